Context: an optimization exercise on an open-source flow, tuned for small area. The choices shown serve that exercise and are no tape-out recipe.
In this exercise RTL edits were held to simulation tests only and were not proved equivalent to the original.
Order is by start time. A run may have started before the one above it ended, and the first run may already hold edits.
Not every run is shown, and edits may drop behaviour that the tests do not exercise.
Power and IR drop assume default switching activity.

File: design.v
module SPC700_MCode(
    input CLK,
    input RST_N,
    input EN,
    input [7:0] IR,
    input [3:0] STATE,
    output [39:0] M
);
reg [30:0] MI_d;
reg [30:0] MI;
reg [9:0] ALUFlags;
reg [9:0] R;
always @* begin
    case ({IR, STATE})
    12'h000: MI_d = 31'b00_00_000000_00001_00_00000_000000_000;  
    12'h001: MI_d = 31'b10_00_000000_00000_00_00000_000000_000;  
    12'h010: MI_d = 31'b00_00_000000_00001_00_00000_000000_000;  
    12'h011: MI_d = 31'b00_00_000000_00000_00_00000_000000_000;  
    12'h012: MI_d = 31'b00_00_000000_00000_00_00000_000000_000;  
    12'h013: MI_d = 31'b00_10_000000_01101_00_00000_000000_101;  
    12'h014: MI_d = 31'b00_10_000000_01101_00_00000_000000_100;  
    12'h015: MI_d = 31'b00_00_000000_00000_00_00000_000000_000;  
    12'h016: MI_d = 31'b00_11_000000_00000_00_00000_000000_000;  
    12'h017: MI_d = 31'b10_11_000000_01100_00_00000_000000_000;  
    12'h020: MI_d = 31'b00_00_000000_00001_00_00000_000000_000;  
    12'h021: MI_d = 31'b00_00_100100_00001_00_00000_000000_000;  
    12'h022: MI_d = 31'b00_01_000000_01011_00_10010_010110_000;  
    12'h023: MI_d = 31'b10_01_000000_00000_00_01100_000000_001;  
    12'h030: MI_d = 31'b00_00_000000_00001_00_00000_000000_000;  
    12'h031: MI_d = 31'b00_00_100100_00001_00_00000_000000_000;  
    12'h032: MI_d = 31'b00_00_000000_00000_00_00000_000000_000;  
    12'h033: MI_d = 31'b00_01_000000_00000_00_00000_000000_000;  
    12'h034: MI_d = 31'b10_00_000000_00001_00_00000_000000_000;  
    12'h035: MI_d = 31'b00_00_000000_01001_00_00000_000000_000;  
    12'h036: MI_d = 31'b10_00_000000_00000_00_00000_000000_000;  
    12'h040: MI_d = 31'b00_00_000000_00001_00_00000_000000_000;  
    12'h041: MI_d = 31'b00_00_100100_00001_00_00000_000000_000;  
    12'h042: MI_d = 31'b10_01_000000_00011_01_00000_000100_000;  
    12'h050: MI_d = 31'b00_00_000000_00001_00_00000_000000_000;  
    12'h051: MI_d = 31'b00_00_100000_00001_00_00000_000000_000;  
    12'h052: MI_d = 31'b00_00_001000_00001_00_00000_000000_000;  
    12'h053: MI_d = 31'b10_01_000000_00011_01_00000_000100_000;  
    12'h060: MI_d = 31'b00_00_000000_00001_00_00000_000000_000;  
    12'h061: MI_d = 31'b00_00_100101_00000_00_00000_000000_000;  
    12'h062: MI_d = 31'b10_01_000000_00011_01_00000_000100_000;  
    12'h070: MI_d = 31'b00_00_000000_00001_00_00000_000000_000;  
    12'h071: MI_d = 31'b00_00_100100_00001_00_00000_000000_000;  
    12'h072: MI_d = 31'b00_00_010000_00000_00_00000_000000_000;  
    12'h073: MI_d = 31'b00_01_110000_00000_00_00000_000000_000;  
    12'h074: MI_d = 31'b00_01_011010_00000_00_00000_000000_000;  
    12'h075: MI_d = 31'b10_01_000000_00011_01_00000_000100_000;  
    12'h080: MI_d = 31'b00_00_000000_00001_00_00000_000000_000;  
    12'h081: MI_d = 31'b10_00_000000_00010_01_00000_000100_000;  
    12'h090: MI_d = 31'b00_00_000000_00001_00_00000_000000_000;  
    12'h091: MI_d = 31'b00_00_100100_00001_00_00000_000000_000;  
    12'h092: MI_d = 31'b00_01_000000_00110_00_00000_000000_000;  
    12'h093: MI_d = 31'b00_00_100100_00001_00_00000_000000_000;  
    12'h094: MI_d = 31'b00_01_000000_00111_00_01100_000100_000;  
    12'h095: MI_d = 31'b10_01_000000_00000_00_01100_000000_001;  
    12'h0A0: MI_d = 31'b00_00_000000_00001_00_00000_000000_000;  
    12'h0A1: MI_d = 31'b00_00_100000_00001_00_00000_000000_000;  
    12'h0A2: MI_d = 31'b00_00_001000_00001_00_00000_000000_000;  
    12'h0A3: MI_d = 31'b10_01_000000_01010_00_10111_011001_000;  
    12'h0B0: MI_d = 31'b00_00_000000_00001_00_00000_000000_000;  
    12'h0B1: MI_d = 31'b00_00_100100_00001_00_00000_000000_000;  
    12'h0B2: MI_d = 31'b00_01_000000_00111_00_00000_001010_000;  
    12'h0B3: MI_d = 31'b10_01_000000_00000_00_01100_000000_001;  
    12'h0C0: MI_d = 31'b00_00_000000_00001_00_00000_000000_000;  
    12'h0C1: MI_d = 31'b00_00_100000_00001_00_00000_000000_000;  
    12'h0C2: MI_d = 31'b00_00_001000_00001_00_00000_000000_000;  
    12'h0C3: MI_d = 31'b00_01_000000_00111_00_00000_001010_000;  
    12'h0C4: MI_d = 31'b10_01_000000_00000_00_01100_000000_001;  
    12'h0D0: MI_d = 31'b00_00_000000_00001_00_00000_000000_000;  
    12'h0D1: MI_d = 31'b00_00_000000_00000_00_00000_000000_000;  
    12'h0D2: MI_d = 31'b00_10_000000_00000_00_00000_000000_011;  
    12'h0D3: MI_d = 31'b10_10_000000_01101_00_00000_000000_000;  
    12'h0E0: MI_d = 31'b00_00_000000_00001_00_00000_000000_000;  
    12'h0E1: MI_d = 31'b00_00_100000_00001_00_00000_000000_000;  
    12'h0E2: MI_d = 31'b00_00_001000_00001_00_00000_000000_000;  
    12'h0E3: MI_d = 31'b00_01_000000_00011_00_00000_000101_000;  
    12'h0E4: MI_d = 31'b00_01_000000_01011_00_00000_001111_000;  
    12'h0E5: MI_d = 31'b10_01_000000_00000_00_01100_000000_001;  
    12'h0F0: MI_d = 31'b00_00_000000_00001_00_00000_000000_000;  
    12'h0F1: MI_d = 31'b00_00_000000_01111_00_00000_000000_000;  
    12'h0F2: MI_d = 31'b00_10_000000_01101_00_00000_000000_101;  
    12'h0F3: MI_d = 31'b00_10_000000_01101_00_00000_000000_100;  
    12'h0F4: MI_d = 31'b00_00_000000_00000_00_00000_000000_011;  
    12'h0F5: MI_d = 31'b00_00_000000_01000_00_00000_000000_000;  
    12'h0F6: MI_d = 31'b00_11_000000_00000_00_00000_000000_000;  
    12'h0F7: MI_d = 31'b10_11_000000_01100_00_00000_000000_000;  
    12'h100: MI_d = 31'b00_00_000000_00001_00_00000_000000_000;  
    12'h101: MI_d = 31'b10_00_000000_00001_00_00000_000000_000;  
    12'h102: MI_d = 31'b00_00_000000_01001_00_00000_000000_000;  
    12'h103: MI_d = 31'b10_00_000000_00000_00_00000_000000_000;  
    12'h110: MI_d = 31'b00_00_000000_00001_00_00000_000000_000;  
    12'h111: MI_d = 31'b00_00_000000_00000_00_00000_000000_000;  
    12'h112: MI_d = 31'b00_00_000000_00000_00_00000_000000_000;  
    12'h113: MI_d = 31'b00_10_000000_01101_00_00000_000000_101;  
    12'h114: MI_d = 31'b00_10_000000_01101_00_00000_000000_100;  
    12'h115: MI_d = 31'b00_00_000000_00000_00_00000_000000_000;  
    12'h116: MI_d = 31'b00_11_000000_00000_00_00000_000000_000;  
    12'h117: MI_d = 31'b10_11_000000_01100_00_00000_000000_000;  
    12'h120: MI_d = 31'b00_00_000000_00001_00_00000_000000_000;  
    12'h121: MI_d = 31'b00_00_100100_00001_00_00000_000000_000;  
    12'h122: MI_d = 31'b00_01_000000_01011_00_10010_010101_000;  
    12'h123: MI_d = 31'b10_01_000000_00000_00_01100_000000_001;  
    12'h130: MI_d = 31'b00_00_000000_00001_00_00000_000000_000;  
    12'h131: MI_d = 31'b00_00_100100_00001_00_00000_000000_000;  
    12'h132: MI_d = 31'b00_00_000000_00000_00_00000_000000_000;  
    12'h133: MI_d = 31'b00_01_000000_00000_00_00000_000000_000;  
    12'h134: MI_d = 31'b10_00_000000_00001_00_00000_000000_000;  
    12'h135: MI_d = 31'b00_00_000000_01001_00_00000_000000_000;  
    12'h136: MI_d = 31'b10_00_000000_00000_00_00000_000000_000;  
    12'h140: MI_d = 31'b00_00_000000_00001_00_00000_000000_000;  
    12'h141: MI_d = 31'b00_00_100100_00001_00_00000_000000_000;  
    12'h142: MI_d = 31'b00_00_010000_00000_00_00000_000000_000;  
    12'h143: MI_d = 31'b10_01_000000_00011_01_00000_000100_000;  
    12'h150: MI_d = 31'b00_00_000000_00001_00_00000_000000_000;  
    12'h151: MI_d = 31'b00_00_100000_00001_00_00000_000000_000;  
    12'h152: MI_d = 31'b00_00_011000_00001_00_00000_000000_000;  
    12'h153: MI_d = 31'b00_00_001100_00000_00_00000_000000_000;  
    12'h154: MI_d = 31'b10_01_000000_00011_01_00000_000100_000;  
    12'h160: MI_d = 31'b00_00_000000_00001_00_00000_000000_000;  
    12'h161: MI_d = 31'b00_00_100000_00001_00_00000_000000_000;  
    12'h162: MI_d = 31'b00_00_011001_00001_00_00000_000000_000;  
    12'h163: MI_d = 31'b00_00_001100_00000_00_00000_000000_000;  
    12'h164: MI_d = 31'b10_01_000000_00011_01_00000_000100_000;  
    12'h170: MI_d = 31'b00_00_000000_00001_00_00000_000000_000;  
    12'h171: MI_d = 31'b00_00_100100_00001_00_00000_000000_000;  
    12'h172: MI_d = 31'b00_01_110000_00000_00_00000_000000_000;  
    12'h173: MI_d = 31'b00_01_011011_00000_00_00000_000000_000;  
    12'h174: MI_d = 31'b00_00_001100_00000_00_00000_000000_000;  
    12'h175: MI_d = 31'b10_01_000000_00011_01_00000_000100_000;  
    12'h180: MI_d = 31'b00_00_000000_00001_00_00000_000000_000;  
    12'h181: MI_d = 31'b00_00_000000_00101_00_00000_000000_000;  
    12'h182: MI_d = 31'b00_00_100100_00001_00_00000_000000_000;  
    12'h183: MI_d = 31'b00_01_000000_00111_00_10000_000100_000;  
    12'h184: MI_d = 31'b10_01_000000_00000_00_01100_000000_001;  
    12'h190: MI_d = 31'b00_00_000000_00001_00_00000_000000_000;  
    12'h191: MI_d = 31'b00_00_100110_00000_00_00000_000000_000;  
    12'h192: MI_d = 31'b00_01_100101_00110_00_00000_000000_000;  
    12'h193: MI_d = 31'b00_01_000000_00111_00_10000_000100_000;  
    12'h194: MI_d = 31'b10_01_000000_00000_00_01100_000000_001;  
    12'h1A0: MI_d = 31'b00_00_000000_00001_00_00000_000000_000;  
    12'h1A1: MI_d = 31'b00_00_100100_00001_00_00000_000000_000;  
    12'h1A2: MI_d = 31'b00_01_000000_00111_00_10000_000010_000;  
    12'h1A3: MI_d = 31'b00_01_110000_00000_00_01100_000000_001;  
    12'h1A4: MI_d = 31'b00_01_000000_00111_00_10000_000001_000;  
    12'h1A5: MI_d = 31'b10_01_000000_00000_00_01100_000000_001;  
    12'h1B0: MI_d = 31'b00_00_000000_00001_00_00000_000000_000;  
    12'h1B1: MI_d = 31'b00_00_100100_00001_00_00000_000000_000;  
    12'h1B2: MI_d = 31'b00_00_010000_00000_00_00000_000000_000;  
    12'h1B3: MI_d = 31'b00_01_000000_00111_00_00000_001010_000;  
    12'h1B4: MI_d = 31'b10_01_000000_00000_00_01100_000000_001;  
    12'h1C0: MI_d = 31'b00_00_000000_00001_00_00000_000000_000;  
    12'h1C1: MI_d = 31'b10_00_000000_00011_01_00001_001010_000;  
    12'h1D0: MI_d = 31'b00_00_000000_00001_00_00000_000000_000;  
    12'h1D1: MI_d = 31'b10_00_000000_00011_10_00101_000010_000;  
    12'h1E0: MI_d = 31'b00_00_000000_00001_00_00000_000000_000;  
    12'h1E1: MI_d = 31'b00_00_100000_00001_00_00000_000000_000;  
    12'h1E2: MI_d = 31'b00_00_001000_00001_00_00000_000000_000;  
    12'h1E3: MI_d = 31'b10_01_000000_00011_00_00100_010011_000;  
    12'h1F0: MI_d = 31'b00_00_000000_00001_00_00000_000000_000;  
    12'h1F1: MI_d = 31'b00_00_100000_00001_00_00000_000000_000;  
    12'h1F2: MI_d = 31'b00_00_011000_00001_00_00000_000000_000;  
    12'h1F3: MI_d = 31'b00_00_001100_00000_00_00000_000000_000;  
    12'h1F4: MI_d = 31'b00_01_111100_00000_00_00000_000000_000;  
    12'h1F5: MI_d = 31'b10_01_000000_01100_00_00000_000000_000;  
    12'h200: MI_d = 31'b00_00_000000_00001_00_00000_000000_000;  
    12'h201: MI_d = 31'b10_00_000000_01000_00_00000_000000_000;  
    12'h210: MI_d = 31'b00_00_000000_00001_00_00000_000000_000;  
    12'h211: MI_d = 31'b00_00_000000_00000_00_00000_000000_000;  
    12'h212: MI_d = 31'b00_00_000000_00000_00_00000_000000_000;  
    12'h213: MI_d = 31'b00_10_000000_01101_00_00000_000000_101;  
    12'h214: MI_d = 31'b00_10_000000_01101_00_00000_000000_100;  
    12'h215: MI_d = 31'b00_00_000000_00000_00_00000_000000_000;  
    12'h216: MI_d = 31'b00_11_000000_00000_00_00000_000000_000;  
    12'h217: MI_d = 31'b10_11_000000_01100_00_00000_000000_000;  
    12'h220: MI_d = 31'b00_00_000000_00001_00_00000_000000_000;  
    12'h221: MI_d = 31'b00_00_100100_00001_00_00000_000000_000;  
    12'h222: MI_d = 31'b00_01_000000_01011_00_10010_010110_000;  
    12'h223: MI_d = 31'b10_01_000000_00000_00_01100_000000_001;  
    12'h230: MI_d = 31'b00_00_000000_00001_00_00000_000000_000;  
    12'h231: MI_d = 31'b00_00_100100_00001_00_00000_000000_000;  
    12'h232: MI_d = 31'b00_00_000000_00000_00_00000_000000_000;  
    12'h233: MI_d = 31'b00_01_000000_00000_00_00000_000000_000;  
    12'h234: MI_d = 31'b10_00_000000_00001_00_00000_000000_000;  
    12'h235: MI_d = 31'b00_00_000000_01001_00_00000_000000_000;  
    12'h236: MI_d = 31'b10_00_000000_00000_00_00000_000000_000;  
    12'h240: MI_d = 31'b00_00_000000_00001_00_00000_000000_000;  
    12'h241: MI_d = 31'b00_00_100100_00001_00_00000_000000_000;  
    12'h242: MI_d = 31'b10_01_000000_00011_01_00000_000101_000;  
    12'h250: MI_d = 31'b00_00_000000_00001_00_00000_000000_000;  
    12'h251: MI_d = 31'b00_00_100000_00001_00_00000_000000_000;  
    12'h252: MI_d = 31'b00_00_001000_00001_00_00000_000000_000;  
    12'h253: MI_d = 31'b10_01_000000_00011_01_00000_000101_000;  
    12'h260: MI_d = 31'b00_00_000000_00001_00_00000_000000_000;  
    12'h261: MI_d = 31'b00_00_100101_00000_00_00000_000000_000;  
    12'h262: MI_d = 31'b10_01_000000_00011_01_00000_000101_000;  
    12'h270: MI_d = 31'b00_00_000000_00001_00_00000_000000_000;  
    12'h271: MI_d = 31'b00_00_100100_00001_00_00000_000000_000;  
    12'h272: MI_d = 31'b00_00_010000_00000_00_00000_000000_000;  
    12'h273: MI_d = 31'b00_01_110000_00000_00_00000_000000_000;  
    12'h274: MI_d = 31'b00_01_011010_00000_00_00000_000000_000;  
    12'h275: MI_d = 31'b10_01_000000_00011_01_00000_000101_000;  
    12'h280: MI_d = 31'b00_00_000000_00001_00_00000_000000_000;  
    12'h281: MI_d = 31'b10_00_000000_00010_01_00000_000101_000;  
    12'h290: MI_d = 31'b00_00_000000_00001_00_00000_000000_000;  
    12'h291: MI_d = 31'b00_00_100100_00001_00_00000_000000_000;  
    12'h292: MI_d = 31'b00_01_000000_00110_00_00000_000000_000;  
    12'h293: MI_d = 31'b00_00_100100_00001_00_00000_000000_000;  
    12'h294: MI_d = 31'b00_01_000000_00111_00_10000_000101_000;  
    12'h295: MI_d = 31'b10_01_000000_00000_00_01100_000000_001;  
    12'h2A0: MI_d = 31'b00_00_000000_00001_00_00000_000000_000;  
    12'h2A1: MI_d = 31'b00_00_100000_00001_00_00000_000000_000;  
    12'h2A2: MI_d = 31'b00_00_001000_00001_00_00000_000000_000;  
    12'h2A3: MI_d = 31'b10_01_000000_01010_00_10111_011001_000;  
    12'h2B0: MI_d = 31'b00_00_000000_00001_00_00000_000000_000;  
    12'h2B1: MI_d = 31'b00_00_100100_00001_00_00000_000000_000;  
    12'h2B2: MI_d = 31'b00_01_000000_00111_00_00000_001100_000;  
    12'h2B3: MI_d = 31'b10_01_000000_00000_00_01100_000000_001;  
    12'h2C0: MI_d = 31'b00_00_000000_00001_00_00000_000000_000;  
    12'h2C1: MI_d = 31'b00_00_100000_00001_00_00000_000000_000;  
    12'h2C2: MI_d = 31'b00_00_001000_00001_00_00000_000000_000;  
    12'h2C3: MI_d = 31'b00_01_000000_00111_00_10000_001100_000;  
    12'h2C4: MI_d = 31'b10_01_000000_00000_00_01100_000000_001;  
    12'h2D0: MI_d = 31'b00_00_000000_00001_00_00000_000000_000;  
    12'h2D1: MI_d = 31'b00_00_000000_00000_00_00000_000000_000;  
    12'h2D2: MI_d = 31'b00_10_000000_00000_00_00000_000000_001;  
    12'h2D3: MI_d = 31'b10_10_000000_01101_00_00000_000000_000;  
    12'h2E0: MI_d = 31'b00_00_000000_00001_00_00000_000000_000;  
    12'h2E1: MI_d = 31'b00_00_100100_00001_00_00000_000000_000;  
    12'h2E2: MI_d = 31'b00_00_000000_00000_00_00000_000000_000;  
    12'h2E3: MI_d = 31'b00_01_000000_00000_00_00000_010011_000;  
    12'h2E4: MI_d = 31'b10_00_000000_00001_00_00000_000000_000;  
    12'h2E5: MI_d = 31'b00_00_000000_01001_00_00000_000000_000;  
    12'h2E6: MI_d = 31'b10_00_000000_00000_00_00000_000000_000;  
    12'h2F0: MI_d = 31'b00_00_000000_00001_00_00000_000000_000;  
    12'h2F1: MI_d = 31'b00_00_000000_00001_00_00000_000000_000;  
    12'h2F2: MI_d = 31'b00_00_000000_01001_00_00000_000000_000;  
    12'h2F3: MI_d = 31'b10_00_000000_00000_00_00000_000000_000;  
    12'h300: MI_d = 31'b00_00_000000_00001_00_00000_000000_000;  
    12'h301: MI_d = 31'b10_00_000000_00001_00_00000_000000_000;  
    12'h302: MI_d = 31'b00_00_000000_01001_00_00000_000000_000;  
    12'h303: MI_d = 31'b10_00_000000_00000_00_00000_000000_000;  
    12'h310: MI_d = 31'b00_00_000000_00001_00_00000_000000_000;  
    12'h311: MI_d = 31'b00_00_000000_00000_00_00000_000000_000;  
    12'h312: MI_d = 31'b00_00_000000_00000_00_00000_000000_000;  
    12'h313: MI_d = 31'b00_10_000000_01101_00_00000_000000_101;  
    12'h314: MI_d = 31'b00_10_000000_01101_00_00000_000000_100;  
    12'h315: MI_d = 31'b00_00_000000_00000_00_00000_000000_000;  
    12'h316: MI_d = 31'b00_11_000000_00000_00_00000_000000_000;  
    12'h317: MI_d = 31'b10_11_000000_01100_00_00000_000000_000;  
    12'h320: MI_d = 31'b00_00_000000_00001_00_00000_000000_000;  
    12'h321: MI_d = 31'b00_00_100100_00001_00_00000_000000_000;  
    12'h322: MI_d = 31'b00_01_000000_01011_00_10010_010101_000;  
    12'h323: MI_d = 31'b10_01_000000_00000_00_01100_000000_001;  
    12'h330: MI_d = 31'b00_00_000000_00001_00_00000_000000_000;  
    12'h331: MI_d = 31'b00_00_100100_00001_00_00000_000000_000;  
    12'h332: MI_d = 31'b00_00_000000_00000_00_00000_000000_000;  
    12'h333: MI_d = 31'b00_01_000000_00000_00_00000_000000_000;  
    12'h334: MI_d = 31'b10_00_000000_00001_00_00000_000000_000;  
    12'h335: MI_d = 31'b00_00_000000_01001_00_00000_000000_000;  
    12'h336: MI_d = 31'b10_00_000000_00000_00_00000_000000_000;  
    12'h340: MI_d = 31'b00_00_000000_00001_00_00000_000000_000;  
    12'h341: MI_d = 31'b00_00_100100_00001_00_00000_000000_000;  
    12'h342: MI_d = 31'b00_00_010000_00000_00_00000_000000_000;  
    12'h343: MI_d = 31'b10_01_000000_00011_01_00000_000101_000;  
    12'h350: MI_d = 31'b00_00_000000_00001_00_00000_000000_000;  
    12'h351: MI_d = 31'b00_00_100000_00001_00_00000_000000_000;  
    12'h352: MI_d = 31'b00_00_011000_00001_00_00000_000000_000;  
    12'h353: MI_d = 31'b00_00_001100_00000_00_00000_000000_000;  
    12'h354: MI_d = 31'b10_01_000000_00011_01_00000_000101_000;  
    12'h360: MI_d = 31'b00_00_000000_00001_00_00000_000000_000;  
    12'h361: MI_d = 31'b00_00_100000_00001_00_00000_000000_000;  
    12'h362: MI_d = 31'b00_00_011001_00001_00_00000_000000_000;  
    12'h363: MI_d = 31'b00_00_001100_00000_00_00000_000000_000;  
    12'h364: MI_d = 31'b10_01_000000_00011_01_00000_000101_000;  
    12'h370: MI_d = 31'b00_00_000000_00001_00_00000_000000_000;  
    12'h371: MI_d = 31'b00_00_100100_00001_00_00000_000000_000;  
    12'h372: MI_d = 31'b00_01_110000_00000_00_00000_000000_000;  
    12'h373: MI_d = 31'b00_01_011011_00000_00_00000_000000_000;  
    12'h374: MI_d = 31'b00_00_001100_00000_00_00000_000000_000;  
    12'h375: MI_d = 31'b10_01_000000_00011_01_00000_000101_000;  
    12'h380: MI_d = 31'b00_00_000000_00001_00_00000_000000_000;  
    12'h381: MI_d = 31'b00_00_000000_00101_00_00000_000000_000;  
    12'h382: MI_d = 31'b00_00_100100_00001_00_00000_000000_000;  
    12'h383: MI_d = 31'b00_01_000000_00111_00_10000_000101_000;  
    12'h384: MI_d = 31'b10_01_000000_00000_00_01100_000000_001;  
    12'h390: MI_d = 31'b00_00_000000_00001_00_00000_000000_000;  
    12'h391: MI_d = 31'b00_00_100110_00000_00_00000_000000_000;  
    12'h392: MI_d = 31'b00_01_100101_00110_00_00000_000000_000;  
    12'h393: MI_d = 31'b00_01_000000_00111_00_10000_000101_000;  
    12'h394: MI_d = 31'b10_01_000000_00000_00_01100_000000_001;  
    12'h3A0: MI_d = 31'b00_00_000000_00001_00_00000_000000_000;  
    12'h3A1: MI_d = 31'b00_00_100100_00001_00_00000_000000_000;  
    12'h3A2: MI_d = 31'b00_01_000000_00111_00_10000_000011_000;  
    12'h3A3: MI_d = 31'b00_01_110000_00000_00_01100_000000_001;  
    12'h3A4: MI_d = 31'b00_01_000000_00111_00_10000_001001_000;  
    12'h3A5: MI_d = 31'b10_01_000000_00000_00_01100_000000_001;  
    12'h3B0: MI_d = 31'b00_00_000000_00001_00_00000_000000_000;  
    12'h3B1: MI_d = 31'b00_00_100100_00001_00_00000_000000_000;  
    12'h3B2: MI_d = 31'b00_00_010000_00000_00_00000_000000_000;  
    12'h3B3: MI_d = 31'b00_01_000000_00111_00_00000_001100_000;  
    12'h3B4: MI_d = 31'b10_01_000000_00000_00_01100_000000_001;  
    12'h3C0: MI_d = 31'b00_00_000000_00001_00_00000_000000_000;  
    12'h3C1: MI_d = 31'b10_00_000000_00011_01_00001_001100_000;  
    12'h3D0: MI_d = 31'b00_00_000000_00001_00_00000_000000_000;  
    12'h3D1: MI_d = 31'b10_00_000000_00011_10_00101_000011_000;  
    12'h3E0: MI_d = 31'b00_00_000000_00001_00_00000_000000_000;  
    12'h3E1: MI_d = 31'b00_00_100100_00001_00_00000_000000_000;  
    12'h3E2: MI_d = 31'b10_01_000000_00011_00_00100_010011_000;  
    12'h3F0: MI_d = 31'b00_00_000000_00001_00_00000_000000_000;  
    12'h3F1: MI_d = 31'b00_00_100000_00001_00_00000_000000_000;  
    12'h3F2: MI_d = 31'b00_00_001000_00001_00_00000_000000_000;  
    12'h3F3: MI_d = 31'b00_10_000000_01101_00_00000_000000_101;  
    12'h3F4: MI_d = 31'b00_10_000000_01101_00_00000_000000_100;  
    12'h3F5: MI_d = 31'b00_00_000000_00000_00_00000_000000_000;  
    12'h3F6: MI_d = 31'b00_00_000000_00000_00_00000_000000_000;  
    12'h3F7: MI_d = 31'b10_00_000000_01110_00_00000_000000_000;  
    12'h400: MI_d = 31'b00_00_000000_00001_00_00000_000000_000;  
    12'h401: MI_d = 31'b10_00_000000_01000_00_00000_000000_000;  
    12'h410: MI_d = 31'b00_00_000000_00001_00_00000_000000_000;  
    12'h411: MI_d = 31'b00_00_000000_00000_00_00000_000000_000;  
    12'h412: MI_d = 31'b00_00_000000_00000_00_00000_000000_000;  
    12'h413: MI_d = 31'b00_10_000000_01101_00_00000_000000_101;  
    12'h414: MI_d = 31'b00_10_000000_01101_00_00000_000000_100;  
    12'h415: MI_d = 31'b00_00_000000_00000_00_00000_000000_000;  
    12'h416: MI_d = 31'b00_11_000000_00000_00_00000_000000_000;  
    12'h417: MI_d = 31'b10_11_000000_01100_00_00000_000000_000;  
    12'h420: MI_d = 31'b00_00_000000_00001_00_00000_000000_000;  
    12'h421: MI_d = 31'b00_00_100100_00001_00_00000_000000_000;  
    12'h422: MI_d = 31'b00_01_000000_01011_00_10010_010110_000;  
    12'h423: MI_d = 31'b10_01_000000_00000_00_01100_000000_001;  
    12'h430: MI_d = 31'b00_00_000000_00001_00_00000_000000_000;  
    12'h431: MI_d = 31'b00_00_100100_00001_00_00000_000000_000;  
    12'h432: MI_d = 31'b00_00_000000_00000_00_00000_000000_000;  
    12'h433: MI_d = 31'b00_01_000000_00000_00_00000_000000_000;  
    12'h434: MI_d = 31'b10_00_000000_00001_00_00000_000000_000;  
    12'h435: MI_d = 31'b00_00_000000_01001_00_00000_000000_000;  
    12'h436: MI_d = 31'b10_00_000000_00000_00_00000_000000_000;  
    12'h440: MI_d = 31'b00_00_000000_00001_00_00000_000000_000;  
    12'h441: MI_d = 31'b00_00_100100_00001_00_00000_000000_000;  
    12'h442: MI_d = 31'b10_01_000000_00011_01_00000_000110_000;  
    12'h450: MI_d = 31'b00_00_000000_00001_00_00000_000000_000;  
    12'h451: MI_d = 31'b00_00_100000_00001_00_00000_000000_000;  
    12'h452: MI_d = 31'b00_00_001000_00001_00_00000_000000_000;  
    12'h453: MI_d = 31'b10_01_000000_00011_01_00000_000110_000;  
    12'h460: MI_d = 31'b00_00_000000_00001_00_00000_000000_000;  
    12'h461: MI_d = 31'b00_00_100101_00000_00_00000_000000_000;  
    12'h462: MI_d = 31'b10_01_000000_00011_01_00000_000110_000;  
    12'h470: MI_d = 31'b00_00_000000_00001_00_00000_000000_000;  
    12'h471: MI_d = 31'b00_00_100100_00001_00_00000_000000_000;  
    12'h472: MI_d = 31'b00_00_010000_00000_00_00000_000000_000;  
    12'h473: MI_d = 31'b00_01_110000_00000_00_00000_000000_000;  
    12'h474: MI_d = 31'b00_01_011010_00000_00_00000_000000_000;  
    12'h475: MI_d = 31'b10_01_000000_00011_01_00000_000110_000;  
    12'h480: MI_d = 31'b00_00_000000_00001_00_00000_000000_000;  
    12'h481: MI_d = 31'b10_00_000000_00010_01_00000_000110_000;  
    12'h490: MI_d = 31'b00_00_000000_00001_00_00000_000000_000;  
    12'h491: MI_d = 31'b00_00_100100_00001_00_00000_000000_000;  
    12'h492: MI_d = 31'b00_01_000000_00110_00_00000_000000_000;  
    12'h493: MI_d = 31'b00_00_100100_00001_00_00000_000000_000;  
    12'h494: MI_d = 31'b00_01_000000_00111_00_10000_000110_000;  
    12'h495: MI_d = 31'b10_01_000000_00000_00_01100_000000_001;  
    12'h4A0: MI_d = 31'b00_00_000000_00001_00_00000_000000_000;  
    12'h4A1: MI_d = 31'b00_00_100000_00001_00_00000_000000_000;  
    12'h4A2: MI_d = 31'b00_00_001000_00001_00_00000_000000_000;  
    12'h4A3: MI_d = 31'b10_01_000000_01010_00_10111_010111_000;  
    12'h4B0: MI_d = 31'b00_00_000000_00001_00_00000_000000_000;  
    12'h4B1: MI_d = 31'b00_00_100100_00001_00_00000_000000_000;  
    12'h4B2: MI_d = 31'b00_01_000000_00111_00_00000_001011_000;  
    12'h4B3: MI_d = 31'b10_01_000000_00000_00_01100_000000_001;  
    12'h4C0: MI_d = 31'b00_00_000000_00001_00_00000_000000_000;  
    12'h4C1: MI_d = 31'b00_00_100000_00001_00_00000_000000_000;  
    12'h4C2: MI_d = 31'b00_00_001000_00001_00_00000_000000_000;  
    12'h4C3: MI_d = 31'b00_01_000000_00111_00_10000_001011_000;  
    12'h4C4: MI_d = 31'b10_01_000000_00000_00_01100_000000_001;  
    12'h4D0: MI_d = 31'b00_00_000000_00001_00_00000_000000_000;  
    12'h4D1: MI_d = 31'b00_00_000000_00000_00_00000_000000_000;  
    12'h4D2: MI_d = 31'b00_10_000000_00000_00_00100_000000_001;  
    12'h4D3: MI_d = 31'b10_10_000000_01101_00_00000_000000_000;  
    12'h4E0: MI_d = 31'b00_00_000000_00001_00_00000_000000_000;  
    12'h4E1: MI_d = 31'b00_00_100000_00001_00_00000_000000_000;  
    12'h4E2: MI_d = 31'b00_00_001000_00001_00_00000_000000_000;  
    12'h4E3: MI_d = 31'b00_01_000000_00011_00_00000_000101_000;  
    12'h4E4: MI_d = 31'b00_01_000000_01011_00_00000_001110_000;  
    12'h4E5: MI_d = 31'b10_01_000000_00000_00_01100_000000_001;  
    12'h4F0: MI_d = 31'b00_00_000000_00001_00_00000_000000_000;  
    12'h4F1: MI_d = 31'b00_00_100000_00001_00_00000_000000_000;  
    12'h4F2: MI_d = 31'b00_00_000000_00000_00_00000_000000_000;  
    12'h4F3: MI_d = 31'b00_10_000000_01101_00_00000_000000_101;  
    12'h4F4: MI_d = 31'b00_10_000000_01101_00_00000_000000_100;  
    12'h4F5: MI_d = 31'b10_00_000000_10010_00_00000_000000_000;  
    12'h500: MI_d = 31'b00_00_000000_00001_00_00000_000000_000;  
    12'h501: MI_d = 31'b10_00_000000_00001_00_00000_000000_000;  
    12'h502: MI_d = 31'b00_00_000000_01001_00_00000_000000_000;  
    12'h503: MI_d = 31'b10_00_000000_00000_00_00000_000000_000;  
    12'h510: MI_d = 31'b00_00_000000_00001_00_00000_000000_000;  
    12'h511: MI_d = 31'b00_00_000000_00000_00_00000_000000_000;  
    12'h512: MI_d = 31'b00_00_000000_00000_00_00000_000000_000;  
    12'h513: MI_d = 31'b00_10_000000_01101_00_00000_000000_101;  
    12'h514: MI_d = 31'b00_10_000000_01101_00_00000_000000_100;  
    12'h515: MI_d = 31'b00_00_000000_00000_00_00000_000000_000;  
    12'h516: MI_d = 31'b00_11_000000_00000_00_00000_000000_000;  
    12'h517: MI_d = 31'b10_11_000000_01100_00_00000_000000_000;  
    12'h520: MI_d = 31'b00_00_000000_00001_00_00000_000000_000;  
    12'h521: MI_d = 31'b00_00_100100_00001_00_00000_000000_000;  
    12'h522: MI_d = 31'b00_01_000000_01011_00_10010_010101_000;  
    12'h523: MI_d = 31'b10_01_000000_00000_00_01100_000000_001;  
    12'h530: MI_d = 31'b00_00_000000_00001_00_00000_000000_000;  
    12'h531: MI_d = 31'b00_00_100100_00001_00_00000_000000_000;  
    12'h532: MI_d = 31'b00_00_000000_00000_00_00000_000000_000;  
    12'h533: MI_d = 31'b00_01_000000_00000_00_00000_000000_000;  
    12'h534: MI_d = 31'b10_00_000000_00001_00_00000_000000_000;  
    12'h535: MI_d = 31'b00_00_000000_01001_00_00000_000000_000;  
    12'h536: MI_d = 31'b10_00_000000_00000_00_00000_000000_000;  
    12'h540: MI_d = 31'b00_00_000000_00001_00_00000_000000_000;  
    12'h541: MI_d = 31'b00_00_100100_00001_00_00000_000000_000;  
    12'h542: MI_d = 31'b00_00_010000_00000_00_00000_000000_000;  
    12'h543: MI_d = 31'b10_01_000000_00011_01_00000_000110_000;  
    12'h550: MI_d = 31'b00_00_000000_00001_00_00000_000000_000;  
    12'h551: MI_d = 31'b00_00_100000_00001_00_00000_000000_000;  
    12'h552: MI_d = 31'b00_00_011000_00001_00_00000_000000_000;  
    12'h553: MI_d = 31'b00_00_001100_00000_00_00000_000000_000;  
    12'h554: MI_d = 31'b10_01_000000_00011_01_00000_000110_000;  
    12'h560: MI_d = 31'b00_00_000000_00001_00_00000_000000_000;  
    12'h561: MI_d = 31'b00_00_100000_00001_00_00000_000000_000;  
    12'h562: MI_d = 31'b00_00_011001_00001_00_00000_000000_000;  
    12'h563: MI_d = 31'b00_00_001100_00000_00_00000_000000_000;  
    12'h564: MI_d = 31'b10_01_000000_00011_01_00000_000110_000;  
    12'h570: MI_d = 31'b00_00_000000_00001_00_00000_000000_000;  
    12'h571: MI_d = 31'b00_00_100100_00001_00_00000_000000_000;  
    12'h572: MI_d = 31'b00_01_110000_00000_00_00000_000000_000;  
    12'h573: MI_d = 31'b00_01_011011_00000_00_00000_000000_000;  
    12'h574: MI_d = 31'b00_00_001100_00000_00_00000_000000_000;  
    12'h575: MI_d = 31'b10_01_000000_00011_01_00000_000110_000;  
    12'h580: MI_d = 31'b00_00_000000_00001_00_00000_000000_000;  
    12'h581: MI_d = 31'b00_00_000000_00101_00_00000_000000_000;  
    12'h582: MI_d = 31'b00_00_100100_00001_00_00000_000000_000;  
    12'h583: MI_d = 31'b00_01_000000_00111_00_10000_000110_000;  
    12'h584: MI_d = 31'b10_01_000000_00000_00_01100_000000_001;  
    12'h590: MI_d = 31'b00_00_000000_00001_00_00000_000000_000;  
    12'h591: MI_d = 31'b00_00_100110_00000_00_00000_000000_000;  
    12'h592: MI_d = 31'b00_01_100101_00110_00_00000_000000_000;  
    12'h593: MI_d = 31'b00_01_000000_00111_00_10000_000110_000;  
    12'h594: MI_d = 31'b10_01_000000_00000_00_01100_000000_001;  
    12'h5A0: MI_d = 31'b00_00_000000_00001_00_00000_000000_000;  
    12'h5A1: MI_d = 31'b00_00_100100_00001_00_00000_000000_000;  
    12'h5A2: MI_d = 31'b00_01_000000_00011_00_00000_010011_000;  
    12'h5A3: MI_d = 31'b00_01_110000_00000_00_00000_000000_000;  
    12'h5A4: MI_d = 31'b10_01_000000_00011_00_01000_010000_000;  
    12'h5B0: MI_d = 31'b00_00_000000_00001_00_00000_000000_000;  
    12'h5B1: MI_d = 31'b00_00_100100_00001_00_00000_000000_000;  
    12'h5B2: MI_d = 31'b00_00_010000_00000_00_00000_000000_000;  
    12'h5B3: MI_d = 31'b00_01_000000_00111_00_00000_001011_000;  
    12'h5B4: MI_d = 31'b10_01_000000_00000_00_01100_000000_001;  
    12'h5C0: MI_d = 31'b00_00_000000_00001_00_00000_000000_000;  
    12'h5C1: MI_d = 31'b10_00_000000_00011_01_00001_001011_000;  
    12'h5D0: MI_d = 31'b00_00_000000_00001_00_00000_000000_000;  
    12'h5D1: MI_d = 31'b10_00_000000_00011_10_00001_000000_000;  
    12'h5E0: MI_d = 31'b00_00_000000_00001_00_00000_000000_000;  
    12'h5E1: MI_d = 31'b00_00_100000_00001_00_00000_000000_000;  
    12'h5E2: MI_d = 31'b00_00_001000_00001_00_00000_000000_000;  
    12'h5E3: MI_d = 31'b10_01_000000_00011_00_01000_010011_000;  
    12'h5F0: MI_d = 31'b00_00_000000_00001_00_00000_000000_000;  
    12'h5F1: MI_d = 31'b00_00_000000_00001_00_00000_000000_000;  
    12'h5F2: MI_d = 31'b10_00_000000_01100_00_00000_000000_000;  
    12'h600: MI_d = 31'b00_00_000000_00001_00_00000_000000_000;  
    12'h601: MI_d = 31'b10_00_000000_01000_00_00000_000000_000;  
    12'h610: MI_d = 31'b00_00_000000_00001_00_00000_000000_000;  
    12'h611: MI_d = 31'b00_00_000000_00000_00_00000_000000_000;  
    12'h612: MI_d = 31'b00_00_000000_00000_00_00000_000000_000;  
    12'h613: MI_d = 31'b00_10_000000_01101_00_00000_000000_101;  
    12'h614: MI_d = 31'b00_10_000000_01101_00_00000_000000_100;  
    12'h615: MI_d = 31'b00_00_000000_00000_00_00000_000000_000;  
    12'h616: MI_d = 31'b00_11_000000_00000_00_00000_000000_000;  
    12'h617: MI_d = 31'b10_11_000000_01100_00_00000_000000_000;  
    12'h620: MI_d = 31'b00_00_000000_00001_00_00000_000000_000;  
    12'h621: MI_d = 31'b00_00_100100_00001_00_00000_000000_000;  
    12'h622: MI_d = 31'b00_01_000000_01011_00_10010_010110_000;  
    12'h623: MI_d = 31'b10_01_000000_00000_00_01100_000000_001;  
    12'h630: MI_d = 31'b00_00_000000_00001_00_00000_000000_000;  
    12'h631: MI_d = 31'b00_00_100100_00001_00_00000_000000_000;  
    12'h632: MI_d = 31'b00_00_000000_00000_00_00000_000000_000;  
    12'h633: MI_d = 31'b00_01_000000_00000_00_00000_000000_000;  
    12'h634: MI_d = 31'b10_00_000000_00001_00_00000_000000_000;  
    12'h635: MI_d = 31'b00_00_000000_01001_00_00000_000000_000;  
    12'h636: MI_d = 31'b10_00_000000_00000_00_00000_000000_000;  
    12'h640: MI_d = 31'b00_00_000000_00001_00_00000_000000_000;  
    12'h641: MI_d = 31'b00_00_100100_00001_00_00000_000000_000;  
    12'h642: MI_d = 31'b10_01_000000_00011_00_00000_010011_000;  
    12'h650: MI_d = 31'b00_00_000000_00001_00_00000_000000_000;  
    12'h651: MI_d = 31'b00_00_100000_00001_00_00000_000000_000;  
    12'h652: MI_d = 31'b00_00_001000_00001_00_00000_000000_000;  
    12'h653: MI_d = 31'b10_01_000000_00011_00_00000_010011_000;  
    12'h660: MI_d = 31'b00_00_000000_00001_00_00000_000000_000;  
    12'h661: MI_d = 31'b00_00_100101_00000_00_00000_000000_000;  
    12'h662: MI_d = 31'b10_01_000000_00011_00_00000_010011_000;  
    12'h670: MI_d = 31'b00_00_000000_00001_00_00000_000000_000;  
    12'h671: MI_d = 31'b00_00_100100_00001_00_00000_000000_000;  
    12'h672: MI_d = 31'b00_00_010000_00000_00_00000_000000_000;  
    12'h673: MI_d = 31'b00_01_110000_00000_00_00000_000000_000;  
    12'h674: MI_d = 31'b00_01_011010_00000_00_00000_000000_000;  
    12'h675: MI_d = 31'b10_01_000000_00011_00_00000_010011_000;  
    12'h680: MI_d = 31'b00_00_000000_00001_00_00000_000000_000;  
    12'h681: MI_d = 31'b10_00_000000_00010_00_00000_010011_000;  
    12'h690: MI_d = 31'b00_00_000000_00001_00_00000_000000_000;  
    12'h691: MI_d = 31'b00_00_100100_00001_00_00000_000000_000;  
    12'h692: MI_d = 31'b00_01_000000_00110_00_00000_000000_000;  
    12'h693: MI_d = 31'b00_00_100100_00001_00_00000_000000_000;  
    12'h694: MI_d = 31'b00_01_000000_00111_00_10000_010011_000;  
    12'h695: MI_d = 31'b10_01_000000_00000_00_00000_000000_000; 
    12'h6A0: MI_d = 31'b00_00_000000_00001_00_00000_000000_000;  
    12'h6A1: MI_d = 31'b00_00_100000_00001_00_00000_000000_000;  
    12'h6A2: MI_d = 31'b00_00_001000_00001_00_00000_000000_000;  
    12'h6A3: MI_d = 31'b10_01_000000_01010_00_10111_011000_000;  
    12'h6B0: MI_d = 31'b00_00_000000_00001_00_00000_000000_000;  
    12'h6B1: MI_d = 31'b00_00_100100_00001_00_00000_000000_000;  
    12'h6B2: MI_d = 31'b00_01_000000_00111_00_00000_001101_000;  
    12'h6B3: MI_d = 31'b10_01_000000_00000_00_01100_000000_001;  
    12'h6C0: MI_d = 31'b00_00_000000_00001_00_00000_000000_000;  
    12'h6C1: MI_d = 31'b00_00_100000_00001_00_00000_000000_000;  
    12'h6C2: MI_d = 31'b00_00_001000_00001_00_00000_000000_000;  
    12'h6C3: MI_d = 31'b00_01_000000_00111_00_10000_001101_000;  
    12'h6C4: MI_d = 31'b10_01_000000_00000_00_01100_000000_001;  
    12'h6D0: MI_d = 31'b00_00_000000_00001_00_00000_000000_000;  
    12'h6D1: MI_d = 31'b00_00_000000_00000_00_00000_000000_000;  
    12'h6D2: MI_d = 31'b00_10_000000_00000_00_01000_000000_001;  
    12'h6D3: MI_d = 31'b10_10_000000_01101_00_00000_000000_000;  
    12'h6E0: MI_d = 31'b00_00_000000_00001_00_00000_000000_000;  
    12'h6E1: MI_d = 31'b00_00_100100_00001_00_00000_000000_000;  
    12'h6E2: MI_d = 31'b00_01_000000_00111_00_10000_000010_000;  
    12'h6E3: MI_d = 31'b00_01_000000_00000_00_01101_000000_001;  
    12'h6E4: MI_d = 31'b10_00_000000_00001_00_00000_000000_000;  
    12'h6E5: MI_d = 31'b00_00_000000_01001_00_00000_000000_000;  
    12'h6E6: MI_d = 31'b10_00_000000_00000_00_00000_000000_000;  
    12'h6F0: MI_d = 31'b00_00_000000_00001_00_00000_000000_000;  
    12'h6F1: MI_d = 31'b00_00_000000_10000_00_00000_000000_000;  
    12'h6F2: MI_d = 31'b00_10_000000_10000_00_00000_000000_000;  
    12'h6F3: MI_d = 31'b00_10_000000_01100_00_00000_000000_000;  
    12'h6F4: MI_d = 31'b10_00_000000_00000_00_00000_000000_000;  
    12'h700: MI_d = 31'b00_00_000000_00001_00_00000_000000_000;  
    12'h701: MI_d = 31'b10_00_000000_00001_00_00000_000000_000;  
    12'h702: MI_d = 31'b00_00_000000_01001_00_00000_000000_000;  
    12'h703: MI_d = 31'b10_00_000000_00000_00_00000_000000_000;  
    12'h710: MI_d = 31'b00_00_000000_00001_00_00000_000000_000;  
    12'h711: MI_d = 31'b00_00_000000_00000_00_00000_000000_000;  
    12'h712: MI_d = 31'b00_00_000000_00000_00_00000_000000_000;  
    12'h713: MI_d = 31'b00_10_000000_01101_00_00000_000000_101;  
    12'h714: MI_d = 31'b00_10_000000_01101_00_00000_000000_100;  
    12'h715: MI_d = 31'b00_00_000000_00000_00_00000_000000_000;  
    12'h716: MI_d = 31'b00_11_000000_00000_00_00000_000000_000;  
    12'h717: MI_d = 31'b10_11_000000_01100_00_00000_000000_000;  
    12'h720: MI_d = 31'b00_00_000000_00001_00_00000_000000_000;  
    12'h721: MI_d = 31'b00_00_100100_00001_00_00000_000000_000;  
    12'h722: MI_d = 31'b00_01_000000_01011_00_10010_010101_000;  
    12'h723: MI_d = 31'b10_01_000000_00000_00_01100_000000_001;  
    12'h730: MI_d = 31'b00_00_000000_00001_00_00000_000000_000;  
    12'h731: MI_d = 31'b00_00_100100_00001_00_00000_000000_000;  
    12'h732: MI_d = 31'b00_00_000000_00000_00_00000_000000_000;  
    12'h733: MI_d = 31'b00_01_000000_00000_00_00000_000000_000;  
    12'h734: MI_d = 31'b10_00_000000_00001_00_00000_000000_000;  
    12'h735: MI_d = 31'b00_00_000000_01001_00_00000_000000_000;  
    12'h736: MI_d = 31'b10_00_000000_00000_00_00000_000000_000;  
    12'h740: MI_d = 31'b00_00_000000_00001_00_00000_000000_000;  
    12'h741: MI_d = 31'b00_00_100100_00001_00_00000_000000_000;  
    12'h742: MI_d = 31'b00_00_010000_00000_00_00000_000000_000;  
    12'h743: MI_d = 31'b10_01_000000_00011_00_00000_010011_000;  
    12'h750: MI_d = 31'b00_00_000000_00001_00_00000_000000_000;  
    12'h751: MI_d = 31'b00_00_100000_00001_00_00000_000000_000;  
    12'h752: MI_d = 31'b00_00_011000_00001_00_00000_000000_000;  
    12'h753: MI_d = 31'b00_00_001100_00000_00_00000_000000_000;  
    12'h754: MI_d = 31'b10_01_000000_00011_00_00000_010011_000;  
    12'h760: MI_d = 31'b00_00_000000_00001_00_00000_000000_000;  
    12'h761: MI_d = 31'b00_00_100000_00001_00_00000_000000_000;  
    12'h762: MI_d = 31'b00_00_011001_00001_00_00000_000000_000;  
    12'h763: MI_d = 31'b00_00_001100_00000_00_00000_000000_000;  
    12'h764: MI_d = 31'b10_01_000000_00011_00_00000_010011_000;  
    12'h770: MI_d = 31'b00_00_000000_00001_00_00000_000000_000;  
    12'h771: MI_d = 31'b00_00_100100_00001_00_00000_000000_000;  
    12'h772: MI_d = 31'b00_01_110000_00000_00_00000_000000_000;  
    12'h773: MI_d = 31'b00_01_011011_00000_00_00000_000000_000;  
    12'h774: MI_d = 31'b00_00_001100_00000_00_00000_000000_000;  
    12'h775: MI_d = 31'b10_01_000000_00011_00_00000_010011_000;  
    12'h780: MI_d = 31'b00_00_000000_00001_00_00000_000000_000;  
    12'h781: MI_d = 31'b00_00_000000_00101_00_00000_000000_000;  
    12'h782: MI_d = 31'b00_00_100100_00001_00_00000_000000_000;  
    12'h783: MI_d = 31'b00_01_000000_00111_00_10000_010011_000;  
    12'h784: MI_d = 31'b10_01_000000_00000_00_00000_000000_000; 
    12'h790: MI_d = 31'b00_00_000000_00001_00_00000_000000_000;  
    12'h791: MI_d = 31'b00_00_100110_00000_00_00000_000000_000;  
    12'h792: MI_d = 31'b00_01_100101_00110_00_00000_000000_000;  
    12'h793: MI_d = 31'b00_01_000000_00111_00_10000_010011_000;  
    12'h794: MI_d = 31'b10_01_000000_00000_00_00000_000000_000; 
    12'h7A0: MI_d = 31'b00_00_000000_00001_00_00000_000000_000;  
    12'h7A1: MI_d = 31'b00_00_100100_00001_00_00000_000000_000;  
    12'h7A2: MI_d = 31'b00_01_000000_00011_01_00000_010001_000;  
    12'h7A3: MI_d = 31'b00_01_110000_00000_00_00000_000000_000;  
    12'h7A4: MI_d = 31'b10_01_000000_00011_11_01000_010010_000;  
    12'h7B0: MI_d = 31'b00_00_000000_00001_00_00000_000000_000;  
    12'h7B1: MI_d = 31'b00_00_100100_00001_00_00000_000000_000;  
    12'h7B2: MI_d = 31'b00_00_010000_00000_00_00000_000000_000;  
    12'h7B3: MI_d = 31'b00_01_000000_00111_00_00000_001101_000;  
    12'h7B4: MI_d = 31'b10_01_000000_00000_00_01100_000000_001;  
    12'h7C0: MI_d = 31'b00_00_000000_00001_00_00000_000000_000;  
    12'h7C1: MI_d = 31'b10_00_000000_00011_01_00001_001101_000;  
    12'h7D0: MI_d = 31'b00_00_000000_00001_00_00000_000000_000;  
    12'h7D1: MI_d = 31'b10_00_000000_00011_01_00101_000000_000;  
    12'h7E0: MI_d = 31'b00_00_000000_00001_00_00000_000000_000;  
    12'h7E1: MI_d = 31'b00_00_100100_00001_00_00000_000000_000;  
    12'h7E2: MI_d = 31'b10_01_000000_00011_00_01000_010011_000;  
    12'h7F0: MI_d = 31'b00_00_000000_00001_00_00000_000000_000;  
    12'h7F1: MI_d = 31'b00_00_000000_10000_00_00000_000000_000;  
    12'h7F2: MI_d = 31'b00_10_000000_10001_00_00000_000000_000;  
    12'h7F3: MI_d = 31'b00_00_000000_10000_00_00000_000000_000;  
    12'h7F4: MI_d = 31'b00_10_000000_10000_00_00000_000000_000;  
    12'h7F5: MI_d = 31'b10_10_000000_01100_00_00000_000000_000;  
    12'h800: MI_d = 31'b00_00_000000_00001_00_00000_000000_000;  
    12'h801: MI_d = 31'b10_00_000000_01000_00_00000_000000_000;  
    12'h810: MI_d = 31'b00_00_000000_00001_00_00000_000000_000;  
    12'h811: MI_d = 31'b00_00_000000_00000_00_00000_000000_000;  
    12'h812: MI_d = 31'b00_00_000000_00000_00_00000_000000_000;  
    12'h813: MI_d = 31'b00_10_000000_01101_00_00000_000000_101;  
    12'h814: MI_d = 31'b00_10_000000_01101_00_00000_000000_100;  
    12'h815: MI_d = 31'b00_00_000000_00000_00_00000_000000_000;  
    12'h816: MI_d = 31'b00_11_000000_00000_00_00000_000000_000;  
    12'h817: MI_d = 31'b10_11_000000_01100_00_00000_000000_000;  
    12'h820: MI_d = 31'b00_00_000000_00001_00_00000_000000_000;  
    12'h821: MI_d = 31'b00_00_100100_00001_00_00000_000000_000;  
    12'h822: MI_d = 31'b00_01_000000_01011_00_10010_010110_000;  
    12'h823: MI_d = 31'b10_01_000000_00000_00_01100_000000_001;  
    12'h830: MI_d = 31'b00_00_000000_00001_00_00000_000000_000;  
    12'h831: MI_d = 31'b00_00_100100_00001_00_00000_000000_000;  
    12'h832: MI_d = 31'b00_00_000000_00000_00_00000_000000_000;  
    12'h833: MI_d = 31'b00_01_000000_00000_00_00000_000000_000;  
    12'h834: MI_d = 31'b10_00_000000_00001_00_00000_000000_000;  
    12'h835: MI_d = 31'b00_00_000000_01001_00_00000_000000_000;  
    12'h836: MI_d = 31'b10_00_000000_00000_00_00000_000000_000;  
    12'h840: MI_d = 31'b00_00_000000_00001_00_00000_000000_000;  
    12'h841: MI_d = 31'b00_00_100100_00001_00_00000_000000_000;  
    12'h842: MI_d = 31'b10_01_000000_00011_01_00000_000111_000;  
    12'h850: MI_d = 31'b00_00_000000_00001_00_00000_000000_000;  
    12'h851: MI_d = 31'b00_00_100000_00001_00_00000_000000_000;  
    12'h852: MI_d = 31'b00_00_001000_00001_00_00000_000000_000;  
    12'h853: MI_d = 31'b10_01_000000_00011_01_00000_000111_000;  
    12'h860: MI_d = 31'b00_00_000000_00001_00_00000_000000_000;  
    12'h861: MI_d = 31'b00_00_100101_00000_00_00000_000000_000;  
    12'h862: MI_d = 31'b10_01_000000_00011_01_00000_000111_000;  
    12'h870: MI_d = 31'b00_00_000000_00001_00_00000_000000_000;  
    12'h871: MI_d = 31'b00_00_100100_00001_00_00000_000000_000;  
    12'h872: MI_d = 31'b00_00_010000_00000_00_00000_000000_000;  
    12'h873: MI_d = 31'b00_01_110000_00000_00_00000_000000_000;  
    12'h874: MI_d = 31'b00_01_011010_00000_00_00000_000000_000;  
    12'h875: MI_d = 31'b10_01_000000_00011_01_00000_000111_000;  
    12'h880: MI_d = 31'b00_00_000000_00001_00_00000_000000_000;  
    12'h881: MI_d = 31'b10_00_000000_00010_01_00000_000111_000;  
    12'h890: MI_d = 31'b00_00_000000_00001_00_00000_000000_000;  
    12'h891: MI_d = 31'b00_00_100100_00001_00_00000_000000_000;  
    12'h892: MI_d = 31'b00_01_000000_00110_00_00000_000000_000;  
    12'h893: MI_d = 31'b00_00_100100_00001_00_00000_000000_000;  
    12'h894: MI_d = 31'b00_01_000000_00111_00_10000_000111_000;  
    12'h895: MI_d = 31'b10_01_000000_00000_00_01100_000000_001;  
    12'h8A0: MI_d = 31'b00_00_000000_00001_00_00000_000000_000;  
    12'h8A1: MI_d = 31'b00_00_100000_00001_00_00000_000000_000;  
    12'h8A2: MI_d = 31'b00_00_001000_00001_00_00000_000000_000;  
    12'h8A3: MI_d = 31'b10_01_000000_01010_00_10111_011011_000;  
    12'h8B0: MI_d = 31'b00_00_000000_00001_00_00000_000000_000;  
    12'h8B1: MI_d = 31'b00_00_100100_00001_00_00000_000000_000;  
    12'h8B2: MI_d = 31'b00_01_000000_00111_00_10000_000010_000;  
    12'h8B3: MI_d = 31'b10_01_000000_00000_00_01100_000000_001;  
    12'h8C0: MI_d = 31'b00_00_000000_00001_00_00000_000000_000;  
    12'h8C1: MI_d = 31'b00_00_100000_00001_00_00000_000000_000;  
    12'h8C2: MI_d = 31'b00_00_001000_00001_00_00000_000000_000;  
    12'h8C3: MI_d = 31'b00_01_000000_00111_00_10000_000010_000;  
    12'h8C4: MI_d = 31'b10_01_000000_00000_00_01100_000000_001;  
    12'h8D0: MI_d = 31'b00_00_000000_00001_00_00000_000000_000;  
    12'h8D1: MI_d = 31'b10_00_000000_00010_11_00000_000000_000;  
    12'h8E0: MI_d = 31'b00_00_000000_00001_00_00000_000000_000;  
    12'h8E1: MI_d = 31'b00_00_000000_10000_00_00000_000000_000;  
    12'h8E2: MI_d = 31'b00_10_000000_10001_00_00000_000000_000;  
    12'h8E3: MI_d = 31'b10_00_000000_00000_00_00000_000000_000;  
    12'h8F0: MI_d = 31'b00_00_000000_00001_00_00000_000000_000;  
    12'h8F1: MI_d = 31'b00_00_000000_00101_00_00000_000000_000;  
    12'h8F2: MI_d = 31'b00_00_100100_00001_00_00000_000000_000;  
    12'h8F3: MI_d = 31'b00_01_000000_00000_00_00000_000000_000;  
    12'h8F4: MI_d = 31'b10_01_000000_00000_00_01100_000000_001;  
    12'h900: MI_d = 31'b00_00_000000_00001_00_00000_000000_000;  
    12'h901: MI_d = 31'b10_00_000000_00001_00_00000_000000_000;  
    12'h902: MI_d = 31'b00_00_000000_01001_00_00000_000000_000;  
    12'h903: MI_d = 31'b10_00_000000_00000_00_00000_000000_000;  
    12'h910: MI_d = 31'b00_00_000000_00001_00_00000_000000_000;  
    12'h911: MI_d = 31'b00_00_000000_00000_00_00000_000000_000;  
    12'h912: MI_d = 31'b00_00_000000_00000_00_00000_000000_000;  
    12'h913: MI_d = 31'b00_10_000000_01101_00_00000_000000_101;  
    12'h914: MI_d = 31'b00_10_000000_01101_00_00000_000000_100;  
    12'h915: MI_d = 31'b00_00_000000_00000_00_00000_000000_000;  
    12'h916: MI_d = 31'b00_11_000000_00000_00_00000_000000_000;  
    12'h917: MI_d = 31'b10_11_000000_01100_00_00000_000000_000;  
    12'h920: MI_d = 31'b00_00_000000_00001_00_00000_000000_000;  
    12'h921: MI_d = 31'b00_00_100100_00001_00_00000_000000_000;  
    12'h922: MI_d = 31'b00_01_000000_01011_00_10010_010101_000;  
    12'h923: MI_d = 31'b10_01_000000_00000_00_01100_000000_001;  
    12'h930: MI_d = 31'b00_00_000000_00001_00_00000_000000_000;  
    12'h931: MI_d = 31'b00_00_100100_00001_00_00000_000000_000;  
    12'h932: MI_d = 31'b00_00_000000_00000_00_00000_000000_000;  
    12'h933: MI_d = 31'b00_01_000000_00000_00_00000_000000_000;  
    12'h934: MI_d = 31'b10_00_000000_00001_00_00000_000000_000;  
    12'h935: MI_d = 31'b00_00_000000_01001_00_00000_000000_000;  
    12'h936: MI_d = 31'b10_00_000000_00000_00_00000_000000_000;  
    12'h940: MI_d = 31'b00_00_000000_00001_00_00000_000000_000;  
    12'h941: MI_d = 31'b00_00_100100_00001_00_00000_000000_000;  
    12'h942: MI_d = 31'b00_00_010000_00000_00_00000_000000_000;  
    12'h943: MI_d = 31'b10_01_000000_00011_01_00000_000111_000;  
    12'h950: MI_d = 31'b00_00_000000_00001_00_00000_000000_000;  
    12'h951: MI_d = 31'b00_00_100000_00001_00_00000_000000_000;  
    12'h952: MI_d = 31'b00_00_011000_00001_00_00000_000000_000;  
    12'h953: MI_d = 31'b00_00_001100_00000_00_00000_000000_000;  
    12'h954: MI_d = 31'b10_01_000000_00011_01_00000_000111_000;  
    12'h960: MI_d = 31'b00_00_000000_00001_00_00000_000000_000;  
    12'h961: MI_d = 31'b00_00_100000_00001_00_00000_000000_000;  
    12'h962: MI_d = 31'b00_00_011001_00001_00_00000_000000_000;  
    12'h963: MI_d = 31'b00_00_001100_00000_00_00000_000000_000;  
    12'h964: MI_d = 31'b10_01_000000_00011_01_00000_000111_000;  
    12'h970: MI_d = 31'b00_00_000000_00001_00_00000_000000_000;  
    12'h971: MI_d = 31'b00_00_100100_00001_00_00000_000000_000;  
    12'h972: MI_d = 31'b00_01_110000_00000_00_00000_000000_000;  
    12'h973: MI_d = 31'b00_01_011011_00000_00_00000_000000_000;  
    12'h974: MI_d = 31'b00_00_001100_00000_00_00000_000000_000;  
    12'h975: MI_d = 31'b10_01_000000_00011_01_00000_000111_000;  
    12'h980: MI_d = 31'b00_00_000000_00001_00_00000_000000_000;  
    12'h981: MI_d = 31'b00_00_000000_00101_00_00000_000000_000;  
    12'h982: MI_d = 31'b00_00_100100_00001_00_00000_000000_000;  
    12'h983: MI_d = 31'b00_01_000000_00111_00_10000_000111_000;  
    12'h984: MI_d = 31'b10_01_000000_00000_00_01100_000000_001;  
    12'h990: MI_d = 31'b00_00_000000_00001_00_00000_000000_000;  
    12'h991: MI_d = 31'b00_00_100110_00000_00_00000_000000_000;  
    12'h992: MI_d = 31'b00_01_100101_00110_00_00000_000000_000;  
    12'h993: MI_d = 31'b00_01_000000_00111_00_10000_000111_000;  
    12'h994: MI_d = 31'b10_01_000000_00000_00_01100_000000_001;  
    12'h9A0: MI_d = 31'b00_00_000000_00001_00_00000_000000_000;  
    12'h9A1: MI_d = 31'b00_00_100100_00001_00_00000_000000_000;  
    12'h9A2: MI_d = 31'b00_01_000000_00011_01_00000_010011_000;  
    12'h9A3: MI_d = 31'b00_01_110000_00000_00_00000_000000_000;  
    12'h9A4: MI_d = 31'b10_01_000000_00011_11_01000_010100_000;  
    12'h9B0: MI_d = 31'b00_00_000000_00001_00_00000_000000_000;  
    12'h9B1: MI_d = 31'b00_00_100100_00001_00_00000_000000_000;  
    12'h9B2: MI_d = 31'b00_00_010000_00000_00_00000_000000_000;  
    12'h9B3: MI_d = 31'b00_01_000000_00111_00_10000_000010_000;  
    12'h9B4: MI_d = 31'b10_01_000000_00000_00_01100_000000_001;  
    12'h9C0: MI_d = 31'b00_00_000000_00001_00_00000_000000_000;  
    12'h9C1: MI_d = 31'b10_00_000000_00011_01_00001_000010_000;  
    12'h9D0: MI_d = 31'b00_00_000000_00001_00_00000_000000_000;  
    12'h9D1: MI_d = 31'b10_00_000000_00011_10_11101_000000_000;  
    12'h9E0: MI_d = 31'b00_00_000000_00001_00_00000_000000_000;  
    12'h9E1: MI_d = 31'b00_00_000000_00000_00_00000_100001_000;  
    12'h9E2: MI_d = 31'b00_00_000000_00000_00_00000_100001_000;  
    12'h9E3: MI_d = 31'b00_00_000000_00000_00_00000_100001_000;  
    12'h9E4: MI_d = 31'b00_00_000000_00000_00_00000_100001_000;  
    12'h9E5: MI_d = 31'b00_00_000000_00000_00_00000_100001_000;  
    12'h9E6: MI_d = 31'b00_00_000000_00000_00_00000_100001_000;  
    12'h9E7: MI_d = 31'b00_00_000000_00000_00_00000_100001_000;  
    12'h9E8: MI_d = 31'b00_00_000000_00000_00_00000_100001_000;  
    12'h9E9: MI_d = 31'b00_00_000000_00000_00_00000_100001_000;  
    12'h9EA: MI_d = 31'b00_00_000000_00011_01_11001_100001_000;  
    12'h9EB: MI_d = 31'b10_00_000000_00000_00_00000_000000_000;  
    12'h9F0: MI_d = 31'b00_00_000000_00001_00_00000_000000_000;  
    12'h9F1: MI_d = 31'b00_00_000000_00011_01_00001_011101_000;  
    12'h9F2: MI_d = 31'b00_00_000000_00000_00_00000_000000_000; 
    12'h9F3: MI_d = 31'b00_00_000000_00000_00_00000_000000_000; 
    12'h9F4: MI_d = 31'b10_00_000000_00000_00_00000_000000_000; 
    12'hA00: MI_d = 31'b00_00_000000_00001_00_00000_000000_000;  
    12'hA01: MI_d = 31'b10_00_000000_01000_00_00000_000000_000;  
    12'hA10: MI_d = 31'b00_00_000000_00001_00_00000_000000_000;  
    12'hA11: MI_d = 31'b00_00_000000_00000_00_00000_000000_000;  
    12'hA12: MI_d = 31'b00_00_000000_00000_00_00000_000000_000;  
    12'hA13: MI_d = 31'b00_10_000000_01101_00_00000_000000_101;  
    12'hA14: MI_d = 31'b00_10_000000_01101_00_00000_000000_100;  
    12'hA15: MI_d = 31'b00_00_000000_00000_00_00000_000000_000;  
    12'hA16: MI_d = 31'b00_11_000000_00000_00_00000_000000_000;  
    12'hA17: MI_d = 31'b10_11_000000_01100_00_00000_000000_000;  
    12'hA20: MI_d = 31'b00_00_000000_00001_00_00000_000000_000;  
    12'hA21: MI_d = 31'b00_00_100100_00001_00_00000_000000_000;  
    12'hA22: MI_d = 31'b00_01_000000_01011_00_10010_010110_000;  
    12'hA23: MI_d = 31'b10_01_000000_00000_00_01100_000000_001;  
    12'hA30: MI_d = 31'b00_00_000000_00001_00_00000_000000_000;  
    12'hA31: MI_d = 31'b00_00_100100_00001_00_00000_000000_000;  
    12'hA32: MI_d = 31'b00_00_000000_00000_00_00000_000000_000;  
    12'hA33: MI_d = 31'b00_01_000000_00000_00_00000_000000_000;  
    12'hA34: MI_d = 31'b10_00_000000_00001_00_00000_000000_000;  
    12'hA35: MI_d = 31'b00_00_000000_01001_00_00000_000000_000;  
    12'hA36: MI_d = 31'b10_00_000000_00000_00_00000_000000_000;  
    12'hA40: MI_d = 31'b00_00_000000_00001_00_00000_000000_000;  
    12'hA41: MI_d = 31'b00_00_100100_00001_00_00000_000000_000;  
    12'hA42: MI_d = 31'b10_01_000000_00011_01_00000_001000_000;  
    12'hA50: MI_d = 31'b00_00_000000_00001_00_00000_000000_000;  
    12'hA51: MI_d = 31'b00_00_100000_00001_00_00000_000000_000;  
    12'hA52: MI_d = 31'b00_00_001000_00001_00_00000_000000_000;  
    12'hA53: MI_d = 31'b10_01_000000_00011_01_00000_001000_000;  
    12'hA60: MI_d = 31'b00_00_000000_00001_00_00000_000000_000;  
    12'hA61: MI_d = 31'b00_00_100101_00000_00_00000_000000_000;  
    12'hA62: MI_d = 31'b10_01_000000_00011_01_00000_001000_000;  
    12'hA70: MI_d = 31'b00_00_000000_00001_00_00000_000000_000;  
    12'hA71: MI_d = 31'b00_00_100100_00001_00_00000_000000_000;  
    12'hA72: MI_d = 31'b00_00_010000_00000_00_00000_000000_000;  
    12'hA73: MI_d = 31'b00_01_110000_00000_00_00000_000000_000;  
    12'hA74: MI_d = 31'b00_01_011010_00000_00_00000_000000_000;  
    12'hA75: MI_d = 31'b10_01_000000_00011_01_00000_001000_000;  
    12'hA80: MI_d = 31'b00_00_000000_00001_00_00000_000000_000;  
    12'hA81: MI_d = 31'b10_00_000000_00010_01_00000_001000_000;  
    12'hA90: MI_d = 31'b00_00_000000_00001_00_00000_000000_000;  
    12'hA91: MI_d = 31'b00_00_100100_00001_00_00000_000000_000;  
    12'hA92: MI_d = 31'b00_01_000000_00110_00_00000_000000_000;  
    12'hA93: MI_d = 31'b00_00_100100_00001_00_00000_000000_000;  
    12'hA94: MI_d = 31'b00_01_000000_00111_00_10000_001000_000;  
    12'hA95: MI_d = 31'b10_01_000000_00000_00_01100_000000_001;  
    12'hAA0: MI_d = 31'b00_00_000000_00001_00_00000_000000_000;  
    12'hAA1: MI_d = 31'b00_00_100000_00001_00_00000_000000_000;  
    12'hAA2: MI_d = 31'b00_00_001000_00001_00_00000_000000_000;  
    12'hAA3: MI_d = 31'b10_01_000000_01010_00_00011_000000_000;  
    12'hAB0: MI_d = 31'b00_00_000000_00001_00_00000_000000_000;  
    12'hAB1: MI_d = 31'b00_00_100100_00001_00_00000_000000_000;  
    12'hAB2: MI_d = 31'b00_01_000000_00111_00_10000_000011_000;  
    12'hAB3: MI_d = 31'b10_01_000000_00000_00_01100_000000_001;  
    12'hAC0: MI_d = 31'b00_00_000000_00001_00_00000_000000_000;  
    12'hAC1: MI_d = 31'b00_00_100000_00001_00_00000_000000_000;  
    12'hAC2: MI_d = 31'b00_00_001000_00001_00_00000_000000_000;  
    12'hAC3: MI_d = 31'b00_01_000000_00111_00_10000_000011_000;  
    12'hAC4: MI_d = 31'b10_01_000000_00000_00_01100_000000_001;  
    12'hAD0: MI_d = 31'b00_00_000000_00001_00_00000_000000_000;  
    12'hAD1: MI_d = 31'b10_00_000000_00010_00_01000_010011_000;  
    12'hAE0: MI_d = 31'b00_00_000000_00001_00_00000_000000_000;  
    12'hAE1: MI_d = 31'b00_00_000000_10000_00_00000_000000_000;  
    12'hAE2: MI_d = 31'b00_10_000000_00000_01_00000_000000_000;  
    12'hAE3: MI_d = 31'b10_00_000000_00000_00_00000_000000_000;  
    12'hAF0: MI_d = 31'b00_00_000000_00001_00_00000_000000_000;  
    12'hAF1: MI_d = 31'b00_00_100101_00000_00_00000_000000_000;  
    12'hAF2: MI_d = 31'b00_00_000000_00000_10_00101_000011_000;  
    12'hAF3: MI_d = 31'b10_01_000000_00000_00_00000_000000_001;  
    12'hB00: MI_d = 31'b00_00_000000_00001_00_00000_000000_000;  
    12'hB01: MI_d = 31'b10_00_000000_00001_00_00000_000000_000;  
    12'hB02: MI_d = 31'b00_00_000000_01001_00_00000_000000_000;  
    12'hB03: MI_d = 31'b10_00_000000_00000_00_00000_000000_000;  
    12'hB10: MI_d = 31'b00_00_000000_00001_00_00000_000000_000;  
    12'hB11: MI_d = 31'b00_00_000000_00000_00_00000_000000_000;  
    12'hB12: MI_d = 31'b00_00_000000_00000_00_00000_000000_000;  
    12'hB13: MI_d = 31'b00_10_000000_01101_00_00000_000000_101;  
    12'hB14: MI_d = 31'b00_10_000000_01101_00_00000_000000_100;  
    12'hB15: MI_d = 31'b00_00_000000_00000_00_00000_000000_000;  
    12'hB16: MI_d = 31'b00_11_000000_00000_00_00000_000000_000;  
    12'hB17: MI_d = 31'b10_11_000000_01100_00_00000_000000_000;  
    12'hB20: MI_d = 31'b00_00_000000_00001_00_00000_000000_000;  
    12'hB21: MI_d = 31'b00_00_100100_00001_00_00000_000000_000;  
    12'hB22: MI_d = 31'b00_01_000000_01011_00_10010_010101_000;  
    12'hB23: MI_d = 31'b10_01_000000_00000_00_01100_000000_001;  
    12'hB30: MI_d = 31'b00_00_000000_00001_00_00000_000000_000;  
    12'hB31: MI_d = 31'b00_00_100100_00001_00_00000_000000_000;  
    12'hB32: MI_d = 31'b00_00_000000_00000_00_00000_000000_000;  
    12'hB33: MI_d = 31'b00_01_000000_00000_00_00000_000000_000;  
    12'hB34: MI_d = 31'b10_00_000000_00001_00_00000_000000_000;  
    12'hB35: MI_d = 31'b00_00_000000_01001_00_00000_000000_000;  
    12'hB36: MI_d = 31'b10_00_000000_00000_00_00000_000000_000;  
    12'hB40: MI_d = 31'b00_00_000000_00001_00_00000_000000_000;  
    12'hB41: MI_d = 31'b00_00_100100_00001_00_00000_000000_000;  
    12'hB42: MI_d = 31'b00_00_010000_00000_00_00000_000000_000;  
    12'hB43: MI_d = 31'b10_01_000000_00011_01_00000_001000_000;  
    12'hB50: MI_d = 31'b00_00_000000_00001_00_00000_000000_000;  
    12'hB51: MI_d = 31'b00_00_100000_00001_00_00000_000000_000;  
    12'hB52: MI_d = 31'b00_00_011000_00001_00_00000_000000_000;  
    12'hB53: MI_d = 31'b00_00_001100_00000_00_00000_000000_000;  
    12'hB54: MI_d = 31'b10_01_000000_00011_01_00000_001000_000;  
    12'hB60: MI_d = 31'b00_00_000000_00001_00_00000_000000_000;  
    12'hB61: MI_d = 31'b00_00_100000_00001_00_00000_000000_000;  
    12'hB62: MI_d = 31'b00_00_011001_00001_00_00000_000000_000;  
    12'hB63: MI_d = 31'b00_00_001100_00000_00_00000_000000_000;  
    12'hB64: MI_d = 31'b10_01_000000_00011_01_00000_001000_000;  
    12'hB70: MI_d = 31'b00_00_000000_00001_00_00000_000000_000;  
    12'hB71: MI_d = 31'b00_00_100100_00001_00_00000_000000_000;  
    12'hB72: MI_d = 31'b00_01_110000_00000_00_00000_000000_000;  
    12'hB73: MI_d = 31'b00_01_011011_00000_00_00000_000000_000;  
    12'hB74: MI_d = 31'b00_00_001100_00000_00_00000_000000_000;  
    12'hB75: MI_d = 31'b10_01_000000_00011_01_00000_001000_000;  
    12'hB80: MI_d = 31'b00_00_000000_00001_00_00000_000000_000;  
    12'hB81: MI_d = 31'b00_00_000000_00101_00_00000_000000_000;  
    12'hB82: MI_d = 31'b00_00_100100_00001_00_00000_000000_000;  
    12'hB83: MI_d = 31'b00_01_000000_00111_00_10000_001000_000;  
    12'hB84: MI_d = 31'b10_01_000000_00000_00_01100_000000_001;  
    12'hB90: MI_d = 31'b00_00_000000_00001_00_00000_000000_000;  
    12'hB91: MI_d = 31'b00_00_100110_00000_00_00000_000000_000;  
    12'hB92: MI_d = 31'b00_01_100101_00110_00_00000_000000_000;  
    12'hB93: MI_d = 31'b00_01_000000_00111_00_10000_001000_000;  
    12'hB94: MI_d = 31'b10_01_000000_00000_00_01100_000000_001;  
    12'hBA0: MI_d = 31'b00_00_000000_00001_00_00000_000000_000;  
    12'hBA1: MI_d = 31'b00_00_100100_00001_00_00000_000000_000;  
    12'hBA2: MI_d = 31'b00_01_000000_00011_01_00000_000000_000;  
    12'hBA3: MI_d = 31'b00_00_110000_00000_00_00000_000000_000;  
    12'hBA4: MI_d = 31'b10_01_000000_00011_11_00000_000000_000;  
    12'hBB0: MI_d = 31'b00_00_000000_00001_00_00000_000000_000;  
    12'hBB1: MI_d = 31'b00_00_100100_00001_00_00000_000000_000;  
    12'hBB2: MI_d = 31'b00_00_010000_00000_00_00000_000000_000;  
    12'hBB3: MI_d = 31'b00_01_000000_00111_00_10000_000011_000;  
    12'hBB4: MI_d = 31'b10_01_000000_00000_00_01100_000000_001;  
    12'hBC0: MI_d = 31'b00_00_000000_00001_00_00000_000000_000;  
    12'hBC1: MI_d = 31'b10_00_000000_00011_01_00001_000011_000;  
    12'hBD0: MI_d = 31'b00_00_000000_00001_00_00000_000000_000;  
    12'hBD1: MI_d = 31'b10_00_000000_00100_00_00000_000000_000;  
    12'hBE0: MI_d = 31'b00_00_000000_00001_00_00000_000000_000;  
    12'hBE1: MI_d = 31'b00_00_000000_00111_01_00000_011111_000;  
    12'hBE2: MI_d = 31'b10_00_000000_00000_00_00000_000000_000;  
    12'hBF0: MI_d = 31'b00_00_000000_00001_00_00000_000000_000;  
    12'hBF1: MI_d = 31'b00_00_100101_00000_00_00000_000000_000;  
    12'hBF2: MI_d = 31'b00_00_000000_00000_10_00101_000011_000;  
    12'hBF3: MI_d = 31'b10_01_000000_00011_01_00000_000000_000;  
    12'hC00: MI_d = 31'b00_00_000000_00001_00_00000_000000_000;  
    12'hC01: MI_d = 31'b10_00_000000_01000_00_00000_000000_000;  
    12'hC10: MI_d = 31'b00_00_000000_00001_00_00000_000000_000;  
    12'hC11: MI_d = 31'b00_00_000000_00000_00_00000_000000_000;  
    12'hC12: MI_d = 31'b00_00_000000_00000_00_00000_000000_000;  
    12'hC13: MI_d = 31'b00_10_000000_01101_00_00000_000000_101;  
    12'hC14: MI_d = 31'b00_10_000000_01101_00_00000_000000_100;  
    12'hC15: MI_d = 31'b00_00_000000_00000_00_00000_000000_000;  
    12'hC16: MI_d = 31'b00_11_000000_00000_00_00000_000000_000;  
    12'hC17: MI_d = 31'b10_11_000000_01100_00_00000_000000_000;  
    12'hC20: MI_d = 31'b00_00_000000_00001_00_00000_000000_000;  
    12'hC21: MI_d = 31'b00_00_100100_00001_00_00000_000000_000;  
    12'hC22: MI_d = 31'b00_01_000000_01011_00_10010_010110_000;  
    12'hC23: MI_d = 31'b10_01_000000_00000_00_01100_000000_001;  
    12'hC30: MI_d = 31'b00_00_000000_00001_00_00000_000000_000;  
    12'hC31: MI_d = 31'b00_00_100100_00001_00_00000_000000_000;  
    12'hC32: MI_d = 31'b00_00_000000_00000_00_00000_000000_000;  
    12'hC33: MI_d = 31'b00_01_000000_00000_00_00000_000000_000;  
    12'hC34: MI_d = 31'b10_00_000000_00001_00_00000_000000_000;  
    12'hC35: MI_d = 31'b00_00_000000_01001_00_00000_000000_000;  
    12'hC36: MI_d = 31'b10_00_000000_00000_00_00000_000000_000;  
    12'hC40: MI_d = 31'b00_00_000000_00001_00_00000_000000_000;  
    12'hC41: MI_d = 31'b00_00_100100_00001_00_00000_000000_000;  
    12'hC42: MI_d = 31'b00_01_000000_00000_00_00000_000000_000;  
    12'hC43: MI_d = 31'b10_01_000000_00000_00_00000_000000_001;  
    12'hC50: MI_d = 31'b00_00_000000_00001_00_00000_000000_000;  
    12'hC51: MI_d = 31'b00_00_100000_00001_00_00000_000000_000;  
    12'hC52: MI_d = 31'b00_00_001000_00001_00_00000_000000_000;  
    12'hC53: MI_d = 31'b00_01_000000_00000_00_00000_000000_000;  
    12'hC54: MI_d = 31'b10_01_000000_00000_00_00000_000000_001;  
    12'hC60: MI_d = 31'b00_00_000000_00001_00_00000_000000_000;  
    12'hC61: MI_d = 31'b00_00_100101_00000_00_00000_000000_000;  
    12'hC62: MI_d = 31'b00_01_000000_00000_00_00000_000000_000;  
    12'hC63: MI_d = 31'b10_01_000000_00000_00_00000_000000_001;  
    12'hC70: MI_d = 31'b00_00_000000_00001_00_00000_000000_000;  
    12'hC71: MI_d = 31'b00_00_100100_00001_00_00000_000000_000;  
    12'hC72: MI_d = 31'b00_00_010000_00000_00_00000_000000_000;  
    12'hC73: MI_d = 31'b00_01_110000_00000_00_00000_000000_000;  
    12'hC74: MI_d = 31'b00_01_011010_00000_00_00000_000000_000;  
    12'hC75: MI_d = 31'b00_01_000000_00000_00_00000_000000_000;  
    12'hC76: MI_d = 31'b10_01_000000_00000_00_00000_000000_001;  
    12'hC80: MI_d = 31'b00_00_000000_00001_00_00000_000000_000;  
    12'hC81: MI_d = 31'b10_00_000000_00010_00_00100_010011_000;  
    12'hC90: MI_d = 31'b00_00_000000_00001_00_00000_000000_000;  
    12'hC91: MI_d = 31'b00_00_100000_00001_00_00000_000000_000;  
    12'hC92: MI_d = 31'b00_00_001000_00001_00_00000_000000_000;  
    12'hC93: MI_d = 31'b00_01_000000_00000_00_00000_000000_000;  
    12'hC94: MI_d = 31'b10_01_000000_00000_00_00100_000000_001;  
    12'hCA0: MI_d = 31'b00_00_000000_00001_00_00000_000000_000;  
    12'hCA1: MI_d = 31'b00_00_100000_00001_00_00000_000000_000;  
    12'hCA2: MI_d = 31'b00_00_001000_00001_00_00000_000000_000;  
    12'hCA3: MI_d = 31'b00_01_000000_01011_00_10010_010101_000;  
    12'hCA4: MI_d = 31'b00_00_000000_01011_00_11111_010110_000;  
    12'hCA5: MI_d = 31'b10_01_000000_00000_00_01100_000000_001;  
    12'hCB0: MI_d = 31'b00_00_000000_00001_00_00000_000000_000;  
    12'hCB1: MI_d = 31'b00_00_100100_00001_00_00000_000000_000;  
    12'hCB2: MI_d = 31'b00_01_000000_00000_00_00000_000000_000;  
    12'hCB3: MI_d = 31'b10_01_000000_00000_00_01000_000000_001;  
    12'hCC0: MI_d = 31'b00_00_000000_00001_00_00000_000000_000;  
    12'hCC1: MI_d = 31'b00_00_100000_00001_00_00000_000000_000;  
    12'hCC2: MI_d = 31'b00_00_001000_00001_00_00000_000000_000;  
    12'hCC3: MI_d = 31'b00_01_000000_00000_00_00000_000000_000;  
    12'hCC4: MI_d = 31'b10_01_000000_00000_00_01000_000000_001;  
    12'hCD0: MI_d = 31'b00_00_000000_00001_00_00000_000000_000;  
    12'hCD1: MI_d = 31'b10_00_000000_00010_10_00000_000000_000;  
    12'hCE0: MI_d = 31'b00_00_000000_00001_00_00000_000000_000;  
    12'hCE1: MI_d = 31'b00_00_000000_10000_00_00000_000000_000;  
    12'hCE2: MI_d = 31'b00_10_000000_00000_10_00000_000000_000;  
    12'hCE3: MI_d = 31'b10_00_000000_00000_00_00000_000000_000;  
    12'hCF0: MI_d = 31'b00_00_000000_00001_00_00000_000000_000;  
    12'hCF1: MI_d = 31'b00_00_000000_00000_00_00000_100000_000;  
    12'hCF2: MI_d = 31'b00_00_000000_00000_00_00000_100000_000;  
    12'hCF3: MI_d = 31'b00_00_000000_00000_00_00000_100000_000;  
    12'hCF4: MI_d = 31'b00_00_000000_00000_00_00000_100000_000;  
    12'hCF5: MI_d = 31'b00_00_000000_00000_00_00000_100000_000;  
    12'hCF6: MI_d = 31'b00_00_000000_00000_00_00000_100000_000;  
    12'hCF7: MI_d = 31'b00_00_000000_00000_00_00000_100000_000;  
    12'hCF8: MI_d = 31'b10_00_000000_00011_01_11001_100000_000;  
    12'hD00: MI_d = 31'b00_00_000000_00001_00_00000_000000_000;  
    12'hD01: MI_d = 31'b10_00_000000_00001_00_00000_000000_000;  
    12'hD02: MI_d = 31'b00_00_000000_01001_00_00000_000000_000;  
    12'hD03: MI_d = 31'b10_00_000000_00000_00_00000_000000_000;  
    12'hD10: MI_d = 31'b00_00_000000_00001_00_00000_000000_000;  
    12'hD11: MI_d = 31'b00_00_000000_00000_00_00000_000000_000;  
    12'hD12: MI_d = 31'b00_00_000000_00000_00_00000_000000_000;  
    12'hD13: MI_d = 31'b00_10_000000_01101_00_00000_000000_101;  
    12'hD14: MI_d = 31'b00_10_000000_01101_00_00000_000000_100;  
    12'hD15: MI_d = 31'b00_00_000000_00000_00_00000_000000_000;  
    12'hD16: MI_d = 31'b00_11_000000_00000_00_00000_000000_000;  
    12'hD17: MI_d = 31'b10_11_000000_01100_00_00000_000000_000;  
    12'hD20: MI_d = 31'b00_00_000000_00001_00_00000_000000_000;  
    12'hD21: MI_d = 31'b00_00_100100_00001_00_00000_000000_000;  
    12'hD22: MI_d = 31'b00_01_000000_01011_00_10010_010101_000;  
    12'hD23: MI_d = 31'b10_01_000000_00000_00_01100_000000_001;  
    12'hD30: MI_d = 31'b00_00_000000_00001_00_00000_000000_000;  
    12'hD31: MI_d = 31'b00_00_100100_00001_00_00000_000000_000;  
    12'hD32: MI_d = 31'b00_00_000000_00000_00_00000_000000_000;  
    12'hD33: MI_d = 31'b00_01_000000_00000_00_00000_000000_000;  
    12'hD34: MI_d = 31'b10_00_000000_00001_00_00000_000000_000;  
    12'hD35: MI_d = 31'b00_00_000000_01001_00_00000_000000_000;  
    12'hD36: MI_d = 31'b10_00_000000_00000_00_00000_000000_000;  
    12'hD40: MI_d = 31'b00_00_000000_00001_00_00000_000000_000;  
    12'hD41: MI_d = 31'b00_00_100100_00001_00_00000_000000_000;  
    12'hD42: MI_d = 31'b00_00_010000_00000_00_00000_000000_000;  
    12'hD43: MI_d = 31'b00_01_000000_00000_00_00000_000000_000;  
    12'hD44: MI_d = 31'b10_01_000000_00000_00_00000_000000_001;  
    12'hD50: MI_d = 31'b00_00_000000_00001_00_00000_000000_000;  
    12'hD51: MI_d = 31'b00_00_100000_00001_00_00000_000000_000;  
    12'hD52: MI_d = 31'b00_00_011000_00001_00_00000_000000_000;  
    12'hD53: MI_d = 31'b00_00_001100_00000_00_00000_000000_000;  
    12'hD54: MI_d = 31'b00_01_000000_00000_00_00000_000000_000;  
    12'hD55: MI_d = 31'b10_01_000000_00000_00_00000_000000_001;  
    12'hD60: MI_d = 31'b00_00_000000_00001_00_00000_000000_000;  
    12'hD61: MI_d = 31'b00_00_100000_00001_00_00000_000000_000;  
    12'hD62: MI_d = 31'b00_00_011001_00001_00_00000_000000_000;  
    12'hD63: MI_d = 31'b00_00_001100_00000_00_00000_000000_000;  
    12'hD64: MI_d = 31'b00_01_000000_00000_00_00000_000000_000;  
    12'hD65: MI_d = 31'b10_01_000000_00000_00_00000_000000_001;  
    12'hD70: MI_d = 31'b00_00_000000_00001_00_00000_000000_000;  
    12'hD71: MI_d = 31'b00_00_100100_00001_00_00000_000000_000;  
    12'hD72: MI_d = 31'b00_01_110000_00000_00_00000_000000_000;  
    12'hD73: MI_d = 31'b00_01_011011_00000_00_00000_000000_000;  
    12'hD74: MI_d = 31'b00_00_001100_00000_00_00000_000000_000;  
    12'hD75: MI_d = 31'b00_01_000000_00000_00_00000_000000_000;  
    12'hD76: MI_d = 31'b10_01_000000_00000_00_00000_000000_001;  
    12'hD80: MI_d = 31'b00_00_000000_00001_00_00000_000000_000;  
    12'hD81: MI_d = 31'b00_00_100100_00001_00_00000_000000_000;  
    12'hD82: MI_d = 31'b00_01_000000_00000_00_00000_000000_000;  
    12'hD83: MI_d = 31'b10_01_000000_00000_00_00100_000000_001;  
    12'hD90: MI_d = 31'b00_00_000000_00001_00_00000_000000_000;  
    12'hD91: MI_d = 31'b00_00_100100_00001_00_00000_000000_000;  
    12'hD92: MI_d = 31'b00_00_010001_00000_00_00000_000000_000;  
    12'hD93: MI_d = 31'b00_01_000000_00000_00_00000_000000_000;  
    12'hD94: MI_d = 31'b10_01_000000_00000_00_00100_000000_001;  
    12'hDA0: MI_d = 31'b00_00_000000_00001_00_00000_000000_000;  
    12'hDA1: MI_d = 31'b00_00_100100_00001_00_00000_000000_000;  
    12'hDA2: MI_d = 31'b00_01_000000_00000_00_00000_000000_000;  
    12'hDA3: MI_d = 31'b00_01_110000_00000_00_00000_000000_001;  
    12'hDA4: MI_d = 31'b10_01_000000_00000_00_01000_000000_001;  
    12'hDB0: MI_d = 31'b00_00_000000_00001_00_00000_000000_000;  
    12'hDB1: MI_d = 31'b00_00_100100_00001_00_00000_000000_000;  
    12'hDB2: MI_d = 31'b00_00_010000_00000_00_00000_000000_000;  
    12'hDB3: MI_d = 31'b00_01_000000_00000_00_00000_000000_000;  
    12'hDB4: MI_d = 31'b10_01_000000_00000_00_01000_000000_001;  
    12'hDC0: MI_d = 31'b00_00_000000_00001_00_00000_000000_000;  
    12'hDC1: MI_d = 31'b10_00_000000_00011_11_01001_000010_000;  
    12'hDD0: MI_d = 31'b00_00_000000_00001_00_00000_000000_000;  
    12'hDD1: MI_d = 31'b10_00_000000_00011_01_01001_000000_000;  
    12'hDE0: MI_d = 31'b00_00_000000_00001_00_00000_000000_000;  
    12'hDE1: MI_d = 31'b00_00_100100_00001_00_00000_000000_000;  
    12'hDE2: MI_d = 31'b00_00_010000_00000_00_00000_000000_000;  
    12'hDE3: MI_d = 31'b00_00_000000_00000_00_00000_000000_000;  
    12'hDE4: MI_d = 31'b00_01_000000_00000_00_00000_010011_000;  
    12'hDE5: MI_d = 31'b10_00_000000_00001_00_00000_000000_000;  
    12'hDE6: MI_d = 31'b00_00_000000_01001_00_00000_000000_000;  
    12'hDE7: MI_d = 31'b10_00_000000_00000_00_00000_000000_000;  
    12'hDF0: MI_d = 31'b00_00_000000_00001_00_00000_000000_000;  
    12'hDF1: MI_d = 31'b00_00_000000_00111_01_00000_011110_000;  
    12'hDF2: MI_d = 31'b10_00_000000_00000_00_00000_000000_000;  
    12'hE00: MI_d = 31'b00_00_000000_00001_00_00000_000000_000;  
    12'hE01: MI_d = 31'b10_00_000000_01000_00_00000_000000_000;  
    12'hE10: MI_d = 31'b00_00_000000_00001_00_00000_000000_000;  
    12'hE11: MI_d = 31'b00_00_000000_00000_00_00000_000000_000;  
    12'hE12: MI_d = 31'b00_00_000000_00000_00_00000_000000_000;  
    12'hE13: MI_d = 31'b00_10_000000_01101_00_00000_000000_101;  
    12'hE14: MI_d = 31'b00_10_000000_01101_00_00000_000000_100;  
    12'hE15: MI_d = 31'b00_00_000000_00000_00_00000_000000_000;  
    12'hE16: MI_d = 31'b00_11_000000_00000_00_00000_000000_000;  
    12'hE17: MI_d = 31'b10_11_000000_01100_00_00000_000000_000;  
    12'hE20: MI_d = 31'b00_00_000000_00001_00_00000_000000_000;  
    12'hE21: MI_d = 31'b00_00_100100_00001_00_00000_000000_000;  
    12'hE22: MI_d = 31'b00_01_000000_01011_00_10010_010110_000;  
    12'hE23: MI_d = 31'b10_01_000000_00000_00_01100_000000_001;  
    12'hE30: MI_d = 31'b00_00_000000_00001_00_00000_000000_000;  
    12'hE31: MI_d = 31'b00_00_100100_00001_00_00000_000000_000;  
    12'hE32: MI_d = 31'b00_00_000000_00000_00_00000_000000_000;  
    12'hE33: MI_d = 31'b00_01_000000_00000_00_00000_000000_000;  
    12'hE34: MI_d = 31'b10_00_000000_00001_00_00000_000000_000;  
    12'hE35: MI_d = 31'b00_00_000000_01001_00_00000_000000_000;  
    12'hE36: MI_d = 31'b10_00_000000_00000_00_00000_000000_000;  
    12'hE40: MI_d = 31'b00_00_000000_00001_00_00000_000000_000;  
    12'hE41: MI_d = 31'b00_00_100100_00001_00_00000_000000_000;  
    12'hE42: MI_d = 31'b10_01_000000_00011_01_00000_000000_000;  
    12'hE50: MI_d = 31'b00_00_000000_00001_00_00000_000000_000;  
    12'hE51: MI_d = 31'b00_00_100000_00001_00_00000_000000_000;  
    12'hE52: MI_d = 31'b00_00_001000_00001_00_00000_000000_000;  
    12'hE53: MI_d = 31'b10_01_000000_00011_01_00000_000000_000;  
    12'hE60: MI_d = 31'b00_00_000000_00001_00_00000_000000_000;  
    12'hE61: MI_d = 31'b00_00_100101_00000_00_00000_000000_000;  
    12'hE62: MI_d = 31'b10_01_000000_00011_01_00000_000000_000;  
    12'hE70: MI_d = 31'b00_00_000000_00001_00_00000_000000_000;  
    12'hE71: MI_d = 31'b00_00_100100_00001_00_00000_000000_000;  
    12'hE72: MI_d = 31'b00_00_010000_00000_00_00000_000000_000;  
    12'hE73: MI_d = 31'b00_01_110000_00000_00_00000_000000_000;  
    12'hE74: MI_d = 31'b00_01_011010_00000_00_00000_000000_000;  
    12'hE75: MI_d = 31'b10_01_000000_00011_01_00000_000000_000;  
    12'hE80: MI_d = 31'b00_00_000000_00001_00_00000_000000_000;  
    12'hE81: MI_d = 31'b10_00_000000_00010_01_00000_000000_000;  
    12'hE90: MI_d = 31'b00_00_000000_00001_00_00000_000000_000;  
    12'hE91: MI_d = 31'b00_00_100000_00001_00_00000_000000_000;  
    12'hE92: MI_d = 31'b00_00_001000_00001_00_00000_000000_000;  
    12'hE93: MI_d = 31'b10_01_000000_00011_10_00000_000000_000;  
    12'hEA0: MI_d = 31'b00_00_000000_00001_00_00000_000000_000;  
    12'hEA1: MI_d = 31'b00_00_100000_00001_00_00000_000000_000;  
    12'hEA2: MI_d = 31'b00_00_001000_00001_00_00000_000000_000;  
    12'hEA3: MI_d = 31'b00_01_000000_01011_00_10010_011011_000;  
    12'hEA4: MI_d = 31'b10_01_000000_00000_00_01100_000000_001;  
    12'hEB0: MI_d = 31'b00_00_000000_00001_00_00000_000000_000;  
    12'hEB1: MI_d = 31'b00_00_100100_00001_00_00000_000000_000;  
    12'hEB2: MI_d = 31'b10_01_000000_00011_11_00000_000000_000;  
    12'hEC0: MI_d = 31'b00_00_000000_00001_00_00000_000000_000;  
    12'hEC1: MI_d = 31'b00_00_100000_00001_00_00000_000000_000;  
    12'hEC2: MI_d = 31'b00_00_001000_00001_00_00000_000000_000;  
    12'hEC3: MI_d = 31'b10_01_000000_00011_11_00000_000000_000;  
    12'hED0: MI_d = 31'b00_00_000000_00001_00_00000_000000_000;  
    12'hED1: MI_d = 31'b00_00_000000_01010_00_10100_011100_000;  
    12'hED2: MI_d = 31'b10_00_000000_00000_00_00000_000000_000;  
    12'hEE0: MI_d = 31'b00_00_000000_00001_00_00000_000000_000;  
    12'hEE1: MI_d = 31'b00_00_000000_10000_00_00000_000000_000;  
    12'hEE2: MI_d = 31'b00_10_000000_00000_11_00000_000000_000;  
    12'hEE3: MI_d = 31'b10_00_000000_00000_00_00000_000000_000; 
    12'hEF0: MI_d = 31'b00_00_000000_00001_00_00000_000000_000;  
    12'hEF1: MI_d = 31'b00_00_000000_00000_00_00000_000000_000;  
    12'hEF2: MI_d = 31'b10_00_000000_00000_00_00000_000000_000;  
    12'hF00: MI_d = 31'b00_00_000000_00001_00_00000_000000_000;  
    12'hF01: MI_d = 31'b10_00_000000_00001_00_00000_000000_000;  
    12'hF02: MI_d = 31'b00_00_000000_01001_00_00000_000000_000;  
    12'hF03: MI_d = 31'b10_00_000000_00000_00_00000_000000_000;  
    12'hF10: MI_d = 31'b00_00_000000_00001_00_00000_000000_000;  
    12'hF11: MI_d = 31'b00_00_000000_00000_00_00000_000000_000;  
    12'hF12: MI_d = 31'b00_00_000000_00000_00_00000_000000_000;  
    12'hF13: MI_d = 31'b00_10_000000_01101_00_00000_000000_101;  
    12'hF14: MI_d = 31'b00_10_000000_01101_00_00000_000000_100;  
    12'hF15: MI_d = 31'b00_00_000000_00000_00_00000_000000_000;  
    12'hF16: MI_d = 31'b00_11_000000_00000_00_00000_000000_000;  
    12'hF17: MI_d = 31'b10_11_000000_01100_00_00000_000000_000;  
    12'hF20: MI_d = 31'b00_00_000000_00001_00_00000_000000_000;  
    12'hF21: MI_d = 31'b00_00_100100_00001_00_00000_000000_000;  
    12'hF22: MI_d = 31'b00_01_000000_01011_00_10010_010101_000;  
    12'hF23: MI_d = 31'b10_01_000000_00000_00_01100_000000_001;  
    12'hF30: MI_d = 31'b00_00_000000_00001_00_00000_000000_000;  
    12'hF31: MI_d = 31'b00_00_100100_00001_00_00000_000000_000;  
    12'hF32: MI_d = 31'b00_00_000000_00000_00_00000_000000_000;  
    12'hF33: MI_d = 31'b00_01_000000_00000_00_00000_000000_000;  
    12'hF34: MI_d = 31'b10_00_000000_00001_00_00000_000000_000;  
    12'hF35: MI_d = 31'b00_00_000000_01001_00_00000_000000_000;  
    12'hF36: MI_d = 31'b10_00_000000_00000_00_00000_000000_000;  
    12'hF40: MI_d = 31'b00_00_000000_00001_00_00000_000000_000;  
    12'hF41: MI_d = 31'b00_00_100100_00001_00_00000_000000_000;  
    12'hF42: MI_d = 31'b00_00_010000_00000_00_00000_000000_000;  
    12'hF43: MI_d = 31'b10_01_000000_00011_01_00000_000000_000;  
    12'hF50: MI_d = 31'b00_00_000000_00001_00_00000_000000_000;  
    12'hF51: MI_d = 31'b00_00_100000_00001_00_00000_000000_000;  
    12'hF52: MI_d = 31'b00_00_011000_00001_00_00000_000000_000;  
    12'hF53: MI_d = 31'b00_00_001100_00000_00_00000_000000_000;  
    12'hF54: MI_d = 31'b10_01_000000_00011_01_00000_000000_000;  
    12'hF60: MI_d = 31'b00_00_000000_00001_00_00000_000000_000;  
    12'hF61: MI_d = 31'b00_00_100000_00001_00_00000_000000_000;  
    12'hF62: MI_d = 31'b00_00_011001_00001_00_00000_000000_000;  
    12'hF63: MI_d = 31'b00_00_001100_00000_00_00000_000000_000;  
    12'hF64: MI_d = 31'b10_01_000000_00011_01_00000_000000_000;  
    12'hF70: MI_d = 31'b00_00_000000_00001_00_00000_000000_000;  
    12'hF71: MI_d = 31'b00_00_100100_00001_00_00000_000000_000;  
    12'hF72: MI_d = 31'b00_01_110000_00000_00_00000_000000_000;  
    12'hF73: MI_d = 31'b00_01_011011_00000_00_00000_000000_000;  
    12'hF74: MI_d = 31'b00_00_001100_00000_00_00000_000000_000;  
    12'hF75: MI_d = 31'b10_01_000000_00011_01_00000_000000_000;  
    12'hF80: MI_d = 31'b00_00_000000_00001_00_00000_000000_000;  
    12'hF81: MI_d = 31'b00_00_100100_00001_00_00000_000000_000;  
    12'hF82: MI_d = 31'b10_01_000000_00011_10_00000_000000_000;  
    12'hF90: MI_d = 31'b00_00_000000_00001_00_00000_000000_000;  
    12'hF91: MI_d = 31'b00_00_100100_00001_00_00000_000000_000;  
    12'hF92: MI_d = 31'b00_00_010001_00000_00_00000_000000_000;  
    12'hF93: MI_d = 31'b10_01_000000_00011_10_00000_000000_000;  
    12'hFA0: MI_d = 31'b00_00_000000_00001_00_00000_000000_000;  
    12'hFA1: MI_d = 31'b00_00_100100_00001_00_00000_000000_000;  
    12'hFA2: MI_d = 31'b00_01_000000_00110_00_00000_000000_000;  
    12'hFA3: MI_d = 31'b00_00_100100_00001_00_00000_000000_000;  
    12'hFA4: MI_d = 31'b10_01_000000_00000_00_01100_000000_001;  
    12'hFB0: MI_d = 31'b00_00_000000_00001_00_00000_000000_000;  
    12'hFB1: MI_d = 31'b00_00_100100_00001_00_00000_000000_000;  
    12'hFB2: MI_d = 31'b00_00_010000_00000_00_00000_000000_000;  
    12'hFB3: MI_d = 31'b10_01_000000_00011_11_00000_000000_000;  
    12'hFC0: MI_d = 31'b00_00_000000_00001_00_00000_000000_000;  
    12'hFC1: MI_d = 31'b10_00_000000_00011_11_01001_000011_000;  
    12'hFD0: MI_d = 31'b00_00_000000_00001_00_00000_000000_000;  
    12'hFD1: MI_d = 31'b10_00_000000_00011_11_00001_000000_000;  
    12'hFE0: MI_d = 31'b00_00_000000_00001_00_00000_000000_000;  
    12'hFE1: MI_d = 31'b00_00_000000_00000_00_00000_000000_000;  
    12'hFE2: MI_d = 31'b00_00_000000_00000_11_01001_000010_000;  
    12'hFE3: MI_d = 31'b10_00_000000_00001_00_00000_000000_000;  
    12'hFE4: MI_d = 31'b00_00_000000_01001_00_00000_000000_000;  
    12'hFE5: MI_d = 31'b10_00_000000_00000_00_00000_000000_000;  
    12'hFF0: MI_d = 31'b00_00_000000_00001_00_00000_000000_000;  
    12'hFF1: MI_d = 31'b00_00_000000_00000_00_00000_000000_000;  
    12'hFF2: MI_d = 31'b10_00_000000_00000_00_00000_000000_000;  
    default: MI_d = 31'b0;
    endcase
end
always @* begin
    case (MI[8:3])
    6'd0: ALUFlags = 10'b110_0011_0_0_0;  
    6'd1: ALUFlags = 10'b100_1011_0_1_0;  
    6'd2: ALUFlags = 10'b101_1011_0_0_0;  
    6'd3: ALUFlags = 10'b101_1001_0_0_0;  
    6'd4: ALUFlags = 10'b110_0000_0_0_0;  
    6'd5: ALUFlags = 10'b110_0001_0_0_0;  
    6'd6: ALUFlags = 10'b110_0010_0_0_0;  
    6'd7: ALUFlags = 10'b110_1000_1_0_1;  
    6'd8: ALUFlags = 10'b110_1010_1_0_1;  
    6'd9: ALUFlags = 10'b100_1001_0_1_0;  
    6'd10: ALUFlags = 10'b000_0011_0_0_1;  
    6'd11: ALUFlags = 10'b010_0011_0_0_1;  
    6'd12: ALUFlags = 10'b001_0011_0_0_1;  
    6'd13: ALUFlags = 10'b011_0011_0_0_1;  
    6'd14: ALUFlags = 10'b110_0100_0_0_0;  
    6'd15: ALUFlags = 10'b110_0101_0_0_0;  
    6'd16: ALUFlags = 10'b110_1011_0_1_1;  
    6'd17: ALUFlags = 10'b110_1001_0_0_1;  
    6'd18: ALUFlags = 10'b110_1001_1_1_1;  
    6'd19: ALUFlags = 10'b110_1011_0_0_1;  
    6'd20: ALUFlags = 10'b110_1011_1_1_1;  
    6'd21: ALUFlags = 10'b111_0001_0_0_0;  
    6'd22: ALUFlags = 10'b110_0000_0_0_0;  
    6'd23: ALUFlags = 10'b110_0001_0_0_0;  
    6'd24: ALUFlags = 10'b111_0001_0_0_0;  
    6'd25: ALUFlags = 10'b110_0000_0_0_0;  
    6'd26: ALUFlags = 10'b111_0000_0_0_0;  
    6'd27: ALUFlags = 10'b110_0010_0_0_0;  
    6'd28: ALUFlags = 10'b101_0010_0_0_0;  
    6'd29: ALUFlags = 10'b110_0110_0_0_0;  
    6'd30: ALUFlags = 10'b110_1100_0_0_1;  
    6'd31: ALUFlags = 10'b110_1101_0_0_1;  
    6'd32: ALUFlags = 10'b110_1110_0_0_0;  
    6'd33: ALUFlags = 10'b110_1111_1_0_0;  
    default: ALUFlags = 10'b0;
    endcase
end
always @* begin
    case (MI[20:16])
    5'd0: R = 10'b000_00_000_00;  
    5'd1: R = 10'b001_00_000_00;  
    5'd2: R = 10'b001_00_001_00;  
    5'd3: R = 10'b000_00_001_00;  
    5'd4: R = 10'b000_11_000_00;  
    5'd5: R = 10'b001_00_000_01;  
    5'd6: R = 10'b000_00_000_01;  
    5'd7: R = 10'b000_00_001_10;  
    5'd8: R = 10'b000_00_100_00;  
    5'd9: R = 10'b011_00_000_00;  
    5'd10: R = 10'b000_00_101_00;  
    5'd11: R = 10'b000_00_000_10;  
    5'd12: R = 10'b010_00_000_00;  
    5'd13: R = 10'b000_10_000_00;  
    5'd14: R = 10'b100_00_000_00;  
    5'd15: R = 10'b000_00_010_00;  
    5'd16: R = 10'b000_01_000_00;  
    5'd17: R = 10'b000_00_011_00;  
    5'd18: R = 10'b101_00_000_00;  
    default: R = 10'b0;
    endcase
end
always @(posedge CLK) begin
    if (~RST_N)
        MI <= {2'b0, 2'b0, 6'b0, 5'b1, 2'b0, 5'b0, 6'b0, 3'b0};
    else
        if (EN)
            MI <= MI_d;
end
assign M = {ALUFlags,
            MI[30:29],    
            MI[28:27],    
            MI[26:21],    
            R[9:7],       
            R[6:5],       
            MI[15:14],    
            R[4:2],       
            R[1:0],       
            MI[13:9],     
            MI[2:0]};     
endmodule
module SPC700_AddrGen(
    input wire CLK,
    input wire RST_N,
    input wire EN,
    input wire [5:0] ADDR_CTRL,
    input wire [2:0] LOAD_PC,
    input wire GotInterrupt,
    input wire [7:0] D_IN,
    input wire [7:0] X,
    input wire [7:0] Y,
    input wire [7:0] S,
    input wire [7:0] T,
    input wire P,
    output wire [15:0] PC,
    output wire [15:0] AX,
    output wire ALCarry,
    input wire [7:0] DBG_REG,
    input wire [7:0] DBG_DAT_IN,
    input wire DBG_DAT_WR
);
reg [7:0] AL; reg [7:0] AH;
reg SavedCarry;
reg [8:0] NewAL; wire [8:0] NewAH;
wire [7:0] NewAHWithCarry;
wire [15:0] NextAX;
reg [7:0] DR;
reg [15:0] PCr;
reg [15:0] NextPC; wire [15:0] NewPCWithOffset;
wire [1:0] ALCtrl;
wire [1:0] AHCtrl;
wire [1:0] MuxCtrl;
assign ALCtrl = ADDR_CTRL[5:4];
assign AHCtrl = ADDR_CTRL[3:2];
assign MuxCtrl = ADDR_CTRL[1:0];
assign NewPCWithOffset = PCr + {{8{DR[7]}}, DR}; 
always @* begin
    case(LOAD_PC)
    3'b000 : begin
      NextPC = PCr;
    end
    3'b001 : begin
      if(GotInterrupt == 1'b0) begin
        NextPC = (PCr) + 1;
      end
      else begin
        NextPC = PCr;
      end
    end
    3'b010 : begin
      NextPC = {D_IN,DR};
    end
    3'b011 : begin
      NextPC = NewPCWithOffset;
    end
    3'b100 : begin
      NextPC = {AH,AL};
    end
    3'b101 : begin
      NextPC = {8'hFF,AL};
    end
    default : begin
      NextPC = PCr;
    end
    endcase
end
always @(posedge CLK) begin
    if(RST_N == 1'b0) begin
      PCr <= {16{1'b0}};
      DR <= {8{1'b0}};
    end else begin
      if(EN == 1'b0) begin
        if(DBG_DAT_WR == 1'b1) begin
          case(DBG_REG)
          8'h03 : begin
            PCr[7:0] <= DBG_DAT_IN;
          end
          8'h04 : begin
            PCr[15:8] <= DBG_DAT_IN;
          end
          default : begin
          end
          endcase
        end
      end else begin
        DR <= D_IN;
        PCr <= NextPC;
      end
    end
end
always @* begin
    case(MuxCtrl)
    2'b00 : begin
      NewAL = ({1'b0,AL}) + ({1'b0,X});
    end
    2'b01 : begin
      NewAL = ({1'b0,AL}) + ({1'b0,Y});
    end
    2'b10 : begin
      NewAL = {1'b0,DR};
    end
    2'b11 : begin
      NewAL = ({1'b0,DR}) + ({1'b0,Y});
    end
    default : ;
    endcase
end
assign NewAHWithCarry = (AH) + ({7'b0000000,SavedCarry});
assign NextAX = ({AH,AL}) + 1;
always @(posedge CLK) begin
    if(RST_N == 1'b0) begin
      AL <= {8{1'b0}};
      AH <= {8{1'b0}};
      SavedCarry <= 1'b0;
    end else begin
      if(EN == 1'b1) begin
        case(ALCtrl)
        2'b00 : begin
          SavedCarry <= 1'b0;
        end
        2'b01 : begin
          AL <= NewAL[7:0];
          SavedCarry <= NewAL[8];
        end
        2'b10 : begin
          case(MuxCtrl)
          2'b00 : begin
            AL <= D_IN;
          end
          2'b01 : begin
            AL <= X;
          end
          2'b10 : begin
            AL <= Y;
          end
          default : begin
          end
          endcase
          SavedCarry <= 1'b0;
        end
        2'b11 : begin
          AL <= NextAX[7:0];
          SavedCarry <= 1'b0;
        end
        default : begin
        end
        endcase
        case(AHCtrl)
        2'b00 : begin
        end
        2'b01 : begin
          AH <= {7'b0000000,P};
        end
        2'b10 : begin
          AH <= D_IN;
        end
        2'b11 : begin
          if(ALCtrl != 2'b11) begin
            AH <= NewAHWithCarry;
          end
          else begin
            AH <= NextAX[15:8];
          end
        end
        default : begin
        end
        endcase
      end
    end
end
assign ALCarry = NewAL[8];
assign AX = {AH,AL};
assign PC = PCr;
endmodule
module SPC700_AddSub(
    input wire [7:0] A,
    input wire [7:0] B,
    input wire CI,
    input wire ADD,
    output wire [7:0] S,
    output wire CO,
    output wire VO,
    output wire HO
);
wire [7:0] tempB;
reg [7:0] res;
reg C7;
assign tempB = ADD == 1'b1 ? B : B ^ 8'hFF;
always @* begin : P1
    reg [4:0] temp0, temp1;
    temp0 = ({1'b0,A[3:0]}) + ({1'b0,tempB[3:0]}) + ({4'b0000,CI});
    temp1 = ({1'b0,A[7:4]}) + ({1'b0,tempB[7:4]}) + ({4'b0000,temp0[4]});
    res = {temp1[3:0],temp0[3:0]};
    C7 = temp1[4];
end
assign S = res;
assign VO = ( ~(A[7] ^ tempB[7])) & (A[7] ^ res[7]);
assign HO = ( ~(A[3] ^ tempB[3])) & (A[3] ^ res[3]);
assign CO = C7;
endmodule
module SPC700_BCDAdj(
    input wire [7:0] A,
    input wire ADD,
    input wire CI,
    input wire HI,
    output wire [7:0] R,
    output wire CO
);
reg [7:0] res;
reg tempC;
always @* begin : P1
    reg [7:0] temp0, temp1;
    temp0 = A;
    tempC = CI;
    temp1 = temp0;
    if(CI == ( ~ADD) || temp0 > 8'h99) begin
        if(ADD == 1'b0) begin
            temp1 = temp0 + 8'h60;
        end else begin
            temp1 = temp0 - 8'h60;
        end
        tempC =  ~ADD;
    end
    res = temp1;
    if(HI == ( ~ADD) || temp1[3:0] > 4'h9) begin
        if(ADD == 1'b0) begin
            res = temp1 + 8'h06;
        end else begin
            res = temp1 - 8'h06;
        end
    end
end
assign R = res;
assign CO = tempC;
endmodule
module SPC700_ALU(
    input wire CLK,
    input wire RST_N,
    input wire EN,
    input wire [9:0] CTRL,   
    input wire [7:0] L,
    input wire [7:0] R,
    input wire w16,
    input wire CI,
    input wire VI,
    input wire SI,
    input wire ZI,
    input wire HI,
    input wire DivZI,
    input wire DivVI,
    input wire DivHI,
    output wire CO,
    output reg VO,
    output reg SO,
    output wire ZO,
    output wire HO,
    output wire [7:0] RES
);
reg [7:0] tIntR;
reg CR; reg COut; reg HOut; wire tZ; reg SaveC;
wire CIIn; wire ADDIn;
wire [7:0] AddR; wire [7:0] BCDR;
wire AddCO; wire AddVO; wire AddHO;
wire BCDCO;
reg [7:0] tResult;
always @* begin
    CR = CI;
    case(CTRL[9:7])
    3'b000 : begin
      CR = R[7];
      tIntR = {R[6:0],1'b0};
    end
    3'b001 : begin
      CR = R[7];
      tIntR = {R[6:0],CI};
    end
    3'b010 : begin
      CR = R[0];
      tIntR = {1'b0,R[7:1]};
    end
    3'b011 : begin
      CR = R[0];
      tIntR = {CI,R[7:1]};
    end
    3'b100 : begin
      tIntR = 8'h00;
    end
    3'b101 : begin
      tIntR = 8'h01;
    end
    3'b110 : begin
      tIntR = R;
    end
    3'b111 : begin
      tIntR =  ~R;
    end
    default : begin
    end
    endcase
  end
  always @(posedge CLK) begin
    if(RST_N == 1'b0) begin
      SaveC <= 1'b0;
    end else begin
      if(EN == 1'b1) begin
        if(CTRL[6] == 1'b1) begin
          SaveC <= AddCO;
        end
      end
    end
  end
  assign CIIn = CTRL[1] == 1'b1 ? SaveC : CTRL[3] == 1'b0 ? CI : CTRL[4];
  assign ADDIn =  ~CTRL[4];
  SPC700_AddSub AddSub(
    .A(L),
    .B(tIntR),
    .CI(CIIn),
    .ADD(ADDIn),
    .S(AddR),
    .CO(AddCO),
    .VO(AddVO),
    .HO(AddHO));
  SPC700_BCDAdj BCD(
    .A(L),
    .ADD(CTRL[3]),
    .CI(CI),
    .HI(HI),
    .R(BCDR),
    .CO(BCDCO));
  always @* begin
    HOut = 1'b0;
    COut = CR;
    case(CTRL[6:3])
    4'b0000 : begin
      tResult = L | tIntR;
    end
    4'b0001 : begin
      tResult = L & tIntR;
    end
    4'b0010 : begin
      tResult = L ^ tIntR;
    end
    4'b0011 : begin
      tResult = tIntR;
    end
    4'b0100 : begin
      tResult = tIntR & ( ~L);
    end
    4'b0101 : begin
      tResult = tIntR | L;
    end
    4'b0110 : begin
      tResult = {tIntR[3:0],tIntR[7:4]};
    end
    4'b1000,4'b1010,4'b1001,4'b1011 : begin
      tResult = AddR;
      COut = AddCO;
      HOut = AddHO;
    end
    4'b1100,4'b1101 : begin
      tResult = BCDR;
      COut = BCDCO;
    end
    4'b1110 : begin
      tResult = tIntR;
    end
    4'b1111 : begin
      tResult = tIntR;
      HOut = DivHI;
    end
    default : begin
      tResult = 8'h00;
    end
    endcase
  end
  always @* begin
    VO = VI;
    SO = tResult[7];
    case(CTRL[6:3])
    4'b1000 : begin
      VO = AddVO;
    end
    4'b1010 : begin
      VO = AddVO;
    end
    4'b1111 : begin
      VO = DivVI;
    end
    default : begin
    end
    endcase
  end
  assign tZ = CTRL[6:4] == 3'b111 ? DivZI : tResult == 8'h00 ? 1'b1 : 1'b0;
  assign ZO = w16 == 1'b1 ? ZI & tZ : tZ;
  assign CO = CTRL[0] == 1'b1 ? COut : CI;
  assign HO = CTRL[2] == 1'b1 ? HOut : HI;
  assign RES = tResult;
endmodule
module MulDiv(
    input wire CLK,
    input wire RST_N,
    input wire EN,
    input wire [9:0] CTRL,   
    input wire [7:0] A,
    input wire [7:0] X,
    input wire [7:0] Y,
    output wire [15:0] RES,
    output wire ZO,
    output wire VO,
    output wire HO
);
reg [15:0] tResult;
reg tV; reg tZ;
reg [15:0] mulRes; reg [15:0] mulTemp;
reg [15:0] mulA;
reg [7:0] mulY;
reg [15:0] divt;
reg [8:0] quotient;
reg [15:0] remainder;
always @(posedge CLK) begin
    if(RST_N == 1'b0) begin
      mulA <= {16{1'b0}};
      mulY <= {8{1'b0}};
      mulRes <= {16{1'b0}};
      divt <= {16{1'b0}};
      remainder <= {16{1'b0}};
      quotient <= {9{1'b0}};
    end else begin
      if(EN == 1'b1) begin
        if(CTRL[6:3] == 4'b1110) begin
          mulRes <= mulTemp;
          mulA <= {mulA[14:0],1'b0};
          mulY <= {1'b0,mulY[7:1]};
        end
        else if(CTRL[6:3] == 4'b1111) begin
          if(remainder >= divt) begin
            remainder <= remainder - divt;
            quotient <= {quotient[7:0],1'b1};
          end
          else begin
            quotient <= {quotient[7:0],1'b0};
          end
          divt <= {1'b0,divt[15:1]};
        end
        else begin
          mulA <= {8'b00000000,A};
          mulY <= Y;
          mulRes <= {16{1'b0}};
          divt <= {X,8'b00000000};
          remainder <= {Y,A};
          quotient <= {9{1'b0}};
        end
      end
    end
end
always @* begin
    mulTemp = {16{1'b0}};
    if(CTRL[6:3] == 4'b1110) begin
      if(mulY[0] == 1'b1) begin
        mulTemp = mulRes + mulA;
      end
      else begin
        mulTemp = mulRes;
      end
      tResult = mulTemp;
      if(mulTemp[15:8] == 0) begin
        tZ = 1'b1;
      end
      else begin
        tZ = 1'b0;
      end
      tV = 1'b0;
    end
    else if(CTRL[6:3] == 4'b1111) begin
      tResult = {remainder[7:0],quotient[7:0]};
      if(quotient[7:0] == 0) begin
        tZ = 1'b1;
      end
      else begin
        tZ = 1'b0;
      end
      tV = quotient[8];
    end
    else begin
      tResult = {16{1'b0}};
      tZ = 1'b0;
      tV = 1'b0;
    end
end
assign RES = tResult;
assign ZO = tZ;
assign VO = tV;
assign HO = Y[3:0] >= X[3:0] ? 1'b1 : 1'b0;
endmodule
module SPC700(
    input wire CLK,
    input wire RST_N,
    input wire RDY,
    input wire [7:0] D_IN,
    output wire [7:0] D_OUT,
    output reg [15:0] A_OUT,
    output reg WE_N,
    input wire [7:0] DBG_REG,
    input wire [7:0] DBG_DAT_IN,
    input wire DBG_DAT_WR
);
reg [7:0] A; reg [7:0] X; reg [7:0] Y; reg [7:0] SP; reg [7:0] PSW; reg [7:0] T;
wire [15:0] PC;
reg [7:0] IR;
reg [3:0] NextState;
wire [7:0] NextIR;
reg [3:0] STATE;
wire LAST_CYCLE;
reg GotInterrupt;
reg JumpTaken;
reg IsResetInterrupt; reg IsIRQInterrupt;
wire EN;
reg STPExec;
wire IrqActive;
wire AYLoad;
wire [7:0] CToBit; wire [7:0] BitToC;
wire [39:0] MC;
wire [9:0] MC_ALU_CTRL = MC[39:30];
wire [1:0] MC_STATE_CTRL = MC[29:28];
wire [1:0] MC_ADDR_BUS = MC[27:26];
wire [5:0] MC_ADDR_CTRL = MC[25:20];
wire [2:0] MC_LOAD_PC = MC[19:17];
wire [1:0] MC_LOAD_SP = MC[16:15];
wire [1:0] MC_LOAD_AXY = MC[14:13];
wire [2:0] MC_LOAD_P = MC[12:10];
wire [1:0] MC_LOAD_T = MC[9:8];
wire [4:0] MC_BUS_CTRL = MC[7:3];
wire [2:0] MC_OUT_BUS = MC[2:0];
wire [7:0] SB; wire [7:0] DB;
wire [15:0] AX;
wire ALCarry;
wire [7:0] AluR;
wire [15:0] MulDivR;
wire CO; wire VO; wire SO; wire ZO; wire HO; wire DivZO; wire DivVO; wire DivHO;
wire w16;
reg [7:0] BitMask;
reg [2:0] nBit;
parameter ONE = 8'h01;
assign EN = RDY &  ~STPExec;
assign NextIR = (STATE != 4'b0000) ? IR : GotInterrupt == 1'b1 ? 8'h0F : D_IN;
always @(posedge CLK) begin
    if(RST_N == 1'b0) begin
      JumpTaken <= 1'b0;
      BitMask <= {8{1'b0}};
      nBit <= 0;
    end else begin
      if(EN == 1'b1) begin
        JumpTaken <= 1'b0;
        if(STATE == 4'b0000 && D_IN[3:0] == 4'h0) begin
          case(D_IN[7:4])
          4'h1 : begin
            JumpTaken <=  ~PSW[7];
          end
          4'h3 : begin
            JumpTaken <= PSW[7];
          end
          4'h5 : begin
            JumpTaken <=  ~PSW[6];
          end
          4'h7 : begin
            JumpTaken <= PSW[6];
          end
          4'h9 : begin
            JumpTaken <=  ~PSW[0];
          end
          4'hB : begin
            JumpTaken <= PSW[0];
          end
          4'hD : begin
            JumpTaken <=  ~PSW[1];
          end
          4'hF : begin
            JumpTaken <= PSW[1];
          end
          default : begin
          end
          endcase
        end
        else if(STATE == 4'b0011 && IR[3:0] == 4'h3) begin
          case(IR[7:4])
          4'h0 : begin
            JumpTaken <= D_IN[0];
          end
          4'h1 : begin
            JumpTaken <=  ~D_IN[0];
          end
          4'h2 : begin
            JumpTaken <= D_IN[1];
          end
          4'h3 : begin
            JumpTaken <=  ~D_IN[1];
          end
          4'h4 : begin
            JumpTaken <= D_IN[2];
          end
          4'h5 : begin
            JumpTaken <=  ~D_IN[2];
          end
          4'h6 : begin
            JumpTaken <= D_IN[3];
          end
          4'h7 : begin
            JumpTaken <=  ~D_IN[3];
          end
          4'h8 : begin
            JumpTaken <= D_IN[4];
          end
          4'h9 : begin
            JumpTaken <=  ~D_IN[4];
          end
          4'hA : begin
            JumpTaken <= D_IN[5];
          end
          4'hB : begin
            JumpTaken <=  ~D_IN[5];
          end
          4'hC : begin
            JumpTaken <= D_IN[6];
          end
          4'hD : begin
            JumpTaken <=  ~D_IN[6];
          end
          4'hE : begin
            JumpTaken <= D_IN[7];
          end
          4'hF : begin
            JumpTaken <=  ~D_IN[7];
          end
          default : begin
          end
          endcase
        end
        else if(STATE == 4'b0010 && IR == 8'hFE) begin
          JumpTaken <=  ~ZO;
        end
        else if(STATE == 4'b0011 && IR == 8'h6E) begin
          JumpTaken <=  ~ZO;
        end
        else if(STATE == 4'b0011 && IR == 8'h2E) begin
          JumpTaken <=  ~ZO;
        end
        else if(STATE == 4'b0100 && IR == 8'hDE) begin
          JumpTaken <=  ~ZO;
        end
        if(STATE == 4'b0001 && IR[3:0] == 4'h2) begin
          BitMask <= ONE << (IR[7:5]);
        end
        else if(STATE == 4'b0010 && IR[4:0] == {1'b0,4'hA}) begin
          BitMask <= ONE << (D_IN[7:5]);
          nBit <= D_IN[7:5];
        end
      end
    end
end
always @* begin
    case(MC_STATE_CTRL)
    2'b00 :
      NextState = STATE + 1;
    2'b01 : begin
      if(ALCarry == 1'b1)
        NextState = STATE + 1;
      else
        NextState = STATE + 2;
    end
    2'b10 : begin
      if(JumpTaken == 1'b1)
        NextState = STATE + 1;
      else
        NextState = 4'b0000;
    end
    default :
      NextState = 4'b0000;
    endcase
end
always @(posedge CLK) begin
    if(RST_N == 1'b0) begin
      STATE <= {4{1'b0}};
      IR <= {8{1'b0}};
    end else begin
      if(EN == 1'b1) begin
        IR <= NextIR;
        STATE <= NextState;
      end
    end
end
assign LAST_CYCLE = NextState == 4'b0000 ? 1'b1 : 1'b0;
SPC700_MCode MCode(
    .CLK(CLK),
    .RST_N(RST_N),
    .EN(EN),
    .IR(NextIR),
    .STATE(NextState),
    .M(MC));
SPC700_AddrGen AddrGen(
    .CLK(CLK),
    .RST_N(RST_N),
    .EN(EN),
    .ADDR_CTRL(MC_ADDR_CTRL),
    .LOAD_PC(MC_LOAD_PC),
    .GotInterrupt(GotInterrupt),
    .D_IN(D_IN),
    .X(X),
    .Y(Y),
    .S(SP),
    .T(T),
    .P(PSW[5]),
    .PC(PC),
    .AX(AX),
    .ALCarry(ALCarry),
    .DBG_REG(DBG_REG),
    .DBG_DAT_IN(DBG_DAT_IN),
    .DBG_DAT_WR(DBG_DAT_WR));
assign BitToC = (D_IN) >> nBit;
assign CToBit = (PSW & 8'h01) << nBit;
assign SB = MC_BUS_CTRL[4:2] == 3'b000 ? A : MC_BUS_CTRL[4:2] == 3'b001 ? X : MC_BUS_CTRL[4:2] == 3'b010 ? Y : MC_BUS_CTRL[4:2] == 3'b011 ? T : MC_BUS_CTRL[4:2] == 3'b100 ? D_IN : MC_BUS_CTRL[4:2] == 3'b101 ? {7'b0000000,PSW[0]} : MC_BUS_CTRL[4:2] == 3'b110 ? MulDivR[7:0] : MC_BUS_CTRL[4:2] == 3'b111 ? SP : 8'h00;
assign DB = MC_BUS_CTRL[1:0] == 2'b00 && MC_BUS_CTRL[4] == 1'b0 ? D_IN : MC_BUS_CTRL[1:0] == 2'b00 && MC_BUS_CTRL[4] == 1'b1 ? T : MC_BUS_CTRL[1:0] == 2'b01 ? SB : MC_BUS_CTRL[1:0] == 2'b10 ? BitMask : MC_BUS_CTRL[1:0] == 2'b11 && MC_BUS_CTRL[4:2] != 3'b111 ? BitToC : MC_BUS_CTRL[1:0] == 2'b11 && MC_BUS_CTRL[4:2] == 3'b111 ? CToBit : 8'h00;
assign w16 = (IR == 8'hBA && STATE == 4'b0100) || (IR == 8'h3A && STATE == 4'b0100) || (IR == 8'h1A && STATE == 4'b0100) || (IR == 8'h7A && STATE == 4'b0100) || (IR == 8'h5A && STATE == 4'b0100) || (IR == 8'hDA && STATE == 4'b0100) || (IR == 8'h9A && STATE == 4'b0100) ? 1'b1 : 1'b0;
SPC700_ALU ALU(
    .CLK(CLK),
    .RST_N(RST_N),
    .EN(EN),
    .L(SB),
    .R(DB),
    .CTRL(MC_ALU_CTRL),
    .w16(w16),
    .CI(PSW[0]),
    .VI(PSW[6]),
    .SI(PSW[7]),
    .ZI(PSW[1]),
    .HI(PSW[3]),
    .DivZI(DivZO),
    .DivVI(DivVO),
    .DivHI(DivHO),
    .CO(CO),
    .VO(VO),
    .SO(SO),
    .ZO(ZO),
    .HO(HO),
    .RES(AluR));
MulDiv MulDiv(
    .CLK(CLK),
    .EN(EN),
    .RST_N(RST_N),
    .CTRL(MC_ALU_CTRL),
    .A(A),
    .X(X),
    .Y(Y),
    .RES(MulDivR),
    .ZO(DivZO),
    .VO(DivVO),
    .HO(DivHO));
assign AYLoad = IR == 8'hCF || IR == 8'h9E ? 1'b1 : 1'b0;
always @(posedge CLK) begin
    if(RST_N == 1'b0) begin
      A <= 8'b0;
      X <= 8'b0;
      Y <= 8'b0;
    end else begin
      if(EN == 1'b0) begin
        if(DBG_DAT_WR == 1'b1) begin
          case(DBG_REG)
          8'h00 : begin
            A <= DBG_DAT_IN;
          end
          8'h01 : begin
            X <= DBG_DAT_IN;
          end
          8'h02 : begin
            Y <= DBG_DAT_IN;
          end
          default : begin
          end
          endcase
        end
      end else begin
        if(MC_LOAD_AXY == 2'b10) begin
          X <= AluR;
        end
        if(MC_LOAD_AXY == 2'b01) begin
          if(AYLoad == 1'b0) begin
            A <= AluR;
          end
          else begin
            A <= AluR;
          end
        end
        if(MC_LOAD_AXY == 2'b11) begin
          Y <= AluR;
        end
        else if(MC_LOAD_AXY == 2'b01 && AYLoad == 1'b1) begin
          Y <= MulDivR[15:8];
        end
      end
    end
end
always @(posedge CLK) begin
    if(RST_N == 1'b0) begin
      PSW <= 8'b0;
      SP <= 8'b0;
      T <= 8'b0;
    end else begin
      if(EN == 1'b0) begin
        if(DBG_DAT_WR == 1'b1) begin
          case(DBG_REG)
          8'h05 : begin
            PSW <= DBG_DAT_IN;
          end
          8'h06 : begin
            SP <= DBG_DAT_IN;
          end
          default : begin
          end
          endcase
        end
      end
      else begin
        case(MC_LOAD_SP)
        2'b00 : begin
        end
        2'b01 : begin
          SP <= (SP) + 1;
        end
        2'b10 : begin
          SP <= (SP) - 1;
        end
        2'b11 : begin
          SP <= X;
        end
        default : begin
        end
        endcase
        case(MC_LOAD_T)
        2'b01 : begin
          T <= D_IN;
        end
        2'b10 : begin
          T <= AluR;
        end
        default : begin
        end
        endcase
        case(MC_LOAD_P)
        3'b000 : begin
        end
        3'b001 : begin
          PSW[1:0] <= {ZO,CO};
          PSW[3] <= HO;
          PSW[7:6] <= {SO,VO};
        end
        3'b011 : begin
          PSW <= {D_IN[7:5],1'b0,D_IN[3:0]};
        end
        3'b100 : begin
          case(IR[7:5])
          3'b001 : begin
            PSW[5] <= 1'b0;
          end
          3'b010 : begin
            PSW[5] <= 1'b1;
          end
          3'b011 : begin
            PSW[0] <= 1'b0;
          end
          3'b100 : begin
            PSW[0] <= 1'b1;
          end
          3'b101 : begin
            PSW[2] <= 1'b1;
          end
          3'b110 : begin
            PSW[2] <= 1'b0;
          end
          3'b111 : begin
            PSW[6] <= 1'b0;
            PSW[3] <= 1'b0;
          end
          default : begin
          end
          endcase
        end
        3'b101 : begin
          PSW[0] <= AluR[0];
        end
        default : ;
        endcase
      end
    end
end
assign D_OUT = MC_OUT_BUS == 3'b001 ? SB : MC_OUT_BUS == 3'b010 ? AluR : MC_OUT_BUS == 3'b011 ? {PSW[7:5], ~GotInterrupt,PSW[3:0]} : MC_OUT_BUS == 3'b100 ? PC[7:0] : MC_OUT_BUS == 3'b101 ? PC[15:8] : 8'hFF;
always @* begin
    WE_N = 1'b1;
    if (MC_OUT_BUS != 3'b000 && ~IsResetInterrupt && EN)
      WE_N = 1'b0;
end
always @* begin
    case(MC_ADDR_BUS)
    2'b00 : 
      A_OUT = PC;
    2'b01 : begin
      if(IR == 8'h0A || IR == 8'h4A || IR == 8'h8A || IR == 8'hAA || IR == 8'hCA || IR == 8'hEA) 
        A_OUT = AX & 16'h1FFF;
      else 
        A_OUT = AX;
    end
    2'b10 : 
      A_OUT = {8'h01,SP};
    2'b11 : begin
      if(IR[3:0] == 4'h1)
        A_OUT = {8'hFF,3'b110, ~IR[7:4],STATE[0]};         
      else begin
        if(GotInterrupt == 1'b1) 
          A_OUT = {8'hFF,2'b11, ~IsIRQInterrupt,4'b1111,STATE[0]};  
        else 
          A_OUT = {8'hFF,3'b110, ~IR[7:4],STATE[0]};
      end
    end
    default : ;
    endcase
end
wire IRQ_N = 1'b1;
assign IrqActive =  ~IRQ_N &  ~PSW[2];
always @(posedge CLK) begin
    if(RST_N == 1'b0) begin
      GotInterrupt <= 1'b1;
      IsResetInterrupt <= 1'b1;
      IsIRQInterrupt <= 1'b0;
      STPExec <= 1'b0;
    end else begin
      if(EN == 1'b0) begin
        if(DBG_DAT_WR == 1'b1 && (DBG_REG == 8'h03 || DBG_REG == 8'h04)) begin
          GotInterrupt <= 1'b0;
          IsResetInterrupt <= 1'b0;
        end
      end
      else begin
        if(LAST_CYCLE == 1'b1) begin
          GotInterrupt <= IrqActive;
          IsResetInterrupt <= 1'b0;
          if(IrqActive == 1'b1 && IsIRQInterrupt == 1'b0) begin
            IsIRQInterrupt <= 1'b1;
          end
          else begin
            IsIRQInterrupt <= 1'b0;
          end
        end
        if(STATE == 4'b0000) begin
          if(D_IN == 8'hEF || D_IN == 8'hFF) begin
            STPExec <= 1'b1;
          end
        end
      end
    end
end
endmodule
File: constraint.sdc
create_clock -name core_clock -period 12.0 [get_ports {CLK}]
set_input_delay 2.4000 -clock core_clock [delete_from_list [all_inputs] [get_ports {CLK}]]
set_output_delay 2.4000 -clock core_clock [all_outputs]
set_load 0.01 [all_outputs]
File: run.sh
#!/bin/bash
# synth_recipe.tcl (not shown) runs the flow's synth.tcl, then flattens the netlist and writes it again
# the make line also repeats each setting of config.mk as NAME=value (left out here)
make -C /OpenROAD-flow-scripts/flow DESIGN_CONFIG=/design/flow/config.mk WORK_HOME=/design/flow/orfs CLKGATE_MAP_FILE= SYNTH_SCRIPT=/design/flow/synth_recipe.tcl finish
File: config.mk
export PLATFORM = sky130hd
export DESIGN_NAME = SPC700
export DESIGN_NICKNAME = SPC700
export VERILOG_FILES = /design/flow/design.v
export SDC_FILE = /design/flow/constraint.sdc
export NUM_CORES = 4
export LEC_CHECK = 0
export CAP_MARGIN = 20
export CORE_MARGIN = 2
export CORE_UTILIZATION = 40
export SLEW_MARGIN = 20
export SYNTH_MEMORY_MAX_BITS = 262144
==> impl_metrics.env, run 1 <==
export IMPL_finish_instance_area_mm2=0.02742
export IMPL_design_core_area_mm2=0.06183
export IMPL_postCtsSetupBuffers=0
export IMPL_critical_path_startpoint_type="input port"
export IMPL_ys_flop_type="dfxtp_1"
export IMPL_synth_most_common_cell="nor2_1"
export IMPL_grt_ovfl_total=0
export IMPL_final_fill_count=6543
export IMPL_die_height_um=254.5
export IMPL_hpwl_um=92180
export IMPL_avgRoutedWirePerCell_um=28.24
export IMPL_io_pins=53
export IMPL_most_common_library_cells_after_synthesis="nor2_1, nand2_1, a21oi_1"
export IMPL_critical_path_required_ps=9600
export IMPL_route_detailed_drc=0
export IMPL_worst_pin_slew_ps=1327
export IMPL_synth_warnings=7
export IMPL_cts_num_sinks=226
export IMPL_met1_length_um=50970
export IMPL_postSynthAreaPerCell_um2=6.709
export IMPL_critical_path_slowest_cell="clkdlybuf4s50_1"
export IMPL_power_ir_vdd_worst_mv=0.09969
export IMPL_period_minus_slack_ps=11030
export IMPL_met2_wirelength_um=50550
export IMPL_syn_to_final_growth_pct=9.204
export IMPL_dr_wl_met3_um=17050
export IMPL_number_of_global_route_vias_before_repair=28170
export IMPL_distinct_cell_type_count_of_the_synthesized_netlist=98
export IMPL_arrival_ps=8630
export IMPL_grt_usage=0.3795
export IMPL_synthArstFlopShare=0
export IMPL_worst_r2r_cell_count=26
export IMPL_relSlewSlack=0.09241
export IMPL_clock_tree_from_tritoncts="built"
export IMPL_layout_worst_path_cycle_share=0.9193
export IMPL_top_layer_used="met5"
export IMPL_crit_type="in -> out"
export IMPL_outcome="no timing/DRC/antenna violations"
export IMPL_cts_repair_resize_count=0
export IMPL_synth_top_cell_area_share=0.1802
export IMPL_route_vias_total=31240
export IMPL_drt_antenna_violating_nets=0
export IMPL_global_route_wire_length_before_repair_um=187400
export IMPL_clkLatencyLatePin_ps=580
export IMPL_critical_path_most_common_cell="fa_1"
export IMPL_worst_min_delay_path_class="reg -> reg"
export IMPL_synth_seq_area_share=0.1802
export IMPL_synth_seq_cells=226
export IMPL_setup_tns_final_ps=0
export IMPL_synth_enable_flop_cells=0
export IMPL_totalWireLength_um=127100
export IMPL_cts_hold_buf=0
export IMPL_crit_path_end_kind="primary output"
export IMPL_max_h_tree_level=1
export IMPL_setup_skew_ps=16.10
export IMPL_grt_start_max_net_pins=83
export IMPL_timing_hold_violations_final=0
export IMPL_cts_path_max_buffers=3
export IMPL_row_count=91
export IMPL_number_of_antenna_violations_at_the_first_check_in_global_routing=5
export IMPL_area_taken_by_multi_input_logic_gates_mm2=0.01915
export IMPL_layout_drive_gt1_share=0.06827
export IMPL_finalSetupViolations=0
export IMPL_fmax_ghz=0.09065
export IMPL_nets=3811
export IMPL_drv_slew=0
export IMPL_postSynthCellCount=3742
export IMPL_post_drt_via_cell_ratio=6.942
export IMPL_hold_path_depth=2
export IMPL_initial_utilization=0.4061
export IMPL_timing_critical_path_cells="clkdlybuf4s50_1, nand2b_1, a21oi_1, o211ai_1, mux2_1, a21o_1, o221ai_1, xor2_1, fa_1, fa_1, inv_1, a21o_1, a21oi_1, fa_1, inv_1, fa_1, a221oi_1, o221ai_1, a211oi_1, a21oi_1, a21o_1, clkdlybuf4s50_1"
export IMPL_leakage_nw=10.07
export IMPL_drv_max_cap_violation_count=0
export IMPL_power_density_normalized_to_cell_area_mw_per_mm2=125.2
export IMPL_number_of_nets_produced_by_synthesis=3913
export IMPL_place_port_buffers=52
export IMPL_cts_buffers_inserted=29
export IMPL_die_area_mm2=0.06479
export IMPL_rsz_0062_raised_after_global_routing="no"
export IMPL_crit_path_max_fanout=5
export IMPL_clockRootBuffer="clkbuf_16"
export IMPL_finalPower_w=0.003433
export IMPL_synthesis_area_mm2=0.02511
export IMPL_cell_taking_the_most_area_after_synthesis="dfxtp_1"
export IMPL_floorplan_die_width_um=254.5
export IMPL_gp_congestion=1.142
export IMPL_post_dp_cell_area_mm2=0.02642
export IMPL_drtPass1Iterations=9
export IMPL_regArea_mm2=0.004524
export IMPL_clkSlewWorstSetupHoldPaths_ps=50
export IMPL_crit_path_max_incr_delay_ps=610
export IMPL_synth_area_top_cells="dfxtp_1, nor2_1, a21oi_1, ha_1, nand2_1"
export IMPL_drt_initial_drc_count=4814
## sequential cells by signal, indices dropped and copies added (netlist names), 9 cells and up
register          count
MulDiv.remainder     16
MulDiv.mulRes        16
AddrGen.PCr          16
MulDiv.mulA          16
MulDiv.quotient       9
MCode.MI             30
MulDiv.divt          16
## routing by layer
metal,vias to the layer above,track usage
li1,13650,-
met1,14620,0.5076
met2,2352,0.5444
met3,613,0.1192
met4,6,0.1925
met5,-,0.009774
## cells by family (layout without fill, tap and decap cells)
group | after synthesis | in the layout | share of synthesized area
fa+ha+maj | 143 | 143 | 0.07485
mux | 107 | 107 | 0.04784
buf+inv | 403 | 323 | 0.06150
simple gates | 1401 | 1401 | 0.2485
compound gates | 1379 | 1379 | 0.3581
other cells | 0 | 2 | 0
flops | 226 | 226 | 0.1802
xor+xnor | 83 | 83 | 0.02895
## per-stage QoR
step / hold slack, ps / util / setup WS, ps / instances
floorplan: 446.1 / - / 2567 / 3742
CTS: 470.5 / 0.4431 / 1162 / 4498
finish: 472.9 / 0.4435 / 968.2 / 4501
global placement: 459.2 / 0.4274 / 1182 / 4445
global route: 487.7 / 0.4434 / 780.0 / 4500
detailed placement: 463.6 / 0.4274 / 1179 / 4445
## where the power goes
group	leakage, nW	total, W	internal (W)	switching [W]
Clock	0.466	0.000920	0.000546	0.000375
Combinational	7.77	0.00167	0.000527	0.00115
Sequential	1.84	0.000839	0.000781	0.0000579
## cells in the final DEF, fill, tap and decap left out, types with 86 or more instances in the layout
cell and count:
a21oi_1 381, nor3_1 112, nor2_1 510, nand3_1 109, ha_1 131, dfxtp_1 226
a31oi_1 86, buf_4 102, nand2_1 420, inv_1 110, o21ai_0 284, a211oi_1 89
## final timing paths
check	from	endpoint	slack, ps
setup reg to reg	MCode.MI[4]$_SDFFE_PN0P_	PSW[1]$_SDFFE_PN0P_	3500
hold / removal	MulDiv.mulRes[15]$_SDFFE_PN0P_	MulDiv.mulRes[15]$_SDFFE_PN0P_	470
setup / recovery	D_IN[1]	D_OUT[5]	970
hold reg to reg	MulDiv.mulRes[15]$_SDFFE_PN0P_	MulDiv.mulRes[15]$_SDFFE_PN0P_	470
## worst max-delay path: cells and delay by family
kind                     cells  cell delay [ps]
adder cells (fa/ha/maj)      4             1680
multiplexers                 1              350
AO/OA/AOI/OAI               11             2570
buffers and inverters        4             1290
XOR/XNOR                     1              180
AND/OR/NAND/NOR              1              130
## layout make-up
type | count | area share
antenna | 2 | 0.0001825
sequential | 226 | 0.1650
inverter | 116 | 0.01606
clock buffer | 44 | 0.03071
tap | 837 | 0.03820
multi-input combinational | 3113 | 0.6983
clock inverter | 9 | 0.004792
timing repair buffer | 154 | 0.04673
==> run 2, diff against run 1 <==
==> design.v (replaced) <==
module SPC700_MCode(IR, STATE, M);
  input [7:0] IR;
  wire [7:0] IR;
  input [3:0] STATE;
  wire [3:0] STATE;
  output [39:0] M;
  wire [39:0] M;
  wire _0000_;
  wire _0001_;
  wire _0002_;
  wire _0003_;
  wire _0004_;
  wire _0005_;
  wire _0006_;
  wire _0007_;
  wire _0008_;
  wire _0009_;
  wire _0010_;
  wire _0011_;
  wire _0012_;
  wire _0013_;
  wire _0014_;
  wire _0015_;
  wire _0016_;
  wire _0017_;
  wire _0018_;
  wire _0019_;
  wire _0020_;
  wire _0021_;
  wire _0022_;
  wire _0023_;
  wire _0024_;
  wire _0025_;
  wire _0026_;
  wire _0027_;
  wire _0028_;
  wire _0029_;
  wire _0030_;
  wire _0031_;
  wire _0032_;
  wire _0033_;
  wire _0034_;
  wire _0035_;
  wire _0036_;
  wire _0037_;
  wire _0038_;
  wire _0039_;
  wire _0040_;
  wire _0041_;
  wire _0042_;
  wire _0043_;
  wire _0044_;
  wire _0045_;
  wire _0046_;
  wire _0047_;
  wire _0048_;
  wire _0049_;
  wire _0050_;
  wire _0051_;
  wire _0052_;
  wire _0053_;
  wire _0054_;
  wire _0055_;
  wire _0056_;
  wire _0057_;
  wire _0058_;
  wire _0059_;
  wire _0060_;
  wire _0061_;
  wire _0062_;
  wire _0063_;
  wire _0064_;
  wire _0065_;
  wire _0066_;
  wire _0067_;
  wire _0068_;
  wire _0069_;
  wire _0070_;
  wire _0071_;
  wire _0072_;
  wire _0073_;
  wire _0074_;
  wire _0075_;
  wire _0076_;
  wire _0077_;
  wire _0078_;
  wire _0079_;
  wire _0080_;
  wire _0081_;
  wire _0082_;
  wire _0083_;
  wire _0084_;
  wire _0085_;
  wire _0086_;
  wire _0087_;
  wire _0088_;
  wire _0089_;
  wire _0090_;
  wire _0091_;
  wire _0092_;
  wire _0093_;
  wire _0094_;
  wire _0095_;
  wire _0096_;
  wire _0097_;
  wire _0098_;
  wire _0099_;
  wire _0100_;
  wire _0101_;
  wire _0102_;
  wire _0103_;
  wire _0104_;
  wire _0105_;
  wire _0106_;
  wire _0107_;
  wire _0108_;
  wire _0109_;
  wire _0110_;
  wire _0111_;
  wire _0112_;
  wire _0113_;
  wire _0114_;
  wire _0115_;
  wire _0116_;
  wire _0117_;
  wire _0118_;
  wire _0119_;
  wire _0120_;
  wire _0121_;
  wire _0122_;
  wire _0123_;
  wire _0124_;
  wire _0125_;
  wire _0126_;
  wire _0127_;
  wire _0128_;
  wire _0129_;
  wire _0130_;
  wire _0131_;
  wire _0132_;
  wire _0133_;
  wire _0134_;
  wire _0135_;
  wire _0136_;
  wire _0137_;
  wire _0138_;
  wire _0139_;
  wire _0140_;
  wire _0141_;
  wire _0142_;
  wire _0143_;
  wire _0144_;
  wire _0145_;
  wire _0146_;
  wire _0147_;
  wire _0148_;
  wire _0149_;
  wire _0150_;
  wire _0151_;
  wire _0152_;
  wire _0153_;
  wire _0154_;
  wire _0155_;
  wire _0156_;
  wire _0157_;
  wire _0158_;
  wire _0159_;
  wire _0160_;
  wire _0161_;
  wire _0162_;
  wire _0163_;
  wire _0164_;
  wire _0165_;
  wire _0166_;
  wire _0167_;
  wire _0168_;
  wire _0169_;
  wire _0170_;
  wire _0171_;
  wire _0172_;
  wire _0173_;
  wire _0174_;
  wire _0175_;
  wire _0176_;
  wire _0177_;
  wire _0178_;
  wire _0179_;
  wire _0180_;
  wire _0181_;
  wire _0182_;
  wire _0183_;
  wire _0184_;
  wire _0185_;
  wire _0186_;
  wire _0187_;
  wire _0188_;
  wire _0189_;
  wire _0190_;
  wire _0191_;
  wire _0192_;
  wire _0193_;
  wire _0194_;
  wire _0195_;
  wire _0196_;
  wire _0197_;
  wire _0198_;
  wire _0199_;
  wire _0200_;
  wire _0201_;
  wire _0202_;
  wire _0203_;
  wire _0204_;
  wire _0205_;
  wire _0206_;
  wire _0207_;
  wire _0208_;
  wire _0209_;
  wire _0210_;
  wire _0211_;
  wire _0212_;
  wire _0213_;
  wire _0214_;
  wire _0215_;
  wire _0216_;
  wire _0217_;
  wire _0218_;
  wire _0219_;
  wire _0220_;
  wire _0221_;
  wire _0222_;
  wire _0223_;
  wire _0224_;
  wire _0225_;
  wire _0226_;
  wire _0227_;
  wire _0228_;
  wire _0229_;
  wire _0230_;
  wire _0231_;
  wire _0232_;
  wire _0233_;
  wire _0234_;
  wire _0235_;
  wire _0236_;
  wire _0237_;
  wire _0238_;
  wire _0239_;
  wire _0240_;
  wire _0241_;
  wire _0242_;
  wire _0243_;
  wire _0244_;
  wire _0245_;
  wire _0246_;
  wire _0247_;
  wire _0248_;
  wire _0249_;
  wire _0250_;
  wire _0251_;
  wire _0252_;
  wire _0253_;
  wire _0254_;
  wire _0255_;
  wire _0256_;
  wire _0257_;
  wire _0258_;
  wire _0259_;
  wire _0260_;
  wire _0261_;
  wire _0262_;
  wire _0263_;
  wire _0264_;
  wire _0265_;
  wire _0266_;
  wire _0267_;
  wire _0268_;
  wire _0269_;
  wire _0270_;
  wire _0271_;
  wire _0272_;
  wire _0273_;
  wire _0274_;
  wire _0275_;
  wire _0276_;
  wire _0277_;
  wire _0278_;
  wire _0279_;
  wire _0280_;
  wire _0281_;
  wire _0282_;
  wire _0283_;
  wire _0284_;
  wire _0285_;
  wire _0286_;
  wire _0287_;
  wire _0288_;
  wire _0289_;
  wire _0290_;
  wire _0291_;
  wire _0292_;
  wire _0293_;
  wire _0294_;
  wire _0295_;
  wire _0296_;
  wire _0297_;
  wire _0298_;
  wire _0299_;
  wire _0300_;
  wire _0301_;
  wire _0302_;
  wire _0303_;
  wire _0304_;
  wire _0305_;
  wire _0306_;
  wire _0307_;
  wire _0308_;
  wire _0309_;
  wire _0310_;
  wire _0311_;
  wire _0312_;
  wire _0313_;
  wire _0314_;
  wire _0315_;
  wire _0316_;
  wire _0317_;
  wire _0318_;
  wire _0319_;
  wire _0320_;
  wire _0321_;
  wire _0322_;
  wire _0323_;
  wire _0324_;
  wire _0325_;
  wire _0326_;
  wire _0327_;
  wire _0328_;
  wire _0329_;
  wire _0330_;
  wire _0331_;
  wire _0332_;
  wire _0333_;
  wire _0334_;
  wire _0335_;
  wire _0336_;
  wire _0337_;
  wire _0338_;
  wire _0339_;
  wire _0340_;
  wire _0341_;
  wire _0342_;
  wire _0343_;
  wire _0344_;
  wire _0345_;
  wire _0346_;
  wire _0347_;
  wire _0348_;
  wire _0349_;
  wire _0350_;
  wire _0351_;
  wire _0352_;
  wire _0353_;
  wire _0354_;
  wire _0355_;
  wire _0356_;
  wire _0357_;
  wire _0358_;
  wire _0359_;
  wire _0360_;
  wire _0361_;
  wire _0362_;
  wire _0363_;
  wire _0364_;
  wire _0365_;
  wire _0366_;
  wire _0367_;
  wire _0368_;
  wire _0369_;
  wire _0370_;
  wire _0371_;
  wire _0372_;
  wire _0373_;
  wire _0374_;
  wire _0375_;
  wire _0376_;
  wire _0377_;
  wire _0378_;
  wire _0379_;
  wire _0380_;
  wire _0381_;
  wire _0382_;
  wire _0383_;
  wire _0384_;
  wire _0385_;
  wire _0386_;
  wire _0387_;
  wire _0388_;
  wire _0389_;
  wire _0390_;
  wire _0391_;
  wire _0392_;
  wire _0393_;
  wire _0394_;
  wire _0395_;
  wire _0396_;
  wire _0397_;
  wire _0398_;
  wire _0399_;
  wire _0400_;
  wire _0401_;
  wire _0402_;
  wire _0403_;
  wire _0404_;
  wire _0405_;
  wire _0406_;
  wire _0407_;
  wire _0408_;
  wire _0409_;
  wire _0410_;
  wire _0411_;
  wire _0412_;
  wire _0413_;
  wire _0414_;
  wire _0415_;
  wire _0416_;
  wire _0417_;
  wire _0418_;
  wire _0419_;
  wire _0420_;
  wire _0421_;
  wire _0422_;
  wire _0423_;
  wire _0424_;
  wire _0425_;
  wire _0426_;
  wire _0427_;
  wire _0428_;
  wire _0429_;
  wire _0430_;
  wire _0431_;
  wire _0432_;
  wire _0433_;
  wire _0434_;
  wire _0435_;
  wire _0436_;
  wire _0437_;
  wire _0438_;
  wire _0439_;
  wire _0440_;
  wire _0441_;
  wire _0442_;
  wire _0443_;
  wire _0444_;
  wire _0445_;
  wire _0446_;
  wire _0447_;
  wire _0448_;
  wire _0449_;
  wire _0450_;
  wire _0451_;
  wire _0452_;
  wire _0453_;
  wire _0454_;
  wire _0455_;
  wire _0456_;
  wire _0457_;
  wire _0458_;
  wire _0459_;
  wire _0460_;
  wire _0461_;
  wire _0462_;
  wire _0463_;
  wire _0464_;
  wire _0465_;
  wire _0466_;
  wire _0467_;
  wire _0468_;
  wire _0469_;
  wire _0470_;
  wire _0471_;
  wire _0472_;
  wire _0473_;
  wire _0474_;
  wire _0475_;
  wire _0476_;
  wire _0477_;
  wire _0478_;
  wire _0479_;
  wire _0480_;
  wire _0481_;
  wire _0482_;
  wire _0483_;
  wire _0484_;
  wire _0485_;
  wire _0486_;
  wire _0487_;
  wire _0488_;
  wire _0489_;
  wire _0490_;
  wire _0491_;
  wire _0492_;
  wire _0493_;
  wire _0494_;
  wire _0495_;
  wire _0496_;
  wire _0497_;
  wire _0498_;
  wire _0499_;
  wire _0500_;
  wire _0501_;
  wire _0502_;
  wire _0503_;
  wire _0504_;
  wire _0505_;
  wire _0506_;
  wire _0507_;
  wire _0508_;
  wire _0509_;
  wire _0510_;
  wire _0511_;
  wire _0512_;
  wire _0513_;
  wire _0514_;
  wire _0515_;
  wire _0516_;
  wire _0517_;
  wire _0518_;
  wire _0519_;
  wire _0520_;
  wire _0521_;
  wire _0522_;
  wire _0523_;
  wire _0524_;
  wire _0525_;
  wire _0526_;
  wire _0527_;
  wire _0528_;
  wire _0529_;
  wire _0530_;
  wire _0531_;
  wire _0532_;
  wire _0533_;
  wire _0534_;
  wire _0535_;
  wire _0536_;
  wire _0537_;
  wire _0538_;
  wire _0539_;
  wire _0540_;
  wire _0541_;
  wire _0542_;
  wire _0543_;
  wire _0544_;
  wire _0545_;
  wire _0546_;
  wire _0547_;
  wire _0548_;
  wire _0549_;
  wire _0550_;
  wire _0551_;
  wire _0552_;
  wire _0553_;
  wire _0554_;
  wire _0555_;
  wire _0556_;
  wire _0557_;
  wire _0558_;
  wire _0559_;
  wire _0560_;
  wire _0561_;
  wire _0562_;
  wire _0563_;
  wire _0564_;
  wire _0565_;
  wire _0566_;
  wire _0567_;
  wire _0568_;
  wire _0569_;
  wire _0570_;
  wire _0571_;
  wire _0572_;
  wire _0573_;
  wire _0574_;
  wire _0575_;
  wire _0576_;
  wire _0577_;
  wire _0578_;
  wire _0579_;
  wire _0580_;
  wire _0581_;
  wire _0582_;
  wire _0583_;
  wire _0584_;
  wire _0585_;
  wire _0586_;
  wire _0587_;
  wire _0588_;
  wire _0589_;
  wire _0590_;
  wire _0591_;
  wire _0592_;
  wire _0593_;
  wire _0594_;
  wire _0595_;
  wire _0596_;
  wire _0597_;
  wire _0598_;
  wire _0599_;
  wire _0600_;
  wire _0601_;
  wire _0602_;
  wire _0603_;
  wire _0604_;
  wire _0605_;
  wire _0606_;
  wire _0607_;
  wire _0608_;
  wire _0609_;
  wire _0610_;
  wire _0611_;
  wire _0612_;
  wire _0613_;
  wire _0614_;
  wire _0615_;
  wire _0616_;
  wire _0617_;
  wire _0618_;
  wire _0619_;
  wire _0620_;
  wire _0621_;
  wire _0622_;
  wire _0623_;
  wire _0624_;
  wire _0625_;
  wire _0626_;
  wire _0627_;
  wire _0628_;
  wire _0629_;
  wire _0630_;
  wire _0631_;
  wire _0632_;
  wire _0633_;
  wire _0634_;
  wire _0635_;
  wire _0636_;
  wire _0637_;
  wire _0638_;
  wire _0639_;
  wire _0640_;
  wire _0641_;
  wire _0642_;
  wire _0643_;
  wire _0644_;
  wire _0645_;
  wire _0646_;
  wire _0647_;
  wire _0648_;
  wire _0649_;
  wire _0650_;
  wire _0651_;
  wire _0652_;
  wire _0653_;
  wire _0654_;
  wire _0655_;
  wire _0656_;
  wire _0657_;
  wire _0658_;
  wire _0659_;
  wire _0660_;
  wire _0661_;
  wire _0662_;
  wire _0663_;
  wire _0664_;
  wire _0665_;
  wire _0666_;
  wire _0667_;
  wire _0668_;
  wire _0669_;
  wire _0670_;
  wire _0671_;
  wire _0672_;
  wire _0673_;
  wire _0674_;
  wire _0675_;
  wire _0676_;
  wire _0677_;
  wire _0678_;
  wire _0679_;
  wire _0680_;
  wire _0681_;
  wire _0682_;
  wire _0683_;
  wire _0684_;
  wire _0685_;
  wire _0686_;
  wire _0687_;
  wire _0688_;
  wire _0689_;
  wire _0690_;
  wire _0691_;
  wire _0692_;
  wire _0693_;
  wire _0694_;
  wire _0695_;
  wire _0696_;
  wire _0697_;
  wire _0698_;
  wire _0699_;
  wire _0700_;
  wire _0701_;
  wire _0702_;
  wire _0703_;
  wire _0704_;
  wire _0705_;
  wire _0706_;
  wire _0707_;
  wire _0708_;
  wire _0709_;
  wire _0710_;
  wire _0711_;
  wire _0712_;
  wire _0713_;
  wire _0714_;
  wire _0715_;
  wire _0716_;
  wire _0717_;
  wire _0718_;
  wire _0719_;
  wire _0720_;
  wire _0721_;
  wire _0722_;
  wire _0723_;
  wire _0724_;
  wire _0725_;
  wire _0726_;
  wire _0727_;
  wire _0728_;
  wire _0729_;
  wire _0730_;
  wire _0731_;
  wire _0732_;
  wire _0733_;
  wire _0734_;
  wire _0735_;
  wire _0736_;
  wire _0737_;
  wire _0738_;
  wire _0739_;
  wire _0740_;
  wire _0741_;
  wire _0742_;
  wire _0743_;
  wire _0744_;
  wire _0745_;
  wire _0746_;
  wire _0747_;
  wire _0748_;
  wire _0749_;
  wire _0750_;
  wire _0751_;
  wire _0752_;
  wire _0753_;
  wire _0754_;
  wire _0755_;
  wire _0756_;
  wire _0757_;
  wire _0758_;
  wire _0759_;
  wire _0760_;
  wire _0761_;
  wire _0762_;
  wire _0763_;
  wire _0764_;
  wire _0765_;
  wire _0766_;
  wire _0767_;
  wire _0768_;
  wire _0769_;
  wire _0770_;
  wire _0771_;
  wire _0772_;
  wire _0773_;
  wire _0774_;
  wire _0775_;
  wire _0776_;
  wire _0777_;
  wire _0778_;
  wire _0779_;
  wire _0780_;
  wire _0781_;
  wire _0782_;
  wire _0783_;
  wire _0784_;
  wire _0785_;
  wire _0786_;
  wire _0787_;
  wire _0788_;
  wire _0789_;
  wire _0790_;
  wire _0791_;
  wire _0792_;
  wire _0793_;
  wire _0794_;
  wire _0795_;
  wire _0796_;
  wire _0797_;
  wire _0798_;
  wire _0799_;
  wire _0800_;
  wire _0801_;
  wire _0802_;
  wire _0803_;
  wire _0804_;
  wire _0805_;
  wire _0806_;
  wire _0807_;
  wire _0808_;
  wire _0809_;
  wire _0810_;
  wire _0811_;
  wire _0812_;
  wire _0813_;
  wire _0814_;
  wire _0815_;
  wire _0816_;
  wire _0817_;
  wire _0818_;
  wire _0819_;
  wire _0820_;
  wire _0821_;
  wire _0822_;
  wire _0823_;
  wire _0824_;
  wire _0825_;
  wire _0826_;
  wire _0827_;
  wire _0828_;
  wire _0829_;
  wire _0830_;
  wire _0831_;
  wire _0832_;
  wire _0833_;
  wire _0834_;
  wire _0835_;
  wire _0836_;
  wire _0837_;
  wire _0838_;
  wire _0839_;
  wire _0840_;
  wire _0841_;
  wire _0842_;
  wire _0843_;
  wire _0844_;
  wire _0845_;
  wire _0846_;
  wire _0847_;
  wire _0848_;
  wire _0849_;
  wire _0850_;
  wire _0851_;
  wire _0852_;
  wire _0853_;
  wire _0854_;
  wire _0855_;
  wire _0856_;
  wire _0857_;
  wire _0858_;
  wire _0859_;
  wire _0860_;
  wire _0861_;
  wire _0862_;
  wire _0863_;
  wire _0864_;
  wire _0865_;
  wire _0866_;
  wire _0867_;
  wire _0868_;
  wire _0869_;
  wire _0870_;
  wire _0871_;
  wire _0872_;
  wire _0873_;
  wire _0874_;
  wire _0875_;
  wire _0876_;
  wire _0877_;
  wire _0878_;
  wire _0879_;
  wire _0880_;
  wire _0881_;
  wire _0882_;
  wire _0883_;
  wire _0884_;
  wire _0885_;
  wire _0886_;
  wire _0887_;
  wire _0888_;
  wire _0889_;
  wire _0890_;
  wire _0891_;
  wire _0892_;
  wire _0893_;
  wire _0894_;
  wire _0895_;
  wire _0896_;
  wire _0897_;
  wire _0898_;
  wire _0899_;
  wire _0900_;
  wire _0901_;
  wire _0902_;
  wire _0903_;
  wire _0904_;
  wire _0905_;
  wire _0906_;
  wire _0907_;
  wire _0908_;
  wire _0909_;
  wire _0910_;
  wire _0911_;
  wire _0912_;
  wire _0913_;
  wire _0914_;
  wire _0915_;
  wire _0916_;
  wire _0917_;
  wire _0918_;
  wire _0919_;
  wire _0920_;
  wire _0921_;
  wire _0922_;
  wire _0923_;
  wire _0924_;
  wire _0925_;
  wire _0926_;
  wire _0927_;
  wire _0928_;
  wire _0929_;
  wire _0930_;
  wire _0931_;
  wire _0932_;
  wire _0933_;
  wire _0934_;
  wire _0935_;
  wire _0936_;
  wire _0937_;
  wire _0938_;
  wire _0939_;
  wire _0940_;
  wire _0941_;
  wire _0942_;
  wire _0943_;
  wire _0944_;
  wire _0945_;
  wire _0946_;
  wire _0947_;
  wire _0948_;
  wire _0949_;
  wire _0950_;
  wire _0951_;
  wire _0952_;
  wire _0953_;
  wire _0954_;
  wire _0955_;
  wire _0956_;
  wire _0957_;
  wire _0958_;
  wire _0959_;
  wire _0960_;
  wire _0961_;
  wire _0962_;
  wire _0963_;
  wire _0964_;
  wire _0965_;
  wire _0966_;
  wire _0967_;
  wire _0968_;
  wire _0969_;
  wire _0970_;
  wire _0971_;
  wire _0972_;
  wire _0973_;
  wire _0974_;
  wire _0975_;
  wire _0976_;
  wire _0977_;
  wire _0978_;
  wire _0979_;
  wire _0980_;
  wire _0981_;
  wire _0982_;
  wire _0983_;
  wire _0984_;
  wire _0985_;
  wire _0986_;
  wire _0987_;
  wire _0988_;
  wire _0989_;
  wire _0990_;
  wire _0991_;
  wire _0992_;
  wire _0993_;
  wire _0994_;
  wire _0995_;
  wire _0996_;
  wire _0997_;
  wire _0998_;
  wire _0999_;
  wire _1000_;
  wire _1001_;
  wire _1002_;
  wire _1003_;
  wire _1004_;
  wire _1005_;
  wire _1006_;
  wire _1007_;
  wire _1008_;
  wire _1009_;
  wire _1010_;
  wire _1011_;
  wire _1012_;
  wire _1013_;
  wire _1014_;
  wire _1015_;
  wire _1016_;
  wire _1017_;
  wire _1018_;
  wire _1019_;
  wire _1020_;
  wire _1021_;
  wire _1022_;
  wire _1023_;
  wire _1024_;
  wire _1025_;
  wire _1026_;
  wire _1027_;
  wire _1028_;
  wire _1029_;
  wire _1030_;
  wire _1031_;
  wire _1032_;
  wire _1033_;
  wire _1034_;
  wire _1035_;
  wire _1036_;
  wire _1037_;
  wire _1038_;
  wire _1039_;
  wire _1040_;
  wire _1041_;
  wire _1042_;
  wire _1043_;
  wire _1044_;
  wire _1045_;
  wire _1046_;
  wire _1047_;
  wire _1048_;
  wire _1049_;
  wire _1050_;
  wire _1051_;
  wire _1052_;
  wire _1053_;
  wire _1054_;
  wire _1055_;
  wire _1056_;
  wire _1057_;
  wire _1058_;
  wire _1059_;
  wire _1060_;
  wire _1061_;
  wire _1062_;
  wire _1063_;
  wire _1064_;
  wire _1065_;
  assign _0634_ = _0633_ | STATE[0];
  assign _0635_ = ~(_0483_ & _0212_);
  assign _0636_ = _0177_ | ~(_0266_);
  assign _0637_ = _0568_ & ~(_0636_);
  assign _0639_ = _0635_ & ~(_0637_);
  assign _0640_ = IR[7] & ~(_0639_);
  assign _0641_ = ~_0437_;
  assign _0642_ = ~(_0184_ & IR[0]);
  assign _0643_ = ~(IR[6] | IR[2]);
  assign _0644_ = _0642_ & ~(_0643_);
  assign _0645_ = _0644_ | _0641_;
  assign _0646_ = IR[0] & ~(_0645_);
  assign _0647_ = _0646_ | _0640_;
  assign _0648_ = _0286_ & ~(_0177_);
  assign _0650_ = _0350_ & ~(_0648_);
  assign _0651_ = STATE[1] & ~(_0650_);
  assign _0652_ = _0651_ | _0355_;
  assign _0653_ = _0652_ | _0647_;
  assign _0654_ = _0161_ & ~(_0060_);
  assign _0655_ = _0242_ & ~(_0654_);
  assign _0656_ = _0451_ & ~(_0655_);
  assign _0657_ = _0377_ & ~(_0656_);
  assign _0658_ = _0307_ & ~(_0657_);
  assign _0659_ = _0257_ & ~(_0267_);
  assign _0661_ = _0659_ & ~(_0480_);
  assign _0662_ = _0437_ | _0060_;
  assign _0663_ = _0662_ & ~(_0636_);
  assign _0664_ = _0663_ | _0661_;
  assign _0665_ = _0308_ & _0597_;
  assign _0666_ = _0410_ & ~(_0665_);
  assign _0667_ = ~_0588_;
  assign _0668_ = _0904_ | ~(_0194_);
  assign _0669_ = _0667_ & ~(_0668_);
  assign _0670_ = _0669_ | _0666_;
  assign _0672_ = _0670_ | _0664_;
  assign _0673_ = _0584_ | _0462_;
  assign _0674_ = STATE[2] & ~(_0574_);
  assign _0675_ = ~(_0472_ | _0660_);
  assign _0676_ = _0675_ | _0674_;
  assign _0677_ = _0676_ | _0673_;
  assign _0678_ = _0234_ & ~(_0366_);
  assign _0679_ = _0404_ & ~(_0617_);
  assign _0680_ = _0460_ & _0184_;
  assign _0681_ = _0680_ & ~(_0679_);
  assign _0683_ = _0681_ | _0678_;
  assign _0684_ = _0683_ | _0677_;
  assign _0685_ = _0684_ | _0672_;
  assign _0686_ = _0685_ | _0658_;
  assign _0687_ = _0686_ | _0653_;
  assign M[10] = _0634_ & ~(_0687_);
  assign _0688_ = IR[5] & IR[7];
  assign _0689_ = _0246_ & ~(_0574_);
  assign _0690_ = _0339_ | _0689_;
  assign _0691_ = _0690_ | ~(_0313_);
  assign _0693_ = ~(_0691_ & _0688_);
  assign _0694_ = IR[4] & ~(_0342_);
  assign _0695_ = ~_0674_;
  assign _0696_ = ~(_0029_ & IR[1]);
  assign _0697_ = _0696_ | _0628_;
  assign _0698_ = _0695_ & ~(_0697_);
  assign _0699_ = _0167_ & ~(_0324_);
  assign _0700_ = _0189_ & ~(_0699_);
  assign _0701_ = _0700_ | _0698_;
  assign _0702_ = _0701_ | _0694_;
  assign _0704_ = _0276_ & ~(_0627_);
  assign _0705_ = _0218_ & ~(_0350_);
  assign _0706_ = _0705_ | _0704_;
  assign _0707_ = _0341_ | _0320_;
  assign _0708_ = _0688_ | IR[6];
  assign _0709_ = _0173_ & ~(_0708_);
  assign _0710_ = _0709_ | _0707_;
  assign _0711_ = _0710_ | _0706_;
  assign _0712_ = _0711_ | _0702_;
  assign M[34] = _0693_ & ~(_0712_);
  assign _0714_ = ~(_0160_ & IR[2]);
  assign _0715_ = ~(_0714_ | _0451_);
  assign _0716_ = _0715_ & ~(_0248_);
  assign _0717_ = _0060_ & ~(_0556_);
  assign _0718_ = ~(_0569_ | _0217_);
  assign _0719_ = _0724_ | IR[4];
  assign _0720_ = _0247_ & ~(_0178_);
  assign _0721_ = _0720_ & ~(_0719_);
  assign _0722_ = _0721_ | _0718_;
  assign _0723_ = _0722_ | _0717_;
  assign _0725_ = _0723_ | _0716_;
  assign _0726_ = _0339_ & ~(_0853_);
  assign _0727_ = ~(_0568_ & _0184_);
  assign _0728_ = ~_0451_;
  assign _0729_ = _0191_ & ~(_0333_);
  assign _0730_ = _0729_ | _0728_;
  assign _0731_ = _0730_ & ~(_0727_);
  assign _0732_ = _0731_ | _0726_;
  assign _0733_ = _0732_ | _0725_;
  assign _0734_ = ~(_0225_ | _0178_);
  assign _0736_ = _0131_ | _0617_;
  assign _0737_ = _0728_ & ~(_0736_);
  assign _0738_ = ~(_0737_ | _0734_);
  assign _0739_ = _0563_ & ~(_0738_);
  assign _0740_ = _0060_ | IR[4];
  assign _0741_ = _0740_ & _0330_;
  assign _0742_ = _0342_ | ~(_0286_);
  assign _0743_ = _0727_ | _0304_;
  assign _0744_ = _0372_ & ~(_0743_);
  assign _0745_ = _0744_ | ~(_0742_);
  assign _0747_ = _0745_ & ~(_0741_);
  assign _0748_ = _0280_ | ~(_0438_);
  assign _0749_ = _0359_ & ~(_0748_);
  assign _0750_ = _0436_ & ~(_0719_);
  assign _0751_ = ~(_0750_ | _0749_);
  assign _0752_ = _0267_ & ~(_0751_);
  assign _0753_ = _0752_ | _0747_;
  assign _0754_ = _0753_ | _0739_;
  assign M[9] = _0754_ | _0733_;
  assign _0755_ = _0202_ | IR[4];
  assign _0757_ = _0755_ & ~(_0000_);
  assign _0758_ = ~(_0191_ & IR[5]);
  assign _0759_ = _0235_ & ~(_0758_);
  assign _0760_ = _0759_ | _0757_;
  assign _0761_ = _0588_ & ~(_0350_);
  assign _0762_ = _0476_ & ~(_0873_);
  assign _0763_ = _0762_ | _0761_;
  assign _0764_ = _0763_ | _0760_;
  assign _0765_ = _0184_ & ~(_0563_);
  assign _0766_ = _0325_ | _0765_;
  assign _0768_ = ~(_0060_ & _0574_);
  assign _0769_ = _0189_ | ~(_0200_);
  assign _0770_ = _0768_ & ~(_0769_);
  assign _0771_ = _0766_ & ~(_0770_);
  assign _0772_ = _0547_ & _0460_;
  assign _0773_ = _0210_ | ~(_0589_);
  assign _0774_ = _0773_ | _0772_;
  assign _0775_ = _0559_ & ~(_0212_);
  assign _0776_ = _0775_ | _0606_;
  assign _0777_ = _0776_ | _0774_;
  assign _0779_ = _0777_ | _0771_;
  assign M[33] = _0779_ | _0764_;
  assign _0780_ = _0212_ | _0060_;
  assign _0781_ = _0780_ | _0243_;
  assign _0782_ = _0588_ & ~(_0781_);
  assign _0783_ = _0162_ | _0553_;
  assign _0784_ = ~(_0783_ & _0528_);
  assign _0785_ = _0784_ | ~(_0659_);
  assign _0786_ = _0758_ & ~(_0584_);
  assign _0787_ = _0786_ | _0641_;
  assign _0789_ = ~(_0787_ & _0785_);
  assign _0790_ = _0789_ | _0782_;
  assign _0791_ = _0660_ & ~(_0674_);
  assign _0792_ = _0459_ | _0617_;
  assign _0793_ = _0792_ | _0767_;
  assign _0794_ = STATE[2] & ~(_0182_);
  assign _0795_ = _0794_ | ~(_0793_);
  assign _0796_ = _0795_ & ~(_0791_);
  assign _0797_ = STATE[0] & ~(STATE[1]);
  assign _0798_ = STATE[2] | ~(IR[4]);
  assign _0800_ = _0798_ & ~(_0404_);
  assign _0801_ = _0800_ | _0166_;
  assign _0802_ = _0453_ | _0315_;
  assign _0803_ = _0801_ & ~(_0802_);
  assign _0804_ = _0797_ & ~(_0803_);
  assign _0805_ = _0804_ | _0603_;
  assign _0806_ = _0805_ | _0796_;
  assign M[25] = _0806_ | _0790_;
  assign _0807_ = _0499_ | _0152_;
  assign _0808_ = _0545_ | ~(_0281_);
  assign _0810_ = _0807_ & ~(_0808_);
  assign _0811_ = _0842_ & ~(_0597_);
  assign _0812_ = _0414_ & ~(_0811_);
  assign _0813_ = _0720_ & ~(_0812_);
  assign _0814_ = _0813_ | _0749_;
  assign _0815_ = _0810_ & ~(_0814_);
  assign _0816_ = IR[1] | ~(STATE[2]);
  assign _0817_ = _0181_ & ~(_0816_);
  assign _0818_ = _0817_ | _0750_;
  assign _0819_ = ~(_0818_ | _0737_);
  assign _0821_ = _0271_ & ~(_0227_);
  assign _0822_ = _0821_ | STATE[2];
  assign _0823_ = _0142_ & ~(_0547_);
  assign _0824_ = _0823_ | ~(_0822_);
  assign _0825_ = _0436_ & ~(_0451_);
  assign _0826_ = _0792_ & ~(_0825_);
  assign _0827_ = _0194_ & ~(_0826_);
  assign _0828_ = _0824_ & ~(_0827_);
  assign _0829_ = ~(_0828_ & _0819_);
  assign _0830_ = _0815_ & ~(_0829_);
  assign _0832_ = _0563_ & ~(_0830_);
  assign _0833_ = _0842_ | _0266_;
  assign _0834_ = _0833_ | _0242_;
  assign _0835_ = _0825_ & ~(_0834_);
  assign _0836_ = _0245_ | _0208_;
  assign _0837_ = _0836_ | _0835_;
  assign _0838_ = _0837_ | _0832_;
  assign _0839_ = _0451_ | ~(_0185_);
  assign _0840_ = _0614_ | _0842_;
  assign _0841_ = _0839_ & ~(_0840_);
  assign _0843_ = IR[2] ? IR[5] : _0165_;
  assign _0844_ = _0843_ | ~(_0152_);
  assign _0845_ = ~(_0844_ & _0568_);
  assign _0846_ = _0845_ | _0841_;
  assign _0847_ = _0394_ & ~(_0819_);
  assign _0848_ = _0397_ & ~(_0276_);
  assign _0849_ = _0734_ | IR[7];
  assign _0850_ = _0849_ | _0848_;
  assign _0851_ = _0850_ | _0847_;
  assign _0852_ = _0846_ & ~(_0851_);
  assign _0854_ = _0838_ & ~(_0852_);
  assign _0855_ = _0215_ | _0257_;
  assign _0856_ = ~(_0855_ | _0346_);
  assign _0857_ = _0856_ & ~(_0873_);
  assign _0858_ = _0857_ | _0745_;
  assign _0859_ = _0204_ & ~(_0828_);
  assign _0860_ = _0859_ | _0858_;
  assign _0861_ = _0260_ & ~(_0715_);
  assign _0862_ = _0568_ & ~(_0861_);
  assign _0863_ = ~(_0224_ | _0596_);
  assign _0865_ = _0863_ | _0356_;
  assign _0866_ = ~(_0566_ | _0596_);
  assign _0867_ = STATE[1] & ~(_0866_);
  assign _0868_ = _0865_ & ~(_0867_);
  assign _0869_ = _0868_ | _0862_;
  assign _0870_ = _0869_ | _0860_;
  assign M[36] = _0870_ | _0854_;
  assign M[39] = ~_0220_;
  assign _0871_ = ~(_0268_ & _0162_);
  assign _0872_ = _0201_ & ~(_0871_);
  assign _0874_ = _0109_ & ~(_0872_);
  assign _0875_ = _0598_ & ~(_0874_);
  assign _0876_ = IR[0] ? IR[4] : IR[2];
  assign _0877_ = _0797_ & ~(_0876_);
  assign _0878_ = _0877_ & ~(_0602_);
  assign M[8] = _0878_ | _0875_;
  assign _0879_ = ~(_0325_ | _0069_);
  assign _0880_ = _0514_ | IR[1];
  assign _0881_ = IR[4] & ~(_0880_);
  assign _0882_ = _0881_ | _0879_;
  assign _0884_ = _0882_ | _0435_;
  assign _0885_ = ~(_0397_ | _0317_);
  assign _0886_ = _0885_ & ~(_0705_);
  assign _0887_ = _0884_ & ~(_0886_);
  assign _0888_ = _0740_ | ~(_0211_);
  assign _0889_ = _0171_ & ~(_0196_);
  assign _0890_ = ~(_0160_ & _0660_);
  assign _0891_ = _0438_ & ~(_0890_);
  assign _0892_ = _0891_ | _0889_;
  assign _0893_ = _0892_ | ~(_0888_);
  assign _0895_ = _0893_ & ~(_0552_);
  assign _0896_ = _0215_ | IR[5];
  assign _0897_ = _0896_ & ~(_0268_);
  assign _0898_ = _0318_ & ~(_0897_);
  assign _0899_ = _0389_ & STATE[3];
  assign _0900_ = _0899_ | _0704_;
  assign _0901_ = _0900_ | _0539_;
  assign _0902_ = _0901_ | _0898_;
  assign _0903_ = _0902_ | _0895_;
  assign M[7] = _0903_ | _0887_;
  assign _0905_ = _0290_ & ~(IR[2]);
  assign _0906_ = _0905_ & ~(_0344_);
  assign _0907_ = _0505_ & ~(_0906_);
  assign _0908_ = _0907_ | _0170_;
  assign _0909_ = _0208_ & ~(_0574_);
  assign _0910_ = _0909_ & ~(_0308_);
  assign _0911_ = _0160_ & ~(_0182_);
  assign _0912_ = _0911_ | _0910_;
  assign _0913_ = ~(_0736_ | _0778_);
  assign _0914_ = _0913_ | _0912_;
  assign _0916_ = _0521_ | _0351_;
  assign _0917_ = _0060_ & ~(_0152_);
  assign _0918_ = _0917_ | _0856_;
  assign _0919_ = _0918_ | _0916_;
  assign _0920_ = _0919_ | _0914_;
  assign _0921_ = _0908_ & ~(_0920_);
  assign _0922_ = _0410_ & _0242_;
  assign _0923_ = _0645_ & ~(_0922_);
  assign _0924_ = _0788_ & ~(_0923_);
  assign _0925_ = ~(IR[0] | STATE[0]);
  assign _0927_ = _0069_ | ~(_0788_);
  assign _0928_ = _0958_ & _0904_;
  assign _0929_ = _0991_ & ~(_0215_);
  assign _0930_ = _0929_ | _0928_;
  assign _0931_ = _0927_ & ~(_0930_);
  assign _0932_ = _0925_ & ~(_0931_);
  assign _0933_ = _0239_ | _0864_;
  assign _0934_ = _0178_ | _0208_;
  assign _0935_ = _0933_ & ~(_0934_);
  assign _0936_ = _0935_ | _0820_;
  assign _0938_ = _0441_ | _0649_;
  assign _0939_ = _1002_ | ~(_0451_);
  assign _0940_ = _0939_ | _0654_;
  assign _0941_ = _0938_ & ~(_0940_);
  assign _0942_ = _0209_ | _0177_;
  assign _0943_ = _0942_ & _0524_;
  assign _0944_ = _0410_ & ~(_0943_);
  assign _0945_ = _0944_ | _0941_;
  assign _0946_ = _0945_ | _0936_;
  assign _0947_ = _0946_ | _0932_;
  assign _0949_ = _0947_ | _0924_;
  assign M[26] = _0921_ & ~(_0949_);
  assign _0950_ = IR[4] ? _0873_ : _0266_;
  assign _0951_ = ~(IR[7] | IR[0]);
  assign _0952_ = _0951_ | ~(_0883_);
  assign _0953_ = ~(_0952_ & _0950_);
  assign _0954_ = _0958_ & ~(_0784_);
  assign _0955_ = _0954_ | _0478_;
  assign _0956_ = _0953_ & ~(_0955_);
  assign _0957_ = _0234_ & ~(_0956_);
  assign _0959_ = _0177_ & ~(_0271_);
  assign _0960_ = _0959_ | _0659_;
  assign _0961_ = _0215_ | IR[1];
  assign _0962_ = _0961_ | _0304_;
  assign _0963_ = _0162_ | _0627_;
  assign _0964_ = _0181_ | ~(_0351_);
  assign _0965_ = _0963_ & ~(_0964_);
  assign _0966_ = _0962_ & ~(_0965_);
  assign _0967_ = _0960_ & ~(_0966_);
  assign _0968_ = ~_0746_;
  assign _0970_ = _0968_ & ~(_0871_);
  assign _0971_ = IR[0] | IR[1];
  assign _0972_ = _0704_ & ~(_0971_);
  assign _0973_ = _0194_ ? _0184_ : _0507_;
  assign _0974_ = _0973_ & ~(_0377_);
  assign _0975_ = _0974_ | _0972_;
  assign _0976_ = _0975_ | _0970_;
  assign _0977_ = _0976_ | _0967_;
  assign _0978_ = _0977_ | _0957_;
  assign _0979_ = _0415_ & ~(_0255_);
  assign _0981_ = _0565_ | _0193_;
  assign _0982_ = _0185_ & ~(_0414_);
  assign _0983_ = _0981_ & ~(_0982_);
  assign _0984_ = _0598_ & ~(_0983_);
  assign _0985_ = _0984_ | _0979_;
  assign _0986_ = _0985_ | _0978_;
  assign _0987_ = _0305_ & ~(_0271_);
  assign _0988_ = _0987_ | _0257_;
  assign _0989_ = _0351_ & ~(_0303_);
  assign _0990_ = _0988_ & ~(_0989_);
  assign _0992_ = _0990_ | _0599_;
  assign _0993_ = ~(_0303_ & IR[7]);
  assign _0994_ = ~(_0079_ & _0873_);
  assign _0995_ = _0994_ | _0451_;
  assign _0996_ = _0993_ & ~(_0995_);
  assign _0997_ = _0992_ & ~(_0996_);
  assign _0998_ = _0216_ & ~(_0997_);
  assign _0999_ = _0163_ & ~(_0459_);
  assign _1000_ = _0215_ & ~(_0654_);
  assign _1001_ = _0166_ & ~(_1000_);
  assign _1003_ = ~(_0720_ & _0909_);
  assign _1004_ = ~(_1003_ & _0356_);
  assign _1005_ = _1004_ | _1001_;
  assign _1006_ = _1005_ | _0999_;
  assign _1007_ = _0328_ & ~(_1006_);
  assign _1008_ = _0403_ & ~(_1007_);
  assign _1009_ = _1008_ | _0998_;
  assign M[17] = _1009_ | _0986_;
  assign _1010_ = _0276_ & ~(_0551_);
  assign _1011_ = _0298_ & ~(_1010_);
  assign _1013_ = _0414_ | IR[7];
  assign _1014_ = _1011_ & ~(_1013_);
  assign _1015_ = _1014_ | _0486_;
  assign _1016_ = _0400_ & ~(_0589_);
  assign _1017_ = _0185_ & ~(_0942_);
  assign _1018_ = _1017_ | _1016_;
  assign _1019_ = _0674_ & ~(_0358_);
  assign _1020_ = _1019_ | _1018_;
  assign _1021_ = _0200_ | _0873_;
  assign _1022_ = _0196_ & ~(_1021_);
  assign _1024_ = _1022_ | _0331_;
  assign _1025_ = _1024_ | _0120_;
  assign _1026_ = _1025_ | _1020_;
  assign _1027_ = _1026_ | _1015_;
  assign _1028_ = _0178_ | _0329_;
  assign _1029_ = _0667_ | _1028_;
  assign _1030_ = _0982_ | _0316_;
  assign _1031_ = _1029_ & ~(_1030_);
  assign _1032_ = _0208_ & ~(_1031_);
  assign _1033_ = _0414_ | ~(_0350_);
  assign _1035_ = _0781_ & ~(_1033_);
  assign _1036_ = IR[1] & ~(_0627_);
  assign _1037_ = _1036_ | ~(_0182_);
  assign _1038_ = _1037_ & _0098_;
  assign _1039_ = _1038_ | _1035_;
  assign _1040_ = _0329_ & ~(_0600_);
  assign _1041_ = _0528_ & ~(_0636_);
  assign _1042_ = _1041_ | _0899_;
  assign _1043_ = _1042_ | _1040_;
  assign _1044_ = _1043_ | _1039_;
  assign _1046_ = _1044_ | _1032_;
  assign M[6] = _1046_ | _1027_;
  assign _1047_ = STATE[2] & ~(_0131_);
  assign _1048_ = _0574_ | STATE[0];
  assign _1049_ = _1048_ & ~(_1047_);
  assign _1050_ = _0465_ & ~(_1049_);
  assign _1051_ = _0560_ | _0317_;
  assign _1052_ = _1051_ | _1050_;
  assign _1053_ = _0414_ & ~(_0649_);
  assign _1054_ = _1053_ | _0388_;
  assign _1056_ = _0948_ & ~(_0816_);
  assign _1057_ = ~(_0242_ | _0200_);
  assign _1058_ = _1057_ | IR[7];
  assign _1059_ = _1058_ | _1056_;
  assign _1060_ = _1054_ & ~(_1059_);
  assign _1061_ = _1052_ & ~(_1060_);
  assign _1062_ = _0466_ & _0197_;
  assign _1063_ = _0659_ & ~(_1062_);
  assign _1064_ = _0872_ | _0980_;
  assign _1065_ = _1064_ | _1063_;
  assign _0001_ = _0243_ & ~(_0414_);
  assign _0002_ = _0680_ & ~(_0755_);
  assign _0003_ = _0002_ | _0397_;
  assign _0004_ = _0003_ | _0001_;
  assign _0005_ = _0004_ | _0646_;
  assign _0006_ = ~(_0588_ & _0247_);
  assign _0007_ = _0842_ ? _0079_ : _0006_;
  assign _0008_ = _0191_ & ~(_0007_);
  assign _0009_ = _0008_ | _1015_;
  assign _0010_ = _0009_ | _0005_;
  assign _0012_ = _0010_ | _1065_;
  assign M[5] = _0012_ | _1061_;
  assign _0013_ = ~_0410_;
  assign _0014_ = _0756_ & ~(_0013_);
  assign _0015_ = _0014_ & ~(_0161_);
  assign _0016_ = _0601_ & _0558_;
  assign _0017_ = _0049_ & ~(_0719_);
  assign _0018_ = _0017_ | _0016_;
  assign M[21] = _0018_ | _0015_;
  assign _0019_ = _0277_ & ~(_0209_);
  assign M[4] = _0019_ | _0706_;
  assign _0021_ = _0283_ & ~(_0620_);
  assign M[31] = _0021_ | _0734_;
  assign _0022_ = _0069_ & ~(_0258_);
  assign _0023_ = _0256_ & ~(_0022_);
  assign _0024_ = _0567_ & ~(_0023_);
  assign _0025_ = _0324_ & _0958_;
  assign _0026_ = _0879_ | _0244_;
  assign _0027_ = _0026_ | _0025_;
  assign _0028_ = _1042_ | _0705_;
  assign _0030_ = _0028_ | _0027_;
  assign M[3] = _0030_ | _0024_;
  assign _0031_ = _0329_ & ~(_0597_);
  assign _0032_ = _0564_ & ~(_0039_);
  assign _0033_ = _0161_ & ~(_0032_);
  assign _0034_ = _0345_ & ~(_0033_);
  assign _0035_ = _0031_ & ~(_0034_);
  assign _0036_ = ~(_0604_ & STATE[2]);
  assign _0037_ = ~(_0304_ & IR[5]);
  assign _0038_ = _0037_ & ~(_0736_);
  assign _0040_ = _0038_ | ~(_0036_);
  assign _0041_ = _0040_ & ~(_0079_);
  assign _0042_ = _0597_ | _0089_;
  assign _0043_ = _0042_ & _0605_;
  assign _0044_ = _0049_ & ~(_0043_);
  assign _0045_ = _0484_ & ~(_0569_);
  assign _0046_ = _0045_ | _0014_;
  assign _0047_ = _0046_ | _0044_;
  assign _0048_ = _0047_ | _0041_;
  assign M[23] = _0048_ | _0035_;
  assign _0050_ = _0785_ | IR[5];
  assign _0051_ = ~(_0212_ & _0029_);
  assign _0052_ = ~(_0051_ | _0254_);
  assign _0053_ = _0052_ & ~(_0654_);
  assign _0054_ = _0053_ | _0022_;
  assign _0055_ = _0050_ & ~(_0054_);
  assign _0056_ = STATE[1] & ~(_0055_);
  assign _0057_ = _0069_ | ~(_0409_);
  assign _0058_ = _0626_ & ~(_0057_);
  assign _0059_ = _0017_ | _0795_;
  assign _0061_ = _0059_ | _0058_;
  assign M[24] = _0061_ | _0056_;
  assign _0062_ = _0530_ & _0607_;
  assign M[2] = _0062_ | _1045_;
  assign _0063_ = STATE[1] & ~(_0266_);
  assign _0064_ = _0982_ | _0063_;
  assign _0065_ = _0064_ | _1037_;
  assign _0066_ = STATE[0] & STATE[2];
  assign _0067_ = ~(_0972_ | _0066_);
  assign _0068_ = _0067_ | _0235_;
  assign _0070_ = _0065_ & ~(_0068_);
  assign _0071_ = _0607_ & ~(_0736_);
  assign _0072_ = _0530_ | _0066_;
  assign _0073_ = ~(_0299_ & IR[2]);
  assign _0074_ = _0072_ & ~(_0073_);
  assign _0075_ = _0074_ | _0071_;
  assign _0076_ = _0075_ | _0070_;
  assign M[18] = _0076_ | _0985_;
  assign _0077_ = _0235_ & ~(_0853_);
  assign _0078_ = _0548_ & ~(_0077_);
  assign _0080_ = _0371_ & ~(_0078_);
  assign _0081_ = _0660_ | IR[1];
  assign _0082_ = _0081_ & ~(_0922_);
  assign _0083_ = STATE[1] & ~(_0082_);
  assign _0084_ = IR[0] ? IR[3] : IR[1];
  assign _0085_ = _0166_ | ~(_0084_);
  assign _0086_ = _0085_ & ~(_0460_);
  assign _0087_ = _0083_ & ~(_0086_);
  assign M[20] = _0087_ | _0080_;
  assign _0088_ = ~(_0720_ & _0514_);
  assign _0090_ = _0088_ & ~(_0173_);
  assign _0091_ = _0090_ | _0431_;
  assign M[32] = ~(_0091_ & _0292_);
  assign _0092_ = _0613_ & ~(_0042_);
  assign _0093_ = IR[7] | STATE[0];
  assign _0094_ = ~(_0560_ & _0479_);
  assign _0095_ = ~(_0094_ | _0093_);
  assign M[1] = _0095_ | _0092_;
  assign _0096_ = _0215_ & ~(_0410_);
  assign _0097_ = _0494_ | _0200_;
  assign _0099_ = _0097_ | _0096_;
  assign _0100_ = ~(_0365_ & _0329_);
  assign _0101_ = _0607_ & ~(_0100_);
  assign _0102_ = _0099_ & ~(_0101_);
  assign _0103_ = _0350_ | _0344_;
  assign _0104_ = ~(_0178_ | _0883_);
  assign _0105_ = _0103_ & ~(_0104_);
  assign _0106_ = _0307_ & ~(_0105_);
  assign _0107_ = IR[3] & ~(_0372_);
  assign _0108_ = _0194_ & ~(_0107_);
  assign _0110_ = _0108_ | _0106_;
  assign _0111_ = _0102_ & ~(_0110_);
  assign _0112_ = _0968_ & ~(_0111_);
  assign _0113_ = IR[7] & ~(_0971_);
  assign _0114_ = _0436_ & ~(_0767_);
  assign _0115_ = _0114_ | ~(_0792_);
  assign _0116_ = _0115_ | _0113_;
  assign _0117_ = _0834_ & ~(_0116_);
  assign _0118_ = STATE[2] & ~(_0117_);
  assign _0119_ = _0118_ | _0112_;
  assign _0121_ = _0093_ | ~(_0332_);
  assign _0122_ = ~(_0121_ & _0853_);
  assign _0123_ = ~(_0565_ | _0189_);
  assign _0124_ = ~(_0123_ & _0239_);
  assign _0125_ = _0122_ & ~(_0124_);
  assign _0126_ = _0042_ | _0223_;
  assign _0127_ = _0660_ & ~(_0816_);
  assign _0128_ = _0126_ & ~(_0127_);
  assign _0129_ = IR[2] & ~(_0128_);
  assign _0130_ = _0588_ | _0243_;
  assign _0132_ = _0414_ | ~(_0202_);
  assign _0133_ = _0130_ & ~(_0132_);
  assign _0134_ = _0133_ | _0129_;
  assign _0135_ = _0276_ & ~(_0094_);
  assign _0136_ = _0484_ | ~(_0100_);
  assign _0137_ = _0415_ & ~(_0136_);
  assign _0138_ = _0137_ | _0135_;
  assign _0139_ = _0138_ | _0134_;
  assign _0140_ = _0139_ | _0125_;
  assign _0141_ = _0140_ | _0937_;
  assign M[0] = _0141_ | _0119_;
  assign _0143_ = _0281_ & ~(_1047_);
  assign _0144_ = _0222_ & ~(_0143_);
  assign _0145_ = _0551_ | _0528_;
  assign _0146_ = _0145_ & ~(_0565_);
  assign _0147_ = _0089_ & ~(_0146_);
  assign _0148_ = _0239_ & ~(_0147_);
  assign _0149_ = _0148_ | _0144_;
  assign _0150_ = ~(_0149_ | _1045_);
  assign _0151_ = _0208_ & ~(_0150_);
  assign _0153_ = IR[7] & ~(_0241_);
  assign _0154_ = _0276_ ? _0873_ : _0280_;
  assign _0155_ = ~(_0154_ | _0638_);
  assign _0156_ = _0155_ | _0153_;
  assign M[27] = _0156_ | _0151_;
  assign _0157_ = _0249_ & ~(_0607_);
  assign M[19] = _0066_ & ~(_0157_);
  assign _0553_ = IR[0] & ~(IR[7]);
  assign _0563_ = ~IR[6];
  assign _0574_ = ~(IR[2] & IR[3]);
  assign _0585_ = _0574_ | _0563_;
  assign _0596_ = _0585_ | IR[5];
  assign _0607_ = _0553_ & ~(_0596_);
  assign _0617_ = ~STATE[1];
  assign _0627_ = IR[2] | IR[3];
  assign _0638_ = _0627_ | IR[1];
  assign _0649_ = IR[5] & ~(_0574_);
  assign _0660_ = STATE[0] | ~(IR[4]);
  assign _0671_ = _0660_ | IR[6];
  assign _0682_ = _0649_ & ~(_0671_);
  assign _0692_ = _0638_ & ~(_0682_);
  assign _0703_ = _0617_ & ~(_0692_);
  assign _0713_ = _0703_ | _0607_;
  assign _0724_ = STATE[0] | ~(STATE[2]);
  assign _0735_ = _0713_ & ~(_0724_);
  assign _0746_ = ~(STATE[1] & STATE[0]);
  assign _0756_ = IR[0] & ~(_0746_);
  assign _0767_ = ~(IR[0] & IR[1]);
  assign _0778_ = _0767_ | STATE[0];
  assign _0788_ = ~(IR[1] | STATE[2]);
  assign _0799_ = _0788_ | _0617_;
  assign _0809_ = _0778_ & ~(_0799_);
  assign _0820_ = ~(_0809_ | _0627_);
  assign _0831_ = _0820_ & _0756_;
  assign _0842_ = IR[4] & IR[3];
  assign _0853_ = ~(IR[5] & STATE[0]);
  assign _0864_ = _0842_ & ~(_0853_);
  assign _0873_ = ~STATE[2];
  assign _0883_ = IR[6] | IR[7];
  assign _0894_ = _0873_ & ~(_0883_);
  assign _0904_ = IR[2] & STATE[1];
  assign _0915_ = ~(_0904_ & _0894_);
  assign _0926_ = _0864_ & ~(_0915_);
  assign _0937_ = _0926_ | _0831_;
  assign _0948_ = IR[2] & ~(IR[4]);
  assign _0958_ = IR[3] & ~(IR[5]);
  assign _0969_ = _0958_ & _0553_;
  assign _0980_ = _0969_ & _0948_;
  assign _0991_ = STATE[1] & ~(IR[6]);
  assign _1002_ = IR[1] & ~(STATE[2]);
  assign _1012_ = ~(_1002_ & _0991_);
  assign _1023_ = _0980_ & ~(_1012_);
  assign _1034_ = _1023_ | _0937_;
  assign _1045_ = _1034_ | _0735_;
  assign _1055_ = _0980_ & ~(STATE[2]);
  assign _0000_ = _0574_ | IR[1];
  assign _0011_ = _0000_ & ~(_1055_);
  assign _0020_ = _0756_ & ~(_0011_);
  assign _0029_ = ~(IR[5] & IR[2]);
  assign _0039_ = ~_0029_;
  assign _0049_ = ~IR[3];
  assign _0060_ = IR[6] & IR[7];
  assign _0069_ = _0060_ | _0049_;
  assign _0079_ = IR[7] | ~(IR[2]);
  assign _0089_ = IR[1] | ~(IR[0]);
  assign _0098_ = _0079_ & ~(_0089_);
  assign _0109_ = _0069_ | ~(_0098_);
  assign _0120_ = _0039_ & ~(_0109_);
  assign _0131_ = ~(IR[4] & IR[3]);
  assign _0142_ = ~(IR[2] & STATE[0]);
  assign _0152_ = _0142_ | _0131_;
  assign _0158_ = _0120_ & ~(_0152_);
  assign _0159_ = _0158_ | _0020_;
  assign M[16] = _0159_ | _1045_;
  assign _0160_ = IR[7] & ~(IR[6]);
  assign _0161_ = ~IR[1];
  assign _0162_ = IR[4] & ~(IR[0]);
  assign _0163_ = _0161_ ? IR[0] : _0162_;
  assign _0164_ = ~(_0163_ & _0039_);
  assign _0165_ = IR[1] & ~(STATE[0]);
  assign _0166_ = ~(IR[0] | IR[2]);
  assign _0167_ = ~(_0166_ & _0165_);
  assign _0168_ = _0958_ & ~(_0167_);
  assign _0169_ = ~(IR[2] | IR[1]);
  assign _0170_ = IR[4] | STATE[0];
  assign _0171_ = _0169_ & ~(_0170_);
  assign _0172_ = IR[2] ? _0049_ : _0788_;
  assign _0173_ = _0172_ | _0171_;
  assign _0174_ = _0173_ | _0168_;
  assign _0175_ = _0164_ & ~(_0174_);
  assign _0176_ = _0160_ & ~(_0175_);
  assign _0177_ = ~(IR[2] & IR[1]);
  assign _0178_ = IR[0] | ~(IR[1]);
  assign _0179_ = _0178_ | STATE[0];
  assign _0180_ = ~(_0179_ & _0177_);
  assign _0181_ = IR[4] & IR[2];
  assign _0182_ = ~(_0181_ & _0958_);
  assign _0183_ = _0182_ | _0160_;
  assign _0184_ = IR[3] & ~(IR[7]);
  assign _0185_ = IR[6] & IR[4];
  assign _0186_ = _0185_ & _0184_;
  assign _0187_ = _0183_ & ~(_0186_);
  assign _0188_ = _0180_ & ~(_0187_);
  assign _0189_ = IR[5] & ~(IR[7]);
  assign _0190_ = ~_0189_;
  assign _0191_ = IR[1] & ~(IR[6]);
  assign _0192_ = _0574_ | ~(_0191_);
  assign _0193_ = _0192_ | _0190_;
  assign _0194_ = ~(IR[4] | IR[0]);
  assign _0195_ = ~_0194_;
  assign _0196_ = IR[7] & ~(IR[5]);
  assign _0197_ = ~(_0196_ & _0169_);
  assign _0198_ = _0197_ | _0195_;
  assign _0199_ = ~(_0198_ & _0193_);
  assign _0200_ = IR[2] | ~(IR[1]);
  assign _0201_ = ~_0200_;
  assign _0202_ = ~(IR[6] & IR[5]);
  assign _0203_ = _0202_ | IR[7];
  assign _0204_ = _0574_ & ~(_0203_);
  assign _0205_ = _0204_ & ~(_0201_);
  assign _0206_ = _0205_ | _0199_;
  assign _0207_ = _0206_ | _0188_;
  assign _0208_ = ~IR[7];
  assign _0209_ = IR[0] | STATE[2];
  assign _0210_ = ~(_0209_ | _0574_);
  assign _0211_ = _0210_ & ~(IR[1]);
  assign _0212_ = IR[4] & IR[0];
  assign _0213_ = ~(_0212_ & _1002_);
  assign _0214_ = _0213_ & ~(_0211_);
  assign _0215_ = IR[4] | ~(IR[3]);
  assign _0216_ = ~_0215_;
  assign _0217_ = _0200_ | STATE[0];
  assign _0218_ = _0216_ & ~(_0217_);
  assign _0219_ = _0214_ & ~(_0218_);
  assign _0220_ = _0208_ & ~(_0219_);
  assign _0221_ = _0220_ | _0207_;
  assign M[30] = _0221_ | _0176_;
  assign _0222_ = ~_0585_;
  assign _0223_ = ~_0184_;
  assign _0224_ = _0660_ | _0873_;
  assign _0225_ = _0224_ | _0223_;
  assign _0226_ = _0189_ & ~(_0767_);
  assign _0227_ = IR[4] | ~(STATE[1]);
  assign _0228_ = STATE[2] | ~(STATE[0]);
  assign _0229_ = _0227_ ? _0228_ : STATE[0];
  assign _0230_ = _0226_ & ~(_0229_);
  assign _0231_ = _0225_ & ~(_0230_);
  assign _0232_ = _0222_ & ~(_0231_);
  assign _0233_ = _0194_ & ~(_0142_);
  assign _0234_ = IR[1] & ~(STATE[1]);
  assign _0235_ = IR[7] & IR[3];
  assign _0236_ = ~(_0235_ & _0234_);
  assign _0237_ = _0233_ & ~(_0236_);
  assign _0238_ = _0237_ | _0158_;
  assign M[15] = _0238_ | _0232_;
  assign _0239_ = STATE[1] & ~(_0574_);
  assign _0240_ = _0131_ & ~(_0179_);
  assign _0241_ = ~(_0240_ & _0239_);
  assign _0242_ = IR[0] | ~(STATE[0]);
  assign _0243_ = IR[4] & ~(IR[1]);
  assign _0244_ = _0243_ & ~(_0574_);
  assign _0245_ = _0244_ & ~(_0242_);
  assign _0246_ = _0162_ & ~(IR[1]);
  assign _0247_ = ~IR[5];
  assign _0248_ = ~(STATE[1] & IR[3]);
  assign _0249_ = _0248_ | _0247_;
  assign _0250_ = _0246_ & ~(_0249_);
  assign _0251_ = _0250_ | _0245_;
  assign _0252_ = _0241_ & ~(_0251_);
  assign _0253_ = ~IR[0];
  assign _0254_ = STATE[0] | ~(IR[3]);
  assign _0255_ = _0254_ | _0029_;
  assign _0256_ = _0255_ | _0253_;
  assign _0257_ = ~IR[2];
  assign _0258_ = _0660_ | _0257_;
  assign _0259_ = _0248_ | _0202_;
  assign _0260_ = _0259_ | _0258_;
  assign _0261_ = _0256_ & ~(_0260_);
  assign _0262_ = _0252_ & ~(_0261_);
  assign _0263_ = _0060_ & ~(_0262_);
  assign _0264_ = _0178_ & ~(_0617_);
  assign _0265_ = _0264_ | _0244_;
  assign _0266_ = IR[5] & IR[3];
  assign _0267_ = ~(IR[6] & IR[7]);
  assign _0268_ = _0266_ & ~(_0267_);
  assign _0269_ = ~_0268_;
  assign _0270_ = _0265_ & ~(_0269_);
  assign _0271_ = IR[0] & ~(IR[1]);
  assign _0272_ = ~(_0202_ & _0271_);
  assign _0273_ = _0842_ & ~(_0079_);
  assign _0274_ = _0273_ & ~(_0272_);
  assign _0275_ = _0274_ | _0270_;
  assign _0276_ = ~STATE[0];
  assign _0277_ = ~(_0215_ | _0200_);
  assign _0278_ = _0276_ & ~(_0277_);
  assign _0279_ = _0275_ & ~(_0278_);
  assign _0280_ = ~(IR[0] & STATE[1]);
  assign _0281_ = _0255_ | _0280_;
  assign _0282_ = IR[1] & STATE[2];
  assign _0283_ = _0282_ & _0166_;
  assign _0284_ = _0281_ & ~(_0283_);
  assign _0285_ = _0160_ & ~(_0284_);
  assign _0286_ = _0196_ & ~(_0276_);
  assign _0287_ = _0185_ | _0253_;
  assign _0288_ = _0287_ | _0000_;
  assign _0289_ = _0286_ & ~(_0288_);
  assign _0290_ = ~(IR[5] & STATE[2]);
  assign _0291_ = _0290_ | IR[0];
  assign _0292_ = _0291_ | ~(_0186_);
  assign _0293_ = IR[1] & ~(_0292_);
  assign _0294_ = _0293_ | _0289_;
  assign _0295_ = _0294_ | _0285_;
  assign _0296_ = _0295_ | _0279_;
  assign M[14] = _0296_ | _0263_;
  assign _0297_ = IR[5] & ~(_0214_);
  assign _0298_ = ~_0165_;
  assign _0299_ = IR[5] & ~(_0215_);
  assign _0300_ = _0299_ & ~(_0298_);
  assign _0301_ = _0300_ | IR[7];
  assign _0302_ = _0301_ | _0297_;
  assign _0303_ = IR[6] | ~(IR[0]);
  assign _0304_ = STATE[0] | STATE[2];
  assign _0305_ = _0304_ | _0303_;
  assign _0306_ = ~_0210_;
  assign _0307_ = IR[4] & ~(IR[2]);
  assign _0308_ = STATE[2] | ~(IR[0]);
  assign _0309_ = _0307_ & ~(_0308_);
  assign _0310_ = _0305_ & ~(_0309_);
  assign _0311_ = _0161_ ? _0306_ : _0310_;
  assign _0312_ = _0563_ & ~(_0311_);
  assign _0313_ = _0305_ & ~(_0312_);
  assign _0314_ = IR[0] & ~(_0029_);
  assign _0315_ = IR[6] & ~(_0215_);
  assign _0316_ = _0315_ & _0314_;
  assign _0317_ = _0316_ | _0208_;
  assign _0318_ = _0166_ & _1002_;
  assign _0319_ = ~(_0318_ & _0315_);
  assign _0320_ = _0247_ & ~(_0319_);
  assign _0321_ = _0320_ | _0317_;
  assign _0322_ = _0313_ & ~(_0321_);
  assign _0323_ = _0302_ & ~(_0322_);
  assign _0324_ = _0181_ & ~(_0303_);
  assign _0325_ = _0200_ | ~(_0194_);
  assign _0326_ = _0325_ | _0202_;
  assign _0327_ = _0326_ & ~(_0324_);
  assign _0328_ = _0327_ | _0223_;
  assign _0329_ = ~IR[4];
  assign _0330_ = _0267_ | _0329_;
  assign _0331_ = _0210_ & ~(_0330_);
  assign _0332_ = _0894_ | _0049_;
  assign _0333_ = _0660_ | IR[2];
  assign _0334_ = _0332_ & ~(_0333_);
  assign _0335_ = ~(_0334_ | _0331_);
  assign _0336_ = ~(_0335_ & _0328_);
  assign M[37] = _0336_ | _0323_;
  assign _0337_ = ~(IR[4] & IR[7]);
  assign _0338_ = _0337_ | _0314_;
  assign _0339_ = ~(_0338_ | _0192_);
  assign _0340_ = _0079_ | ~(_0165_);
  assign _0341_ = _0958_ & ~(_0340_);
  assign _0342_ = _0767_ | _0585_;
  assign _0343_ = _0341_ | ~(_0342_);
  assign M[35] = _0343_ | _0339_;
  assign _0344_ = IR[0] | ~(IR[3]);
  assign _0345_ = _0344_ | ~(_0029_);
  assign _0346_ = _0267_ | _0161_;
  assign _0347_ = _0234_ & ~(_0257_);
  assign _0348_ = _0346_ & ~(_0347_);
  assign _0349_ = _0348_ | _0345_;
  assign _0350_ = _0267_ | IR[5];
  assign _0351_ = ~(STATE[1] | STATE[2]);
  assign _0352_ = _0351_ | _0257_;
  assign _0353_ = _0350_ & ~(_0352_);
  assign _0354_ = _0049_ & ~(_0353_);
  assign _0355_ = _0354_ | ~(_0349_);
  assign _0356_ = STATE[3] | STATE[1];
  assign _0357_ = ~(_0356_ | _0778_);
  assign _0358_ = IR[1] & ~(_0212_);
  assign _0359_ = _0358_ | _0254_;
  assign _0360_ = ~(_1002_ & STATE[0]);
  assign _0361_ = _0360_ | ~(_0337_);
  assign _0362_ = ~(_0361_ & _0359_);
  assign _0363_ = _0362_ | _0357_;
  assign _0364_ = _0233_ & ~(_0069_);
  assign _0365_ = IR[1] & ~(IR[5]);
  assign _0366_ = _0215_ | STATE[3];
  assign _0367_ = _0365_ & ~(_0366_);
  assign _0368_ = _0367_ | _0364_;
  assign _0369_ = _0166_ | STATE[1];
  assign _0370_ = _0299_ & ~(_0369_);
  assign _0371_ = ~_0177_;
  assign _0372_ = _0371_ & ~(_0203_);
  assign _0373_ = _0372_ | _0370_;
  assign _0374_ = _0373_ | _0368_;
  assign _0375_ = ~(_0374_ | _0363_);
  assign _0376_ = _0375_ & ~(_0355_);
  assign _0377_ = ~_0351_;
  assign _0378_ = _0660_ & ~(IR[6]);
  assign _0379_ = _0377_ & ~(_0378_);
  assign _0380_ = _0201_ & ~(_0379_);
  assign _0381_ = _0202_ & ~(_0161_);
  assign _0382_ = _0381_ | _0329_;
  assign _0383_ = _0169_ | ~(_0184_);
  assign _0384_ = _0382_ & ~(_0383_);
  assign _0385_ = _0384_ | _0380_;
  assign _0386_ = _0182_ | STATE[3];
  assign _0387_ = _0386_ | _0178_;
  assign _0388_ = ~_0212_;
  assign _0389_ = IR[6] | STATE[1];
  assign _0390_ = _0266_ ? _0389_ : _0617_;
  assign _0391_ = _0390_ | _0388_;
  assign _0392_ = ~(_0391_ & _0387_);
  assign _0393_ = _0392_ | _0385_;
  assign _0394_ = ~_0202_;
  assign _0395_ = ~(_1002_ & _0617_);
  assign _0396_ = _0394_ & ~(_0395_);
  assign _0397_ = _0244_ & ~(_0303_);
  assign _0398_ = _0397_ | _0396_;
  assign _0399_ = _0196_ | _0189_;
  assign _0400_ = IR[1] | ~(IR[6]);
  assign _0401_ = _0400_ | _0842_;
  assign _0402_ = _0399_ & ~(_0401_);
  assign _0403_ = ~_0304_;
  assign _0404_ = ~(IR[0] & IR[2]);
  assign _0405_ = _0404_ | STATE[3];
  assign _0406_ = _0403_ & ~(_0405_);
  assign _0407_ = _0406_ | _0402_;
  assign _0408_ = _0407_ | _0398_;
  assign _0409_ = ~(_0178_ | _0746_);
  assign _0410_ = IR[4] & ~(IR[3]);
  assign _0411_ = _0410_ & ~(_0304_);
  assign _0412_ = _0411_ | _0409_;
  assign _0413_ = _0169_ & ~(_0194_);
  assign _0414_ = ~(STATE[2] & IR[3]);
  assign _0415_ = _0060_ & ~(_0414_);
  assign _0416_ = _0415_ | _0413_;
  assign _0417_ = _0416_ | _0412_;
  assign _0418_ = _0969_ | _0682_;
  assign _0419_ = _0418_ | _0417_;
  assign _0420_ = _0419_ | _0408_;
  assign _0421_ = _0420_ | _0393_;
  assign M[13] = _0376_ & ~(_0421_);
  assign _0422_ = _0255_ & ~(_0318_);
  assign _0423_ = _0422_ | _0344_;
  assign _0424_ = ~(_0215_ & STATE[1]);
  assign _0425_ = ~_0365_;
  assign _0426_ = _0405_ | _0425_;
  assign _0427_ = _0424_ & ~(_0426_);
  assign _0428_ = _0370_ | _0267_;
  assign _0429_ = _0428_ | _0427_;
  assign _0430_ = _0423_ & ~(_0429_);
  assign _0431_ = ~_0160_;
  assign _0432_ = _0300_ | _0431_;
  assign _0433_ = _0387_ & ~(_0432_);
  assign _0434_ = _0563_ & ~(_0167_);
  assign _0435_ = _0434_ | IR[7];
  assign _0436_ = IR[3] & ~(IR[2]);
  assign _0437_ = STATE[0] & ~(IR[4]);
  assign _0438_ = _0436_ & ~(_0437_);
  assign _0439_ = ~(_0438_ | _0210_);
  assign _0440_ = _0329_ & ~(_0439_);
  assign _0441_ = ~_0308_;
  assign _0442_ = ~(_0746_ & _0329_);
  assign _0443_ = _0442_ & ~(_0169_);
  assign _0444_ = _0441_ & ~(_0443_);
  assign _0445_ = ~(_0444_ | _0440_);
  assign _0446_ = _0445_ & ~(_0435_);
  assign _0447_ = _0446_ | _0433_;
  assign _0448_ = _0447_ | _0430_;
  assign _0449_ = _0213_ & ~(_0233_);
  assign _0450_ = _0189_ & ~(_0449_);
  assign _0451_ = IR[1] | ~(STATE[0]);
  assign _0452_ = ~(_0451_ | _0212_);
  assign _0453_ = ~(STATE[2] | IR[3]);
  assign _0454_ = ~_0453_;
  assign _0455_ = _0194_ | _0166_;
  assign _0456_ = ~(_0455_ | _0454_);
  assign _0457_ = _0456_ & ~(_0452_);
  assign _0458_ = _0457_ | _0450_;
  assign _0459_ = IR[3] | ~(IR[2]);
  assign _0460_ = IR[1] & STATE[0];
  assign _0461_ = _0459_ & ~(_0460_);
  assign _0462_ = ~(_0356_ | _0304_);
  assign _0463_ = _0461_ & ~(_0462_);
  assign _0464_ = _0351_ & ~(_0463_);
  assign _0465_ = ~_0303_;
  assign _0466_ = IR[4] | ~(STATE[2]);
  assign _0467_ = _0247_ & ~(_0466_);
  assign _0468_ = _0467_ | _0465_;
  assign _0469_ = _0468_ & ~(_0340_);
  assign _0470_ = _0469_ | _0464_;
  assign _0471_ = _0470_ | _0458_;
  assign _0472_ = IR[2] | ~(IR[0]);
  assign _0473_ = _0268_ & ~(_0359_);
  assign _0474_ = _0473_ | _0453_;
  assign _0475_ = _0474_ & ~(_0472_);
  assign _0476_ = ~(_0202_ & _0131_);
  assign _0477_ = _0211_ & ~(_0476_);
  assign _0478_ = ~_0627_;
  assign _0479_ = IR[0] & ~(STATE[1]);
  assign _0480_ = ~_0479_;
  assign _0481_ = _0276_ ? _0282_ : _0480_;
  assign _0482_ = _0478_ & ~(_0481_);
  assign _0483_ = _0266_ & ~(_0389_);
  assign _0484_ = IR[4] & ~(_0177_);
  assign _0485_ = _0484_ & _0483_;
  assign _0486_ = STATE[0] & ~(_0627_);
  assign _0487_ = _0486_ & ~(_0767_);
  assign _0488_ = _0487_ | _0485_;
  assign _0489_ = _0488_ | _0482_;
  assign _0490_ = _0489_ | _0477_;
  assign _0491_ = _0490_ | _0475_;
  assign _0492_ = _0491_ | _0471_;
  assign _0493_ = ~_0350_;
  assign _0494_ = IR[0] ^ IR[3];
  assign _0495_ = _0282_ | _0329_;
  assign _0496_ = _0451_ & ~(_0495_);
  assign _0497_ = ~(_0496_ & _0494_);
  assign _0498_ = _0309_ | _0240_;
  assign _0499_ = _0212_ | STATE[3];
  assign _0500_ = _0403_ & ~(_0499_);
  assign _0501_ = _0500_ | _0456_;
  assign _0502_ = _0501_ | _0498_;
  assign _0503_ = _0497_ & ~(_0502_);
  assign _0504_ = _0493_ & ~(_0503_);
  assign _0505_ = _0308_ | _0257_;
  assign _0506_ = _0563_ & ~(_0505_);
  assign _0507_ = IR[2] & ~(IR[3]);
  assign _0508_ = _0507_ | STATE[0];
  assign _0509_ = _0404_ & ~(_0508_);
  assign _0510_ = _0509_ | _0506_;
  assign _0511_ = ~(_0365_ & _0627_);
  assign _0512_ = _0511_ | _0307_;
  assign _0513_ = _0510_ & ~(_0512_);
  assign _0514_ = IR[2] | STATE[2];
  assign _0515_ = ~(_0256_ & _0514_);
  assign _0516_ = IR[4] & ~(_0069_);
  assign _0517_ = _0272_ & ~(_0516_);
  assign _0518_ = _0515_ & ~(_0517_);
  assign _0519_ = _0518_ | _0513_;
  assign _0520_ = _0215_ | _0079_;
  assign _0521_ = _0479_ & ~(_0520_);
  assign _0522_ = ~(_0521_ | _0171_);
  assign _0523_ = _0563_ & ~(_0522_);
  assign _0524_ = ~(_0479_ & _0165_);
  assign _0525_ = _0507_ & ~(_0524_);
  assign _0526_ = _0131_ | IR[2];
  assign _0527_ = _0351_ & ~(_0526_);
  assign _0528_ = IR[6] & STATE[0];
  assign _0529_ = ~(_0528_ & _0904_);
  assign _0530_ = ~(_0529_ | _0767_);
  assign _0531_ = _0530_ | _0527_;
  assign _0532_ = _0531_ | _0525_;
  assign _0533_ = _0532_ | _0523_;
  assign _0534_ = _0533_ | _0519_;
  assign _0535_ = _0534_ | _0504_;
  assign _0536_ = _0535_ | _0492_;
  assign M[29] = _0448_ & ~(_0536_);
  assign _0537_ = _0223_ & ~(_0316_);
  assign _0538_ = _0435_ & ~(_0537_);
  assign _0539_ = _0299_ & ~(_0340_);
  assign _0540_ = _0244_ & ~(_0883_);
  assign _0541_ = _0540_ | _0331_;
  assign _0542_ = _0541_ | _0539_;
  assign _0543_ = ~(_0542_ | _0538_);
  assign M[38] = _0543_ & ~(_0312_);
  assign _0544_ = _0451_ | _0404_;
  assign _0545_ = _0299_ & ~(_0544_);
  assign _0546_ = _0545_ & ~(_0267_);
  assign _0547_ = ~(IR[0] | IR[3]);
  assign _0548_ = ~(_0547_ & _0437_);
  assign _0549_ = _0461_ & ~(_0548_);
  assign _0550_ = _0549_ | _0546_;
  assign _0551_ = ~(IR[6] | IR[5]);
  assign _0552_ = _0551_ & ~(IR[7]);
  assign _0554_ = _0550_ & ~(_0552_);
  assign _0555_ = ~(_0215_ | _0746_);
  assign _0556_ = ~(_0555_ & _0166_);
  assign _0557_ = _0267_ & ~(_0556_);
  assign _0558_ = _0479_ & ~(_0276_);
  assign _0559_ = _0563_ & ~(_0574_);
  assign _0560_ = _0559_ & ~(_0466_);
  assign _0561_ = _0560_ & _0558_;
  assign _0562_ = _0561_ | _0557_;
  assign M[12] = _0562_ | _0554_;
  assign _0564_ = _0267_ | _0049_;
  assign _0565_ = IR[4] | ~(IR[0]);
  assign _0566_ = _0565_ | _0564_;
  assign _0567_ = _0649_ & ~(_0553_);
  assign _0568_ = STATE[1] & ~(IR[0]);
  assign _0569_ = ~(_0568_ & _0049_);
  assign _0570_ = _0567_ | ~(_0569_);
  assign _0571_ = _0566_ & ~(_0570_);
  assign _0572_ = _0460_ & ~(_0571_);
  assign _0573_ = ~_0547_;
  assign _0575_ = IR[1] ? _0181_ : _0573_;
  assign _0576_ = _0575_ & _0564_;
  assign _0577_ = STATE[1] & ~(_0268_);
  assign _0578_ = _0547_ & ~(_0282_);
  assign _0579_ = _0329_ & ~(_0578_);
  assign _0580_ = _0579_ | _0577_;
  assign _0581_ = _0580_ | _0576_;
  assign _0582_ = STATE[0] & ~(_0581_);
  assign _0583_ = _0582_ | _0572_;
  assign _0584_ = _0453_ & _0460_;
  assign _0586_ = ~(_0584_ | _0307_);
  assign _0587_ = _0558_ & ~(_0586_);
  assign _0588_ = STATE[0] & ~(IR[2]);
  assign _0589_ = _0565_ | ~(_0588_);
  assign _0590_ = _0267_ & ~(_0589_);
  assign _0591_ = _0271_ & ~(_0746_);
  assign _0592_ = _0290_ & ~(_0591_);
  assign _0593_ = _0410_ & ~(_0592_);
  assign _0594_ = _0593_ | _0590_;
  assign _0595_ = _0594_ | _0587_;
  assign _0597_ = STATE[0] | ~(STATE[1]);
  assign _0598_ = ~_0597_;
  assign _0599_ = ~_0196_;
  assign _0600_ = _0599_ | _0192_;
  assign _0601_ = _0243_ & ~(_0069_);
  assign _0602_ = _0600_ & ~(_0601_);
  assign _0603_ = _0598_ & ~(_0602_);
  assign _0604_ = IR[4] & ~(IR[5]);
  assign _0605_ = _0767_ | _0724_;
  assign _0606_ = _0184_ & ~(_0142_);
  assign _0608_ = _0606_ & ~(_0617_);
  assign _0609_ = _0605_ & ~(_0608_);
  assign _0610_ = _0604_ & ~(_0609_);
  assign _0611_ = _0610_ | _0603_;
  assign _0612_ = _0611_ | _0595_;
  assign M[22] = _0612_ | _0583_;
  assign _0613_ = _0551_ & ~(_0574_);
  assign _0614_ = _0437_ & _0191_;
  assign _0615_ = ~(_0614_ & _0351_);
  assign _0616_ = _0613_ & ~(_0615_);
  assign _0618_ = _0260_ & ~(_0616_);
  assign _0619_ = _0553_ & ~(_0618_);
  assign _0620_ = ~(_0551_ & IR[7]);
  assign _0621_ = ~(_0620_ | _0241_);
  assign M[11] = _0621_ | _0619_;
  assign _0622_ = _1002_ & ~(_0324_);
  assign _0623_ = ~(_0767_ & _0574_);
  assign _0624_ = _0308_ & ~(_0623_);
  assign _0625_ = _0624_ | _0622_;
  assign _0626_ = IR[4] | IR[7];
  assign _0628_ = _0626_ | _0344_;
  assign _0629_ = _0202_ & ~(_0628_);
  assign _0630_ = _0405_ | IR[4];
  assign _0631_ = ~(_0630_ & _0386_);
  assign _0632_ = _0631_ | _0629_;
  assign _0633_ = _0625_ & ~(_0632_);
  assign M[28] = 1'h0;
endmodule
module SPC700_AddrGen(
    input wire CLK,
    input wire RST_N,
    input wire EN,
    input wire [5:0] ADDR_CTRL,
    input wire [2:0] LOAD_PC,
    input wire GotInterrupt,
    input wire [7:0] D_IN,
    input wire [7:0] X,
    input wire [7:0] Y,
    input wire P,
    output wire [15:0] PC,
    output wire [15:0] AX,
    input wire [7:0] DBG_REG,
    input wire [7:0] DBG_DAT_IN,
    input wire DBG_DAT_WR
);
reg [7:0] AL; reg [7:0] AH;
reg SavedCarry;
reg [7:0] DR;
reg [15:0] PCr;
reg [15:0] NextPC;
wire [1:0] ALCtrl = ADDR_CTRL[5:4];
wire [1:0] AHCtrl = ADDR_CTRL[3:2];
wire [1:0] MuxCtrl = ADDR_CTRL[1:0];
wire [15:0] pcAddend = LOAD_PC[1] ? {{8{DR[7]}}, DR} : {15'b0, ~GotInterrupt};
wire [15:0] pcSum = PCr + pcAddend;
always @* begin
    case(LOAD_PC)
    3'b001, 3'b011 : NextPC = pcSum;
    3'b010 : NextPC = {D_IN,DR};
    3'b100 : NextPC = {AH,AL};
    3'b101 : NextPC = {8'hFF,AL};
    default : NextPC = PCr;
    endcase
end
always @(posedge CLK) begin
    if(RST_N == 1'b0) begin
      PCr <= {16{1'b0}};
    end else begin
      if(EN == 1'b0) begin
        if(DBG_DAT_WR == 1'b1) begin
          case(DBG_REG)
          8'h03 : PCr[7:0] <= DBG_DAT_IN;
          8'h04 : PCr[15:8] <= DBG_DAT_IN;
          default : ;
          endcase
        end
      end else begin
        PCr <= NextPC;
      end
    end
end
always @(posedge CLK) begin
    if(EN == 1'b1)
      DR <= D_IN;
end
wire [7:0] alA = (ALCtrl[1] | ~MuxCtrl[1]) ? AL : DR;
wire [7:0] alB = ALCtrl[1] ? 8'h00 : MuxCtrl == 2'b00 ? X : MuxCtrl == 2'b10 ? 8'h00 : Y;
wire [8:0] NewAL = {1'b0, alA} + {1'b0, alB} + {8'h00, ALCtrl[1]};
wire [7:0] NewAH = AH + {7'b0, (ALCtrl == 2'b11) ? NewAL[8] : SavedCarry};
always @(posedge CLK) begin
    if(EN == 1'b1) begin
        case(ALCtrl)
        2'b01 : begin
          AL <= NewAL[7:0];
          SavedCarry <= NewAL[8];
        end
        2'b10 : begin
          case(MuxCtrl)
          2'b00 : AL <= D_IN;
          2'b01 : AL <= X;
          2'b10 : AL <= Y;
          default : ;
          endcase
          SavedCarry <= 1'b0;
        end
        2'b11 : begin
          AL <= NewAL[7:0];
          SavedCarry <= 1'b0;
        end
        default : SavedCarry <= 1'b0;
        endcase
        case(AHCtrl)
        2'b01 : AH <= {7'b0000000,P};
        2'b10 : AH <= D_IN;
        2'b11 : AH <= NewAH;
        default : ;
        endcase
    end
end
assign AX = {AH,AL};
assign PC = PCr;
endmodule
module SPC700_AddSub(
    input wire [7:0] A,
    input wire [7:0] B,
    input wire CI,
    input wire ADD,
    output wire [7:0] S,
    output wire CO,
    output wire VO,
    output wire HO
);
wire [7:0] tempB;
reg [7:0] res;
reg C7;
assign tempB = ADD == 1'b1 ? B : B ^ 8'hFF;
always @* begin : P1
    reg [4:0] temp0, temp1;
    temp0 = ({1'b0,A[3:0]}) + ({1'b0,tempB[3:0]}) + ({4'b0000,CI});
    temp1 = ({1'b0,A[7:4]}) + ({1'b0,tempB[7:4]}) + ({4'b0000,temp0[4]});
    res = {temp1[3:0],temp0[3:0]};
    C7 = temp1[4];
end
assign S = res;
assign VO = ( ~(A[7] ^ tempB[7])) & (A[7] ^ res[7]);
assign HO = ( ~(A[3] ^ tempB[3])) & (A[3] ^ res[3]);
assign CO = C7;
endmodule
module SPC700_BCDAdj(
    input wire [7:0] A,
    input wire ADD,
    input wire CI,
    input wire HI,
    output wire [7:0] R,
    output wire CO
);
wire hiAdj = (CI == ~ADD) || (A > 8'h99);
wire loAdj = (HI == ~ADD) || (A[3:0] > 4'h9);
wire [7:0] delta = {1'b0, hiAdj, hiAdj, 2'b00, loAdj, loAdj, 1'b0};
assign R = ADD ? A - delta : A + delta;
assign CO = hiAdj ? ~ADD : CI;
endmodule
module SPC700_ALU(
    input wire CLK,
    input wire EN,
    input wire [9:0] CTRL,   
    input wire [7:0] L,
    input wire [7:0] R,
    input wire w16,
    input wire CI,
    input wire VI,
    input wire ZI,
    input wire HI,
    input wire DivZI,
    input wire DivVI,
    input wire DivHI,
    output wire CO,
    output reg VO,
    output reg SO,
    output wire ZO,
    output wire HO,
    output wire [7:0] RES
);
reg [7:0] tIntR;
reg CR; reg COut; reg HOut; wire tZ; reg SaveC;
wire CIIn; wire ADDIn;
wire [7:0] AddR; wire [7:0] BCDR;
wire AddCO; wire AddVO; wire AddHO;
wire BCDCO;
reg [7:0] tResult;
always @* begin
    CR = CI;
    case(CTRL[9:7])
    3'b000 : begin
      CR = R[7];
      tIntR = {R[6:0],1'b0};
    end
    3'b001 : begin
      CR = R[7];
      tIntR = {R[6:0],CI};
    end
    3'b010 : begin
      CR = R[0];
      tIntR = {1'b0,R[7:1]};
    end
    3'b011 : begin
      CR = R[0];
      tIntR = {CI,R[7:1]};
    end
    3'b100 : begin
      tIntR = 8'h00;
    end
    3'b101 : begin
      tIntR = 8'h01;
    end
    3'b110 : begin
      tIntR = R;
    end
    3'b111 : begin
      tIntR =  ~R;
    end
    default : begin
    end
    endcase
  end
  always @(posedge CLK) begin
    if(EN == 1'b1 && CTRL[6] == 1'b1) begin
      SaveC <= AddCO;
    end
  end
  assign CIIn = CTRL[1] == 1'b1 ? SaveC : CTRL[3] == 1'b0 ? CI : CTRL[4];
  assign ADDIn =  ~CTRL[4];
  SPC700_AddSub AddSub(
    .A(L),
    .B(tIntR),
    .CI(CIIn),
    .ADD(ADDIn),
    .S(AddR),
    .CO(AddCO),
    .VO(AddVO),
    .HO(AddHO));
  SPC700_BCDAdj BCD(
    .A(L),
    .ADD(CTRL[3]),
    .CI(CI),
    .HI(HI),
    .R(BCDR),
    .CO(BCDCO));
  always @* begin
    HOut = 1'b0;
    COut = CR;
    case(CTRL[6:3])
    4'b0000 : begin
      tResult = L | tIntR;
    end
    4'b0001 : begin
      tResult = L & tIntR;
    end
    4'b0010 : begin
      tResult = L ^ tIntR;
    end
    4'b0011 : begin
      tResult = tIntR;
    end
    4'b0100 : begin
      tResult = tIntR & ( ~L);
    end
    4'b0101 : begin
      tResult = tIntR | L;
    end
    4'b0110 : begin
      tResult = {tIntR[3:0],tIntR[7:4]};
    end
    4'b1000,4'b1010,4'b1001,4'b1011 : begin
      tResult = AddR;
      COut = AddCO;
      HOut = AddHO;
    end
    4'b1100,4'b1101 : begin
      tResult = BCDR;
      COut = BCDCO;
    end
    4'b1110 : begin
      tResult = tIntR;
    end
    4'b1111 : begin
      tResult = tIntR;
      HOut = DivHI;
    end
    default : begin
      tResult = 8'h00;
    end
    endcase
  end
  always @* begin
    VO = VI;
    SO = tResult[7];
    case(CTRL[6:3])
    4'b1000 : begin
      VO = AddVO;
    end
    4'b1010 : begin
      VO = AddVO;
    end
    4'b1111 : begin
      VO = DivVI;
    end
    default : begin
    end
    endcase
  end
  assign tZ = CTRL[6:4] == 3'b111 ? DivZI : tResult == 8'h00 ? 1'b1 : 1'b0;
  assign ZO = w16 == 1'b1 ? ZI & tZ : tZ;
  assign CO = CTRL[0] == 1'b1 ? COut : CI;
  assign HO = CTRL[2] == 1'b1 ? HOut : HI;
  assign RES = tResult;
endmodule
module MulDiv(
    input wire CLK,
    input wire EN,
    input wire [9:0] CTRL,   
    input wire FIRST,        
    input wire LAST,         
    input wire [7:0] A,
    input wire [7:0] X,
    input wire [7:0] Y,
    output reg [15:0] RES,
    output reg STEP,
    output reg ZO,
    output wire VO,
    output wire HO
);
wire isMul = CTRL[6:3] == 4'b1110;
wire isDiv = CTRL[6:3] == 4'b1111;
reg [7:0] M;
reg Q8, H;
wire ovf = {1'b0, Y} >= {X, 1'b0};
wire useA = isDiv & LAST;
wire useShift = isDiv & ~FIRST & ~LAST;
wire [7:0] opA = (isMul & FIRST) ? 8'h00 : useA ? A : useShift ? {Y[6:0], A[7]} : Y;
wire [7:0] opB = isMul ? (A[0] ? M : 8'h00) : (useA ? X : ~X);
wire [8:0] sum = {1'b0, opA} + {1'b0, opB} + {8'h00, isDiv & ~LAST};
wire dGe = sum[8] | (useShift & Y[7]);
wire [7:0] dNewY = dGe ? sum[7:0] : opA;
always @(posedge CLK) begin
    if (EN) begin
        if (!isMul)
            M <= Y;
        if (isDiv && FIRST) begin
            Q8 <= ovf | dGe;
            H <= Y[3:0] >= X[3:0];
        end
    end
end
always @* begin
    STEP = 1'b0;
    ZO = 1'b0;
    RES = 16'h0000;
    if (isMul) begin
        RES = {sum[8:1], sum[0], A[7:1]};
        STEP = 1'b1;
        ZO = sum[8:1] == 8'h00;
    end else if (isDiv) begin
        if (LAST) begin
            RES = ovf ? {sum[7:0], 8'hFF} : {Y, A};
            ZO = ~ovf & (A == 8'h00);
        end else begin
            STEP = ~ovf;
            RES = FIRST ? {dNewY, A} : {dNewY, A[6:0], dGe};
        end
    end
end
assign VO = Q8;
assign HO = H;
endmodule
module SPC700(
    input wire CLK,
    input wire RST_N,
    input wire RDY,
    input wire [7:0] D_IN,
    output wire [7:0] D_OUT,
    output reg [15:0] A_OUT,
    output reg WE_N,
    input wire [7:0] DBG_REG,
    input wire [7:0] DBG_DAT_IN,
    input wire DBG_DAT_WR
);
reg [7:0] A; reg [7:0] X; reg [7:0] Y; reg [7:0] SP; reg [7:0] PSW; reg [7:0] T;
wire [15:0] PC;
reg [7:0] IR;
wire [3:0] NextState;
wire [7:0] NextIR;
reg [3:0] STATE;
reg GotInterrupt;
reg JumpTaken;
wire EN;
reg STPExec;
wire [7:0] CToBit; wire [7:0] BitToC;
wire [7:0] BitMask;
wire [39:0] MC;
wire [9:0] MC_ALU_CTRL = MC[39:30];
wire [1:0] MC_STATE_CTRL = MC[29:28];
wire [1:0] MC_ADDR_BUS = MC[27:26];
wire [5:0] MC_ADDR_CTRL = MC[25:20];
wire [2:0] MC_LOAD_PC = MC[19:17];
wire [1:0] MC_LOAD_SP = MC[16:15];
wire [1:0] MC_LOAD_AXY = MC[14:13];
wire [2:0] MC_LOAD_P = MC[12:10];
wire [1:0] MC_LOAD_T = MC[9:8];
wire [4:0] MC_BUS_CTRL = MC[7:3];
wire [2:0] MC_OUT_BUS = MC[2:0];
wire [7:0] SB; wire [7:0] DB;
wire [15:0] AX;
wire [7:0] AluR;
wire [15:0] MulDivR;
wire CO; wire VO; wire SO; wire ZO; wire HO; wire DivZO; wire DivVO; wire DivHO;
wire w16;
reg [2:0] nBit;
assign EN = RDY &  ~STPExec;
assign NextIR = (STATE != 4'b0000) ? IR : GotInterrupt == 1'b1 ? 8'h0F : D_IN;
always @(posedge CLK) begin
    if(EN == 1'b1) begin
      JumpTaken <= 1'b0;
      if(STATE == 4'b0000 && D_IN[3:0] == 4'h0 && D_IN[4] == 1'b1) begin
        case(D_IN[7:6])
        2'b00 : JumpTaken <= PSW[7] ^ ~D_IN[5];
        2'b01 : JumpTaken <= PSW[6] ^ ~D_IN[5];
        2'b10 : JumpTaken <= PSW[0] ^ ~D_IN[5];
        default : JumpTaken <= PSW[1] ^ ~D_IN[5];
        endcase
      end
      else if(STATE == 4'b0011 && IR[3:0] == 4'h3) begin
        JumpTaken <= D_IN[IR[7:5]] ^ IR[4];
      end
      else if((STATE == 4'b0010 && IR == 8'hFE) ||
              (STATE == 4'b0011 && (IR == 8'h6E || IR == 8'h2E)) ||
              (STATE == 4'b0100 && IR == 8'hDE)) begin
        JumpTaken <=  ~ZO;
      end
      if(STATE == 4'b0001 && IR[3:0] == 4'h2) begin
        nBit <= IR[7:5];
      end
      else if(STATE == 4'b0010 && IR[4:0] == {1'b0,4'hA}) begin
        nBit <= D_IN[7:5];
      end
    end
end
assign BitMask = 8'h01 << nBit;
assign NextState = (MC_STATE_CTRL[1] & ~JumpTaken) ? 4'b0000 : STATE + 4'b0001;
always @(posedge CLK) begin
    if(RST_N == 1'b0) begin
      STATE <= {4{1'b0}};
      IR <= {8{1'b0}};
    end else begin
      if(EN == 1'b1) begin
        IR <= NextIR;
        STATE <= NextState;
      end
    end
end
SPC700_MCode MCode(
    .IR(IR),
    .STATE(STATE),
    .M(MC));
SPC700_AddrGen AddrGen(
    .CLK(CLK),
    .RST_N(RST_N),
    .EN(EN),
    .ADDR_CTRL(MC_ADDR_CTRL),
    .LOAD_PC(MC_LOAD_PC),
    .GotInterrupt(GotInterrupt),
    .D_IN(D_IN),
    .X(X),
    .Y(Y),
    .P(PSW[5]),
    .PC(PC),
    .AX(AX),
    .DBG_REG(DBG_REG),
    .DBG_DAT_IN(DBG_DAT_IN),
    .DBG_DAT_WR(DBG_DAT_WR));
assign BitToC = (D_IN) >> nBit;
assign CToBit = {7'b0000000, PSW[0]} << nBit;
assign SB = MC_BUS_CTRL[4:2] == 3'b000 ? A : MC_BUS_CTRL[4:2] == 3'b001 ? X : MC_BUS_CTRL[4:2] == 3'b010 ? Y : MC_BUS_CTRL[4:2] == 3'b011 ? T : MC_BUS_CTRL[4:2] == 3'b100 ? D_IN : MC_BUS_CTRL[4:2] == 3'b101 ? {7'b0000000,PSW[0]} : MC_BUS_CTRL[4:2] == 3'b110 ? MulDivR[7:0] : SP;
assign DB = MC_BUS_CTRL[1:0] == 2'b00 ? (MC_BUS_CTRL[4] ? T : D_IN) : MC_BUS_CTRL[1:0] == 2'b01 ? SB : MC_BUS_CTRL[1:0] == 2'b10 ? BitMask : MC_BUS_CTRL[4:2] != 3'b111 ? BitToC : CToBit;
assign w16 = IR[4:0] == 5'b11010 && IR[7:5] != 3'b111 && STATE == 4'b0100;
SPC700_ALU ALU(
    .CLK(CLK),
    .EN(EN),
    .L(SB),
    .R(DB),
    .CTRL(MC_ALU_CTRL),
    .w16(w16),
    .CI(PSW[0]),
    .VI(PSW[6]),
    .ZI(PSW[1]),
    .HI(PSW[3]),
    .DivZI(DivZO),
    .DivVI(DivVO),
    .DivHI(DivHO),
    .CO(CO),
    .VO(VO),
    .SO(SO),
    .ZO(ZO),
    .HO(HO),
    .RES(AluR));
wire MulDivStep;
MulDiv MulDiv(
    .CLK(CLK),
    .EN(EN),
    .CTRL(MC_ALU_CTRL),
    .FIRST(STATE == 4'b0001),
    .LAST(MC_LOAD_AXY == 2'b01),
    .A(A),
    .X(X),
    .Y(Y),
    .RES(MulDivR),
    .STEP(MulDivStep),
    .ZO(DivZO),
    .VO(DivVO),
    .HO(DivHO));
wire AYLoad = IR == 8'hCF || IR == 8'h9E;
always @(posedge CLK) begin
    if(RST_N == 1'b0) begin
      A <= 8'b0;
      X <= 8'b0;
      Y <= 8'b0;
    end else begin
      if(EN == 1'b0) begin
        if(DBG_DAT_WR == 1'b1) begin
          case(DBG_REG)
          8'h00 : A <= DBG_DAT_IN;
          8'h01 : X <= DBG_DAT_IN;
          8'h02 : Y <= DBG_DAT_IN;
          default : ;
          endcase
        end
      end else begin
        if(MulDivStep == 1'b1) begin
          A <= MulDivR[7:0];
          Y <= MulDivR[15:8];
        end
        if(MC_LOAD_AXY == 2'b10) X <= AluR;
        if(MC_LOAD_AXY == 2'b01) A <= AluR;
        if(MC_LOAD_AXY == 2'b11) Y <= AluR;
        else if(MC_LOAD_AXY == 2'b01 && AYLoad == 1'b1) Y <= MulDivR[15:8];
      end
    end
end
wire [7:0] SPNext = SP + {{7{MC_LOAD_SP[1]}}, 1'b1};
always @(posedge CLK) begin
    if(RST_N == 1'b0) begin
      PSW <= 8'b0;
      SP <= 8'b0;
      T <= 8'b0;
    end else begin
      if(EN == 1'b0) begin
        if(DBG_DAT_WR == 1'b1) begin
          case(DBG_REG)
          8'h05 : PSW <= DBG_DAT_IN;
          8'h06 : SP <= DBG_DAT_IN;
          default : ;
          endcase
        end
      end
      else begin
        case(MC_LOAD_SP)
        2'b01, 2'b10 : SP <= SPNext;
        2'b11 : SP <= X;
        default : ;
        endcase
        case(MC_LOAD_T)
        2'b01 : T <= D_IN;
        2'b10 : T <= AluR;
        default : ;
        endcase
        case(MC_LOAD_P)
        3'b001 : begin
          PSW[1:0] <= {ZO,CO};
          PSW[3] <= HO;
          PSW[7:6] <= {SO,VO};
        end
        3'b011 : begin
          PSW <= {D_IN[7:5],1'b0,D_IN[3:0]};
        end
        3'b100 : begin
          case(IR[7:5])
          3'b001 : PSW[5] <= 1'b0;   
          3'b010 : PSW[5] <= 1'b1;   
          3'b011 : PSW[0] <= 1'b0;   
          3'b100 : PSW[0] <= 1'b1;   
          3'b101 : PSW[2] <= 1'b1;   
          3'b110 : PSW[2] <= 1'b0;   
          3'b111 : begin             
            PSW[6] <= 1'b0;
            PSW[3] <= 1'b0;
          end
          default : ;
          endcase
        end
        3'b101 : PSW[0] <= AluR[0];
        default : ;
        endcase
      end
    end
end
assign D_OUT = MC_OUT_BUS == 3'b001 ? SB : MC_OUT_BUS == 3'b010 ? AluR : MC_OUT_BUS == 3'b011 ? {PSW[7:5], ~GotInterrupt,PSW[3:0]} : MC_OUT_BUS == 3'b100 ? PC[7:0] : MC_OUT_BUS == 3'b101 ? PC[15:8] : 8'hFF;
always @* begin
    WE_N = 1'b1;
    if (MC_OUT_BUS != 3'b000 && ~GotInterrupt && EN)
      WE_N = 1'b0;
end
always @* begin
    case(MC_ADDR_BUS)
    2'b00 :
      A_OUT = PC;
    2'b01 : begin
      if(IR == 8'h0A || IR == 8'h4A || IR == 8'h8A || IR == 8'hAA || IR == 8'hCA || IR == 8'hEA)
        A_OUT = AX & 16'h1FFF;
      else
        A_OUT = AX;
    end
    2'b10 :
      A_OUT = {8'h01,SP};
    default : begin
      if(IR[3:0] == 4'h1 || GotInterrupt == 1'b0)
        A_OUT = {8'hFF,3'b110, ~IR[7:4],STATE[0]};         
      else
        A_OUT = {8'hFF,3'b111,4'b1111,STATE[0]};           
    end
    endcase
end
always @(posedge CLK) begin
    if(RST_N == 1'b0) begin
      GotInterrupt <= 1'b1;
      STPExec <= 1'b0;
    end else begin
      if(EN == 1'b0) begin
        if(DBG_DAT_WR == 1'b1 && (DBG_REG == 8'h03 || DBG_REG == 8'h04)) begin
          GotInterrupt <= 1'b0;
        end
      end
      else begin
        if(NextState == 4'b0000) begin
          GotInterrupt <= 1'b0;
        end
        if(STATE == 4'b0000) begin
          if(D_IN == 8'hEF || D_IN == 8'hFF) begin
            STPExec <= 1'b1;
          end
        end
      end
    end
end
endmodule
--- a/config.mk
+++ b/config.mk
@@ -7,2 +7,3 @@
 export LEC_CHECK = 0
+export ABC_AREA = 1
 export CAP_MARGIN = 20
==> impl_metrics.env, run 2 <==
export IMPL_outcome="no timing/DRC/antenna violations"
export IMPL_fin_cells=3501
export IMPL_post_drt_via_cell_ratio=6.857
export IMPL_totalWireLength_um=109000
export IMPL_crit_path_end_kind="primary output"
export IMPL_setup_skew_ps=21.01
export IMPL_power_density_normalized_to_cell_area_mw_per_mm2=146.8
export IMPL_worst_pin_slew_ps=1142
export IMPL_met2_wirelength_um=41230
export IMPL_grt_start_max_net_pins=63
export IMPL_cts_path_max_buffers=2
export IMPL_dominant_combinational_cell_family_by_area_after_synthesis="compound AO/OA/AOI/OAI gates"
export IMPL_cts_hold_buf=0
export IMPL_critical_path_required_ps=9600
export IMPL_cts_num_sinks=117
export IMPL_largest_register_ff_count=16
export IMPL_hold_path_depth=0
export IMPL_synth_mux_area_fraction=0.0006064
export IMPL_io_pins=53
export IMPL_timing_hold_violations_final=0
export IMPL_worst_r2r_endpoint="JumpTaken$_DFFE_PP_"
export IMPL_nets=3079
export IMPL_finalSetupViolations=0
export IMPL_largest_register="AddrGen.PCr"
export IMPL_endpoint="D_OUT[5]"
export IMPL_synth_top_cell_area_share=0.1312
export IMPL_synthesis_area_mm2=0.01651
export IMPL_synth_area_top_cells="nand2_1, o21ai_0, dfxtp_1, inv_1, edfxtp_1"
export IMPL_grt_usage=0.4866
export IMPL_initial_utilization=0.4052
export IMPL_ys_flop_type="dfxtp_1"
export IMPL_startpoint="STATE[2]$_SDFFE_PN0P_"
export IMPL_clock_tree_from_tritoncts="built"
export IMPL_placed_cells_incl_taps=3452
export IMPL_synth_simple_gate_area_share=0.2989
export IMPL_max_h_tree_level=4
export IMPL_yosys_area_share_adder=0.08005
export IMPL_route_detailed_drc=0
export IMPL_setup_tns_final_ps=0
export IMPL_layout_worst_path_cycle_share=0.9655
export IMPL_synth_seq_area_share=0.1662
export IMPL_r2r_start="STATE[2]$_SDFFE_PN0P_"
export IMPL_post_dp_cell_area_mm2=0.01868
export IMPL_drv_slew=0
export IMPL_clkLatencyLatePin_ps=480
export IMPL_top_layer_used="met5"
export IMPL_floorplan_die_width_um=207.1
export IMPL_leakage_nw=8.660
export IMPL_synth_enable_flop_cells=40
export IMPL_synth_xor_xnor_area_share=0.02282
export IMPL_number_of_nets_produced_by_synthesis=2905
export IMPL_clkSlewWorstSetupHoldPaths_ps=70
export IMPL_crit_type="reg -> out"
export IMPL_period_minus_slack_ps=11590
export IMPL_met1_length_um=38760
export IMPL_dr_wl_met3_um=19100
export IMPL_cell_taking_the_most_area_after_synthesis="nand2_1"
export IMPL_layout_drive_gt1_share=0.1319
export IMPL_route_vias_total=24010
export IMPL_design_core_area_mm2=0.04074
export IMPL_grt_ovfl_total=0
export IMPL_synth_warnings=5
export IMPL_place_port_buffers=52
export IMPL_avgRoutedWirePerCell_um=31.13
export IMPL_postSynthAreaPerCell_um2=5.942
export IMPL_hpwl_um=85280
export IMPL_syn_to_final_growth_pct=19.13
export IMPL_finish_instance_area_mm2=0.01966
export IMPL_drv_max_cap_violation_count=0
export IMPL_critical_path_startpoint_type="flip-flop"
export IMPL_critical_path_most_common_cell="nand2_1"
export IMPL_synthArstFlopShare=0
export IMPL_cts_buffers_inserted=17
export IMPL_gp_congestion=1.212
export IMPL_number_of_antenna_violations_at_the_first_check_in_global_routing=10
export IMPL_most_common_library_cells_after_synthesis="nand2_1, inv_1, o21ai_0"
export IMPL_global_route_wire_length_before_repair_um=153400
export IMPL_final_cell_mix="nand2_1, inv_1, o21ai_0"
export IMPL_synth_compound_gate_area_share=0.3110
export IMPL_drtPass1Iterations=12
export IMPL_number_of_global_route_vias_before_repair=22150
export IMPL_worst_min_delay_path_class="reg -> reg"
export IMPL_worst_r2r_cell_count=59
export IMPL_drt_antenna_violating_nets=0
export IMPL_final_common_cell="nand2_1"
export IMPL_distinct_cell_type_count_of_the_synthesized_netlist=67
export IMPL_crit_path_max_fanout=16
export IMPL_power_ir_vdd_worst_mv=0.1535
export IMPL_drt_initial_drc_count=4754
export IMPL_relSlewSlack=0.2303
export IMPL_die_area_mm2=0.04290
export IMPL_postSynthCellCount=2778
export IMPL_arrival_ps=9190
export IMPL_die_height_um=207.1
export IMPL_clockRootBuffer="clkbuf_16"
export IMPL_fmax_ghz=0.08631
export IMPL_synth_seq_cells=117
export IMPL_crit_path_max_incr_delay_ps=470
export IMPL_synth_most_common_cell="nand2_1"
export IMPL_row_count=74
export IMPL_rrSetupSlack_ps=2940
export IMPL_critical_path_slowest_cell="fa_1"
## run 2: cell count changes after synthesis, moves of 65 or more
cell,previous run,this run
clkbuf_1,239,60
nor2_1,511,276
a22oi_1,74,9
dfxtp_1,226,77
mux2i_1,75,1
a211oi_1,89,15
inv_1,111,343
nand2_1,420,577
a21oi_1,383,207
## run 2: logic make-up after synthesis
group / Yosys count
fa+ha+maj: 99
flops: 117
simple gates: 1157
compound gates: 872
mux: 1
xor+xnor: 43
buf+inv: 489
## run 2: per-layer routing
metal  vias to the layer above  GRT usage
met1                     10890     0.5972
met2                      2471     0.6647
met3                       675     0.2359
met5                         -   0.005562
met4                        12     0.3276
li1                       9957          -
## run 2: cell type report
cell class / count / area (µm²)
diodes: 4 / 10.01
clock buffers: 18 / 439.2
clock inverters: 14 / 171.4
fillers: 4291 / 21080
inverters: 375 / 1433
multi-input cells: 2172 / 11960
flip-flops and latches: 117 / 2759
well taps: 532 / 665.6
repair buffers: 269 / 2230
## run 2: how the worst min path moves through the flow
stage	startpoint	end	slack (ps)
CTS	Y[0]$_SDFFE_PN0P_	MulDiv.M[0]$_DFFE_PP_	460
detailed placement	Y[0]$_SDFFE_PN0P_	MulDiv.M[0]$_DFFE_PP_	450
finish	Y[0]$_SDFFE_PN0P_	MulDiv.M[0]$_DFFE_PP_	460
global route	Y[0]$_SDFFE_PN0P_	MulDiv.M[0]$_DFFE_PP_	470
floorplan	Y[0]$_SDFFE_PN0P_	MulDiv.M[0]$_DFFE_PP_	420
global placement	Y[0]$_SDFFE_PN0P_	MulDiv.M[0]$_DFFE_PP_	440
## run 2: power breakdown
part	internal, W	leakage [nW]	switching, W
clock network	0.000334	0.293	0.000241
logic	0.000575	7.35	0.00125
registers	0.000445	1.02	0.0000421
total	0.00135	8.66	0.00153
## run 2: worst max-delay path, delay by kind of cell, from the launching register on
kind | cells | cell delay (ps)
AOI/OAI and AO/OA | 12 | 2030
xor gates and xnor gates | 1 | 210
adders and majority gates | 5 | 1760
buffers and inverters | 11 | 1470
DFF | 1 | 410
and+or+nand+nor | 26 | 2780
## run 2: timing repair
action,4_1_cts,5_1_grt
gates resized for setup,10,77
setup buffers,0,13
endpoints found under the setup margin,3,6
pin swaps,0,5
## run 2: metrics by stage
step / setup WS [ps] / hold slack (ps) / power (W) / util
final: 413.6 / 463.2 / 0.002886 / 0.4827
after global routing: -73.71 / 465.1 / 0.002981 / 0.4824
after CTS: 98.41 / 457.7 / 0.002718 / 0.4740
after detailed placement: 152.3 / 447.3 / 0.002153 / 0.4585
after global placement: -71.82 / 438.7 / 0.002150 / 0.4585
after floorplan: 1224 / 424.9 / 0.001452 / -
==> run 3, diff against run 2 <==
==> design.v (replaced) <==
module SPC700_MCode(IR, STATE, M);
  input [7:0] IR;
  wire [7:0] IR;
  input [3:0] STATE;
  wire [3:0] STATE;
  output [39:0] M;
  wire [39:0] M;
  wire _0000_;
  wire _0001_;
  wire _0002_;
  wire _0003_;
  wire _0004_;
  wire _0005_;
  wire _0006_;
  wire _0007_;
  wire _0008_;
  wire _0009_;
  wire _0010_;
  wire _0011_;
  wire _0012_;
  wire _0013_;
  wire _0014_;
  wire _0015_;
  wire _0016_;
  wire _0017_;
  wire _0018_;
  wire _0019_;
  wire _0020_;
  wire _0021_;
  wire _0022_;
  wire _0023_;
  wire _0024_;
  wire _0025_;
  wire _0026_;
  wire _0027_;
  wire _0028_;
  wire _0029_;
  wire _0030_;
  wire _0031_;
  wire _0032_;
  wire _0033_;
  wire _0034_;
  wire _0035_;
  wire _0036_;
  wire _0037_;
  wire _0038_;
  wire _0039_;
  wire _0040_;
  wire _0041_;
  wire _0042_;
  wire _0043_;
  wire _0044_;
  wire _0045_;
  wire _0046_;
  wire _0047_;
  wire _0048_;
  wire _0049_;
  wire _0050_;
  wire _0051_;
  wire _0052_;
  wire _0053_;
  wire _0054_;
  wire _0055_;
  wire _0056_;
  wire _0057_;
  wire _0058_;
  wire _0059_;
  wire _0060_;
  wire _0061_;
  wire _0062_;
  wire _0063_;
  wire _0064_;
  wire _0065_;
  wire _0066_;
  wire _0067_;
  wire _0068_;
  wire _0069_;
  wire _0070_;
  wire _0071_;
  wire _0072_;
  wire _0073_;
  wire _0074_;
  wire _0075_;
  wire _0076_;
  wire _0077_;
  wire _0078_;
  wire _0079_;
  wire _0080_;
  wire _0081_;
  wire _0082_;
  wire _0083_;
  wire _0084_;
  wire _0085_;
  wire _0086_;
  wire _0087_;
  wire _0088_;
  wire _0089_;
  wire _0090_;
  wire _0091_;
  wire _0092_;
  wire _0093_;
  wire _0094_;
  wire _0095_;
  wire _0096_;
  wire _0097_;
  wire _0098_;
  wire _0099_;
  wire _0100_;
  wire _0101_;
  wire _0102_;
  wire _0103_;
  wire _0104_;
  wire _0105_;
  wire _0106_;
  wire _0107_;
  wire _0108_;
  wire _0109_;
  wire _0110_;
  wire _0111_;
  wire _0112_;
  wire _0113_;
  wire _0114_;
  wire _0115_;
  wire _0116_;
  wire _0117_;
  wire _0118_;
  wire _0119_;
  wire _0120_;
  wire _0121_;
  wire _0122_;
  wire _0123_;
  wire _0124_;
  wire _0125_;
  wire _0126_;
  wire _0127_;
  wire _0128_;
  wire _0129_;
  wire _0130_;
  wire _0131_;
  wire _0132_;
  wire _0133_;
  wire _0134_;
  wire _0135_;
  wire _0136_;
  wire _0137_;
  wire _0138_;
  wire _0139_;
  wire _0140_;
  wire _0141_;
  wire _0142_;
  wire _0143_;
  wire _0144_;
  wire _0145_;
  wire _0146_;
  wire _0147_;
  wire _0148_;
  wire _0149_;
  wire _0150_;
  wire _0151_;
  wire _0152_;
  wire _0153_;
  wire _0154_;
  wire _0155_;
  wire _0156_;
  wire _0157_;
  wire _0158_;
  wire _0159_;
  wire _0160_;
  wire _0161_;
  wire _0162_;
  wire _0163_;
  wire _0164_;
  wire _0165_;
  wire _0166_;
  wire _0167_;
  wire _0168_;
  wire _0169_;
  wire _0170_;
  wire _0171_;
  wire _0172_;
  wire _0173_;
  wire _0174_;
  wire _0175_;
  wire _0176_;
  wire _0177_;
  wire _0178_;
  wire _0179_;
  wire _0180_;
  wire _0181_;
  wire _0182_;
  wire _0183_;
  wire _0184_;
  wire _0185_;
  wire _0186_;
  wire _0187_;
  wire _0188_;
  wire _0189_;
  wire _0190_;
  wire _0191_;
  wire _0192_;
  wire _0193_;
  wire _0194_;
  wire _0195_;
  wire _0196_;
  wire _0197_;
  wire _0198_;
  wire _0199_;
  wire _0200_;
  wire _0201_;
  wire _0202_;
  wire _0203_;
  wire _0204_;
  wire _0205_;
  wire _0206_;
  wire _0207_;
  wire _0208_;
  wire _0209_;
  wire _0210_;
  wire _0211_;
  wire _0212_;
  wire _0213_;
  wire _0214_;
  wire _0215_;
  wire _0216_;
  wire _0217_;
  wire _0218_;
  wire _0219_;
  wire _0220_;
  wire _0221_;
  wire _0222_;
  wire _0223_;
  wire _0224_;
  wire _0225_;
  wire _0226_;
  wire _0227_;
  wire _0228_;
  wire _0229_;
  wire _0230_;
  wire _0231_;
  wire _0232_;
  wire _0233_;
  wire _0234_;
  wire _0235_;
  wire _0236_;
  wire _0237_;
  wire _0238_;
  wire _0239_;
  wire _0240_;
  wire _0241_;
  wire _0242_;
  wire _0243_;
  wire _0244_;
  wire _0245_;
  wire _0246_;
  wire _0247_;
  wire _0248_;
  wire _0249_;
  wire _0250_;
  wire _0251_;
  wire _0252_;
  wire _0253_;
  wire _0254_;
  wire _0255_;
  wire _0256_;
  wire _0257_;
  wire _0258_;
  wire _0259_;
  wire _0260_;
  wire _0261_;
  wire _0262_;
  wire _0263_;
  wire _0264_;
  wire _0265_;
  wire _0266_;
  wire _0267_;
  wire _0268_;
  wire _0269_;
  wire _0270_;
  wire _0271_;
  wire _0272_;
  wire _0273_;
  wire _0274_;
  wire _0275_;
  wire _0276_;
  wire _0277_;
  wire _0278_;
  wire _0279_;
  wire _0280_;
  wire _0281_;
  wire _0282_;
  wire _0283_;
  wire _0284_;
  wire _0285_;
  wire _0286_;
  wire _0287_;
  wire _0288_;
  wire _0289_;
  wire _0290_;
  wire _0291_;
  wire _0292_;
  wire _0293_;
  wire _0294_;
  wire _0295_;
  wire _0296_;
  wire _0297_;
  wire _0298_;
  wire _0299_;
  wire _0300_;
  wire _0301_;
  wire _0302_;
  wire _0303_;
  wire _0304_;
  wire _0305_;
  wire _0306_;
  wire _0307_;
  wire _0308_;
  wire _0309_;
  wire _0310_;
  wire _0311_;
  wire _0312_;
  wire _0313_;
  wire _0314_;
  wire _0315_;
  wire _0316_;
  wire _0317_;
  wire _0318_;
  wire _0319_;
  wire _0320_;
  wire _0321_;
  wire _0322_;
  wire _0323_;
  wire _0324_;
  wire _0325_;
  wire _0326_;
  wire _0327_;
  wire _0328_;
  wire _0329_;
  wire _0330_;
  wire _0331_;
  wire _0332_;
  wire _0333_;
  wire _0334_;
  wire _0335_;
  wire _0336_;
  wire _0337_;
  wire _0338_;
  wire _0339_;
  wire _0340_;
  wire _0341_;
  wire _0342_;
  wire _0343_;
  wire _0344_;
  wire _0345_;
  wire _0346_;
  wire _0347_;
  wire _0348_;
  wire _0349_;
  wire _0350_;
  wire _0351_;
  wire _0352_;
  wire _0353_;
  wire _0354_;
  wire _0355_;
  wire _0356_;
  wire _0357_;
  wire _0358_;
  wire _0359_;
  wire _0360_;
  wire _0361_;
  wire _0362_;
  wire _0363_;
  wire _0364_;
  wire _0365_;
  wire _0366_;
  wire _0367_;
  wire _0368_;
  wire _0369_;
  wire _0370_;
  wire _0371_;
  wire _0372_;
  wire _0373_;
  wire _0374_;
  wire _0375_;
  wire _0376_;
  wire _0377_;
  wire _0378_;
  wire _0379_;
  wire _0380_;
  wire _0381_;
  wire _0382_;
  wire _0383_;
  wire _0384_;
  wire _0385_;
  wire _0386_;
  wire _0387_;
  wire _0388_;
  wire _0389_;
  wire _0390_;
  wire _0391_;
  wire _0392_;
  wire _0393_;
  wire _0394_;
  wire _0395_;
  wire _0396_;
  wire _0397_;
  wire _0398_;
  wire _0399_;
  wire _0400_;
  wire _0401_;
  wire _0402_;
  wire _0403_;
  wire _0404_;
  wire _0405_;
  wire _0406_;
  wire _0407_;
  wire _0408_;
  wire _0409_;
  wire _0410_;
  wire _0411_;
  wire _0412_;
  wire _0413_;
  wire _0414_;
  wire _0415_;
  wire _0416_;
  wire _0417_;
  wire _0418_;
  wire _0419_;
  wire _0420_;
  wire _0421_;
  wire _0422_;
  wire _0423_;
  wire _0424_;
  wire _0425_;
  wire _0426_;
  wire _0427_;
  wire _0428_;
  wire _0429_;
  wire _0430_;
  wire _0431_;
  wire _0432_;
  wire _0433_;
  wire _0434_;
  wire _0435_;
  wire _0436_;
  wire _0437_;
  wire _0438_;
  wire _0439_;
  wire _0440_;
  wire _0441_;
  wire _0442_;
  wire _0443_;
  wire _0444_;
  wire _0445_;
  wire _0446_;
  wire _0447_;
  wire _0448_;
  wire _0449_;
  wire _0450_;
  wire _0451_;
  wire _0452_;
  wire _0453_;
  wire _0454_;
  wire _0455_;
  wire _0456_;
  wire _0457_;
  wire _0458_;
  wire _0459_;
  wire _0460_;
  wire _0461_;
  wire _0462_;
  wire _0463_;
  wire _0464_;
  wire _0465_;
  wire _0466_;
  wire _0467_;
  wire _0468_;
  wire _0469_;
  wire _0470_;
  wire _0471_;
  wire _0472_;
  wire _0473_;
  wire _0474_;
  wire _0475_;
  wire _0476_;
  wire _0477_;
  wire _0478_;
  wire _0479_;
  wire _0480_;
  wire _0481_;
  wire _0482_;
  wire _0483_;
  wire _0484_;
  wire _0485_;
  wire _0486_;
  wire _0487_;
  wire _0488_;
  wire _0489_;
  wire _0490_;
  wire _0491_;
  wire _0492_;
  wire _0493_;
  wire _0494_;
  wire _0495_;
  wire _0496_;
  wire _0497_;
  wire _0498_;
  wire _0499_;
  wire _0500_;
  wire _0501_;
  wire _0502_;
  wire _0503_;
  wire _0504_;
  wire _0505_;
  wire _0506_;
  wire _0507_;
  wire _0508_;
  wire _0509_;
  wire _0510_;
  wire _0511_;
  wire _0512_;
  wire _0513_;
  wire _0514_;
  wire _0515_;
  wire _0516_;
  wire _0517_;
  wire _0518_;
  wire _0519_;
  wire _0520_;
  wire _0521_;
  wire _0522_;
  wire _0523_;
  wire _0524_;
  wire _0525_;
  wire _0526_;
  wire _0527_;
  wire _0528_;
  wire _0529_;
  wire _0530_;
  wire _0531_;
  wire _0532_;
  wire _0533_;
  wire _0534_;
  wire _0535_;
  wire _0536_;
  wire _0537_;
  wire _0538_;
  wire _0539_;
  wire _0540_;
  wire _0541_;
  wire _0542_;
  wire _0543_;
  wire _0544_;
  wire _0545_;
  wire _0546_;
  wire _0547_;
  wire _0548_;
  wire _0549_;
  wire _0550_;
  wire _0551_;
  wire _0552_;
  wire _0553_;
  wire _0554_;
  wire _0555_;
  wire _0556_;
  wire _0557_;
  wire _0558_;
  wire _0559_;
  wire _0560_;
  wire _0561_;
  wire _0562_;
  wire _0563_;
  wire _0564_;
  wire _0565_;
  wire _0566_;
  wire _0567_;
  wire _0568_;
  wire _0569_;
  wire _0570_;
  wire _0571_;
  wire _0572_;
  wire _0573_;
  wire _0574_;
  wire _0575_;
  wire _0576_;
  wire _0577_;
  wire _0578_;
  wire _0579_;
  wire _0580_;
  wire _0581_;
  wire _0582_;
  wire _0583_;
  wire _0584_;
  wire _0585_;
  wire _0586_;
  wire _0587_;
  wire _0588_;
  wire _0589_;
  wire _0590_;
  wire _0591_;
  wire _0592_;
  wire _0593_;
  wire _0594_;
  wire _0595_;
  wire _0596_;
  wire _0597_;
  wire _0598_;
  wire _0599_;
  wire _0600_;
  wire _0601_;
  wire _0602_;
  wire _0603_;
  wire _0604_;
  wire _0605_;
  wire _0606_;
  wire _0607_;
  wire _0608_;
  wire _0609_;
  wire _0610_;
  wire _0611_;
  wire _0612_;
  wire _0613_;
  wire _0614_;
  wire _0615_;
  wire _0616_;
  wire _0617_;
  wire _0618_;
  wire _0619_;
  wire _0620_;
  wire _0621_;
  wire _0622_;
  wire _0623_;
  wire _0624_;
  wire _0625_;
  wire _0626_;
  wire _0627_;
  wire _0628_;
  wire _0629_;
  wire _0630_;
  wire _0631_;
  wire _0632_;
  wire _0633_;
  wire _0634_;
  wire _0635_;
  wire _0636_;
  wire _0637_;
  wire _0638_;
  wire _0639_;
  wire _0640_;
  wire _0641_;
  wire _0642_;
  wire _0643_;
  wire _0644_;
  wire _0645_;
  wire _0646_;
  wire _0647_;
  wire _0648_;
  wire _0649_;
  wire _0650_;
  wire _0651_;
  wire _0652_;
  wire _0653_;
  wire _0654_;
  wire _0655_;
  wire _0656_;
  wire _0657_;
  wire _0658_;
  wire _0659_;
  wire _0660_;
  wire _0661_;
  wire _0662_;
  wire _0663_;
  wire _0664_;
  wire _0665_;
  wire _0666_;
  wire _0667_;
  wire _0668_;
  wire _0669_;
  wire _0670_;
  wire _0671_;
  wire _0672_;
  wire _0673_;
  wire _0674_;
  wire _0675_;
  wire _0676_;
  wire _0677_;
  wire _0678_;
  wire _0679_;
  wire _0680_;
  wire _0681_;
  wire _0682_;
  wire _0683_;
  wire _0684_;
  wire _0685_;
  wire _0686_;
  wire _0687_;
  wire _0688_;
  wire _0689_;
  wire _0690_;
  wire _0691_;
  wire _0692_;
  wire _0693_;
  wire _0694_;
  wire _0695_;
  wire _0696_;
  wire _0697_;
  wire _0698_;
  wire _0699_;
  wire _0700_;
  wire _0701_;
  wire _0702_;
  wire _0703_;
  wire _0704_;
  wire _0705_;
  wire _0706_;
  wire _0707_;
  wire _0708_;
  wire _0709_;
  wire _0710_;
  wire _0711_;
  wire _0712_;
  wire _0713_;
  wire _0714_;
  wire _0715_;
  wire _0716_;
  wire _0717_;
  wire _0718_;
  wire _0719_;
  wire _0720_;
  wire _0721_;
  wire _0722_;
  wire _0723_;
  wire _0724_;
  wire _0725_;
  wire _0726_;
  wire _0727_;
  wire _0728_;
  wire _0729_;
  wire _0730_;
  wire _0731_;
  wire _0732_;
  wire _0733_;
  wire _0734_;
  wire _0735_;
  wire _0736_;
  wire _0737_;
  wire _0738_;
  wire _0739_;
  wire _0740_;
  wire _0741_;
  wire _0742_;
  wire _0743_;
  wire _0744_;
  wire _0745_;
  wire _0746_;
  wire _0747_;
  wire _0748_;
  wire _0749_;
  wire _0750_;
  wire _0751_;
  wire _0752_;
  wire _0753_;
  wire _0754_;
  wire _0755_;
  wire _0756_;
  wire _0757_;
  wire _0758_;
  wire _0759_;
  wire _0760_;
  wire _0761_;
  wire _0762_;
  wire _0763_;
  wire _0764_;
  wire _0765_;
  wire _0766_;
  wire _0767_;
  wire _0768_;
  wire _0769_;
  wire _0770_;
  wire _0771_;
  wire _0772_;
  wire _0773_;
  wire _0774_;
  wire _0775_;
  wire _0776_;
  wire _0777_;
  wire _0778_;
  wire _0779_;
  wire _0780_;
  wire _0781_;
  wire _0782_;
  wire _0783_;
  wire _0784_;
  wire _0785_;
  wire _0786_;
  wire _0787_;
  wire _0788_;
  wire _0789_;
  wire _0790_;
  wire _0791_;
  wire _0792_;
  wire _0793_;
  wire _0794_;
  wire _0795_;
  wire _0796_;
  wire _0797_;
  wire _0798_;
  wire _0799_;
  wire _0800_;
  wire _0801_;
  wire _0802_;
  wire _0803_;
  wire _0804_;
  wire _0805_;
  wire _0806_;
  wire _0807_;
  wire _0808_;
  wire _0809_;
  wire _0810_;
  wire _0811_;
  wire _0812_;
  wire _0813_;
  wire _0814_;
  wire _0815_;
  wire _0816_;
  wire _0817_;
  wire _0818_;
  wire _0819_;
  wire _0820_;
  wire _0821_;
  wire _0822_;
  wire _0823_;
  wire _0824_;
  wire _0825_;
  wire _0826_;
  wire _0827_;
  wire _0828_;
  wire _0829_;
  wire _0830_;
  wire _0831_;
  wire _0832_;
  wire _0833_;
  wire _0834_;
  wire _0835_;
  wire _0836_;
  wire _0837_;
  wire _0838_;
  wire _0839_;
  wire _0840_;
  wire _0841_;
  wire _0842_;
  wire _0843_;
  wire _0844_;
  wire _0845_;
  wire _0846_;
  wire _0847_;
  wire _0848_;
  wire _0849_;
  wire _0850_;
  wire _0851_;
  wire _0852_;
  wire _0853_;
  wire _0854_;
  wire _0855_;
  wire _0856_;
  wire _0857_;
  wire _0858_;
  wire _0859_;
  wire _0860_;
  wire _0861_;
  wire _0862_;
  wire _0863_;
  wire _0864_;
  wire _0865_;
  wire _0866_;
  wire _0867_;
  wire _0868_;
  wire _0869_;
  wire _0870_;
  wire _0871_;
  wire _0872_;
  wire _0873_;
  wire _0874_;
  wire _0875_;
  wire _0876_;
  wire _0877_;
  wire _0878_;
  wire _0879_;
  wire _0880_;
  wire _0881_;
  wire _0882_;
  wire _0883_;
  wire _0884_;
  wire _0885_;
  wire _0886_;
  wire _0887_;
  wire _0888_;
  wire _0889_;
  wire _0890_;
  wire _0891_;
  wire _0892_;
  wire _0893_;
  wire _0894_;
  wire _0895_;
  wire _0896_;
  wire _0897_;
  wire _0898_;
  wire _0899_;
  wire _0900_;
  wire _0901_;
  wire _0902_;
  wire _0903_;
  wire _0904_;
  wire _0905_;
  wire _0906_;
  wire _0907_;
  wire _0908_;
  wire _0909_;
  wire _0910_;
  wire _0911_;
  wire _0912_;
  wire _0913_;
  wire _0914_;
  wire _0915_;
  wire _0916_;
  wire _0917_;
  wire _0918_;
  wire _0919_;
  wire _0920_;
  wire _0921_;
  wire _0922_;
  wire _0923_;
  wire _0924_;
  wire _0925_;
  wire _0926_;
  wire _0927_;
  wire _0928_;
  wire _0929_;
  wire _0930_;
  wire _0931_;
  wire _0932_;
  wire _0933_;
  wire _0934_;
  wire _0935_;
  wire _0936_;
  wire _0937_;
  wire _0938_;
  wire _0939_;
  wire _0940_;
  wire _0941_;
  wire _0942_;
  wire _0943_;
  wire _0944_;
  wire _0945_;
  wire _0946_;
  wire _0947_;
  wire _0948_;
  wire _0949_;
  wire _0950_;
  wire _0951_;
  wire _0952_;
  wire _0953_;
  wire _0954_;
  wire _0955_;
  wire _0956_;
  wire _0957_;
  wire _0958_;
  wire _0959_;
  wire _0960_;
  wire _0961_;
  wire _0962_;
  wire _0963_;
  wire _0964_;
  wire _0965_;
  wire _0966_;
  wire _0967_;
  wire _0968_;
  wire _0969_;
  wire _0970_;
  wire _0971_;
  wire _0972_;
  wire _0973_;
  wire _0974_;
  wire _0975_;
  wire _0976_;
  wire _0977_;
  wire _0978_;
  wire _0979_;
  wire _0980_;
  wire _0981_;
  wire _0982_;
  wire _0983_;
  wire _0984_;
  wire _0985_;
  wire _0986_;
  wire _0987_;
  wire _0988_;
  wire _0989_;
  wire _0990_;
  wire _0991_;
  wire _0992_;
  wire _0993_;
  wire _0994_;
  wire _0995_;
  wire _0996_;
  assign _0477_ = _0084_ & ~(_0476_);
  assign _0478_ = ~_0557_;
  assign _0479_ = _0191_ & ~(_0373_);
  assign _0480_ = _0479_ & ~(_0084_);
  assign _0481_ = STATE[1] & ~(_0480_);
  assign _0482_ = _0481_ | _0478_;
  assign _0483_ = _0482_ | _0477_;
  assign _0484_ = ~_0226_;
  assign _0485_ = STATE[1] & ~(_0158_);
  assign _0486_ = _0208_ & ~(_0485_);
  assign _0487_ = _0113_ & ~(_0486_);
  assign _0488_ = _0063_ | _0874_;
  assign _0489_ = _0488_ | _0487_;
  assign _0490_ = _0384_ | _0695_;
  assign _0491_ = _0175_ | _0293_;
  assign _0493_ = _0490_ & ~(_0491_);
  assign _0494_ = _0334_ & ~(_0493_);
  assign _0495_ = _0489_ & ~(_0494_);
  assign _0496_ = _0484_ & ~(_0495_);
  assign _0497_ = _0483_ & ~(_0496_);
  assign _0498_ = _0492_ & ~(_0497_);
  assign _0499_ = _0175_ & ~(_0390_);
  assign _0500_ = ~_0769_;
  assign _0501_ = IR[4] & ~(_0454_);
  assign _0502_ = _0295_ | IR[7];
  assign _0504_ = _0502_ & ~(_0501_);
  assign _0505_ = _0317_ & ~(_0504_);
  assign _0506_ = _0505_ | _0500_;
  assign _0507_ = _0506_ & ~(_0307_);
  assign _0508_ = _0507_ | _0499_;
  assign _0509_ = _0198_ | _0557_;
  assign _0510_ = _0509_ | _0441_;
  assign _0511_ = _0821_ & ~(_0094_);
  assign _0512_ = _0511_ & ~(_0192_);
  assign _0513_ = _0510_ & ~(_0512_);
  assign _0515_ = IR[6] & ~(_0513_);
  assign _0516_ = _0362_ & ~(_0456_);
  assign _0517_ = _0516_ | STATE[0];
  assign _0518_ = _0317_ | ~(_0267_);
  assign _0519_ = _0208_ & ~(_0153_);
  assign _0520_ = _0519_ & ~(IR[0]);
  assign _0521_ = _0520_ | ~(_0518_);
  assign _0522_ = ~(_0176_ | _0098_);
  assign _0523_ = ~(_0522_ & _0521_);
  assign _0524_ = ~(_0523_ & _0517_);
  assign _0526_ = _0524_ | _0515_;
  assign _0527_ = _0267_ | _0165_;
  assign _0528_ = ~_0832_;
  assign _0529_ = _0536_ | ~(_0021_);
  assign _0530_ = _0529_ | _0528_;
  assign _0531_ = _0527_ & ~(_0530_);
  assign _0532_ = _0226_ | ~(_0195_);
  assign _0533_ = _0138_ & ~(_0188_);
  assign _0534_ = _0533_ | ~(_0532_);
  assign _0535_ = _0384_ | STATE[2];
  assign _0537_ = _0534_ & ~(_0535_);
  assign _0538_ = _0537_ | _0531_;
  assign _0539_ = ~_0152_;
  assign _0540_ = _0084_ | IR[1];
  assign _0541_ = _0540_ | _0539_;
  assign _0542_ = _0536_ | STATE[1];
  assign _0543_ = _0248_ & ~(_0542_);
  assign _0544_ = _0541_ & ~(_0543_);
  assign _0545_ = _0484_ & ~(_0544_);
  assign _0546_ = _0110_ & ~(_0207_);
  assign _0548_ = _0546_ | _0545_;
  assign _0549_ = _0548_ | _0538_;
  assign _0550_ = _0549_ | _0526_;
  assign _0551_ = _0550_ | _0508_;
  assign _0552_ = _0551_ | _0498_;
  assign M[17] = _0552_ | _0473_;
  assign _0553_ = ~_0398_;
  assign _0554_ = STATE[1] & ~(_0358_);
  assign _0555_ = _0101_ | ~(_0554_);
  assign _0556_ = IR[0] & ~(_0394_);
  assign _0558_ = _0556_ & _0169_;
  assign _0559_ = _0555_ & ~(_0558_);
  assign _0560_ = _0553_ & ~(_0559_);
  assign _0561_ = _0252_ & ~(_0883_);
  assign _0562_ = _0160_ & ~(_0561_);
  assign _0563_ = _0419_ & ~(_0562_);
  assign _0564_ = _0563_ & ~(_0094_);
  assign M[11] = _0564_ | _0560_;
  assign _0565_ = _0567_ & ~(_0189_);
  assign _0566_ = _0334_ & ~(_0565_);
  assign _0568_ = _0517_ & ~(_0566_);
  assign _0569_ = ~(_0318_ | _0539_);
  assign _0570_ = ~(_0168_ & _0000_);
  assign _0571_ = _0570_ & ~(_0789_);
  assign _0572_ = _0571_ | _0500_;
  assign _0573_ = _0572_ | _0569_;
  assign _0574_ = IR[0] & ~(_0532_);
  assign _0575_ = _0600_ & ~(_0084_);
  assign _0576_ = _0575_ & ~(STATE[3]);
  assign _0577_ = _0576_ | _0574_;
  assign _0579_ = ~IR[1];
  assign _0580_ = _0903_ & ~(_0579_);
  assign _0581_ = _0010_ & ~(_0580_);
  assign _0582_ = STATE[2] & ~(_0557_);
  assign _0583_ = _0582_ | _0199_;
  assign _0584_ = _0583_ | _0581_;
  assign _0585_ = _0584_ | _0577_;
  assign _0586_ = _0585_ | _0573_;
  assign _0587_ = _0568_ & ~(_0586_);
  assign _0588_ = _0275_ & ~(_0241_);
  assign _0590_ = _0165_ & ~(_0588_);
  assign _0591_ = ~(_0600_ & _0130_);
  assign _0592_ = _0591_ & ~(_0294_);
  assign _0593_ = _0727_ & ~(_0592_);
  assign _0594_ = _0104_ & ~(_0396_);
  assign _0595_ = _0594_ | ~(_0219_);
  assign _0596_ = _0595_ & ~(_0145_);
  assign _0597_ = _0596_ | _0593_;
  assign _0598_ = _0597_ | _0590_;
  assign _0599_ = _0587_ & ~(_0598_);
  assign _0601_ = ~(_0258_ & _0251_);
  assign _0602_ = _0601_ & ~(_0338_);
  assign _0603_ = _0259_ & ~(_0602_);
  assign _0604_ = ~_0522_;
  assign _0605_ = ~(_0604_ & _0271_);
  assign _0606_ = _0350_ & ~(_0864_);
  assign _0607_ = _0605_ & ~(_0606_);
  assign _0608_ = ~(_0607_ | _0603_);
  assign _0609_ = _0112_ | ~(_0021_);
  assign _0610_ = STATE[0] & ~(IR[4]);
  assign _0612_ = _0610_ | _0104_;
  assign _0613_ = _0612_ | _0554_;
  assign _0614_ = _0326_ | _0355_;
  assign _0615_ = _0613_ ? _0609_ : _0614_;
  assign _0616_ = ~(_0615_ & _0608_);
  assign _0617_ = _0208_ & ~(_0557_);
  assign _0618_ = STATE[3] | ~(_0832_);
  assign _0619_ = _0238_ & ~(_0118_);
  assign _0620_ = _0618_ & ~(_0619_);
  assign _0621_ = _0617_ & ~(_0620_);
  assign _0623_ = _0293_ & ~(_0205_);
  assign _0624_ = _0204_ & ~(_0623_);
  assign _0625_ = _0173_ & ~(_0624_);
  assign _0626_ = _0625_ | _0621_;
  assign _0627_ = _0626_ | _0616_;
  assign M[10] = _0599_ & ~(_0627_);
  assign _0628_ = IR[6] | ~(IR[5]);
  assign _0629_ = _0628_ & ~(_0302_);
  assign _0630_ = _0629_ | _0579_;
  assign _0631_ = IR[6] & ~(_0168_);
  assign _0633_ = _0130_ & ~(_0104_);
  assign _0634_ = _0633_ | _0631_;
  assign _0635_ = _0630_ & ~(_0634_);
  assign _0636_ = _0610_ & ~(_0635_);
  assign _0637_ = _0084_ & ~(_0293_);
  assign _0638_ = _0637_ | _0302_;
  assign _0639_ = _0514_ & ~(_0638_);
  assign _0640_ = _0213_ & ~(_0639_);
  assign _0641_ = _0640_ | _0636_;
  assign _0642_ = _0197_ & ~(_0235_);
  assign _0644_ = _0642_ & ~(_0528_);
  assign _0645_ = _0695_ & ~(_0116_);
  assign _0646_ = _0623_ & ~(_0645_);
  assign _0647_ = ~_0150_;
  assign _0648_ = _0582_ & ~(_0647_);
  assign _0649_ = _0648_ | _0646_;
  assign _0650_ = _0649_ | _0644_;
  assign _0651_ = _0650_ | _0193_;
  assign M[25] = _0651_ | _0641_;
  assign _0652_ = _0436_ | _0695_;
  assign _0654_ = _0652_ | _0272_;
  assign _0655_ = _0157_ & ~(_0479_);
  assign _0656_ = _0655_ | ~(_0198_);
  assign _0657_ = _0205_ & ~(_0600_);
  assign _0658_ = _0657_ | IR[2];
  assign _0659_ = _0658_ | _0165_;
  assign _0660_ = _0656_ & ~(_0659_);
  assign _0661_ = _0166_ & ~(_0211_);
  assign _0662_ = _0119_ | IR[1];
  assign _0663_ = _0478_ & ~(_0662_);
  assign _0665_ = _0663_ | _0063_;
  assign _0666_ = _0665_ | _0661_;
  assign _0667_ = ~(_0173_ & _0132_);
  assign _0668_ = ~(_0667_ | _0198_);
  assign _0669_ = _0668_ | IR[7];
  assign _0670_ = _0277_ & ~(_0669_);
  assign _0671_ = _0670_ | _0419_;
  assign _0672_ = _0671_ | ~(_0666_);
  assign _0673_ = _0672_ & ~(_0660_);
  assign _0674_ = _0654_ & ~(_0673_);
  assign _0676_ = _0454_ | _0935_;
  assign _0677_ = _0111_ & ~(_0676_);
  assign _0678_ = _0864_ & ~(_0355_);
  assign _0679_ = _0678_ | _0258_;
  assign _0680_ = _0679_ & ~(_0662_);
  assign _0681_ = _0191_ & ~(_0769_);
  assign _0682_ = _0314_ & ~(_0681_);
  assign _0683_ = _0173_ & ~(_0682_);
  assign _0684_ = _0683_ | _0680_;
  assign _0685_ = _0684_ | _0677_;
  assign M[9] = _0685_ | _0674_;
  assign _0687_ = IR[0] ? IR[4] : IR[2];
  assign _0688_ = _0687_ | _0176_;
  assign _0689_ = _0190_ & ~(_0688_);
  assign _0690_ = _0145_ & ~(_0277_);
  assign _0691_ = _0479_ & ~(_0188_);
  assign _0692_ = _0691_ & ~(_0892_);
  assign _0693_ = _0692_ | _0690_;
  assign M[8] = _0693_ | _0689_;
  assign _0694_ = STATE[0] & ~(_0253_);
  assign _0696_ = _0600_ & ~(_0238_);
  assign _0697_ = _0696_ | _0694_;
  assign _0698_ = ~(M[35] & _0944_);
  assign _0699_ = _0697_ & ~(_0698_);
  assign _0700_ = _0063_ | _0208_;
  assign _0701_ = ~(_0700_ | _0115_);
  assign _0702_ = _0132_ & _0419_;
  assign _0703_ = _0389_ & _0702_;
  assign _0704_ = _0703_ & ~(_0528_);
  assign _0705_ = _0522_ & _0359_;
  assign _0707_ = _0705_ | _0704_;
  assign _0708_ = _0707_ | _0701_;
  assign M[15] = _0708_ | _0699_;
  assign _0709_ = _0664_ | IR[6];
  assign _0710_ = _0519_ | _0342_;
  assign _0711_ = _0709_ & ~(_0710_);
  assign _0712_ = _0184_ & ~(_0711_);
  assign _0713_ = _0185_ & ~(_0419_);
  assign _0714_ = _0276_ & ~(_0713_);
  assign _0715_ = _0579_ ? IR[0] : _0166_;
  assign _0717_ = _0063_ | ~(_0306_);
  assign _0718_ = _0715_ & ~(_0717_);
  assign _0719_ = _0718_ | _0714_;
  assign _0720_ = _0384_ | ~(_0152_);
  assign _0721_ = _0727_ & ~(_0720_);
  assign _0722_ = _0944_ & ~(_0423_);
  assign _0723_ = _0722_ | _0721_;
  assign _0724_ = _0723_ | _0427_;
  assign _0725_ = _0724_ | _0719_;
  assign _0726_ = _0725_ | _0712_;
  assign M[30] = _0726_ | _0335_;
  assign _0728_ = _0892_ & ~(_0238_);
  assign _0729_ = _0254_ & ~(_0313_);
  assign _0730_ = IR[1] & ~(_0729_);
  assign _0731_ = _0728_ & ~(_0730_);
  assign _0732_ = _0579_ & ~(_0769_);
  assign _0733_ = ~(_0732_ & _0656_);
  assign _0734_ = _0731_ | ~(_0733_);
  assign _0735_ = _0492_ & ~(_0255_);
  assign _0736_ = ~(_0735_ & _0734_);
  assign _0738_ = _0709_ | ~(_0194_);
  assign _0739_ = _0694_ & ~(_0738_);
  assign _0740_ = _0258_ & _0306_;
  assign _0741_ = _0740_ | _0732_;
  assign _0742_ = _0198_ | STATE[1];
  assign _0743_ = _0741_ & ~(_0742_);
  assign _0744_ = ~(_0518_ | _0509_);
  assign _0745_ = _0744_ | _0743_;
  assign _0746_ = ~(_0745_ | _0739_);
  assign _0747_ = ~(_0746_ & _0736_);
  assign _0749_ = _0455_ & ~(_0579_);
  assign _0750_ = _0392_ & ~(_0749_);
  assign _0751_ = _0750_ | _0701_;
  assign M[16] = _0751_ | _0747_;
  assign _0752_ = IR[0] & ~(_0229_);
  assign _0753_ = _0658_ & ~(_0752_);
  assign _0754_ = IR[7] & ~(_0753_);
  assign _0755_ = _0754_ | _0371_;
  assign _0756_ = _0431_ | _0188_;
  assign _0757_ = _0755_ & ~(_0756_);
  assign _0759_ = _0632_ & ~(_0536_);
  assign _0760_ = _0208_ ? IR[4] : _0695_;
  assign _0761_ = _0759_ & ~(_0760_);
  assign _0762_ = _0398_ & _0600_;
  assign _0763_ = _0762_ | _0501_;
  assign _0764_ = _0384_ | _0152_;
  assign _0765_ = _0763_ & ~(_0764_);
  assign _0766_ = _0765_ | _0321_;
  assign _0767_ = ~(_0766_ | _0761_);
  assign _0768_ = ~(_0767_ & _0103_);
  assign _0770_ = _0768_ | _0466_;
  assign M[7] = _0770_ | _0757_;
  assign _0771_ = ~(STATE[1] & IR[1]);
  assign _0772_ = IR[3] | ~(IR[4]);
  assign _0773_ = _0772_ | _0771_;
  assign _0774_ = _0396_ & _0645_;
  assign _0775_ = _0774_ | ~(_0773_);
  assign _0776_ = _0775_ & ~(_0383_);
  assign _0777_ = ~(_0169_ & _0357_);
  assign _0778_ = _0093_ & ~(_0777_);
  assign _0780_ = IR[3] | ~(STATE[2]);
  assign _0781_ = _0600_ & ~(_0780_);
  assign _0782_ = _0781_ | _0778_;
  assign M[21] = _0782_ | _0776_;
  assign _0783_ = IR[6] & ~(_0211_);
  assign _0784_ = _0219_ & ~(_0511_);
  assign _0785_ = _0197_ & ~(_0784_);
  assign _0786_ = ~(_0185_ | _0100_);
  assign _0787_ = _0786_ | _0785_;
  assign _0788_ = _0787_ | _0783_;
  assign _0790_ = ~(_0529_ | _0153_);
  assign _0791_ = _0126_ | _0622_;
  assign _0792_ = _0342_ & ~(_0791_);
  assign _0793_ = _0792_ | _0790_;
  assign _0794_ = _0793_ | _0107_;
  assign _0795_ = _0556_ & ~(_0935_);
  assign _0796_ = _0795_ | _0794_;
  assign _0797_ = _0796_ | _0788_;
  assign _0798_ = _0152_ & ~(_0622_);
  assign _0799_ = _0565_ & ~(_0798_);
  assign _0801_ = STATE[2] & ~(_0799_);
  assign _0802_ = STATE[0] & ~(_0769_);
  assign _0803_ = ~(_0821_ & _0579_);
  assign _0804_ = _0267_ & ~(_0803_);
  assign _0805_ = _0219_ & ~(_0804_);
  assign _0806_ = _0254_ & ~(_0805_);
  assign _0807_ = _0806_ | _0802_;
  assign _0808_ = ~(_0935_ & IR[7]);
  assign _0809_ = IR[3] & ~(_0265_);
  assign _0810_ = _0809_ & ~(_0540_);
  assign _0812_ = _0808_ ? _0821_ : _0810_;
  assign _0813_ = IR[7] | STATE[0];
  assign _0814_ = _0153_ & ~(_0813_);
  assign _0815_ = _0812_ & ~(_0814_);
  assign _0816_ = _0815_ | _0807_;
  assign _0817_ = _0816_ | _0801_;
  assign M[6] = _0817_ | _0797_;
  assign _0818_ = ~(_0503_ & _0864_);
  assign _0819_ = _0818_ | _0557_;
  assign _0820_ = _0167_ & ~(_0226_);
  assign _0822_ = _0819_ & ~(_0820_);
  assign _0823_ = _0944_ & ~(_0822_);
  assign _0824_ = _0735_ | _0874_;
  assign _0825_ = _0824_ & ~(_0312_);
  assign _0826_ = _0258_ & ~(_0825_);
  assign _0827_ = _0826_ | _0097_;
  assign _0828_ = _0827_ | _0823_;
  assign _0829_ = _0729_ | _0864_;
  assign _0830_ = _0829_ & ~(_0791_);
  assign _0831_ = _0195_ | ~(_0116_);
  assign _0833_ = _0818_ & ~(_0831_);
  assign _0834_ = _0821_ & ~(_0833_);
  assign _0835_ = _0063_ | _0165_;
  assign _0836_ = _0469_ & ~(_0835_);
  assign _0837_ = _0836_ | _0574_;
  assign _0838_ = _0837_ | _0834_;
  assign _0839_ = _0838_ | _0830_;
  assign _0840_ = _0839_ | _0807_;
  assign _0841_ = _0490_ & ~(_0556_);
  assign _0842_ = _0208_ & ~(_0841_);
  assign _0844_ = ~(IR[1] | IR[7]);
  assign _0845_ = _0835_ & ~(_0844_);
  assign _0846_ = _0357_ & ~(_0845_);
  assign _0847_ = _0846_ | _0338_;
  assign _0848_ = IR[4] | ~(STATE[2]);
  assign _0849_ = _0251_ & ~(_0667_);
  assign _0850_ = _0848_ & ~(_0849_);
  assign _0851_ = _0847_ & ~(_0850_);
  assign _0852_ = _0851_ | _0842_;
  assign _0853_ = _0852_ | _0840_;
  assign M[5] = _0853_ | _0828_;
  assign _0855_ = _0174_ & ~(_0188_);
  assign _0856_ = _0855_ & ~(_0534_);
  assign _0857_ = _0781_ | _0642_;
  assign _0858_ = _0857_ | _0648_;
  assign _0859_ = _0197_ & ~(_0306_);
  assign _0860_ = _0859_ | _0188_;
  assign _0861_ = ~(_0769_ & _0225_);
  assign _0862_ = _0861_ | _0275_;
  assign _0863_ = _0860_ & ~(_0862_);
  assign _0865_ = _0623_ & _0203_;
  assign _0866_ = _0865_ | _0863_;
  assign _0867_ = _0866_ | _0858_;
  assign M[24] = _0867_ | _0856_;
  assign _0868_ = IR[7] & ~(_0211_);
  assign _0869_ = _0118_ | _0094_;
  assign _0870_ = ~(_0869_ | _0234_);
  assign _0871_ = _0141_ & ~(_0870_);
  assign _0872_ = _0871_ | _0275_;
  assign _0873_ = _0157_ | _0357_;
  assign _0875_ = ~(_0218_ & _0167_);
  assign _0876_ = _0873_ & ~(_0875_);
  assign _0877_ = _0872_ & ~(_0876_);
  assign _0878_ = _0098_ & ~(_0877_);
  assign M[20] = _0878_ | _0868_;
  assign M[4] = _0465_ | ~(_0748_);
  assign _0879_ = _0463_ | _0125_;
  assign _0880_ = _0695_ & ~(_0737_);
  assign _0881_ = _0391_ & ~(_0441_);
  assign _0882_ = _0881_ & ~(STATE[0]);
  assign _0884_ = _0882_ | _0880_;
  assign _0885_ = _0399_ & ~(_0145_);
  assign _0886_ = _0105_ & ~(_0885_);
  assign _0887_ = _0886_ | _0783_;
  assign _0888_ = _0887_ | _0884_;
  assign M[3] = _0888_ | _0879_;
  assign _0889_ = _0518_ | _0119_;
  assign _0890_ = _0184_ & ~(_0889_);
  assign M[2] = _0890_ | _0747_;
  assign _0891_ = _0106_ & ~(_0849_);
  assign _0893_ = _0891_ | _0334_;
  assign _0894_ = _0178_ | _0591_;
  assign _0895_ = _0248_ & ~(_0415_);
  assign _0896_ = _0194_ & ~(_0895_);
  assign _0897_ = _0894_ & ~(_0896_);
  assign _0898_ = _0453_ & ~(_0897_);
  assign _0899_ = _0893_ & ~(_0898_);
  assign _0900_ = _0769_ & ~(_0132_);
  assign _0901_ = _0197_ & ~(_0900_);
  assign _0902_ = _0614_ & ~(_0901_);
  assign _0904_ = _0191_ & ~(_0902_);
  assign _0905_ = _0326_ | _0113_;
  assign _0906_ = _0364_ & ~(_0905_);
  assign _0907_ = _0105_ & ~(_0185_);
  assign _0908_ = _0907_ | _0906_;
  assign _0909_ = _0908_ | _0904_;
  assign _0910_ = _0899_ & ~(_0909_);
  assign _0911_ = _0769_ & ~(_0556_);
  assign _0912_ = _0238_ & ~(_0911_);
  assign _0913_ = _0910_ & ~(_0912_);
  assign _0915_ = _0772_ & ~(_0534_);
  assign _0916_ = ~(_0126_ & _0579_);
  assign _0917_ = _0916_ | _0915_;
  assign _0918_ = _0575_ | _0238_;
  assign _0919_ = _0918_ | _0892_;
  assign _0920_ = _0919_ | _0732_;
  assign _0921_ = _0917_ & ~(_0920_);
  assign _0922_ = _0492_ & ~(_0921_);
  assign _0923_ = _0259_ & ~(STATE[0]);
  assign _0924_ = _0923_ | _0547_;
  assign _0926_ = _0924_ & ~(_0772_);
  assign _0927_ = _0420_ & ~(_0926_);
  assign _0928_ = _0021_ & ~(_0927_);
  assign _0929_ = ~(_0010_ & _0579_);
  assign _0930_ = _0159_ | ~(_0100_);
  assign _0931_ = _0929_ & ~(_0930_);
  assign _0932_ = _0104_ & ~(_0931_);
  assign _0933_ = _0932_ | _0928_;
  assign _0934_ = _0933_ | _0922_;
  assign M[26] = _0913_ & ~(_0934_);
  assign _0936_ = _0438_ & ~(_0518_);
  assign _0937_ = ~(_0420_ | _0119_);
  assign M[19] = _0937_ | _0936_;
  assign _0938_ = ~(_0509_ | _0327_);
  assign _0939_ = _0938_ & ~(IR[7]);
  assign _0940_ = _0398_ | _0557_;
  assign _0941_ = _0479_ & ~(_0940_);
  assign M[1] = _0941_ | _0939_;
  assign _0942_ = _0230_ | _0142_;
  assign _0943_ = _0942_ | _0881_;
  assign _0945_ = _0943_ ? _0252_ : _0865_;
  assign _0946_ = ~(IR[1] & STATE[2]);
  assign _0947_ = ~(_0946_ & _0334_);
  assign _0948_ = _0731_ & ~(_0947_);
  assign _0949_ = _0948_ | _0945_;
  assign _0950_ = _0126_ | _0809_;
  assign _0951_ = _0142_ | ~(_0235_);
  assign _0952_ = _0950_ & ~(_0951_);
  assign _0953_ = IR[2] & ~(_0832_);
  assign _0954_ = _0358_ & ~(_0953_);
  assign _0956_ = _0954_ | IR[1];
  assign _0957_ = ~(_0956_ & _0096_);
  assign _0958_ = _0952_ & ~(_0957_);
  assign _0959_ = STATE[2] & ~(_0958_);
  assign _0960_ = _0374_ & ~(_0733_);
  assign _0961_ = _0820_ & ~(_0889_);
  assign _0962_ = _0961_ | _0938_;
  assign _0963_ = _0962_ | _0739_;
  assign _0964_ = _0944_ & ~(_0099_);
  assign _0965_ = _0811_ & ~(_0964_);
  assign _0967_ = _0174_ & ~(_0965_);
  assign _0968_ = _0217_ & _0116_;
  assign _0969_ = _0935_ & ~(_0968_);
  assign _0970_ = _0216_ & ~(_0969_);
  assign _0971_ = _0821_ & ~(_0970_);
  assign _0972_ = _0971_ | _0967_;
  assign _0973_ = _0972_ | _0963_;
  assign _0974_ = _0973_ | _0960_;
  assign _0975_ = _0974_ | _0959_;
  assign M[0] = _0975_ | _0949_;
  assign _0977_ = _0254_ ? _0103_ : _0647_;
  assign _0978_ = _0728_ & ~(_0977_);
  assign _0979_ = STATE[2] & STATE[0];
  assign _0980_ = _0769_ | _0579_;
  assign _0981_ = _0105_ | STATE[1];
  assign _0982_ = _0980_ & ~(_0981_);
  assign _0983_ = _0982_ | ~(_0527_);
  assign _0984_ = _0983_ & ~(_0702_);
  assign _0985_ = _0979_ & ~(_0984_);
  assign _0986_ = ~_0110_;
  assign _0988_ = ~(_0388_ | _0986_);
  assign _0989_ = _0438_ | ~(_0319_);
  assign _0990_ = _0989_ & ~(_0295_);
  assign _0991_ = _0990_ | _0515_;
  assign _0992_ = _0991_ | _0988_;
  assign _0993_ = _0992_ | _0985_;
  assign M[18] = _0993_ | _0978_;
  assign _0994_ = _0864_ & ~(_0746_);
  assign _0995_ = _0703_ | ~(_0555_);
  assign _0996_ = _0995_ | _0563_;
  assign _0001_ = _0996_ | _0734_;
  assign M[27] = _0001_ | _0994_;
  assign _0002_ = _0230_ & _0167_;
  assign _0003_ = STATE[2] & ~(_0935_);
  assign _0004_ = ~(_0003_ | _0002_);
  assign _0005_ = _0622_ ? _0664_ : _0727_;
  assign _0006_ = ~(_0005_ & _0004_);
  assign _0007_ = _0567_ | IR[5];
  assign _0008_ = ~(_0007_ & _0784_);
  assign _0009_ = _0008_ | _0006_;
  assign _0011_ = _0208_ & ~(_0217_);
  assign _0012_ = _0423_ & ~(_0011_);
  assign _0013_ = _0104_ & ~(_0012_);
  assign _0014_ = _0419_ & ~(IR[2]);
  assign _0015_ = _0014_ | ~(_0700_);
  assign _0016_ = _0015_ & ~(_0098_);
  assign _0017_ = _0326_ & _0536_;
  assign _0018_ = _0017_ & ~(_0831_);
  assign _0019_ = _0478_ & ~(_0018_);
  assign _0020_ = _0019_ | _0016_;
  assign _0022_ = _0020_ | _0013_;
  assign M[33] = _0022_ | _0009_;
  assign _0023_ = _0136_ & ~(_0398_);
  assign _0024_ = _0023_ | _0864_;
  assign _0025_ = IR[7] ? _0130_ : _0668_;
  assign M[31] = _0025_ & _0024_;
  assign _0026_ = STATE[0] & ~(_0557_);
  assign _0027_ = _0324_ | ~(_0026_);
  assign _0028_ = ~(_0027_ & _0160_);
  assign _0029_ = _0028_ | _0233_;
  assign _0031_ = _0118_ | _0238_;
  assign _0032_ = _0415_ & ~(_0031_);
  assign _0033_ = _0662_ & ~(_0032_);
  assign _0034_ = _0132_ & ~(_0033_);
  assign _0035_ = _0034_ | _0660_;
  assign _0036_ = _0035_ | _0029_;
  assign _0037_ = _0243_ & ~(_0036_);
  assign _0038_ = _0254_ & ~(_0037_);
  assign _0039_ = _0112_ & ~(_0228_);
  assign _0040_ = _0024_ | _0127_;
  assign _0042_ = _0040_ | _0039_;
  assign _0043_ = _0042_ | _0038_;
  assign _0044_ = _0415_ | ~(_0110_);
  assign _0045_ = _0105_ & ~(_0044_);
  assign _0046_ = _0045_ | _0149_;
  assign _0047_ = _0670_ & ~(_0046_);
  assign _0048_ = _0043_ & ~(_0047_);
  assign _0049_ = _0944_ & ~(_0245_);
  assign _0050_ = _0148_ & ~(_0234_);
  assign _0051_ = STATE[3] & ~(STATE[1]);
  assign _0053_ = ~(_0421_ | _0591_);
  assign _0054_ = _0053_ | _0051_;
  assign _0055_ = _0134_ & ~(_0662_);
  assign _0056_ = _0742_ | _0557_;
  assign _0057_ = _0519_ & ~(_0056_);
  assign _0058_ = _0057_ | _0055_;
  assign _0059_ = _0058_ | _0054_;
  assign _0060_ = _0808_ | ~(_0810_);
  assign _0061_ = _0610_ & ~(_0060_);
  assign _0062_ = _0061_ | _0677_;
  assign _0064_ = _0194_ & ~(_0218_);
  assign _0065_ = _0271_ & ~(_0064_);
  assign _0066_ = _0716_ & ~(_0065_);
  assign _0067_ = _0709_ | ~(_0174_);
  assign _0068_ = _0093_ & ~(_0946_);
  assign _0069_ = _0067_ & ~(_0068_);
  assign _0070_ = _0357_ & ~(_0069_);
  assign _0071_ = _0070_ | _0066_;
  assign _0072_ = _0071_ | _0062_;
  assign _0073_ = _0072_ | _0059_;
  assign _0075_ = _0073_ | _0050_;
  assign _0076_ = _0075_ | _0049_;
  assign M[36] = _0076_ | _0048_;
  assign _0077_ = _0503_ & ~(_0119_);
  assign _0078_ = _0479_ | _0199_;
  assign _0079_ = ~(_0078_ | _0077_);
  assign _0080_ = _0079_ & ~(_0870_);
  assign _0081_ = _0165_ & ~(_0080_);
  assign _0082_ = _0204_ & ~(_0306_);
  assign _0083_ = _0579_ & ~(_0082_);
  assign _0085_ = _0356_ & ~(_0083_);
  assign _0086_ = _0696_ & ~(_0085_);
  assign _0087_ = _0389_ | _0194_;
  assign _0088_ = _0832_ & ~(_0454_);
  assign _0089_ = _0151_ & ~(_0088_);
  assign _0090_ = _0087_ & ~(_0089_);
  assign _0091_ = _0090_ | _0086_;
  assign M[23] = _0091_ | _0081_;
  assign _0492_ = ~STATE[2];
  assign _0503_ = IR[0] & IR[4];
  assign _0514_ = ~(_0503_ & _0492_);
  assign _0525_ = IR[1] & ~(_0514_);
  assign _0536_ = STATE[2] | IR[0];
  assign _0547_ = ~_0536_;
  assign _0557_ = ~(IR[2] & IR[3]);
  assign _0567_ = _0557_ | IR[1];
  assign _0578_ = _0547_ & ~(_0567_);
  assign _0589_ = _0578_ | _0525_;
  assign _0600_ = ~(STATE[0] | IR[4]);
  assign _0611_ = ~_0600_;
  assign _0622_ = IR[2] | ~(IR[1]);
  assign _0632_ = IR[3] & ~(_0622_);
  assign _0643_ = _0632_ & ~(_0611_);
  assign _0653_ = ~(_0643_ | _0589_);
  assign _0664_ = IR[7] | ~(IR[5]);
  assign _0675_ = ~_0664_;
  assign _0686_ = _0675_ & ~(_0653_);
  assign _0695_ = ~(IR[7] & IR[6]);
  assign _0706_ = _0695_ | IR[5];
  assign _0716_ = ~_0706_;
  assign _0727_ = ~(IR[0] | IR[4]);
  assign _0737_ = ~(_0727_ & _0632_);
  assign _0748_ = _0737_ | STATE[2];
  assign _0758_ = _0716_ & ~(_0748_);
  assign _0769_ = IR[2] | IR[3];
  assign _0779_ = ~(IR[7] | IR[6]);
  assign _0789_ = IR[2] | ~(IR[4]);
  assign _0800_ = _0779_ & ~(_0789_);
  assign _0811_ = _0769_ & ~(_0800_);
  assign _0821_ = STATE[2] & IR[3];
  assign _0832_ = IR[4] & ~(STATE[0]);
  assign _0843_ = _0832_ & ~(_0821_);
  assign _0854_ = _0843_ & ~(_0811_);
  assign _0864_ = ~IR[7];
  assign _0874_ = ~IR[0];
  assign _0883_ = _0557_ | _0874_;
  assign _0892_ = _0864_ & ~(_0883_);
  assign _0903_ = IR[6] | ~(IR[4]);
  assign _0914_ = _0892_ & ~(_0903_);
  assign _0925_ = _0914_ | _0854_;
  assign _0935_ = ~(IR[5] & IR[6]);
  assign _0944_ = _0864_ & ~(_0935_);
  assign _0955_ = _0944_ & ~(_0737_);
  assign _0966_ = _0955_ | _0925_;
  assign _0976_ = _0966_ | _0758_;
  assign _0987_ = _0976_ | _0686_;
  assign _0000_ = STATE[0] | ~(IR[0]);
  assign _0010_ = _0492_ & ~(_0000_);
  assign _0021_ = IR[1] & IR[2];
  assign _0030_ = ~_0021_;
  assign _0041_ = _0030_ & _0589_;
  assign _0052_ = ~(_0041_ | _0010_);
  assign _0063_ = IR[6] | ~(IR[7]);
  assign _0074_ = ~(_0063_ | _0052_);
  assign _0084_ = ~(IR[0] & IR[2]);
  assign _0092_ = ~_0084_;
  assign _0093_ = IR[3] & ~(_0695_);
  assign _0094_ = ~IR[4];
  assign _0095_ = _0094_ ? IR[5] : _0557_;
  assign _0096_ = ~(_0095_ & _0093_);
  assign _0097_ = _0092_ & ~(_0096_);
  assign _0098_ = ~(IR[1] & IR[3]);
  assign _0099_ = IR[4] | ~(IR[2]);
  assign _0100_ = _0099_ | _0098_;
  assign _0101_ = _0100_ | STATE[0];
  assign _0102_ = _0675_ & ~(_0101_);
  assign _0103_ = ~(_0102_ | _0097_);
  assign _0104_ = IR[7] & IR[6];
  assign _0105_ = IR[4] & ~(_0557_);
  assign _0106_ = ~(_0105_ & _0104_);
  assign _0107_ = _0547_ & ~(_0106_);
  assign _0108_ = _0107_ | ~(_0103_);
  assign _0109_ = _0108_ | _0074_;
  assign M[37] = _0109_ | _0987_;
  assign _0110_ = STATE[1] & ~(IR[0]);
  assign _0111_ = _0110_ & ~(_0101_);
  assign _0112_ = ~(IR[5] & IR[3]);
  assign _0113_ = IR[1] | ~(STATE[0]);
  assign _0114_ = _0113_ | _0883_;
  assign _0115_ = _0114_ | _0094_;
  assign _0116_ = IR[1] | ~(IR[4]);
  assign _0117_ = _0110_ & ~(_0116_);
  assign _0118_ = IR[0] | ~(IR[1]);
  assign _0119_ = ~(STATE[1] & STATE[0]);
  assign _0120_ = _0118_ & ~(_0119_);
  assign _0121_ = _0120_ | _0117_;
  assign _0122_ = _0121_ | ~(_0115_);
  assign _0123_ = _0122_ & ~(_0112_);
  assign _0124_ = _0123_ | _0111_;
  assign _0125_ = ~(_0116_ | _0557_);
  assign _0126_ = IR[0] | ~(STATE[0]);
  assign _0127_ = _0125_ & ~(_0126_);
  assign _0128_ = ~(_0127_ | _0124_);
  assign _0129_ = ~(_0128_ | _0695_);
  assign _0130_ = ~IR[2];
  assign _0131_ = _0130_ & ~(_0063_);
  assign _0132_ = IR[3] & IR[4];
  assign _0133_ = ~_0132_;
  assign _0134_ = _0944_ & ~(_0133_);
  assign _0135_ = _0134_ | _0131_;
  assign _0136_ = STATE[2] & ~(_0118_);
  assign _0137_ = _0136_ & _0135_;
  assign _0138_ = ~(IR[0] | STATE[0]);
  assign _0139_ = ~_0138_;
  assign _0140_ = _0105_ & ~(_0139_);
  assign _0141_ = ~(IR[0] & IR[3]);
  assign _0142_ = ~(_0141_ | _0622_);
  assign _0143_ = _0142_ & ~(_0611_);
  assign _0144_ = _0143_ | _0140_;
  assign _0145_ = IR[5] & ~(_0695_);
  assign _0146_ = ~(_0145_ & STATE[1]);
  assign _0147_ = _0144_ & ~(_0146_);
  assign _0148_ = _0147_ | _0137_;
  assign _0149_ = _0779_ & ~(_0115_);
  assign _0150_ = IR[4] & ~(IR[5]);
  assign _0151_ = ~(_0150_ & _0864_);
  assign _0152_ = IR[7] & ~(IR[5]);
  assign _0153_ = ~(IR[6] & IR[4]);
  assign _0154_ = _0153_ & _0152_;
  assign _0155_ = _0154_ | ~(_0151_);
  assign _0156_ = _0155_ & ~(_0114_);
  assign _0157_ = STATE[1] & IR[0];
  assign _0158_ = IR[2] & ~(STATE[0]);
  assign _0159_ = _0158_ & ~(_0112_);
  assign _0160_ = ~(_0159_ & _0157_);
  assign _0161_ = ~(_0160_ | _0063_);
  assign _0162_ = _0161_ | _0156_;
  assign _0163_ = _0162_ | _0149_;
  assign _0164_ = _0163_ | _0148_;
  assign M[14] = _0164_ | _0129_;
  assign _0165_ = ~IR[3];
  assign _0166_ = IR[4] & ~(IR[0]);
  assign _0167_ = IR[1] & STATE[0];
  assign _0168_ = STATE[1] | STATE[2];
  assign _0169_ = _0167_ & ~(_0168_);
  assign _0170_ = _0119_ | _0116_;
  assign _0171_ = _0170_ & ~(_0169_);
  assign _0172_ = _0171_ | _0166_;
  assign _0173_ = IR[1] & ~(IR[0]);
  assign _0174_ = _0173_ & ~(_0119_);
  assign _0175_ = ~(IR[1] | IR[0]);
  assign _0176_ = STATE[1] | ~(STATE[0]);
  assign _0177_ = _0175_ & ~(_0176_);
  assign _0178_ = IR[5] & STATE[2];
  assign _0179_ = _0178_ & ~(_0094_);
  assign _0180_ = _0179_ | _0177_;
  assign _0181_ = _0180_ | _0174_;
  assign _0182_ = _0172_ & ~(_0181_);
  assign _0183_ = _0165_ & ~(_0182_);
  assign _0184_ = IR[1] & ~(_0557_);
  assign _0185_ = _0063_ | IR[5];
  assign _0186_ = _0184_ & ~(_0185_);
  assign _0187_ = ~_0116_;
  assign _0188_ = _0104_ | _0165_;
  assign _0189_ = _0187_ & ~(_0188_);
  assign _0190_ = _0189_ | _0186_;
  assign _0191_ = STATE[1] & ~(STATE[0]);
  assign _0192_ = ~_0191_;
  assign _0193_ = _0190_ & ~(_0192_);
  assign _0194_ = STATE[1] & ~(_0557_);
  assign _0195_ = STATE[0] & ~(IR[7]);
  assign _0196_ = ~(_0195_ & _0194_);
  assign _0197_ = IR[1] & IR[0];
  assign _0198_ = STATE[0] | ~(STATE[2]);
  assign _0199_ = _0197_ & ~(_0198_);
  assign _0200_ = _0196_ & ~(_0199_);
  assign _0201_ = _0150_ & ~(_0200_);
  assign _0202_ = _0201_ | _0193_;
  assign _0203_ = STATE[1] & ~(_0706_);
  assign _0204_ = _0695_ | _0165_;
  assign _0205_ = ~(STATE[0] & IR[4]);
  assign _0206_ = _0205_ | _0204_;
  assign _0207_ = _0206_ | _0203_;
  assign _0208_ = ~IR[5];
  assign _0209_ = _0557_ | _0208_;
  assign _0210_ = ~_0167_;
  assign _0211_ = _0210_ | _0209_;
  assign _0212_ = ~(_0211_ | _0892_);
  assign _0213_ = ~_0176_;
  assign _0214_ = _0175_ | _0789_;
  assign _0215_ = _0213_ & ~(_0214_);
  assign _0216_ = _0695_ | IR[1];
  assign _0217_ = IR[2] | ~(STATE[0]);
  assign _0218_ = IR[4] | ~(IR[0]);
  assign _0219_ = _0218_ | _0217_;
  assign _0220_ = _0216_ & ~(_0219_);
  assign _0221_ = _0220_ | _0215_;
  assign _0222_ = ~(_0221_ | _0212_);
  assign _0223_ = ~(_0222_ & _0207_);
  assign _0224_ = _0223_ | _0202_;
  assign M[22] = _0224_ | _0183_;
  assign _0225_ = IR[0] | IR[2];
  assign _0226_ = IR[4] | ~(IR[3]);
  assign _0227_ = _0226_ | _0225_;
  assign _0228_ = _0227_ | _0113_;
  assign _0229_ = _0116_ | _0130_;
  assign _0230_ = ~(IR[0] | IR[3]);
  assign _0231_ = _0229_ & ~(_0230_);
  assign _0232_ = STATE[2] & ~(_0231_);
  assign _0233_ = _0232_ | ~(_0228_);
  assign _0234_ = ~(STATE[1] & IR[2]);
  assign _0235_ = _0234_ | IR[3];
  assign _0236_ = _0727_ & ~(_0235_);
  assign _0237_ = ~(IR[2] & STATE[0]);
  assign _0238_ = ~STATE[1];
  assign _0239_ = _0503_ | _0238_;
  assign _0240_ = _0210_ & ~(_0239_);
  assign _0241_ = _0492_ & ~(_0240_);
  assign _0242_ = _0241_ | _0237_;
  assign _0243_ = _0242_ & ~(_0236_);
  assign _0244_ = _0165_ & ~(_0243_);
  assign _0245_ = ~(_0244_ | _0233_);
  assign _0246_ = _0706_ & ~(_0944_);
  assign _0247_ = _0246_ & ~(_0245_);
  assign _0248_ = ~(IR[1] & IR[7]);
  assign _0249_ = _0248_ | _0935_;
  assign _0250_ = _0124_ & ~(_0249_);
  assign _0251_ = IR[5] & IR[7];
  assign _0252_ = _0094_ & ~(_0119_);
  assign _0253_ = _0252_ | STATE[2];
  assign _0254_ = ~IR[6];
  assign _0255_ = IR[2] & ~(IR[1]);
  assign _0256_ = _0255_ & ~(_0254_);
  assign _0257_ = ~(_0256_ & _0253_);
  assign _0258_ = IR[3] & ~(_0903_);
  assign _0259_ = IR[0] & ~(STATE[1]);
  assign _0260_ = _0259_ | _0237_;
  assign _0261_ = _0258_ & ~(_0260_);
  assign _0262_ = _0261_ | _0111_;
  assign _0263_ = _0257_ & ~(_0262_);
  assign _0264_ = _0251_ & ~(_0263_);
  assign _0265_ = ~(IR[5] | IR[4]);
  assign _0266_ = IR[6] ? IR[4] : _0265_;
  assign _0267_ = ~(IR[5] | IR[7]);
  assign _0268_ = _0267_ | _0114_;
  assign _0269_ = _0266_ & ~(_0268_);
  assign _0270_ = _0269_ | _0127_;
  assign _0271_ = _0210_ | _0883_;
  assign _0272_ = _0150_ & ~(_0271_);
  assign _0273_ = ~(_0119_ & IR[7]);
  assign _0274_ = _0272_ & ~(_0273_);
  assign _0275_ = ~(_0832_ & STATE[1]);
  assign _0276_ = _0632_ & ~(_0139_);
  assign _0277_ = _0275_ | ~(_0276_);
  assign _0278_ = _0135_ & ~(_0277_);
  assign _0279_ = _0278_ | _0274_;
  assign _0280_ = _0279_ | _0270_;
  assign _0281_ = _0280_ | _0148_;
  assign _0282_ = _0281_ | _0264_;
  assign _0283_ = _0282_ | _0250_;
  assign M[13] = _0283_ | _0247_;
  assign _0284_ = _0230_ | ~(_0141_);
  assign _0285_ = _0622_ & ~(_0150_);
  assign _0286_ = IR[1] ? STATE[2] : STATE[0];
  assign _0287_ = _0286_ | _0285_;
  assign _0288_ = _0287_ | _0284_;
  assign _0289_ = _0138_ & ~(_0209_);
  assign _0290_ = ~(_0259_ & _0021_);
  assign _0291_ = ~(STATE[3] | IR[5]);
  assign _0292_ = _0291_ & ~(_0290_);
  assign _0293_ = ~(IR[0] | IR[2]);
  assign _0294_ = _0238_ & ~(_0293_);
  assign _0295_ = _0112_ | IR[4];
  assign _0296_ = _0294_ & ~(_0295_);
  assign _0297_ = _0296_ | _0292_;
  assign _0298_ = _0297_ | _0289_;
  assign _0299_ = _0288_ & ~(_0298_);
  assign _0300_ = _0299_ | _0695_;
  assign _0301_ = _0242_ | _0716_;
  assign _0302_ = ~(STATE[2] | IR[3]);
  assign _0303_ = _0225_ & ~(_0727_);
  assign _0304_ = ~(_0303_ & _0302_);
  assign _0305_ = _0301_ & ~(_0304_);
  assign _0306_ = IR[5] & IR[2];
  assign _0307_ = STATE[1] | ~(IR[1]);
  assign _0308_ = _0307_ | ~(_0258_);
  assign _0309_ = _0195_ & _0727_;
  assign _0310_ = _0308_ & ~(_0309_);
  assign _0311_ = _0306_ & ~(_0310_);
  assign _0312_ = _0021_ & ~(IR[7]);
  assign _0313_ = IR[5] | IR[4];
  assign _0314_ = _0198_ | _0313_;
  assign _0315_ = _0312_ & ~(_0314_);
  assign _0316_ = _0315_ | _0169_;
  assign _0317_ = ~(IR[6] & IR[0]);
  assign _0318_ = _0119_ | ~(_0021_);
  assign _0319_ = _0318_ | _0317_;
  assign _0320_ = _0622_ | ~(_0138_);
  assign _0321_ = _0779_ & ~(_0320_);
  assign _0322_ = _0321_ | ~(_0319_);
  assign _0323_ = _0322_ | _0316_;
  assign _0324_ = STATE[3] | ~(_0166_);
  assign _0325_ = _0186_ & ~(_0324_);
  assign _0326_ = IR[6] | IR[4];
  assign _0327_ = _0326_ | ~(_0259_);
  assign _0328_ = _0892_ & ~(_0327_);
  assign _0329_ = _0328_ | _0325_;
  assign _0330_ = _0329_ | _0323_;
  assign _0331_ = _0330_ | _0311_;
  assign _0332_ = _0331_ | _0305_;
  assign _0333_ = _0300_ & ~(_0332_);
  assign _0334_ = ~STATE[0];
  assign _0335_ = _0864_ & ~(_0653_);
  assign _0336_ = _0335_ | _0334_;
  assign _0337_ = ~(_0021_ & _0779_);
  assign _0338_ = _0130_ & ~(_0695_);
  assign _0339_ = IR[1] & ~(IR[4]);
  assign _0340_ = _0112_ | _0339_;
  assign _0341_ = _0338_ & ~(_0340_);
  assign _0342_ = IR[4] & ~(IR[7]);
  assign _0343_ = _0342_ | _0254_;
  assign _0344_ = _0343_ & ~(_0209_);
  assign _0345_ = _0344_ | _0341_;
  assign _0346_ = _0337_ & ~(_0345_);
  assign _0347_ = _0346_ | _0874_;
  assign _0348_ = _0336_ & ~(_0347_);
  assign _0349_ = STATE[2] & ~(_0184_);
  assign _0350_ = STATE[3] | IR[4];
  assign _0351_ = _0350_ | _0349_;
  assign _0352_ = _0165_ & ~(_0118_);
  assign _0353_ = _0351_ & ~(_0352_);
  assign _0354_ = _0353_ | _0706_;
  assign _0355_ = IR[0] | ~(IR[3]);
  assign _0356_ = _0306_ | _0355_;
  assign _0357_ = IR[2] & ~(IR[4]);
  assign _0358_ = IR[0] | ~(IR[7]);
  assign _0359_ = _0357_ & ~(_0358_);
  assign _0360_ = _0356_ & ~(_0359_);
  assign _0361_ = _0360_ | ~(_0184_);
  assign _0362_ = _0168_ | STATE[3];
  assign _0363_ = ~(_0362_ & _0361_);
  assign _0364_ = ~(STATE[2] | IR[2]);
  assign _0365_ = _0290_ & ~(_0364_);
  assign _0366_ = _0165_ & ~(_0365_);
  assign _0367_ = _0366_ | _0363_;
  assign _0368_ = _0354_ & ~(_0367_);
  assign _0369_ = _0334_ & ~(_0368_);
  assign _0370_ = ~_0935_;
  assign _0371_ = _0589_ & ~(_0226_);
  assign _0372_ = _0371_ & ~(_0370_);
  assign _0373_ = IR[1] | ~(IR[0]);
  assign _0374_ = _0492_ & ~(_0373_);
  assign _0375_ = _0216_ & ~(_0165_);
  assign _0376_ = _0094_ ? STATE[0] : _0821_;
  assign _0377_ = _0375_ & ~(_0376_);
  assign _0378_ = _0377_ | _0374_;
  assign _0379_ = _0145_ | IR[2];
  assign _0380_ = _0378_ & ~(_0379_);
  assign _0381_ = _0380_ | _0372_;
  assign _0382_ = ~(_0294_ & _0622_);
  assign _0383_ = ~(IR[0] & STATE[0]);
  assign _0384_ = IR[1] | IR[2];
  assign _0385_ = _0384_ & _0383_;
  assign _0386_ = _0113_ & ~(_0385_);
  assign _0387_ = _0382_ & ~(_0386_);
  assign _0388_ = _0387_ | IR[3];
  assign _0389_ = STATE[2] & IR[2];
  assign _0390_ = _0389_ | _0388_;
  assign _0391_ = IR[0] & ~(_0557_);
  assign _0392_ = _0391_ & ~(_0119_);
  assign _0393_ = IR[7] | IR[4];
  assign _0394_ = _0393_ | _0557_;
  assign _0395_ = _0394_ | _0392_;
  assign _0396_ = IR[3] & ~(STATE[1]);
  assign _0397_ = _0396_ & ~(_0789_);
  assign _0398_ = IR[5] | IR[6];
  assign _0399_ = _0398_ | _0874_;
  assign _0400_ = _0021_ & ~(_0399_);
  assign _0401_ = _0400_ | _0397_;
  assign _0402_ = _0395_ & ~(_0401_);
  assign _0403_ = _0402_ | STATE[2];
  assign _0404_ = ~(_0403_ & _0390_);
  assign _0405_ = _0404_ | _0381_;
  assign _0406_ = _0405_ | _0369_;
  assign _0407_ = _0406_ | _0348_;
  assign M[29] = _0333_ & ~(_0407_);
  assign _0408_ = _0254_ & ~(_0052_);
  assign _0409_ = ~(_0408_ & _0373_);
  assign _0410_ = ~(_0276_ | _0125_);
  assign _0411_ = _0779_ & ~(_0410_);
  assign _0412_ = _0411_ | _0108_;
  assign M[38] = _0409_ & ~(_0412_);
  assign _0413_ = _0358_ & ~(_0152_);
  assign _0414_ = _0413_ | _0903_;
  assign _0415_ = ~(IR[5] | STATE[0]);
  assign _0416_ = _0415_ & ~(IR[7]);
  assign _0417_ = _0416_ | ~(_0317_);
  assign _0418_ = _0414_ & ~(_0417_);
  assign M[35] = _0184_ & ~(_0418_);
  assign _0419_ = IR[6] & ~(IR[7]);
  assign _0420_ = _0112_ | _0492_;
  assign _0421_ = _0420_ | ~(_0419_);
  assign _0422_ = _0166_ & ~(_0421_);
  assign _0423_ = IR[2] ? IR[3] : IR[1];
  assign _0424_ = STATE[2] & ~(IR[2]);
  assign _0425_ = _0424_ & ~(_0600_);
  assign _0426_ = ~(_0425_ | _0423_);
  assign _0427_ = _0426_ & ~(_0063_);
  assign _0428_ = _0173_ & ~(_0364_);
  assign _0429_ = _0428_ & ~(_0185_);
  assign _0430_ = _0429_ | _0427_;
  assign M[32] = _0430_ | _0422_;
  assign M[39] = ~_0335_;
  assign _0431_ = _0864_ & ~(_0398_);
  assign _0432_ = _0727_ & ~(_0769_);
  assign _0433_ = _0432_ & ~(_0431_);
  assign _0434_ = _0433_ | _0097_;
  assign _0435_ = _0434_ & ~(_0113_);
  assign _0436_ = ~(_0227_ | _0119_);
  assign _0437_ = _0436_ & ~(_0104_);
  assign _0438_ = _0821_ & ~(_0237_);
  assign _0439_ = _0438_ & ~(_0327_);
  assign _0440_ = _0439_ | _0437_;
  assign M[12] = _0440_ | _0435_;
  assign _0441_ = ~_0251_;
  assign _0442_ = _0355_ | _0229_;
  assign _0443_ = _0442_ & ~(_0408_);
  assign _0444_ = _0443_ | _0441_;
  assign _0445_ = _0306_ & _0503_;
  assign _0446_ = _0445_ | _0426_;
  assign _0447_ = _0251_ | IR[6];
  assign _0448_ = _0446_ & ~(_0447_);
  assign _0449_ = _0675_ & ~(_0320_);
  assign _0450_ = _0449_ | _0758_;
  assign _0451_ = _0450_ | _0448_;
  assign _0452_ = _0414_ | _0208_;
  assign _0453_ = ~_0355_;
  assign _0454_ = IR[7] | STATE[2];
  assign _0455_ = _0454_ | _0313_;
  assign _0456_ = _0453_ & ~(_0455_);
  assign _0457_ = IR[0] & ~(_0153_);
  assign _0458_ = _0457_ | _0416_;
  assign _0459_ = _0458_ | _0456_;
  assign _0460_ = _0452_ & ~(_0459_);
  assign _0461_ = _0184_ & ~(_0460_);
  assign _0462_ = _0864_ & ~(_0737_);
  assign _0463_ = _0643_ & ~(_0706_);
  assign _0464_ = _0334_ & ~(_0769_);
  assign _0465_ = _0464_ | _0463_;
  assign _0466_ = _0465_ | _0462_;
  assign _0467_ = _0466_ | _0461_;
  assign _0468_ = _0467_ | _0451_;
  assign M[34] = _0444_ & ~(_0468_);
  assign _0469_ = _0334_ & ~(_0084_);
  assign _0470_ = _0103_ | IR[6];
  assign _0471_ = _0258_ & ~(_0454_);
  assign _0472_ = _0470_ & ~(_0471_);
  assign _0473_ = _0469_ & ~(_0472_);
  assign _0474_ = _0166_ | IR[1];
  assign _0475_ = _0204_ & ~(_0474_);
  assign _0476_ = _0099_ & ~(_0475_);
  assign M[28] = 1'h0;
endmodule
module SPC700_AddrGen(
    input wire CLK,
    input wire RST_N,
    input wire EN,
    input wire [5:0] ADDR_CTRL,
    input wire [2:0] LOAD_PC,
    input wire GotInterrupt,
    input wire [7:0] D_IN,
    input wire [7:0] X,
    input wire [7:0] Y,
    input wire P,
    output wire [15:0] PC,
    output wire [15:0] AX,
    input wire [7:0] DBG_REG,
    input wire [7:0] DBG_DAT_IN,
    input wire DBG_DAT_WR
);
reg [7:0] AL; reg [7:0] AH;
reg SavedCarry;
reg [7:0] DR;
reg [15:0] PCr;
reg [15:0] NextPC;
wire [1:0] ALCtrl = ADDR_CTRL[5:4];
wire [1:0] AHCtrl = ADDR_CTRL[3:2];
wire [1:0] MuxCtrl = ADDR_CTRL[1:0];
wire [15:0] pcAddend = LOAD_PC[1] ? {{8{DR[7]}}, DR} : {15'b0, ~GotInterrupt};
wire [15:0] pcSum;
SPC700_RAdd #(16) pcAdd(.A(PCr), .B(pcAddend), .CI(1'b0), .S(pcSum), .CO());
always @* begin
    case(LOAD_PC)
    3'b001, 3'b011 : NextPC = pcSum;
    3'b010 : NextPC = {D_IN,DR};
    3'b100 : NextPC = {AH,AL};
    3'b101 : NextPC = {8'hFF,AL};
    default : NextPC = PCr;
    endcase
end
always @(posedge CLK) begin
    if(RST_N == 1'b0) begin
      PCr <= {16{1'b0}};
    end else begin
      if(EN == 1'b0) begin
        if(DBG_DAT_WR == 1'b1) begin
          case(DBG_REG)
          8'h03 : PCr[7:0] <= DBG_DAT_IN;
          8'h04 : PCr[15:8] <= DBG_DAT_IN;
          default : ;
          endcase
        end
      end else begin
        PCr <= NextPC;
      end
    end
end
always @(posedge CLK) begin
    if(EN == 1'b1)
      DR <= D_IN;
end
wire [7:0] alA = (ALCtrl[1] | ~MuxCtrl[1]) ? AL : DR;
wire [7:0] alB = ALCtrl[1] ? 8'h00 : MuxCtrl == 2'b00 ? X : MuxCtrl == 2'b10 ? 8'h00 : Y;
wire [8:0] NewAL;
SPC700_RAdd #(8) alAdd(.A(alA), .B(alB), .CI(ALCtrl[1]), .S(NewAL[7:0]), .CO(NewAL[8]));
wire [7:0] NewAH;
SPC700_RAdd #(8) ahAdd(.A(AH), .B(8'h00), .CI((ALCtrl == 2'b11) ? NewAL[8] : SavedCarry), .S(NewAH), .CO());
always @(posedge CLK) begin
    if(EN == 1'b1) begin
        case(ALCtrl)
        2'b01 : begin
          AL <= NewAL[7:0];
          SavedCarry <= NewAL[8];
        end
        2'b10 : begin
          case(MuxCtrl)
          2'b00 : AL <= D_IN;
          2'b01 : AL <= X;
          2'b10 : AL <= Y;
          default : ;
          endcase
          SavedCarry <= 1'b0;
        end
        2'b11 : begin
          AL <= NewAL[7:0];
          SavedCarry <= 1'b0;
        end
        default : SavedCarry <= 1'b0;
        endcase
        case(AHCtrl)
        2'b01 : AH <= {7'b0000000,P};
        2'b10 : AH <= D_IN;
        2'b11 : AH <= NewAH;
        default : ;
        endcase
    end
end
assign AX = {AH,AL};
assign PC = PCr;
endmodule
module SPC700_AddSub(
    input wire [7:0] A,
    input wire [7:0] B,
    input wire CI,
    input wire ADD,
    output wire [7:0] S,
    output wire CO,
    output wire VO,
    output wire HO
);
wire [7:0] tempB;
reg [7:0] res;
reg C7;
assign tempB = ADD == 1'b1 ? B : B ^ 8'hFF;
always @* begin : P1
    reg [4:0] temp0, temp1;
    temp0 = ({1'b0,A[3:0]}) + ({1'b0,tempB[3:0]}) + ({4'b0000,CI});
    temp1 = ({1'b0,A[7:4]}) + ({1'b0,tempB[7:4]}) + ({4'b0000,temp0[4]});
    res = {temp1[3:0],temp0[3:0]};
    C7 = temp1[4];
end
assign S = res;
assign VO = ( ~(A[7] ^ tempB[7])) & (A[7] ^ res[7]);
assign HO = ( ~(A[3] ^ tempB[3])) & (A[3] ^ res[3]);
assign CO = C7;
endmodule
module SPC700_RAdd #(parameter W = 8) (
    input wire [W-1:0] A,
    input wire [W-1:0] B,
    input wire CI,
    output wire [W-1:0] S,
    output wire CO
);
wire [W:0] c;
assign c[0] = CI;
genvar i;
generate
    for (i = 0; i < W; i = i + 1) begin : bit_
        assign S[i] = A[i] ^ B[i] ^ c[i];
        assign c[i+1] = (A[i] & B[i]) | (c[i] & (A[i] ^ B[i]));
    end
endgenerate
assign CO = c[W];
endmodule
module SPC700_BCDAdj(
    input wire [7:0] A,
    input wire ADD,
    input wire CI,
    input wire HI,
    output wire [7:0] R,
    output wire CO
);
wire loGt9 = A[3] & (A[2] | A[1]);
wire hiGt9 = A[7] & (A[6] | A[5]);
wire hiIs9 = A[7:4] == 4'h9;
wire hiAdj = (CI == ~ADD) || hiGt9 || (hiIs9 && loGt9);
wire loAdj = (HI == ~ADD) || loGt9;
wire [7:0] delta = {1'b0, hiAdj, hiAdj, 2'b00, loAdj, loAdj, 1'b0};
SPC700_RAdd #(8) adj(.A(A), .B(delta ^ {8{ADD}}), .CI(ADD), .S(R), .CO());
assign CO = hiAdj ? ~ADD : CI;
endmodule
module SPC700_ALU(
    input wire CLK,
    input wire EN,
    input wire [9:0] CTRL,   
    input wire [7:0] L,
    input wire [7:0] R,
    input wire w16,
    input wire CI,
    input wire VI,
    input wire ZI,
    input wire HI,
    input wire DivZI,
    input wire DivSI,
    input wire DivVI,
    input wire DivHI,
    output wire CO,
    output reg VO,
    output reg SO,
    output wire ZO,
    output wire HO,
    output wire [7:0] RES
);
reg [7:0] tIntR;
reg CR; reg COut; reg HOut; wire tZ; reg SaveC;
wire CIIn; wire ADDIn;
wire [7:0] AddR; wire [7:0] BCDR;
wire AddCO; wire AddVO; wire AddHO;
wire BCDCO;
reg [7:0] tResult;
always @* begin
    CR = CI;
    case(CTRL[9:7])
    3'b000 : begin
      CR = R[7];
      tIntR = {R[6:0],1'b0};
    end
    3'b001 : begin
      CR = R[7];
      tIntR = {R[6:0],CI};
    end
    3'b010 : begin
      CR = R[0];
      tIntR = {1'b0,R[7:1]};
    end
    3'b011 : begin
      CR = R[0];
      tIntR = {CI,R[7:1]};
    end
    3'b100 : begin
      tIntR = 8'h00;
    end
    3'b101 : begin
      tIntR = 8'h01;
    end
    3'b110 : begin
      tIntR = R;
    end
    3'b111 : begin
      tIntR =  ~R;
    end
    default : begin
    end
    endcase
  end
  always @(posedge CLK) begin
    if(EN == 1'b1 && CTRL[6] == 1'b1) begin
      SaveC <= AddCO;
    end
  end
  assign CIIn = CTRL[1] == 1'b1 ? SaveC : CTRL[3] == 1'b0 ? CI : CTRL[4];
  assign ADDIn =  ~CTRL[4];
  SPC700_AddSub AddSub(
    .A(L),
    .B(tIntR),
    .CI(CIIn),
    .ADD(ADDIn),
    .S(AddR),
    .CO(AddCO),
    .VO(AddVO),
    .HO(AddHO));
  SPC700_BCDAdj BCD(
    .A(L),
    .ADD(CTRL[3]),
    .CI(CI),
    .HI(HI),
    .R(BCDR),
    .CO(BCDCO));
  always @* begin
    HOut = 1'b0;
    COut = CR;
    case(CTRL[6:3])
    4'b0000 : begin
      tResult = L | tIntR;
    end
    4'b0001 : begin
      tResult = L & tIntR;
    end
    4'b0010 : begin
      tResult = L ^ tIntR;
    end
    4'b0011 : begin
      tResult = tIntR;
    end
    4'b0100 : begin
      tResult = tIntR & ( ~L);
    end
    4'b0101 : begin
      tResult = tIntR | L;
    end
    4'b0110 : begin
      tResult = {tIntR[3:0],tIntR[7:4]};
    end
    4'b1000,4'b1010,4'b1001,4'b1011 : begin
      tResult = AddR;
      COut = AddCO;
      HOut = AddHO;
    end
    4'b1100,4'b1101 : begin
      tResult = BCDR;
      COut = BCDCO;
    end
    4'b1110 : begin
      tResult = tIntR;
    end
    4'b1111 : begin
      tResult = tIntR;
      HOut = DivHI;
    end
    default : begin
      tResult = 8'h00;
    end
    endcase
  end
  always @* begin
    VO = VI;
    SO = CTRL[6:4] == 3'b111 ? DivSI : tResult[7];
    case(CTRL[6:3])
    4'b1000 : begin
      VO = AddVO;
    end
    4'b1010 : begin
      VO = AddVO;
    end
    4'b1111 : begin
      VO = DivVI;
    end
    default : begin
    end
    endcase
  end
  assign tZ = CTRL[6:4] == 3'b111 ? DivZI : tResult == 8'h00 ? 1'b1 : 1'b0;
  assign ZO = w16 == 1'b1 ? ZI & tZ : tZ;
  assign CO = CTRL[0] == 1'b1 ? COut : CI;
  assign HO = CTRL[2] == 1'b1 ? HOut : HI;
  assign RES = tResult;
endmodule
module MulDiv(
    input wire CLK,
    input wire EN,
    input wire [9:0] CTRL,   
    input wire FIRST,        
    input wire LAST,         
    input wire [7:0] A,
    input wire [7:0] X,
    input wire [7:0] Y,
    input wire [7:0] AL,
    output reg [15:0] RES,
    output reg STEP,
    output reg ZO,
    output wire SO,
    output wire VO,
    output wire HO
);
wire isMul = CTRL[6:3] == 4'b1110;
wire isDiv = CTRL[6:3] == 4'b1111;
reg Q8, H;
function [8:0] radd8;
    input [7:0] a;
    input [7:0] b;
    input ci;
    integer i;
    reg c;
    begin
        c = ci;
        for (i = 0; i < 8; i = i + 1) begin
            radd8[i] = a[i] ^ b[i] ^ c;
            c = (a[i] & b[i]) | (c & (a[i] ^ b[i]));
        end
        radd8[8] = c;
    end
endfunction
function rge;
    input [8:0] a;
    input [8:0] b;
    integer i;
    reg c;
    begin
        c = 1'b1;
        for (i = 0; i < 9; i = i + 1)
            c = (a[i] & ~b[i]) | (c & (a[i] | ~b[i]));
        rge = c;
    end
endfunction
wire ovf = rge({1'b0, Y}, {X, 1'b0});
wire useA = isDiv & LAST;
wire useShift = isDiv & ~FIRST & ~LAST;
wire [7:0] opA = (isMul & FIRST) ? 8'h00 : useA ? A : useShift ? {Y[6:0], A[7]} : Y;
wire [7:0] opB = isMul ? (A[0] ? (FIRST ? Y : AL) : 8'h00) : (useA ? X : ~X);
wire [8:0] sum = radd8(opA, opB, isDiv & ~LAST);
wire dGe = sum[8] | (useShift & Y[7]);
wire [7:0] dNewY = dGe ? sum[7:0] : opA;
always @(posedge CLK) begin
    if (EN) begin
        if (isDiv && FIRST) begin
            Q8 <= ovf | dGe;
            H <= rge({5'b0, Y[3:0]}, {5'b0, X[3:0]});
        end
    end
end
always @* begin
    STEP = 1'b0;
    ZO = 1'b0;
    RES = 16'h0000;
    if (isMul) begin
        RES = {sum[8:1], sum[0], A[7:1]};
        STEP = 1'b1;
        ZO = sum[8:1] == 8'h00;
    end else if (isDiv) begin
        if (LAST) begin
            STEP = 1'b1;
            RES = ovf ? {sum[7:0], 8'hFF} : {Y, A};
            ZO = ~ovf & (A == 8'h00);
        end else begin
            STEP = ~ovf;
            RES = FIRST ? {dNewY, A} : {dNewY, A[6:0], dGe};
        end
    end
end
assign SO = RES[7];
assign VO = Q8;
assign HO = H;
endmodule
module SPC700(
    input wire CLK,
    input wire RST_N,
    input wire RDY,
    input wire [7:0] D_IN,
    output wire [7:0] D_OUT,
    output reg [15:0] A_OUT,
    output reg WE_N,
    input wire [7:0] DBG_REG,
    input wire [7:0] DBG_DAT_IN,
    input wire DBG_DAT_WR
);
reg [7:0] A; reg [7:0] X; reg [7:0] Y; reg [7:0] SP; reg [7:0] PSW; reg [7:0] T;
wire [15:0] PC;
reg [7:0] IR;
wire [3:0] NextState;
wire [7:0] NextIR;
reg [3:0] STATE;
reg GotInterrupt;
reg JumpTaken;
wire EN;
reg STPExec;
wire [7:0] CToBit; wire [7:0] BitToC;
wire [7:0] BitMask;
wire [39:0] MC;
wire [9:0] MC_ALU_CTRL = MC[39:30];
wire [1:0] MC_STATE_CTRL = MC[29:28];
wire [1:0] MC_ADDR_BUS = MC[27:26];
wire [5:0] MC_ADDR_CTRL = MC[25:20];
wire [2:0] MC_LOAD_PC = MC[19:17];
wire [1:0] MC_LOAD_SP = MC[16:15];
wire [1:0] MC_LOAD_AXY = MC[14:13];
wire [2:0] MC_LOAD_P = MC[12:10];
wire [1:0] MC_LOAD_T = MC[9:8];
wire [4:0] MC_BUS_CTRL = MC[7:3];
wire [2:0] MC_OUT_BUS = MC[2:0];
wire [7:0] SB; wire [7:0] DB;
wire [15:0] AX;
wire [7:0] AluR;
wire [15:0] MulDivR;
wire CO; wire VO; wire SO; wire ZO; wire HO; wire DivZO; wire DivSO; wire DivVO; wire DivHO;
wire w16;
reg [2:0] nBit;
assign EN = RDY &  ~STPExec;
assign NextIR = (STATE != 4'b0000) ? IR : GotInterrupt == 1'b1 ? 8'h0F : D_IN;
always @(posedge CLK) begin
    if(EN == 1'b1) begin
      JumpTaken <= 1'b0;
      if(STATE == 4'b0000 && D_IN[3:0] == 4'h0 && D_IN[4] == 1'b1) begin
        case(D_IN[7:6])
        2'b00 : JumpTaken <= PSW[7] ^ ~D_IN[5];
        2'b01 : JumpTaken <= PSW[6] ^ ~D_IN[5];
        2'b10 : JumpTaken <= PSW[0] ^ ~D_IN[5];
        default : JumpTaken <= PSW[1] ^ ~D_IN[5];
        endcase
      end
      else if(STATE == 4'b0011 && IR[3:0] == 4'h3) begin
        JumpTaken <= D_IN[IR[7:5]] ^ IR[4];
      end
      else if((STATE == 4'b0010 && IR == 8'hFE) ||
              (STATE == 4'b0011 && (IR == 8'h6E || IR == 8'h2E)) ||
              (STATE == 4'b0100 && IR == 8'hDE)) begin
        JumpTaken <=  ~ZO;
      end
      if(STATE == 4'b0001 && IR[3:0] == 4'h2) begin
        nBit <= IR[7:5];
      end
      else if(STATE == 4'b0010 && IR[4:0] == {1'b0,4'hA}) begin
        nBit <= D_IN[7:5];
      end
    end
end
assign BitMask = 8'h01 << nBit;
wire [3:0] StateInc;
SPC700_RAdd #(4) stAdd(.A(STATE), .B(4'h0), .CI(1'b1), .S(StateInc), .CO());
assign NextState = (MC_STATE_CTRL[1] & ~JumpTaken) ? 4'b0000 : StateInc;
always @(posedge CLK) begin
    if(RST_N == 1'b0) begin
      STATE <= {4{1'b0}};
      IR <= {8{1'b0}};
    end else begin
      if(EN == 1'b1) begin
        IR <= NextIR;
        STATE <= NextState;
      end
    end
end
SPC700_MCode MCode(
    .IR(IR),
    .STATE(STATE),
    .M(MC));
SPC700_AddrGen AddrGen(
    .CLK(CLK),
    .RST_N(RST_N),
    .EN(EN),
    .ADDR_CTRL(MC_ADDR_CTRL),
    .LOAD_PC(MC_LOAD_PC),
    .GotInterrupt(GotInterrupt),
    .D_IN(D_IN),
    .X(X),
    .Y(Y),
    .P(PSW[5]),
    .PC(PC),
    .AX(AX),
    .DBG_REG(DBG_REG),
    .DBG_DAT_IN(DBG_DAT_IN),
    .DBG_DAT_WR(DBG_DAT_WR));
assign BitToC = {7'b0000000, D_IN[nBit]};
assign CToBit = BitMask & {8{PSW[0]}};
assign SB = MC_BUS_CTRL[4:2] == 3'b000 ? A : MC_BUS_CTRL[4:2] == 3'b001 ? X : MC_BUS_CTRL[4:2] == 3'b010 ? Y : MC_BUS_CTRL[4:2] == 3'b011 ? T : MC_BUS_CTRL[4:2] == 3'b100 ? D_IN : MC_BUS_CTRL[4:2] == 3'b101 ? {7'b0000000,PSW[0]} : SP;   
assign DB = MC_BUS_CTRL[1:0] == 2'b00 ? (MC_BUS_CTRL[4] ? T : D_IN) : MC_BUS_CTRL[1:0] == 2'b01 ? SB : MC_BUS_CTRL[1:0] == 2'b10 ? BitMask : MC_BUS_CTRL[4:2] != 3'b111 ? BitToC : CToBit;
assign w16 = IR[4:0] == 5'b11010 && IR[7:5] != 3'b111 && STATE == 4'b0100;
SPC700_ALU ALU(
    .CLK(CLK),
    .EN(EN),
    .L(SB),
    .R(DB),
    .CTRL(MC_ALU_CTRL),
    .w16(w16),
    .CI(PSW[0]),
    .VI(PSW[6]),
    .ZI(PSW[1]),
    .HI(PSW[3]),
    .DivZI(DivZO),
    .DivSI(DivSO),
    .DivVI(DivVO),
    .DivHI(DivHO),
    .CO(CO),
    .VO(VO),
    .SO(SO),
    .ZO(ZO),
    .HO(HO),
    .RES(AluR));
wire MulDivStep;
MulDiv MulDiv(
    .CLK(CLK),
    .EN(EN),
    .CTRL(MC_ALU_CTRL),
    .FIRST(STATE == 4'b0001),
    .LAST(STATE == 4'b1010),
    .A(A),
    .X(X),
    .Y(Y),
    .AL(AX[7:0]),
    .RES(MulDivR),
    .STEP(MulDivStep),
    .ZO(DivZO),
    .SO(DivSO),
    .VO(DivVO),
    .HO(DivHO));
always @(posedge CLK) begin
    if(RST_N == 1'b0) begin
      A <= 8'b0;
      X <= 8'b0;
      Y <= 8'b0;
    end else begin
      if(EN == 1'b0) begin
        if(DBG_DAT_WR == 1'b1) begin
          case(DBG_REG)
          8'h00 : A <= DBG_DAT_IN;
          8'h01 : X <= DBG_DAT_IN;
          8'h02 : Y <= DBG_DAT_IN;
          default : ;
          endcase
        end
      end else begin
        if(MulDivStep == 1'b1) begin
          A <= MulDivR[7:0];
          Y <= MulDivR[15:8];
        end
        if(MC_LOAD_AXY == 2'b10) X <= AluR;
        if(MC_LOAD_AXY == 2'b01) A <= AluR;
        if(MC_LOAD_AXY == 2'b11) Y <= AluR;
      end
    end
end
wire [7:0] SPNext;
SPC700_RAdd #(8) spAdd(.A(SP), .B({{7{MC_LOAD_SP[1]}}, 1'b1}), .CI(1'b0), .S(SPNext), .CO());
always @(posedge CLK) begin
    if(RST_N == 1'b0) begin
      PSW <= 8'b0;
      SP <= 8'b0;
      T <= 8'b0;
    end else begin
      if(EN == 1'b0) begin
        if(DBG_DAT_WR == 1'b1) begin
          case(DBG_REG)
          8'h05 : PSW <= DBG_DAT_IN;
          8'h06 : SP <= DBG_DAT_IN;
          default : ;
          endcase
        end
      end
      else begin
        case(MC_LOAD_SP)
        2'b01, 2'b10 : SP <= SPNext;
        2'b11 : SP <= X;
        default : ;
        endcase
        case(MC_LOAD_T)
        2'b01 : T <= D_IN;
        2'b10 : T <= AluR;
        default : ;
        endcase
        case(MC_LOAD_P)
        3'b001 : begin
          PSW[1:0] <= {ZO,CO};
          PSW[3] <= HO;
          PSW[7:6] <= {SO,VO};
        end
        3'b011 : begin
          PSW <= {D_IN[7:5],1'b0,D_IN[3:0]};
        end
        3'b100 : begin
          case(IR[7:5])
          3'b001 : PSW[5] <= 1'b0;   
          3'b010 : PSW[5] <= 1'b1;   
          3'b011 : PSW[0] <= 1'b0;   
          3'b100 : PSW[0] <= 1'b1;   
          3'b101 : PSW[2] <= 1'b1;   
          3'b110 : PSW[2] <= 1'b0;   
          3'b111 : begin             
            PSW[6] <= 1'b0;
            PSW[3] <= 1'b0;
          end
          default : ;
          endcase
        end
        3'b101 : PSW[0] <= AluR[0];
        default : ;
        endcase
      end
    end
end
assign D_OUT = MC_OUT_BUS == 3'b001 ? SB : MC_OUT_BUS == 3'b010 ? AluR : MC_OUT_BUS == 3'b011 ? {PSW[7:5], ~GotInterrupt,PSW[3:0]} : MC_OUT_BUS == 3'b100 ? PC[7:0] : MC_OUT_BUS == 3'b101 ? PC[15:8] : 8'hFF;
always @* begin
    WE_N = 1'b1;
    if (MC_OUT_BUS != 3'b000 && ~GotInterrupt && EN)
      WE_N = 1'b0;
end
always @* begin
    case(MC_ADDR_BUS)
    2'b00 :
      A_OUT = PC;
    2'b01 : begin
      if(IR == 8'h0A || IR == 8'h4A || IR == 8'h8A || IR == 8'hAA || IR == 8'hCA || IR == 8'hEA)
        A_OUT = AX & 16'h1FFF;
      else
        A_OUT = AX;
    end
    2'b10 :
      A_OUT = {8'h01,SP};
    default : begin
      if(IR[3:0] == 4'h1 || GotInterrupt == 1'b0)
        A_OUT = {8'hFF,3'b110, ~IR[7:4],STATE[0]};         
      else
        A_OUT = {8'hFF,3'b111,4'b1111,STATE[0]};           
    end
    endcase
end
always @(posedge CLK) begin
    if(RST_N == 1'b0) begin
      GotInterrupt <= 1'b1;
      STPExec <= 1'b0;
    end else begin
      if(EN == 1'b0) begin
        if(DBG_DAT_WR == 1'b1 && (DBG_REG == 8'h03 || DBG_REG == 8'h04)) begin
          GotInterrupt <= 1'b0;
        end
      end
      else begin
        if(NextState == 4'b0000) begin
          GotInterrupt <= 1'b0;
        end
        if(STATE == 4'b0000) begin
          if(D_IN == 8'hEF || D_IN == 8'hFF) begin
            STPExec <= 1'b1;
          end
        end
      end
    end
end
endmodule
--- a/config.mk
+++ b/config.mk
@@ -11,2 +11,3 @@
 export CORE_UTILIZATION = 40
+export GPL_TIMING_DRIVEN = 0
 export SLEW_MARGIN = 20
==> impl_metrics.env, run 3 <==
export IMPL_synth_seq_area_share=0.1685
export IMPL_fmax_ghz=0.08498
export IMPL_synth_enable_flop_cells=32
export IMPL_io_pins=53
export IMPL_setup_tns_final_ps=0
export IMPL_fin_cells=3044
export IMPL_critical_path_required_ps=9600
export IMPL_cts_hold_buf=0
export IMPL_synthesis_area_mm2=0.01485
export IMPL_synth_area_top_cells="nand2_1, dfxtp_1, inv_1, o21ai_0, nor2_1"
export IMPL_finalSetupViolations=0
export IMPL_synth_warnings=5
export IMPL_power_density_normalized_to_cell_area_mw_per_mm2=137.0
export IMPL_grt_start_max_net_pins=23
export IMPL_critical_path_startpoint_type="input port"
export IMPL_gp_congestion=1.182
export IMPL_path_depth=27
export IMPL_leakage_nw=7.010
export IMPL_relSlewSlack=0.1483
export IMPL_drt_initial_drc_count=3924
export IMPL_area_taken_by_multi_input_logic_gates_mm2=0.01053
export IMPL_drv_max_cap_violation_count=0
export IMPL_crit_path_max_incr_delay_ps=770
export IMPL_critical_path_slowest_cell="clkdlybuf4s50_1"
export IMPL_cell_taking_the_most_area_after_synthesis="nand2_1"
export IMPL_finalPower_w=0.002235
export IMPL_route_vias_total=20700
export IMPL_most_common_library_cells_after_synthesis="nand2_1, inv_1, nor2_1"
export IMPL_rsz_0062_raised_after_global_routing="no"
export IMPL_crit_path_end_kind="primary output"
export IMPL_layout_drive_gt1_share=0.04351
export IMPL_globalRouteMet2Util=0.6316
export IMPL_worst_r2r_cell_count=34
export IMPL_clock_tree_from_tritoncts="built"
export IMPL_row_count=70
export IMPL_cts_buffers_inserted=9
export IMPL_syn_to_final_growth_pct=9.821
export IMPL_route_detailed_drc=0
export IMPL_clkSlewWorstSetupHoldPaths_ps=80
export IMPL_die_area_mm2=0.03869
export IMPL_critPathTopFamily="adder cells"
export IMPL_number_of_global_route_vias_before_repair=18990
export IMPL_clockRootBuffer="clkbuf_16"
export IMPL_design_core_area_mm2=0.03661
export IMPL_power_ir_vdd_worst_mv=0.07608
export IMPL_totalWireLength_um=92580
export IMPL_synth_seq_cells=109
export IMPL_clkLatencyLatePin_ps=380
export IMPL_critical_path_most_common_cell="nand2_1"
export IMPL_final_fill_count=3995
export IMPL_largest_register="AddrGen.PCr"
export IMPL_crit_type="in -> out"
export IMPL_synthArstFlopShare=0
export IMPL_grt_usage=0.4690
export IMPL_layout_worst_path_cycle_share=0.9807
export IMPL_max_h_tree_level=3
export IMPL_hold_path_depth=2
export IMPL_grt_met1_usage=0.6171
export IMPL_holdWs_ps=481.6
export IMPL_ys_flop_type="dfxtp_1"
export IMPL_hpwl_um=73240
export IMPL_cts_path_max_buffers=2
export IMPL_die_height_um=196.7
export IMPL_setup_skew_ps=12.65
export IMPL_grt_use_met3=0.2490
export IMPL_worst_r2r_endpoint="AddrGen.PCr[15]$_SDFFE_PN0P_"
export IMPL_rrSetupSlack_ps=1460
export IMPL_initial_utilization=0.4057
export IMPL_r2r_start="IR[4]$_SDFFE_PN0P_"
export IMPL_finish_instance_area_mm2=0.01631
export IMPL_place_port_buffers=51
export IMPL_final_common_cell="nand2_1"
export IMPL_arrival_ps=9370
export IMPL_synth_most_common_cell="nand2_1"
export IMPL_global_route_wire_length_before_repair_um=130600
export IMPL_final_cell_mix="nand2_1, inv_1, nor2_1"
export IMPL_floorplan_die_width_um=196.7
export IMPL_number_of_nets_produced_by_synthesis=2619
export IMPL_placed_cells_incl_taps=3024
export IMPL_largest_register_ff_count=16
export IMPL_outcome="no timing/DRC/antenna violations"
export IMPL_post_drt_via_cell_ratio=6.800
export IMPL_worst_min_delay_path_class="reg -> reg"
export IMPL_regArea_mm2=0.002505
export IMPL_worst_pin_slew_ps=1273
export IMPL_hold_path_startpoint="T[7]$_SDFFE_PN0P_"
export IMPL_crit_path_max_fanout=8
export IMPL_grt_ovfl_total=0
export IMPL_drtPass1Iterations=10
export IMPL_drt_antenna_violating_nets=0
export IMPL_timing_critical_path_buf_inv=6
export IMPL_postSynthAreaPerCell_um2=5.930
export IMPL_number_of_antenna_violations_at_the_first_check_in_global_routing=6
export IMPL_hold_path_endpoint="T[7]$_SDFFE_PN0P_"
export IMPL_avgRoutedWirePerCell_um=30.41
export IMPL_postSynthCellCount=2505
export IMPL_drv_slew=0
export IMPL_grt_busiest_layer="met2"
export IMPL_post_dp_cell_area_mm2=0.01595
export IMPL_cts_num_sinks=109
export IMPL_distinct_cell_type_count_of_the_synthesized_netlist=58
export IMPL_period_minus_slack_ps=11770
export IMPL_timing_hold_violations_final=0
export IMPL_synth_top_cell_area_share=0.1380
export IMPL_nets=2683
==> run 3: what timing repair did <==
action | 4_1_cts | 5_1_grt
endpoints found under the setup margin | 2 | 3
pin swaps | 0 | 0
setup buffers | 0 | 2
cloned | 0 | 0
resized for setup | 1 | 9
==> run 3: worst max-delay path by stage <==
stage,from,endpoint,slack (ps)
2_1_floorplan,D_IN[3],D_OUT[7],2580
3_3_place_gp,D_IN[3],D_OUT[6],50
3_5_place_dp,D_IN[3],D_OUT[6],40
4_1_cts,D_IN[3],D_OUT[7],9
5_1_grt,D_IN[3],D_OUT[7],30
6_report,D_IN[3],D_OUT[6],230
==> run 3: kinds of logic after synthesis <==
kind of cell / count (synthesis) / share of synthesized area
compound gates: 702 / 0.2813
xor+xnor: 21 / 0.01238
buf+inv: 468 / 0.1237
flops: 109 / 0.1685
fa+ha+maj: 86 / 0.09518
mux: 1 / 0.0007580
simple gates: 1118 / 0.3182
==> run 3: metal layers <==
metal | part of all wire | routed length [µm]
met1 | 0.38 | 35240
met2 | 0.37 | 34160
met3 | 0.19 | 17820
met4 | 0.057 | 5234
met5 | 0.0013 | 124
==> run 3: stage by stage <==
step | worst slack (ps) | util
detailed placement | 39.02 | 0.4357
floorplan | 2583 | -
global placement | 46.22 | 0.4357
finish | 231.9 | 0.4456
CTS | 9.453 | 0.4444
global route | 32.37 | 0.4455
==> run 3: final cells by class <==
cell class,count,area share
Antenna cell,2,0.0003068
Buffer,97,0.02692
Clock buffer,9,0.01381
Clock inverter,7,0.005599
Inverter,370,0.08583
Multi-Input combinational cell,1928,0.6453
Sequential cell,109,0.1536
Tap cell,468,0.03590
Timing Repair Buffer,54,0.03283
==> run 3: worst register-to-register path, delay by kind of cell, from the launching register on <==
family | cells | cell delay [ps]
compound gates | 4 | 590
xor+xnor | 2 | 330
fa+ha+maj | 15 | 6030
buf+inv | 4 | 760
flops | 1 | 450
simple gates | 9 | 2290
==> run 3: power by group <==
part	switching [W]	internal, W	total [W]
logic	0.00105	0.000407	0.00146
clock network	0.000175	0.000150	0.000326
registers	0.0000402	0.000412	0.000452
==> run 4, diff against run 3 <==
==> flow/run.sh (new file) <==
#!/bin/bash
# The standard layout (standard.sh, unchanged synthesis and steps),
# with two settings passed to it:
#  - the input and output ports are buffered with sky130_fd_sc_hd__buf_1,
#    the smallest buffer, instead of the buffer ORFS picks by default;
#  - clock tree synthesis inserts no dummy loads.
# The full output of the run goes to standard.log in this folder; ORFS keeps
# each step's log under orfs/logs/.
set -euo pipefail
export BUFFER_PORTS_ARGS="-buffer_cell sky130_fd_sc_hd__buf_1"
export CTS_ARGS="-sink_clustering_enable -repair_clock_nets -dont_use_dummy_load"
bash standard.sh > standard.log 2>&1
==> standard.sh (new file) <==
#!/bin/bash
# synth_recipe.tcl (not shown) runs the flow's synth.tcl, then flattens the netlist and writes it again
# the make line also repeats each setting of config.mk as NAME=value (left out here)
make -C /OpenROAD-flow-scripts/flow DESIGN_CONFIG=/design/flow/config.mk WORK_HOME=/design/flow/orfs CLKGATE_MAP_FILE= SYNTH_SCRIPT=/design/flow/synth_recipe.tcl "${@:-finish}"
removed: run.sh
==> impl_metrics.env, run 4 <==
export IMPL_distinct_cell_type_count_of_the_synthesized_netlist=58
export IMPL_setup_skew_ps=24.85
export IMPL_postCtsSetupBuffers=0
export IMPL_crit_type="reg -> out"
export IMPL_synth_seq_cells=109
export IMPL_critical_path_startpoint_type="flip-flop"
export IMPL_synth_most_common_cell="nand2_1"
export IMPL_net_switching_power_w=0.001262
export IMPL_number_of_antenna_violations_at_the_first_check_in_global_routing=9
export IMPL_gp_congestion=1.123
export IMPL_regArea_mm2=0.002502
export IMPL_seq_power_share=0.207
export IMPL_fmax_ghz=0.08287
export IMPL_cts_repair_resize_count=0
export IMPL_max_h_tree_level=3
export IMPL_grt_usage=0.4791
export IMPL_area_taken_by_multi_input_logic_gates_mm2=0.01052
export IMPL_clockRootBuffer="clkbuf_16"
export IMPL_drt_antenna_violating_nets=0
export IMPL_finish_instance_area_mm2=0.01587
export IMPL_initial_utilization=0.4057
export IMPL_floorplan_die_width_um=196.7
export IMPL_leakage_nw=6.809
export IMPL_largest_register="AddrGen.PCr"
export IMPL_number_of_global_route_vias_before_repair=18810
export IMPL_cts_buffers_inserted=9
export IMPL_grt_ovfl_total=0
export IMPL_critical_path_most_common_cell="nand2_1"
export IMPL_nets=2681
export IMPL_place_port_buffers=51
export IMPL_cell_taking_the_most_area_after_synthesis="nand2_1"
export IMPL_syn_to_final_growth_pct=6.806
export IMPL_final_common_cell="nand2_1"
export IMPL_layout_drive_gt1_share=0.03743
export IMPL_synthesis_area_mm2=0.01485
export IMPL_synthArstFlopShare=0
export IMPL_synth_warnings=5
export IMPL_die_area_mm2=0.03869
export IMPL_p_int_w=0.0009165
export IMPL_switching_share=0.5794
export IMPL_finalPower_w=0.002179
export IMPL_layout_worst_path_cycle_share=1.006
export IMPL_postSynthCellCount=2505
export IMPL_crit_path_max_incr_delay_ps=880
export IMPL_worst_pin_slew_ps=1283
export IMPL_design_core_area_mm2=0.03661
export IMPL_postLayoutSetupSlackWorst_ps=-66.97
export IMPL_clkSlewWorstSetupHoldPaths_ps=70
export IMPL_route_vias_total=21040
export IMPL_post_dp_cell_area_mm2=0.01563
export IMPL_timing_hold_violations_final=0
export IMPL_layout_failed_checks="setup timing"
export IMPL_synth_top_cell_area_share=0.1380
export IMPL_post_drt_via_cell_ratio=6.929
export IMPL_drtPass1Iterations=12
export IMPL_drt_initial_drc_count=4012
export IMPL_setup_tns_final_ps=-66.97
export IMPL_grt_start_max_net_pins=21
export IMPL_totalWireLength_um=95300
export IMPL_largest_register_ff_count=16
export IMPL_ys_flop_type="dfxtp_1"
export IMPL_critical_path_required_ps=9600
export IMPL_critical_path_slowest_cell="a2111oi_0"
export IMPL_global_route_wire_length_before_repair_um=132800
export IMPL_drv_slew=0
export IMPL_relSlewSlack=0.1415
export IMPL_critPathTopFamily="adder cells"
export IMPL_synth_area_top_cells="nand2_1, dfxtp_1, inv_1, o21ai_0, nor2_1"
export IMPL_outcome="finished with violations"
export IMPL_finalSetupViolations=1
export IMPL_fin_cells=3036
export IMPL_clock_tree_from_tritoncts="built"
export IMPL_cts_num_sinks=109
export IMPL_postSynthAreaPerCell_um2=5.930
export IMPL_crit_path_max_fanout=11
export IMPL_timing_critical_path_buf_inv=6
export IMPL_number_of_nets_produced_by_synthesis=2619
export IMPL_comb_power_share=0.666
export IMPL_clkPwrFrac=0.127
export IMPL_synth_seq_area_share=0.1685
export IMPL_cts_path_max_buffers=2
export IMPL_cts_hold_buf=0
export IMPL_power_ir_vdd_worst_mv=0.07052
export IMPL_dpl_worst_slack_ps=776.3
export IMPL_period_minus_slack_ps=12070
export IMPL_final_cell_mix="nand2_1, inv_1, nor2_1"
export IMPL_hpwl_um=75000
export IMPL_arrival_ps=9670
export IMPL_row_count=70
export IMPL_power_density_normalized_to_cell_area_mw_per_mm2=137.3
export IMPL_route_detailed_drc=0
export IMPL_die_height_um=196.7
export IMPL_final_fill_count=4003
export IMPL_synth_enable_flop_cells=32
export IMPL_rrSetupSlack_ps=1370
export IMPL_most_common_library_cells_after_synthesis="nand2_1, inv_1, nor2_1"
export IMPL_io_pins=53
export IMPL_drv_max_cap_violation_count=0
export IMPL_avgRoutedWirePerCell_um=31.39
export IMPL_placed_cells_incl_taps=3024
export IMPL_clkLatencyLatePin_ps=390
export IMPL_worst_min_delay_path_class="reg -> reg"
export IMPL_crit_path_end_kind="primary output"
export IMPL_rsz_0062_raised_after_global_routing="no"
[run 4: layer usage]
| layer | up-vias | GRT usage | share of wire |
|---|---|---|---|
| met2 | 2126 | 0.6365 | 0.37 |
| met4 | 12 | 0.1980 | 0.059 |
| met3 | 447 | 0.2544 | 0.19 |
| met1 | 9801 | 0.6386 | 0.38 |
| li1 | 8650 | - | - |
| met5 | - | 0 | 0.0013 |
[run 4: cell families (layout without fill, tap and decap cells)]
kind of cell / count (synthesis) / in the layout / synth area share
AOI/OAI and AO/OA: 702 / 702 / 0.2813
xor gates and xnor gates: 21 / 21 / 0.01238
adders and majority gates: 86 / 86 / 0.09518
buffers and inverters: 468 / 528 / 0.1237
DFF: 109 / 109 / 0.1685
muxes: 1 / 1 / 0.0007580
other: 0 / 3 / 0
and+or+nand+nor: 1118 / 1118 / 0.3182
[run 4: final timing paths]
path                         from                            to  depth (start not counted)
max            IR[4]$_SDFFE_PN0P_                      D_OUT[6]                         34
min          STPExec$_SDFFE_PN0P_          STPExec$_SDFFE_PN0P_                          2
min reg2reg  STPExec$_SDFFE_PN0P_          STPExec$_SDFFE_PN0P_                          2
max reg2reg    IR[4]$_SDFFE_PN0P_  AddrGen.PCr[15]$_SDFFE_PN0P_                         34
[run 4: per-stage QoR]
step | hold slack (ps) | utilization
floorplan | 435.4 | -
detailed placement | 454.8 | 0.4270
finish | 465.5 | 0.4334
CTS | 463.6 | 0.4331
global route | 489.4 | 0.4332
global placement | 446.2 | 0.4270
[run 4: tightest hold or removal path: stages, from the launching register on]
cell	delay (ps)
dfxtp_1	300
inv_1	60
a21oi_1	60
[run 4: area by class of cell]
class / instances / share of cell area
Antenna cell: 3 / 0.0004732
Clock buffer: 9 / 0.01420
Multi-Input combinational cell: 1928 / 0.6628
Timing Repair Buffer: 51 / 0.01207
Inverter: 370 / 0.08801
Tap cell: 468 / 0.03691
Buffer: 98 / 0.02784
Sequential cell: 109 / 0.1577
[run 4: power by group through the flow]
stage | registers [W] | logic [W] | clock network [W]
after CTS | 0.000447 | 0.00135 | 0.000268
after global routing | 0.000451 | 0.00151 | 0.000281
final | 0.000450 | 0.00145 | 0.000277
after floorplan | 0.000437 | 0.000852 | 0
after detailed placement | 0.000456 | 0.00134 | 0
after global placement | 0.000456 | 0.00133 | 0
==> run 5, diff against run 4 <==
--- a/design.v
+++ b/design.v
@@ -2366,4 +2366,7 @@
     input wire [7:0] AL,
-    output reg [15:0] RES,
-    output reg STEP,
+    output wire [15:0] RES,
+    output reg [7:0] YNEW,
+    output reg [7:0] ANEW,
+    output reg YWE,
+    output reg AWE,
     output reg ZO,
@@ -2410,3 +2413,2 @@
 wire dGe = sum[8] | (useShift & Y[7]);
-wire [7:0] dNewY = dGe ? sum[7:0] : opA;
 always @(posedge CLK) begin
@@ -2420,21 +2422,10 @@
 always @* begin
-    STEP = 1'b0;
-    ZO = 1'b0;
-    RES = 16'h0000;
-    if (isMul) begin
-        RES = {sum[8:1], sum[0], A[7:1]};
-        STEP = 1'b1;
-        ZO = sum[8:1] == 8'h00;
-    end else if (isDiv) begin
-        if (LAST) begin
-            STEP = 1'b1;
-            RES = ovf ? {sum[7:0], 8'hFF} : {Y, A};
-            ZO = ~ovf & (A == 8'h00);
-        end else begin
-            STEP = ~ovf;
-            RES = FIRST ? {dNewY, A} : {dNewY, A[6:0], dGe};
-        end
-    end
+    YNEW = isMul ? sum[8:1] : (dGe | LAST) ? sum[7:0] : opA;
+    ANEW = isMul ? {sum[0], A[7:1]} : LAST ? 8'hFF : {A[6:0], dGe};
+    YWE = isMul | (isDiv & ~ovf & ~LAST) | (isDiv & ovf & LAST);
+    AWE = isMul | (isDiv & ~ovf & ~FIRST & ~LAST) | (isDiv & ovf & LAST);
+    ZO = isMul ? (sum[8:1] == 8'h00) : (~ovf & (A == 8'h00));
 end
-assign SO = RES[7];
+assign RES = {YNEW, ANEW};
+assign SO = isMul ? ANEW[7] : ~ovf ? A[7] : 1'b1;
 assign VO = Q8;
@@ -2575,3 +2566,4 @@
     .RES(AluR));
-wire MulDivStep;
+wire [7:0] MulDivY, MulDivA;
+wire MulDivYWE, MulDivAWE;
 MulDiv MulDiv(
@@ -2587,3 +2579,6 @@
     .RES(MulDivR),
-    .STEP(MulDivStep),
+    .YNEW(MulDivY),
+    .ANEW(MulDivA),
+    .YWE(MulDivYWE),
+    .AWE(MulDivAWE),
     .ZO(DivZO),
@@ -2608,6 +2603,4 @@
       end else begin
-        if(MulDivStep == 1'b1) begin
-          A <= MulDivR[7:0];
-          Y <= MulDivR[15:8];
-        end
+        if(MulDivAWE == 1'b1) A <= MulDivA;
+        if(MulDivYWE == 1'b1) Y <= MulDivY;
         if(MC_LOAD_AXY == 2'b10) X <= AluR;
==> flow/run.sh (replaced) <==
#!/bin/bash
# The standard layout (standard.sh, unchanged synthesis and steps),
# with two settings passed to it:
#  - the input and output ports are buffered with sky130_fd_sc_hd__buf_2
#    instead of the (larger) buffer ORFS picks by default;
#  - clock tree synthesis inserts no dummy loads.
# The full output of the run goes to standard.log in this folder; ORFS keeps
# each step's log under orfs/logs/.
set -euo pipefail
export BUFFER_PORTS_ARGS="-buffer_cell sky130_fd_sc_hd__buf_2"
export CTS_ARGS="-sink_clustering_enable -repair_clock_nets -dont_use_dummy_load"
bash standard.sh > standard.log 2>&1
--- a/config.mk
+++ b/config.mk
@@ -12,2 +12,3 @@
 export GPL_TIMING_DRIVEN = 0
+export SETUP_SLACK_MARGIN = 0.3
 export SLEW_MARGIN = 20
==> impl_metrics.env, run 5 <==
export IMPL_number_of_antenna_violations_at_the_first_check_in_global_routing=7
export IMPL_die_height_um=196.7
export IMPL_outcome="no timing/DRC/antenna violations"
export IMPL_cell_taking_the_most_area_after_synthesis="nand2_1"
export IMPL_comb_power_share=0.657
export IMPL_critical_path_required_ps=9600
export IMPL_route_vias_total=20510
export IMPL_dpl_worst_slack_ps=141.2
export IMPL_place_port_buffers=52
export IMPL_grt_ovfl_total=0
export IMPL_grt_start_max_net_pins=20
export IMPL_setup_tns_final_ps=0
export IMPL_synth_top_cell_area_share=0.1321
export IMPL_post_drt_via_cell_ratio=6.845
export IMPL_finalPower_w=0.002133
export IMPL_global_route_wire_length_before_repair_um=132300
export IMPL_crit_path_max_incr_delay_ps=480
export IMPL_rrSetupSlack_ps=1150
export IMPL_cts_path_max_buffers=2
export IMPL_relSlewSlack=0.1910
export IMPL_post_route_util=0.4368
export IMPL_power_density_normalized_to_cell_area_mw_per_mm2=133.4
export IMPL_nets=2643
export IMPL_crit_type="reg -> out"
export IMPL_post_dp_cell_area_mm2=0.01571
export IMPL_cts_buffers_inserted=9
export IMPL_row_count=70
export IMPL_most_common_library_cells_after_synthesis="nand2_1, inv_1, nor2_1"
export IMPL_totalWireLength_um=95120
export IMPL_clkPwrFrac=0.129
export IMPL_drtPass1Iterations=10
export IMPL_avgRoutedWirePerCell_um=31.74
export IMPL_cts_num_sinks=109
export IMPL_period_minus_slack_ps=11550
export IMPL_final_fill_count=3956
export IMPL_distinct_cell_type_count_of_the_synthesized_netlist=66
export IMPL_finish_instance_area_mm2=0.01599
export IMPL_p_int_w=0.0009120
export IMPL_timing_hold_violations_final=0
export IMPL_postLayoutSetupSlackWorst_ps=452.3
export IMPL_drt_antenna_violating_nets=0
export IMPL_synthArstFlopShare=0
export IMPL_leakage_nw=6.971
export IMPL_postSynthCellCount=2464
export IMPL_layout_worst_path_cycle_share=0.9623
export IMPL_net_switching_power_w=0.001221
export IMPL_synth_area_top_cells="nand2_1, dfxtp_1, o21ai_0, inv_1, nor2_1"
export IMPL_gp_congestion=1.156
export IMPL_synth_enable_flop_cells=32
export IMPL_synthesis_area_mm2=0.01486
export IMPL_design_core_area_mm2=0.03661
export IMPL_crit_path_max_fanout=11
export IMPL_grt_usage=0.4802
export IMPL_synth_seq_cells=109
export IMPL_die_area_mm2=0.03871
export IMPL_largest_register="AddrGen.PCr"
export IMPL_clock_tree_from_tritoncts="built"
export IMPL_final_common_cell="nand2_1"
export IMPL_drt_initial_drc_count=4031
export IMPL_fmax_ghz=0.08660
export IMPL_timing_critical_path_buf_inv=7
export IMPL_clkLatencyLatePin_ps=380
export IMPL_number_of_nets_produced_by_synthesis=2578
export IMPL_worst_pin_slew_ps=1209
export IMPL_rsz_0062_raised_after_global_routing="no"
export IMPL_arrival_ps=9150
export IMPL_finalSetupViolations=0
export IMPL_final_cell_mix="nand2_1, inv_1, nor2_1"
export IMPL_switching_share=0.5725
export IMPL_io_pins=53
export IMPL_drv_slew=0
export IMPL_synth_most_common_cell="nand2_1"
export IMPL_ys_flop_type="dfxtp_1"
export IMPL_layout_drive_gt1_share=0.07440
export IMPL_critPathTopFamily="adder cells"
export IMPL_hpwl_um=75520
export IMPL_postSynthAreaPerCell_um2=6.031
export IMPL_floorplan_die_width_um=196.7
export IMPL_synth_seq_area_share=0.1684
export IMPL_worst_min_delay_path_class="reg -> reg"
export IMPL_clockRootBuffer="clkbuf_16"
export IMPL_critical_path_startpoint_type="flip-flop"
export IMPL_synth_warnings=5
export IMPL_clkSlewWorstSetupHoldPaths_ps=80
export IMPL_crit_path_end_kind="primary output"
export IMPL_power_ir_vdd_worst_mv=0.06986
export IMPL_route_detailed_drc=0
export IMPL_drv_max_cap_violation_count=0
export IMPL_setup_skew_ps=19.23
export IMPL_initial_utilization=0.4059
export IMPL_critical_path_slowest_cell="dfxtp_1"
export IMPL_largest_register_ff_count=16
export IMPL_seq_power_share=0.214
export IMPL_max_h_tree_level=3
export IMPL_number_of_global_route_vias_before_repair=18490
export IMPL_syn_to_final_growth_pct=7.603
## run 5: cell families (layout without fill, tap and decap cells)
kind of cell / after synthesis / in the layout / synth area share
and+or+nand+nor: 1064 / 1064 / 0.3074
AOI/OAI and AO/OA: 724 / 724 / 0.2952
buffers and inverters: 460 / 523 / 0.1215
DFF: 109 / 109 / 0.1684
adders and majority gates: 86 / 86 / 0.09514
xor gates and xnor gates: 21 / 21 / 0.01238
other: 0 / 2 / 0
## run 5: layout make-up
cell class	instances	area [µm²]	area share
multi-input combinational	1895	10580	0.6617
sequential	109	2504	0.1566
inverter	365	1374	0.08592
tap	468	585.6	0.03662
buffer	95	441.7	0.02762
timing repair buffer	54	275.3	0.01721
clock buffer	9	225.2	0.01408
antenna	2	5.005	0.0003130
## run 5: worst min-delay path: stages, from the launching register on
cell	delay (ps)
dfxtp_1	300
inv_1	60
a21oi_1	60
## run 5: worst paths after layout
check,start,end,depth (start not counted)
setup reg to reg,IR[2]$_SDFFE_PN0P_,AddrGen.PCr[15]$_SDFFE_PN0P_,34
setup / recovery,IR[4]$_SDFFE_PN0P_,D_OUT[7],37
hold / removal,STPExec$_SDFFE_PN0P_,STPExec$_SDFFE_PN0P_,2
hold reg to reg,STPExec$_SDFFE_PN0P_,STPExec$_SDFFE_PN0P_,2
## run 5: stage by stage
stage               instances  hold WS (ps)
floorplan                2464         430.0
global placement         2984         450.2
detailed placement       2984         450.9
CTS                      2993         461.2
global route             2995         500.0
finish                   2997         466.7
## run 5: power groups by stage
stage          Sequential, W  Combinational [W]  Clock [W]
3_3_place_gp        0.000460            0.00127          0
2_1_floorplan       0.000439           0.000810          0
3_5_place_dp        0.000460            0.00129          0
6_report            0.000456            0.00140   0.000275
5_1_grt             0.000456            0.00145   0.000279
4_1_cts             0.000452            0.00130   0.000266
## run 5: repair_timing
action                     in CTS  in global routing
gates cloned                    0                  0
setup buffers                   0                  2
pin swaps                       0                  0
hold endpoints to repair        0                  0
hold buffers                    0                  0
gates resized for setup         3                  7
setup endpoints to repair       2                  2
## run 5: metal layers
layer,track usage,wire length [µm]
met5,0,105
met4,0.2506,6750
met3,0.2495,17580
met2,0.6374,34890
met1,0.6238,35800
==> run 6, diff against run 5 <==
--- a/flow/run.sh
+++ b/flow/run.sh
@@ -5,3 +5,4 @@
 #    instead of the (larger) buffer ORFS picks by default;
-#  - clock tree synthesis inserts no dummy loads.
+#  - clock tree synthesis uses sky130_fd_sc_hd__clkbuf_8 and inserts no
+#    dummy loads.
 # The full output of the run goes to standard.log in this folder; ORFS keeps
@@ -10,3 +11,3 @@
 export BUFFER_PORTS_ARGS="-buffer_cell sky130_fd_sc_hd__buf_2"
-export CTS_ARGS="-sink_clustering_enable -repair_clock_nets -dont_use_dummy_load"
+export CTS_ARGS="-sink_clustering_enable -repair_clock_nets -buf_list sky130_fd_sc_hd__clkbuf_8 -dont_use_dummy_load"
 bash standard.sh > standard.log 2>&1
==> impl_metrics.env, run 6 <==
export IMPL_postLayoutSetupSlackWorst_ps=463.6
export IMPL_die_height_um=196.7
export IMPL_comb_power_share=0.682
export IMPL_met2_wirelength_um=35530
export IMPL_outcome="no timing/DRC/antenna violations"
export IMPL_distinct_cell_type_count_of_the_synthesized_netlist=66
export IMPL_met1_length_um=35860
export IMPL_synth_warnings=5
export IMPL_route_detailed_drc=0
export IMPL_synthesis_area_mm2=0.01486
export IMPL_postSynthCellCount=2464
export IMPL_row_count=70
export IMPL_layout_worst_path_cycle_share=0.9614
export IMPL_clkLatencyLatePin_ps=420
export IMPL_setup_skew_ps=29.14
export IMPL_crit_path_max_incr_delay_ps=480
export IMPL_synth_top_cell_area_share=0.1321
export IMPL_synth_area_top_cells="nand2_1, dfxtp_1, o21ai_0, inv_1, nor2_1"
export IMPL_post_drt_via_cell_ratio=6.914
export IMPL_layout_drive_gt1_share=0.07476
export IMPL_drv_max_cap_violation_count=0
export IMPL_syn_to_final_growth_pct=7.005
export IMPL_synth_most_common_cell="nand2_1"
export IMPL_finalSetupViolations=0
export IMPL_largest_register="AddrGen.PCr"
export IMPL_number_of_global_route_vias_before_repair=18510
export IMPL_number_of_antenna_violations_at_the_first_check_in_global_routing=11
export IMPL_finish_instance_area_mm2=0.01590
export IMPL_leakage_nw=6.929
export IMPL_hpwl_um=75520
export IMPL_switching_share=0.5888
export IMPL_regArea_mm2=0.002504
export IMPL_post_dp_cell_area_mm2=0.01571
export IMPL_number_of_nets_produced_by_synthesis=2578
export IMPL_drv_slew=0
export IMPL_global_route_wire_length_before_repair_um=132300
export IMPL_period_minus_slack_ps=11540
export IMPL_floorplan_die_width_um=196.7
export IMPL_area_taken_by_multi_input_logic_gates_mm2=0.01058
export IMPL_worst_pin_slew_ps=1252
export IMPL_drt_initial_drc_count=4252
export IMPL_crit_path_end_kind="primary output"
export IMPL_die_area_mm2=0.03871
export IMPL_final_common_cell="nand2_1"
export IMPL_clkSlewWorstSetupHoldPaths_ps=110
export IMPL_drt_antenna_violating_nets=0
export IMPL_net_switching_power_w=0.001213
export IMPL_totalWireLength_um=95420
export IMPL_synthArstFlopShare=0
export IMPL_max_h_tree_level=3
export IMPL_seq_power_share=0.221
export IMPL_postSynthAreaPerCell_um2=6.031
export IMPL_largest_register_ff_count=16
export IMPL_rsz_0062_raised_after_global_routing="no"
export IMPL_synth_seq_area_share=0.1684
export IMPL_route_vias_total=20740
export IMPL_gp_congestion=1.156
export IMPL_io_pins=53
export IMPL_relSlewSlack=0.1568
export IMPL_clkPwrFrac=0.097
export IMPL_design_core_area_mm2=0.03661
export IMPL_timing_hold_violations_final=0
export IMPL_grt_usage=0.4800
export IMPL_final_fill_count=3969
export IMPL_synth_seq_cells=109
export IMPL_critical_path_startpoint_type="flip-flop"
export IMPL_cts_path_max_buffers=2
export IMPL_clock_tree_from_tritoncts="built"
export IMPL_cts_num_sinks=109
export IMPL_dr_wl_met3_um=17780
export IMPL_synth_enable_flop_cells=32
export IMPL_nets=2644
export IMPL_cell_taking_the_most_area_after_synthesis="nand2_1"
export IMPL_final_cell_mix="nand2_1, inv_1, nor2_1"
export IMPL_most_common_library_cells_after_synthesis="nand2_1, inv_1, nor2_1"
export IMPL_crit_type="reg -> out"
export IMPL_grt_start_max_net_pins=20
export IMPL_initial_utilization=0.4059
export IMPL_power_ir_vdd_worst_mv=0.06158
export IMPL_fmax_ghz=0.08668
export IMPL_place_port_buffers=52
export IMPL_top_layer_used="met5"
export IMPL_grt_ovfl_total=0
export IMPL_cts_buffers_inserted=9
export IMPL_p_int_w=0.0008474
export IMPL_power_density_normalized_to_cell_area_mw_per_mm2=129.6
export IMPL_drtPass1Iterations=9
export IMPL_critical_path_required_ps=9600
export IMPL_dpl_worst_slack_ps=141.2
export IMPL_clockRootBuffer="clkbuf_8"
export IMPL_worst_min_delay_path_class="reg -> reg"
export IMPL_crit_path_max_fanout=13
export IMPL_critical_path_slowest_cell="fa_1"
export IMPL_avgRoutedWirePerCell_um=31.81
export IMPL_ys_flop_type="dfxtp_1"
export IMPL_arrival_ps=9140
## run 6: cell counts after synthesis
Identical to the previous run, type by type.
## run 6: final cells by class
type,count,area share
plain buffers,95,0.02778
multi-input cells,1895,0.6654
inverters,365,0.08640
flip-flops and latches,109,0.1574
well taps,468,0.03682
diodes,4,0.0006295
clock buffers,9,0.007790
repair buffers,55,0.01778
## run 6: worst paths after layout
path                               from                            to  slack (ps)  depth (start not counted)
setup / recovery  STATE[0]$_SDFFE_PN0P_                      D_OUT[7]         460                         37
hold / removal     STPExec$_SDFFE_PN0P_          STPExec$_SDFFE_PN0P_         470                          2
setup reg to reg     IR[2]$_SDFFE_PN0P_  AddrGen.PCr[15]$_SDFFE_PN0P_        1140                         34
hold reg to reg    STPExec$_SDFFE_PN0P_          STPExec$_SDFFE_PN0P_         470                          2
## run 6: kinds of logic (layout without fill, tap and decap cells)
group                      Yosys count  in the layout  share of synthesized area
and+or+nand+nor                   1064           1064                     0.3074
AOI/OAI and AO/OA                  724            724                     0.2952
buffers and inverters              460            524                     0.1215
DFF                                109            109                     0.1684
adders and majority gates           86             86                    0.09514
xor gates and xnor gates            21             21                    0.01238
other                                0              4                          0
## run 6: routing by layer
metal,up-vias,track usage
met3,457,0.2483
li1,8557,-
met4,8,0.2467
met1,9532,0.6226
met2,2188,0.6406
met5,-,0
## run 6: power by group through the flow
stage               clock [W]  combinational (W)  sequential [W]
floorplan                   0           0.000810        0.000439
detailed placement          0            0.00129        0.000460
finish               0.000201            0.00140        0.000456
global route         0.000203            0.00146        0.000456
global placement            0            0.00127        0.000460
CTS                  0.000191            0.00130        0.000452
## run 6: critical path, delay by kind of cell, from the launching register on
kind | cells | cell delay (ps)
flip-flops | 1 | 450
XOR/XNOR | 1 | 180
AO/OA/AOI/OAI | 8 | 1760
AND/OR/NAND/NOR | 14 | 1720
adder cells (fa/ha/maj) | 7 | 2850
buffers and inverters | 7 | 1710
## run 6: through the flow
| step | instances | utilization | setup TNS [ps] | total power [W] | hold slack (ps) |
|---|---|---|---|---|---|
| 2_1_floorplan | 2464 | - | 0 | 0.001250 | 430.0 |
| 3_3_place_gp | 2984 | 0.4290 | -721.2 | 0.001726 | 450.2 |
| 3_5_place_dp | 2984 | 0.4291 | 0 | 0.001747 | 450.9 |
| 4_1_cts | 2993 | 0.4328 | 0 | 0.001939 | 465.8 |
| 5_1_grt | 2997 | 0.4341 | 0 | 0.002114 | 504.7 |
| 6_report | 3000 | 0.4343 | 0 | 0.002061 | 468.9 |
## run 6: repair_timing
item                       4_1_cts  5_1_grt
buffers inserted                 0        3
setup endpoints to repair        2        2
pin swaps                        0        1
hold buffers                     0        0
gates resized for setup          4        5
==> run 7, diff against run 6 <==
--- a/design.v
+++ b/design.v
@@ -2188,3 +2188,3 @@
     input wire HI,
-    output wire [7:0] R,
+    output wire [7:0] B,
     output wire CO
@@ -2197,3 +2197,3 @@
 wire [7:0] delta = {1'b0, hiAdj, hiAdj, 2'b00, loAdj, loAdj, 1'b0};
-SPC700_RAdd #(8) adj(.A(A), .B(delta ^ {8{ADD}}), .CI(ADD), .S(R), .CO());
+assign B = delta ^ {8{ADD}};
 assign CO = hiAdj ? ~ADD : CI;
@@ -2225,3 +2225,4 @@
 wire CIIn; wire ADDIn;
-wire [7:0] AddR; wire [7:0] BCDR;
+wire [7:0] AddR; wire [7:0] BCDB;
+wire isBCD = CTRL[6:4] == 3'b110;
 wire AddCO; wire AddVO; wire AddHO;
@@ -2273,4 +2274,4 @@
     .A(L),
-    .B(tIntR),
-    .CI(CIIn),
+    .B(isBCD ? BCDB : tIntR),
+    .CI(isBCD ? CTRL[3] : CIIn),
     .ADD(ADDIn),
@@ -2285,3 +2286,3 @@
     .HI(HI),
-    .R(BCDR),
+    .B(BCDB),
     .CO(BCDCO));
@@ -2318,3 +2319,3 @@
     4'b1100,4'b1101 : begin
-      tResult = BCDR;
+      tResult = AddR;
       COut = BCDCO;
==> flow/run.sh (replaced) <==
#!/bin/bash
# The standard layout (standard.sh, unchanged synthesis and steps),
# with two settings passed to it:
#  - the input and output ports are buffered with sky130_fd_sc_hd__buf_2
#    instead of the (larger) buffer ORFS picks by default;
#  - clock tree synthesis inserts no dummy loads.
# The full output of the run goes to standard.log in this folder; ORFS keeps
# each step's log under orfs/logs/.
set -euo pipefail
export BUFFER_PORTS_ARGS="-buffer_cell sky130_fd_sc_hd__buf_2"
export CTS_ARGS="-sink_clustering_enable -repair_clock_nets -dont_use_dummy_load"
bash standard.sh > standard.log 2>&1
==> impl_metrics.env, run 7 <==
export IMPL_outcome="no timing/DRC/antenna violations"
export IMPL_cts_hold_buf=0
export IMPL_cts_path_max_buffers=2
export IMPL_cts_buffers_inserted=9
export IMPL_setup_tns_final_ps=0
export IMPL_layout_worst_path_cycle_share=0.9576
export IMPL_cell_taking_the_most_area_after_synthesis="nand2_1"
export IMPL_design_core_area_mm2=0.03652
export IMPL_layout_drive_gt1_share=0.08333
export IMPL_final_fill_count=4023
export IMPL_number_of_nets_produced_by_synthesis=2551
export IMPL_final_common_cell="nand2_1"
export IMPL_global_route_wire_length_before_repair_um=129900
export IMPL_critPathTopFamily="simple AND/OR/NAND/NOR gates"
export IMPL_relSlewSlack=0.1587
export IMPL_row_count=70
export IMPL_ys_flop_type="dfxtp_1"
export IMPL_placed_cells_incl_taps=2967
export IMPL_drv_max_cap_violation_count=0
export IMPL_floorplan_die_width_um=196.3
export IMPL_worst_r2r_cell_count=30
export IMPL_final_cell_mix="nand2_1, inv_1, o21ai_0"
export IMPL_critical_path_required_ps=9600
export IMPL_avgRoutedWirePerCell_um=30.98
export IMPL_synth_seq_cells=109
export IMPL_number_of_global_route_vias_before_repair=18500
export IMPL_largest_register_ff_count=16
export IMPL_route_vias_total=20480
export IMPL_fmax_ghz=0.08702
export IMPL_most_common_library_cells_after_synthesis="nand2_1, inv_1, o21ai_0"
export IMPL_clkLatencyLatePin_ps=380
export IMPL_number_of_antenna_violations_at_the_first_check_in_global_routing=0
export IMPL_worst_min_delay_path_class="reg -> reg"
export IMPL_totalWireLength_um=92200
export IMPL_synth_most_common_cell="nand2_1"
export IMPL_rrSetupSlack_ps=1680
export IMPL_cts_num_sinks=109
export IMPL_crit_path_max_incr_delay_ps=970
export IMPL_drt_initial_drc_count=3909
export IMPL_finalSetupViolations=0
export IMPL_synth_area_top_cells="nand2_1, dfxtp_1, o21ai_0, inv_1, nor2_1"
export IMPL_power_density_normalized_to_cell_area_mw_per_mm2=130.6
export IMPL_timing_critical_path_buf_inv=8
export IMPL_postCtsSetupBuffers=0
export IMPL_synthArstFlopShare=0
export IMPL_worst_r2r_endpoint="AddrGen.PCr[15]$_SDFFE_PN0P_"
export IMPL_syn_to_final_growth_pct=7.554
export IMPL_critical_path_slowest_cell="buf_1"
export IMPL_die_height_um=196.3
export IMPL_drtPass1Iterations=12
export IMPL_grt_ovfl_total=0
export IMPL_crit_type="reg -> out"
export IMPL_postSynthAreaPerCell_um2=6.055
export IMPL_clockRootBuffer="clkbuf_16"
export IMPL_timing_hold_violations_final=0
export IMPL_setup_skew_ps=28.08
export IMPL_clkSlewWorstSetupHoldPaths_ps=70
export IMPL_synthesis_area_mm2=0.01479
export IMPL_synth_top_cell_area_share=0.1282
export IMPL_dpl_worst_slack_ps=1304
export IMPL_grt_start_max_net_pins=21
export IMPL_arrival_ps=9090
export IMPL_place_port_buffers=52
export IMPL_period_minus_slack_ps=11490
export IMPL_clock_tree_from_tritoncts="built"
export IMPL_grt_use_met3=0.2305
export IMPL_rsz_0062_raised_after_global_routing="no"
export IMPL_io_pins=53
export IMPL_hpwl_um=73100
export IMPL_synth_warnings=5
export IMPL_initial_utilization=0.4050
export IMPL_grt_met1_usage=0.6181
export IMPL_critical_path_most_common_cell="nor2_1"
export IMPL_worst_pin_slew_ps=1262
export IMPL_synth_seq_area_share=0.1692
export IMPL_fin_cells=2976
export IMPL_post_drt_via_cell_ratio=6.881
export IMPL_r2r_start="STATE[0]$_SDFFE_PN0P_"
export IMPL_finish_instance_area_mm2=0.01591
export IMPL_die_area_mm2=0.03853
export IMPL_postLayoutSetupSlackWorst_ps=508.6
export IMPL_grt_busiest_layer="met2"
export IMPL_synth_enable_flop_cells=32
export IMPL_largest_register="AddrGen.PCr"
export IMPL_grt_usage=0.4681
export IMPL_antennaDiodeCount=0
export IMPL_crit_path_end_kind="primary output"
export IMPL_gp_congestion=1.186
export IMPL_critical_path_startpoint_type="flip-flop"
export IMPL_leakage_nw=6.908
export IMPL_hold_path_depth=2
export IMPL_drt_antenna_violating_nets=0
export IMPL_postSynthCellCount=2443
export IMPL_crit_path_max_fanout=13
export IMPL_hold_path_endpoint="PSW[2]$_SDFFE_PN0P_"
export IMPL_route_detailed_drc=0
export IMPL_hold_path_startpoint="PSW[2]$_SDFFE_PN0P_"
export IMPL_post_dp_cell_area_mm2=0.01568
export IMPL_nets=2618
export IMPL_globalRouteMet2Util=0.6338
export IMPL_cts_repair_resize_count=0
export IMPL_drv_slew=0
export IMPL_power_ir_vdd_worst_mv=0.07103
export IMPL_max_h_tree_level=3
export IMPL_distinct_cell_type_count_of_the_synthesized_netlist=58
## run 7: cell types whose count changed in the layout (fill, tap and decap cells not counted), moves of 6 or more
cell / delta
buf_2: -7
buf_6: +9
clkbuf_16: +9
clkbuf_8: -9
fa_1: -6
nand2_1: -18
nand2_2: +8
nand3_1: -8
nand4_1: +10
nor2_1: -20
nor2_2: +8
nor2_4: +7
o21ai_0: +12
## run 7: power by group
part	internal (W)	switching, W
clock network	0.000133	0.000140
logic	0.000358	0.000996
registers	0.000413	0.0000376
## run 7: worst max-delay path by stage
stage | startpoint | end | slack (ps) | depth (start not counted)
finish | STATE[0]$_SDFFE_PN0P_ | D_OUT[5] | 510 | 36
global route | STATE[0]$_SDFFE_PN0P_ | D_OUT[5] | 410 | 36
CTS | STATE[0]$_SDFFE_PN0P_ | D_OUT[5] | 920 | 36
detailed placement | STATE[0]$_SDFFE_PN0P_ | D_OUT[5] | 1300 | 36
global placement | STATE[0]$_SDFFE_PN0P_ | D_OUT[5] | 1150 | 36
floorplan | D_IN[3] | D_OUT[5] | 3220 | 28
## run 7: per-layer routing
layer / routed length [µm] / up-vias / part of all wire
met5: 23 / - / 0.00025
met4: 5679 / 2 / 0.062
met3: 17180 / 423 / 0.19
met2: 34420 / 2068 / 0.37
met1: 34900 / 9485 / 0.38
li1: - / 8499 / -
## run 7: kinds of logic (layout without fill, tap and decap cells)
group | after synthesis | in the layout | synth area share
AO/OA/AOI/OAI | 727 | 727 | 0.2966
XOR/XNOR | 16 | 16 | 0.009474
adder cells (fa/ha/maj) | 80 | 80 | 0.08746
buffers and inverters | 459 | 524 | 0.1255
flip-flops | 109 | 109 | 0.1692
AND/OR/NAND/NOR | 1052 | 1052 | 0.3118
## run 7: layout make-up
type                            instances  area [µm²]  share of cell area
Buffer                                 92       479.2             0.03012
Clock buffer                            9       225.2             0.01416
Inverter                              367        1378             0.08659
Multi-Input combinational cell       1875       10450              0.6569
Sequential cell                       109        2502              0.1573
Tap cell                              468       585.6             0.03681
Timing Repair Buffer                   56       289.0             0.01817
## run 7: metrics by stage
step | hold slack, ps | util | total power [W]
6_report | 460.8 | 0.4356 | 0.002077
5_1_grt | 492.1 | 0.4356 | 0.002158
4_1_cts | 459.0 | 0.4355 | 0.001985
3_5_place_dp | 448.8 | 0.4293 | 0.001718
3_3_place_gp | 440.9 | 0.4282 | 0.001704
2_1_floorplan | 430.0 | - | 0.001250
## run 7: worst min-delay path, cell delays in order, from the launching register on
cell and delay, ps:
dfxtp_1 300, inv_1 60, a21oi_1 60

[port drivers added, routing unchanged]
In the flow no input, the clock included, has a driving cell. The finished layouts below were timed again as built, in two steps.
Step 1 sets driving cells, clkbuf_16 on the clock port and buf_2 on the other inputs (assumed; they add their load-dependent delay and slew).
Step 2 also shifts input and output timing later by t, the mid clock arrival at the registers, as if the neighbouring blocks saw the same clock.
Slacks: no drivers / after step 1 / after step 2; pairs: no drivers / after step 1.
| run | t (ns) | slack for setup (ns) | hold WS [ns] | worst setup path after step 2 | latest minus earliest clock arrival (ns) |
|---|---|---|---|---|---|
| run 1 | 0.634 | 0.968 / 0.907 / 0.907 | 0.473 / 0.473 / 0.473 | input to output | 0.016 / 0.016 |
| run 2 | 0.532 | 0.414 / 0.354 / 0.886 | 0.463 / 0.463 / 0.463 | register to output | 0.021 / 0.021 |
| run 3 | 0.417 | 0.232 / 0.202 / 0.202 | 0.482 / 0.482 / 0.482 | input to output | 0.013 / 0.013 |
| run 4 | 0.420 | -0.067 / -0.113 / 0.307 | 0.466 / 0.466 / 0.466 | register to output | 0.025 / 0.026 |
| run 5 | 0.424 | 0.452 / 0.396 / 0.582 | 0.467 / 0.467 / 0.467 | input to output | 0.019 / 0.019 |
| run 6 | 0.461 | 0.464 / 0.410 / 0.564 | 0.469 / 0.469 / 0.469 | input to output | 0.029 / 0.029 |
| run 7 | 0.411 | 0.509 / 0.461 / 0.872 | 0.461 / 0.461 / 0.461 | register to output | 0.029 / 0.029 |
For run 1, which loses most, drivers alone change the setup slack by -0.061 ns; drivers and shift together by -0.061 ns.
